This design comes from an exercise in tuning for small area, a short achievable clock period and few clock cycles on the open sky130 flow, not from production work. At most, simulation tests tie the RTL to the original design; equivalence was not proved. Runs are listed by start time; runs that overlapped did not see each other's results, and the first one shown may already differ from the original design. Not every run is shown, and edits may drop behaviour that the tests do not exercise. For runs 16, 17, 19, 24 and 25, only the layout was checked, not whether the RTL still works. Power is estimated from default activity; no workload was simulated.

==> flow/design.v <==
module mul_unit
    (
        input logic clk,
        input logic rst,
        input logic [1:0] issue_fn3,
        input logic [31:0] rs1,
        input logic [31:0] rs2,
        input logic issue_new_request,
        input logic [3:0] issue_id,
        output logic issue_ready,
        input logic wb_ack,
        output logic wb_done,
        output logic [3:0] wb_id,
        output logic [31:0] wb_rd
    );
    logic signed [63:0] result;
    logic mulh_0;
    logic mulh_1;
    logic valid_0;
    logic valid_1;
    logic [3:0] id_0;
    logic [3:0] id_1;
    logic rs1_is_signed, rs2_is_signed, is_mulhx;
    logic signed [32:0] rs1_ext, rs2_ext;
    logic signed [32:0] rs1_r, rs2_r;
    logic stage1_advance;
    logic stage2_advance;
    assign rs1_is_signed = (issue_fn3 == 2'b01) | (issue_fn3 == 2'b10);
    assign rs2_is_signed = (issue_fn3 == 2'b01);
    assign is_mulhx = (issue_fn3 != 2'b00);
    assign rs1_ext = signed'({rs1_is_signed & rs1[31], rs1});
    assign rs2_ext = signed'({rs2_is_signed & rs2[31], rs2});
    assign issue_ready = stage1_advance;
    assign stage1_advance = ~valid_0 | stage2_advance;
    assign stage2_advance = ~valid_1 | wb_ack;
    always_ff @ (posedge clk) begin
        if (stage1_advance) begin
            rs1_r <= rs1_ext;
            rs2_r <= rs2_ext;
        end
        if (stage2_advance) begin
            result <= 64'(rs1_r * rs2_r);
        end
    end
    always_ff @ (posedge clk) begin
        if (stage1_advance) begin
            mulh_0 <= is_mulhx;
            id_0 <= issue_id;
        end
        if (stage2_advance) begin
            mulh_1 <= mulh_0;
            id_1 <= id_0;
        end
    end
    always_ff @ (posedge clk) begin
        if (rst) begin
            valid_0 <= 0;
            valid_1 <= 0;
        end
        else begin
            valid_0 <= stage1_advance ? issue_new_request : valid_0;
            valid_1 <= stage2_advance ? valid_0 : valid_1;
        end
    end
    assign wb_rd = mulh_1 ? result[63:32] : result[31:0];
    assign wb_done = valid_1;
    assign wb_id = id_1;
endmodule
==> flow/run.sh <==
#!/bin/bash
# synth_recipe.tcl (not shown) runs the flow's synth.tcl, then flattens the netlist and writes it again
# the make line also repeats each setting of config.mk as NAME=value (left out here)
make -C /OpenROAD-flow-scripts/flow DESIGN_CONFIG=/design/flow/config.mk WORK_HOME=/design/flow/orfs CLKGATE_MAP_FILE= SYNTH_SCRIPT=/design/flow/synth_recipe.tcl finish
==> flow/config.mk <==
export PLATFORM = sky130hd
export DESIGN_NAME = mul_unit
export DESIGN_NICKNAME = mul_unit
export VERILOG_FILES = /design/flow/design.v
export SDC_FILE = /design/flow/constraint.sdc
export NUM_CORES = 4
export LEC_CHECK = 0
export CAP_MARGIN = 20
export CORE_MARGIN = 2
export CORE_UTILIZATION = 40
export SLEW_MARGIN = 20
==> flow/constraint.sdc <==
create_clock -name core_clock -period 10.0 [get_ports {clk}]
set_input_delay 2.0000 -clock core_clock [delete_from_list [all_inputs] [get_ports {clk}]]
set_output_delay 2.0000 -clock core_clock [all_outputs]
set_load 0.01 [all_outputs]
==> flow_summary_export.csv, run 1 <==
group,metric,value,unit
outcome,status,"no timing/DRC/antenna violations",
die,core_area,0.107,mm²
min_path,hold_class,"register to register",
critical_path,path_delay_family,"adder cells",
critical_path,critical_path.max_stage_delay,1.00,ns
die,die_h,333,µm
critical_path,r2r_start,"rs2_r[0]",
synth,synth_area_per_cell,9.92,µm²
critical_path,cp-start-kind,"register",
critical_path,crit_path_start,"rs2_r[0]",
timing,rsz0062_at_grt,"false",
cells_and_area,most-common-layout-cells,"1125 x fa_1, 1096 x inv_1, 555 x nand2_1, 549 x and2_1, 214 x ha_1",
clock_network,clkLatencyLatePin,0.52,ns
clock_network,numCtsBuffers,17,
critical_path,cp_max_fo,33,
synth,synth_edf_count,140,
critical_path,crit_type,"register to register",
critical_path,crit_required,10.25,ns
routing,wl_per_cell,19.5,µm
critical_path,cp.depth,21,
timing,worst_clock_skew,0.0299,ns
routing,first_iter_violations,1284,
routing,routed_wl,113000,µm
cells_and_area,finish.net_count,5754,
cells_and_area,layout-drive-gt1-share,3.88,%
run,maxCapViolCount,0,
synth,netlist_instances,4361,
synth,async_reset_ff_share,0,%
critical_path,cp-end-kind,"register",
global_routing,grt_max_degree,66,
clock_network,cts_sinks,142,
timing,final-hold-violation-count,0,
clock_network,cts_tree,"done",
timing,setup_viol,0,
placement,gp_congestion,0.882,
synth,syn-num-nets,5774,
die,io_pins,112,
timing,setup_tns,0,ns
global_routing,grt_overflow,0,
clock_network,cts_hold_buffers,0,
critical_path,r2r-end,"result[61]",
routing,drc_errors,0,
timing,final.min_clock_period,9.21,ns
cells_and_area,layout_commonest_cell,"fa_1",
timing,max_freq,0.109,GHz
clock_network,h-tree-depth,4,
cells_and_area,syn_to_final_growth,7.41,%
synth,yosysUniqueCellTypes,74,
synth,synthesis.area,0.0432,mm²
clock_network,cts-root-buf,"clkbuf_16",
die,die_w,333,µm
critical_path,cp_data_arrival_time,9.45,ns
global_routing,grt_use_total,21.3,%
timing,finalMaxSlewViolations,0,
synth,synth_ff_type,"edfxtp_1",
clock_network,cts_resized,0,
die,dieArea,0.111,mm²
critical_path,crit_chain,"nand2_1 -> inv_1 -> fa_1 -> fa_1 -> fa_1 -> inv_1 -> fa_1 -> inv_1 -> fa_1 -> fa_1 -> fa_1 -> fa_1 -> ha_1 -> and4_1 -> a221oi_2 -> o211ai_1 -> a221oi_2 -> o31ai_2 -> a31oi_4 -> nor4b_2 -> a211o_1",
clock_network,clk_path_buf_depth,2,
die,rows,120,
placement,port_buffers,111,
placement,hpwl,96200,µm
timing,relSlewSlack,21.9,%
synth,synth-seq-cells,142,
timing,min_period_over_period,92.1,%
global_routing,grt_first_pass_wirelength,182000,µm
routing,first_pass_iters,7,
routing,route.vias.total,28409,
critical_path,crit_buf_inv,3,
routing,via_per_inst,4.93,
critical_path,r2r_cells,21,
global_routing,grt_pass1_vias,31638,
clock_network,cts_setup_buffers,0,
critical_path,crit_end,"result[61]",
critical_path,cp_slowest_cell,"edfxtp_1",
synth,yosys_warnings,1,
die,start_util,40.3,%
routing,ant_nets,0,
timing,tightestPinTransition,1.17,ns
clock_network,clk_pin_slew_worst_paths,0.08,ns
critical_path,cp_common_cell,"fa_1",
critical_path,regToRegSetupSlack,0.79,ns
global_routing,antenna_found_initial,1,
synth,yosysSeqAreaShare,9.81,%
## layout make-up
class | instances | area [µm²]
diodes | 2 | 5.00
clock inverters | 15 | 174
inverters | 1097 | 4120
repair buffers | 189 | 1730
well taps | 1403 | 1760
clock buffers | 17 | 425
flip-flops and latches | 142 | 4240
fillers | 10371 | 60800
multi-input cells | 2894 | 34000
## worst reg2reg max path, cell delays in order, from the launching register on
cell      delay [ns]
edfxtp_1        1.00
nand2_1         0.22
inv_1           0.18
fa_1            0.50
fa_1            0.57
fa_1            0.92
inv_1           0.25
fa_1            0.95
inv_1           0.30
fa_1            0.52
fa_1            0.56
fa_1            0.43
fa_1            0.44
ha_1            0.41
and4_1          0.25
a221oi_2        0.23
o211ai_1        0.17
a221oi_2        0.30
o31ai_2         0.16
a31oi_4         0.29
nor4b_2         0.08
a211o_1         0.23
## layer usage
metal,GRT usage (%),up-vias,wire [µm]
li1,-,12512,-
met1,28.4,15214,48100
met2,37.3,599,57700
met3,2.65,84,4840
met4,4.36,0,1940
met5,0,-,0
## how the worst min path moves through the flow
stage / start / to / slack, ns / depth (start not counted)
after global routing: id_0[3] / id_1[3] / 0.43 / 0
after detailed placement: id_0[3] / id_1[3] / 0.41 / 0
after floorplan: id_0[0] / id_1[0] / 0.40 / 0
final: id_0[3] / id_1[3] / 0.42 / 0
after global placement: id_0[3] / id_1[3] / 0.40 / 0
after CTS: id_0[3] / id_1[3] / 0.43 / 0
## logic make-up (layout without fill, tap and decap cells)
| logic type | Yosys count | count (layout) | share of synthesized area (%) |
|---|---|---|---|
| AOI/OAI and AO/OA | 193 | 193 | 3.16 |
| xor gates and xnor gates | 78 | 78 | 1.58 |
| adders and majority gates | 1339 | 1339 | 58.3 |
| buffers and inverters | 1325 | 1318 | 11.6 |
| DFF | 142 | 142 | 9.81 |
| muxes | 33 | 33 | 0.856 |
| other | 0 | 2 | 0 |
| and+or+nand+nor | 1251 | 1251 | 14.7 |
## registers in the layout, summed over array words and instances (netlist names)
register,flops
rs2_r,33
mulh_1,1
valid_0,1
id_1,4
id_0,4
mulh_0,1
valid_1,1
rs1_r,33
result,64
## cell usage after synthesis (all sizes together), types with 32 or more instances
cell    instances  area (µm²)
a21o           37         282
a21oi          53         280
and2          551        3450
clkbuf        208         782
edfxtp        140        4200
fa           1125       22500
ha            214        2680
inv          1097        4120
mux2           32         360
nand2         556        2090
nor2           32         120
nor2b          32         200
o21ai          34         178
xnor2          48         420
## stage by stage
stage | hold slack [ns] | worst slack, ns | cells | util (%) | area, µm²
final | 0.422 | 0.792 | 5759 | 43.3 | 46400
after global routing | 0.428 | 0.255 | 5757 | 43.3 | 46400
after CTS | 0.426 | 0.787 | 5755 | 43.3 | 46400
after detailed placement | 0.408 | 0.860 | 5723 | 42.7 | 45800
after global placement | 0.404 | 0.934 | 5720 | 42.7 | 45800
after floorplan | 0.400 | 2.01 | 4361 | - | 43200
Testbench counts, summed over its fixed seeds: cycles 20,113.
Power of run 1 is left out: the tool's default activity adds up to more than one toggle a clock period on the data nets, which glitch-free logic cannot reach.
## Run 2: large edit since run 1, in outline
flow/design.v: 68 -> 1718 lines; modules unchanged: 0
  mul_unit: edited, 68 -> 1718 lines, shown in part
==> module mul_unit, changes in run 2, first 23 of 1748 lines <==
@@ -15,14 +15,13 @@
     );
-    logic signed [63:0] result;
-    logic mulh_0;
-    logic mulh_1;
-    logic valid_0;
-    logic valid_1;
-    logic [3:0] id_0;
-    logic [3:0] id_1;
     logic rs1_is_signed, rs2_is_signed, is_mulhx;
-    logic signed [32:0] rs1_ext, rs2_ext;
-    logic signed [32:0] rs1_r, rs2_r;
-    logic stage1_advance;
-    logic stage2_advance;
+    logic [32:0] a;
+    logic [33:0] b;
+    logic advance;
+    logic valid_r;
+    logic mulh_r;
+    logic [3:0] id_r;
+    logic [126:0] cut_d;
+    logic [126:0] cut_q;
+    logic [63:0] sum_x, sum_y, product;
==> flow_summary_export.csv, run 2 <==
group,metric,value,unit
outcome,status,"no timing/DRC/antenna violations",
global_routing,grt_use_total,29.4,%
synth,netlist_instances,5480,
routing,ant_nets,0,
critical_path,crit_required,10.18,ns
die,die_h,319,µm
cells_and_area,fillers,10056,
routing,wl_per_cell,24.2,µm
cells_and_area,multi_input_area,0.0310,mm²
min_path,hold_class,"register to register",
clock_network,numCtsBuffers,17,
die,die_w,319,µm
synth,synthesis.area,0.0396,mm²
synth,yosysMostFrequentCell,"nand2_1",
critical_path,crit_type,"input port to register",
synth,netlist.area_leader.share,23.7,%
cells_and_area,most-common-layout-cells,"748 x nand2_1, 579 x a21oi_1, 549 x inv_1, 469 x fa_1, 392 x nor2_1",
clock_network,clk_pin_slew_worst_paths,0.06,ns
routing,first_iter_violations,6466,
cells_and_area,regMostFlops,"cut_q",
synth,yosysSeqAreaShare,10.1,%
power_and_ir_drop,p_per_area,290,mW/mm²
clock_network,clkLatencyLatePin,0.44,ns
timing,finalMaxSlewViolations,0,
routing,via_per_inst,6.29,
timing,rsz0062_at_grt,"false",
clock_network,cts_hold_buffers,0,
cells_and_area,finish.net_count,5699,
global_routing,antenna_found_initial,6,
timing,setup_viol,0,
die,io_pins,112,
synth,async_reset_ff_share,0,%
placement,port_buffers,111,
cells_and_area,final-seq-area,0.00398,mm²
timing,relSlewSlack,25.8,%
clock_network,cts_sinks,133,
global_routing,grt_max_degree,116,
timing,tightestPinTransition,1.11,ns
clock_network,clk_path_buf_depth,2,
die,rows,115,
clock_network,cts_resized,0,
cells_and_area,largest_reg_flops,127,
power_and_ir_drop,ir_worst_vdd,0.222,mV
critical_path,r2r-end,"cut_q[9]",
clock_network,h-tree-depth,4,
synth,post-synth-top-area-cell,"fa_1",
synth,yosysUniqueCellTypes,69,
synth,synth_ff_type,"edfxtp_1",
run,maxCapViolCount,0,
timing,final.min_clock_period,7.27,ns
min_path,min_from,"valid_r",
critical_path,cp-end-kind,"register",
critical_path,r2r_start,"valid_r",
synth,synthTopCellsByArea,"fa_1 24%, edfxtp_1 10%, a21oi_1 7.3%, nand2_1 7.1%, inv_1 5.2%",
die,dieArea,0.102,mm²
placement,hpwl,112000,µm
clock_network,cts-root-buf,"clkbuf_16",
cells_and_area,largestRegisters,"cut_q x127, id_r x4",
clock_network,cts_tree,"done",
critical_path,cp-start-kind,"input port",
timing,worst_clock_skew,0.00983,ns
min_path,hold_depth,2,
critical_path,regToRegSetupSlack,7.70,ns
synth,synth_area_per_cell,7.23,µm²
synth,yosys_warnings,1,
timing,setup_tns,0,ns
die,core_area,0.0983,mm²
cells_and_area,layout_commonest_cell,"nand2_1",
global_routing,grt_pass1_vias,35408,
placement,gp_congestion,0.945,
timing,min_period_over_period,72.7,%
routing,routed_wl,153000,µm
synth,synth-seq-cells,133,
min_path,min_to,"valid_r",
synth,synth_edf_count,132,
critical_path,r2r_cells,2,
power_and_ir_drop,p_leak,16.5,nW
cells_and_area,layout-drive-gt1-share,4.45,%
routing,drc_errors,0,
timing,max_freq,0.138,GHz
global_routing,grt_overflow,0,
clock_network,cts_setup_buffers,0,
critical_path,cp_max_fo,23,
cells_and_area,syn_to_final_growth,3.51,%
synth,synth_commonest_cells,"749 x nand2_1, 579 x a21oi_1, 549 x inv_1",
power_and_ir_drop,fin_total_pwr,11.9,mW
synth,syn-num-nets,6140,
die,start_util,40.3,%
critical_path,cp_data_arrival_time,7.44,ns
global_routing,grt_first_pass_wirelength,232000,µm
routing,route.vias.total,39919,
timing,final-hold-violation-count,0,
routing,first_pass_iters,7,
-- run 2: cell count changes after synthesis, moves of 194 or more --
cell | before | now
fa_1 | 1125 | 469
and2_1 | 549 | 36
inv_1 | 1097 | 549
o22ai_1 | 1 | 247
a21oi_1 | 51 | 579
clkbuf_1 | 207 | 541
o21ai_0 | 24 | 218
nor2_1 | 32 | 403
-- run 2: worst max-delay path by stage --
stage / to / from / slack [ns]
6_report: cut_q[66] / rs2[24] / 2.73
3_5_place_dp: cut_q[66] / rs2[24] / 2.38
2_1_floorplan: issue_ready / wb_ack / 2.73
4_1_cts: wb_rd[29] / cut_q[3] / 2.76
5_1_grt: cut_q[66] / rs2[24] / 2.47
3_3_place_gp: cut_q[66] / rs2[24] / 2.43
-- run 2: layout make-up --
type	count	share of cell area, %
multi-input cells	4109	75.7
diodes	4	0.0244
inverters	556	5.09
repair buffers	222	4.10
clock buffers	19	1.06
flip-flops and latches	133	9.71
well taps	1287	3.93
clock inverters	13	0.418
-- run 2: stage by stage --
step	setup WS, ns	area, µm²	cells	hold slack, ns	utilization [%]
final	2.73	41000	6343	1.14	41.7
after detailed placement	2.38	40400	6306	1.18	41.1
after global placement	2.43	40400	6306	1.19	41.1
after global routing	2.47	41000	6340	1.27	41.7
after floorplan	2.73	39600	5480	2.07	-
after CTS	2.76	41000	6338	1.19	41.7
-- run 2: cell families after synthesis --
group / Yosys count / share of synthesized area, %
xor gates and xnor gates: 91 / 2.01
buffers and inverters: 1238 / 11.8
and+or+nand+nor: 1419 / 15.0
muxes: 10 / 0.259
AOI/OAI and AO/OA: 1844 / 29.5
DFF: 133 / 10.1
adders and majority gates: 745 / 31.4
-- run 2: power by group --
part	total, mW	switching (mW)	internal (mW)	leakage (nW)
clock network	0.651	0.256	0.395	0.289
registers	1.49	0.112	1.38	1.38
logic	9.73	5.96	3.77	14.9
-- run 2: worst max-delay path, cell delays in order --
cell and delay, ns:
clkdlybuf4s50_1 1.01, inv_1 0.43, nor2_1 0.18, buf_4 0.34, nand2_1 0.09, a21oi_1 0.14
nor2_1 0.05, a221oi_1 0.27, ha_1 0.32, fa_1 0.51, fa_1 0.44, fa_1 0.54
inv_1 0.05, fa_1 0.51, inv_1 0.06, fa_1 0.48
-- run 2: layer usage --
metal / routed length, µm / GRT usage (%) / part of all wire (%) / vias up
met1: 66300 / 43.5 / 43 / 19420
met2: 63600 / 42.3 / 41 / 2268
met3: 18500 / 6.83 / 12 / 245
li1: - / - / - / 17982
met5: 21 / 0 / 0.014 / -
met4: 5110 / 8.65 / 3.3 / 4
Testbench counts for the RTL of run 2, summed over its fixed seeds: cycles 16,008.
==> run 3: changes to the inputs <==
--- a/flow/design.v
+++ b/flow/design.v
@@ -22,4 +22,4 @@
     logic [3:0] id_r;
-    logic [126:0] cut_d;
-    logic [126:0] cut_q;
+    logic [187:0] cut_d;
+    logic [187:0] cut_q;
     logic [63:0] sum_x, sum_y, product;
@@ -1571,129 +1571,129 @@
     assign c1540 = 1'b1 & pp575;
-    assign s1541 = b[3] ^ pp5;
-    assign c1542 = b[3] & pp5;
-    assign s1543 = pp6 ^ pp40;
-    assign c1544 = pp6 & pp40;
-    assign s1545 = pp41 ^ pp75 ^ s1423;
-    assign c1546 = (pp41 & pp75) | (pp41 & s1423) | (pp75 & s1423);
-    assign s1547 = pp76 ^ c1424 ^ s1425;
-    assign c1548 = (pp76 & c1424) | (pp76 & s1425) | (c1424 & s1425);
-    assign s1549 = c1426 ^ s1211 ^ s1427;
-    assign c1550 = (c1426 & s1211) | (c1426 & s1427) | (s1211 & s1427);
-    assign s1551 = s1213 ^ c1428 ^ s1429;
-    assign c1552 = (s1213 & c1428) | (s1213 & s1429) | (c1428 & s1429);
-    assign s1553 = s1215 ^ c1430 ^ s1431;
-    assign c1554 = (s1215 & c1430) | (s1215 & s1431) | (c1430 & s1431);
-    assign s1555 = s1219 ^ c1432 ^ s1433;
-    assign c1556 = (s1219 & c1432) | (s1219 & s1433) | (c1432 & s1433);
-    assign s1557 = s1225 ^ c1434 ^ s1435;
-    assign c1558 = (s1225 & c1434) | (s1225 & s1435) | (c1434 & s1435);
-    assign s1559 = s1229 ^ c1436 ^ s1437;
-    assign c1560 = (s1229 & c1436) | (s1229 & s1437) | (c1436 & s1437);
-    assign s1561 = s1233 ^ c1438 ^ s1439;
-    assign c1562 = (s1233 & c1438) | (s1233 & s1439) | (c1438 & s1439);
-    assign s1563 = s1237 ^ c1440 ^ s1441;
-    assign c1564 = (s1237 & c1440) | (s1237 & s1441) | (c1440 & s1441);
-    assign s1565 = s1241 ^ c1442 ^ s1443;
-    assign c1566 = (s1241 & c1442) | (s1241 & s1443) | (c1442 & s1443);
-    assign s1567 = s1245 ^ c1444 ^ s1445;
-    assign c1568 = (s1245 & c1444) | (s1245 & s1445) | (c1444 & s1445);
-    assign s1569 = s1249 ^ c1446 ^ s1447;
-    assign c1570 = (s1249 & c1446) | (s1249 & s1447) | (c1446 & s1447);
-    assign s1571 = s1253 ^ c1448 ^ s1449;
-    assign c1572 = (s1253 & c1448) | (s1253 & s1449) | (c1448 & s1449);
-    assign s1573 = s1257 ^ c1450 ^ s1451;
-    assign c1574 = (s1257 & c1450) | (s1257 & s1451) | (c1450 & s1451);
-    assign s1575 = s1261 ^ c1452 ^ s1453;
-    assign c1576 = (s1261 & c1452) | (s1261 & s1453) | (c1452 & s1453);
-    assign s1577 = s1265 ^ c1454 ^ s1455;
-    assign c1578 = (s1265 & c1454) | (s1265 & s1455) | (c1454 & s1455);
-    assign s1579 = s1269 ^ c1456 ^ s1457;
-    assign c1580 = (s1269 & c1456) | (s1269 & s1457) | (c1456 & s1457);
-    assign s1581 = s1273 ^ c1458 ^ s1459;
-    assign c1582 = (s1273 & c1458) | (s1273 & s1459) | (c1458 & s1459);
-    assign s1583 = s1277 ^ c1460 ^ s1461;
-    assign c1584 = (s1277 & c1460) | (s1277 & s1461) | (c1460 & s1461);
-    assign s1585 = s1281 ^ c1462 ^ s1463;
-    assign c1586 = (s1281 & c1462) | (s1281 & s1463) | (c1462 & s1463);
-    assign s1587 = s1285 ^ c1464 ^ s1465;
-    assign c1588 = (s1285 & c1464) | (s1285 & s1465) | (c1464 & s1465);
-    assign s1589 = s1289 ^ c1466 ^ s1467;
-    assign c1590 = (s1289 & c1466) | (s1289 & s1467) | (c1466 & s1467);
-    assign s1591 = s1293 ^ c1468 ^ s1469;
-    assign c1592 = (s1293 & c1468) | (s1293 & s1469) | (c1468 & s1469);
-    assign s1593 = s1297 ^ c1470 ^ s1471;
-    assign c1594 = (s1297 & c1470) | (s1297 & s1471) | (c1470 & s1471);
-    assign s1595 = s1301 ^ c1472 ^ s1473;
-    assign c1596 = (s1301 & c1472) | (s1301 & s1473) | (c1472 & s1473);
-    assign s1597 = s1305 ^ c1474 ^ s1475;
-    assign c1598 = (s1305 & c1474) | (s1305 & s1475) | (c1474 & s1475);
-    assign s1599 = s1309 ^ c1476 ^ s1477;
-    assign c1600 = (s1309 & c1476) | (s1309 & s1477) | (c1476 & s1477);
-    assign s1601 = s1313 ^ c1478 ^ s1479;
-    assign c1602 = (s1313 & c1478) | (s1313 & s1479) | (c1478 & s1479);
-    assign s1603 = s1317 ^ c1480 ^ s1481;
-    assign c1604 = (s1317 & c1480) | (s1317 & s1481) | (c1480 & s1481);
-    assign s1605 = s1321 ^ c1482 ^ s1483;
-    assign c1606 = (s1321 & c1482) | (s1321 & s1483) | (c1482 & s1483);
-    assign s1607 = s1325 ^ c1484 ^ s1485;
-    assign c1608 = (s1325 & c1484) | (s1325 & s1485) | (c1484 & s1485);
-    assign s1609 = s1329 ^ c1486 ^ s1487;
-    assign c1610 = (s1329 & c1486) | (s1329 & s1487) | (c1486 & s1487);
-    assign s1611 = s1333 ^ c1488 ^ s1489;
-    assign c1612 = (s1333 & c1488) | (s1333 & s1489) | (c1488 & s1489);
-    assign s1613 = s1337 ^ c1490 ^ s1491;
-    assign c1614 = (s1337 & c1490) | (s1337 & s1491) | (c1490 & s1491);
-    assign s1615 = s1341 ^ c1492 ^ s1493;
-    assign c1616 = (s1341 & c1492) | (s1341 & s1493) | (c1492 & s1493);
-    assign s1617 = s1345 ^ c1494 ^ s1495;
-    assign c1618 = (s1345 & c1494) | (s1345 & s1495) | (c1494 & s1495);
-    assign s1619 = s1349 ^ c1496 ^ s1497;
-    assign c1620 = (s1349 & c1496) | (s1349 & s1497) | (c1496 & s1497);
-    assign s1621 = c1350 ^ c1498 ^ s1499;
-    assign c1622 = (c1350 & c1498) | (c1350 & s1499) | (c1498 & s1499);
-    assign s1623 = s1357 ^ c1500 ^ s1501;
-    assign c1624 = (s1357 & c1500) | (s1357 & s1501) | (c1500 & s1501);
-    assign s1625 = c1358 ^ s1503 ^ c1502;
-    assign c1626 = (c1358 & s1503) | (c1358 & c1502) | (s1503 & c1502);
-    assign s1627 = c1362 ^ s1505 ^ c1504;
-    assign c1628 = (c1362 & s1505) | (c1362 & c1504) | (s1505 & c1504);
-    assign s1629 = s1369 ^ c1506 ^ s1507;
-    assign c1630 = (s1369 & c1506) | (s1369 & s1507) | (c1506 & s1507);
-    assign s1631 = s1373 ^ c1508 ^ s1509;
-    assign c1632 = (s1373 & c1508) | (s1373 & s1509) | (c1508 & s1509);
-    assign s1633 = s1377 ^ c1510 ^ s1511;
-    assign c1634 = (s1377 & c1510) | (s1377 & s1511) | (c1510 & s1511);
-    assign s1635 = s1381 ^ c1512 ^ s1513;
-    assign c1636 = (s1381 & c1512) | (s1381 & s1513) | (c1512 & s1513);
-    assign s1637 = s1385 ^ c1514 ^ s1515;
-    assign c1638 = (s1385 & c1514) | (s1385 & s1515) | (c1514 & s1515);
-    assign s1639 = s1389 ^ s1517 ^ c1516;
-    assign c1640 = (s1389 & s1517) | (s1389 & c1516) | (s1517 & c1516);
-    assign s1641 = c1390 ^ s1519 ^ c1518;
-    assign c1642 = (c1390 & s1519) | (c1390 & c1518) | (s1519 & c1518);
-    assign s1643 = c1394 ^ s1521 ^ c1520;
-    assign c1644 = (c1394 & s1521) | (c1394 & c1520) | (s1521 & c1520);
-    assign s1645 = s1401 ^ c1522 ^ s1523;
-    assign c1646 = (s1401 & c1522) | (s1401 & s1523) | (c1522 & s1523);
-    assign s1647 = s1405 ^ c1524 ^ s1525;
-    assign c1648 = (s1405 & c1524) | (s1405 & s1525) | (c1524 & s1525);
-    assign s1649 = s1409 ^ c1526 ^ s1527;
-    assign c1650 = (s1409 & c1526) | (s1409 & s1527) | (c1526 & s1527);
-    assign s1651 = c1410 ^ s1529 ^ c1528;
-    assign c1652 = (c1410 & s1529) | (c1410 & c1528) | (s1529 & c1528);
-    assign s1653 = c1414 ^ s1531 ^ c1530;
-    assign c1654 = (c1414 & s1531) | (c1414 & c1530) | (s1531 & c1530);
-    assign s1655 = s1419 ^ c1532 ^ s1533;
-    assign c1656 = (s1419 & c1532) | (s1419 & s1533) | (c1532 & s1533);
-    assign s1657 = c1420 ^ s1535 ^ c1534;
-    assign c1658 = (c1420 & s1535) | (c1420 & c1534) | (s1535 & c1534);
-    assign s1659 = c1422 ^ s1537 ^ c1536;
-    assign c1660 = (c1422 & s1537) | (c1422 & c1536) | (s1537 & c1536);
-    assign s1661 = pp609 ^ s1539 ^ c1538;
-    assign c1662 = (pp609 & s1539) | (pp609 & c1538) | (s1539 & c1538);
-    assign s1663 = pp576 ^ pp610 ^ c1540;
-    assign c1664 = (pp576 & pp610) | (pp576 & c1540) | (pp610 & c1540);
-    assign cut_d = {c1662, s1663, c1660, s1661, c1658, s1659, s1657, c1656, c1654, s1655, c1652, s1653, c1650, s1651, s1649, c1648, s1647, c1646, c1644, s1645, c1642, s1643, c1640, s1641, s1639, c1638, s1637, c1636, s1635, c1634, s1633, c1632, s1631, c1630, c1628, s1629, c1626, s1627, s1625, c1624, s1623, c1622, s1621, c1620, s1619, c1618, s1617, c1616, s1615, c1614, s1613, c1612, s1611, c1610, s1609, c1608, s1607, c1606, s1605, c1604, s1603, c1602, s1601, c1600, s1599, c1598, s1597, c1596, s1595, c1594, s1593, c1592, s1591, c1590, s1589, c1588, s1587, c1586, s1585, c1584, s1583, c1582, s1581, c1580, s1579, c1578, s1577, c1576, s1575, c1574, s1573, c1572, s1571, c1570, s1569, c1568, s1567, c1566, s1565, c1564, s1563, c1562, s1561, c1560, s1559, c1558, s1557, c1556, s1555, c1554, s1553, c1552, s1551, c1550, s1549, c1548, s1547, c1546, s1545, c1544, s1543, c1542, s1541, pp39, pp4, pp3, b[1]};
-    assign sum_x = {cut_q[125], cut_q[123], cut_q[121], cut_q[119], cut_q[117], cut_q[115], cut_q[113], cut_q[111], cut_q[109], cut_q[107], cut_q[105], cut_q[103], cut_q[101], cut_q[99], cut_q[97], cut_q[95], cut_q[93], cut_q[91], cut_q[89], cut_q[87], cut_q[85], cut_q[83], cut_q[81], cut_q[79], cut_q[77], cut_q[75], cut_q[73], cut_q[71], cut_q[69], cut_q[67], cut_q[65], cut_q[63], cut_q[61], cut_q[59], cut_q[57], cut_q[55], cut_q[53], cut_q[51], cut_q[49], cut_q[47], cut_q[45], cut_q[43], cut_q[41], cut_q[39], cut_q[37], cut_q[35], cut_q[33], cut_q[31], cut_q[29], cut_q[27], cut_q[25], cut_q[23], cut_q[21], cut_q[19], cut_q[17], cut_q[15], cut_q[13], cut_q[11], cut_q[9], cut_q[7], cut_q[5], cut_q[3], cut_q[2], cut_q[0]};
-    assign sum_y = {cut_q[126], cut_q[124], cut_q[122], cut_q[120], cut_q[118], cut_q[116], cut_q[114], cut_q[112], cut_q[110], cut_q[108], cut_q[106], cut_q[104], cut_q[102], cut_q[100], cut_q[98], cut_q[96], cut_q[94], cut_q[92], cut_q[90], cut_q[88], cut_q[86], cut_q[84], cut_q[82], cut_q[80], cut_q[78], cut_q[76], cut_q[74], cut_q[72], cut_q[70], cut_q[68], cut_q[66], cut_q[64], cut_q[62], cut_q[60], cut_q[58], cut_q[56], cut_q[54], cut_q[52], cut_q[50], cut_q[48], cut_q[46], cut_q[44], cut_q[42], cut_q[40], cut_q[38], cut_q[36], cut_q[34], cut_q[32], cut_q[30], cut_q[28], cut_q[26], cut_q[24], cut_q[22], cut_q[20], cut_q[18], cut_q[16], cut_q[14], cut_q[12], cut_q[10], cut_q[8], cut_q[6], cut_q[4], 1'b0, cut_q[1]};
+    assign cut_d = {c1540, pp610, pp576, c1538, s1539, pp609, c1536, s1537, c1422, c1534, s1535, c1420, s1533, c1532, s1419, c1530, s1531, c1414, c1528, s1529, c1410, s1527, c1526, s1409, s1525, c1524, s1405, s1523, c1522, s1401, c1520, s1521, c1394, c1518, s1519, c1390, c1516, s1517, s1389, s1515, c1514, s1385, s1513, c1512, s1381, s1511, c1510, s1377, s1509, c1508, s1373, s1507, c1506, s1369, c1504, s1505, c1362, c1502, s1503, c1358, s1501, c1500, s1357, s1499, c1498, c1350, s1497, c1496, s1349, s1495, c1494, s1345, s1493, c1492, s1341, s1491, c1490, s1337, s1489, c1488, s1333, s1487, c1486, s1329, s1485, c1484, s1325, s1483, c1482, s1321, s1481, c1480, s1317, s1479, c1478, s1313, s1477, c1476, s1309, s1475, c1474, s1305, s1473, c1472, s1301, s1471, c1470, s1297, s1469, c1468, s1293, s1467, c1466, s1289, s1465, c1464, s1285, s1463, c1462, s1281, s1461, c1460, s1277, s1459, c1458, s1273, s1457, c1456, s1269, s1455, c1454, s1265, s1453, c1452, s1261, s1451, c1450, s1257, s1449, c1448, s1253, s1447, c1446, s1249, s1445, c1444, s1245, s1443, c1442, s1241, s1441, c1440, s1237, s1439, c1438, s1233, s1437, c1436, s1229, s1435, c1434, s1225, s1433, c1432, s1219, s1431, c1430, s1215, s1429, c1428, s1213, s1427, s1211, c1426, s1425, c1424, pp76, s1423, pp75, pp41, pp40, pp6, pp39, pp5, b[3], pp4, pp3, b[1]};
+    assign s1541 = cut_q[3] ^ cut_q[4];
+    assign c1542 = cut_q[3] & cut_q[4];
+    assign s1543 = cut_q[6] ^ cut_q[7];
+    assign c1544 = cut_q[6] & cut_q[7];
+    assign s1545 = cut_q[8] ^ cut_q[9] ^ cut_q[10];
+    assign c1546 = (cut_q[8] & cut_q[9]) | (cut_q[8] & cut_q[10]) | (cut_q[9] & cut_q[10]);
+    assign s1547 = cut_q[11] ^ cut_q[12] ^ cut_q[13];
+    assign c1548 = (cut_q[11] & cut_q[12]) | (cut_q[11] & cut_q[13]) | (cut_q[12] & cut_q[13]);
+    assign s1549 = cut_q[14] ^ cut_q[15] ^ cut_q[16];
+    assign c1550 = (cut_q[14] & cut_q[15]) | (cut_q[14] & cut_q[16]) | (cut_q[15] & cut_q[16]);
+    assign s1551 = cut_q[17] ^ cut_q[18] ^ cut_q[19];
+    assign c1552 = (cut_q[17] & cut_q[18]) | (cut_q[17] & cut_q[19]) | (cut_q[18] & cut_q[19]);
+    assign s1553 = cut_q[20] ^ cut_q[21] ^ cut_q[22];
+    assign c1554 = (cut_q[20] & cut_q[21]) | (cut_q[20] & cut_q[22]) | (cut_q[21] & cut_q[22]);
+    assign s1555 = cut_q[23] ^ cut_q[24] ^ cut_q[25];
+    assign c1556 = (cut_q[23] & cut_q[24]) | (cut_q[23] & cut_q[25]) | (cut_q[24] & cut_q[25]);
+    assign s1557 = cut_q[26] ^ cut_q[27] ^ cut_q[28];
+    assign c1558 = (cut_q[26] & cut_q[27]) | (cut_q[26] & cut_q[28]) | (cut_q[27] & cut_q[28]);
+    assign s1559 = cut_q[29] ^ cut_q[30] ^ cut_q[31];
+    assign c1560 = (cut_q[29] & cut_q[30]) | (cut_q[29] & cut_q[31]) | (cut_q[30] & cut_q[31]);
+    assign s1561 = cut_q[32] ^ cut_q[33] ^ cut_q[34];
+    assign c1562 = (cut_q[32] & cut_q[33]) | (cut_q[32] & cut_q[34]) | (cut_q[33] & cut_q[34]);
+    assign s1563 = cut_q[35] ^ cut_q[36] ^ cut_q[37];
+    assign c1564 = (cut_q[35] & cut_q[36]) | (cut_q[35] & cut_q[37]) | (cut_q[36] & cut_q[37]);
+    assign s1565 = cut_q[38] ^ cut_q[39] ^ cut_q[40];
+    assign c1566 = (cut_q[38] & cut_q[39]) | (cut_q[38] & cut_q[40]) | (cut_q[39] & cut_q[40]);
+    assign s1567 = cut_q[41] ^ cut_q[42] ^ cut_q[43];
+    assign c1568 = (cut_q[41] & cut_q[42]) | (cut_q[41] & cut_q[43]) | (cut_q[42] & cut_q[43]);
+    assign s1569 = cut_q[44] ^ cut_q[45] ^ cut_q[46];
+    assign c1570 = (cut_q[44] & cut_q[45]) | (cut_q[44] & cut_q[46]) | (cut_q[45] & cut_q[46]);
+    assign s1571 = cut_q[47] ^ cut_q[48] ^ cut_q[49];
+    assign c1572 = (cut_q[47] & cut_q[48]) | (cut_q[47] & cut_q[49]) | (cut_q[48] & cut_q[49]);
+    assign s1573 = cut_q[50] ^ cut_q[51] ^ cut_q[52];
+    assign c1574 = (cut_q[50] & cut_q[51]) | (cut_q[50] & cut_q[52]) | (cut_q[51] & cut_q[52]);
+    assign s1575 = cut_q[53] ^ cut_q[54] ^ cut_q[55];
+    assign c1576 = (cut_q[53] & cut_q[54]) | (cut_q[53] & cut_q[55]) | (cut_q[54] & cut_q[55]);
+    assign s1577 = cut_q[56] ^ cut_q[57] ^ cut_q[58];
+    assign c1578 = (cut_q[56] & cut_q[57]) | (cut_q[56] & cut_q[58]) | (cut_q[57] & cut_q[58]);
+    assign s1579 = cut_q[59] ^ cut_q[60] ^ cut_q[61];
+    assign c1580 = (cut_q[59] & cut_q[60]) | (cut_q[59] & cut_q[61]) | (cut_q[60] & cut_q[61]);
+    assign s1581 = cut_q[62] ^ cut_q[63] ^ cut_q[64];
+    assign c1582 = (cut_q[62] & cut_q[63]) | (cut_q[62] & cut_q[64]) | (cut_q[63] & cut_q[64]);
+    assign s1583 = cut_q[65] ^ cut_q[66] ^ cut_q[67];
+    assign c1584 = (cut_q[65] & cut_q[66]) | (cut_q[65] & cut_q[67]) | (cut_q[66] & cut_q[67]);
+    assign s1585 = cut_q[68] ^ cut_q[69] ^ cut_q[70];
+    assign c1586 = (cut_q[68] & cut_q[69]) | (cut_q[68] & cut_q[70]) | (cut_q[69] & cut_q[70]);
+    assign s1587 = cut_q[71] ^ cut_q[72] ^ cut_q[73];
+    assign c1588 = (cut_q[71] & cut_q[72]) | (cut_q[71] & cut_q[73]) | (cut_q[72] & cut_q[73]);
+    assign s1589 = cut_q[74] ^ cut_q[75] ^ cut_q[76];
+    assign c1590 = (cut_q[74] & cut_q[75]) | (cut_q[74] & cut_q[76]) | (cut_q[75] & cut_q[76]);
+    assign s1591 = cut_q[77] ^ cut_q[78] ^ cut_q[79];
+    assign c1592 = (cut_q[77] & cut_q[78]) | (cut_q[77] & cut_q[79]) | (cut_q[78] & cut_q[79]);
+    assign s1593 = cut_q[80] ^ cut_q[81] ^ cut_q[82];
+    assign c1594 = (cut_q[80] & cut_q[81]) | (cut_q[80] & cut_q[82]) | (cut_q[81] & cut_q[82]);
+    assign s1595 = cut_q[83] ^ cut_q[84] ^ cut_q[85];
+    assign c1596 = (cut_q[83] & cut_q[84]) | (cut_q[83] & cut_q[85]) | (cut_q[84] & cut_q[85]);
+    assign s1597 = cut_q[86] ^ cut_q[87] ^ cut_q[88];
+    assign c1598 = (cut_q[86] & cut_q[87]) | (cut_q[86] & cut_q[88]) | (cut_q[87] & cut_q[88]);
+    assign s1599 = cut_q[89] ^ cut_q[90] ^ cut_q[91];
+    assign c1600 = (cut_q[89] & cut_q[90]) | (cut_q[89] & cut_q[91]) | (cut_q[90] & cut_q[91]);
+    assign s1601 = cut_q[92] ^ cut_q[93] ^ cut_q[94];
+    assign c1602 = (cut_q[92] & cut_q[93]) | (cut_q[92] & cut_q[94]) | (cut_q[93] & cut_q[94]);
+    assign s1603 = cut_q[95] ^ cut_q[96] ^ cut_q[97];
+    assign c1604 = (cut_q[95] & cut_q[96]) | (cut_q[95] & cut_q[97]) | (cut_q[96] & cut_q[97]);
+    assign s1605 = cut_q[98] ^ cut_q[99] ^ cut_q[100];
+    assign c1606 = (cut_q[98] & cut_q[99]) | (cut_q[98] & cut_q[100]) | (cut_q[99] & cut_q[100]);
+    assign s1607 = cut_q[101] ^ cut_q[102] ^ cut_q[103];
+    assign c1608 = (cut_q[101] & cut_q[102]) | (cut_q[101] & cut_q[103]) | (cut_q[102] & cut_q[103]);
+    assign s1609 = cut_q[104] ^ cut_q[105] ^ cut_q[106];
+    assign c1610 = (cut_q[104] & cut_q[105]) | (cut_q[104] & cut_q[106]) | (cut_q[105] & cut_q[106]);
+    assign s1611 = cut_q[107] ^ cut_q[108] ^ cut_q[109];
+    assign c1612 = (cut_q[107] & cut_q[108]) | (cut_q[107] & cut_q[109]) | (cut_q[108] & cut_q[109]);
+    assign s1613 = cut_q[110] ^ cut_q[111] ^ cut_q[112];
+    assign c1614 = (cut_q[110] & cut_q[111]) | (cut_q[110] & cut_q[112]) | (cut_q[111] & cut_q[112]);
+    assign s1615 = cut_q[113] ^ cut_q[114] ^ cut_q[115];
+    assign c1616 = (cut_q[113] & cut_q[114]) | (cut_q[113] & cut_q[115]) | (cut_q[114] & cut_q[115]);
+    assign s1617 = cut_q[116] ^ cut_q[117] ^ cut_q[118];
+    assign c1618 = (cut_q[116] & cut_q[117]) | (cut_q[116] & cut_q[118]) | (cut_q[117] & cut_q[118]);
+    assign s1619 = cut_q[119] ^ cut_q[120] ^ cut_q[121];
+    assign c1620 = (cut_q[119] & cut_q[120]) | (cut_q[119] & cut_q[121]) | (cut_q[120] & cut_q[121]);
+    assign s1621 = cut_q[122] ^ cut_q[123] ^ cut_q[124];
+    assign c1622 = (cut_q[122] & cut_q[123]) | (cut_q[122] & cut_q[124]) | (cut_q[123] & cut_q[124]);
+    assign s1623 = cut_q[125] ^ cut_q[126] ^ cut_q[127];
+    assign c1624 = (cut_q[125] & cut_q[126]) | (cut_q[125] & cut_q[127]) | (cut_q[126] & cut_q[127]);
+    assign s1625 = cut_q[128] ^ cut_q[129] ^ cut_q[130];
+    assign c1626 = (cut_q[128] & cut_q[129]) | (cut_q[128] & cut_q[130]) | (cut_q[129] & cut_q[130]);
+    assign s1627 = cut_q[131] ^ cut_q[132] ^ cut_q[133];
+    assign c1628 = (cut_q[131] & cut_q[132]) | (cut_q[131] & cut_q[133]) | (cut_q[132] & cut_q[133]);
+    assign s1629 = cut_q[134] ^ cut_q[135] ^ cut_q[136];
+    assign c1630 = (cut_q[134] & cut_q[135]) | (cut_q[134] & cut_q[136]) | (cut_q[135] & cut_q[136]);
+    assign s1631 = cut_q[137] ^ cut_q[138] ^ cut_q[139];
+    assign c1632 = (cut_q[137] & cut_q[138]) | (cut_q[137] & cut_q[139]) | (cut_q[138] & cut_q[139]);
+    assign s1633 = cut_q[140] ^ cut_q[141] ^ cut_q[142];
+    assign c1634 = (cut_q[140] & cut_q[141]) | (cut_q[140] & cut_q[142]) | (cut_q[141] & cut_q[142]);
+    assign s1635 = cut_q[143] ^ cut_q[144] ^ cut_q[145];
+    assign c1636 = (cut_q[143] & cut_q[144]) | (cut_q[143] & cut_q[145]) | (cut_q[144] & cut_q[145]);
+    assign s1637 = cut_q[146] ^ cut_q[147] ^ cut_q[148];
+    assign c1638 = (cut_q[146] & cut_q[147]) | (cut_q[146] & cut_q[148]) | (cut_q[147] & cut_q[148]);
+    assign s1639 = cut_q[149] ^ cut_q[150] ^ cut_q[151];
+    assign c1640 = (cut_q[149] & cut_q[150]) | (cut_q[149] & cut_q[151]) | (cut_q[150] & cut_q[151]);
+    assign s1641 = cut_q[152] ^ cut_q[153] ^ cut_q[154];
+    assign c1642 = (cut_q[152] & cut_q[153]) | (cut_q[152] & cut_q[154]) | (cut_q[153] & cut_q[154]);
+    assign s1643 = cut_q[155] ^ cut_q[156] ^ cut_q[157];
+    assign c1644 = (cut_q[155] & cut_q[156]) | (cut_q[155] & cut_q[157]) | (cut_q[156] & cut_q[157]);
+    assign s1645 = cut_q[158] ^ cut_q[159] ^ cut_q[160];
+    assign c1646 = (cut_q[158] & cut_q[159]) | (cut_q[158] & cut_q[160]) | (cut_q[159] & cut_q[160]);
+    assign s1647 = cut_q[161] ^ cut_q[162] ^ cut_q[163];
+    assign c1648 = (cut_q[161] & cut_q[162]) | (cut_q[161] & cut_q[163]) | (cut_q[162] & cut_q[163]);
+    assign s1649 = cut_q[164] ^ cut_q[165] ^ cut_q[166];
+    assign c1650 = (cut_q[164] & cut_q[165]) | (cut_q[164] & cut_q[166]) | (cut_q[165] & cut_q[166]);
+    assign s1651 = cut_q[167] ^ cut_q[168] ^ cut_q[169];
+    assign c1652 = (cut_q[167] & cut_q[168]) | (cut_q[167] & cut_q[169]) | (cut_q[168] & cut_q[169]);
+    assign s1653 = cut_q[170] ^ cut_q[171] ^ cut_q[172];
+    assign c1654 = (cut_q[170] & cut_q[171]) | (cut_q[170] & cut_q[172]) | (cut_q[171] & cut_q[172]);
+    assign s1655 = cut_q[173] ^ cut_q[174] ^ cut_q[175];
+    assign c1656 = (cut_q[173] & cut_q[174]) | (cut_q[173] & cut_q[175]) | (cut_q[174] & cut_q[175]);
+    assign s1657 = cut_q[176] ^ cut_q[177] ^ cut_q[178];
+    assign c1658 = (cut_q[176] & cut_q[177]) | (cut_q[176] & cut_q[178]) | (cut_q[177] & cut_q[178]);
+    assign s1659 = cut_q[179] ^ cut_q[180] ^ cut_q[181];
+    assign c1660 = (cut_q[179] & cut_q[180]) | (cut_q[179] & cut_q[181]) | (cut_q[180] & cut_q[181]);
+    assign s1661 = cut_q[182] ^ cut_q[183] ^ cut_q[184];
+    assign c1662 = (cut_q[182] & cut_q[183]) | (cut_q[182] & cut_q[184]) | (cut_q[183] & cut_q[184]);
+    assign s1663 = cut_q[185] ^ cut_q[186] ^ cut_q[187];
+    assign c1664 = (cut_q[185] & cut_q[186]) | (cut_q[185] & cut_q[187]) | (cut_q[186] & cut_q[187]);
+    assign sum_x = {c1662, c1660, c1658, c1656, c1654, c1652, c1650, c1648, c1646, c1644, c1642, c1640, c1638, c1636, c1634, c1632, c1630, c1628, c1626, c1624, c1622, c1620, c1618, c1616, c1614, c1612, c1610, c1608, c1606, c1604, c1602, c1600, c1598, c1596, c1594, c1592, c1590, c1588, c1586, c1584, c1582, c1580, c1578, c1576, c1574, c1572, c1570, c1568, c1566, c1564, c1562, c1560, c1558, c1556, c1554, c1552, c1550, c1548, c1546, c1544, c1542, cut_q[5], cut_q[2], cut_q[0]};
+    assign sum_y = {s1663, s1661, s1659, s1657, s1655, s1653, s1651, s1649, s1647, s1645, s1643, s1641, s1639, s1637, s1635, s1633, s1631, s1629, s1627, s1625, s1623, s1621, s1619, s1617, s1615, s1613, s1611, s1609, s1607, s1605, s1603, s1601, s1599, s1597, s1595, s1593, s1591, s1589, s1587, s1585, s1583, s1581, s1579, s1577, s1575, s1573, s1571, s1569, s1567, s1565, s1563, s1561, s1559, s1557, s1555, s1553, s1551, s1549, s1547, s1545, s1543, s1541, 1'b0, cut_q[1]};
     assign advance = ~valid_r | wb_ack;
==> flow_summary_export.csv, run 3 <==
group,metric,value,unit
critical_path,cp_data_arrival_time,5.10,ns
clock_network,numCtsBuffers,17,
timing,tightestPinTransition,1.16,ns
global_routing,grt_overflow,0,
placement,port_buffers,111,
timing,final.min_clock_period,7.10,ns
critical_path,crit_required,8.00,ns
cells_and_area,syn_to_final_growth,3.06,%
synth,synth_commonest_cells,"854 x nand2_1, 559 x clkbuf_1, 534 x a21oi_1",
synth,synth-xor-area-share,1.52,%
routing,via_per_inst,6.34,
routing,routed_wl,167000,µm
timing,setup_tns,0,ns
clock_network,cts_setup_buffers,0,
die,rows,119,
synth,async_reset_ff_share,0,%
routing,ant_nets,0,
placement,hpwl,123000,µm
cells_and_area,multi_input_area,0.0324,mm²
die,die_w,331,µm
routing,wl_per_cell,25.6,µm
synth,yosysSeqAreaShare,13.6,%
timing,relSlewSlack,22.8,%
synth,synthAdderAreaFrac,30.8,%
timing,rsz0062_at_grt,"false",
clock_network,clk_pin_slew_worst_paths,0.07,ns
timing,final-hold-violation-count,0,
synth,synth_edf_count,193,
critical_path,cp-end-kind,"output port",
synth,syn-num-nets,6253,
power_and_ir_drop,ir_worst_vdd,0.230,mV
clock_network,cts_hold_buffers,0,
cells_and_area,layout_commonest_cell,"nand2_1",
critical_path,crit_type,"register to output port",
clock_network,clkLatencyLatePin,0.47,ns
synth,yosys_warnings,1,
synth,synth_top_family_by_area,"adder cells",
cells_and_area,finish.net_count,5791,
clock_network,cts_tree,"done",
synth,synth_area_per_cell,7.64,µm²
routing,route.vias.total,41424,
synth,synth-seq-cells,194,
critical_path,cp_max_fo,7,
outcome,status,"no timing/DRC/antenna violations",
critical_path,cp-start-kind,"register",
timing,holdWs,1.21,ns
cells_and_area,fillers,10683,
synth,synthesis.area,0.0427,mm²
clock_network,cts_sinks,194,
global_routing,grt_pass1_vias,36527,
die,die_h,331,µm
synth,post-synth-top-area-cell,"fa_1",
cells_and_area,largest_reg_flops,188,
cells_and_area,most-common-layout-cells,"854 x nand2_1, 534 x a21oi_1, 471 x inv_1, 469 x fa_1, 255 x nor2_1",
timing,setup_viol,0,
synth,synthMuxAreaShare,0.173,%
clock_network,cts-root-buf,"clkbuf_16",
cells_and_area,stdcell_area,0.0441,mm²
timing,finalMaxSlewViolations,0,
synth,synthSimpleGateAreaFrac,15.4,%
synth,synthTopCellsByArea,"fa_1 22%, edfxtp_1 14%, nand2_1 7.5%, a21oi_1 6.3%, maj3_1 5.4%",
die,dieArea,0.110,mm²
synth,netlist.area_leader.share,22.0,%
clock_network,clk_path_buf_depth,2,
run,maxCapViolCount,0,
synth,synth_ff_type,"edfxtp_1",
clock_network,h-tree-depth,4,
routing,first_pass_iters,7,
cells_and_area,largestRegisters,"cut_q x188, id_r x4",
routing,drc_errors,0,
placement,gp_congestion,0.978,
synth,synth_compound_gate_area_share,27.9,%
synth,yosysMostFrequentCell,"nand2_1",
cells_and_area,final-seq-area,0.00582,mm²
global_routing,antenna_found_initial,3,
cells_and_area,final_core_util,41.7,%
global_routing,grt_first_pass_wirelength,247000,µm
timing,max_freq,0.141,GHz
synth,yosysUniqueCellTypes,79,
min_path,hold_class,"register to register",
cells_and_area,layout-drive-gt1-share,4.39,%
synth,netlist_instances,5593,
die,io_pins,112,
routing,first_iter_violations,6267,
global_routing,grt_use_total,29.9,%
power_and_ir_drop,p_leak,17.0,nW
timing,min_period_over_period,71.0,%
cells_and_area,regMostFlops,"cut_q",
placement,place_area,0.0435,mm²
die,core_area,0.106,mm²
cells_and_area,diodes,0,
clock_network,cts_resized,0,
die,start_util,40.4,%
power_and_ir_drop,p_per_area,350,mW/mm²
global_routing,grt_max_degree,106,
timing,worst_clock_skew,0.0219,ns
## run 3: cell types whose count changed in the layout (fill, tap and decap cells not counted), moves of 45 or more
cell,change
a21oi_1,-45
edfxtp_1,+61
inv_1,-78
maj3_1,+73
nand2_1,+106
nor2_1,-137
nor2b_1,+65
o21ai_1,-109
## run 3: cells by family (layout without fill, tap and decap cells)
family,Yosys count,count (layout)
xor+xnor,74,74
mux,7,7
compound gates,1809,1809
fa+ha+maj,818,818
buf+inv,1180,731
simple gates,1511,1511
flops,194,194
## run 3: cell type report
| cell class | instances | area share, % |
|---|---|---|
| Multi-Input combinational cell | 4219 | 73.6 |
| Sequential cell | 194 | 13.2 |
| Inverter | 478 | 4.07 |
| Tap cell | 1391 | 3.95 |
| Timing Repair Buffer | 221 | 3.87 |
| Clock buffer | 18 | 0.974 |
| Clock inverter | 14 | 0.290 |
## run 3: path summary, 6_finish.rpt
check | start | endpoint | depth (start not counted) | slack, ns
setup / recovery | cut_q[38] | wb_rd[25] | 11 | 2.90
hold / removal | valid_r | valid_r | 2 | 1.21
setup reg to reg | valid_r | cut_q[169] | 3 | 6.97
hold reg to reg | valid_r | valid_r | 2 | 1.21
## run 3: worst max-delay path, stage by stage, from the launching register on
cell and delay, ns:
edfxtp_1 0.41, fa_1 0.56, ha_1 0.48, a21oi_1 0.15, o21ai_0 0.36, a311oi_1 0.09, o21ai_1 0.59, o21ai_1 0.29
o2bb2ai_1 0.55, nor2_1 0.10, o311ai_0 0.43, clkdlybuf4s50_1 0.62
## run 3: power breakdown
part | switching (mW) | internal (mW) | total (mW)
combinational | 8.13 | 4.83 | 13.0
sequential | 0.222 | 1.58 | 1.80
clock | 0.349 | 0.328 | 0.677
## run 3: through the flow
| step | total power, mW | setup WS, ns | instances |
|---|---|---|---|
| 2_1_floorplan | 9.52 | 1.28 | 5593 |
| 3_3_place_gp | 14.4 | 2.63 | 6502 |
| 3_5_place_dp | 14.5 | 2.54 | 6502 |
| 4_1_cts | 15.2 | 2.89 | 6534 |
| 5_1_grt | 16.6 | 2.60 | 6535 |
| 6_report | 15.4 | 2.90 | 6535 |
## run 3: per-layer routing
metal / track usage [%] / up-vias / routed length, µm
met2: 43.8 / 2343 / 71400
met5: 0 / - / 12
li1: - / 18626 / -
met3: 6.86 / 189 / 20100
met4: 8.52 / 2 / 5350
met1: 43.7 / 20264 / 70700
Testbench counts for the RTL of run 3, summed over its fixed seeds: cycles 16,008.
--- run 4: outline of the changes from run 3 ---
flow/design.v: 1718 -> 2844 lines; modules unchanged: 0
  mul_unit: edited, 1718 -> 2844 lines, shown in part
==> module mul_unit as of run 4, first 25 of 2844 lines <==
module mul_unit
    (
        input logic clk,
        input logic rst,
        input logic [1:0] issue_fn3,
        input logic [31:0] rs1,
        input logic [31:0] rs2,
        input logic issue_new_request,
        input logic [3:0] issue_id,
        output logic issue_ready,
        input logic wb_ack,
        output logic wb_done,
        output logic [3:0] wb_id,
        output logic [31:0] wb_rd
    );
    logic rs1_is_signed, rs2_is_signed, is_mulhx;
    logic [32:0] a;
    logic [33:0] b;
    logic advance;
    logic valid_r;
    logic mulh_r;
    logic [3:0] id_r;
    logic [126:0] cut_d;
    logic [126:0] cut_q;
    logic [63:0] sum_x, sum_y, product;
--- a/flow/config.mk
+++ b/flow/config.mk
@@ -10,2 +10,3 @@
 export CORE_UTILIZATION = 40
+export SETUP_SLACK_MARGIN = 4
 export SLEW_MARGIN = 20
==> flow_summary_export.csv, run 4 <==
group,metric,value,unit
outcome,status,"no timing/DRC/antenna violations",
synth,yosysUniqueCellTypes,80,
die,dieArea,0.0776,mm²
synth,synthTopCellsByArea,"fa_1 31%, edfxtp_1 13%, xnor2_1 8.5%, xor2_1 7.2%, a22oi_1 6.7%",
critical_path,r2r_start,"valid_r",
timing,rsz0062_at_grt,"true",
cells_and_area,regMostFlops,"cut_q",
synth,async_reset_ff_share,0,%
routing,wl_per_cell,27.0,µm
critical_path,crit_buf_inv,3,
critical_path,cp_slowest_cell,"fa_2",
cells_and_area,syn_to_final_growth,22.2,%
timing,relSlewSlack,35.9,%
timing,holdWs,1.05,ns
critical_path,r2r-end,"cut_q[48]",
cells_and_area,largestRegisters,"cut_q x127, id_r x4",
placement,hpwl,85300,µm
synth,yosys_warnings,1,
clock_network,cts-root-buf,"clkbuf_16",
die,start_util,40.4,%
global_routing,grt_pass1_vias,26270,
critical_path,crit_type,"input port to register",
critical_path,critical_path.max_stage_delay,0.68,ns
synth,synth_edf_count,132,
global_routing,grt_overflow,0,
clock_network,cts_sinks,133,
run,maxCapViolCount,0,
cells_and_area,most-common-layout-cells,"400 x fa_1, 272 x inv_1, 267 x xnor2_1, 223 x a22oi_1, 200 x a21oi_1",
clock_network,cts_hold_buffers,0,
synth,netlist.area_leader.share,31.2,%
routing,first_pass_iters,8,
die,die_w,278,µm
die,core_area,0.0746,mm²
timing,worst_clock_skew,0.00965,ns
synth,synth_commonest_cells,"469 x fa_1, 294 x inv_1, 293 x xnor2_1",
placement,place_inst,4143,
critical_path,cp-start-kind,"input port",
cells_and_area,layout-drive-gt1-share,19.8,%
min_path,hold_depth,1,
min_path,hold_class,"register to register",
clock_network,clk_path_buf_depth,2,
critical_path,cp_max_fo,18,
min_path,min_from,"valid_r",
routing,ant_nets,0,
timing,finalMaxSlewViolations,0,
timing,tightestPinTransition,0.961,ns
die,rows,100,
clock_network,clkLatencyLatePin,0.43,ns
placement,gp_congestion,0.973,
synth,synthesis.area,0.0301,mm²
routing,first_iter_violations,3139,
cells_and_area,layout_commonest_cell,"fa_1",
timing,max_freq,0.164,GHz
timing,setup_viol,0,
timing,setup_tns,0,ns
synth,netlist_instances,3251,
synth,synth-seq-cells,133,
synth,post-synth-top-area-cell,"fa_1",
die,io_pins,112,
timing,final-hold-violation-count,0,
synth,synth_area_per_cell,9.27,µm²
synth,syn-num-nets,3926,
cells_and_area,finish.net_count,4033,
clock_network,clk_pin_slew_worst_paths,0.06,ns
global_routing,antenna_found_initial,5,
synth,yosysMostFrequentCell,"fa_1",
critical_path,crit_chain,"clkdlybuf4s50_1 -> buf_12 -> xor2_1 -> a22oi_1 -> fa_2 -> fa_2 -> fa_1 -> fa_2 -> fa_1 -> fa_1 -> inv_1",
critical_path,path_delay_family,"adder cells",
critical_path,r2r_cells,2,
global_routing,grt_use_total,29.7,%
clock_network,cts_tree,"done",
routing,routed_wl,117000,µm
cells_and_area,largest_reg_flops,127,
global_routing,grt_first_pass_wirelength,171000,µm
min_path,min_to,"cut_q[56]",
routing,drc_errors,0,
critical_path,cp_data_arrival_time,6.28,ns
synth,yosysSeqAreaShare,13.2,%
global_routing,grt_max_degree,69,
critical_path,regToRegSetupSlack,8.12,ns
die,die_h,278,µm
routing,via_per_inst,6.00,
critical_path,crit_required,10.18,ns
clock_network,h-tree-depth,4,
timing,min_period_over_period,61.0,%
synth,synth_ff_type,"edfxtp_1",
placement,port_buffers,111,
cells_and_area,final_core_util,49.4,%
timing,final.min_clock_period,6.10,ns
routing,route.vias.total,26051,
critical_path,cp-end-kind,"register",
clock_network,numCtsBuffers,17,
cells_and_area,fin_cells,4342,
## run 4: changes by cell type after synthesis, moves of 131 or more
cell,delta
o22ai_1,-167
nand2_1,-653
inv_1,-178
maj3_1,-232
nor2b_1,-176
xor2_1,+215
clkbuf_1,-385
a22oi_1,+131
a221oi_1,-159
a21oi_1,-318
xnor2_1,+252
## run 4: worst max path at each step
stage | startpoint | endpoint | slack, ns | cells after the start
after floorplan | rs2[5] | cut_q[68] | 3.93 | 15
after global placement | rs2[13] | cut_q[66] | 2.57 | 14
after detailed placement | issue_fn3[0] | cut_q[80] | 2.53 | 16
after CTS | rs2[30] | cut_q[78] | 3.96 | 15
after global routing | rs1[16] | cut_q[72] | 3.88 | 11
final | rs1[16] | cut_q[72] | 3.90 | 11
## run 4: through the flow
stage          area [µm²]  setup WS, ns
2_1_floorplan       30700          3.93
3_3_place_gp        32200          2.57
3_5_place_dp        32200          2.53
4_1_cts             35500          3.96
5_1_grt             36800          3.88
6_report            36800          3.90
## run 4: cells by family (layout without fill, tap and decap cells)
group | Yosys count | after routing | share of synthesized area [%]
xor+xnor | 541 | 541 | 15.7
compound gates | 873 | 875 | 18.9
fa+ha+maj | 601 | 601 | 36.6
mux | 13 | 13 | 0.440
simple gates | 522 | 527 | 7.63
buf+inv | 567 | 680 | 7.48
flops | 133 | 133 | 13.2
other cells | 1 | 3 | 0.0124
## run 4: cell type report
class,instances,area [µm²]
clock inverter,14,196
timing repair buffer,348,3840
antenna,2,5.00
clock buffer,18,429
timing repair inverter,1,7.51
multi-input combinational,2558,25900
fill,6794,37700
tap,969,1210
sequential,133,3980
inverter,299,1200
## run 4: metal layers
metal  global-route usage, %  part of all wire, %  up-vias
li1                        -                    -    11195
met1                    39.3                   40    12824
met2                    44.9                   43     1651
met3                    8.36                   12      375
met4                    14.0                  5.9        6
met5                       0                0.039        -
## run 4: repair_timing
item                                    in CTS  in global routing
hold endpoints to repair                     0                  0
buffers inserted                            99                 40
cloned                                      21                  5
endpoints found under the setup margin     103                 66
resized for setup                          365                248
pin swaps                                   80                 84
Testbench counts for the RTL of run 4, summed over its fixed seeds: cycles 16,008.
Power of run 4 is not shown: the default activity estimate is doubtful for this run.
==> run 5: changes to the inputs <==
--- a/flow/config.mk
+++ b/flow/config.mk
@@ -10,3 +10,2 @@
 export CORE_UTILIZATION = 40
-export SETUP_SLACK_MARGIN = 4
 export SLEW_MARGIN = 20
==> flow_summary_export.csv, run 5 <==
group,metric,value,unit
clock_network,clkLatencyLatePin,0.42,ns
global_routing,antenna_found_initial,0,
synth,synthSimpleGateAreaFrac,7.63,%
clock_network,numCtsBuffers,17,
timing,finalMaxSlewViolations,0,
synth,post-synth-top-area-cell,"fa_1",
die,die_w,278,µm
clock_network,cts-root-buf,"clkbuf_16",
critical_path,crit_required,10.15,ns
timing,worst_clock_skew,0.0143,ns
synth,synthAdderAreaFrac,36.6,%
synth,synth-seq-cells,133,
routing,routed_wl,106000,µm
routing,wl_per_cell,25.4,µm
synth,yosys_warnings,1,
timing,holdWs,0.698,ns
global_routing,grt_first_pass_wirelength,160000,µm
critical_path,cp-start-kind,"input port",
cells_and_area,fillers,7252,
synth,synth_top_family_by_area,"adder cells",
global_routing,grt_max_degree,129,
synth,netlist_instances,3251,
clock_network,clk_path_buf_depth,2,
cells_and_area,largest_reg_flops,127,
global_routing,grt_use_total,27.5,%
cells_and_area,multi_input_area,0.0240,mm²
cells_and_area,final-seq-area,0.00398,mm²
synth,synth-xor-area-share,15.7,%
critical_path,cp_data_arrival_time,7.51,ns
placement,port_buffers,111,
cells_and_area,finish.net_count,3870,
cells_and_area,final_core_util,43.8,%
clock_network,cts_setup_buffers,0,
synth,synth_area_per_cell,9.27,µm²
synth,synthTopCellsByArea,"fa_1 31%, edfxtp_1 13%, xnor2_1 8.5%, xor2_1 7.2%, a22oi_1 6.7%",
cells_and_area,diodes,0,
timing,relSlewSlack,22.6,%
synth,yosysSeqAreaShare,13.2,%
routing,route.vias.total,24787,
die,die_h,278,µm
die,core_area,0.0746,mm²
critical_path,cp-end-kind,"register",
clock_network,cts_hold_buffers,0,
clock_network,cts_resized,0,
synth,synthesis.area,0.0301,mm²
routing,ant_nets,0,
routing,first_pass_iters,5,
global_routing,grt_pass1_vias,24802,
synth,synth_compound_gate_area_share,18.9,%
outcome,status,"no timing/DRC/antenna violations",
cells_and_area,most-common-layout-cells,"469 x fa_1, 294 x inv_1, 293 x xnor2_1, 269 x a22oi_1, 248 x xor2_1",
cells_and_area,syn_to_final_growth,8.28,%
die,rows,100,
cells_and_area,regMostFlops,"cut_q",
synth,yosysUniqueCellTypes,80,
synth,synth_ff_type,"edfxtp_1",
routing,via_per_inst,5.93,
timing,setup_viol,0,
cells_and_area,layout-drive-gt1-share,5.14,%
clock_network,cts_sinks,133,
timing,rsz0062_at_grt,"false",
placement,gp_congestion,0.960,
clock_network,h-tree-depth,4,
critical_path,crit_type,"input port to register",
global_routing,grt_overflow,0,
timing,final.min_clock_period,7.37,ns
routing,first_iter_violations,2616,
min_path,hold_class,"register to register",
die,dieArea,0.0776,mm²
cells_and_area,largestRegisters,"cut_q x127, id_r x4",
cells_and_area,layout_commonest_cell,"fa_1",
die,start_util,40.4,%
die,io_pins,112,
routing,drc_errors,0,
timing,min_period_over_period,73.7,%
timing,tightestPinTransition,1.16,ns
synth,synthMuxAreaShare,0.440,%
timing,max_freq,0.136,GHz
run,maxCapViolCount,0,
synth,synth_commonest_cells,"469 x fa_1, 294 x inv_1, 293 x xnor2_1",
synth,yosysMostFrequentCell,"fa_1",
synth,synth_edf_count,132,
timing,final-hold-violation-count,0,
placement,hpwl,83900,µm
critical_path,cp_max_fo,26,
timing,setup_tns,0,ns
synth,syn-num-nets,3926,
clock_network,clk_pin_slew_worst_paths,0.07,ns
synth,async_reset_ff_share,0,%
synth,netlist.area_leader.share,31.2,%
clock_network,cts_tree,"done",
==> run 5: cell counts after synthesis <==
Identical to the previous run, type by type.
==> run 5: worst paths after layout <==
kind,from,end,slack (ns),depth (start not counted)
worst max register to register,valid_r,cut_q[4],8.43,2
worst min-delay path,valid_r,cut_q[18],0.70,1
worst max-delay path,rs2[17],cut_q[66],2.63,12
worst min register to register,valid_r,cut_q[18],0.70,1
==> run 5: cells by family (layout without fill, tap and decap cells) <==
logic type,Yosys count,after routing
AOI/OAI and AO/OA,873,873
DFF,133,133
buffers and inverters,567,524
and+or+nand+nor,522,522
other,1,1
muxes,13,13
xor gates and xnor gates,541,541
adders and majority gates,601,601
==> run 5: worst max-delay path, stage by stage <==
cell             delay [ns]
clkdlybuf4s50_1        0.61
ha_1                   1.00
clkinv_1               0.58
o22ai_1                0.55
ha_1                   0.25
inv_1                  0.06
fa_1                   0.42
fa_1                   0.51
fa_1                   0.50
fa_1                   0.53
inv_1                  0.05
fa_1                   0.45
==> run 5: stage by stage <==
stage | worst slack [ns] | instance area, µm² | instances
2_1_floorplan | 2.73 | 30100 | 3251
3_3_place_gp | 2.38 | 32100 | 4145
3_5_place_dp | 2.35 | 32100 | 4145
4_1_cts | 2.80 | 32600 | 4177
5_1_grt | 2.42 | 32600 | 4177
6_report | 2.63 | 32600 | 4177
==> run 5: final cells by class <==
cell class / count / area share, %
clock buffer: 17 / 1.30
multi-input combinational: 2551 / 73.6
inverter: 299 / 3.44
timing repair buffer: 193 / 5.27
clock inverter: 15 / 0.418
sequential: 133 / 12.2
tap: 969 / 3.72
==> run 5: layer usage <==
metal	vias up	track usage, %	routed length, µm
li1	10891	-	-
met1	12331	38.6	45100
met2	1367	41.8	45600
met3	198	6.41	11900
met4	0	8.86	3580
met5	-	0	0
Power of run 5 is not shown: the default activity estimate is doubtful for this run.
==> run 6: too many edits to list; what changed since run 5 <==
flow/design.v: 2844 -> 2459 lines; modules unchanged: 0
  mul_unit: edited, 2844 -> 2459 lines, shown in part
==> module mul_unit, changes in run 6, first 7 of 1494 lines <==
@@ -22,6 +22,7 @@
     logic [3:0] id_r;
-    logic [126:0] cut_d;
-    logic [126:0] cut_q;
+    logic [112:0] cut_d;
+    logic [112:0] cut_q;
     logic [63:0] sum_x, sum_y, product;
--- a/flow/config.mk
+++ b/flow/config.mk
@@ -10,2 +10,3 @@
 export CORE_UTILIZATION = 40
+export SETUP_SLACK_MARGIN = 4
 export SLEW_MARGIN = 20
==> flow_summary_export.csv, run 6 <==
group,metric,value,unit
outcome,status,"no timing/DRC/antenna violations",
synth,yosys_warnings,1,
global_routing,antenna_found_initial,5,
critical_path,cp_max_fo,11,
timing,relSlewSlack,33.9,%
die,rows,97,
critical_path,crit_chain,"buf_2 -> buf_4 -> xor2_2 -> a21oi_2 -> fa_1 -> fa_1 -> fa_1 -> inv_2 -> ha_4 -> and2_4 -> a31oi_4 -> o31ai_2 -> or3_4 -> a31oi_4 -> xnor2_2",
cells_and_area,finish.net_count,3876,
clock_network,cts_hold_buffers,0,
cells_and_area,largest_reg_flops,113,
timing,rsz0062_at_grt,"true",
critical_path,cp-end-kind,"register",
routing,route.vias.total,25218,
synth,synth_commonest_cells,"471 x fa_1, 326 x xnor2_1, 305 x inv_1",
clock_network,cts_sinks,119,
min_path,hold_class,"register to register",
global_routing,grt_overflow,0,
die,dieArea,0.0734,mm²
routing,wl_per_cell,28.2,µm
timing,final.min_clock_period,6.01,ns
routing,drc_errors,0,
synth,synth_edf_count,118,
synth,yosysMostFrequentCell,"fa_1",
clock_network,clk_pin_slew_worst_paths,0.06,ns
synth,async_reset_ff_share,0,%
routing,routed_wl,117000,µm
synth,netlist_instances,3031,
die,start_util,40.6,%
timing,final-hold-violation-count,0,
cells_and_area,layout-drive-gt1-share,21.5,%
clock_network,cts_tree,"done",
placement,hpwl,81700,µm
die,core_area,0.0703,mm²
synth,synthesis.area,0.0285,mm²
global_routing,grt_max_degree,74,
timing,setup_slack,3.99,ns
cells_and_area,layout_commonest_cell,"fa_1",
cells_and_area,stdcell_area,0.0356,mm²
critical_path,cp_data_arrival_time,6.20,ns
placement,port_buffers,111,
critical_path,crit_type,"input port to register",
die,die_h,271,µm
synth,synth-seq-cells,119,
synth,netlist.area_leader.share,33.1,%
critical_path,crit_buf_inv,3,
die,die_w,271,µm
clock_network,h-tree-depth,4,
clock_network,numCtsBuffers,17,
clock_network,clkLatencyLatePin,0.43,ns
global_routing,grt_first_pass_wirelength,168000,µm
synth,post-synth-top-area-cell,"fa_1",
timing,max_freq,0.166,GHz
timing,setup_viol,0,
global_routing,grt_use_total,31.1,%
global_routing,grt_pass1_vias,25360,
critical_path,cp-start-kind,"input port",
placement,gp_congestion,0.982,
synth,yosysUniqueCellTypes,59,
cells_and_area,regMostFlops,"cut_q",
run,maxCapViolCount,0,
cells_and_area,largestRegisters,"cut_q x113, id_r x4",
critical_path,critical_path.max_stage_delay,0.59,ns
routing,via_per_inst,6.07,
clock_network,cts-root-buf,"clkbuf_16",
critical_path,cp_common_cell,"fa_1",
cells_and_area,most-common-layout-cells,"412 x fa_1, 287 x inv_1, 278 x xnor2_1, 227 x a22oi_1, 180 x xor2_1",
timing,setup_tns,0,ns
synth,synth_area_per_cell,9.41,µm²
synth,synth_ff_type,"edfxtp_1",
critical_path,crit_required,10.19,ns
timing,finalMaxSlewViolations,0,
synth,yosysSeqAreaShare,12.5,%
placement,place_ws,2.03,ns
timing,tightestPinTransition,0.991,ns
critical_path,cp_slowest_cell,"fa_1",
routing,first_iter_violations,3133,
critical_path,path_delay_family,"adder cells",
clock_network,clk_path_buf_depth,2,
timing,holdWs,1.04,ns
routing,ant_nets,0,
synth,syn-num-nets,3708,
timing,worst_clock_skew,0.00744,ns
die,io_pins,112,
timing,min_period_over_period,60.1,%
placement,place_area,0.0309,mm²
cells_and_area,syn_to_final_growth,24.9,%
routing,first_pass_iters,9,
cells_and_area,fillers,6162,
synth,synthTopCellsByArea,"fa_1 33%, edfxtp_1 12%, xnor2_1 10%, xor2_1 6.8%, a22oi_1 6.8%",
==> run 6: cell count changes after synthesis, moves of 11 or more <==
| cell | before | now |
|---|---|---|
| o21ai_0 | 133 | 103 |
| a22oi_1 | 269 | 257 |
| a21o_1 | 29 | 14 |
| nor2_1 | 172 | 160 |
| mux2_2 | 2 | 13 |
| nand4_1 | 23 | 4 |
| nand2_1 | 201 | 146 |
| xnor2_1 | 293 | 326 |
| inv_1 | 294 | 305 |
| edfxtp_1 | 132 | 118 |
| xor2_1 | 248 | 222 |
| clkbuf_1 | 174 | 159 |
| a21oi_1 | 216 | 191 |
==> run 6: worst reg2reg max path: stages, from the launching register on <==
cell and delay [ns]:
dfxtp_1 0.33, nand2b_4 0.52, buf_4 0.91
==> run 6: final timing paths <==
check,from,end,slack (ns),depth (start not counted)
max,rs1[4],cut_q[15],3.99,15
min,valid_r,valid_r,1.04,2
max reg2reg,valid_r,cut_q[21],7.79,2
min reg2reg,valid_r,valid_r,1.04,2
==> run 6: through the flow <==
| stage | util, % | cells |
|---|---|---|
| finish | 50.7 | 4153 |
| global route | 50.7 | 4152 |
| global placement | 44.0 | 3916 |
| floorplan | - | 3031 |
| CTS | 48.3 | 4072 |
| detailed placement | 44.0 | 3916 |
==> run 6: timing repair <==
action,4_1_cts,5_1_grt
setup endpoints to repair,103,64
pin swaps,56,76
gates resized for setup,327,261
setup buffers,101,76
cloned,23,4
==> run 6: final cells by class <==
cell class	instances	area (µm²)	area share [%]
Tap cell	940	1180	3.30
Antenna cell	1	2.50	0.00703
Sequential cell	119	3560	10.0
Timing Repair inverter	4	41.3	0.116
Clock buffer	18	439	1.23
Multi-Input combinational cell	2361	24700	69.5
Clock inverter	14	220	0.619
Timing Repair Buffer	382	4140	11.6
Inverter	314	1290	3.63
==> run 6: cell families (layout without fill, tap and decap cells) <==
kind of cell	count (synthesis)	after routing	synth area share (%)
other cells	1	2	0.0132
buf+inv	558	732	7.39
compound gates	757	757	17.1
simple gates	425	432	6.53
flops	119	119	12.5
fa+ha+maj	603	603	38.9
xor+xnor	548	548	16.8
mux	20	20	0.781
==> run 6: metal layers <==
layer  vias to the layer above  global-route usage, %  wire length [µm]
met3                       420                   9.80             16200
met2                      1920                   46.8             50200
met5                         -                      0                27
li1                      10488                      -                 -
met1                     12386                   40.4             43400
met4                         4                   15.0              7190
Testbench counts for the RTL of run 6, summed over its fixed seeds: cycles 16,008.
Power of run 6 is not shown: the default activity estimate is doubtful for this run.
==> run 7: changes to the inputs <==
--- a/flow/config.mk
+++ b/flow/config.mk
@@ -10,3 +10,3 @@
 export CORE_UTILIZATION = 40
-export SETUP_SLACK_MARGIN = 4
+export SETUP_SLACK_MARGIN = 5
 export SLEW_MARGIN = 20
==> flow_summary_export.csv, run 7 <==
group,metric,value,unit
global_routing,grt_use_total,34.5,%
die,dieArea,0.0734,mm²
die,die_h,271,µm
clock_network,clkLatencyLatePin,0.42,ns
routing,drc_errors,0,
critical_path,cp_max_fo,8,
cells_and_area,fillers,5287,
synth,yosysSeqAreaShare,12.5,%
global_routing,grt_max_degree,78,
critical_path,cp-start-kind,"input port",
routing,wl_per_cell,30.2,µm
outcome,status,"no timing/DRC/antenna violations",
placement,gp_congestion,0.960,
synth,synth_edf_count,118,
cells_and_area,most-common-layout-cells,"288 x buf_4, 240 x fa_1, 231 x fa_2, 227 x inv_1, 187 x xnor2_1",
cells_and_area,syn_to_final_growth,50.8,%
synth,netlist.area_leader.share,33.1,%
critical_path,cp_slowest_cell,"fa_1",
placement,port_buffers,111,
synth,synth_commonest_cells,"471 x fa_1, 326 x xnor2_1, 305 x inv_1",
synth,yosys_warnings,1,
routing,routed_wl,134000,µm
cells_and_area,regMostFlops,"cut_q",
cells_and_area,diodes,0,
clock_network,clk_pin_slew_worst_paths,0.06,ns
clock_network,cts_sinks,119,
timing,setup_tns,0,ns
critical_path,crit_required,10.16,ns
min_path,hold_class,"register to register",
critical_path,crit_type,"input port to register",
clock_network,cts_tree,"done",
timing,worst_clock_skew,0.00914,ns
synth,netlist_instances,3031,
routing,ant_nets,0,
routing,first_iter_violations,3214,
critical_path,critical_path.max_stage_delay,0.52,ns
cells_and_area,largestRegisters,"cut_q x113, id_r x4",
placement,hpwl,83800,µm
timing,max_freq,0.169,GHz
cells_and_area,largest_reg_flops,113,
clock_network,numCtsBuffers,17,
synth,synthesis.area,0.0285,mm²
critical_path,cp_data_arrival_time,6.08,ns
critical_path,crit_buf_inv,5,
clock_network,cts-root-buf,"clkbuf_16",
timing,setup_viol,0,
timing,final.min_clock_period,5.92,ns
run,maxCapViolCount,0,
synth,yosysUniqueCellTypes,59,
synth,async_reset_ff_share,0,%
global_routing,grt_pass1_vias,27703,
global_routing,grt_overflow,0,
timing,relSlewSlack,32.4,%
die,io_pins,112,
critical_path,path_delay_family,"adder cells",
global_routing,grt_first_pass_wirelength,185000,µm
routing,via_per_inst,6.15,
clock_network,h-tree-depth,4,
synth,yosysMostFrequentCell,"fa_1",
timing,finalMaxSlewViolations,0,
die,rows,97,
timing,min_period_over_period,59.2,%
die,core_area,0.0703,mm²
cells_and_area,layout-drive-gt1-share,46.5,%
synth,synth-seq-cells,119,
critical_path,crit_chain,"buf_8 -> ha_4 -> nor2b_4 -> buf_12 -> buf_4 -> buf_12 -> xnor2_1 -> nor2_1 -> a21oi_2 -> fa_2 -> fa_1 -> fa_1 -> inv_2 -> ha_4 -> and2_4 -> a31oi_4 -> o31ai_2 -> or3_1 -> a31oi_1 -> xnor2_1",
synth,synth_ff_type,"edfxtp_1",
global_routing,antenna_found_initial,2,
cells_and_area,finish.net_count,4147,
synth,post-synth-top-area-cell,"fa_1",
timing,rsz0062_at_grt,"true",
critical_path,cp-end-kind,"register",
timing,tightestPinTransition,1.01,ns
synth,synth_area_per_cell,9.41,µm²
cells_and_area,layout_commonest_cell,"buf_4",
routing,first_pass_iters,6,
synth,synthTopCellsByArea,"fa_1 33%, edfxtp_1 12%, xnor2_1 10%, xor2_1 6.8%, a22oi_1 6.8%",
die,die_w,271,µm
timing,final-hold-violation-count,0,
clock_network,clk_path_buf_depth,2,
die,start_util,40.6,%
synth,syn-num-nets,3708,
routing,route.vias.total,27181,
==> run 7: worst paths after layout <==
check | endpoint | cells past startpoint | startpoint | slack [ns]
worst max-delay path | cut_q[15] | 20 | rs2[5] | 4.08
worst min register to register | cut_q[108] | 2 | valid_r | 0.85
worst max register to register | cut_q[26] | 3 | valid_r | 8.05
worst min-delay path | cut_q[108] | 2 | valid_r | 0.85
==> run 7: final cells by class <==
| class | count | area (µm²) | share of cell area (%) |
|---|---|---|---|
| clock buffers | 18 | 429 | 0.998 |
| repair inverters | 8 | 129 | 0.300 |
| well taps | 940 | 1180 | 2.74 |
| clock inverters | 14 | 150 | 0.349 |
| flip-flops and latches | 119 | 3560 | 8.29 |
| multi-input cells | 2366 | 28900 | 67.2 |
| repair buffers | 644 | 7300 | 17.0 |
| inverters | 314 | 1340 | 3.13 |
==> run 7: cells by family after synthesis <==
logic type                 Yosys count  synth area share, %
AOI/OAI and AO/OA                  757                 17.1
adders and majority gates          603                 38.9
buffers and inverters              558                 7.39
xor gates and xnor gates           548                 16.8
and+or+nand+nor                    425                 6.53
DFF                                119                 12.5
muxes                               20                0.781
other                                1               0.0132
==> run 7: worst min-delay path: stages (launching register included) <==
cell and delay (ns):
dfxtp_1 0.40, nand2b_4 0.11, buf_4 0.19
==> run 7: stage by stage <==
step	utilization [%]	hold slack (ns)	instance area (µm²)	std cells	setup WS, ns
after floorplan	-	1.97	30600	3031	3.94
after global placement	45.2	0.919	31800	3905	2.49
after detailed placement	45.2	0.965	31800	3905	2.42
after CTS	57.0	0.867	40100	4325	4.13
after global routing	61.2	0.890	43000	4423	3.99
final	61.2	0.852	43000	4423	4.08
==> run 7: metal layers <==
layer	GRT usage [%]	routed length, µm
met1	43.2	48400
met2	51.3	56600
met3	12.0	17700
met4	21.0	10700
met5	0	103
==> run 7: repair_timing <==
| item | in CTS | in global routing |
|---|---|---|
| hold buffers | 0 | 0 |
| hold endpoints to repair | 0 | 0 |
| endpoints found under the setup margin | 139 | 127 |
| buffers inserted | 352 | 96 |
| pin swaps | 292 | 244 |
| cloned | 36 | 2 |
| gates resized for setup | 1182 | 410 |
Power of run 7 is not shown: the default activity estimate is doubtful for this run.
==> run 8: changes to the inputs <==
==> flow/flow/run.sh (new file) <==
#!/bin/bash
# Standard ORFS layout (standard.sh), with the port buffers that
# buffer_ports inserts made plain buffers instead of the default delay cells.
cp standard.sh standard_sh_copy.log
export BUFFER_PORTS_ARGS="-buffer_cell sky130_fd_sc_hd__buf_4"
bash standard.sh > standard.log 2>&1
status=$?
tail -50 standard.log
exit $status
==> flow/standard.sh (new file) <==
#!/bin/bash
# synth_recipe.tcl (not shown) runs the flow's synth.tcl, then flattens the netlist and writes it again
# the make line also repeats each setting of config.mk as NAME=value (left out here)
make -C /OpenROAD-flow-scripts/flow DESIGN_CONFIG=/design/flow/config.mk WORK_HOME=/design/flow/orfs CLKGATE_MAP_FILE= SYNTH_SCRIPT=/design/flow/synth_recipe.tcl "${@:-finish}"
--- a/flow/config.mk
+++ b/flow/config.mk
@@ -10,3 +10,3 @@
 export CORE_UTILIZATION = 40
-export SETUP_SLACK_MARGIN = 5
+export SETUP_SLACK_MARGIN = 4
 export SLEW_MARGIN = 20
removed: flow/run.sh
==> flow_summary_export.csv, run 8 <==
group,metric,value,unit
outcome,status,"no timing/DRC/antenna violations",
critical_path,cp_data_arrival_time,6.16,ns
timing,setup_tns,0,ns
clock_network,cts_tree,"done",
timing,rsz0062_at_grt,"true",
synth,synth_ff_type,"edfxtp_1",
synth,netlist.area_leader.share,33.1,%
synth,synthAdderAreaFrac,38.9,%
synth,synthMuxAreaShare,0.781,%
critical_path,crit_type,"input port to register",
cells_and_area,regMostFlops,"cut_q",
critical_path,crit_chain,"buf_4 -> ha_2 -> buf_8 -> clkinvlp_4 -> buf_12 -> a21oi_4 -> fa_1 -> fa_2 -> fa_1 -> fa_1 -> fa_1 -> fa_1 -> inv_1",
die,die_h,271,µm
synth,synthesis.area,0.0285,mm²
critical_path,cp-end-kind,"register",
synth,synth_area_per_cell,9.41,µm²
critical_path,cp_max_fo,24,
die,die_w,271,µm
synth,yosysUniqueCellTypes,59,
synth,synth_top_family_by_area,"adder cells",
critical_path,regToRegSetupSlack,7.85,ns
global_routing,grt_max_degree,75,
clock_network,h-tree-depth,4,
cells_and_area,multi_input_area,0.0239,mm²
die,dieArea,0.0734,mm²
routing,via_per_inst,5.98,
clock_network,clkLatencyLatePin,0.43,ns
synth,synth-xor-area-share,16.8,%
critical_path,r2r_cells,2,
clock_network,clk_path_buf_depth,2,
timing,setup_viol,0,
routing,route.vias.total,23902,
global_routing,grt_pass1_vias,23909,
cells_and_area,layout_commonest_cell,"fa_1",
cells_and_area,diodes,0,
global_routing,grt_first_pass_wirelength,159000,µm
critical_path,critical_path.max_stage_delay,0.56,ns
routing,routed_wl,110000,µm
global_routing,antenna_found_initial,3,
cells_and_area,syn_to_final_growth,14.3,%
clock_network,cts_sinks,119,
global_routing,grt_use_total,29.3,%
critical_path,cp_common_cell,"fa_1",
synth,synth_commonest_cells,"471 x fa_1, 326 x xnor2_1, 305 x inv_1",
timing,min_period_over_period,59.7,%
timing,worst_clock_skew,0.0108,ns
min_path,hold_class,"register to register",
clock_network,numCtsBuffers,17,
clock_network,cts-root-buf,"clkbuf_16",
die,start_util,40.6,%
placement,hpwl,79300,µm
critical_path,cp_slowest_cell,"fa_2",
critical_path,crit_required,10.19,ns
synth,yosys_warnings,1,
synth,async_reset_ff_share,0,%
timing,tightestPinTransition,1.01,ns
synth,synthSimpleGateAreaFrac,6.53,%
cells_and_area,largestRegisters,"cut_q x113, id_r x4",
synth,post-synth-top-area-cell,"fa_1",
cells_and_area,final-seq-area,0.00356,mm²
placement,port_buffers,111,
routing,first_iter_violations,2726,
min_path,hold_depth,2,
timing,finalMaxSlewViolations,0,
synth,synth_edf_count,118,
cells_and_area,fillers,6565,
cells_and_area,layout-drive-gt1-share,15.7,%
synth,yosysSeqAreaShare,12.5,%
synth,syn-num-nets,3708,
synth,synthTopCellsByArea,"fa_1 33%, edfxtp_1 12%, xnor2_1 10%, xor2_1 6.8%, a22oi_1 6.8%",
timing,relSlewSlack,33.0,%
critical_path,r2r_start,"valid_r",
min_path,min_to,"valid_r",
die,core_area,0.0703,mm²
clock_network,clk_pin_slew_worst_paths,0.06,ns
cells_and_area,largest_reg_flops,113,
timing,max_freq,0.167,GHz
routing,drc_errors,0,
critical_path,r2r-end,"cut_q[6]",
synth,synth_compound_gate_area_share,17.1,%
placement,gp_congestion,0.931,
synth,netlist_instances,3031,
critical_path,crit_path_start,"rs2[3]",
die,io_pins,112,
cells_and_area,most-common-layout-cells,"428 x fa_1, 305 x xnor2_1, 292 x inv_1, 243 x a22oi_1, 202 x xor2_1",
routing,first_pass_iters,6,
routing,ant_nets,0,
die,rows,97,
timing,final-hold-violation-count,0,
timing,final.min_clock_period,5.97,ns
global_routing,grt_overflow,0,
synth,synth-seq-cells,119,
cells_and_area,finish.net_count,3722,
run,maxCapViolCount,0,
critical_path,cp-start-kind,"input port",
routing,wl_per_cell,27.5,µm
synth,yosysMostFrequentCell,"fa_1",
min_path,min_from,"valid_r",
==> run 8: cell counts after synthesis <==
No cell type changed its count.
==> run 8: cell families after synthesis <==
| group | after synthesis |
|---|---|
| buffers and inverters | 558 |
| XOR/XNOR | 548 |
| multiplexers | 20 |
| other | 1 |
| flip-flops | 119 |
| adder cells (fa/ha/maj) | 603 |
| AO/OA/AOI/OAI | 757 |
| AND/OR/NAND/NOR | 425 |
==> run 8: worst max-delay path by stage <==
stage	end	slack, ns	cells after the start
4_1_cts	cut_q[62]	3.98	12
6_report	cut_q[62]	4.03	13
5_1_grt	cut_q[62]	3.94	13
3_3_place_gp	cut_q[62]	2.64	13
3_5_place_dp	cut_q[62]	2.51	13
2_1_floorplan	cut_q[62]	3.88	14
==> run 8: final cells by class <==
| class | count | share of cell area, % |
|---|---|---|
| tap | 940 | 3.61 |
| multi-input combinational | 2362 | 73.2 |
| timing repair inverter | 4 | 0.0844 |
| clock buffer | 17 | 1.30 |
| timing repair buffer | 227 | 6.50 |
| inverter | 314 | 3.88 |
| sequential | 119 | 10.9 |
| clock inverter | 14 | 0.464 |
==> run 8: stage by stage <==
step                util [%]  hold slack, ns  cells  area [µm²]  setup WS, ns
global placement        43.2            1.00   3876       30300          2.64
global route            46.4            1.10   3997       32600          3.94
detailed placement      43.2           0.995   3877       30300          2.51
floorplan                  -            1.97   3031       29300          3.88
finish                  46.4           0.983   3997       32600          4.03
CTS                     45.0            1.01   3951       31600          3.98
==> run 8: worst max-delay path, delay by kind of cell <==
family | cells | cell delay (ns)
AO/OA/AOI/OAI | 1 | 0.19
buffers and inverters | 5 | 0.73
adder cells (fa/ha/maj) | 7 | 3.23
==> run 8: timing repair <==
action / CTS / global route
resized for setup: 65 / 96
setup endpoints to repair: 82 / 46
endpoints found under the hold margin: 0 / 0
pin swaps: 0 / 14
hold buffers: 0 / 0
setup buffers: 31 / 39
cloned: 12 / 7
==> run 8: per-layer routing <==
layer	track usage (%)	vias up	part of all wire [%]
li1	-	10210	-
met1	39.3	11735	40
met2	43.3	1638	42
met3	9.72	317	13
met4	12.2	2	5.0
met5	0	-	0.010
Power of run 8 is not shown: the default activity estimate is doubtful for this run.
==> run 9: changes to the inputs <==
--- a/flow/config.mk
+++ b/flow/config.mk
@@ -10,3 +10,3 @@
 export CORE_UTILIZATION = 40
-export SETUP_SLACK_MARGIN = 4
+export SETUP_SLACK_MARGIN = 4.5
 export SLEW_MARGIN = 20
==> flow_summary_export.csv, run 9 <==
group,metric,value,unit
synth,yosysSeqAreaShare,12.5,%
routing,routed_wl,122000,µm
cells_and_area,syn_to_final_growth,32.1,%
cells_and_area,regMostFlops,"cut_q",
timing,setup_viol,0,
routing,route.vias.total,25186,
run,maxCapViolCount,0,
synth,yosys_warnings,1,
global_routing,grt_overflow,0,
timing,rsz0062_at_grt,"true",
cells_and_area,final-seq-area,0.00356,mm²
synth,post-synth-top-area-cell,"fa_1",
cells_and_area,layout_commonest_cell,"fa_1",
clock_network,clk_path_buf_depth,2,
cells_and_area,largest_reg_flops,113,
timing,min_period_over_period,58.9,%
critical_path,cp-start-kind,"input port",
synth,synthesis.area,0.0285,mm²
critical_path,crit_path_start,"rs2[6]",
cells_and_area,largestRegisters,"cut_q x113, id_r x4",
timing,max_freq,0.170,GHz
die,dieArea,0.0734,mm²
routing,first_iter_violations,2828,
critical_path,cp_max_fo,6,
clock_network,cts_hold_buffers,0,
critical_path,cp_slowest_cell,"fa_2",
global_routing,grt_pass1_vias,26091,
cells_and_area,fillers,5964,
critical_path,regToRegSetupSlack,7.88,ns
timing,finalMaxSlewViolations,0,
clock_network,clkLatencyLatePin,0.44,ns
cells_and_area,layout-drive-gt1-share,34.4,%
critical_path,r2r_cells,2,
synth,syn-num-nets,3708,
die,die_w,271,µm
placement,gp_congestion,0.932,
routing,via_per_inst,6.04,
clock_network,cts_tree,"done",
synth,netlist_instances,3031,
global_routing,grt_use_total,32.7,%
timing,setup_tns,0,ns
synth,async_reset_ff_share,0,%
die,rows,97,
synth,yosysUniqueCellTypes,59,
critical_path,r2r-end,"cut_q[2]",
min_path,min_from,"valid_r",
routing,ant_nets,0,
synth,synth-seq-cells,119,
routing,first_pass_iters,6,
clock_network,cts_sinks,119,
die,start_util,40.6,%
timing,relSlewSlack,33.6,%
timing,tightestPinTransition,0.996,ns
critical_path,critical_path.max_stage_delay,0.60,ns
critical_path,cp_data_arrival_time,6.09,ns
timing,setup_slack,4.11,ns
cells_and_area,most-common-layout-cells,"286 x fa_1, 265 x buf_4, 260 x inv_1, 247 x xnor2_1, 189 x a22oi_1",
die,die_h,271,µm
critical_path,crit_required,10.20,ns
min_path,hold_class,"register to register",
placement,hpwl,83800,µm
cells_and_area,multi_input_area,0.0267,mm²
timing,final.min_clock_period,5.89,ns
cells_and_area,finish.net_count,3895,
synth,synthTopCellsByArea,"fa_1 33%, edfxtp_1 12%, xnor2_1 10%, xor2_1 6.8%, a22oi_1 6.8%",
clock_network,clk_pin_slew_worst_paths,0.07,ns
routing,drc_errors,0,
synth,yosysMostFrequentCell,"fa_1",
synth,synth_edf_count,118,
critical_path,crit_type,"input port to register",
die,io_pins,112,
placement,place_ws,2.49,ns
timing,worst_clock_skew,0.0140,ns
synth,synth_ff_type,"edfxtp_1",
routing,wl_per_cell,29.2,µm
critical_path,r2r_start,"valid_r",
global_routing,grt_max_degree,78,
synth,synth_area_per_cell,9.41,µm²
critical_path,cp-end-kind,"register",
synth,netlist.area_leader.share,33.1,%
die,core_area,0.0703,mm²
critical_path,crit_chain,"buf_8 -> ha_4 -> nor2b_4 -> buf_4 -> buf_12 -> xor2_4 -> a22oi_2 -> fa_2 -> fa_2 -> fa_2 -> fa_2 -> fa_2 -> fa_1 -> inv_1",
placement,port_buffers,111,
critical_path,cp_common_cell,"fa_2",
global_routing,antenna_found_initial,4,
outcome,status,"no timing/DRC/antenna violations",
clock_network,numCtsBuffers,17,
clock_network,cts-root-buf,"clkbuf_16",
critical_path,crit_end,"cut_q[62]",
timing,final-hold-violation-count,0,
timing,holdWs,0.972,ns
synth,synth_commonest_cells,"471 x fa_1, 326 x xnor2_1, 305 x inv_1",
global_routing,grt_first_pass_wirelength,175000,µm
clock_network,h-tree-depth,4,
==> run 9: cells by family (layout without fill, tap and decap cells) <==
| kind of cell | after synthesis | count (layout) | synth area share, % |
|---|---|---|---|
| DFF | 119 | 119 | 12.5 |
| xor gates and xnor gates | 548 | 548 | 16.8 |
| buffers and inverters | 558 | 750 | 7.39 |
| AOI/OAI and AO/OA | 757 | 757 | 17.1 |
| other | 1 | 2 | 0.0132 |
| and+or+nand+nor | 425 | 433 | 6.53 |
| muxes | 20 | 20 | 0.781 |
| adders and majority gates | 603 | 603 | 38.9 |
==> run 9: worst min-delay path by stage <==
stage | end | depth (start not counted) | slack, ns
2_1_floorplan | valid_r | 2 | 1.97
3_3_place_gp | valid_r | 2 | 0.96
3_5_place_dp | valid_r | 2 | 0.97
4_1_cts | valid_r | 2 | 0.98
5_1_grt | valid_r | 2 | 1.05
6_report | valid_r | 2 | 0.97
==> run 9: timing repair <==
action | CTS | global route
cloned | 24 | 3
pin swaps | 119 | 127
setup endpoints to repair | 108 | 83
hold endpoints to repair | 0 | 0
buffers inserted | 194 | 45
resized for setup | 478 | 246
==> run 9: stage by stage <==
step           utilization (%)  instances  area (µm²)
2_1_floorplan                -       3031       30300
3_3_place_gp              44.1       3873       31000
3_5_place_dp              44.1       3873       31000
4_1_cts                   51.3       4123       36000
5_1_grt                   53.6       4171       37700
6_report                  53.6       4172       37700
==> run 9: final cells by class <==
cell class              instances  share of cell area [%]
flip-flops and latches        119                    9.46
repair inverters                7                   0.223
well taps                     940                    3.12
clock buffers                  18                    1.14
repair buffers                397                    11.3
clock inverters                14                   0.432
diodes                          1                 0.00664
inverters                     314                    3.53
multi-input cells            2362                    70.8
==> run 9: routing by layer <==
layer	vias up	part of all wire [%]	GRT usage, %
met3	417	13	9.85
met4	4	6.1	15.8
met5	-	0.024	0
li1	10517	-	-
met1	12542	38	42.8
met2	1706	43	49.2
==> run 9: critical path, delay by kind of cell <==
| kind | cells | cell delay (ns) |
|---|---|---|
| xor+xnor | 1 | 0.09 |
| compound gates | 1 | 0.30 |
| simple gates | 1 | 0.16 |
| buf+inv | 4 | 0.44 |
| fa+ha+maj | 7 | 3.11 |
Power of run 9 is not shown: the default activity estimate is doubtful for this run.
==> run 10: changes to the inputs <==
==> flow/flow/run.sh (replaced) <==
#!/bin/bash
# The standard ORFS layout (standard.sh) with two changes:
#  - SYNTH_ARGS=-noabc: Yosys's synth skips its quick "abc -fast" pass, so
#    the full adders written in the RTL reach extract_fa as written; the
#    registers are the same as the standard synthesis's;
#  - the port buffers that buffer_ports inserts are plain buffers
#    (buf_4) instead of the default delay cells.
cp standard.sh standard_sh_copy.log
export BUFFER_PORTS_ARGS="-buffer_cell sky130_fd_sc_hd__buf_4"
bash standard.sh SYNTH_ARGS=-noabc finish > standard.log 2>&1
status=$?
tail -50 standard.log
exit $status
--- a/flow/config.mk
+++ b/flow/config.mk
@@ -10,3 +10,3 @@
 export CORE_UTILIZATION = 40
-export SETUP_SLACK_MARGIN = 4.5
+export SETUP_SLACK_MARGIN = 4
 export SLEW_MARGIN = 20
==> flow_summary_export.csv, run 10 <==
group,metric,value,unit
outcome,status,"no timing/DRC/antenna violations",
routing,route.vias.total,22903,
die,die_h,265,µm
critical_path,cp-end-kind,"register",
clock_network,clkLatencyLatePin,0.45,ns
cells_and_area,stdcell_area,0.0305,mm²
die,io_pins,112,
cells_and_area,largest_reg_flops,113,
critical_path,crit_buf_inv,3,
routing,drc_errors,0,
routing,via_per_inst,6.37,
power_and_ir_drop,ir_worst_vdd,0.320,mV
timing,max_freq,0.167,GHz
critical_path,cp-start-kind,"input port",
critical_path,cp.depth,10,
timing,final-hold-violation-count,0,
routing,first_pass_iters,8,
global_routing,grt_max_degree,70,
synth,yosysUniqueCellTypes,61,
min_path,min_from,"valid_r",
routing,wl_per_cell,29.1,µm
critical_path,r2r_cells,3,
clock_network,cts-root-buf,"clkbuf_16",
critical_path,path_delay_family,"adder cells",
placement,port_buffers,111,
power_and_ir_drop,fin_total_pwr,11.6,mW
power_and_ir_drop,p_int,5.83,mW
die,rows,95,
cells_and_area,fin_cells,3594,
global_routing,grt_use_total,29.2,%
die,dieArea,0.0702,mm²
clock_network,cts_sinks,119,
clock_network,h-tree-depth,4,
clock_network,cts_tree,"done",
min_path,hold_depth,2,
clock_network,numCtsBuffers,17,
synth,synth_ff_type,"edfxtp_1",
routing,routed_wl,104000,µm
synth,netlist.area_leader.share,34.6,%
cells_and_area,finish.net_count,3386,
synth,yosys_warnings,1,
die,die_w,265,µm
power_and_ir_drop,p_per_area,381,mW/mm²
cells_and_area,fillers,6264,
clock_network,clk_path_buf_depth,2,
timing,final.min_clock_period,5.98,ns
routing,ant_nets,0,
synth,post-synth-top-area-cell,"fa_1",
cells_and_area,regMostFlops,"cut_q",
critical_path,cp_common_cell,"fa_1",
critical_path,critical_path.max_stage_delay,0.57,ns
critical_path,r2r_start,"valid_r",
power_and_ir_drop,pwr-share-clk,5.2,%
critical_path,cp_slowest_cell,"fa_1",
critical_path,crit_required,10.17,ns
placement,hpwl,75900,µm
timing,holdWs,0.682,ns
power_and_ir_drop,pwr-share-comb,81.4,%
synth,yosysSeqAreaShare,13.1,%
timing,worst_clock_skew,0.00780,ns
global_routing,grt_overflow,0,
critical_path,crit_path_start,"rs2[25]",
timing,rsz0062_at_grt,"true",
cells_and_area,syn_to_final_growth,12.0,%
timing,setup_tns,0,ns
synth,synth-seq-cells,119,
placement,gp_congestion,0.986,
timing,relSlewSlack,12.0,%
synth,synthTopCellsByArea,"fa_1 35%, xnor2_1 17%, edfxtp_1 13%, o22ai_1 10%, ha_1 6.1%",
min_path,hold_class,"register to register",
synth,synth_commonest_cells,"521 x xnor2_1, 471 x fa_1, 438 x o22ai_1",
run,maxCapViolCount,0,
synth,syn-num-nets,3395,
synth,synth_edf_count,118,
clock_network,cts_hold_buffers,0,
routing,first_iter_violations,2943,
global_routing,grt_first_pass_wirelength,152000,µm
synth,netlist_instances,2717,
power_and_ir_drop,p_switching,5.79,mW
critical_path,crit_type,"input port to register",
cells_and_area,largestRegisters,"cut_q x113, id_r x4",
placement,place_area,0.0287,mm²
global_routing,grt_pass1_vias,23315,
global_routing,antenna_found_initial,3,
critical_path,cp_max_fo,22,
power_and_ir_drop,p_leak,11.5,nW
synth,yosysMostFrequentCell,"xnor2_1",
die,start_util,40.5,%
cells_and_area,layout_commonest_cell,"xnor2_1",
synth,synth_area_per_cell,10.0,µm²
cells_and_area,diodes,0,
synth,synthesis.area,0.0272,mm²
synth,async_reset_ff_share,0,%
power_and_ir_drop,p_seq_share,13.4,%
timing,tightestPinTransition,1.31,ns
timing,setup_viol,0,
critical_path,crit_chain,"buf_4 -> ha_1 -> clkinvlp_4 -> buf_4 -> o22ai_1 -> fa_1 -> fa_1 -> fa_1 -> fa_2 -> fa_2",
cells_and_area,layout-drive-gt1-share,13.3,%
clock_network,clk_pin_slew_worst_paths,0.07,ns
cells_and_area,most-common-layout-cells,"510 x xnor2_1, 465 x fa_1, 432 x o22ai_1, 177 x buf_4, 128 x ha_1",
timing,finalMaxSlewViolations,0,
timing,min_period_over_period,59.8,%
power_and_ir_drop,p_sw_share,49.8,%
critical_path,cp_data_arrival_time,6.15,ns
die,core_area,0.0673,mm²
placement,place_inst,3502,
[run 10: cells by family (layout without fill, tap and decap cells)]
| family | after synthesis | count (layout) | synth area share (%) |
|---|---|---|---|
| buffers and inverters | 356 | 359 | 4.92 |
| DFF | 119 | 119 | 13.1 |
| muxes | 18 | 18 | 0.735 |
| adders and majority gates | 604 | 604 | 40.7 |
| xor gates and xnor gates | 573 | 573 | 18.4 |
| and+or+nand+nor | 318 | 319 | 5.52 |
| AOI/OAI and AO/OA | 729 | 729 | 16.6 |
[run 10: per-stage QoR]
stage / util, % / setup slack [ns]
2_1_floorplan: - / 4.00
3_3_place_gp: 42.7 / 2.80
3_5_place_dp: 42.7 / 2.88
4_1_cts: 44.4 / 4.01
5_1_grt: 45.3 / 3.99
6_report: 45.3 / 4.02
[run 10: what timing repair did]
action	in CTS	in global routing
endpoints found under the setup margin	95	51
gates resized for setup	66	70
cloned	6	8
hold endpoints to repair	0	0
pin swaps	0	2
buffers inserted	17	29
[run 10: layer usage]
layer	share of wire [%]	track usage, %	vias up	wire, µm
li1	-	-	9513	-
met1	39	39.0	11451	40900
met2	43	44.0	1607	44800
met3	12	8.16	328	12600
met4	5.9	13.4	4	6120
met5	0.088	0	-	92
[run 10: power by group through the flow]
stage               Combinational [mW]  Sequential, mW  Clock (mW)
floorplan                         5.57            1.47           0
detailed placement                9.01            1.57           0
finish                            9.46            1.56       0.608
global route                      10.3            1.58       0.627
CTS                               9.12            1.56       0.611
global placement                  8.70            1.57           0
[run 10: layout make-up]
cell class                 instances  area (µm²)  share of cell area (%)
multi-input combinational       2243       22800                    74.7
sequential                       119        3560                    11.7
timing repair buffer             212        1960                    6.43
tap                              873        1090                    3.58
inverter                         109         500                    1.64
clock buffer                      17         425                    1.39
clock inverter                    15         125                   0.410
timing repair inverter             6        40.0                   0.131
[run 10: worst min-delay path, stage by stage, from the launching register on]
cell and delay [ns]:
dfxtp_1 0.33, nand2b_4 0.21, a21oi_1 0.10
[run 10: worst paths after layout]
| path | to | slack [ns] |
|---|---|---|
| worst max-delay path | cut_q[70] | 4.02 |
| worst min-delay path | valid_r | 0.68 |
| worst max register to register | cut_q[24] | 7.52 |
| worst min register to register | valid_r | 0.68 |
==> run 11: changes to the inputs <==
--- a/flow/config.mk
+++ b/flow/config.mk
@@ -10,3 +10,3 @@
 export CORE_UTILIZATION = 40
-export SETUP_SLACK_MARGIN = 4
+export SETUP_SLACK_MARGIN = 3.5
 export SLEW_MARGIN = 20
==> flow_summary_export.csv, run 11 <==
group,metric,value,unit
placement,hpwl,76400,µm
routing,via_per_inst,6.32,
die,io_pins,112,
timing,rsz0062_at_grt,"true",
timing,worst_clock_skew,0.0145,ns
power_and_ir_drop,p_per_area,371,mW/mm²
routing,first_pass_iters,8,
critical_path,cp-end-kind,"register",
critical_path,cp_max_fo,27,
clock_network,cts_tree,"done",
min_path,hold_class,"register to register",
power_and_ir_drop,ir_worst_vdd,0.190,mV
global_routing,grt_first_pass_wirelength,149000,µm
synth,synth_commonest_cells,"521 x xnor2_1, 471 x fa_1, 438 x o22ai_1",
clock_network,clkLatencyLatePin,0.47,ns
routing,ant_nets,0,
synth,yosysSeqAreaShare,13.1,%
min_path,hold_depth,2,
synth,synth_edf_count,118,
clock_network,cts-root-buf,"clkbuf_16",
synth,netlist_instances,2717,
synth,post-synth-top-area-cell,"fa_1",
timing,tightestPinTransition,1.10,ns
power_and_ir_drop,p_leak,11.1,nW
critical_path,cp-start-kind,"input port",
synth,syn-num-nets,3395,
timing,relSlewSlack,26.5,%
timing,max_freq,0.155,GHz
clock_network,clk_pin_slew_worst_paths,0.06,ns
min_path,min_from,"valid_r",
timing,final.min_clock_period,6.45,ns
routing,first_iter_violations,3113,
cells_and_area,regMostFlops,"cut_q",
global_routing,grt_max_degree,70,
run,maxCapViolCount,0,
timing,setup_viol,0,
timing,min_period_over_period,64.5,%
cells_and_area,largestRegisters,"cut_q x113, id_r x4",
timing,finalMaxSlewViolations,0,
synth,yosys_warnings,1,
die,start_util,40.5,%
routing,wl_per_cell,28.1,µm
cells_and_area,layout_commonest_cell,"xnor2_1",
die,core_area,0.0673,mm²
cells_and_area,largest_reg_flops,113,
clock_network,cts_sinks,119,
die,die_h,265,µm
outcome,status,"no timing/DRC/antenna violations",
cells_and_area,most-common-layout-cells,"519 x xnor2_1, 471 x fa_1, 438 x o22ai_1, 163 x buf_4, 132 x ha_1",
global_routing,grt_use_total,28.5,%
critical_path,r2r_start,"valid_r",
cells_and_area,finish.net_count,3339,
synth,yosysMostFrequentCell,"xnor2_1",
die,dieArea,0.0702,mm²
cells_and_area,diodes,0,
critical_path,crit_required,10.20,ns
synth,synthesis.area,0.0272,mm²
critical_path,cp_data_arrival_time,6.65,ns
synth,synth-seq-cells,119,
timing,setup_tns,0,ns
cells_and_area,fin_cells,3547,
routing,routed_wl,99500,µm
timing,final-hold-violation-count,0,
clock_network,clk_path_buf_depth,2,
critical_path,regToRegSetupSlack,7.53,ns
synth,async_reset_ff_share,0,%
synth,netlist.area_leader.share,34.6,%
cells_and_area,syn_to_final_growth,8.60,%
synth,yosysUniqueCellTypes,61,
critical_path,crit_type,"input port to register",
min_path,min_to,"valid_r",
global_routing,antenna_found_initial,0,
placement,place_inst,3503,
routing,route.vias.total,22402,
clock_network,numCtsBuffers,17,
synth,synth_ff_type,"edfxtp_1",
routing,drc_errors,0,
placement,port_buffers,111,
synth,synth_area_per_cell,10.0,µm²
critical_path,r2r_cells,3,
global_routing,grt_overflow,0,
clock_network,h-tree-depth,4,
critical_path,r2r-end,"cut_q[33]",
cells_and_area,layout-drive-gt1-share,10.2,%
die,die_w,265,µm
die,rows,95,
placement,gp_congestion,0.992,
global_routing,grt_pass1_vias,22892,
timing,holdWs,0.933,ns
synth,synthTopCellsByArea,"fa_1 35%, xnor2_1 17%, edfxtp_1 13%, o22ai_1 10%, ha_1 6.1%",
run 11: cell counts after synthesis:
Identical to the previous run, type by type.
run 11: logic make-up (layout without fill, tap and decap cells):
| family | after synthesis | after routing | synth area share [%] |
|---|---|---|---|
| muxes | 18 | 18 | 0.735 |
| AOI/OAI and AO/OA | 729 | 729 | 16.6 |
| buffers and inverters | 356 | 311 | 4.92 |
| and+or+nand+nor | 318 | 320 | 5.52 |
| DFF | 119 | 119 | 13.1 |
| adders and majority gates | 604 | 604 | 40.7 |
| xor gates and xnor gates | 573 | 573 | 18.4 |
run 11: layout make-up:
cell class | count | area, µm²
sequential | 119 | 3560
tap | 873 | 1090
fill | 6326 | 37700
timing repair inverter | 1 | 5.00
inverter | 109 | 440
clock buffer | 17 | 425
multi-input combinational | 2244 | 22500
clock inverter | 15 | 216
timing repair buffer | 169 | 1300
run 11: power breakdown:
part / leakage [nW] / internal [mW] / switching, mW / total [mW]
logic: 9.54 / 3.82 / 4.89 / 8.71
registers: 1.24 / 1.42 / 0.154 / 1.57
clock network: 0.312 / 0.423 / 0.273 / 0.696
total: 11.1 / 5.66 / 5.32 / 11.0
run 11: through the flow:
step                      power (mW)  setup slack [ns]  utilization [%]  area (µm²)
after CTS                       10.9              3.49             43.7       29400
after detailed placement        10.2              2.65             42.7       28700
after global routing            12.0              3.47             44.0       29600
after global placement          9.89              2.64             42.7       28700
final                           11.0              3.55             44.0       29600
after floorplan                 7.03              3.53                -       27200
run 11: worst max path at each step:
stage                            start        end  depth (start not counted)
after floorplan                rs2[21]  cut_q[58]                         12
after global placement    issue_fn3[1]  cut_q[64]                         15
after detailed placement  issue_fn3[1]  cut_q[62]                         15
after CTS                 issue_fn3[1]  cut_q[62]                         15
after global routing           rs2[19]  cut_q[62]                         11
final                     issue_fn3[1]  cut_q[62]                         15
run 11: repair_timing:
item,CTS,global route
hold buffers,0,0
endpoints found under the setup margin,35,37
resized for setup,11,21
setup buffers,0,9
cloned,1,2
run 11: critical path, cell delays in order:
cell and delay, ns:
buf_4 0.08, inv_1 0.05, ha_1 0.32, buf_12 0.21, nand2_2 0.19, buf_6 0.28
xnor2_4 0.30, a21oi_1 0.13, fa_1 0.51, inv_1 0.05, fa_1 0.58, fa_1 0.50
fa_1 0.43, fa_1 0.55, fa_1 0.44
run 11: metal layers:
layer	global-route usage [%]	vias up	part of all wire, %
met5	0	-	0
met2	42.1	1527	42
met4	11.6	0	4.6
li1	-	9417	-
met1	39.1	11216	41
met3	8.31	242	12
==> run 12: changes to the inputs <==
--- a/flow/design.v
+++ b/flow/design.v
@@ -25,2 +25,4 @@
     logic [63:0] sum_x, sum_y, product;
+    logic held_r;
+    logic [31:0] held_rd;
     logic one1, two2, neg3, x4, x5, x6, x7, x8, x9, x10, x11, x12, x13, x14, x15, x16, x17, x18, x19, x20, x21, x22, x23, x24, x25, x26, x27, x28, x29, x30, x31, x32, x33, x34, x35, x36, pp37, pp38, pp39, pp40, pp41, pp42, pp43, pp44, pp45, pp46, pp47, pp48, pp49, pp50, pp51, pp52, pp53, pp54, pp55, pp56, pp57, pp58, pp59, pp60, pp61, pp62, pp63, pp64, pp65, pp66, pp67, pp68, pp69, pp70, one71, two72, neg73, x74, x75, x76, x77, x78, x79, x80, x81, x82, x83, x84, x85, x86, x87, x88, x89, x90, x91, x92, x93, x94, x95, x96, x97, x98, x99, x100, x101, x102, x103, x104, x105, x106, pp107, pp108, pp109, pp110, pp111, pp112, pp113, pp114, pp115, pp116, pp117, pp118, pp119, pp120, pp121, pp122, pp123, pp124, pp125, pp126, pp127, pp128, pp129, pp130, pp131, pp132, pp133, pp134, pp135, pp136, pp137, pp138, pp139, pp140, one141, two142, neg143, x144, x145, x146, x147, x148, x149, x150, x151, x152, x153, x154, x155, x156, x157, x158, x159, x160, x161, x162, x163, x164, x165, x166, x167, x168, x169, x170, x171, x172, x173, x174, x175, x176, pp177, pp178, pp179, pp180, pp181, pp182, pp183, pp184, pp185, pp186, pp187, pp188, pp189, pp190, pp191, pp192, pp193, pp194, pp195, pp196, pp197, pp198, pp199, pp200, pp201, pp202, pp203, pp204, pp205, pp206, pp207, pp208, pp209, pp210, one211, two212, neg213, x214, x215, x216, x217, x218, x219, x220, x221, x222, x223, x224, x225, x226, x227, x228, x229, x230, x231, x232, x233, x234, x235, x236, x237, x238, x239, x240, x241, x242, x243, x244, x245, x246, pp247, pp248, pp249, pp250, pp251, pp252, pp253, pp254, pp255, pp256, pp257, pp258, pp259, pp260, pp261, pp262, pp263, pp264, pp265, pp266, pp267, pp268, pp269, pp270, pp271, pp272, pp273, pp274, pp275, pp276, pp277, pp278, pp279, pp280, one281, two282, neg283, x284, x285, x286, x287, x288, x289, x290, x291, x292, x293, x294, x295, x296, x297, x298, x299, x300, x301, x302, x303, x304, x305, x306, x307, x308, x309, x310, x311, x312, x313, x314, x315, x316, pp317, pp318, pp319, pp320, pp321, pp322, pp323, pp324, pp325, pp326, pp327, pp328, pp329, pp330, pp331, pp332, pp333, pp334, pp335, pp336, pp337, pp338, pp339, pp340, pp341, pp342, pp343, pp344, pp345, pp346, pp347, pp348, pp349, pp350, one351, two352, neg353, x354, x355, x356, x357, x358, x359, x360, x361, x362, x363, x364, x365, x366, x367, x368, x369, x370, x371, x372, x373, x374, x375, x376, x377, x378, x379, x380, x381, x382, x383, x384, x385, x386, pp387, pp388, pp389, pp390, pp391, pp392, pp393, pp394, pp395, pp396, pp397, pp398, pp399, pp400, pp401, pp402, pp403, pp404, pp405, pp406, pp407, pp408, pp409, pp410, pp411, pp412, pp413, pp414, pp415, pp416, pp417, pp418, pp419, pp420, one421, two422, neg423, x424, x425, x426, x427, x428, x429, x430, x431, x432, x433, x434, x435, x436, x437, x438, x439, x440, x441, x442, x443, x444, x445, x446, x447, x448, x449, x450, x451, x452, x453, x454, x455, x456, pp457, pp458, pp459, pp460, pp461, pp462, pp463, pp464, pp465, pp466, pp467, pp468, pp469, pp470, pp471, pp472, pp473, pp474, pp475, pp476, pp477, pp478, pp479, pp480, pp481, pp482, pp483, pp484, pp485, pp486, pp487, pp488, pp489, pp490, one491, two492, neg493, x494, x495, x496, x497, x498, x499, x500, x501, x502, x503, x504, x505, x506, x507, x508, x509, x510, x511, x512, x513, x514, x515, x516, x517, x518, x519, x520, x521, x522, x523, x524, x525, x526, pp527, pp528, pp529, pp530, pp531, pp532, pp533, pp534, pp535, pp536, pp537, pp538, pp539, pp540, pp541, pp542, pp543, pp544, pp545, pp546, pp547, pp548, pp549, pp550, pp551, pp552, pp553, pp554, pp555, pp556, pp557, pp558, pp559, pp560, one561, two562, neg563, x564, x565, x566, x567, x568, x569, x570, x571, x572, x573, x574, x575, x576, x577, x578, x579, x580, x581, x582, x583, x584, x585, x586, x587, x588, x589, x590, x591, x592, x593, x594, x595, x596, pp597, pp598, pp599, pp600, pp601, pp602, pp603, pp604, pp605, pp606, pp607, pp608, pp609, pp610, pp611, pp612, pp613, pp614, pp615, pp616, pp617, pp618, pp619, pp620, pp621, pp622, pp623, pp624, pp625, pp626, pp627, pp628, pp629, pp630, one631, two632, neg633, x634, x635, x636, x637, x638, x639, x640, x641, x642, x643, x644, x645, x646, x647, x648, x649, x650, x651, x652, x653, x654, x655, x656, x657, x658, x659, x660, x661, x662, x663, x664, x665, x666, pp667, pp668, pp669, pp670, pp671, pp672, pp673, pp674, pp675, pp676, pp677, pp678, pp679, pp680, pp681, pp682, pp683, pp684, pp685, pp686, pp687, pp688, pp689, pp690, pp691, pp692, pp693, pp694, pp695, pp696, pp697, pp698, pp699, pp700, one701, two702, neg703, x704, x705, x706, x707, x708, x709, x710, x711, x712, x713, x714, x715, x716, x717, x718, x719, x720, x721, x722, x723, x724, x725, x726, x727, x728, x729, x730, x731, x732, x733, x734, x735, x736, pp737, pp738, pp739, pp740, pp741, pp742, pp743, pp744, pp745, pp746, pp747, pp748, pp749, pp750, pp751, pp752, pp753, pp754, pp755, pp756, pp757, pp758, pp759, pp760, pp761, pp762, pp763, pp764, pp765, pp766, pp767, pp768, pp769, pp770, one771, two772, neg773, x774, x775, x776, x777, x778, x779, x780, x781, x782, x783, x784, x785, x786, x787, x788, x789, x790, x791, x792, x793, x794, x795, x796, x797, x798, x799, x800, x801, x802, x803, x804, x805, x806, pp807, pp808, pp809, pp810, pp811, pp812, pp813, pp814, pp815, pp816, pp817, pp818, pp819, pp820, pp821, pp822, pp823, pp824, pp825, pp826, pp827, pp828, pp829, pp830, pp831, pp832, pp833, pp834, pp835, pp836, pp837, pp838, pp839, pp840, one841, two842, neg843, x844, x845, x846, x847, x848, x849, x850, x851, x852, x853, x854, x855, x856, x857, x858, x859, x860, x861, x862, x863, x864, x865, x866, x867, x868, x869, x870, x871, x872, x873, x874, x875, x876, pp877, pp878, pp879, pp880, pp881, pp882, pp883, pp884, pp885, pp886, pp887, pp888, pp889, pp890, pp891, pp892, pp893, pp894, pp895, pp896, pp897, pp898, pp899, pp900, pp901, pp902, pp903, pp904, pp905, pp906, pp907, pp908, pp909, pp910, one911, two912, neg913, x914, x915, x916, x917, x918, x919, x920, x921, x922, x923, x924, x925, x926, x927, x928, x929, x930, x931, x932, x933, x934, x935, x936, x937, x938, x939, x940, x941, x942, x943, x944, x945, x946, pp947, pp948, pp949, pp950, pp951, pp952, pp953, pp954, pp955, pp956, pp957, pp958, pp959, pp960, pp961, pp962, pp963, pp964, pp965, pp966, pp967, pp968, pp969, pp970, pp971, pp972, pp973, pp974, pp975, pp976, pp977, pp978, pp979, pp980, one981, two982, neg983, x984, x985, x986, x987, x988, x989, x990, x991, x992, x993, x994, x995, x996, x997, x998, x999, x1000, x1001, x1002, x1003, x1004, x1005, x1006, x1007, x1008, x1009, x1010, x1011, x1012, x1013, x1014, x1015, x1016, pp1017, pp1018, pp1019, pp1020, pp1021, pp1022, pp1023, pp1024, pp1025, pp1026, pp1027, pp1028, pp1029, pp1030, pp1031, pp1032, pp1033, pp1034, pp1035, pp1036, pp1037, pp1038, pp1039, pp1040, pp1041, pp1042, pp1043, pp1044, pp1045, pp1046, pp1047, pp1048, pp1049, pp1050, one1051, two1052, neg1053, x1054, x1055, x1056, x1057, x1058, x1059, x1060, x1061, x1062, x1063, x1064, x1065, x1066, x1067, x1068, x1069, x1070, x1071, x1072, x1073, x1074, x1075, x1076, x1077, x1078, x1079, x1080, x1081, x1082, x1083, x1084, x1085, x1086, pp1087, pp1088, pp1089, pp1090, pp1091, pp1092, pp1093, pp1094, pp1095, pp1096, pp1097, pp1098, pp1099, pp1100, pp1101, pp1102, pp1103, pp1104, pp1105, pp1106, pp1107, pp1108, pp1109, pp1110, pp1111, pp1112, pp1113, pp1114, pp1115, pp1116, pp1117, pp1118, pp1119, pp1120, one1121, two1122, neg1123, x1124, x1125, x1126, x1127, x1128, x1129, x1130, x1131, x1132, x1133, x1134, x1135, x1136, x1137, x1138, x1139, x1140, x1141, x1142, x1143, x1144, x1145, x1146, x1147, x1148, x1149, x1150, x1151, x1152, x1153, x1154, x1155, x1156, pp1157, pp1158, pp1159, pp1160, pp1161, pp1162, pp1163, pp1164, pp1165, pp1166, pp1167, pp1168, pp1169, pp1170, pp1171, pp1172, pp1173, pp1174, pp1175, pp1176, pp1177, pp1178, pp1179, pp1180, pp1181, pp1182, pp1183, pp1184, pp1185, pp1186, pp1187, pp1188, s1189, c1190, s1191, c1192, s1193, c1194, s1195, c1196, s1197, c1198, s1199, c1200, s1201, c1202, s1203, c1204, s1205, c1206, s1207, c1208, s1209, c1210, s1211, c1212, s1213, c1214, s1215, c1216, s1217, c1218, s1219, c1220, s1221, c1222, s1223, c1224, s1225, c1226, s1227, c1228, s1229, c1230, s1231, c1232, s1233, c1234, s1235, c1236, s1237, c1238, s1239, c1240, s1241, c1242, s1243, c1244, s1245, c1246, s1247, c1248, s1249, c1250, s1251, c1252, s1253, c1254, s1255, c1256, s1257, c1258, s1259, c1260, s1261, c1262, s1263, c1264, s1265, c1266, s1267, c1268, s1269, c1270, s1271, c1272, s1273, c1274, s1275, c1276, s1277, c1278, s1279, c1280, s1281, c1282, s1283, c1284, s1285, c1286, s1287, c1288, s1289, c1290, s1291, c1292, s1293, c1294, s1295, c1296, s1297, c1298, s1299, c1300, s1301, c1302, s1303, c1304, s1305, c1306, s1307, c1308, s1309, c1310, s1311, c1312, s1313, c1314, s1315, c1316, s1317, c1318, s1319, c1320, s1321, c1322, s1323, c1324, s1325, c1326, s1327, c1328, s1329, c1330, s1331, c1332, s1333, c1334, s1335, c1336, s1337, c1338, s1339, c1340, s1341, c1342, s1343, c1344, s1345, c1346, s1347, c1348, s1349, c1350, s1351, c1352, s1353, c1354, s1355, c1356, s1357, c1358, s1359, c1360, s1361, c1362, s1363, c1364, s1365, c1366, s1367, c1368, s1369, c1370, s1371, c1372, s1373, c1374, s1375, c1376, s1377, c1378, s1379, c1380, s1381, c1382, s1383, c1384, s1385, c1386, s1387, c1388, s1389, c1390, s1391, c1392, s1393, c1394, s1395, c1396, s1397, c1398, s1399, c1400, s1401, c1402, s1403, c1404, s1405, c1406, s1407, c1408, s1409, c1410, s1411, c1412, s1413, c1414, s1415, c1416, s1417, c1418, s1419, c1420, s1421, c1422, s1423, c1424, s1425, c1426, s1427, c1428, s1429, c1430, s1431, c1432, s1433, c1434, s1435, c1436, s1437, c1438, s1439, c1440, s1441, c1442, s1443, c1444, s1445, c1446, s1447, c1448, s1449, c1450, s1451, c1452, s1453, c1454, s1455, c1456, s1457, c1458, s1459, c1460, s1461, c1462, s1463, c1464, s1465, c1466, s1467, c1468, s1469, c1470, s1471, c1472, s1473, c1474, s1475, c1476, s1477, c1478, s1479, c1480, s1481, c1482, s1483, c1484, s1485, c1486, s1487, c1488, s1489, c1490, s1491, c1492, s1493, c1494, s1495, c1496, s1497, c1498, s1499, c1500, s1501, c1502, s1503, c1504, s1505, c1506, s1507, c1508, s1509, c1510, s1511, c1512, s1513, c1514, s1515, c1516, s1517, c1518, s1519, c1520, s1521, c1522, s1523, c1524, s1525, c1526, s1527, c1528, s1529, c1530, s1531, c1532, s1533, c1534, s1535, c1536, s1537, c1538, s1539, c1540, s1541, c1542, s1543, c1544, s1545, c1546, s1547, c1548, s1549, c1550, s1551, c1552, s1553, c1554, s1555, c1556, s1557, c1558, s1559, c1560, s1561, c1562, s1563, c1564, s1565, c1566, s1567, c1568, s1569, c1570, s1571, c1572, s1573, c1574, s1575, c1576, s1577, c1578, s1579, c1580, s1581, c1582, s1583, c1584, s1585, c1586, s1587, c1588, s1589, c1590, s1591, c1592, s1593, c1594, s1595, c1596, s1597, c1598, s1599, c1600, s1601, c1602, s1603, c1604, s1605, c1606, s1607, c1608, s1609, c1610, s1611, c1612, s1613, c1614, s1615, c1616, s1617, c1618, s1619, c1620, s1621, c1622, s1623, c1624, s1625, c1626, s1627, c1628, s1629, c1630, s1631, c1632, s1633, c1634, s1635, c1636, s1637, c1638, s1639, c1640, s1641, c1642, s1643, c1644, s1645, c1646, s1647, c1648, s1649, c1650, s1651, c1652, s1653, c1654, s1655, c1656, s1657, c1658, s1659, c1660, s1661, c1662, s1663, c1664, s1665, c1666, s1667, c1668, s1669, c1670, s1671, c1672, s1673, c1674, s1675, c1676, s1677, c1678, s1679, c1680, s1681, c1682, s1683, c1684, s1685, c1686, s1687, c1688, s1689, c1690, s1691, c1692, s1693, c1694, s1695, c1696, s1697, c1698, s1699, c1700, s1701, c1702, s1703, c1704, s1705, c1706, s1707, c1708, s1709, c1710, s1711, c1712, s1713, c1714, s1715, c1716, s1717, c1718, s1719, c1720, s1721, c1722, s1723, c1724, s1725, c1726, s1727, c1728, s1729, c1730, s1731, c1732, s1733, c1734, s1735, c1736, s1737, c1738, s1739, c1740, s1741, c1742, s1743, c1744, s1745, c1746, s1747, c1748, s1749, c1750, s1751, c1752, s1753, c1754, s1755, c1756, s1757, c1758, s1759, c1760, s1761, c1762, s1763, c1764, s1765, c1766, s1767, c1768, s1769, c1770, s1771, c1772, s1773, c1774, s1775, c1776, s1777, c1778, s1779, c1780, s1781, c1782, s1783, c1784, s1785, c1786, s1787, c1788, s1789, c1790, s1791, c1792, s1793, c1794, s1795, c1796, s1797, c1798, s1799, c1800, s1801, c1802, s1803, c1804, s1805, c1806, s1807, c1808, s1809, c1810, s1811, c1812, s1813, c1814, s1815, c1816, s1817, c1818, s1819, c1820, s1821, c1822, s1823, c1824, s1825, c1826, s1827, c1828, s1829, c1830, s1831, c1832, s1833, c1834, s1835, c1836, s1837, c1838, s1839, c1840, s1841, c1842, s1843, c1844, s1845, c1846, s1847, c1848, s1849, c1850, s1851, c1852, s1853, c1854, s1855, c1856, s1857, c1858, s1859, c1860, s1861, c1862, s1863, c1864, s1865, c1866, s1867, c1868, s1869, c1870, s1871, c1872, s1873, c1874, s1875, c1876, s1877, c1878, s1879, c1880, s1881, c1882, s1883, c1884, s1885, c1886, s1887, c1888, s1889, c1890, s1891, c1892, s1893, c1894, s1895, c1896, s1897, c1898, s1899, c1900, s1901, c1902, s1903, c1904, s1905, c1906, s1907, c1908, s1909, c1910, s1911, c1912, s1913, c1914, s1915, c1916, s1917, c1918, s1919, c1920, s1921, c1922, s1923, c1924, s1925, c1926, s1927, c1928, s1929, c1930, s1931, c1932, s1933, c1934, s1935, c1936, s1937, c1938, s1939, c1940, s1941, c1942, s1943, c1944, s1945, c1946, s1947, c1948, s1949, c1950, s1951, c1952, s1953, c1954, s1955, c1956, s1957, c1958, s1959, c1960, s1961, c1962, s1963, c1964, s1965, c1966, s1967, c1968, s1969, c1970, s1971, c1972, s1973, c1974, s1975, c1976, s1977, c1978, s1979, c1980, s1981, c1982, s1983, c1984, s1985, c1986, s1987, c1988, s1989, c1990, s1991, c1992, s1993, c1994, s1995, c1996, s1997, c1998, s1999, c2000, s2001, c2002, s2003, c2004, s2005, c2006, s2007, c2008, s2009, c2010, s2011, c2012, s2013, c2014, s2015, c2016, s2017, c2018, s2019, c2020, s2021, c2022, s2023, c2024, s2025, c2026, s2027, c2028, s2029, c2030, s2031, c2032, s2033, c2034, s2035, c2036, s2037, c2038, s2039, c2040, s2041, c2042, s2043, c2044, s2045, c2046, s2047, c2048, s2049, c2050, s2051, c2052, s2053, c2054, s2055, c2056, s2057, c2058, s2059, c2060, s2061, c2062, s2063, c2064, s2065, c2066, s2067, c2068, s2069, c2070, s2071, c2072, s2073, c2074, s2075, c2076, s2077, c2078, s2079, c2080, s2081, c2082, s2083, c2084, s2085, c2086, s2087, c2088, s2089, c2090, s2091, c2092, s2093, c2094, s2095, c2096, s2097, c2098, s2099, c2100, s2101, c2102, s2103, c2104, s2105, c2106, s2107, c2108, s2109, c2110, s2111, c2112, s2113, c2114, s2115, c2116, s2117, c2118, s2119, c2120, s2121, c2122, s2123, c2124, s2125, c2126, s2127, c2128, s2129, c2130, s2131, c2132, s2133, c2134, s2135, c2136, s2137, c2138, s2139, c2140, s2141, c2142, s2143, c2144, s2145, c2146, s2147, c2148, s2149, c2150, s2151, c2152, s2153, c2154, s2155, c2156, s2157, c2158, s2159, c2160, s2161, c2162, s2163, c2164, s2165, c2166, s2167, c2168, s2169, c2170, s2171, c2172, s2173, c2174, s2175, c2176, s2177, c2178, s2179, c2180, s2181, c2182, s2183, c2184, s2185, c2186, s2187, c2188, s2189, c2190, s2191, c2192, s2193, c2194, s2195, c2196, s2197, c2198, s2199, c2200, s2201, c2202, s2203, c2204, s2205, c2206, s2207, c2208, s2209, c2210, s2211, c2212, s2213, c2214, s2215, c2216, s2217, c2218, s2219, c2220, s2221, c2222, s2223, c2224, s2225, c2226, s2227, c2228, s2229, c2230, s2231, c2232, s2233, c2234, s2235, c2236, s2237, c2238, s2239, c2240, s2241, c2242;
@@ -1800,4 +1802,4 @@
     always_ff @ (posedge clk) begin
+        cut_q <= cut_d;
         if (advance) begin
-            cut_q <= cut_d;
             mulh_r <= is_mulhx;
@@ -1807,7 +1809,14 @@
     always_ff @ (posedge clk) begin
-        if (rst)
+        if (rst) begin
             valid_r <= 0;
-        else if (advance)
-            valid_r <= issue_new_request;
+            held_r <= 0;
+        end
+        else begin
+            if (advance)
+                valid_r <= issue_new_request;
+            held_r <= valid_r & ~wb_ack;
+        end
     end
+    always_ff @ (posedge clk)
+        held_rd <= wb_rd;
     logic [63:0] ag, ap;
@@ -2455,3 +2464,3 @@
     assign product[63] = ap[63] ^ kg191;
-    assign wb_rd = mulh_r ? product[63:32] : product[31:0];
+    assign wb_rd = held_r ? held_rd : mulh_r ? product[63:32] : product[31:0];
     assign wb_done = valid_r;
--- a/flow/config.mk
+++ b/flow/config.mk
@@ -10,3 +10,3 @@
 export CORE_UTILIZATION = 40
-export SETUP_SLACK_MARGIN = 3.5
+export SETUP_SLACK_MARGIN = 4
 export SLEW_MARGIN = 20
==> flow_summary_export.csv, run 12 <==
group,metric,value,unit
outcome,status,"no timing/DRC/antenna violations",
critical_path,critical_path.max_stage_delay,0.38,ns
critical_path,r2r_cells,12,
placement,place_ws,2.82,ns
synth,async_reset_ff_share,0,%
timing,max_freq,0.168,GHz
clock_network,cts_tree,"done",
synth,yosysSeqAreaShare,11.4,%
die,die_w,264,µm
placement,place_area,0.0286,mm²
global_routing,grt_max_degree,66,
critical_path,r2r-end,"held_rd[22]",
synth,netlist_instances,2788,
timing,holdWs,0.458,ns
clock_network,clk_path_buf_depth,2,
critical_path,crit_path_start,"cut_q[49]",
global_routing,antenna_found_initial,0,
routing,wl_per_cell,25.0,µm
die,start_util,40.4,%
synth,synth_area_per_cell,9.73,µm²
cells_and_area,syn_to_final_growth,10.7,%
cells_and_area,finish.net_count,3443,
cells_and_area,final_core_util,44.7,%
cells_and_area,stdcell_area,0.0300,mm²
power_and_ir_drop,p_leak,11.5,nW
critical_path,crit_required,8.00,ns
synth,synth_edf_count,5,
critical_path,crit_type,"register to output port",
die,io_pins,112,
critical_path,crit_end,"wb_rd[22]",
clock_network,cts_sinks,152,
clock_network,clk_pin_slew_worst_paths,0.08,ns
critical_path,cp-end-kind,"output port",
global_routing,grt_pass1_vias,23596,
timing,setup_tns,0,ns
run,maxCapViolCount,0,
synth,yosys_warnings,1,
cells_and_area,regMostFlops,"cut_q",
die,rows,95,
timing,tightestPinTransition,0.995,ns
critical_path,cp_data_arrival_time,3.96,ns
synth,post-synth-top-area-cell,"fa_1",
routing,routed_wl,91200,µm
cells_and_area,diodes,0,
placement,place_inst,3569,
critical_path,cp_common_cell,"a21o_1",
critical_path,cp_max_fo,3,
synth,yosysMostFrequentCell,"xnor2_1",
cells_and_area,most-common-layout-cells,"508 x xnor2_1, 471 x fa_1, 435 x o22ai_1, 190 x buf_4, 142 x dfxtp_1",
critical_path,crit_chain,"ha_1 -> a21o_1 -> a21o_1 -> a221o_1 -> a221oi_2 -> o211a_4 -> a21oi_2 -> a211o_1 -> o21a_1 -> or3_1 -> and3_1 -> o31a_1 -> buf_4",
timing,final-hold-violation-count,0,
placement,port_buffers,111,
routing,via_per_inst,6.06,
timing,setup_slack,4.04,ns
min_path,hold_class,"register to register",
clock_network,cts-root-buf,"clkbuf_16",
power_and_ir_drop,p_per_area,340,mW/mm²
routing,first_iter_violations,2118,
synth,syn-num-nets,3466,
die,core_area,0.0672,mm²
clock_network,numCtsBuffers,17,
power_and_ir_drop,ir_worst_vdd,0.180,mV
critical_path,cp_slowest_cell,"a221o_1",
routing,ant_nets,0,
placement,gp_congestion,0.928,
synth,synthTopCellsByArea,"fa_1 35%, xnor2_1 16%, dfxtp_1 11%, o22ai_1 10%, ha_1 6.1%",
timing,setup_viol,0,
routing,first_pass_iters,7,
critical_path,regToRegSetupSlack,6.55,ns
timing,worst_clock_skew,0.00913,ns
timing,finalMaxSlewViolations,0,
global_routing,grt_use_total,26.0,%
clock_network,cts_hold_buffers,0,
timing,rsz0062_at_grt,"true",
routing,route.vias.total,22127,
clock_network,clkLatencyLatePin,0.49,ns
power_and_ir_drop,fin_total_pwr,10.2,mW
critical_path,r2r_start,"cut_q[49]",
global_routing,grt_first_pass_wirelength,139000,µm
synth,synthesis.area,0.0271,mm²
routing,drc_errors,0,
synth,yosysUniqueCellTypes,58,
cells_and_area,largest_reg_flops,113,
synth,synth_ff_type,"dfxtp_1",
timing,relSlewSlack,33.4,%
cells_and_area,largestRegisters,"cut_q x113, held_rd x32, id_r x4",
cells_and_area,layout-drive-gt1-share,11.8,%
timing,min_period_over_period,59.6,%
critical_path,cp-start-kind,"register",
cells_and_area,fin_cells,3651,
timing,final.min_clock_period,5.96,ns
die,dieArea,0.0699,mm²
clock_network,h-tree-depth,4,
synth,synth-seq-cells,152,
synth,netlist.area_leader.share,34.8,%
global_routing,grt_overflow,0,
placement,hpwl,68500,µm
synth,synth_commonest_cells,"508 x xnor2_1, 471 x fa_1, 436 x o22ai_1",
cells_and_area,layout_commonest_cell,"xnor2_1",
die,die_h,264,µm
## run 12: what timing repair did
| item | CTS | global route |
|---|---|---|
| pin swaps | 11 | 10 |
| gates cloned | 4 | 6 |
| setup buffers | 11 | 29 |
| setup endpoints to repair | 71 | 48 |
| resized for setup | 48 | 44 |
## run 12: where the power goes
| group | internal (mW) | switching, mW | leakage (nW) |
|---|---|---|---|
| sequential | 1.12 | 0.122 | 1.29 |
| clock | 0.398 | 0.310 | 0.299 |
| combinational | 3.69 | 4.57 | 9.95 |
| total | 5.20 | 5.00 | 11.5 |
## run 12: worst min path at each step
stage,startpoint,end,cells after the start
floorplan,held_rd[24],held_rd[24],2
finish,held_rd[19],held_rd[19],2
detailed placement,held_rd[19],held_rd[19],2
global route,held_rd[24],held_rd[24],2
global placement,held_rd[7],held_rd[7],2
CTS,held_rd[19],held_rd[19],2
## run 12: cells by family (layout without fill, tap and decap cells)
kind of cell / Yosys count / count (layout) / synth area share (%)
AND/OR/NAND/NOR: 293 / 295 / 5.08
multiplexers: 17 / 17 / 0.651
flip-flops: 152 / 152 / 11.4
XOR/XNOR: 603 / 603 / 19.5
AO/OA/AOI/OAI: 759 / 759 / 17.5
adder cells (fa/ha/maj): 604 / 604 / 40.9
buffers and inverters: 360 / 348 / 5.00
## run 12: routing by layer
| metal | part of all wire [%] | up-vias | global-route usage (%) |
|---|---|---|---|
| met5 | 0 | - | 0 |
| met4 | 4.9 | 0 | 12.6 |
| met3 | 8.2 | 266 | 5.54 |
| met2 | 47 | 1148 | 42.1 |
| met1 | 40 | 11080 | 33.1 |
| li1 | - | 9633 | - |
## run 12: critical path: cells and delay by family (launching register included)
kind                       cells  cell delay [ns]
and+or+nand+nor                2             0.51
buffers and inverters          1             0.16
adders and majority gates      1             0.23
DFF                            1             0.35
AOI/OAI and AO/OA              9             2.23
## run 12: area by class of cell
class / instances / area (µm²)
Clock buffer: 17 / 425
Clock inverter: 15 / 190
Fill cell: 6349 / 37100
Inverter: 107 / 489
Multi-Input combinational cell: 2278 / 23100
Sequential cell: 152 / 3100
Tap cell: 873 / 1090
Timing Repair Buffer: 202 / 1610
Timing Repair inverter: 7 / 53.8
Testbench counts for the RTL of run 12, summed over its fixed seeds: cycles 16,008.
==> run 13: changes to the inputs <==
--- a/flow/config.mk
+++ b/flow/config.mk
@@ -10,3 +10,3 @@
 export CORE_UTILIZATION = 40
-export SETUP_SLACK_MARGIN = 4
+export SETUP_SLACK_MARGIN = 4.25
 export SLEW_MARGIN = 20
==> flow_summary_export.csv, run 13 <==
group,metric,value,unit
synth,synthesis.area,0.0271,mm²
critical_path,cp_max_fo,4,
timing,tightestPinTransition,0.950,ns
clock_network,cts_tree,"done",
global_routing,grt_first_pass_wirelength,143000,µm
critical_path,crit_type,"register to output port",
die,io_pins,112,
placement,place_area,0.0287,mm²
timing,final-hold-violation-count,0,
synth,yosysSeqAreaShare,11.4,%
synth,yosys_warnings,1,
routing,ant_nets,0,
timing,finalMaxSlewViolations,0,
cells_and_area,largestRegisters,"cut_q x113, held_rd x32, id_r x4",
timing,min_period_over_period,59.3,%
timing,rsz0062_at_grt,"true",
critical_path,cp_slowest_cell,"a221o_2",
placement,gp_congestion,0.910,
critical_path,cp-start-kind,"register",
die,start_util,40.4,%
synth,synth-seq-cells,152,
placement,hpwl,68700,µm
routing,via_per_inst,6.09,
synth,synth_area_per_cell,9.73,µm²
cells_and_area,largest_reg_flops,113,
synth,synthTopCellsByArea,"fa_1 35%, xnor2_1 16%, dfxtp_1 11%, o22ai_1 10%, ha_1 6.1%",
cells_and_area,layout_commonest_cell,"xnor2_1",
clock_network,h-tree-depth,4,
routing,first_pass_iters,6,
cells_and_area,stdcell_area,0.0309,mm²
routing,drc_errors,0,
global_routing,grt_max_degree,66,
critical_path,critical_path.max_stage_delay,0.41,ns
timing,setup_tns,0,ns
power_and_ir_drop,p_per_area,346,mW/mm²
synth,syn-num-nets,3466,
clock_network,cts_sinks,152,
synth,netlist_instances,2788,
cells_and_area,syn_to_final_growth,14.0,%
synth,synth_ff_type,"dfxtp_1",
placement,place_ws,3.04,ns
timing,setup_viol,0,
global_routing,grt_pass1_vias,23919,
global_routing,grt_overflow,0,
die,die_h,264,µm
die,rows,95,
critical_path,crit_chain,"ha_4 -> a21o_1 -> a21o_1 -> a221o_2 -> a221oi_4 -> o211a_4 -> a21oi_4 -> a211o_1 -> o21a_1 -> or3_1 -> and3_4 -> o31a_1 -> buf_6",
clock_network,clk_path_buf_depth,2,
cells_and_area,finish.net_count,3459,
power_and_ir_drop,ir_worst_vdd,0.161,mV
routing,route.vias.total,22323,
timing,setup_slack,4.07,ns
die,die_w,264,µm
synth,post-synth-top-area-cell,"fa_1",
global_routing,grt_use_total,27.0,%
timing,worst_clock_skew,0.0202,ns
placement,port_buffers,111,
global_routing,antenna_found_initial,0,
clock_network,cts-root-buf,"clkbuf_16",
critical_path,cp_common_cell,"a21o_1",
synth,synth_commonest_cells,"508 x xnor2_1, 471 x fa_1, 436 x o22ai_1",
die,dieArea,0.0699,mm²
cells_and_area,fin_cells,3666,
synth,netlist.area_leader.share,34.8,%
timing,holdWs,0.456,ns
cells_and_area,layout-drive-gt1-share,15.2,%
synth,synth_edf_count,5,
die,core_area,0.0672,mm²
clock_network,clkLatencyLatePin,0.50,ns
power_and_ir_drop,p_leak,11.8,nW
critical_path,cp-end-kind,"output port",
clock_network,numCtsBuffers,17,
min_path,hold_class,"register to register",
run,maxCapViolCount,0,
outcome,status,"no timing/DRC/antenna violations",
timing,max_freq,0.169,GHz
routing,first_iter_violations,2185,
synth,async_reset_ff_share,0,%
cells_and_area,most-common-layout-cells,"494 x xnor2_1, 443 x fa_1, 433 x o22ai_1, 189 x buf_4, 140 x dfxtp_1",
timing,relSlewSlack,36.4,%
clock_network,clk_pin_slew_worst_paths,0.07,ns
routing,wl_per_cell,25.7,µm
cells_and_area,diodes,0,
placement,place_inst,3568,
timing,final.min_clock_period,5.93,ns
synth,yosysMostFrequentCell,"xnor2_1",
cells_and_area,regMostFlops,"cut_q",
critical_path,cp_data_arrival_time,3.93,ns
routing,routed_wl,94100,µm
synth,yosysUniqueCellTypes,58,
critical_path,crit_required,8.00,ns
[run 13: cell types whose count changed in the layout (fill, tap and decap cells not counted), sizes merged]
cell and change:
inv -1, bufinv -1, buf +14, clkinvlp -3
nor2b +1, clkbuf +4, bufbuf +1
[run 13: final cells by class]
type                       count  area (µm²)
multi-input combinational   2279       23600
timing repair buffer         220        1950
clock buffer                  18         429
tap                          873        1090
inverter                     107         488
clock inverter                13         194
sequential                   152        3100
fill                        6256       36300
timing repair inverter         4        31.3
[run 13: what timing repair did]
action                                  CTS  global route
pin swaps                                32            28
cloned                                    8             3
setup buffers                            23            33
endpoints found under the setup margin  100            56
hold buffers                              0             0
gates resized for setup                 101            88
[run 13: worst max-delay path, delay by kind of cell, from the launching register on]
family | cells | cell delay [ns]
buffers and inverters | 1 | 0.15
flip-flops | 1 | 0.33
AO/OA/AOI/OAI | 9 | 2.20
AND/OR/NAND/NOR | 2 | 0.50
adder cells (fa/ha/maj) | 1 | 0.25
[run 13: stage by stage]
| step | utilization, % | power [mW] |
|---|---|---|
| 3_3_place_gp | 42.8 | 9.16 |
| 2_1_floorplan | - | 6.79 |
| 6_report | 46.0 | 10.7 |
| 5_1_grt | 46.0 | 11.7 |
| 3_5_place_dp | 42.8 | 9.38 |
| 4_1_cts | 44.9 | 10.5 |
[run 13: kinds of logic after synthesis]
| group | synth area share (%) |
|---|---|
| DFF | 11.4 |
| xor gates and xnor gates | 19.5 |
| AOI/OAI and AO/OA | 17.5 |
| adders and majority gates | 40.9 |
| muxes | 0.651 |
| and+or+nand+nor | 5.08 |
| buffers and inverters | 5.00 |
[run 13: final timing paths]
| kind | slack, ns | endpoint | depth (start not counted) | start |
|---|---|---|---|---|
| worst min-delay path | 0.46 | held_rd[24] | 2 | held_rd[24] |
| worst max register to register | 6.55 | held_rd[26] | 16 | cut_q[51] |
| worst min register to register | 0.46 | held_rd[24] | 2 | held_rd[24] |
| worst max-delay path | 4.07 | wb_rd[22] | 13 | cut_q[51] |
[run 13: layer usage]
metal,global-route usage [%],up-vias,routed length (µm)
met5,0,-,0
met3,6.30,259,8280
met4,13.2,0,4570
met2,43.9,1158,44300
met1,33.8,11214,37000
li1,-,9692,-
[run 13: report_power, final]
group | total (mW) | switching, mW | internal [mW] | leakage (nW)
registers | 1.27 | 0.145 | 1.12 | 1.29
logic | 8.68 | 4.72 | 3.96 | 10.2
clock network | 0.729 | 0.310 | 0.419 | 0.307
==> run 14: changes to the inputs <==
--- a/flow/config.mk
+++ b/flow/config.mk
@@ -9,4 +9,4 @@
 export CORE_MARGIN = 2
-export CORE_UTILIZATION = 40
-export SETUP_SLACK_MARGIN = 4.25
+export CORE_UTILIZATION = 65
+export SETUP_SLACK_MARGIN = 4
 export SLEW_MARGIN = 20
==> flow_summary_export.csv, run 14 <==
group,metric,value,unit
synth,synth_ff_type,"dfxtp_1",
routing,drc_errors,0,
critical_path,cp-end-kind,"output port",
power_and_ir_drop,ir_worst_vdd,0.359,mV
synth,synth_area_per_cell,9.73,µm²
global_routing,grt_overflow,0,
cells_and_area,regMostFlops,"cut_q",
cells_and_area,syn_to_final_growth,8.14,%
synth,synth-seq-cells,152,
die,core_area,0.0410,mm²
critical_path,cp_max_fo,3,
critical_path,path_delay_family,"compound AO/OA/AOI/OAI gates",
placement,place_area,0.0281,mm²
synth,yosys_warnings,1,
synth,synth-xor-area-share,19.5,%
global_routing,grt_first_pass_wirelength,137000,µm
synth,yosysSeqAreaShare,11.4,%
global_routing,grt_use_total,42.1,%
cells_and_area,layout-drive-gt1-share,11.2,%
synth,synthTopCellsByArea,"fa_1 35%, xnor2_1 16%, dfxtp_1 11%, o22ai_1 10%, ha_1 6.1%",
synth,synthesis.area,0.0271,mm²
cells_and_area,finish.net_count,3417,
timing,tightestPinTransition,0.900,ns
synth,yosysMostFrequentCell,"xnor2_1",
global_routing,antenna_found_initial,2,
die,dieArea,0.0434,mm²
die,die_h,208,µm
cells_and_area,largestRegisters,"cut_q x113, held_rd x32, id_r x4",
routing,via_per_inst,6.87,
die,start_util,66.1,%
timing,max_freq,0.166,GHz
cells_and_area,diodes,0,
run,maxCapViolCount,0,
cells_and_area,largest_reg_flops,113,
critical_path,crit_chain,"ha_4 -> a21o_1 -> a21o_1 -> a221o_1 -> a221oi_4 -> o211a_4 -> a21oi_4 -> a211o_1 -> o21a_1 -> or3_4 -> and3_4 -> o31a_1 -> buf_6",
synth,netlist_instances,2788,
synth,synth_top_family_by_area,"adder cells",
global_routing,grt_busiest_layer,"met2",
critical_path,critical_path.max_stage_delay,0.42,ns
global_routing,grt_pass1_vias,23567,
die,rows,74,
clock_network,cts_sinks,152,
timing,min_period_over_period,60.3,%
clock_network,numCtsBuffers,17,
cells_and_area,layout_commonest_cell,"xnor2_1",
cells_and_area,stdcell_area,0.0293,mm²
timing,holdWs,0.459,ns
synth,synthMuxAreaShare,0.651,%
timing,final-hold-violation-count,0,
die,die_w,208,µm
clock_network,cts_hold_buffers,0,
synth,synth_commonest_cells,"508 x xnor2_1, 471 x fa_1, 436 x o22ai_1",
critical_path,cp_slowest_cell,"a221o_1",
critical_path,crit_buf_inv,1,
clock_network,clk_path_buf_depth,2,
critical_path,crit_type,"register to output port",
critical_path,cp_common_cell,"a21o_1",
clock_network,h-tree-depth,4,
min_path,hold_class,"register to register",
synth,yosysUniqueCellTypes,58,
synth,synth_compound_gate_area_share,17.5,%
critical_path,cp-start-kind,"register",
clock_network,clkLatencyLatePin,0.49,ns
power_and_ir_drop,p_leak,11.4,nW
critical_path,crit_required,8.00,ns
synth,synthSimpleGateAreaFrac,5.08,%
routing,wl_per_cell,27.4,µm
placement,gp_congestion,0.953,
timing,setup_viol,0,
global_routing,grt_max_degree,66,
synth,post-synth-top-area-cell,"fa_1",
timing,finalMaxSlewViolations,0,
timing,worst_clock_skew,0.00907,ns
synth,synth_edf_count,5,
synth,async_reset_ff_share,0,%
routing,ant_nets,0,
routing,routed_wl,90000,µm
timing,rsz0062_at_grt,"true",
cells_and_area,most-common-layout-cells,"508 x xnor2_1, 471 x fa_1, 435 x o22ai_1, 167 x buf_4, 143 x dfxtp_1",
timing,relSlewSlack,39.7,%
routing,route.vias.total,22574,
global_routing,grt_use_met2,65.4,%
synth,netlist.area_leader.share,34.8,%
global_routing,gr-usage-met3,10.7,%
critical_path,cp_data_arrival_time,4.03,ns
placement,port_buffers,111,
timing,final.min_clock_period,6.03,ns
synth,syn-num-nets,3466,
die,io_pins,112,
clock_network,clk_pin_slew_worst_paths,0.08,ns
global_routing,grt_util_met1,53.9,%
timing,setup_tns,0,ns
power_and_ir_drop,p_per_area,348,mW/mm²
clock_network,cts_tree,"done",
clock_network,cts-root-buf,"clkbuf_16",
placement,hpwl,65600,µm
routing,first_iter_violations,2454,
outcome,status,"no timing/DRC/antenna violations",
synth,synthAdderAreaFrac,40.9,%
routing,first_pass_iters,6,
## run 14: cell counts after synthesis
Identical to the previous run, type by type.
## run 14: cell type report
cell class,count,area [µm²]
inverter,107,473
tap,532,666
timing repair inverter,5,31.3
fill,3201,11700
clock buffer,18,429
multi-input combinational,2278,23100
timing repair buffer,178,1410
sequential,152,3100
clock inverter,14,154
## run 14: final timing paths
kind              start           to  slack, ns  cells past startpoint
min          held_rd[7]   held_rd[7]       0.46                      2
min reg2reg  held_rd[7]   held_rd[7]       0.46                      2
max           cut_q[51]    wb_rd[22]       3.97                     13
max reg2reg   cut_q[51]  held_rd[22]       6.46                     12
## run 14: cell families (layout without fill, tap and decap cells)
group | count (synthesis) | after routing
AND/OR/NAND/NOR | 293 | 295
buffers and inverters | 360 | 322
AO/OA/AOI/OAI | 759 | 759
multiplexers | 17 | 17
XOR/XNOR | 603 | 603
flip-flops | 152 | 152
adder cells (fa/ha/maj) | 604 | 604
## run 14: worst register-to-register path, cell delays in order (launching register included)
cell      delay, ns
dfxtp_2        0.34
ha_4           0.25
a21o_1         0.16
a21o_1         0.18
a221o_1        0.42
a221oi_4       0.39
o211a_4        0.26
a21oi_4        0.08
a211o_1        0.28
o21a_1         0.20
or3_4          0.35
and3_4         0.20
o31a_1         0.30
## run 14: layer usage
| metal | share of wire, % | vias to the layer above | wire length [µm] |
|---|---|---|---|
| met5 | 0 | - | 0 |
| met4 | 6.4 | 0 | 5800 |
| met3 | 11 | 384 | 10100 |
| met2 | 45 | 1557 | 40400 |
| met1 | 37 | 11063 | 33700 |
| li1 | - | 9570 | - |
## run 14: what timing repair did
| action | CTS | global route |
|---|---|---|
| gates cloned | 1 | 6 |
| gates resized for setup | 35 | 57 |
| setup buffers | 9 | 12 |
| pin swaps | 5 | 11 |
| endpoints found under the setup margin | 68 | 61 |
## run 14: per-stage QoR
step / utilization, % / setup slack [ns] / cells / power (mW)
after detailed placement: 68.6 / 3.05 / 3223 / 9.24
after global routing: 71.5 / 3.89 / 3284 / 11.2
final: 71.5 / 3.97 / 3284 / 10.2
after global placement: 68.6 / 3.18 / 3223 / 8.91
after floorplan: - / 4.00 / 2788 / 6.69
after CTS: 70.5 / 3.89 / 3265 / 10.0
## run 14: report_power, final
part	total, mW	switching, mW	internal [mW]
Sequential	1.25	0.134	1.12
Combinational	8.27	4.58	3.69
Clock	0.679	0.325	0.354
==> run 15: changes to the inputs <==
--- a/flow/config.mk
+++ b/flow/config.mk
@@ -7,5 +7,6 @@
 export LEC_CHECK = 0
+export ABC_AREA = 1
 export CAP_MARGIN = 20
 export CORE_MARGIN = 2
-export CORE_UTILIZATION = 65
+export CORE_UTILIZATION = 40
 export SETUP_SLACK_MARGIN = 4
==> flow_summary_export.csv, run 15 <==
group,metric,value,unit
outcome,status,"no timing/DRC/antenna violations",
critical_path,cp_data_arrival_time,6.35,ns
critical_path,crit_type,"input port to register",
global_routing,antenna_found_initial,3,
die,io_pins,112,
cells_and_area,layout_commonest_cell,"o22ai_1",
timing,worst_clock_skew,0.0160,ns
synth,synth_area_per_cell,8.85,µm²
cells_and_area,largestRegisters,"cut_q x113, held_rd x32, id_r x4",
synth,syn-num-nets,3874,
critical_path,cp-end-kind,"register",
critical_path,regToRegSetupSlack,7.11,ns
die,die_w,270,µm
timing,setup_tns,0,ns
synth,synth_ff_type,"dfxtp_1",
cells_and_area,diodes,0,
critical_path,crit_end,"cut_q[26]",
timing,relSlewSlack,31.3,%
critical_path,r2r_start,"cut_q[36]",
clock_network,numCtsBuffers,17,
cells_and_area,largest_reg_flops,113,
synth,yosysSeqAreaShare,10.9,%
cells_and_area,finish.net_count,3881,
routing,wl_per_cell,24.2,µm
routing,via_per_inst,5.76,
critical_path,crit_required,10.32,ns
timing,min_period_over_period,60.3,%
synth,netlist.area_leader.share,33.3,%
routing,ant_nets,0,
power_and_ir_drop,ir_worst_vdd,0.231,mV
synth,async_reset_ff_share,0,%
clock_network,h-tree-depth,4,
power_and_ir_drop,p_leak,13.6,nW
routing,route.vias.total,23940,
global_routing,grt_overflow,0,
synth,synthesis.area,0.0283,mm²
critical_path,r2r_cells,12,
power_and_ir_drop,p_per_area,354,mW/mm²
clock_network,cts_tree,"done",
cells_and_area,most-common-layout-cells,"494 x o22ai_1, 471 x fa_1, 431 x xor2_1, 293 x nand2_1, 292 x inv_1",
global_routing,grt_pass1_vias,23356,
synth,synthTopCellsByArea,"fa_1 33%, xor2_1 13%, o22ai_1 11%, dfxtp_1 10%, ha_1 5.9%",
critical_path,crit_path_start,"rs2[1]",
synth,yosys_warnings,1,
placement,gp_congestion,0.940,
synth,post-synth-top-area-cell,"fa_1",
synth,synth_commonest_cells,"494 x o22ai_1, 471 x fa_1, 431 x xor2_1",
global_routing,grt_max_degree,42,
die,rows,97,
routing,first_iter_violations,2543,
placement,hpwl,77800,µm
global_routing,grt_use_total,27.1,%
run,maxCapViolCount,0,
timing,finalMaxSlewViolations,0,
critical_path,cp-start-kind,"input port",
synth,synth-seq-cells,152,
critical_path,cp_max_fo,39,
synth,netlist_instances,3196,
clock_network,clk_pin_slew_worst_paths,0.07,ns
routing,drc_errors,0,
cells_and_area,layout-drive-gt1-share,10.9,%
die,dieArea,0.0729,mm²
cells_and_area,syn_to_final_growth,9.01,%
timing,holdWs,0.462,ns
routing,routed_wl,100000,µm
clock_network,clk_path_buf_depth,2,
synth,yosysMostFrequentCell,"o22ai_1",
routing,first_pass_iters,5,
critical_path,r2r-end,"held_rd[1]",
timing,tightestPinTransition,1.03,ns
die,core_area,0.0700,mm²
clock_network,clkLatencyLatePin,0.46,ns
placement,port_buffers,111,
min_path,hold_class,"register to register",
timing,final.min_clock_period,6.03,ns
clock_network,cts-root-buf,"clkbuf_16",
synth,synth_edf_count,5,
timing,max_freq,0.166,GHz
timing,final-hold-violation-count,0,
timing,rsz0062_at_grt,"true",
die,start_util,40.4,%
cells_and_area,regMostFlops,"cut_q",
global_routing,grt_first_pass_wirelength,150000,µm
synth,yosysUniqueCellTypes,45,
clock_network,cts_sinks,152,
die,die_h,270,µm
timing,setup_viol,0,
-- run 15: cell count changes in the layout (fill, tap and decap cells not counted), moves of 59 or more --
cell,change
inv_1,+199
nand2_1,+200
nand3_1,+101
o22ai_1,+59
xnor2_1,-391
xor2_1,+342
-- run 15: critical path, cell delays in order --
cell and delay, ns:
clkbuf_8 0.27, ha_2 0.32, nor2_4 0.49, xor2_1 0.20
o22ai_1 0.38, fa_1 0.53, fa_1 0.46, fa_1 0.46
fa_1 0.48, fa_1 0.73
-- run 15: what timing repair did --
| action | in CTS | in global routing |
|---|---|---|
| buffers inserted | 16 | 16 |
| setup endpoints to repair | 58 | 66 |
| hold buffers | 0 | 0 |
| gates cloned | 5 | 4 |
| pin swaps | 3 | 3 |
| resized for setup | 24 | 39 |
-- run 15: worst min-delay path by stage --
stage | cells past startpoint | slack, ns | startpoint | end
3_3_place_gp | 2 | 0.44 | held_rd[14] | held_rd[14]
6_report | 2 | 0.46 | held_rd[5] | held_rd[5]
5_1_grt | 2 | 0.48 | held_rd[11] | held_rd[11]
3_5_place_dp | 2 | 0.45 | held_rd[5] | held_rd[5]
2_1_floorplan | 2 | 0.48 | held_rd[11] | held_rd[11]
4_1_cts | 2 | 0.46 | held_rd[5] | held_rd[5]
-- run 15: cell families (layout without fill, tap and decap cells) --
group	after synthesis	count (layout)	share of synthesized area [%]
fa+ha+maj	604	604	39.2
xor+xnor	548	548	17.0
buf+inv	543	559	7.86
compound gates	747	747	15.6
simple gates	602	605	9.40
flops	152	152	10.9
-- run 15: layout make-up --
cell class	count	area, µm²
fillers	6920	39200
multi-input cells	2504	23100
flip-flops and latches	152	3090
repair buffers	191	1540
inverters	331	1270
well taps	940	1180
clock buffers	19	453
clock inverters	12	118
repair inverters	6	42.5
-- run 15: where the power goes --
group	total [mW]	leakage, nW	internal, mW	switching [mW]
Clock	0.638	0.277	0.357	0.281
Combinational	9.01	12.1	3.66	5.34
Sequential	1.28	1.29	1.12	0.160
Total	10.9	13.6	5.14	5.78
-- run 15: stage by stage --
step / setup slack (ns) / power [mW] / util, % / instances / area (µm²)
floorplan: 4.00 / 7.12 / - / 3196 / 28300
global placement: 2.94 / 9.90 / 42.5 / 4083 / 29700
detailed placement: 2.91 / 10.1 / 42.5 / 4083 / 29700
CTS: 4.01 / 10.8 / 43.6 / 4135 / 30500
global route: 3.88 / 12.1 / 44.0 / 4155 / 30800
finish: 3.97 / 10.9 / 44.0 / 4155 / 30800
-- run 15: per-layer routing --
metal / vias to the layer above / GRT usage [%] / wire length [µm]
met1: 11603 / 37.6 / 42200
met2: 1397 / 39.8 / 42200
met3: 214 / 7.37 / 11600
li1: 10724 / - / -
met5: - / 0 / 12
met4: 2 / 10.8 / 4470
==> run 16: changes to the inputs <==
--- a/flow/design.v
+++ b/flow/design.v
@@ -1828,574 +1828,961 @@
     logic kg2, kp2;
-    assign kg2 = ag[3] | (ap[3] & ag[2]);
-    assign kp2 = ap[3] & ap[2];
+    assign kg2 = ag[2] | (ap[2] & ag[1]);
+    assign kp2 = ap[2] & ap[1];
     logic kg3, kp3;
-    assign kg3 = ag[5] | (ap[5] & ag[4]);
-    assign kp3 = ap[5] & ap[4];
+    assign kg3 = ag[3] | (ap[3] & ag[2]);
+    assign kp3 = ap[3] & ap[2];
     logic kg4, kp4;
-    assign kg4 = ag[7] | (ap[7] & ag[6]);
-    assign kp4 = ap[7] & ap[6];
+    assign kg4 = ag[4] | (ap[4] & ag[3]);
+    assign kp4 = ap[4] & ap[3];
     logic kg5, kp5;
-    assign kg5 = ag[9] | (ap[9] & ag[8]);
-    assign kp5 = ap[9] & ap[8];
+    assign kg5 = ag[5] | (ap[5] & ag[4]);
+    assign kp5 = ap[5] & ap[4];
     logic kg6, kp6;
-    assign kg6 = ag[11] | (ap[11] & ag[10]);
-    assign kp6 = ap[11] & ap[10];
+    assign kg6 = ag[6] | (ap[6] & ag[5]);
+    assign kp6 = ap[6] & ap[5];
     logic kg7, kp7;
-    assign kg7 = ag[13] | (ap[13] & ag[12]);
-    assign kp7 = ap[13] & ap[12];
+    assign kg7 = ag[7] | (ap[7] & ag[6]);
+    assign kp7 = ap[7] & ap[6];
     logic kg8, kp8;
-    assign kg8 = ag[15] | (ap[15] & ag[14]);
-    assign kp8 = ap[15] & ap[14];
+    assign kg8 = ag[8] | (ap[8] & ag[7]);
+    assign kp8 = ap[8] & ap[7];
     logic kg9, kp9;
-    assign kg9 = ag[17] | (ap[17] & ag[16]);
-    assign kp9 = ap[17] & ap[16];
+    assign kg9 = ag[9] | (ap[9] & ag[8]);
+    assign kp9 = ap[9] & ap[8];
     logic kg10, kp10;
-    assign kg10 = ag[19] | (ap[19] & ag[18]);
-    assign kp10 = ap[19] & ap[18];
+    assign kg10 = ag[10] | (ap[10] & ag[9]);
+    assign kp10 = ap[10] & ap[9];
     logic kg11, kp11;
-    assign kg11 = ag[21] | (ap[21] & ag[20]);
-    assign kp11 = ap[21] & ap[20];
+    assign kg11 = ag[11] | (ap[11] & ag[10]);
+    assign kp11 = ap[11] & ap[10];
     logic kg12, kp12;
-    assign kg12 = ag[23] | (ap[23] & ag[22]);
-    assign kp12 = ap[23] & ap[22];
+    assign kg12 = ag[12] | (ap[12] & ag[11]);
+    assign kp12 = ap[12] & ap[11];
     logic kg13, kp13;
-    assign kg13 = ag[25] | (ap[25] & ag[24]);
-    assign kp13 = ap[25] & ap[24];
+    assign kg13 = ag[13] | (ap[13] & ag[12]);
+    assign kp13 = ap[13] & ap[12];
     logic kg14, kp14;
-    assign kg14 = ag[27] | (ap[27] & ag[26]);
-    assign kp14 = ap[27] & ap[26];
+    assign kg14 = ag[14] | (ap[14] & ag[13]);
+    assign kp14 = ap[14] & ap[13];
     logic kg15, kp15;
-    assign kg15 = ag[29] | (ap[29] & ag[28]);
-    assign kp15 = ap[29] & ap[28];
+    assign kg15 = ag[15] | (ap[15] & ag[14]);
+    assign kp15 = ap[15] & ap[14];
     logic kg16, kp16;
-    assign kg16 = ag[31] | (ap[31] & ag[30]);
-    assign kp16 = ap[31] & ap[30];
+    assign kg16 = ag[16] | (ap[16] & ag[15]);
+    assign kp16 = ap[16] & ap[15];
     logic kg17, kp17;
-    assign kg17 = ag[33] | (ap[33] & ag[32]);
-    assign kp17 = ap[33] & ap[32];
+    assign kg17 = ag[17] | (ap[17] & ag[16]);
+    assign kp17 = ap[17] & ap[16];
     logic kg18, kp18;
-    assign kg18 = ag[35] | (ap[35] & ag[34]);
-    assign kp18 = ap[35] & ap[34];
+    assign kg18 = ag[18] | (ap[18] & ag[17]);
+    assign kp18 = ap[18] & ap[17];
     logic kg19, kp19;
-    assign kg19 = ag[37] | (ap[37] & ag[36]);
-    assign kp19 = ap[37] & ap[36];
+    assign kg19 = ag[19] | (ap[19] & ag[18]);
+    assign kp19 = ap[19] & ap[18];
     logic kg20, kp20;
-    assign kg20 = ag[39] | (ap[39] & ag[38]);
-    assign kp20 = ap[39] & ap[38];
+    assign kg20 = ag[20] | (ap[20] & ag[19]);
+    assign kp20 = ap[20] & ap[19];
     logic kg21, kp21;
-    assign kg21 = ag[41] | (ap[41] & ag[40]);
-    assign kp21 = ap[41] & ap[40];
+    assign kg21 = ag[21] | (ap[21] & ag[20]);
+    assign kp21 = ap[21] & ap[20];
     logic kg22, kp22;
-    assign kg22 = ag[43] | (ap[43] & ag[42]);
-    assign kp22 = ap[43] & ap[42];
+    assign kg22 = ag[22] | (ap[22] & ag[21]);
+    assign kp22 = ap[22] & ap[21];
     logic kg23, kp23;
-    assign kg23 = ag[45] | (ap[45] & ag[44]);
-    assign kp23 = ap[45] & ap[44];
+    assign kg23 = ag[23] | (ap[23] & ag[22]);
+    assign kp23 = ap[23] & ap[22];
     logic kg24, kp24;
-    assign kg24 = ag[47] | (ap[47] & ag[46]);
-    assign kp24 = ap[47] & ap[46];
+    assign kg24 = ag[24] | (ap[24] & ag[23]);
+    assign kp24 = ap[24] & ap[23];
     logic kg25, kp25;
-    assign kg25 = ag[49] | (ap[49] & ag[48]);
-    assign kp25 = ap[49] & ap[48];
+    assign kg25 = ag[25] | (ap[25] & ag[24]);
+    assign kp25 = ap[25] & ap[24];
     logic kg26, kp26;
-    assign kg26 = ag[51] | (ap[51] & ag[50]);
-    assign kp26 = ap[51] & ap[50];
+    assign kg26 = ag[26] | (ap[26] & ag[25]);
+    assign kp26 = ap[26] & ap[25];
     logic kg27, kp27;
-    assign kg27 = ag[53] | (ap[53] & ag[52]);
-    assign kp27 = ap[53] & ap[52];
+    assign kg27 = ag[27] | (ap[27] & ag[26]);
+    assign kp27 = ap[27] & ap[26];
     logic kg28, kp28;
-    assign kg28 = ag[55] | (ap[55] & ag[54]);
-    assign kp28 = ap[55] & ap[54];
+    assign kg28 = ag[28] | (ap[28] & ag[27]);
+    assign kp28 = ap[28] & ap[27];
     logic kg29, kp29;
-    assign kg29 = ag[57] | (ap[57] & ag[56]);
-    assign kp29 = ap[57] & ap[56];
+    assign kg29 = ag[29] | (ap[29] & ag[28]);
+    assign kp29 = ap[29] & ap[28];
     logic kg30, kp30;
-    assign kg30 = ag[59] | (ap[59] & ag[58]);
-    assign kp30 = ap[59] & ap[58];
+    assign kg30 = ag[30] | (ap[30] & ag[29]);
+    assign kp30 = ap[30] & ap[29];
     logic kg31, kp31;
-    assign kg31 = ag[61] | (ap[61] & ag[60]);
-    assign kp31 = ap[61] & ap[60];
+    assign kg31 = ag[31] | (ap[31] & ag[30]);
+    assign kp31 = ap[31] & ap[30];
     logic kg32, kp32;
-    assign kg32 = ag[63] | (ap[63] & ag[62]);
-    assign kp32 = ap[63] & ap[62];
+    assign kg32 = ag[32] | (ap[32] & ag[31]);
+    assign kp32 = ap[32] & ap[31];
     logic kg33, kp33;
-    assign kg33 = ag[2] | (ap[2] & kg1);
-    assign kp33 = ap[2] & kp1;
+    assign kg33 = ag[33] | (ap[33] & ag[32]);
+    assign kp33 = ap[33] & ap[32];
     logic kg34, kp34;
-    assign kg34 = kg2 | (kp2 & kg1);
-    assign kp34 = kp2 & kp1;
+    assign kg34 = ag[34] | (ap[34] & ag[33]);
+    assign kp34 = ap[34] & ap[33];
     logic kg35, kp35;
-    assign kg35 = ag[6] | (ap[6] & kg3);
-    assign kp35 = ap[6] & kp3;
+    assign kg35 = ag[35] | (ap[35] & ag[34]);
+    assign kp35 = ap[35] & ap[34];
     logic kg36, kp36;
-    assign kg36 = kg4 | (kp4 & kg3);
-    assign kp36 = kp4 & kp3;
+    assign kg36 = ag[36] | (ap[36] & ag[35]);
+    assign kp36 = ap[36] & ap[35];
     logic kg37, kp37;
-    assign kg37 = ag[10] | (ap[10] & kg5);
-    assign kp37 = ap[10] & kp5;
+    assign kg37 = ag[37] | (ap[37] & ag[36]);
+    assign kp37 = ap[37] & ap[36];
     logic kg38, kp38;
-    assign kg38 = kg6 | (kp6 & kg5);
-    assign kp38 = kp6 & kp5;
+    assign kg38 = ag[38] | (ap[38] & ag[37]);
+    assign kp38 = ap[38] & ap[37];
     logic kg39, kp39;
-    assign kg39 = ag[14] | (ap[14] & kg7);
-    assign kp39 = ap[14] & kp7;
+    assign kg39 = ag[39] | (ap[39] & ag[38]);
+    assign kp39 = ap[39] & ap[38];
     logic kg40, kp40;
-    assign kg40 = kg8 | (kp8 & kg7);
-    assign kp40 = kp8 & kp7;
+    assign kg40 = ag[40] | (ap[40] & ag[39]);
+    assign kp40 = ap[40] & ap[39];
     logic kg41, kp41;
-    assign kg41 = ag[18] | (ap[18] & kg9);
-    assign kp41 = ap[18] & kp9;
+    assign kg41 = ag[41] | (ap[41] & ag[40]);
+    assign kp41 = ap[41] & ap[40];
     logic kg42, kp42;
-    assign kg42 = kg10 | (kp10 & kg9);
-    assign kp42 = kp10 & kp9;
+    assign kg42 = ag[42] | (ap[42] & ag[41]);
+    assign kp42 = ap[42] & ap[41];
     logic kg43, kp43;
-    assign kg43 = ag[22] | (ap[22] & kg11);
-    assign kp43 = ap[22] & kp11;
+    assign kg43 = ag[43] | (ap[43] & ag[42]);
+    assign kp43 = ap[43] & ap[42];
     logic kg44, kp44;
-    assign kg44 = kg12 | (kp12 & kg11);
-    assign kp44 = kp12 & kp11;
+    assign kg44 = ag[44] | (ap[44] & ag[43]);
+    assign kp44 = ap[44] & ap[43];
     logic kg45, kp45;
-    assign kg45 = ag[26] | (ap[26] & kg13);
-    assign kp45 = ap[26] & kp13;
+    assign kg45 = ag[45] | (ap[45] & ag[44]);
+    assign kp45 = ap[45] & ap[44];
     logic kg46, kp46;
-    assign kg46 = kg14 | (kp14 & kg13);
-    assign kp46 = kp14 & kp13;
+    assign kg46 = ag[46] | (ap[46] & ag[45]);
+    assign kp46 = ap[46] & ap[45];
     logic kg47, kp47;
-    assign kg47 = ag[30] | (ap[30] & kg15);
-    assign kp47 = ap[30] & kp15;
+    assign kg47 = ag[47] | (ap[47] & ag[46]);
+    assign kp47 = ap[47] & ap[46];
     logic kg48, kp48;
-    assign kg48 = kg16 | (kp16 & kg15);
-    assign kp48 = kp16 & kp15;
+    assign kg48 = ag[48] | (ap[48] & ag[47]);
+    assign kp48 = ap[48] & ap[47];
     logic kg49, kp49;
-    assign kg49 = ag[34] | (ap[34] & kg17);
-    assign kp49 = ap[34] & kp17;
+    assign kg49 = ag[49] | (ap[49] & ag[48]);
+    assign kp49 = ap[49] & ap[48];
     logic kg50, kp50;
-    assign kg50 = kg18 | (kp18 & kg17);
-    assign kp50 = kp18 & kp17;
+    assign kg50 = ag[50] | (ap[50] & ag[49]);
+    assign kp50 = ap[50] & ap[49];
     logic kg51, kp51;
-    assign kg51 = ag[38] | (ap[38] & kg19);
-    assign kp51 = ap[38] & kp19;
+    assign kg51 = ag[51] | (ap[51] & ag[50]);
+    assign kp51 = ap[51] & ap[50];
     logic kg52, kp52;
-    assign kg52 = kg20 | (kp20 & kg19);
-    assign kp52 = kp20 & kp19;
+    assign kg52 = ag[52] | (ap[52] & ag[51]);
+    assign kp52 = ap[52] & ap[51];
     logic kg53, kp53;
-    assign kg53 = ag[42] | (ap[42] & kg21);
-    assign kp53 = ap[42] & kp21;
+    assign kg53 = ag[53] | (ap[53] & ag[52]);
+    assign kp53 = ap[53] & ap[52];
     logic kg54, kp54;
-    assign kg54 = kg22 | (kp22 & kg21);
-    assign kp54 = kp22 & kp21;
+    assign kg54 = ag[54] | (ap[54] & ag[53]);
+    assign kp54 = ap[54] & ap[53];
     logic kg55, kp55;
-    assign kg55 = ag[46] | (ap[46] & kg23);
-    assign kp55 = ap[46] & kp23;
+    assign kg55 = ag[55] | (ap[55] & ag[54]);
+    assign kp55 = ap[55] & ap[54];
     logic kg56, kp56;
-    assign kg56 = kg24 | (kp24 & kg23);
-    assign kp56 = kp24 & kp23;
+    assign kg56 = ag[56] | (ap[56] & ag[55]);
+    assign kp56 = ap[56] & ap[55];
     logic kg57, kp57;
-    assign kg57 = ag[50] | (ap[50] & kg25);
-    assign kp57 = ap[50] & kp25;
+    assign kg57 = ag[57] | (ap[57] & ag[56]);
+    assign kp57 = ap[57] & ap[56];
     logic kg58, kp58;
-    assign kg58 = kg26 | (kp26 & kg25);
-    assign kp58 = kp26 & kp25;
+    assign kg58 = ag[58] | (ap[58] & ag[57]);
+    assign kp58 = ap[58] & ap[57];
     logic kg59, kp59;
-    assign kg59 = ag[54] | (ap[54] & kg27);
-    assign kp59 = ap[54] & kp27;
+    assign kg59 = ag[59] | (ap[59] & ag[58]);
+    assign kp59 = ap[59] & ap[58];
     logic kg60, kp60;
-    assign kg60 = kg28 | (kp28 & kg27);
-    assign kp60 = kp28 & kp27;
+    assign kg60 = ag[60] | (ap[60] & ag[59]);
+    assign kp60 = ap[60] & ap[59];
     logic kg61, kp61;
-    assign kg61 = ag[58] | (ap[58] & kg29);
-    assign kp61 = ap[58] & kp29;
+    assign kg61 = ag[61] | (ap[61] & ag[60]);
+    assign kp61 = ap[61] & ap[60];
     logic kg62, kp62;
-    assign kg62 = kg30 | (kp30 & kg29);
-    assign kp62 = kp30 & kp29;
+    assign kg62 = ag[62] | (ap[62] & ag[61]);
+    assign kp62 = ap[62] & ap[61];
     logic kg63, kp63;
-    assign kg63 = ag[62] | (ap[62] & kg31);
-    assign kp63 = ap[62] & kp31;
+    assign kg63 = ag[63] | (ap[63] & ag[62]);
+    assign kp63 = ap[63] & ap[62];
     logic kg64, kp64;
-    assign kg64 = kg32 | (kp32 & kg31);
-    assign kp64 = kp32 & kp31;
+    assign kg64 = kg2 | (kp2 & ag[0]);
+    assign kp64 = kp2 & ap[0];
     logic kg65, kp65;
-    assign kg65 = ag[4] | (ap[4] & kg34);
-    assign kp65 = ap[4] & kp34;
+    assign kg65 = kg3 | (kp3 & kg1);
+    assign kp65 = kp3 & kp1;
     logic kg66, kp66;
-    assign kg66 = kg3 | (kp3 & kg34);
-    assign kp66 = kp3 & kp34;
+    assign kg66 = kg4 | (kp4 & kg2);
+    assign kp66 = kp4 & kp2;
     logic kg67, kp67;
-    assign kg67 = kg35 | (kp35 & kg34);
-    assign kp67 = kp35 & kp34;
+    assign kg67 = kg5 | (kp5 & kg3);
+    assign kp67 = kp5 & kp3;
     logic kg68, kp68;
-    assign kg68 = kg36 | (kp36 & kg34);
-    assign kp68 = kp36 & kp34;
+    assign kg68 = kg6 | (kp6 & kg4);
+    assign kp68 = kp6 & kp4;
     logic kg69, kp69;
-    assign kg69 = ag[12] | (ap[12] & kg38);
-    assign kp69 = ap[12] & kp38;
+    assign kg69 = kg7 | (kp7 & kg5);
+    assign kp69 = kp7 & kp5;
     logic kg70, kp70;
-    assign kg70 = kg7 | (kp7 & kg38);
-    assign kp70 = kp7 & kp38;
+    assign kg70 = kg8 | (kp8 & kg6);
+    assign kp70 = kp8 & kp6;
     logic kg71, kp71;
-    assign kg71 = kg39 | (kp39 & kg38);
-    assign kp71 = kp39 & kp38;
+    assign kg71 = kg9 | (kp9 & kg7);
+    assign kp71 = kp9 & kp7;
     logic kg72, kp72;
-    assign kg72 = kg40 | (kp40 & kg38);
-    assign kp72 = kp40 & kp38;
+    assign kg72 = kg10 | (kp10 & kg8);
+    assign kp72 = kp10 & kp8;
     logic kg73, kp73;
-    assign kg73 = ag[20] | (ap[20] & kg42);
-    assign kp73 = ap[20] & kp42;
+    assign kg73 = kg11 | (kp11 & kg9);
+    assign kp73 = kp11 & kp9;
     logic kg74, kp74;
-    assign kg74 = kg11 | (kp11 & kg42);
-    assign kp74 = kp11 & kp42;
+    assign kg74 = kg12 | (kp12 & kg10);
+    assign kp74 = kp12 & kp10;
     logic kg75, kp75;
-    assign kg75 = kg43 | (kp43 & kg42);
-    assign kp75 = kp43 & kp42;
+    assign kg75 = kg13 | (kp13 & kg11);
+    assign kp75 = kp13 & kp11;
     logic kg76, kp76;
-    assign kg76 = kg44 | (kp44 & kg42);
-    assign kp76 = kp44 & kp42;
+    assign kg76 = kg14 | (kp14 & kg12);
+    assign kp76 = kp14 & kp12;
     logic kg77, kp77;
-    assign kg77 = ag[28] | (ap[28] & kg46);
-    assign kp77 = ap[28] & kp46;
+    assign kg77 = kg15 | (kp15 & kg13);
+    assign kp77 = kp15 & kp13;
     logic kg78, kp78;
-    assign kg78 = kg15 | (kp15 & kg46);
-    assign kp78 = kp15 & kp46;
+    assign kg78 = kg16 | (kp16 & kg14);
+    assign kp78 = kp16 & kp14;
     logic kg79, kp79;
-    assign kg79 = kg47 | (kp47 & kg46);
-    assign kp79 = kp47 & kp46;
+    assign kg79 = kg17 | (kp17 & kg15);
+    assign kp79 = kp17 & kp15;
     logic kg80, kp80;
-    assign kg80 = kg48 | (kp48 & kg46);
-    assign kp80 = kp48 & kp46;
+    assign kg80 = kg18 | (kp18 & kg16);
+    assign kp80 = kp18 & kp16;
     logic kg81, kp81;
-    assign kg81 = ag[36] | (ap[36] & kg50);
-    assign kp81 = ap[36] & kp50;
+    assign kg81 = kg19 | (kp19 & kg17);
+    assign kp81 = kp19 & kp17;
     logic kg82, kp82;
-    assign kg82 = kg19 | (kp19 & kg50);
-    assign kp82 = kp19 & kp50;
+    assign kg82 = kg20 | (kp20 & kg18);
+    assign kp82 = kp20 & kp18;
     logic kg83, kp83;
-    assign kg83 = kg51 | (kp51 & kg50);
-    assign kp83 = kp51 & kp50;
+    assign kg83 = kg21 | (kp21 & kg19);
+    assign kp83 = kp21 & kp19;
     logic kg84, kp84;
-    assign kg84 = kg52 | (kp52 & kg50);
-    assign kp84 = kp52 & kp50;
+    assign kg84 = kg22 | (kp22 & kg20);
+    assign kp84 = kp22 & kp20;
     logic kg85, kp85;
-    assign kg85 = ag[44] | (ap[44] & kg54);
-    assign kp85 = ap[44] & kp54;
+    assign kg85 = kg23 | (kp23 & kg21);
+    assign kp85 = kp23 & kp21;
     logic kg86, kp86;
-    assign kg86 = kg23 | (kp23 & kg54);
-    assign kp86 = kp23 & kp54;
+    assign kg86 = kg24 | (kp24 & kg22);
+    assign kp86 = kp24 & kp22;
     logic kg87, kp87;
-    assign kg87 = kg55 | (kp55 & kg54);
-    assign kp87 = kp55 & kp54;
+    assign kg87 = kg25 | (kp25 & kg23);
+    assign kp87 = kp25 & kp23;
     logic kg88, kp88;
-    assign kg88 = kg56 | (kp56 & kg54);
-    assign kp88 = kp56 & kp54;
+    assign kg88 = kg26 | (kp26 & kg24);
+    assign kp88 = kp26 & kp24;
     logic kg89, kp89;
-    assign kg89 = ag[52] | (ap[52] & kg58);
-    assign kp89 = ap[52] & kp58;
+    assign kg89 = kg27 | (kp27 & kg25);
+    assign kp89 = kp27 & kp25;
     logic kg90, kp90;
-    assign kg90 = kg27 | (kp27 & kg58);
-    assign kp90 = kp27 & kp58;
+    assign kg90 = kg28 | (kp28 & kg26);
+    assign kp90 = kp28 & kp26;
     logic kg91, kp91;
-    assign kg91 = kg59 | (kp59 & kg58);
-    assign kp91 = kp59 & kp58;
+    assign kg91 = kg29 | (kp29 & kg27);
+    assign kp91 = kp29 & kp27;
     logic kg92, kp92;
-    assign kg92 = kg60 | (kp60 & kg58);
-    assign kp92 = kp60 & kp58;
+    assign kg92 = kg30 | (kp30 & kg28);
+    assign kp92 = kp30 & kp28;
     logic kg93, kp93;
-    assign kg93 = ag[60] | (ap[60] & kg62);
-    assign kp93 = ap[60] & kp62;
+    assign kg93 = kg31 | (kp31 & kg29);
+    assign kp93 = kp31 & kp29;
     logic kg94, kp94;
-    assign kg94 = kg31 | (kp31 & kg62);
-    assign kp94 = kp31 & kp62;
+    assign kg94 = kg32 | (kp32 & kg30);
+    assign kp94 = kp32 & kp30;
     logic kg95, kp95;
-    assign kg95 = kg63 | (kp63 & kg62);
-    assign kp95 = kp63 & kp62;
+    assign kg95 = kg33 | (kp33 & kg31);
+    assign kp95 = kp33 & kp31;
     logic kg96, kp96;
-    assign kg96 = kg64 | (kp64 & kg62);
-    assign kp96 = kp64 & kp62;
+    assign kg96 = kg34 | (kp34 & kg32);
+    assign kp96 = kp34 & kp32;
     logic kg97, kp97;
-    assign kg97 = ag[8] | (ap[8] & kg68);
-    assign kp97 = ap[8] & kp68;
+    assign kg97 = kg35 | (kp35 & kg33);
+    assign kp97 = kp35 & kp33;
     logic kg98, kp98;
-    assign kg98 = kg5 | (kp5 & kg68);
-    assign kp98 = kp5 & kp68;
+    assign kg98 = kg36 | (kp36 & kg34);
+    assign kp98 = kp36 & kp34;
     logic kg99, kp99;
-    assign kg99 = kg37 | (kp37 & kg68);
-    assign kp99 = kp37 & kp68;
+    assign kg99 = kg37 | (kp37 & kg35);
+    assign kp99 = kp37 & kp35;
     logic kg100, kp100;
-    assign kg100 = kg38 | (kp38 & kg68);
-    assign kp100 = kp38 & kp68;
+    assign kg100 = kg38 | (kp38 & kg36);
+    assign kp100 = kp38 & kp36;
     logic kg101, kp101;
-    assign kg101 = kg69 | (kp69 & kg68);
-    assign kp101 = kp69 & kp68;
+    assign kg101 = kg39 | (kp39 & kg37);
+    assign kp101 = kp39 & kp37;
     logic kg102, kp102;
-    assign kg102 = kg70 | (kp70 & kg68);
-    assign kp102 = kp70 & kp68;
+    assign kg102 = kg40 | (kp40 & kg38);
+    assign kp102 = kp40 & kp38;
     logic kg103, kp103;
-    assign kg103 = kg71 | (kp71 & kg68);
-    assign kp103 = kp71 & kp68;
+    assign kg103 = kg41 | (kp41 & kg39);
+    assign kp103 = kp41 & kp39;
     logic kg104, kp104;
-    assign kg104 = kg72 | (kp72 & kg68);
-    assign kp104 = kp72 & kp68;
+    assign kg104 = kg42 | (kp42 & kg40);
+    assign kp104 = kp42 & kp40;
     logic kg105, kp105;
-    assign kg105 = ag[24] | (ap[24] & kg76);
-    assign kp105 = ap[24] & kp76;
+    assign kg105 = kg43 | (kp43 & kg41);
+    assign kp105 = kp43 & kp41;
     logic kg106, kp106;
-    assign kg106 = kg13 | (kp13 & kg76);
-    assign kp106 = kp13 & kp76;
+    assign kg106 = kg44 | (kp44 & kg42);
+    assign kp106 = kp44 & kp42;
     logic kg107, kp107;
-    assign kg107 = kg45 | (kp45 & kg76);
-    assign kp107 = kp45 & kp76;
+    assign kg107 = kg45 | (kp45 & kg43);
+    assign kp107 = kp45 & kp43;
     logic kg108, kp108;
-    assign kg108 = kg46 | (kp46 & kg76);
-    assign kp108 = kp46 & kp76;
+    assign kg108 = kg46 | (kp46 & kg44);
+    assign kp108 = kp46 & kp44;
     logic kg109, kp109;
-    assign kg109 = kg77 | (kp77 & kg76);
-    assign kp109 = kp77 & kp76;
+    assign kg109 = kg47 | (kp47 & kg45);
+    assign kp109 = kp47 & kp45;
     logic kg110, kp110;
-    assign kg110 = kg78 | (kp78 & kg76);
-    assign kp110 = kp78 & kp76;
+    assign kg110 = kg48 | (kp48 & kg46);
+    assign kp110 = kp48 & kp46;
     logic kg111, kp111;
-    assign kg111 = kg79 | (kp79 & kg76);
-    assign kp111 = kp79 & kp76;
+    assign kg111 = kg49 | (kp49 & kg47);
+    assign kp111 = kp49 & kp47;
     logic kg112, kp112;
-    assign kg112 = kg80 | (kp80 & kg76);
-    assign kp112 = kp80 & kp76;
+    assign kg112 = kg50 | (kp50 & kg48);
+    assign kp112 = kp50 & kp48;
     logic kg113, kp113;
-    assign kg113 = ag[40] | (ap[40] & kg84);
-    assign kp113 = ap[40] & kp84;
+    assign kg113 = kg51 | (kp51 & kg49);
+    assign kp113 = kp51 & kp49;
     logic kg114, kp114;
-    assign kg114 = kg21 | (kp21 & kg84);
-    assign kp114 = kp21 & kp84;
+    assign kg114 = kg52 | (kp52 & kg50);
+    assign kp114 = kp52 & kp50;
     logic kg115, kp115;
-    assign kg115 = kg53 | (kp53 & kg84);
-    assign kp115 = kp53 & kp84;
+    assign kg115 = kg53 | (kp53 & kg51);
+    assign kp115 = kp53 & kp51;
     logic kg116, kp116;
-    assign kg116 = kg54 | (kp54 & kg84);
-    assign kp116 = kp54 & kp84;
+    assign kg116 = kg54 | (kp54 & kg52);
+    assign kp116 = kp54 & kp52;
     logic kg117, kp117;
-    assign kg117 = kg85 | (kp85 & kg84);
-    assign kp117 = kp85 & kp84;
+    assign kg117 = kg55 | (kp55 & kg53);
+    assign kp117 = kp55 & kp53;
     logic kg118, kp118;
-    assign kg118 = kg86 | (kp86 & kg84);
-    assign kp118 = kp86 & kp84;
+    assign kg118 = kg56 | (kp56 & kg54);
+    assign kp118 = kp56 & kp54;
     logic kg119, kp119;
-    assign kg119 = kg87 | (kp87 & kg84);
-    assign kp119 = kp87 & kp84;
+    assign kg119 = kg57 | (kp57 & kg55);
+    assign kp119 = kp57 & kp55;
     logic kg120, kp120;
-    assign kg120 = kg88 | (kp88 & kg84);
-    assign kp120 = kp88 & kp84;
+    assign kg120 = kg58 | (kp58 & kg56);
+    assign kp120 = kp58 & kp56;
     logic kg121, kp121;
-    assign kg121 = ag[56] | (ap[56] & kg92);
-    assign kp121 = ap[56] & kp92;
+    assign kg121 = kg59 | (kp59 & kg57);
+    assign kp121 = kp59 & kp57;
     logic kg122, kp122;
-    assign kg122 = kg29 | (kp29 & kg92);
-    assign kp122 = kp29 & kp92;
+    assign kg122 = kg60 | (kp60 & kg58);
+    assign kp122 = kp60 & kp58;
     logic kg123, kp123;
-    assign kg123 = kg61 | (kp61 & kg92);
-    assign kp123 = kp61 & kp92;
+    assign kg123 = kg61 | (kp61 & kg59);
+    assign kp123 = kp61 & kp59;
     logic kg124, kp124;
-    assign kg124 = kg62 | (kp62 & kg92);
-    assign kp124 = kp62 & kp92;
+    assign kg124 = kg62 | (kp62 & kg60);
+    assign kp124 = kp62 & kp60;
     logic kg125, kp125;
-    assign kg125 = kg93 | (kp93 & kg92);
-    assign kp125 = kp93 & kp92;
+    assign kg125 = kg63 | (kp63 & kg61);
+    assign kp125 = kp63 & kp61;
     logic kg126, kp126;
-    assign kg126 = kg94 | (kp94 & kg92);
-    assign kp126 = kp94 & kp92;
+    assign kg126 = kg66 | (kp66 & ag[0]);
+    assign kp126 = kp66 & ap[0];
     logic kg127, kp127;
-    assign kg127 = kg95 | (kp95 & kg92);
-    assign kp127 = kp95 & kp92;
+    assign kg127 = kg67 | (kp67 & kg1);
+    assign kp127 = kp67 & kp1;
     logic kg128, kp128;
-    assign kg128 = kg96 | (kp96 & kg92);
-    assign kp128 = kp96 & kp92;
+    assign kg128 = kg68 | (kp68 & kg64);
+    assign kp128 = kp68 & kp64;
     logic kg129, kp129;
-    assign kg129 = ag[16] | (ap[16] & kg104);
-    assign kp129 = ap[16] & kp104;
+    assign kg129 = kg69 | (kp69 & kg65);
+    assign kp129 = kp69 & kp65;
     logic kg130, kp130;
-    assign kg130 = kg9 | (kp9 & kg104);
-    assign kp130 = kp9 & kp104;
+    assign kg130 = kg70 | (kp70 & kg66);
+    assign kp130 = kp70 & kp66;
     logic kg131, kp131;
-    assign kg131 = kg41 | (kp41 & kg104);
-    assign kp131 = kp41 & kp104;
+    assign kg131 = kg71 | (kp71 & kg67);
+    assign kp131 = kp71 & kp67;
     logic kg132, kp132;
-    assign kg132 = kg42 | (kp42 & kg104);
-    assign kp132 = kp42 & kp104;
+    assign kg132 = kg72 | (kp72 & kg68);
+    assign kp132 = kp72 & kp68;
     logic kg133, kp133;
-    assign kg133 = kg73 | (kp73 & kg104);
-    assign kp133 = kp73 & kp104;
+    assign kg133 = kg73 | (kp73 & kg69);
+    assign kp133 = kp73 & kp69;
     logic kg134, kp134;
-    assign kg134 = kg74 | (kp74 & kg104);
-    assign kp134 = kp74 & kp104;
+    assign kg134 = kg74 | (kp74 & kg70);
+    assign kp134 = kp74 & kp70;
     logic kg135, kp135;
-    assign kg135 = kg75 | (kp75 & kg104);
-    assign kp135 = kp75 & kp104;
+    assign kg135 = kg75 | (kp75 & kg71);
+    assign kp135 = kp75 & kp71;
     logic kg136, kp136;
-    assign kg136 = kg76 | (kp76 & kg104);
-    assign kp136 = kp76 & kp104;
+    assign kg136 = kg76 | (kp76 & kg72);
+    assign kp136 = kp76 & kp72;
     logic kg137, kp137;
-    assign kg137 = kg105 | (kp105 & kg104);
-    assign kp137 = kp105 & kp104;
+    assign kg137 = kg77 | (kp77 & kg73);
+    assign kp137 = kp77 & kp73;
     logic kg138, kp138;
-    assign kg138 = kg106 | (kp106 & kg104);
-    assign kp138 = kp106 & kp104;
+    assign kg138 = kg78 | (kp78 & kg74);
+    assign kp138 = kp78 & kp74;
     logic kg139, kp139;
-    assign kg139 = kg107 | (kp107 & kg104);
-    assign kp139 = kp107 & kp104;
+    assign kg139 = kg79 | (kp79 & kg75);
+    assign kp139 = kp79 & kp75;
     logic kg140, kp140;
-    assign kg140 = kg108 | (kp108 & kg104);
-    assign kp140 = kp108 & kp104;
+    assign kg140 = kg80 | (kp80 & kg76);
+    assign kp140 = kp80 & kp76;
     logic kg141, kp141;
-    assign kg141 = kg109 | (kp109 & kg104);
-    assign kp141 = kp109 & kp104;
+    assign kg141 = kg81 | (kp81 & kg77);
+    assign kp141 = kp81 & kp77;
     logic kg142, kp142;
-    assign kg142 = kg110 | (kp110 & kg104);
-    assign kp142 = kp110 & kp104;
+    assign kg142 = kg82 | (kp82 & kg78);
+    assign kp142 = kp82 & kp78;
     logic kg143, kp143;
-    assign kg143 = kg111 | (kp111 & kg104);
-    assign kp143 = kp111 & kp104;
+    assign kg143 = kg83 | (kp83 & kg79);
+    assign kp143 = kp83 & kp79;
     logic kg144, kp144;
-    assign kg144 = kg112 | (kp112 & kg104);
-    assign kp144 = kp112 & kp104;
+    assign kg144 = kg84 | (kp84 & kg80);
+    assign kp144 = kp84 & kp80;
     logic kg145, kp145;
-    assign kg145 = ag[48] | (ap[48] & kg120);
-    assign kp145 = ap[48] & kp120;
+    assign kg145 = kg85 | (kp85 & kg81);
+    assign kp145 = kp85 & kp81;
     logic kg146, kp146;
-    assign kg146 = kg25 | (kp25 & kg120);
-    assign kp146 = kp25 & kp120;
+    assign kg146 = kg86 | (kp86 & kg82);
+    assign kp146 = kp86 & kp82;
     logic kg147, kp147;
-    assign kg147 = kg57 | (kp57 & kg120);
-    assign kp147 = kp57 & kp120;
+    assign kg147 = kg87 | (kp87 & kg83);
+    assign kp147 = kp87 & kp83;
     logic kg148, kp148;
-    assign kg148 = kg58 | (kp58 & kg120);
-    assign kp148 = kp58 & kp120;
+    assign kg148 = kg88 | (kp88 & kg84);
+    assign kp148 = kp88 & kp84;
     logic kg149, kp149;
-    assign kg149 = kg89 | (kp89 & kg120);
-    assign kp149 = kp89 & kp120;
+    assign kg149 = kg89 | (kp89 & kg85);
+    assign kp149 = kp89 & kp85;
     logic kg150, kp150;
-    assign kg150 = kg90 | (kp90 & kg120);
-    assign kp150 = kp90 & kp120;
+    assign kg150 = kg90 | (kp90 & kg86);
+    assign kp150 = kp90 & kp86;
     logic kg151, kp151;
-    assign kg151 = kg91 | (kp91 & kg120);
-    assign kp151 = kp91 & kp120;
+    assign kg151 = kg91 | (kp91 & kg87);
+    assign kp151 = kp91 & kp87;
     logic kg152, kp152;
-    assign kg152 = kg92 | (kp92 & kg120);
-    assign kp152 = kp92 & kp120;
+    assign kg152 = kg92 | (kp92 & kg88);
+    assign kp152 = kp92 & kp88;
     logic kg153, kp153;
-    assign kg153 = kg121 | (kp121 & kg120);
-    assign kp153 = kp121 & kp120;
+    assign kg153 = kg93 | (kp93 & kg89);
+    assign kp153 = kp93 & kp89;
     logic kg154, kp154;
-    assign kg154 = kg122 | (kp122 & kg120);
-    assign kp154 = kp122 & kp120;
+    assign kg154 = kg94 | (kp94 & kg90);
+    assign kp154 = kp94 & kp90;
     logic kg155, kp155;
-    assign kg155 = kg123 | (kp123 & kg120);
-    assign kp155 = kp123 & kp120;
+    assign kg155 = kg95 | (kp95 & kg91);
+    assign kp155 = kp95 & kp91;
     logic kg156, kp156;
-    assign kg156 = kg124 | (kp124 & kg120);
-    assign kp156 = kp124 & kp120;
+    assign kg156 = kg96 | (kp96 & kg92);
+    assign kp156 = kp96 & kp92;
     logic kg157, kp157;
-    assign kg157 = kg125 | (kp125 & kg120);
-    assign kp157 = kp125 & kp120;
+    assign kg157 = kg97 | (kp97 & kg93);
+    assign kp157 = kp97 & kp93;
     logic kg158, kp158;
-    assign kg158 = kg126 | (kp126 & kg120);
-    assign kp158 = kp126 & kp120;
+    assign kg158 = kg98 | (kp98 & kg94);
+    assign kp158 = kp98 & kp94;
     logic kg159, kp159;
-    assign kg159 = kg127 | (kp127 & kg120);
-    assign kp159 = kp127 & kp120;
+    assign kg159 = kg99 | (kp99 & kg95);
+    assign kp159 = kp99 & kp95;
     logic kg160, kp160;
-    assign kg160 = kg128 | (kp128 & kg120);
-    assign kp160 = kp128 & kp120;
+    assign kg160 = kg100 | (kp100 & kg96);
+    assign kp160 = kp100 & kp96;
     logic kg161, kp161;
-    assign kg161 = ag[32] | (ap[32] & kg144);
-    assign kp161 = ap[32] & kp144;
+    assign kg161 = kg101 | (kp101 & kg97);
+    assign kp161 = kp101 & kp97;
     logic kg162, kp162;
-    assign kg162 = kg17 | (kp17 & kg144);
-    assign kp162 = kp17 & kp144;
+    assign kg162 = kg102 | (kp102 & kg98);
+    assign kp162 = kp102 & kp98;
     logic kg163, kp163;
-    assign kg163 = kg49 | (kp49 & kg144);
-    assign kp163 = kp49 & kp144;
+    assign kg163 = kg103 | (kp103 & kg99);
+    assign kp163 = kp103 & kp99;
     logic kg164, kp164;
-    assign kg164 = kg50 | (kp50 & kg144);
-    assign kp164 = kp50 & kp144;
+    assign kg164 = kg104 | (kp104 & kg100);
+    assign kp164 = kp104 & kp100;
     logic kg165, kp165;
-    assign kg165 = kg81 | (kp81 & kg144);
-    assign kp165 = kp81 & kp144;
+    assign kg165 = kg105 | (kp105 & kg101);
+    assign kp165 = kp105 & kp101;
     logic kg166, kp166;
-    assign kg166 = kg82 | (kp82 & kg144);
-    assign kp166 = kp82 & kp144;
+    assign kg166 = kg106 | (kp106 & kg102);
+    assign kp166 = kp106 & kp102;
     logic kg167, kp167;
-    assign kg167 = kg83 | (kp83 & kg144);
-    assign kp167 = kp83 & kp144;
+    assign kg167 = kg107 | (kp107 & kg103);
+    assign kp167 = kp107 & kp103;
     logic kg168, kp168;
-    assign kg168 = kg84 | (kp84 & kg144);
-    assign kp168 = kp84 & kp144;
+    assign kg168 = kg108 | (kp108 & kg104);
+    assign kp168 = kp108 & kp104;
     logic kg169, kp169;
-    assign kg169 = kg113 | (kp113 & kg144);
-    assign kp169 = kp113 & kp144;
+    assign kg169 = kg109 | (kp109 & kg105);
+    assign kp169 = kp109 & kp105;
     logic kg170, kp170;
-    assign kg170 = kg114 | (kp114 & kg144);
-    assign kp170 = kp114 & kp144;
+    assign kg170 = kg110 | (kp110 & kg106);
+    assign kp170 = kp110 & kp106;
     logic kg171, kp171;
-    assign kg171 = kg115 | (kp115 & kg144);
-    assign kp171 = kp115 & kp144;
+    assign kg171 = kg111 | (kp111 & kg107);
+    assign kp171 = kp111 & kp107;
     logic kg172, kp172;
-    assign kg172 = kg116 | (kp116 & kg144);
-    assign kp172 = kp116 & kp144;
+    assign kg172 = kg112 | (kp112 & kg108);
+    assign kp172 = kp112 & kp108;
     logic kg173, kp173;
-    assign kg173 = kg117 | (kp117 & kg144);
-    assign kp173 = kp117 & kp144;
+    assign kg173 = kg113 | (kp113 & kg109);
+    assign kp173 = kp113 & kp109;
     logic kg174, kp174;
-    assign kg174 = kg118 | (kp118 & kg144);
-    assign kp174 = kp118 & kp144;
+    assign kg174 = kg114 | (kp114 & kg110);
+    assign kp174 = kp114 & kp110;
     logic kg175, kp175;
-    assign kg175 = kg119 | (kp119 & kg144);
-    assign kp175 = kp119 & kp144;
+    assign kg175 = kg115 | (kp115 & kg111);
+    assign kp175 = kp115 & kp111;
     logic kg176, kp176;
-    assign kg176 = kg120 | (kp120 & kg144);
-    assign kp176 = kp120 & kp144;
+    assign kg176 = kg116 | (kp116 & kg112);
+    assign kp176 = kp116 & kp112;
     logic kg177, kp177;
-    assign kg177 = kg145 | (kp145 & kg144);
-    assign kp177 = kp145 & kp144;
+    assign kg177 = kg117 | (kp117 & kg113);
+    assign kp177 = kp117 & kp113;
     logic kg178, kp178;
-    assign kg178 = kg146 | (kp146 & kg144);
-    assign kp178 = kp146 & kp144;
+    assign kg178 = kg118 | (kp118 & kg114);
+    assign kp178 = kp118 & kp114;
     logic kg179, kp179;
-    assign kg179 = kg147 | (kp147 & kg144);
-    assign kp179 = kp147 & kp144;
+    assign kg179 = kg119 | (kp119 & kg115);
+    assign kp179 = kp119 & kp115;
     logic kg180, kp180;
-    assign kg180 = kg148 | (kp148 & kg144);
-    assign kp180 = kp148 & kp144;
+    assign kg180 = kg120 | (kp120 & kg116);
+    assign kp180 = kp120 & kp116;
     logic kg181, kp181;
-    assign kg181 = kg149 | (kp149 & kg144);
-    assign kp181 = kp149 & kp144;
+    assign kg181 = kg121 | (kp121 & kg117);
+    assign kp181 = kp121 & kp117;
     logic kg182, kp182;
-    assign kg182 = kg150 | (kp150 & kg144);
-    assign kp182 = kp150 & kp144;
+    assign kg182 = kg122 | (kp122 & kg118);
+    assign kp182 = kp122 & kp118;
     logic kg183, kp183;
-    assign kg183 = kg151 | (kp151 & kg144);
-    assign kp183 = kp151 & kp144;
+    assign kg183 = kg123 | (kp123 & kg119);
+    assign kp183 = kp123 & kp119;
     logic kg184, kp184;
-    assign kg184 = kg152 | (kp152 & kg144);
-    assign kp184 = kp152 & kp144;
+    assign kg184 = kg124 | (kp124 & kg120);
+    assign kp184 = kp124 & kp120;
     logic kg185, kp185;
-    assign kg185 = kg153 | (kp153 & kg144);
-    assign kp185 = kp153 & kp144;
+    assign kg185 = kg125 | (kp125 & kg121);
+    assign kp185 = kp125 & kp121;
     logic kg186, kp186;
-    assign kg186 = kg154 | (kp154 & kg144);
-    assign kp186 = kp154 & kp144;
+    assign kg186 = kg130 | (kp130 & ag[0]);
+    assign kp186 = kp130 & ap[0];
     logic kg187, kp187;
-    assign kg187 = kg155 | (kp155 & kg144);
-    assign kp187 = kp155 & kp144;
+    assign kg187 = kg131 | (kp131 & kg1);
+    assign kp187 = kp131 & kp1;
     logic kg188, kp188;
-    assign kg188 = kg156 | (kp156 & kg144);
-    assign kp188 = kp156 & kp144;
+    assign kg188 = kg132 | (kp132 & kg64);
+    assign kp188 = kp132 & kp64;
     logic kg189, kp189;
-    assign kg189 = kg157 | (kp157 & kg144);
-    assign kp189 = kp157 & kp144;
+    assign kg189 = kg133 | (kp133 & kg65);
+    assign kp189 = kp133 & kp65;
     logic kg190, kp190;
-    assign kg190 = kg158 | (kp158 & kg144);
-    assign kp190 = kp158 & kp144;
+    assign kg190 = kg134 | (kp134 & kg126);
+    assign kp190 = kp134 & kp126;
     logic kg191, kp191;
-    assign kg191 = kg159 | (kp159 & kg144);
-    assign kp191 = kp159 & kp144;
+    assign kg191 = kg135 | (kp135 & kg127);
+    assign kp191 = kp135 & kp127;
     logic kg192, kp192;
-    assign kg192 = kg160 | (kp160 & kg144);
-    assign kp192 = kp160 & kp144;
+    assign kg192 = kg136 | (kp136 & kg128);
+    assign kp192 = kp136 & kp128;
+    logic kg193, kp193;
+    assign kg193 = kg137 | (kp137 & kg129);
+    assign kp193 = kp137 & kp129;
+    logic kg194, kp194;
+    assign kg194 = kg138 | (kp138 & kg130);
+    assign kp194 = kp138 & kp130;
+    logic kg195, kp195;
+    assign kg195 = kg139 | (kp139 & kg131);
+    assign kp195 = kp139 & kp131;
+    logic kg196, kp196;
+    assign kg196 = kg140 | (kp140 & kg132);
+    assign kp196 = kp140 & kp132;
+    logic kg197, kp197;
+    assign kg197 = kg141 | (kp141 & kg133);
+    assign kp197 = kp141 & kp133;
+    logic kg198, kp198;
+    assign kg198 = kg142 | (kp142 & kg134);
+    assign kp198 = kp142 & kp134;
+    logic kg199, kp199;
+    assign kg199 = kg143 | (kp143 & kg135);
+    assign kp199 = kp143 & kp135;
+    logic kg200, kp200;
+    assign kg200 = kg144 | (kp144 & kg136);
+    assign kp200 = kp144 & kp136;
+    logic kg201, kp201;
+    assign kg201 = kg145 | (kp145 & kg137);
+    assign kp201 = kp145 & kp137;
+    logic kg202, kp202;
+    assign kg202 = kg146 | (kp146 & kg138);
+    assign kp202 = kp146 & kp138;
+    logic kg203, kp203;
+    assign kg203 = kg147 | (kp147 & kg139);
+    assign kp203 = kp147 & kp139;
+    logic kg204, kp204;
+    assign kg204 = kg148 | (kp148 & kg140);
+    assign kp204 = kp148 & kp140;
+    logic kg205, kp205;
+    assign kg205 = kg149 | (kp149 & kg141);
+    assign kp205 = kp149 & kp141;
+    logic kg206, kp206;
+    assign kg206 = kg150 | (kp150 & kg142);
+    assign kp206 = kp150 & kp142;
+    logic kg207, kp207;
+    assign kg207 = kg151 | (kp151 & kg143);
+    assign kp207 = kp151 & kp143;
+    logic kg208, kp208;
+    assign kg208 = kg152 | (kp152 & kg144);
+    assign kp208 = kp152 & kp144;
+    logic kg209, kp209;
+    assign kg209 = kg153 | (kp153 & kg145);
+    assign kp209 = kp153 & kp145;
+    logic kg210, kp210;
+    assign kg210 = kg154 | (kp154 & kg146);
+    assign kp210 = kp154 & kp146;
+    logic kg211, kp211;
+    assign kg211 = kg155 | (kp155 & kg147);
+    assign kp211 = kp155 & kp147;
+    logic kg212, kp212;
+    assign kg212 = kg156 | (kp156 & kg148);
+    assign kp212 = kp156 & kp148;
+    logic kg213, kp213;
+    assign kg213 = kg157 | (kp157 & kg149);
+    assign kp213 = kp157 & kp149;
+    logic kg214, kp214;
+    assign kg214 = kg158 | (kp158 & kg150);
+    assign kp214 = kp158 & kp150;
+    logic kg215, kp215;
+    assign kg215 = kg159 | (kp159 & kg151);
+    assign kp215 = kp159 & kp151;
+    logic kg216, kp216;
+    assign kg216 = kg160 | (kp160 & kg152);
+    assign kp216 = kp160 & kp152;
+    logic kg217, kp217;
+    assign kg217 = kg161 | (kp161 & kg153);
+    assign kp217 = kp161 & kp153;
+    logic kg218, kp218;
+    assign kg218 = kg162 | (kp162 & kg154);
+    assign kp218 = kp162 & kp154;
+    logic kg219, kp219;
+    assign kg219 = kg163 | (kp163 & kg155);
+    assign kp219 = kp163 & kp155;
+    logic kg220, kp220;
+    assign kg220 = kg164 | (kp164 & kg156);
+    assign kp220 = kp164 & kp156;
+    logic kg221, kp221;
+    assign kg221 = kg165 | (kp165 & kg157);
+    assign kp221 = kp165 & kp157;
+    logic kg222, kp222;
+    assign kg222 = kg166 | (kp166 & kg158);
+    assign kp222 = kp166 & kp158;
+    logic kg223, kp223;
+    assign kg223 = kg167 | (kp167 & kg159);
+    assign kp223 = kp167 & kp159;
+    logic kg224, kp224;
+    assign kg224 = kg168 | (kp168 & kg160);
+    assign kp224 = kp168 & kp160;
+    logic kg225, kp225;
+    assign kg225 = kg169 | (kp169 & kg161);
+    assign kp225 = kp169 & kp161;
+    logic kg226, kp226;
+    assign kg226 = kg170 | (kp170 & kg162);
+    assign kp226 = kp170 & kp162;
+    logic kg227, kp227;
+    assign kg227 = kg171 | (kp171 & kg163);
+    assign kp227 = kp171 & kp163;
+    logic kg228, kp228;
+    assign kg228 = kg172 | (kp172 & kg164);
+    assign kp228 = kp172 & kp164;
+    logic kg229, kp229;
+    assign kg229 = kg173 | (kp173 & kg165);
+    assign kp229 = kp173 & kp165;
+    logic kg230, kp230;
+    assign kg230 = kg174 | (kp174 & kg166);
+    assign kp230 = kp174 & kp166;
+    logic kg231, kp231;
+    assign kg231 = kg175 | (kp175 & kg167);
+    assign kp231 = kp175 & kp167;
+    logic kg232, kp232;
+    assign kg232 = kg176 | (kp176 & kg168);
+    assign kp232 = kp176 & kp168;
+    logic kg233, kp233;
+    assign kg233 = kg177 | (kp177 & kg169);
+    assign kp233 = kp177 & kp169;
+    logic kg234, kp234;
+    assign kg234 = kg178 | (kp178 & kg170);
+    assign kp234 = kp178 & kp170;
+    logic kg235, kp235;
+    assign kg235 = kg179 | (kp179 & kg171);
+    assign kp235 = kp179 & kp171;
+    logic kg236, kp236;
+    assign kg236 = kg180 | (kp180 & kg172);
+    assign kp236 = kp180 & kp172;
+    logic kg237, kp237;
+    assign kg237 = kg181 | (kp181 & kg173);
+    assign kp237 = kp181 & kp173;
+    logic kg238, kp238;
+    assign kg238 = kg182 | (kp182 & kg174);
+    assign kp238 = kp182 & kp174;
+    logic kg239, kp239;
+    assign kg239 = kg183 | (kp183 & kg175);
+    assign kp239 = kp183 & kp175;
+    logic kg240, kp240;
+    assign kg240 = kg184 | (kp184 & kg176);
+    assign kp240 = kp184 & kp176;
+    logic kg241, kp241;
+    assign kg241 = kg185 | (kp185 & kg177);
+    assign kp241 = kp185 & kp177;
+    logic kg242, kp242;
+    assign kg242 = kg194 | (kp194 & ag[0]);
+    assign kp242 = kp194 & ap[0];
+    logic kg243, kp243;
+    assign kg243 = kg195 | (kp195 & kg1);
+    assign kp243 = kp195 & kp1;
+    logic kg244, kp244;
+    assign kg244 = kg196 | (kp196 & kg64);
+    assign kp244 = kp196 & kp64;
+    logic kg245, kp245;
+    assign kg245 = kg197 | (kp197 & kg65);
+    assign kp245 = kp197 & kp65;
+    logic kg246, kp246;
+    assign kg246 = kg198 | (kp198 & kg126);
+    assign kp246 = kp198 & kp126;
+    logic kg247, kp247;
+    assign kg247 = kg199 | (kp199 & kg127);
+    assign kp247 = kp199 & kp127;
+    logic kg248, kp248;
+    assign kg248 = kg200 | (kp200 & kg128);
+    assign kp248 = kp200 & kp128;
+    logic kg249, kp249;
+    assign kg249 = kg201 | (kp201 & kg129);
+    assign kp249 = kp201 & kp129;
+    logic kg250, kp250;
+    assign kg250 = kg202 | (kp202 & kg186);
+    assign kp250 = kp202 & kp186;
+    logic kg251, kp251;
+    assign kg251 = kg203 | (kp203 & kg187);
+    assign kp251 = kp203 & kp187;
+    logic kg252, kp252;
+    assign kg252 = kg204 | (kp204 & kg188);
+    assign kp252 = kp204 & kp188;
+    logic kg253, kp253;
+    assign kg253 = kg205 | (kp205 & kg189);
+    assign kp253 = kp205 & kp189;
+    logic kg254, kp254;
+    assign kg254 = kg206 | (kp206 & kg190);
+    assign kp254 = kp206 & kp190;
+    logic kg255, kp255;
+    assign kg255 = kg207 | (kp207 & kg191);
+    assign kp255 = kp207 & kp191;
+    logic kg256, kp256;
+    assign kg256 = kg208 | (kp208 & kg192);
+    assign kp256 = kp208 & kp192;
+    logic kg257, kp257;
+    assign kg257 = kg209 | (kp209 & kg193);
+    assign kp257 = kp209 & kp193;
+    logic kg258, kp258;
+    assign kg258 = kg210 | (kp210 & kg194);
+    assign kp258 = kp210 & kp194;
+    logic kg259, kp259;
+    assign kg259 = kg211 | (kp211 & kg195);
+    assign kp259 = kp211 & kp195;
+    logic kg260, kp260;
+    assign kg260 = kg212 | (kp212 & kg196);
+    assign kp260 = kp212 & kp196;
+    logic kg261, kp261;
+    assign kg261 = kg213 | (kp213 & kg197);
+    assign kp261 = kp213 & kp197;
+    logic kg262, kp262;
+    assign kg262 = kg214 | (kp214 & kg198);
+    assign kp262 = kp214 & kp198;
+    logic kg263, kp263;
+    assign kg263 = kg215 | (kp215 & kg199);
+    assign kp263 = kp215 & kp199;
+    logic kg264, kp264;
+    assign kg264 = kg216 | (kp216 & kg200);
+    assign kp264 = kp216 & kp200;
+    logic kg265, kp265;
+    assign kg265 = kg217 | (kp217 & kg201);
+    assign kp265 = kp217 & kp201;
+    logic kg266, kp266;
+    assign kg266 = kg218 | (kp218 & kg202);
+    assign kp266 = kp218 & kp202;
+    logic kg267, kp267;
+    assign kg267 = kg219 | (kp219 & kg203);
+    assign kp267 = kp219 & kp203;
+    logic kg268, kp268;
+    assign kg268 = kg220 | (kp220 & kg204);
+    assign kp268 = kp220 & kp204;
+    logic kg269, kp269;
+    assign kg269 = kg221 | (kp221 & kg205);
+    assign kp269 = kp221 & kp205;
+    logic kg270, kp270;
+    assign kg270 = kg222 | (kp222 & kg206);
+    assign kp270 = kp222 & kp206;
+    logic kg271, kp271;
+    assign kg271 = kg223 | (kp223 & kg207);
+    assign kp271 = kp223 & kp207;
+    logic kg272, kp272;
+    assign kg272 = kg224 | (kp224 & kg208);
+    assign kp272 = kp224 & kp208;
+    logic kg273, kp273;
+    assign kg273 = kg225 | (kp225 & kg209);
+    assign kp273 = kp225 & kp209;
+    logic kg274, kp274;
+    assign kg274 = kg226 | (kp226 & kg210);
+    assign kp274 = kp226 & kp210;
+    logic kg275, kp275;
+    assign kg275 = kg227 | (kp227 & kg211);
+    assign kp275 = kp227 & kp211;
+    logic kg276, kp276;
+    assign kg276 = kg228 | (kp228 & kg212);
+    assign kp276 = kp228 & kp212;
+    logic kg277, kp277;
+    assign kg277 = kg229 | (kp229 & kg213);
+    assign kp277 = kp229 & kp213;
+    logic kg278, kp278;
+    assign kg278 = kg230 | (kp230 & kg214);
+    assign kp278 = kp230 & kp214;
+    logic kg279, kp279;
+    assign kg279 = kg231 | (kp231 & kg215);
+    assign kp279 = kp231 & kp215;
+    logic kg280, kp280;
+    assign kg280 = kg232 | (kp232 & kg216);
+    assign kp280 = kp232 & kp216;
+    logic kg281, kp281;
+    assign kg281 = kg233 | (kp233 & kg217);
+    assign kp281 = kp233 & kp217;
+    logic kg282, kp282;
+    assign kg282 = kg234 | (kp234 & kg218);
+    assign kp282 = kp234 & kp218;
+    logic kg283, kp283;
+    assign kg283 = kg235 | (kp235 & kg219);
+    assign kp283 = kp235 & kp219;
+    logic kg284, kp284;
+    assign kg284 = kg236 | (kp236 & kg220);
+    assign kp284 = kp236 & kp220;
+    logic kg285, kp285;
+    assign kg285 = kg237 | (kp237 & kg221);
+    assign kp285 = kp237 & kp221;
+    logic kg286, kp286;
+    assign kg286 = kg238 | (kp238 & kg222);
+    assign kp286 = kp238 & kp222;
+    logic kg287, kp287;
+    assign kg287 = kg239 | (kp239 & kg223);
+    assign kp287 = kp239 & kp223;
+    logic kg288, kp288;
+    assign kg288 = kg240 | (kp240 & kg224);
+    assign kp288 = kp240 & kp224;
+    logic kg289, kp289;
+    assign kg289 = kg241 | (kp241 & kg225);
+    assign kp289 = kp241 & kp225;
+    logic kg290, kp290;
+    assign kg290 = kg258 | (kp258 & ag[0]);
+    assign kp290 = kp258 & ap[0];
+    logic kg291, kp291;
+    assign kg291 = kg259 | (kp259 & kg1);
+    assign kp291 = kp259 & kp1;
+    logic kg292, kp292;
+    assign kg292 = kg260 | (kp260 & kg64);
+    assign kp292 = kp260 & kp64;
+    logic kg293, kp293;
+    assign kg293 = kg261 | (kp261 & kg65);
+    assign kp293 = kp261 & kp65;
+    logic kg294, kp294;
+    assign kg294 = kg262 | (kp262 & kg126);
+    assign kp294 = kp262 & kp126;
+    logic kg295, kp295;
+    assign kg295 = kg263 | (kp263 & kg127);
+    assign kp295 = kp263 & kp127;
+    logic kg296, kp296;
+    assign kg296 = kg264 | (kp264 & kg128);
+    assign kp296 = kp264 & kp128;
+    logic kg297, kp297;
+    assign kg297 = kg265 | (kp265 & kg129);
+    assign kp297 = kp265 & kp129;
+    logic kg298, kp298;
+    assign kg298 = kg266 | (kp266 & kg186);
+    assign kp298 = kp266 & kp186;
+    logic kg299, kp299;
+    assign kg299 = kg267 | (kp267 & kg187);
+    assign kp299 = kp267 & kp187;
+    logic kg300, kp300;
+    assign kg300 = kg268 | (kp268 & kg188);
+    assign kp300 = kp268 & kp188;
+    logic kg301, kp301;
+    assign kg301 = kg269 | (kp269 & kg189);
+    assign kp301 = kp269 & kp189;
+    logic kg302, kp302;
+    assign kg302 = kg270 | (kp270 & kg190);
+    assign kp302 = kp270 & kp190;
+    logic kg303, kp303;
+    assign kg303 = kg271 | (kp271 & kg191);
+    assign kp303 = kp271 & kp191;
+    logic kg304, kp304;
+    assign kg304 = kg272 | (kp272 & kg192);
+    assign kp304 = kp272 & kp192;
+    logic kg305, kp305;
+    assign kg305 = kg273 | (kp273 & kg193);
+    assign kp305 = kp273 & kp193;
+    logic kg306, kp306;
+    assign kg306 = kg274 | (kp274 & kg242);
+    assign kp306 = kp274 & kp242;
+    logic kg307, kp307;
+    assign kg307 = kg275 | (kp275 & kg243);
+    assign kp307 = kp275 & kp243;
+    logic kg308, kp308;
+    assign kg308 = kg276 | (kp276 & kg244);
+    assign kp308 = kp276 & kp244;
+    logic kg309, kp309;
+    assign kg309 = kg277 | (kp277 & kg245);
+    assign kp309 = kp277 & kp245;
+    logic kg310, kp310;
+    assign kg310 = kg278 | (kp278 & kg246);
+    assign kp310 = kp278 & kp246;
+    logic kg311, kp311;
+    assign kg311 = kg279 | (kp279 & kg247);
+    assign kp311 = kp279 & kp247;
+    logic kg312, kp312;
+    assign kg312 = kg280 | (kp280 & kg248);
+    assign kp312 = kp280 & kp248;
+    logic kg313, kp313;
+    assign kg313 = kg281 | (kp281 & kg249);
+    assign kp313 = kp281 & kp249;
+    logic kg314, kp314;
+    assign kg314 = kg282 | (kp282 & kg250);
+    assign kp314 = kp282 & kp250;
+    logic kg315, kp315;
+    assign kg315 = kg283 | (kp283 & kg251);
+    assign kp315 = kp283 & kp251;
+    logic kg316, kp316;
+    assign kg316 = kg284 | (kp284 & kg252);
+    assign kp316 = kp284 & kp252;
+    logic kg317, kp317;
+    assign kg317 = kg285 | (kp285 & kg253);
+    assign kp317 = kp285 & kp253;
+    logic kg318, kp318;
+    assign kg318 = kg286 | (kp286 & kg254);
+    assign kp318 = kp286 & kp254;
+    logic kg319, kp319;
+    assign kg319 = kg287 | (kp287 & kg255);
+    assign kp319 = kp287 & kp255;
+    logic kg320, kp320;
+    assign kg320 = kg288 | (kp288 & kg256);
+    assign kp320 = kp288 & kp256;
+    logic kg321, kp321;
+    assign kg321 = kg289 | (kp289 & kg257);
+    assign kp321 = kp289 & kp257;
     assign product[0] = ap[0];
@@ -2403,63 +2790,63 @@
     assign product[2] = ap[2] ^ kg1;
-    assign product[3] = ap[3] ^ kg33;
-    assign product[4] = ap[4] ^ kg34;
-    assign product[5] = ap[5] ^ kg65;
-    assign product[6] = ap[6] ^ kg66;
-    assign product[7] = ap[7] ^ kg67;
-    assign product[8] = ap[8] ^ kg68;
-    assign product[9] = ap[9] ^ kg97;
-    assign product[10] = ap[10] ^ kg98;
-    assign product[11] = ap[11] ^ kg99;
-    assign product[12] = ap[12] ^ kg100;
-    assign product[13] = ap[13] ^ kg101;
-    assign product[14] = ap[14] ^ kg102;
-    assign product[15] = ap[15] ^ kg103;
-    assign product[16] = ap[16] ^ kg104;
-    assign product[17] = ap[17] ^ kg129;
-    assign product[18] = ap[18] ^ kg130;
-    assign product[19] = ap[19] ^ kg131;
-    assign product[20] = ap[20] ^ kg132;
-    assign product[21] = ap[21] ^ kg133;
-    assign product[22] = ap[22] ^ kg134;
-    assign product[23] = ap[23] ^ kg135;
-    assign product[24] = ap[24] ^ kg136;
-    assign product[25] = ap[25] ^ kg137;
-    assign product[26] = ap[26] ^ kg138;
-    assign product[27] = ap[27] ^ kg139;
-    assign product[28] = ap[28] ^ kg140;
-    assign product[29] = ap[29] ^ kg141;
-    assign product[30] = ap[30] ^ kg142;
-    assign product[31] = ap[31] ^ kg143;
-    assign product[32] = ap[32] ^ kg144;
-    assign product[33] = ap[33] ^ kg161;
-    assign product[34] = ap[34] ^ kg162;
-    assign product[35] = ap[35] ^ kg163;
-    assign product[36] = ap[36] ^ kg164;
-    assign product[37] = ap[37] ^ kg165;
-    assign product[38] = ap[38] ^ kg166;
-    assign product[39] = ap[39] ^ kg167;
-    assign product[40] = ap[40] ^ kg168;
-    assign product[41] = ap[41] ^ kg169;
-    assign product[42] = ap[42] ^ kg170;
-    assign product[43] = ap[43] ^ kg171;
-    assign product[44] = ap[44] ^ kg172;
-    assign product[45] = ap[45] ^ kg173;
-    assign product[46] = ap[46] ^ kg174;
-    assign product[47] = ap[47] ^ kg175;
-    assign product[48] = ap[48] ^ kg176;
-    assign product[49] = ap[49] ^ kg177;
-    assign product[50] = ap[50] ^ kg178;
-    assign product[51] = ap[51] ^ kg179;
-    assign product[52] = ap[52] ^ kg180;
-    assign product[53] = ap[53] ^ kg181;
-    assign product[54] = ap[54] ^ kg182;
-    assign product[55] = ap[55] ^ kg183;
-    assign product[56] = ap[56] ^ kg184;
-    assign product[57] = ap[57] ^ kg185;
-    assign product[58] = ap[58] ^ kg186;
-    assign product[59] = ap[59] ^ kg187;
-    assign product[60] = ap[60] ^ kg188;
-    assign product[61] = ap[61] ^ kg189;
-    assign product[62] = ap[62] ^ kg190;
-    assign product[63] = ap[63] ^ kg191;
+    assign product[3] = ap[3] ^ kg64;
+    assign product[4] = ap[4] ^ kg65;
+    assign product[5] = ap[5] ^ kg126;
+    assign product[6] = ap[6] ^ kg127;
+    assign product[7] = ap[7] ^ kg128;
+    assign product[8] = ap[8] ^ kg129;
+    assign product[9] = ap[9] ^ kg186;
+    assign product[10] = ap[10] ^ kg187;
+    assign product[11] = ap[11] ^ kg188;
+    assign product[12] = ap[12] ^ kg189;
+    assign product[13] = ap[13] ^ kg190;
+    assign product[14] = ap[14] ^ kg191;
+    assign product[15] = ap[15] ^ kg192;
+    assign product[16] = ap[16] ^ kg193;
+    assign product[17] = ap[17] ^ kg242;
+    assign product[18] = ap[18] ^ kg243;
+    assign product[19] = ap[19] ^ kg244;
+    assign product[20] = ap[20] ^ kg245;
+    assign product[21] = ap[21] ^ kg246;
+    assign product[22] = ap[22] ^ kg247;
+    assign product[23] = ap[23] ^ kg248;
+    assign product[24] = ap[24] ^ kg249;
+    assign product[25] = ap[25] ^ kg250;
+    assign product[26] = ap[26] ^ kg251;
+    assign product[27] = ap[27] ^ kg252;
+    assign product[28] = ap[28] ^ kg253;
+    assign product[29] = ap[29] ^ kg254;
+    assign product[30] = ap[30] ^ kg255;
+    assign product[31] = ap[31] ^ kg256;
+    assign product[32] = ap[32] ^ kg257;
+    assign product[33] = ap[33] ^ kg290;
+    assign product[34] = ap[34] ^ kg291;
+    assign product[35] = ap[35] ^ kg292;
+    assign product[36] = ap[36] ^ kg293;
+    assign product[37] = ap[37] ^ kg294;
+    assign product[38] = ap[38] ^ kg295;
+    assign product[39] = ap[39] ^ kg296;
+    assign product[40] = ap[40] ^ kg297;
+    assign product[41] = ap[41] ^ kg298;
+    assign product[42] = ap[42] ^ kg299;
+    assign product[43] = ap[43] ^ kg300;
+    assign product[44] = ap[44] ^ kg301;
+    assign product[45] = ap[45] ^ kg302;
+    assign product[46] = ap[46] ^ kg303;
+    assign product[47] = ap[47] ^ kg304;
+    assign product[48] = ap[48] ^ kg305;
+    assign product[49] = ap[49] ^ kg306;
+    assign product[50] = ap[50] ^ kg307;
+    assign product[51] = ap[51] ^ kg308;
+    assign product[52] = ap[52] ^ kg309;
+    assign product[53] = ap[53] ^ kg310;
+    assign product[54] = ap[54] ^ kg311;
+    assign product[55] = ap[55] ^ kg312;
+    assign product[56] = ap[56] ^ kg313;
+    assign product[57] = ap[57] ^ kg314;
+    assign product[58] = ap[58] ^ kg315;
+    assign product[59] = ap[59] ^ kg316;
+    assign product[60] = ap[60] ^ kg317;
+    assign product[61] = ap[61] ^ kg318;
+    assign product[62] = ap[62] ^ kg319;
+    assign product[63] = ap[63] ^ kg320;
     assign wb_rd = held_r ? held_rd : mulh_r ? product[63:32] : product[31:0];
==> flow_summary_export.csv, run 16 <==
group,metric,value,unit
synth,async_reset_ff_share,0,%
critical_path,regToRegSetupSlack,7.45,ns
global_routing,grt_max_degree,52,
run,maxCapViolCount,0,
clock_network,h-tree-depth,4,
cells_and_area,regMostFlops,"cut_q",
synth,netlist.area_leader.share,31.8,%
synth,synth_ff_type,"dfxtp_1",
critical_path,r2r_start,"cut_q[73]",
routing,ant_nets,0,
synth,synthTopCellsByArea,"fa_1 32%, xor2_1 13%, o22ai_1 10%, dfxtp_1 9.9%, nand2_1 6.6%",
clock_network,clk_path_buf_depth,2,
timing,finalMaxSlewViolations,0,
placement,gp_congestion,0.975,
clock_network,cts_hold_buffers,0,
routing,via_per_inst,5.65,
die,rows,99,
synth,syn-num-nets,4221,
global_routing,grt_overflow,0,
clock_network,clk_pin_slew_worst_paths,0.08,ns
cells_and_area,layout_commonest_cell,"nand2_1",
synth,synthesis.area,0.0296,mm²
timing,rsz0062_at_grt,"true",
synth,synth_edf_count,5,
global_routing,grt_use_total,28.3,%
timing,setup_viol,0,
die,die_h,276,µm
die,start_util,40.5,%
routing,first_iter_violations,2608,
critical_path,crit_path_start,"rs2[5]",
synth,yosys_warnings,1,
cells_and_area,stdcell_area,0.0321,mm²
synth,netlist_instances,3544,
synth,yosysSeqAreaShare,10.5,%
critical_path,cp-end-kind,"register",
die,io_pins,112,
timing,final.min_clock_period,5.96,ns
cells_and_area,fillers,7447,
synth,post-synth-top-area-cell,"fa_1",
cells_and_area,layout-drive-gt1-share,10.4,%
critical_path,cp_max_fo,35,
global_routing,antenna_found_initial,4,
clock_network,cts-root-buf,"clkbuf_16",
cells_and_area,finish.net_count,4233,
placement,place_ws,3.00,ns
clock_network,cts_tree,"done",
die,core_area,0.0731,mm²
timing,setup_tns,0,ns
synth,yosysMostFrequentCell,"nand2_1",
timing,min_period_over_period,59.6,%
global_routing,grt_first_pass_wirelength,159000,µm
timing,setup_slack,4.04,ns
synth,yosysUniqueCellTypes,43,
routing,route.vias.total,25570,
critical_path,r2r_cells,12,
die,dieArea,0.0762,mm²
routing,routed_wl,106000,µm
placement,port_buffers,111,
timing,max_freq,0.168,GHz
synth,synth_commonest_cells,"520 x nand2_1, 494 x o22ai_1, 470 x fa_1",
critical_path,crit_end,"cut_q[60]",
critical_path,r2r-end,"held_rd[13]",
cells_and_area,syn_to_final_growth,8.62,%
cells_and_area,largestRegisters,"cut_q x113, held_rd x32, id_r x4",
global_routing,grt_pass1_vias,25086,
critical_path,cp_data_arrival_time,6.32,ns
critical_path,crit_required,10.36,ns
clock_network,numCtsBuffers,17,
routing,wl_per_cell,23.5,µm
min_path,hold_class,"register to register",
placement,hpwl,85000,µm
timing,holdWs,0.465,ns
cells_and_area,most-common-layout-cells,"520 x nand2_1, 494 x o22ai_1, 470 x fa_1, 440 x xor2_1, 405 x inv_1",
routing,first_pass_iters,17,
cells_and_area,largest_reg_flops,113,
placement,place_area,0.0311,mm²
timing,tightestPinTransition,0.866,ns
synth,synth_area_per_cell,8.35,µm²
outcome,status,"no timing/DRC/antenna violations",
die,die_w,276,µm
critical_path,crit_type,"input port to register",
timing,worst_clock_skew,0.0132,ns
synth,synth-seq-cells,152,
routing,drc_errors,0,
critical_path,cp-start-kind,"input port",
timing,relSlewSlack,41.6,%
timing,final-hold-violation-count,0,
clock_network,cts_sinks,152,
clock_network,clkLatencyLatePin,0.49,ns
[run 16: cell count changes in the layout (fill, tap and decap cells not counted), sizes merged, moves of 18 or more]
cell	delta
nand3	-22
nand2	+214
nor2	+18
o21ai	+18
a21oi	-20
inv	+139
[run 16: routing by layer]
| layer | wire (µm) | vias to the layer above | share of wire, % | GRT usage, % |
|---|---|---|---|---|
| met3 | 12300 | 217 | 12 | 8.58 |
| met4 | 4370 | 0 | 4.1 | 11.1 |
| met2 | 45400 | 1332 | 43 | 42.0 |
| met1 | 44300 | 12384 | 42 | 38.5 |
| li1 | - | 11637 | - | - |
| met5 | 0 | - | 0 | 0 |
[run 16: timing repair]
action / in CTS / in global routing
endpoints found under the hold margin: 0 / 0
gates cloned: 3 / 0
setup endpoints to repair: 58 / 42
setup buffers: 8 / 26
resized for setup: 15 / 32
pin swaps: 2 / 5
[run 16: worst max-delay path, cell delays in order]
cell	delay [ns]
buf_4	0.14
ha_1	0.22
nor2_4	0.11
buf_6	0.40
xor2_1	0.33
o22ai_1	0.18
fa_1	0.49
fa_1	0.54
fa_1	0.45
fa_1	0.48
fa_1	0.54
fa_1	0.41
[run 16: logic make-up (layout without fill, tap and decap cells)]
logic type	Yosys count	in the layout	synth area share (%)
xor+xnor	553	553	16.4
compound gates	742	742	14.8
simple gates	827	827	12.0
other cells	0	1	0
buf+inv	667	692	8.96
fa+ha+maj	603	603	37.4
flops	152	152	10.5
[run 16: how the worst min path moves through the flow]
stage,from,to,cells after the start
floorplan,held_rd[14],held_rd[14],2
global placement,held_rd[15],held_rd[15],2
detailed placement,held_rd[16],held_rd[16],2
CTS,held_rd[16],held_rd[16],2
global route,held_rd[16],held_rd[16],2
finish,held_rd[16],held_rd[16],2
[run 16: final cells by class]
type / instances / area, µm² / share of cell area, %
multi-input cells: 2725 / 23900 / 74.4
inverters: 461 / 1750 / 5.45
flip-flops and latches: 152 / 3090 / 9.62
well taps: 959 / 1200 / 3.73
clock buffers: 17 / 425 / 1.32
repair inverters: 3 / 22.5 / 0.0701
clock inverters: 15 / 173 / 0.537
repair buffers: 196 / 1550 / 4.82
diodes: 1 / 2.50 / 0.00779
[run 16: per-stage QoR]
step / util, % / cells
global placement: 42.5 / 4459
floorplan: - / 3544
detailed placement: 42.5 / 4459
global route: 44.0 / 4528
CTS: 43.5 / 4502
finish: 44.0 / 4529
Power of run 16 is not shown: the default activity estimate is doubtful for this run.
==> run 17: changes to the inputs <==
--- a/flow/design.v
+++ b/flow/design.v
@@ -22,4 +22,4 @@
     logic [3:0] id_r;
-    logic [112:0] cut_d;
-    logic [112:0] cut_q;
+    logic [141:0] cut_d;
+    logic [141:0] cut_q;
     logic [63:0] sum_x, sum_y, product;
@@ -27,4 +27,4 @@
     logic [31:0] held_rd;
-    logic one1, two2, neg3, x4, x5, x6, x7, x8, x9, x10, x11, x12, x13, x14, x15, x16, x17, x18, x19, x20, x21, x22, x23, x24, x25, x26, x27, x28, x29, x30, x31, x32, x33, x34, x35, x36, pp37, pp38, pp39, pp40, pp41, pp42, pp43, pp44, pp45, pp46, pp47, pp48, pp49, pp50, pp51, pp52, pp53, pp54, pp55, pp56, pp57, pp58, pp59, pp60, pp61, pp62, pp63, pp64, pp65, pp66, pp67, pp68, pp69, pp70, one71, two72, neg73, x74, x75, x76, x77, x78, x79, x80, x81, x82, x83, x84, x85, x86, x87, x88, x89, x90, x91, x92, x93, x94, x95, x96, x97, x98, x99, x100, x101, x102, x103, x104, x105, x106, pp107, pp108, pp109, pp110, pp111, pp112, pp113, pp114, pp115, pp116, pp117, pp118, pp119, pp120, pp121, pp122, pp123, pp124, pp125, pp126, pp127, pp128, pp129, pp130, pp131, pp132, pp133, pp134, pp135, pp136, pp137, pp138, pp139, pp140, one141, two142, neg143, x144, x145, x146, x147, x148, x149, x150, x151, x152, x153, x154, x155, x156, x157, x158, x159, x160, x161, x162, x163, x164, x165, x166, x167, x168, x169, x170, x171, x172, x173, x174, x175, x176, pp177, pp178, pp179, pp180, pp181, pp182, pp183, pp184, pp185, pp186, pp187, pp188, pp189, pp190, pp191, pp192, pp193, pp194, pp195, pp196, pp197, pp198, pp199, pp200, pp201, pp202, pp203, pp204, pp205, pp206, pp207, pp208, pp209, pp210, one211, two212, neg213, x214, x215, x216, x217, x218, x219, x220, x221, x222, x223, x224, x225, x226, x227, x228, x229, x230, x231, x232, x233, x234, x235, x236, x237, x238, x239, x240, x241, x242, x243, x244, x245, x246, pp247, pp248, pp249, pp250, pp251, pp252, pp253, pp254, pp255, pp256, pp257, pp258, pp259, pp260, pp261, pp262, pp263, pp264, pp265, pp266, pp267, pp268, pp269, pp270, pp271, pp272, pp273, pp274, pp275, pp276, pp277, pp278, pp279, pp280, one281, two282, neg283, x284, x285, x286, x287, x288, x289, x290, x291, x292, x293, x294, x295, x296, x297, x298, x299, x300, x301, x302, x303, x304, x305, x306, x307, x308, x309, x310, x311, x312, x313, x314, x315, x316, pp317, pp318, pp319, pp320, pp321, pp322, pp323, pp324, pp325, pp326, pp327, pp328, pp329, pp330, pp331, pp332, pp333, pp334, pp335, pp336, pp337, pp338, pp339, pp340, pp341, pp342, pp343, pp344, pp345, pp346, pp347, pp348, pp349, pp350, one351, two352, neg353, x354, x355, x356, x357, x358, x359, x360, x361, x362, x363, x364, x365, x366, x367, x368, x369, x370, x371, x372, x373, x374, x375, x376, x377, x378, x379, x380, x381, x382, x383, x384, x385, x386, pp387, pp388, pp389, pp390, pp391, pp392, pp393, pp394, pp395, pp396, pp397, pp398, pp399, pp400, pp401, pp402, pp403, pp404, pp405, pp406, pp407, pp408, pp409, pp410, pp411, pp412, pp413, pp414, pp415, pp416, pp417, pp418, pp419, pp420, one421, two422, neg423, x424, x425, x426, x427, x428, x429, x430, x431, x432, x433, x434, x435, x436, x437, x438, x439, x440, x441, x442, x443, x444, x445, x446, x447, x448, x449, x450, x451, x452, x453, x454, x455, x456, pp457, pp458, pp459, pp460, pp461, pp462, pp463, pp464, pp465, pp466, pp467, pp468, pp469, pp470, pp471, pp472, pp473, pp474, pp475, pp476, pp477, pp478, pp479, pp480, pp481, pp482, pp483, pp484, pp485, pp486, pp487, pp488, pp489, pp490, one491, two492, neg493, x494, x495, x496, x497, x498, x499, x500, x501, x502, x503, x504, x505, x506, x507, x508, x509, x510, x511, x512, x513, x514, x515, x516, x517, x518, x519, x520, x521, x522, x523, x524, x525, x526, pp527, pp528, pp529, pp530, pp531, pp532, pp533, pp534, pp535, pp536, pp537, pp538, pp539, pp540, pp541, pp542, pp543, pp544, pp545, pp546, pp547, pp548, pp549, pp550, pp551, pp552, pp553, pp554, pp555, pp556, pp557, pp558, pp559, pp560, one561, two562, neg563, x564, x565, x566, x567, x568, x569, x570, x571, x572, x573, x574, x575, x576, x577, x578, x579, x580, x581, x582, x583, x584, x585, x586, x587, x588, x589, x590, x591, x592, x593, x594, x595, x596, pp597, pp598, pp599, pp600, pp601, pp602, pp603, pp604, pp605, pp606, pp607, pp608, pp609, pp610, pp611, pp612, pp613, pp614, pp615, pp616, pp617, pp618, pp619, pp620, pp621, pp622, pp623, pp624, pp625, pp626, pp627, pp628, pp629, pp630, one631, two632, neg633, x634, x635, x636, x637, x638, x639, x640, x641, x642, x643, x644, x645, x646, x647, x648, x649, x650, x651, x652, x653, x654, x655, x656, x657, x658, x659, x660, x661, x662, x663, x664, x665, x666, pp667, pp668, pp669, pp670, pp671, pp672, pp673, pp674, pp675, pp676, pp677, pp678, pp679, pp680, pp681, pp682, pp683, pp684, pp685, pp686, pp687, pp688, pp689, pp690, pp691, pp692, pp693, pp694, pp695, pp696, pp697, pp698, pp699, pp700, one701, two702, neg703, x704, x705, x706, x707, x708, x709, x710, x711, x712, x713, x714, x715, x716, x717, x718, x719, x720, x721, x722, x723, x724, x725, x726, x727, x728, x729, x730, x731, x732, x733, x734, x735, x736, pp737, pp738, pp739, pp740, pp741, pp742, pp743, pp744, pp745, pp746, pp747, pp748, pp749, pp750, pp751, pp752, pp753, pp754, pp755, pp756, pp757, pp758, pp759, pp760, pp761, pp762, pp763, pp764, pp765, pp766, pp767, pp768, pp769, pp770, one771, two772, neg773, x774, x775, x776, x777, x778, x779, x780, x781, x782, x783, x784, x785, x786, x787, x788, x789, x790, x791, x792, x793, x794, x795, x796, x797, x798, x799, x800, x801, x802, x803, x804, x805, x806, pp807, pp808, pp809, pp810, pp811, pp812, pp813, pp814, pp815, pp816, pp817, pp818, pp819, pp820, pp821, pp822, pp823, pp824, pp825, pp826, pp827, pp828, pp829, pp830, pp831, pp832, pp833, pp834, pp835, pp836, pp837, pp838, pp839, pp840, one841, two842, neg843, x844, x845, x846, x847, x848, x849, x850, x851, x852, x853, x854, x855, x856, x857, x858, x859, x860, x861, x862, x863, x864, x865, x866, x867, x868, x869, x870, x871, x872, x873, x874, x875, x876, pp877, pp878, pp879, pp880, pp881, pp882, pp883, pp884, pp885, pp886, pp887, pp888, pp889, pp890, pp891, pp892, pp893, pp894, pp895, pp896, pp897, pp898, pp899, pp900, pp901, pp902, pp903, pp904, pp905, pp906, pp907, pp908, pp909, pp910, one911, two912, neg913, x914, x915, x916, x917, x918, x919, x920, x921, x922, x923, x924, x925, x926, x927, x928, x929, x930, x931, x932, x933, x934, x935, x936, x937, x938, x939, x940, x941, x942, x943, x944, x945, x946, pp947, pp948, pp949, pp950, pp951, pp952, pp953, pp954, pp955, pp956, pp957, pp958, pp959, pp960, pp961, pp962, pp963, pp964, pp965, pp966, pp967, pp968, pp969, pp970, pp971, pp972, pp973, pp974, pp975, pp976, pp977, pp978, pp979, pp980, one981, two982, neg983, x984, x985, x986, x987, x988, x989, x990, x991, x992, x993, x994, x995, x996, x997, x998, x999, x1000, x1001, x1002, x1003, x1004, x1005, x1006, x1007, x1008, x1009, x1010, x1011, x1012, x1013, x1014, x1015, x1016, pp1017, pp1018, pp1019, pp1020, pp1021, pp1022, pp1023, pp1024, pp1025, pp1026, pp1027, pp1028, pp1029, pp1030, pp1031, pp1032, pp1033, pp1034, pp1035, pp1036, pp1037, pp1038, pp1039, pp1040, pp1041, pp1042, pp1043, pp1044, pp1045, pp1046, pp1047, pp1048, pp1049, pp1050, one1051, two1052, neg1053, x1054, x1055, x1056, x1057, x1058, x1059, x1060, x1061, x1062, x1063, x1064, x1065, x1066, x1067, x1068, x1069, x1070, x1071, x1072, x1073, x1074, x1075, x1076, x1077, x1078, x1079, x1080, x1081, x1082, x1083, x1084, x1085, x1086, pp1087, pp1088, pp1089, pp1090, pp1091, pp1092, pp1093, pp1094, pp1095, pp1096, pp1097, pp1098, pp1099, pp1100, pp1101, pp1102, pp1103, pp1104, pp1105, pp1106, pp1107, pp1108, pp1109, pp1110, pp1111, pp1112, pp1113, pp1114, pp1115, pp1116, pp1117, pp1118, pp1119, pp1120, one1121, two1122, neg1123, x1124, x1125, x1126, x1127, x1128, x1129, x1130, x1131, x1132, x1133, x1134, x1135, x1136, x1137, x1138, x1139, x1140, x1141, x1142, x1143, x1144, x1145, x1146, x1147, x1148, x1149, x1150, x1151, x1152, x1153, x1154, x1155, x1156, pp1157, pp1158, pp1159, pp1160, pp1161, pp1162, pp1163, pp1164, pp1165, pp1166, pp1167, pp1168, pp1169, pp1170, pp1171, pp1172, pp1173, pp1174, pp1175, pp1176, pp1177, pp1178, pp1179, pp1180, pp1181, pp1182, pp1183, pp1184, pp1185, pp1186, pp1187, pp1188, s1189, c1190, s1191, c1192, s1193, c1194, s1195, c1196, s1197, c1198, s1199, c1200, s1201, c1202, s1203, c1204, s1205, c1206, s1207, c1208, s1209, c1210, s1211, c1212, s1213, c1214, s1215, c1216, s1217, c1218, s1219, c1220, s1221, c1222, s1223, c1224, s1225, c1226, s1227, c1228, s1229, c1230, s1231, c1232, s1233, c1234, s1235, c1236, s1237, c1238, s1239, c1240, s1241, c1242, s1243, c1244, s1245, c1246, s1247, c1248, s1249, c1250, s1251, c1252, s1253, c1254, s1255, c1256, s1257, c1258, s1259, c1260, s1261, c1262, s1263, c1264, s1265, c1266, s1267, c1268, s1269, c1270, s1271, c1272, s1273, c1274, s1275, c1276, s1277, c1278, s1279, c1280, s1281, c1282, s1283, c1284, s1285, c1286, s1287, c1288, s1289, c1290, s1291, c1292, s1293, c1294, s1295, c1296, s1297, c1298, s1299, c1300, s1301, c1302, s1303, c1304, s1305, c1306, s1307, c1308, s1309, c1310, s1311, c1312, s1313, c1314, s1315, c1316, s1317, c1318, s1319, c1320, s1321, c1322, s1323, c1324, s1325, c1326, s1327, c1328, s1329, c1330, s1331, c1332, s1333, c1334, s1335, c1336, s1337, c1338, s1339, c1340, s1341, c1342, s1343, c1344, s1345, c1346, s1347, c1348, s1349, c1350, s1351, c1352, s1353, c1354, s1355, c1356, s1357, c1358, s1359, c1360, s1361, c1362, s1363, c1364, s1365, c1366, s1367, c1368, s1369, c1370, s1371, c1372, s1373, c1374, s1375, c1376, s1377, c1378, s1379, c1380, s1381, c1382, s1383, c1384, s1385, c1386, s1387, c1388, s1389, c1390, s1391, c1392, s1393, c1394, s1395, c1396, s1397, c1398, s1399, c1400, s1401, c1402, s1403, c1404, s1405, c1406, s1407, c1408, s1409, c1410, s1411, c1412, s1413, c1414, s1415, c1416, s1417, c1418, s1419, c1420, s1421, c1422, s1423, c1424, s1425, c1426, s1427, c1428, s1429, c1430, s1431, c1432, s1433, c1434, s1435, c1436, s1437, c1438, s1439, c1440, s1441, c1442, s1443, c1444, s1445, c1446, s1447, c1448, s1449, c1450, s1451, c1452, s1453, c1454, s1455, c1456, s1457, c1458, s1459, c1460, s1461, c1462, s1463, c1464, s1465, c1466, s1467, c1468, s1469, c1470, s1471, c1472, s1473, c1474, s1475, c1476, s1477, c1478, s1479, c1480, s1481, c1482, s1483, c1484, s1485, c1486, s1487, c1488, s1489, c1490, s1491, c1492, s1493, c1494, s1495, c1496, s1497, c1498, s1499, c1500, s1501, c1502, s1503, c1504, s1505, c1506, s1507, c1508, s1509, c1510, s1511, c1512, s1513, c1514, s1515, c1516, s1517, c1518, s1519, c1520, s1521, c1522, s1523, c1524, s1525, c1526, s1527, c1528, s1529, c1530, s1531, c1532, s1533, c1534, s1535, c1536, s1537, c1538, s1539, c1540, s1541, c1542, s1543, c1544, s1545, c1546, s1547, c1548, s1549, c1550, s1551, c1552, s1553, c1554, s1555, c1556, s1557, c1558, s1559, c1560, s1561, c1562, s1563, c1564, s1565, c1566, s1567, c1568, s1569, c1570, s1571, c1572, s1573, c1574, s1575, c1576, s1577, c1578, s1579, c1580, s1581, c1582, s1583, c1584, s1585, c1586, s1587, c1588, s1589, c1590, s1591, c1592, s1593, c1594, s1595, c1596, s1597, c1598, s1599, c1600, s1601, c1602, s1603, c1604, s1605, c1606, s1607, c1608, s1609, c1610, s1611, c1612, s1613, c1614, s1615, c1616, s1617, c1618, s1619, c1620, s1621, c1622, s1623, c1624, s1625, c1626, s1627, c1628, s1629, c1630, s1631, c1632, s1633, c1634, s1635, c1636, s1637, c1638, s1639, c1640, s1641, c1642, s1643, c1644, s1645, c1646, s1647, c1648, s1649, c1650, s1651, c1652, s1653, c1654, s1655, c1656, s1657, c1658, s1659, c1660, s1661, c1662, s1663, c1664, s1665, c1666, s1667, c1668, s1669, c1670, s1671, c1672, s1673, c1674, s1675, c1676, s1677, c1678, s1679, c1680, s1681, c1682, s1683, c1684, s1685, c1686, s1687, c1688, s1689, c1690, s1691, c1692, s1693, c1694, s1695, c1696, s1697, c1698, s1699, c1700, s1701, c1702, s1703, c1704, s1705, c1706, s1707, c1708, s1709, c1710, s1711, c1712, s1713, c1714, s1715, c1716, s1717, c1718, s1719, c1720, s1721, c1722, s1723, c1724, s1725, c1726, s1727, c1728, s1729, c1730, s1731, c1732, s1733, c1734, s1735, c1736, s1737, c1738, s1739, c1740, s1741, c1742, s1743, c1744, s1745, c1746, s1747, c1748, s1749, c1750, s1751, c1752, s1753, c1754, s1755, c1756, s1757, c1758, s1759, c1760, s1761, c1762, s1763, c1764, s1765, c1766, s1767, c1768, s1769, c1770, s1771, c1772, s1773, c1774, s1775, c1776, s1777, c1778, s1779, c1780, s1781, c1782, s1783, c1784, s1785, c1786, s1787, c1788, s1789, c1790, s1791, c1792, s1793, c1794, s1795, c1796, s1797, c1798, s1799, c1800, s1801, c1802, s1803, c1804, s1805, c1806, s1807, c1808, s1809, c1810, s1811, c1812, s1813, c1814, s1815, c1816, s1817, c1818, s1819, c1820, s1821, c1822, s1823, c1824, s1825, c1826, s1827, c1828, s1829, c1830, s1831, c1832, s1833, c1834, s1835, c1836, s1837, c1838, s1839, c1840, s1841, c1842, s1843, c1844, s1845, c1846, s1847, c1848, s1849, c1850, s1851, c1852, s1853, c1854, s1855, c1856, s1857, c1858, s1859, c1860, s1861, c1862, s1863, c1864, s1865, c1866, s1867, c1868, s1869, c1870, s1871, c1872, s1873, c1874, s1875, c1876, s1877, c1878, s1879, c1880, s1881, c1882, s1883, c1884, s1885, c1886, s1887, c1888, s1889, c1890, s1891, c1892, s1893, c1894, s1895, c1896, s1897, c1898, s1899, c1900, s1901, c1902, s1903, c1904, s1905, c1906, s1907, c1908, s1909, c1910, s1911, c1912, s1913, c1914, s1915, c1916, s1917, c1918, s1919, c1920, s1921, c1922, s1923, c1924, s1925, c1926, s1927, c1928, s1929, c1930, s1931, c1932, s1933, c1934, s1935, c1936, s1937, c1938, s1939, c1940, s1941, c1942, s1943, c1944, s1945, c1946, s1947, c1948, s1949, c1950, s1951, c1952, s1953, c1954, s1955, c1956, s1957, c1958, s1959, c1960, s1961, c1962, s1963, c1964, s1965, c1966, s1967, c1968, s1969, c1970, s1971, c1972, s1973, c1974, s1975, c1976, s1977, c1978, s1979, c1980, s1981, c1982, s1983, c1984, s1985, c1986, s1987, c1988, s1989, c1990, s1991, c1992, s1993, c1994, s1995, c1996, s1997, c1998, s1999, c2000, s2001, c2002, s2003, c2004, s2005, c2006, s2007, c2008, s2009, c2010, s2011, c2012, s2013, c2014, s2015, c2016, s2017, c2018, s2019, c2020, s2021, c2022, s2023, c2024, s2025, c2026, s2027, c2028, s2029, c2030, s2031, c2032, s2033, c2034, s2035, c2036, s2037, c2038, s2039, c2040, s2041, c2042, s2043, c2044, s2045, c2046, s2047, c2048, s2049, c2050, s2051, c2052, s2053, c2054, s2055, c2056, s2057, c2058, s2059, c2060, s2061, c2062, s2063, c2064, s2065, c2066, s2067, c2068, s2069, c2070, s2071, c2072, s2073, c2074, s2075, c2076, s2077, c2078, s2079, c2080, s2081, c2082, s2083, c2084, s2085, c2086, s2087, c2088, s2089, c2090, s2091, c2092, s2093, c2094, s2095, c2096, s2097, c2098, s2099, c2100, s2101, c2102, s2103, c2104, s2105, c2106, s2107, c2108, s2109, c2110, s2111, c2112, s2113, c2114, s2115, c2116, s2117, c2118, s2119, c2120, s2121, c2122, s2123, c2124, s2125, c2126, s2127, c2128, s2129, c2130, s2131, c2132, s2133, c2134, s2135, c2136, s2137, c2138, s2139, c2140, s2141, c2142, s2143, c2144, s2145, c2146, s2147, c2148, s2149, c2150, s2151, c2152, s2153, c2154, s2155, c2156, s2157, c2158, s2159, c2160, s2161, c2162, s2163, c2164, s2165, c2166, s2167, c2168, s2169, c2170, s2171, c2172, s2173, c2174, s2175, c2176, s2177, c2178, s2179, c2180, s2181, c2182, s2183, c2184, s2185, c2186, s2187, c2188, s2189, c2190, s2191, c2192, s2193, c2194, s2195, c2196, s2197, c2198, s2199, c2200, s2201, c2202, s2203, c2204, s2205, c2206, s2207, c2208, s2209, c2210, s2211, c2212, s2213, c2214, s2215, c2216, s2217, c2218, s2219, c2220, s2221, c2222, s2223, c2224, s2225, c2226, s2227, c2228, s2229, c2230, s2231, c2232, s2233, c2234, s2235, c2236, s2237, c2238, s2239, c2240, s2241, c2242;
-    logic [16:0] low_sum;
+    logic one1, two2, neg3, x4, x5, x6, x7, x8, x9, x10, x11, x12, x13, x14, x15, x16, x17, x18, x19, x20, x21, x22, x23, x24, x25, x26, x27, x28, x29, x30, x31, x32, x33, x34, x35, x36, pp37, pp38, pp39, pp40, pp41, pp42, pp43, pp44, pp45, pp46, pp47, pp48, pp49, pp50, pp51, pp52, pp53, pp54, pp55, pp56, pp57, pp58, pp59, pp60, pp61, pp62, pp63, pp64, pp65, pp66, pp67, pp68, pp69, pp70, one71, two72, neg73, x74, x75, x76, x77, x78, x79, x80, x81, x82, x83, x84, x85, x86, x87, x88, x89, x90, x91, x92, x93, x94, x95, x96, x97, x98, x99, x100, x101, x102, x103, x104, x105, x106, pp107, pp108, pp109, pp110, pp111, pp112, pp113, pp114, pp115, pp116, pp117, pp118, pp119, pp120, pp121, pp122, pp123, pp124, pp125, pp126, pp127, pp128, pp129, pp130, pp131, pp132, pp133, pp134, pp135, pp136, pp137, pp138, pp139, pp140, one141, two142, neg143, x144, x145, x146, x147, x148, x149, x150, x151, x152, x153, x154, x155, x156, x157, x158, x159, x160, x161, x162, x163, x164, x165, x166, x167, x168, x169, x170, x171, x172, x173, x174, x175, x176, pp177, pp178, pp179, pp180, pp181, pp182, pp183, pp184, pp185, pp186, pp187, pp188, pp189, pp190, pp191, pp192, pp193, pp194, pp195, pp196, pp197, pp198, pp199, pp200, pp201, pp202, pp203, pp204, pp205, pp206, pp207, pp208, pp209, pp210, one211, two212, neg213, x214, x215, x216, x217, x218, x219, x220, x221, x222, x223, x224, x225, x226, x227, x228, x229, x230, x231, x232, x233, x234, x235, x236, x237, x238, x239, x240, x241, x242, x243, x244, x245, x246, pp247, pp248, pp249, pp250, pp251, pp252, pp253, pp254, pp255, pp256, pp257, pp258, pp259, pp260, pp261, pp262, pp263, pp264, pp265, pp266, pp267, pp268, pp269, pp270, pp271, pp272, pp273, pp274, pp275, pp276, pp277, pp278, pp279, pp280, one281, two282, neg283, x284, x285, x286, x287, x288, x289, x290, x291, x292, x293, x294, x295, x296, x297, x298, x299, x300, x301, x302, x303, x304, x305, x306, x307, x308, x309, x310, x311, x312, x313, x314, x315, x316, pp317, pp318, pp319, pp320, pp321, pp322, pp323, pp324, pp325, pp326, pp327, pp328, pp329, pp330, pp331, pp332, pp333, pp334, pp335, pp336, pp337, pp338, pp339, pp340, pp341, pp342, pp343, pp344, pp345, pp346, pp347, pp348, pp349, pp350, one351, two352, neg353, x354, x355, x356, x357, x358, x359, x360, x361, x362, x363, x364, x365, x366, x367, x368, x369, x370, x371, x372, x373, x374, x375, x376, x377, x378, x379, x380, x381, x382, x383, x384, x385, x386, pp387, pp388, pp389, pp390, pp391, pp392, pp393, pp394, pp395, pp396, pp397, pp398, pp399, pp400, pp401, pp402, pp403, pp404, pp405, pp406, pp407, pp408, pp409, pp410, pp411, pp412, pp413, pp414, pp415, pp416, pp417, pp418, pp419, pp420, one421, two422, neg423, x424, x425, x426, x427, x428, x429, x430, x431, x432, x433, x434, x435, x436, x437, x438, x439, x440, x441, x442, x443, x444, x445, x446, x447, x448, x449, x450, x451, x452, x453, x454, x455, x456, pp457, pp458, pp459, pp460, pp461, pp462, pp463, pp464, pp465, pp466, pp467, pp468, pp469, pp470, pp471, pp472, pp473, pp474, pp475, pp476, pp477, pp478, pp479, pp480, pp481, pp482, pp483, pp484, pp485, pp486, pp487, pp488, pp489, pp490, one491, two492, neg493, x494, x495, x496, x497, x498, x499, x500, x501, x502, x503, x504, x505, x506, x507, x508, x509, x510, x511, x512, x513, x514, x515, x516, x517, x518, x519, x520, x521, x522, x523, x524, x525, x526, pp527, pp528, pp529, pp530, pp531, pp532, pp533, pp534, pp535, pp536, pp537, pp538, pp539, pp540, pp541, pp542, pp543, pp544, pp545, pp546, pp547, pp548, pp549, pp550, pp551, pp552, pp553, pp554, pp555, pp556, pp557, pp558, pp559, pp560, one561, two562, neg563, x564, x565, x566, x567, x568, x569, x570, x571, x572, x573, x574, x575, x576, x577, x578, x579, x580, x581, x582, x583, x584, x585, x586, x587, x588, x589, x590, x591, x592, x593, x594, x595, x596, pp597, pp598, pp599, pp600, pp601, pp602, pp603, pp604, pp605, pp606, pp607, pp608, pp609, pp610, pp611, pp612, pp613, pp614, pp615, pp616, pp617, pp618, pp619, pp620, pp621, pp622, pp623, pp624, pp625, pp626, pp627, pp628, pp629, pp630, one631, two632, neg633, x634, x635, x636, x637, x638, x639, x640, x641, x642, x643, x644, x645, x646, x647, x648, x649, x650, x651, x652, x653, x654, x655, x656, x657, x658, x659, x660, x661, x662, x663, x664, x665, x666, pp667, pp668, pp669, pp670, pp671, pp672, pp673, pp674, pp675, pp676, pp677, pp678, pp679, pp680, pp681, pp682, pp683, pp684, pp685, pp686, pp687, pp688, pp689, pp690, pp691, pp692, pp693, pp694, pp695, pp696, pp697, pp698, pp699, pp700, one701, two702, neg703, x704, x705, x706, x707, x708, x709, x710, x711, x712, x713, x714, x715, x716, x717, x718, x719, x720, x721, x722, x723, x724, x725, x726, x727, x728, x729, x730, x731, x732, x733, x734, x735, x736, pp737, pp738, pp739, pp740, pp741, pp742, pp743, pp744, pp745, pp746, pp747, pp748, pp749, pp750, pp751, pp752, pp753, pp754, pp755, pp756, pp757, pp758, pp759, pp760, pp761, pp762, pp763, pp764, pp765, pp766, pp767, pp768, pp769, pp770, one771, two772, neg773, x774, x775, x776, x777, x778, x779, x780, x781, x782, x783, x784, x785, x786, x787, x788, x789, x790, x791, x792, x793, x794, x795, x796, x797, x798, x799, x800, x801, x802, x803, x804, x805, x806, pp807, pp808, pp809, pp810, pp811, pp812, pp813, pp814, pp815, pp816, pp817, pp818, pp819, pp820, pp821, pp822, pp823, pp824, pp825, pp826, pp827, pp828, pp829, pp830, pp831, pp832, pp833, pp834, pp835, pp836, pp837, pp838, pp839, pp840, one841, two842, neg843, x844, x845, x846, x847, x848, x849, x850, x851, x852, x853, x854, x855, x856, x857, x858, x859, x860, x861, x862, x863, x864, x865, x866, x867, x868, x869, x870, x871, x872, x873, x874, x875, x876, pp877, pp878, pp879, pp880, pp881, pp882, pp883, pp884, pp885, pp886, pp887, pp888, pp889, pp890, pp891, pp892, pp893, pp894, pp895, pp896, pp897, pp898, pp899, pp900, pp901, pp902, pp903, pp904, pp905, pp906, pp907, pp908, pp909, pp910, one911, two912, neg913, x914, x915, x916, x917, x918, x919, x920, x921, x922, x923, x924, x925, x926, x927, x928, x929, x930, x931, x932, x933, x934, x935, x936, x937, x938, x939, x940, x941, x942, x943, x944, x945, x946, pp947, pp948, pp949, pp950, pp951, pp952, pp953, pp954, pp955, pp956, pp957, pp958, pp959, pp960, pp961, pp962, pp963, pp964, pp965, pp966, pp967, pp968, pp969, pp970, pp971, pp972, pp973, pp974, pp975, pp976, pp977, pp978, pp979, pp980, one981, two982, neg983, x984, x985, x986, x987, x988, x989, x990, x991, x992, x993, x994, x995, x996, x997, x998, x999, x1000, x1001, x1002, x1003, x1004, x1005, x1006, x1007, x1008, x1009, x1010, x1011, x1012, x1013, x1014, x1015, x1016, pp1017, pp1018, pp1019, pp1020, pp1021, pp1022, pp1023, pp1024, pp1025, pp1026, pp1027, pp1028, pp1029, pp1030, pp1031, pp1032, pp1033, pp1034, pp1035, pp1036, pp1037, pp1038, pp1039, pp1040, pp1041, pp1042, pp1043, pp1044, pp1045, pp1046, pp1047, pp1048, pp1049, pp1050, one1051, two1052, neg1053, x1054, x1055, x1056, x1057, x1058, x1059, x1060, x1061, x1062, x1063, x1064, x1065, x1066, x1067, x1068, x1069, x1070, x1071, x1072, x1073, x1074, x1075, x1076, x1077, x1078, x1079, x1080, x1081, x1082, x1083, x1084, x1085, x1086, pp1087, pp1088, pp1089, pp1090, pp1091, pp1092, pp1093, pp1094, pp1095, pp1096, pp1097, pp1098, pp1099, pp1100, pp1101, pp1102, pp1103, pp1104, pp1105, pp1106, pp1107, pp1108, pp1109, pp1110, pp1111, pp1112, pp1113, pp1114, pp1115, pp1116, pp1117, pp1118, pp1119, pp1120, one1121, two1122, neg1123, x1124, x1125, x1126, x1127, x1128, x1129, x1130, x1131, x1132, x1133, x1134, x1135, x1136, x1137, x1138, x1139, x1140, x1141, x1142, x1143, x1144, x1145, x1146, x1147, x1148, x1149, x1150, x1151, x1152, x1153, x1154, x1155, x1156, pp1157, pp1158, pp1159, pp1160, pp1161, pp1162, pp1163, pp1164, pp1165, pp1166, pp1167, pp1168, pp1169, pp1170, pp1171, pp1172, pp1173, pp1174, pp1175, pp1176, pp1177, pp1178, pp1179, pp1180, pp1181, pp1182, pp1183, pp1184, pp1185, pp1186, pp1187, pp1188, s1189, c1190, s1191, c1192, s1193, c1194, s1195, c1196, s1197, c1198, s1199, c1200, s1201, c1202, s1203, c1204, s1205, c1206, s1207, c1208, s1209, c1210, s1211, c1212, s1213, c1214, s1215, c1216, s1217, c1218, s1219, c1220, s1221, c1222, s1223, c1224, s1225, c1226, s1227, c1228, s1229, c1230, s1231, c1232, s1233, c1234, s1235, c1236, s1237, c1238, s1239, c1240, s1241, c1242, s1243, c1244, s1245, c1246, s1247, c1248, s1249, c1250, s1251, c1252, s1253, c1254, s1255, c1256, s1257, c1258, s1259, c1260, s1261, c1262, s1263, c1264, s1265, c1266, s1267, c1268, s1269, c1270, s1271, c1272, s1273, c1274, s1275, c1276, s1277, c1278, s1279, c1280, s1281, c1282, s1283, c1284, s1285, c1286, s1287, c1288, s1289, c1290, s1291, c1292, s1293, c1294, s1295, c1296, s1297, c1298, s1299, c1300, s1301, c1302, s1303, c1304, s1305, c1306, s1307, c1308, s1309, c1310, s1311, c1312, s1313, c1314, s1315, c1316, s1317, c1318, s1319, c1320, s1321, c1322, s1323, c1324, s1325, c1326, s1327, c1328, s1329, c1330, s1331, c1332, s1333, c1334, s1335, c1336, s1337, c1338, s1339, c1340, s1341, c1342, s1343, c1344, s1345, c1346, s1347, c1348, s1349, c1350, s1351, c1352, s1353, c1354, s1355, c1356, s1357, c1358, s1359, c1360, s1361, c1362, s1363, c1364, s1365, c1366, s1367, c1368, s1369, c1370, s1371, c1372, s1373, c1374, s1375, c1376, s1377, c1378, s1379, c1380, s1381, c1382, s1383, c1384, s1385, c1386, s1387, c1388, s1389, c1390, s1391, c1392, s1393, c1394, s1395, c1396, s1397, c1398, s1399, c1400, s1401, c1402, s1403, c1404, s1405, c1406, s1407, c1408, s1409, c1410, s1411, c1412, s1413, c1414, s1415, c1416, s1417, c1418, s1419, c1420, s1421, c1422, s1423, c1424, s1425, c1426, s1427, c1428, s1429, c1430, s1431, c1432, s1433, c1434, s1435, c1436, s1437, c1438, s1439, c1440, s1441, c1442, s1443, c1444, s1445, c1446, s1447, c1448, s1449, c1450, s1451, c1452, s1453, c1454, s1455, c1456, s1457, c1458, s1459, c1460, s1461, c1462, s1463, c1464, s1465, c1466, s1467, c1468, s1469, c1470, s1471, c1472, s1473, c1474, s1475, c1476, s1477, c1478, s1479, c1480, s1481, c1482, s1483, c1484, s1485, c1486, s1487, c1488, s1489, c1490, s1491, c1492, s1493, c1494, s1495, c1496, s1497, c1498, s1499, c1500, s1501, c1502, s1503, c1504, s1505, c1506, s1507, c1508, s1509, c1510, s1511, c1512, s1513, c1514, s1515, c1516, s1517, c1518, s1519, c1520, s1521, c1522, s1523, c1524, s1525, c1526, s1527, c1528, s1529, c1530, s1531, c1532, s1533, c1534, s1535, c1536, s1537, c1538, s1539, c1540, s1541, c1542, s1543, c1544, s1545, c1546, s1547, c1548, s1549, c1550, s1551, c1552, s1553, c1554, s1555, c1556, s1557, c1558, s1559, c1560, s1561, c1562, s1563, c1564, s1565, c1566, s1567, c1568, s1569, c1570, s1571, c1572, s1573, c1574, s1575, c1576, s1577, c1578, s1579, c1580, s1581, c1582, s1583, c1584, s1585, c1586, s1587, c1588, s1589, c1590, s1591, c1592, s1593, c1594, s1595, c1596, s1597, c1598, s1599, c1600, s1601, c1602, s1603, c1604, s1605, c1606, s1607, c1608, s1609, c1610, s1611, c1612, s1613, c1614, s1615, c1616, s1617, c1618, s1619, c1620, s1621, c1622, s1623, c1624, s1625, c1626, s1627, c1628, s1629, c1630, s1631, c1632, s1633, c1634, s1635, c1636, s1637, c1638, s1639, c1640, s1641, c1642, s1643, c1644, s1645, c1646, s1647, c1648, s1649, c1650, s1651, c1652, s1653, c1654, s1655, c1656, s1657, c1658, s1659, c1660, s1661, c1662, s1663, c1664, s1665, c1666, s1667, c1668, s1669, c1670, s1671, c1672, s1673, c1674, s1675, c1676, s1677, c1678, s1679, c1680, s1681, c1682, s1683, c1684, s1685, c1686, s1687, c1688, s1689, c1690, s1691, c1692, s1693, c1694, s1695, c1696, s1697, c1698, s1699, c1700, s1701, c1702, s1703, c1704, s1705, c1706, s1707, c1708, s1709, c1710, s1711, c1712, s1713, c1714, s1715, c1716, s1717, c1718, s1719, c1720, s1721, c1722, s1723, c1724, s1725, c1726, s1727, c1728, s1729, c1730, s1731, c1732, s1733, c1734, s1735, c1736, s1737, c1738, s1739, c1740, s1741, c1742, s1743, c1744, s1745, c1746, s1747, c1748, s1749, c1750, s1751, c1752, s1753, c1754, s1755, c1756, s1757, c1758, s1759, c1760, s1761, c1762, s1763, c1764, s1765, c1766, s1767, c1768, s1769, c1770, s1771, c1772, s1773, c1774, s1775, c1776, s1777, c1778, s1779, c1780, s1781, c1782, s1783, c1784, s1785, c1786, s1787, c1788, s1789, c1790, s1791, c1792, s1793, c1794, s1795, c1796, s1797, c1798, s1799, c1800, s1801, c1802, s1803, c1804, s1805, c1806, s1807, c1808, s1809, c1810, s1811, c1812, s1813, c1814, s1815, c1816, s1817, c1818, s1819, c1820, s1821, c1822, s1823, c1824, s1825, c1826, s1827, c1828, s1829, c1830, s1831, c1832, s1833, c1834, s1835, c1836, s1837, c1838, s1839, c1840, s1841, c1842, s1843, c1844, s1845, c1846, s1847, c1848, s1849, c1850, s1851, c1852, s1853, c1854, s1855, c1856, s1857, c1858, s1859, c1860, s1861, c1862, s1863, c1864, s1865, c1866, s1867, c1868, s1869, c1870, s1871, c1872, s1873, c1874, s1875, c1876, s1877, c1878, s1879, c1880, s1881, c1882, s1883, c1884, s1885, c1886, s1887, c1888, s1889, c1890, s1891, c1892, s1893, c1894, s1895, c1896, s1897, c1898, s1899, c1900, s1901, c1902, s1903, c1904, s1905, c1906, s1907, c1908, s1909, c1910, s1911, c1912, s1913, c1914, s1915, c1916, s1917, c1918, s1919, c1920, s1921, c1922, s1923, c1924, s1925, c1926, s1927, c1928, s1929, c1930, s1931, c1932, s1933, c1934, s1935, c1936, s1937, c1938, s1939, c1940, s1941, c1942, s1943, c1944, s1945, c1946, s1947, c1948, s1949, c1950, s1951, c1952, s1953, c1954, s1955, c1956, s1957, c1958, s1959, c1960, s1961, c1962, s1963, c1964, s1965, c1966, s1967, c1968, s1969, c1970, s1971, c1972, s1973, c1974, s1975, c1976, s1977, c1978, s1979, c1980, s1981, c1982, s1983, c1984, s1985, c1986, s1987, c1988, s1989, c1990, s1991, c1992, s1993, c1994, s1995, c1996, s1997, c1998, s1999, c2000, s2001, c2002, s2003, c2004, s2005, c2006, s2007, c2008, s2009, c2010, s2011, c2012, s2013, c2014, s2015, c2016, s2017, c2018, s2019, c2020, s2021, c2022, s2023, c2024, s2025, c2026, s2027, c2028, s2029, c2030, s2031, c2032, s2033, c2034, s2035, c2036, s2037, c2038, s2039, c2040, s2041, c2042, s2043, c2044, s2045, c2046, s2047, c2048, s2049, c2050, s2051, c2052, s2053, c2054, s2055, c2056, s2057, c2058, s2059, c2060, s2061, c2062, s2063, c2064, s2065, c2066, s2067, c2068, s2069, c2070, s2071, c2072, s2073, c2074, s2075, c2076, s2077, c2078, s2079, c2080, s2081, c2082, s2083, c2084, s2085, c2086, s2087, c2088, s2089, c2090, s2091, c2092, s2093, c2094, s2095, c2096, s2097, c2098, s2099, c2100, s2101, c2102, s2103, c2104, s2105, c2106, s2107, c2108, s2109, c2110, s2111, c2112, s2113, c2114, s2115, c2116, s2117, c2118, s2119, c2120, s2121, c2122, s2123, c2124, s2125, c2126, s2127, c2128, s2129, c2130, s2131, c2132, s2133, c2134, s2135, c2136, s2137, c2138, s2139, c2140, s2141, c2142, s2143, c2144, s2145, c2146, s2147, c2148, s2149, c2150, s2151, c2152, s2153, c2154, s2155, c2156, s2157, c2158, s2159, c2160, s2161, c2162, s2163, c2164, s2165, c2166, s2167, c2168, s2169, c2170, s2171, c2172, s2173, c2174, s2175, c2176, s2177, c2178, s2179, c2180, s2181, c2182, s2183, c2184, s2185, c2186, s2187, c2188, s2189, c2190, s2191, c2192, s2193, c2194, s2195, c2196, s2197, c2198, s2199, c2200, s2201, c2202, s2203, c2204, s2205, c2206, s2207, c2208, s2209, c2210, s2211, c2212, s2213, c2214, s2215, c2216, s2217, c2218, s2219, c2220, s2221, c2222, s2223, c2224, s2225, c2226, s2227, c2228, s2229, c2230, s2231, c2232, s2233, c2234, s2235, c2236, s2237, c2238, s2239, c2240, s2241, c2242, s2243, c2244, s2245, c2246, s2247, c2248, s2249, c2250, s2251, c2252, s2253, c2254, s2255, c2256, s2257, c2258, s2259, c2260, s2261, c2262, s2263, c2264, s2265, c2266, s2267, c2268, s2269, c2270, s2271, c2272, s2273, c2274, s2275, c2276, s2277, c2278;
+    logic [8:0] low_sum;
     assign rs1_is_signed = (issue_fn3 == 2'b01) | (issue_fn3 == 2'b10);
@@ -1757,44 +1757,81 @@
     assign {c2166, s2165} = {1'b0, s1863} + {1'b0, c2042} + {1'b0, s2043};
-    assign {c2168, s2167} = {1'b0, s1867} + {1'b0, c2044} + {1'b0, s2045};
-    assign {c2170, s2169} = {1'b0, s1871} + {1'b0, c2046} + {1'b0, s2047};
-    assign {c2172, s2171} = {1'b0, s1875} + {1'b0, c2048} + {1'b0, s2049};
-    assign {c2174, s2173} = {1'b0, s1879} + {1'b0, c2050} + {1'b0, s2051};
-    assign {c2176, s2175} = {1'b0, s1883} + {1'b0, c2052} + {1'b0, s2053};
-    assign {c2178, s2177} = {1'b0, s1887} + {1'b0, c2054} + {1'b0, s2055};
-    assign {c2180, s2179} = {1'b0, s1891} + {1'b0, c2056} + {1'b0, s2057};
-    assign {c2182, s2181} = {1'b0, s1895} + {1'b0, c2058} + {1'b0, s2059};
-    assign {c2184, s2183} = {1'b0, s1899} + {1'b0, c2060} + {1'b0, s2061};
-    assign {c2186, s2185} = {1'b0, s1903} + {1'b0, c2062} + {1'b0, s2063};
-    assign {c2188, s2187} = {1'b0, s1907} + {1'b0, c2064} + {1'b0, s2065};
-    assign {c2190, s2189} = {1'b0, s1911} + {1'b0, c2066} + {1'b0, s2067};
-    assign {c2192, s2191} = {1'b0, s1915} + {1'b0, c2068} + {1'b0, s2069};
-    assign {c2194, s2193} = {1'b0, s1919} + {1'b0, c2070} + {1'b0, s2071};
-    assign {c2196, s2195} = {1'b0, s1923} + {1'b0, c2072} + {1'b0, s2073};
-    assign {c2198, s2197} = {1'b0, s1927} + {1'b0, c2074} + {1'b0, s2075};
-    assign {c2200, s2199} = {1'b0, c1928} + {1'b0, c2076} + {1'b0, s2077};
-    assign {c2202, s2201} = {1'b0, s1935} + {1'b0, c2078} + {1'b0, s2079};
-    assign {c2204, s2203} = {1'b0, c1936} + {1'b0, s2081} + {1'b0, c2080};
-    assign {c2206, s2205} = {1'b0, c1940} + {1'b0, s2083} + {1'b0, c2082};
-    assign {c2208, s2207} = {1'b0, s1947} + {1'b0, c2084} + {1'b0, s2085};
-    assign {c2210, s2209} = {1'b0, s1951} + {1'b0, c2086} + {1'b0, s2087};
-    assign {c2212, s2211} = {1'b0, s1955} + {1'b0, c2088} + {1'b0, s2089};
-    assign {c2214, s2213} = {1'b0, s1959} + {1'b0, c2090} + {1'b0, s2091};
-    assign {c2216, s2215} = {1'b0, s1963} + {1'b0, c2092} + {1'b0, s2093};
-    assign {c2218, s2217} = {1'b0, s1967} + {1'b0, s2095} + {1'b0, c2094};
-    assign {c2220, s2219} = {1'b0, c1968} + {1'b0, s2097} + {1'b0, c2096};
-    assign {c2222, s2221} = {1'b0, c1972} + {1'b0, s2099} + {1'b0, c2098};
-    assign {c2224, s2223} = {1'b0, s1979} + {1'b0, c2100} + {1'b0, s2101};
-    assign {c2226, s2225} = {1'b0, s1983} + {1'b0, c2102} + {1'b0, s2103};
-    assign {c2228, s2227} = {1'b0, s1987} + {1'b0, c2104} + {1'b0, s2105};
-    assign {c2230, s2229} = {1'b0, c1988} + {1'b0, s2107} + {1'b0, c2106};
-    assign {c2232, s2231} = {1'b0, c1992} + {1'b0, s2109} + {1'b0, c2108};
-    assign {c2234, s2233} = {1'b0, s1997} + {1'b0, c2110} + {1'b0, s2111};
-    assign {c2236, s2235} = {1'b0, c1998} + {1'b0, s2113} + {1'b0, c2112};
-    assign {c2238, s2237} = {1'b0, c2000} + {1'b0, s2115} + {1'b0, c2114};
-    assign {c2240, s2239} = {1'b0, pp1187} + {1'b0, s2117} + {1'b0, c2116};
-    assign {c2242, s2241} = {1'b0, pp1120} + {1'b0, pp1188} + {1'b0, c2118};
-    assign low_sum = {1'b0, c2144, c2142, c2140, c2138, c2136, c2134, c2132, c2130, c2128, c2126, c2124, c2122, c2120, pp107, pp38, neg3} + {1'b0, s2145, s2143, s2141, s2139, s2137, s2135, s2133, s2131, s2129, s2127, s2125, s2123, s2121, s2119, 1'b0, pp37};
-    assign cut_d = {c2240, s2241, c2238, s2239, c2236, s2237, s2235, c2234, c2232, s2233, c2230, s2231, c2228, s2229, s2227, c2226, s2225, c2224, c2222, s2223, c2220, s2221, c2218, s2219, s2217, c2216, s2215, c2214, s2213, c2212, s2211, c2210, s2209, c2208, c2206, s2207, c2204, s2205, s2203, c2202, s2201, c2200, s2199, c2198, s2197, c2196, s2195, c2194, s2193, c2192, s2191, c2190, s2189, c2188, s2187, c2186, s2185, c2184, s2183, c2182, s2181, c2180, s2179, c2178, s2177, c2176, s2175, c2174, s2173, c2172, s2171, c2170, s2169, c2168, s2167, c2166, s2165, c2164, s2163, c2162, s2161, c2160, s2159, c2158, s2157, c2156, s2155, c2154, s2153, c2152, s2151, c2150, s2149, c2148, s2147, c2146, low_sum[16], low_sum[15], low_sum[14], low_sum[13], low_sum[12], low_sum[11], low_sum[10], low_sum[9], low_sum[8], low_sum[7], low_sum[6], low_sum[5], low_sum[4], low_sum[3], low_sum[2], low_sum[1], low_sum[0]};
-    assign sum_x = {cut_q[111], cut_q[109], cut_q[107], cut_q[105], cut_q[103], cut_q[101], cut_q[99], cut_q[97], cut_q[95], cut_q[93], cut_q[91], cut_q[89], cut_q[87], cut_q[85], cut_q[83], cut_q[81], cut_q[79], cut_q[77], cut_q[75], cut_q[73], cut_q[71], cut_q[69], cut_q[67], cut_q[65], cut_q[63], cut_q[61], cut_q[59], cut_q[57], cut_q[55], cut_q[53], cut_q[51], cut_q[49], cut_q[47], cut_q[45], cut_q[43], cut_q[41], cut_q[39], cut_q[37], cut_q[35], cut_q[33], cut_q[31], cut_q[29], cut_q[27], cut_q[25], cut_q[23], cut_q[21], cut_q[19], cut_q[17], cut_q[15], cut_q[14], cut_q[13], cut_q[12], cut_q[11], cut_q[10], cut_q[9], cut_q[8], cut_q[7], cut_q[6], cut_q[5], cut_q[4], cut_q[3], cut_q[2], cut_q[1], cut_q[0]};
-    assign sum_y = {cut_q[112], cut_q[110], cut_q[108], cut_q[106], cut_q[104], cut_q[102], cut_q[100], cut_q[98], cut_q[96], cut_q[94], cut_q[92], cut_q[90], cut_q[88], cut_q[86], cut_q[84], cut_q[82], cut_q[80], cut_q[78], cut_q[76], cut_q[74], cut_q[72], cut_q[70], cut_q[68], cut_q[66], cut_q[64], cut_q[62], cut_q[60], cut_q[58], cut_q[56], cut_q[54], cut_q[52], cut_q[50], cut_q[48], cut_q[46], cut_q[44], cut_q[42], cut_q[40], cut_q[38], cut_q[36], cut_q[34], cut_q[32], cut_q[30], cut_q[28], cut_q[26], cut_q[24], cut_q[22], cut_q[20], cut_q[18], 1'b0, 1'b0, 1'b0, 1'b0, 1'b0, 1'b0, 1'b0, 1'b0, 1'b0, 1'b0, 1'b0, 1'b0, 1'b0, 1'b0, 1'b0, 1'b0};
+    assign s2167 = s1947 ^ c2084;
+    assign c2168 = s1947 & c2084;
+    assign {c2170, s2169} = {1'b0, s1951} + {1'b0, c2086} + {1'b0, s2087};
+    assign {c2172, s2171} = {1'b0, s1955} + {1'b0, c2088} + {1'b0, s2089};
+    assign {c2174, s2173} = {1'b0, s1959} + {1'b0, c2090} + {1'b0, s2091};
+    assign {c2176, s2175} = {1'b0, s1963} + {1'b0, c2092} + {1'b0, s2093};
+    assign {c2178, s2177} = {1'b0, s1967} + {1'b0, s2095} + {1'b0, c2094};
+    assign {c2180, s2179} = {1'b0, c1968} + {1'b0, s2097} + {1'b0, c2096};
+    assign {c2182, s2181} = {1'b0, c1972} + {1'b0, s2099} + {1'b0, c2098};
+    assign {c2184, s2183} = {1'b0, s1979} + {1'b0, c2100} + {1'b0, s2101};
+    assign {c2186, s2185} = {1'b0, s1983} + {1'b0, c2102} + {1'b0, s2103};
+    assign {c2188, s2187} = {1'b0, s1987} + {1'b0, c2104} + {1'b0, s2105};
+    assign {c2190, s2189} = {1'b0, c1988} + {1'b0, s2107} + {1'b0, c2106};
+    assign {c2192, s2191} = {1'b0, c1992} + {1'b0, s2109} + {1'b0, c2108};
+    assign {c2194, s2193} = {1'b0, s1997} + {1'b0, c2110} + {1'b0, s2111};
+    assign {c2196, s2195} = {1'b0, c1998} + {1'b0, s2113} + {1'b0, c2112};
+    assign {c2198, s2197} = {1'b0, c2000} + {1'b0, s2115} + {1'b0, c2114};
+    assign {c2200, s2199} = {1'b0, pp1187} + {1'b0, s2117} + {1'b0, c2116};
+    assign {c2202, s2201} = {1'b0, pp1120} + {1'b0, pp1188} + {1'b0, c2118};
+    assign low_sum = {1'b0, c2128, c2126, c2124, c2122, c2120, pp107, pp38, neg3} + {1'b0, s2129, s2127, s2125, s2123, s2121, s2119, 1'b0, pp37};
+    assign cut_d = {c2200, s2201, c2198, s2199, c2196, s2197, s2195, c2194, c2192, s2193, c2190, s2191, c2188, s2189, s2187, c2186, s2185, c2184, c2182, s2183, c2180, s2181, c2178, s2179, s2177, c2176, s2175, c2174, s2173, c2172, s2171, c2170, s2169, c2168, s2167, s2085, c2082, s2083, c1940, c2080, s2081, c1936, s2079, c2078, s1935, s2077, c2076, c1928, s2075, c2074, s1927, s2073, c2072, s1923, s2071, c2070, s1919, s2069, c2068, s1915, s2067, c2066, s1911, s2065, c2064, s1907, s2063, c2062, s1903, s2061, c2060, s1899, s2059, c2058, s1895, s2057, c2056, s1891, s2055, c2054, s1887, s2053, c2052, s1883, s2051, c2050, s1879, s2049, c2048, s1875, s2047, c2046, s1871, c2166, s2045, c2044, s1867, s2165, c2164, s2163, c2162, s2161, c2160, s2159, c2158, s2157, c2156, s2155, c2154, s2153, c2152, s2151, c2150, s2149, c2148, s2147, c2146, s2145, c2144, s2143, c2142, s2141, c2140, s2139, c2138, s2137, c2136, s2135, c2134, s2133, c2132, s2131, c2130, low_sum[8], low_sum[7], low_sum[6], low_sum[5], low_sum[4], low_sum[3], low_sum[2], low_sum[1], low_sum[0]};
+    assign {c2204, s2203} = {1'b0, cut_q[45]} + {1'b0, cut_q[46]} + {1'b0, cut_q[47]};
+    assign {c2206, s2205} = {1'b0, cut_q[49]} + {1'b0, cut_q[50]} + {1'b0, cut_q[51]};
+    assign {c2208, s2207} = {1'b0, cut_q[52]} + {1'b0, cut_q[53]} + {1'b0, cut_q[54]};
+    assign {c2210, s2209} = {1'b0, cut_q[55]} + {1'b0, cut_q[56]} + {1'b0, cut_q[57]};
+    assign {c2212, s2211} = {1'b0, cut_q[58]} + {1'b0, cut_q[59]} + {1'b0, cut_q[60]};
+    assign {c2214, s2213} = {1'b0, cut_q[61]} + {1'b0, cut_q[62]} + {1'b0, cut_q[63]};
+    assign {c2216, s2215} = {1'b0, cut_q[64]} + {1'b0, cut_q[65]} + {1'b0, cut_q[66]};
+    assign {c2218, s2217} = {1'b0, cut_q[67]} + {1'b0, cut_q[68]} + {1'b0, cut_q[69]};
+    assign {c2220, s2219} = {1'b0, cut_q[70]} + {1'b0, cut_q[71]} + {1'b0, cut_q[72]};
+    assign {c2222, s2221} = {1'b0, cut_q[73]} + {1'b0, cut_q[74]} + {1'b0, cut_q[75]};
+    assign {c2224, s2223} = {1'b0, cut_q[76]} + {1'b0, cut_q[77]} + {1'b0, cut_q[78]};
+    assign {c2226, s2225} = {1'b0, cut_q[79]} + {1'b0, cut_q[80]} + {1'b0, cut_q[81]};
+    assign {c2228, s2227} = {1'b0, cut_q[82]} + {1'b0, cut_q[83]} + {1'b0, cut_q[84]};
+    assign {c2230, s2229} = {1'b0, cut_q[85]} + {1'b0, cut_q[86]} + {1'b0, cut_q[87]};
+    assign {c2232, s2231} = {1'b0, cut_q[88]} + {1'b0, cut_q[89]} + {1'b0, cut_q[90]};
+    assign {c2234, s2233} = {1'b0, cut_q[91]} + {1'b0, cut_q[92]} + {1'b0, cut_q[93]};
+    assign {c2236, s2235} = {1'b0, cut_q[94]} + {1'b0, cut_q[95]} + {1'b0, cut_q[96]};
+    assign {c2238, s2237} = {1'b0, cut_q[97]} + {1'b0, cut_q[98]} + {1'b0, cut_q[99]};
+    assign {c2240, s2239} = {1'b0, cut_q[100]} + {1'b0, cut_q[101]} + {1'b0, cut_q[102]};
+    assign {c2242, s2241} = {1'b0, cut_q[103]} + {1'b0, cut_q[104]} + {1'b0, cut_q[105]};
+    assign s2243 = cut_q[106] ^ cut_q[107];
+    assign c2244 = cut_q[106] & cut_q[107];
+    assign s2245 = cut_q[108] ^ cut_q[109];
+    assign c2246 = cut_q[108] & cut_q[109];
+    assign s2247 = cut_q[110] ^ cut_q[111];
+    assign c2248 = cut_q[110] & cut_q[111];
+    assign s2249 = cut_q[112] ^ cut_q[113];
+    assign c2250 = cut_q[112] & cut_q[113];
+    assign s2251 = cut_q[114] ^ cut_q[115];
+    assign c2252 = cut_q[114] & cut_q[115];
+    assign s2253 = cut_q[116] ^ cut_q[117];
+    assign c2254 = cut_q[116] & cut_q[117];
+    assign s2255 = cut_q[118] ^ cut_q[119];
+    assign c2256 = cut_q[118] & cut_q[119];
+    assign s2257 = cut_q[120] ^ cut_q[121];
+    assign c2258 = cut_q[120] & cut_q[121];
+    assign s2259 = cut_q[122] ^ cut_q[123];
+    assign c2260 = cut_q[122] & cut_q[123];
+    assign s2261 = cut_q[124] ^ cut_q[125];
+    assign c2262 = cut_q[124] & cut_q[125];
+    assign s2263 = cut_q[126] ^ cut_q[127];
+    assign c2264 = cut_q[126] & cut_q[127];
+    assign s2265 = cut_q[128] ^ cut_q[129];
+    assign c2266 = cut_q[128] & cut_q[129];
+    assign s2267 = cut_q[130] ^ cut_q[131];
+    assign c2268 = cut_q[130] & cut_q[131];
+    assign s2269 = cut_q[132] ^ cut_q[133];
+    assign c2270 = cut_q[132] & cut_q[133];
+    assign s2271 = cut_q[134] ^ cut_q[135];
+    assign c2272 = cut_q[134] & cut_q[135];
+    assign s2273 = cut_q[136] ^ cut_q[137];
+    assign c2274 = cut_q[136] & cut_q[137];
+    assign s2275 = cut_q[138] ^ cut_q[139];
+    assign c2276 = cut_q[138] & cut_q[139];
+    assign s2277 = cut_q[140] ^ cut_q[141];
+    assign c2278 = cut_q[140] & cut_q[141];
+    assign sum_x = {c2276, c2274, c2272, c2270, c2268, c2266, c2264, c2262, c2260, c2258, c2256, c2254, c2252, c2250, c2248, c2246, c2244, c2242, c2240, c2238, c2236, c2234, c2232, c2230, c2228, c2226, c2224, c2222, c2220, c2218, c2216, c2214, c2212, c2210, c2208, c2206, c2204, s2203, cut_q[43], cut_q[41], cut_q[39], cut_q[37], cut_q[35], cut_q[33], cut_q[31], cut_q[29], cut_q[27], cut_q[25], cut_q[23], cut_q[21], cut_q[19], cut_q[17], cut_q[15], cut_q[13], cut_q[11], cut_q[9], cut_q[7], cut_q[6], cut_q[5], cut_q[4], cut_q[3], cut_q[2], cut_q[1], cut_q[0]};
+    assign sum_y = {s2277, s2275, s2273, s2271, s2269, s2267, s2265, s2263, s2261, s2259, s2257, s2255, s2253, s2251, s2249, s2247, s2245, s2243, s2241, s2239, s2237, s2235, s2233, s2231, s2229, s2227, s2225, s2223, s2221, s2219, s2217, s2215, s2213, s2211, s2209, s2207, s2205, cut_q[48], cut_q[44], cut_q[42], cut_q[40], cut_q[38], cut_q[36], cut_q[34], cut_q[32], cut_q[30], cut_q[28], cut_q[26], cut_q[24], cut_q[22], cut_q[20], cut_q[18], cut_q[16], cut_q[14], cut_q[12], cut_q[10], 1'b0, 1'b0, 1'b0, 1'b0, 1'b0, 1'b0, 1'b0, 1'b0};
     assign advance = ~valid_r | wb_ack;
@@ -1822,3 +1859,3 @@
     logic [63:0] ag, ap;
-    assign ag = (sum_x & sum_y) | {48'b0, cut_q[16], 15'b0};
+    assign ag = (sum_x & sum_y) | {56'b0, cut_q[8], 7'b0};
     assign ap = sum_x ^ sum_y;
==> flow_summary_export.csv, run 17 <==
group,metric,value,unit
outcome,status,"no timing/DRC/antenna violations",
die,die_w,283,µm
critical_path,crit_buf_inv,5,
synth,yosysUniqueCellTypes,39,
placement,hpwl,87500,µm
synth,yosysMostFrequentCell,"nand2_1",
critical_path,crit_type,"input port to register",
critical_path,cp_data_arrival_time,6.25,ns
timing,setup_tns,0,ns
synth,syn-num-nets,4458,
timing,rsz0062_at_grt,"false",
critical_path,critical_path.max_stage_delay,0.53,ns
global_routing,grt_max_degree,52,
critical_path,cp-end-kind,"register",
synth,post-synth-top-area-cell,"fa_1",
critical_path,r2r_cells,13,
routing,route.vias.total,26519,
cells_and_area,layout_commonest_cell,"nand2_1",
die,rows,102,
synth,synth_ff_type,"dfxtp_1",
clock_network,clkLatencyLatePin,0.49,ns
min_path,hold_class,"register to register",
cells_and_area,syn_to_final_growth,7.09,%
cells_and_area,fillers,7863,
synth,synthesis.area,0.0310,mm²
critical_path,cp_common_cell,"fa_1",
critical_path,r2r-end,"held_rd[7]",
cells_and_area,multi_input_area,0.0244,mm²
timing,min_period_over_period,58.7,%
routing,wl_per_cell,22.9,µm
clock_network,numCtsBuffers,17,
global_routing,grt_first_pass_wirelength,165000,µm
critical_path,regToRegSetupSlack,6.97,ns
cells_and_area,finish.net_count,4435,
clock_network,clk_path_buf_depth,2,
synth,netlist_instances,3764,
placement,port_buffers,111,
critical_path,cp_slowest_cell,"fa_1",
min_path,min_to,"held_rd[17]",
cells_and_area,largestRegisters,"cut_q x142, held_rd x32, id_r x4",
cells_and_area,most-common-layout-cells,"629 x nand2_1, 495 x o22ai_1, 480 x inv_1, 469 x fa_1, 429 x xor2_1",
synth,synth_area_per_cell,8.24,µm²
clock_network,h-tree-depth,4,
placement,gp_congestion,0.962,
clock_network,cts_tree,"done",
cells_and_area,regMostFlops,"cut_q",
cells_and_area,final-seq-area,0.00367,mm²
timing,worst_clock_skew,0.0102,ns
critical_path,path_delay_family,"adder cells",
synth,synthTopCellsByArea,"fa_1 30%, xor2_1 12%, dfxtp_1 11%, o22ai_1 10%, nand2_1 7.6%",
routing,via_per_inst,5.53,
global_routing,grt_use_total,27.9,%
synth,synth_edf_count,5,
routing,routed_wl,110000,µm
clock_network,cts-root-buf,"clkbuf_16",
die,dieArea,0.0798,mm²
clock_network,cts_sinks,181,
synth,synth_commonest_cells,"629 x nand2_1, 495 x o22ai_1, 481 x inv_1",
clock_network,cts_hold_buffers,0,
critical_path,crit_chain,"buf_4 -> inv_1 -> ha_1 -> nand2_1 -> buf_4 -> xnor2_1 -> o21ai_1 -> inv_1 -> fa_1 -> inv_1 -> fa_1 -> fa_1 -> fa_1 -> fa_1",
timing,final-hold-violation-count,0,
synth,netlist.area_leader.share,30.3,%
timing,setup_viol,0,
timing,finalMaxSlewViolations,0,
routing,ant_nets,0,
synth,yosysSeqAreaShare,11.8,%
min_path,hold_depth,2,
die,die_h,283,µm
run,maxCapViolCount,0,
synth,synth-seq-cells,181,
critical_path,crit_required,10.38,ns
timing,max_freq,0.170,GHz
die,io_pins,112,
timing,tightestPinTransition,1.05,ns
routing,drc_errors,0,
cells_and_area,largest_reg_flops,142,
min_path,min_from,"held_rd[17]",
critical_path,r2r_start,"cut_q[45]",
timing,final.min_clock_period,5.87,ns
global_routing,grt_overflow,0,
synth,yosys_warnings,1,
die,start_util,40.3,%
critical_path,cp_max_fo,17,
routing,first_iter_violations,2824,
global_routing,antenna_found_initial,2,
clock_network,clk_pin_slew_worst_paths,0.07,ns
routing,first_pass_iters,6,
global_routing,grt_pass1_vias,26251,
cells_and_area,layout-drive-gt1-share,9.11,%
timing,relSlewSlack,29.6,%
die,core_area,0.0771,mm²
synth,async_reset_ff_share,0,%
critical_path,cp-start-kind,"input port",
run 17: timing repair:
item                       in CTS  in global routing
buffers inserted                0                  0
gates resized for setup         0                  2
setup endpoints to repair       0                  7
run 17: logic make-up (layout without fill, tap and decap cells):
| kind of cell | after synthesis | after routing | synth area share, % |
|---|---|---|---|
| and+or+nand+nor | 958 | 958 | 13.2 |
| buffers and inverters | 742 | 731 | 9.65 |
| AOI/OAI and AO/OA | 722 | 722 | 13.7 |
| adders and majority gates | 620 | 620 | 36.3 |
| xor gates and xnor gates | 541 | 541 | 15.3 |
| DFF | 181 | 181 | 11.8 |
| other | 0 | 1 | 0 |
run 17: worst max path at each step:
| stage | start | endpoint | cells after the start |
|---|---|---|---|
| floorplan | rs2[1] | cut_q[44] | 10 |
| global placement | issue_fn3[0] | cut_q[90] | 14 |
| detailed placement | issue_fn3[0] | cut_q[90] | 14 |
| CTS | issue_fn3[0] | cut_q[90] | 14 |
| global route | rs2[19] | cut_q[118] | 13 |
| finish | issue_fn3[0] | cut_q[90] | 14 |
run 17: metrics by stage:
step	worst slack (ns)	utilization, %	cells	hold WS (ns)	instance area, µm²
2_1_floorplan	4.44	-	3764	0.479	31000
3_3_place_gp	3.63	42.4	4762	0.439	32600
3_5_place_dp	3.64	42.4	4762	0.442	32600
4_1_cts	4.17	43.1	4793	0.460	33200
5_1_grt	4.03	43.1	4793	0.492	33200
6_report	4.13	43.1	4794	0.457	33200
run 17: tightest hold or removal path: cells and delay by family (launching register included):
kind	cells	cell delay, ns
flip-flops	1	0.31
AND/OR/NAND/NOR	2	0.11
run 17: layer usage:
layer	wire, µm	global-route usage [%]	part of all wire [%]	vias to the layer above
met3	10800	6.86	9.9	228
met4	5070	12.1	4.6	0
met2	46600	42.0	42	1394
met1	47200	38.0	43	12762
met5	0	0	0	-
li1	-	-	-	12135
run 17: final cells by class:
class | count | area share (%)
diodes | 1 | 0.00753
clock inverters | 11 | 0.346
inverters | 537 | 6.08
flip-flops and latches | 181 | 11.1
well taps | 1040 | 3.92
repair buffers | 163 | 3.68
clock buffers | 20 | 1.37
multi-input cells | 2841 | 73.5
Power of run 17 is not shown: the default activity estimate is doubtful for this run.
==> run 18: changes to the inputs <==
==> flow/design.v: back to that of run 12 <==
--- a/flow/config.mk
+++ b/flow/config.mk
@@ -7,3 +7,2 @@
 export LEC_CHECK = 0
-export ABC_AREA = 1
 export CAP_MARGIN = 20
@@ -11,2 +10,3 @@
 export CORE_UTILIZATION = 40
+export CTS_BUF_LIST = sky130_fd_sc_hd__clkbuf_4 sky130_fd_sc_hd__clkbuf_8
 export SETUP_SLACK_MARGIN = 4
==> flow_summary_export.csv, run 18 <==
group,metric,value,unit
die,core_area,0.0672,mm²
timing,setup_viol,0,
critical_path,cp-end-kind,"output port",
critical_path,cp-start-kind,"register",
power_and_ir_drop,p_per_area,341,mW/mm²
critical_path,cp_slowest_cell,"a221o_1",
power_and_ir_drop,ir_worst_vdd,0.180,mV
critical_path,crit_buf_inv,1,
synth,synthesis.area,0.0271,mm²
timing,finalMaxSlewViolations,0,
routing,ant_nets,0,
clock_network,cts-root-buf,"clkbuf_8",
synth,synth_top_family_by_area,"adder cells",
critical_path,critical_path.max_stage_delay,0.38,ns
critical_path,cp_common_cell,"a21o_1",
power_and_ir_drop,pwr-share-clk,5.4,%
power_and_ir_drop,p_seq_share,12.3,%
synth,yosysSeqAreaShare,11.4,%
synth,netlist.area_leader.share,34.8,%
global_routing,grt_max_degree,66,
synth,yosysUniqueCellTypes,58,
routing,first_iter_violations,2058,
placement,gp_congestion,0.928,
synth,synth_area_per_cell,9.73,µm²
timing,tightestPinTransition,0.998,ns
synth,synth_edf_count,5,
global_routing,grt_overflow,0,
critical_path,path_delay_family,"compound AO/OA/AOI/OAI gates",
critical_path,crit_chain,"ha_4 -> a21o_1 -> a21o_1 -> a221o_1 -> a221oi_2 -> o211a_4 -> a21oi_4 -> a211o_1 -> o21a_1 -> or3_1 -> and3_4 -> o31a_1 -> buf_6",
clock_network,cts_hold_buffers,0,
synth,synthMuxAreaShare,0.651,%
timing,rsz0062_at_grt,"true",
routing,route.vias.total,21981,
cells_and_area,finish.net_count,3424,
synth,synth_ff_type,"dfxtp_1",
die,rows,95,
synth,yosysMostFrequentCell,"xnor2_1",
global_routing,grt_pass1_vias,23573,
clock_network,cts_sinks,152,
die,start_util,40.4,%
placement,hpwl,68500,µm
cells_and_area,layout_commonest_cell,"xnor2_1",
synth,synth-seq-cells,152,
placement,place_ws,2.82,ns
routing,first_pass_iters,5,
cells_and_area,regMostFlops,"cut_q",
synth,synth_commonest_cells,"508 x xnor2_1, 471 x fa_1, 436 x o22ai_1",
clock_network,clkLatencyLatePin,0.56,ns
cells_and_area,largest_reg_flops,113,
timing,setup_tns,0,ns
run,maxCapViolCount,0,
power_and_ir_drop,p_switching,5.02,mW
synth,synthSimpleGateAreaFrac,5.08,%
timing,worst_clock_skew,0.0192,ns
cells_and_area,most-common-layout-cells,"507 x xnor2_1, 471 x fa_1, 435 x o22ai_1, 179 x buf_4, 140 x dfxtp_1",
cells_and_area,largestRegisters,"cut_q x113, held_rd x32, id_r x4",
synth,synth-xor-area-share,19.5,%
outcome,status,"no timing/DRC/antenna violations",
routing,routed_wl,89900,µm
clock_network,clk_path_buf_depth,2,
timing,final-hold-violation-count,0,
placement,port_buffers,111,
power_and_ir_drop,p_leak,11.4,nW
synth,syn-num-nets,3466,
timing,min_period_over_period,60.2,%
critical_path,crit_required,8.00,ns
synth,synth_compound_gate_area_share,17.5,%
power_and_ir_drop,p_int,5.10,mW
clock_network,h-tree-depth,4,
die,io_pins,112,
critical_path,cp_data_arrival_time,4.02,ns
routing,drc_errors,0,
die,die_h,264,µm
synth,async_reset_ff_share,0,%
global_routing,grt_first_pass_wirelength,139000,µm
cells_and_area,syn_to_final_growth,9.55,%
timing,max_freq,0.166,GHz
timing,final.min_clock_period,6.02,ns
synth,post-synth-top-area-cell,"fa_1",
critical_path,cp_max_fo,4,
power_and_ir_drop,p_sw_share,49.6,%
die,dieArea,0.0699,mm²
synth,yosys_warnings,1,
synth,netlist_instances,2788,
global_routing,antenna_found_initial,2,
timing,relSlewSlack,33.1,%
clock_network,clk_pin_slew_worst_paths,0.11,ns
synth,synthTopCellsByArea,"fa_1 35%, xnor2_1 16%, dfxtp_1 11%, o22ai_1 10%, ha_1 6.1%",
cells_and_area,layout-drive-gt1-share,11.7,%
die,die_w,264,µm
global_routing,grt_use_total,25.9,%
critical_path,crit_type,"register to output port",
timing,setup_slack,3.98,ns
clock_network,numCtsBuffers,17,
power_and_ir_drop,pwr-share-comb,82.4,%
clock_network,cts_tree,"done",
synth,synthAdderAreaFrac,40.9,%
routing,via_per_inst,6.05,
routing,wl_per_cell,24.8,µm
min_path,hold_class,"register to register",
[run 18: cells by family after synthesis]
| family | count (synthesis) |
|---|---|
| buffers and inverters | 360 |
| XOR/XNOR | 603 |
| flip-flops | 152 |
| multiplexers | 17 |
| adder cells (fa/ha/maj) | 604 |
| AND/OR/NAND/NOR | 293 |
| AO/OA/AOI/OAI | 759 |
[run 18: power by group through the flow]
stage	Combinational, mW	Sequential (mW)	Clock [mW]
2_1_floorplan	5.49	1.20	0
3_3_place_gp	7.88	1.24	0
3_5_place_dp	8.11	1.25	0
4_1_cts	8.26	1.24	0.561
5_1_grt	9.32	1.27	0.585
6_report	8.33	1.24	0.544
[run 18: area by class of cell]
| cell class | instances | area, µm² |
|---|---|---|
| fillers | 6383 | 37500 |
| clock inverters | 15 | 190 |
| diodes | 1 | 2.50 |
| clock buffers | 17 | 234 |
| flip-flops and latches | 152 | 3100 |
| multi-input cells | 2278 | 23100 |
| well taps | 873 | 1090 |
| repair inverters | 3 | 21.3 |
| repair buffers | 187 | 1450 |
| inverters | 107 | 475 |
[run 18: what timing repair did]
item,CTS,global route
gates cloned,2,3
gates resized for setup,54,50
endpoints found under the setup margin,70,41
pin swaps,19,9
buffers inserted,11,15
[run 18: worst reg2reg max path: cells and delay by family, from the launching register on]
kind	cells	cell delay [ns]
compound gates	9	2.22
simple gates	2	0.51
flops	1	0.35
fa+ha+maj	1	0.25
[run 18: path summary, 6_finish.rpt]
path | from | to | slack, ns | cells past startpoint
worst max-delay path | cut_q[52] | wb_rd[22] | 3.98 | 13
worst min-delay path | held_rd[24] | held_rd[24] | 0.46 | 2
worst min register to register | held_rd[24] | held_rd[24] | 0.46 | 2
worst max register to register | cut_q[52] | held_rd[22] | 6.55 | 12
[run 18: layer usage]
layer / share of wire (%) / vias up / GRT usage, %
li1: - / 9598 / -
met1: 40 / 10940 / 33.1
met2: 46 / 1182 / 42.0
met3: 8.3 / 261 / 5.30
met4: 5.2 / 0 / 12.9
met5: 0 / - / 0
[run 18: stage by stage]
step	instance area, µm²	util (%)	power (mW)	hold slack, ns	std cells
floorplan	27200	-	6.69	0.484	2788
global placement	28600	42.6	9.12	0.451	3569
detailed placement	28600	42.6	9.35	0.451	3569
CTS	29400	43.7	10.1	0.466	3614
global route	29700	44.2	11.2	0.471	3633
finish	29700	44.2	10.1	0.458	3633
Testbench counts for the RTL of run 18, summed over its fixed seeds: cycles 16,008.
==> run 19: changes to the inputs <==
--- a/flow/design.v
+++ b/flow/design.v
@@ -22,4 +22,4 @@
     logic [3:0] id_r;
-    logic [112:0] cut_d;
-    logic [112:0] cut_q;
+    logic [141:0] cut_d;
+    logic [141:0] cut_q;
     logic [63:0] sum_x, sum_y, product;
@@ -27,4 +27,4 @@
     logic [31:0] held_rd;
-    logic one1, two2, neg3, x4, x5, x6, x7, x8, x9, x10, x11, x12, x13, x14, x15, x16, x17, x18, x19, x20, x21, x22, x23, x24, x25, x26, x27, x28, x29, x30, x31, x32, x33, x34, x35, x36, pp37, pp38, pp39, pp40, pp41, pp42, pp43, pp44, pp45, pp46, pp47, pp48, pp49, pp50, pp51, pp52, pp53, pp54, pp55, pp56, pp57, pp58, pp59, pp60, pp61, pp62, pp63, pp64, pp65, pp66, pp67, pp68, pp69, pp70, one71, two72, neg73, x74, x75, x76, x77, x78, x79, x80, x81, x82, x83, x84, x85, x86, x87, x88, x89, x90, x91, x92, x93, x94, x95, x96, x97, x98, x99, x100, x101, x102, x103, x104, x105, x106, pp107, pp108, pp109, pp110, pp111, pp112, pp113, pp114, pp115, pp116, pp117, pp118, pp119, pp120, pp121, pp122, pp123, pp124, pp125, pp126, pp127, pp128, pp129, pp130, pp131, pp132, pp133, pp134, pp135, pp136, pp137, pp138, pp139, pp140, one141, two142, neg143, x144, x145, x146, x147, x148, x149, x150, x151, x152, x153, x154, x155, x156, x157, x158, x159, x160, x161, x162, x163, x164, x165, x166, x167, x168, x169, x170, x171, x172, x173, x174, x175, x176, pp177, pp178, pp179, pp180, pp181, pp182, pp183, pp184, pp185, pp186, pp187, pp188, pp189, pp190, pp191, pp192, pp193, pp194, pp195, pp196, pp197, pp198, pp199, pp200, pp201, pp202, pp203, pp204, pp205, pp206, pp207, pp208, pp209, pp210, one211, two212, neg213, x214, x215, x216, x217, x218, x219, x220, x221, x222, x223, x224, x225, x226, x227, x228, x229, x230, x231, x232, x233, x234, x235, x236, x237, x238, x239, x240, x241, x242, x243, x244, x245, x246, pp247, pp248, pp249, pp250, pp251, pp252, pp253, pp254, pp255, pp256, pp257, pp258, pp259, pp260, pp261, pp262, pp263, pp264, pp265, pp266, pp267, pp268, pp269, pp270, pp271, pp272, pp273, pp274, pp275, pp276, pp277, pp278, pp279, pp280, one281, two282, neg283, x284, x285, x286, x287, x288, x289, x290, x291, x292, x293, x294, x295, x296, x297, x298, x299, x300, x301, x302, x303, x304, x305, x306, x307, x308, x309, x310, x311, x312, x313, x314, x315, x316, pp317, pp318, pp319, pp320, pp321, pp322, pp323, pp324, pp325, pp326, pp327, pp328, pp329, pp330, pp331, pp332, pp333, pp334, pp335, pp336, pp337, pp338, pp339, pp340, pp341, pp342, pp343, pp344, pp345, pp346, pp347, pp348, pp349, pp350, one351, two352, neg353, x354, x355, x356, x357, x358, x359, x360, x361, x362, x363, x364, x365, x366, x367, x368, x369, x370, x371, x372, x373, x374, x375, x376, x377, x378, x379, x380, x381, x382, x383, x384, x385, x386, pp387, pp388, pp389, pp390, pp391, pp392, pp393, pp394, pp395, pp396, pp397, pp398, pp399, pp400, pp401, pp402, pp403, pp404, pp405, pp406, pp407, pp408, pp409, pp410, pp411, pp412, pp413, pp414, pp415, pp416, pp417, pp418, pp419, pp420, one421, two422, neg423, x424, x425, x426, x427, x428, x429, x430, x431, x432, x433, x434, x435, x436, x437, x438, x439, x440, x441, x442, x443, x444, x445, x446, x447, x448, x449, x450, x451, x452, x453, x454, x455, x456, pp457, pp458, pp459, pp460, pp461, pp462, pp463, pp464, pp465, pp466, pp467, pp468, pp469, pp470, pp471, pp472, pp473, pp474, pp475, pp476, pp477, pp478, pp479, pp480, pp481, pp482, pp483, pp484, pp485, pp486, pp487, pp488, pp489, pp490, one491, two492, neg493, x494, x495, x496, x497, x498, x499, x500, x501, x502, x503, x504, x505, x506, x507, x508, x509, x510, x511, x512, x513, x514, x515, x516, x517, x518, x519, x520, x521, x522, x523, x524, x525, x526, pp527, pp528, pp529, pp530, pp531, pp532, pp533, pp534, pp535, pp536, pp537, pp538, pp539, pp540, pp541, pp542, pp543, pp544, pp545, pp546, pp547, pp548, pp549, pp550, pp551, pp552, pp553, pp554, pp555, pp556, pp557, pp558, pp559, pp560, one561, two562, neg563, x564, x565, x566, x567, x568, x569, x570, x571, x572, x573, x574, x575, x576, x577, x578, x579, x580, x581, x582, x583, x584, x585, x586, x587, x588, x589, x590, x591, x592, x593, x594, x595, x596, pp597, pp598, pp599, pp600, pp601, pp602, pp603, pp604, pp605, pp606, pp607, pp608, pp609, pp610, pp611, pp612, pp613, pp614, pp615, pp616, pp617, pp618, pp619, pp620, pp621, pp622, pp623, pp624, pp625, pp626, pp627, pp628, pp629, pp630, one631, two632, neg633, x634, x635, x636, x637, x638, x639, x640, x641, x642, x643, x644, x645, x646, x647, x648, x649, x650, x651, x652, x653, x654, x655, x656, x657, x658, x659, x660, x661, x662, x663, x664, x665, x666, pp667, pp668, pp669, pp670, pp671, pp672, pp673, pp674, pp675, pp676, pp677, pp678, pp679, pp680, pp681, pp682, pp683, pp684, pp685, pp686, pp687, pp688, pp689, pp690, pp691, pp692, pp693, pp694, pp695, pp696, pp697, pp698, pp699, pp700, one701, two702, neg703, x704, x705, x706, x707, x708, x709, x710, x711, x712, x713, x714, x715, x716, x717, x718, x719, x720, x721, x722, x723, x724, x725, x726, x727, x728, x729, x730, x731, x732, x733, x734, x735, x736, pp737, pp738, pp739, pp740, pp741, pp742, pp743, pp744, pp745, pp746, pp747, pp748, pp749, pp750, pp751, pp752, pp753, pp754, pp755, pp756, pp757, pp758, pp759, pp760, pp761, pp762, pp763, pp764, pp765, pp766, pp767, pp768, pp769, pp770, one771, two772, neg773, x774, x775, x776, x777, x778, x779, x780, x781, x782, x783, x784, x785, x786, x787, x788, x789, x790, x791, x792, x793, x794, x795, x796, x797, x798, x799, x800, x801, x802, x803, x804, x805, x806, pp807, pp808, pp809, pp810, pp811, pp812, pp813, pp814, pp815, pp816, pp817, pp818, pp819, pp820, pp821, pp822, pp823, pp824, pp825, pp826, pp827, pp828, pp829, pp830, pp831, pp832, pp833, pp834, pp835, pp836, pp837, pp838, pp839, pp840, one841, two842, neg843, x844, x845, x846, x847, x848, x849, x850, x851, x852, x853, x854, x855, x856, x857, x858, x859, x860, x861, x862, x863, x864, x865, x866, x867, x868, x869, x870, x871, x872, x873, x874, x875, x876, pp877, pp878, pp879, pp880, pp881, pp882, pp883, pp884, pp885, pp886, pp887, pp888, pp889, pp890, pp891, pp892, pp893, pp894, pp895, pp896, pp897, pp898, pp899, pp900, pp901, pp902, pp903, pp904, pp905, pp906, pp907, pp908, pp909, pp910, one911, two912, neg913, x914, x915, x916, x917, x918, x919, x920, x921, x922, x923, x924, x925, x926, x927, x928, x929, x930, x931, x932, x933, x934, x935, x936, x937, x938, x939, x940, x941, x942, x943, x944, x945, x946, pp947, pp948, pp949, pp950, pp951, pp952, pp953, pp954, pp955, pp956, pp957, pp958, pp959, pp960, pp961, pp962, pp963, pp964, pp965, pp966, pp967, pp968, pp969, pp970, pp971, pp972, pp973, pp974, pp975, pp976, pp977, pp978, pp979, pp980, one981, two982, neg983, x984, x985, x986, x987, x988, x989, x990, x991, x992, x993, x994, x995, x996, x997, x998, x999, x1000, x1001, x1002, x1003, x1004, x1005, x1006, x1007, x1008, x1009, x1010, x1011, x1012, x1013, x1014, x1015, x1016, pp1017, pp1018, pp1019, pp1020, pp1021, pp1022, pp1023, pp1024, pp1025, pp1026, pp1027, pp1028, pp1029, pp1030, pp1031, pp1032, pp1033, pp1034, pp1035, pp1036, pp1037, pp1038, pp1039, pp1040, pp1041, pp1042, pp1043, pp1044, pp1045, pp1046, pp1047, pp1048, pp1049, pp1050, one1051, two1052, neg1053, x1054, x1055, x1056, x1057, x1058, x1059, x1060, x1061, x1062, x1063, x1064, x1065, x1066, x1067, x1068, x1069, x1070, x1071, x1072, x1073, x1074, x1075, x1076, x1077, x1078, x1079, x1080, x1081, x1082, x1083, x1084, x1085, x1086, pp1087, pp1088, pp1089, pp1090, pp1091, pp1092, pp1093, pp1094, pp1095, pp1096, pp1097, pp1098, pp1099, pp1100, pp1101, pp1102, pp1103, pp1104, pp1105, pp1106, pp1107, pp1108, pp1109, pp1110, pp1111, pp1112, pp1113, pp1114, pp1115, pp1116, pp1117, pp1118, pp1119, pp1120, one1121, two1122, neg1123, x1124, x1125, x1126, x1127, x1128, x1129, x1130, x1131, x1132, x1133, x1134, x1135, x1136, x1137, x1138, x1139, x1140, x1141, x1142, x1143, x1144, x1145, x1146, x1147, x1148, x1149, x1150, x1151, x1152, x1153, x1154, x1155, x1156, pp1157, pp1158, pp1159, pp1160, pp1161, pp1162, pp1163, pp1164, pp1165, pp1166, pp1167, pp1168, pp1169, pp1170, pp1171, pp1172, pp1173, pp1174, pp1175, pp1176, pp1177, pp1178, pp1179, pp1180, pp1181, pp1182, pp1183, pp1184, pp1185, pp1186, pp1187, pp1188, s1189, c1190, s1191, c1192, s1193, c1194, s1195, c1196, s1197, c1198, s1199, c1200, s1201, c1202, s1203, c1204, s1205, c1206, s1207, c1208, s1209, c1210, s1211, c1212, s1213, c1214, s1215, c1216, s1217, c1218, s1219, c1220, s1221, c1222, s1223, c1224, s1225, c1226, s1227, c1228, s1229, c1230, s1231, c1232, s1233, c1234, s1235, c1236, s1237, c1238, s1239, c1240, s1241, c1242, s1243, c1244, s1245, c1246, s1247, c1248, s1249, c1250, s1251, c1252, s1253, c1254, s1255, c1256, s1257, c1258, s1259, c1260, s1261, c1262, s1263, c1264, s1265, c1266, s1267, c1268, s1269, c1270, s1271, c1272, s1273, c1274, s1275, c1276, s1277, c1278, s1279, c1280, s1281, c1282, s1283, c1284, s1285, c1286, s1287, c1288, s1289, c1290, s1291, c1292, s1293, c1294, s1295, c1296, s1297, c1298, s1299, c1300, s1301, c1302, s1303, c1304, s1305, c1306, s1307, c1308, s1309, c1310, s1311, c1312, s1313, c1314, s1315, c1316, s1317, c1318, s1319, c1320, s1321, c1322, s1323, c1324, s1325, c1326, s1327, c1328, s1329, c1330, s1331, c1332, s1333, c1334, s1335, c1336, s1337, c1338, s1339, c1340, s1341, c1342, s1343, c1344, s1345, c1346, s1347, c1348, s1349, c1350, s1351, c1352, s1353, c1354, s1355, c1356, s1357, c1358, s1359, c1360, s1361, c1362, s1363, c1364, s1365, c1366, s1367, c1368, s1369, c1370, s1371, c1372, s1373, c1374, s1375, c1376, s1377, c1378, s1379, c1380, s1381, c1382, s1383, c1384, s1385, c1386, s1387, c1388, s1389, c1390, s1391, c1392, s1393, c1394, s1395, c1396, s1397, c1398, s1399, c1400, s1401, c1402, s1403, c1404, s1405, c1406, s1407, c1408, s1409, c1410, s1411, c1412, s1413, c1414, s1415, c1416, s1417, c1418, s1419, c1420, s1421, c1422, s1423, c1424, s1425, c1426, s1427, c1428, s1429, c1430, s1431, c1432, s1433, c1434, s1435, c1436, s1437, c1438, s1439, c1440, s1441, c1442, s1443, c1444, s1445, c1446, s1447, c1448, s1449, c1450, s1451, c1452, s1453, c1454, s1455, c1456, s1457, c1458, s1459, c1460, s1461, c1462, s1463, c1464, s1465, c1466, s1467, c1468, s1469, c1470, s1471, c1472, s1473, c1474, s1475, c1476, s1477, c1478, s1479, c1480, s1481, c1482, s1483, c1484, s1485, c1486, s1487, c1488, s1489, c1490, s1491, c1492, s1493, c1494, s1495, c1496, s1497, c1498, s1499, c1500, s1501, c1502, s1503, c1504, s1505, c1506, s1507, c1508, s1509, c1510, s1511, c1512, s1513, c1514, s1515, c1516, s1517, c1518, s1519, c1520, s1521, c1522, s1523, c1524, s1525, c1526, s1527, c1528, s1529, c1530, s1531, c1532, s1533, c1534, s1535, c1536, s1537, c1538, s1539, c1540, s1541, c1542, s1543, c1544, s1545, c1546, s1547, c1548, s1549, c1550, s1551, c1552, s1553, c1554, s1555, c1556, s1557, c1558, s1559, c1560, s1561, c1562, s1563, c1564, s1565, c1566, s1567, c1568, s1569, c1570, s1571, c1572, s1573, c1574, s1575, c1576, s1577, c1578, s1579, c1580, s1581, c1582, s1583, c1584, s1585, c1586, s1587, c1588, s1589, c1590, s1591, c1592, s1593, c1594, s1595, c1596, s1597, c1598, s1599, c1600, s1601, c1602, s1603, c1604, s1605, c1606, s1607, c1608, s1609, c1610, s1611, c1612, s1613, c1614, s1615, c1616, s1617, c1618, s1619, c1620, s1621, c1622, s1623, c1624, s1625, c1626, s1627, c1628, s1629, c1630, s1631, c1632, s1633, c1634, s1635, c1636, s1637, c1638, s1639, c1640, s1641, c1642, s1643, c1644, s1645, c1646, s1647, c1648, s1649, c1650, s1651, c1652, s1653, c1654, s1655, c1656, s1657, c1658, s1659, c1660, s1661, c1662, s1663, c1664, s1665, c1666, s1667, c1668, s1669, c1670, s1671, c1672, s1673, c1674, s1675, c1676, s1677, c1678, s1679, c1680, s1681, c1682, s1683, c1684, s1685, c1686, s1687, c1688, s1689, c1690, s1691, c1692, s1693, c1694, s1695, c1696, s1697, c1698, s1699, c1700, s1701, c1702, s1703, c1704, s1705, c1706, s1707, c1708, s1709, c1710, s1711, c1712, s1713, c1714, s1715, c1716, s1717, c1718, s1719, c1720, s1721, c1722, s1723, c1724, s1725, c1726, s1727, c1728, s1729, c1730, s1731, c1732, s1733, c1734, s1735, c1736, s1737, c1738, s1739, c1740, s1741, c1742, s1743, c1744, s1745, c1746, s1747, c1748, s1749, c1750, s1751, c1752, s1753, c1754, s1755, c1756, s1757, c1758, s1759, c1760, s1761, c1762, s1763, c1764, s1765, c1766, s1767, c1768, s1769, c1770, s1771, c1772, s1773, c1774, s1775, c1776, s1777, c1778, s1779, c1780, s1781, c1782, s1783, c1784, s1785, c1786, s1787, c1788, s1789, c1790, s1791, c1792, s1793, c1794, s1795, c1796, s1797, c1798, s1799, c1800, s1801, c1802, s1803, c1804, s1805, c1806, s1807, c1808, s1809, c1810, s1811, c1812, s1813, c1814, s1815, c1816, s1817, c1818, s1819, c1820, s1821, c1822, s1823, c1824, s1825, c1826, s1827, c1828, s1829, c1830, s1831, c1832, s1833, c1834, s1835, c1836, s1837, c1838, s1839, c1840, s1841, c1842, s1843, c1844, s1845, c1846, s1847, c1848, s1849, c1850, s1851, c1852, s1853, c1854, s1855, c1856, s1857, c1858, s1859, c1860, s1861, c1862, s1863, c1864, s1865, c1866, s1867, c1868, s1869, c1870, s1871, c1872, s1873, c1874, s1875, c1876, s1877, c1878, s1879, c1880, s1881, c1882, s1883, c1884, s1885, c1886, s1887, c1888, s1889, c1890, s1891, c1892, s1893, c1894, s1895, c1896, s1897, c1898, s1899, c1900, s1901, c1902, s1903, c1904, s1905, c1906, s1907, c1908, s1909, c1910, s1911, c1912, s1913, c1914, s1915, c1916, s1917, c1918, s1919, c1920, s1921, c1922, s1923, c1924, s1925, c1926, s1927, c1928, s1929, c1930, s1931, c1932, s1933, c1934, s1935, c1936, s1937, c1938, s1939, c1940, s1941, c1942, s1943, c1944, s1945, c1946, s1947, c1948, s1949, c1950, s1951, c1952, s1953, c1954, s1955, c1956, s1957, c1958, s1959, c1960, s1961, c1962, s1963, c1964, s1965, c1966, s1967, c1968, s1969, c1970, s1971, c1972, s1973, c1974, s1975, c1976, s1977, c1978, s1979, c1980, s1981, c1982, s1983, c1984, s1985, c1986, s1987, c1988, s1989, c1990, s1991, c1992, s1993, c1994, s1995, c1996, s1997, c1998, s1999, c2000, s2001, c2002, s2003, c2004, s2005, c2006, s2007, c2008, s2009, c2010, s2011, c2012, s2013, c2014, s2015, c2016, s2017, c2018, s2019, c2020, s2021, c2022, s2023, c2024, s2025, c2026, s2027, c2028, s2029, c2030, s2031, c2032, s2033, c2034, s2035, c2036, s2037, c2038, s2039, c2040, s2041, c2042, s2043, c2044, s2045, c2046, s2047, c2048, s2049, c2050, s2051, c2052, s2053, c2054, s2055, c2056, s2057, c2058, s2059, c2060, s2061, c2062, s2063, c2064, s2065, c2066, s2067, c2068, s2069, c2070, s2071, c2072, s2073, c2074, s2075, c2076, s2077, c2078, s2079, c2080, s2081, c2082, s2083, c2084, s2085, c2086, s2087, c2088, s2089, c2090, s2091, c2092, s2093, c2094, s2095, c2096, s2097, c2098, s2099, c2100, s2101, c2102, s2103, c2104, s2105, c2106, s2107, c2108, s2109, c2110, s2111, c2112, s2113, c2114, s2115, c2116, s2117, c2118, s2119, c2120, s2121, c2122, s2123, c2124, s2125, c2126, s2127, c2128, s2129, c2130, s2131, c2132, s2133, c2134, s2135, c2136, s2137, c2138, s2139, c2140, s2141, c2142, s2143, c2144, s2145, c2146, s2147, c2148, s2149, c2150, s2151, c2152, s2153, c2154, s2155, c2156, s2157, c2158, s2159, c2160, s2161, c2162, s2163, c2164, s2165, c2166, s2167, c2168, s2169, c2170, s2171, c2172, s2173, c2174, s2175, c2176, s2177, c2178, s2179, c2180, s2181, c2182, s2183, c2184, s2185, c2186, s2187, c2188, s2189, c2190, s2191, c2192, s2193, c2194, s2195, c2196, s2197, c2198, s2199, c2200, s2201, c2202, s2203, c2204, s2205, c2206, s2207, c2208, s2209, c2210, s2211, c2212, s2213, c2214, s2215, c2216, s2217, c2218, s2219, c2220, s2221, c2222, s2223, c2224, s2225, c2226, s2227, c2228, s2229, c2230, s2231, c2232, s2233, c2234, s2235, c2236, s2237, c2238, s2239, c2240, s2241, c2242;
-    logic [16:0] low_sum;
+    logic one1, two2, neg3, x4, x5, x6, x7, x8, x9, x10, x11, x12, x13, x14, x15, x16, x17, x18, x19, x20, x21, x22, x23, x24, x25, x26, x27, x28, x29, x30, x31, x32, x33, x34, x35, x36, pp37, pp38, pp39, pp40, pp41, pp42, pp43, pp44, pp45, pp46, pp47, pp48, pp49, pp50, pp51, pp52, pp53, pp54, pp55, pp56, pp57, pp58, pp59, pp60, pp61, pp62, pp63, pp64, pp65, pp66, pp67, pp68, pp69, pp70, one71, two72, neg73, x74, x75, x76, x77, x78, x79, x80, x81, x82, x83, x84, x85, x86, x87, x88, x89, x90, x91, x92, x93, x94, x95, x96, x97, x98, x99, x100, x101, x102, x103, x104, x105, x106, pp107, pp108, pp109, pp110, pp111, pp112, pp113, pp114, pp115, pp116, pp117, pp118, pp119, pp120, pp121, pp122, pp123, pp124, pp125, pp126, pp127, pp128, pp129, pp130, pp131, pp132, pp133, pp134, pp135, pp136, pp137, pp138, pp139, pp140, one141, two142, neg143, x144, x145, x146, x147, x148, x149, x150, x151, x152, x153, x154, x155, x156, x157, x158, x159, x160, x161, x162, x163, x164, x165, x166, x167, x168, x169, x170, x171, x172, x173, x174, x175, x176, pp177, pp178, pp179, pp180, pp181, pp182, pp183, pp184, pp185, pp186, pp187, pp188, pp189, pp190, pp191, pp192, pp193, pp194, pp195, pp196, pp197, pp198, pp199, pp200, pp201, pp202, pp203, pp204, pp205, pp206, pp207, pp208, pp209, pp210, one211, two212, neg213, x214, x215, x216, x217, x218, x219, x220, x221, x222, x223, x224, x225, x226, x227, x228, x229, x230, x231, x232, x233, x234, x235, x236, x237, x238, x239, x240, x241, x242, x243, x244, x245, x246, pp247, pp248, pp249, pp250, pp251, pp252, pp253, pp254, pp255, pp256, pp257, pp258, pp259, pp260, pp261, pp262, pp263, pp264, pp265, pp266, pp267, pp268, pp269, pp270, pp271, pp272, pp273, pp274, pp275, pp276, pp277, pp278, pp279, pp280, one281, two282, neg283, x284, x285, x286, x287, x288, x289, x290, x291, x292, x293, x294, x295, x296, x297, x298, x299, x300, x301, x302, x303, x304, x305, x306, x307, x308, x309, x310, x311, x312, x313, x314, x315, x316, pp317, pp318, pp319, pp320, pp321, pp322, pp323, pp324, pp325, pp326, pp327, pp328, pp329, pp330, pp331, pp332, pp333, pp334, pp335, pp336, pp337, pp338, pp339, pp340, pp341, pp342, pp343, pp344, pp345, pp346, pp347, pp348, pp349, pp350, one351, two352, neg353, x354, x355, x356, x357, x358, x359, x360, x361, x362, x363, x364, x365, x366, x367, x368, x369, x370, x371, x372, x373, x374, x375, x376, x377, x378, x379, x380, x381, x382, x383, x384, x385, x386, pp387, pp388, pp389, pp390, pp391, pp392, pp393, pp394, pp395, pp396, pp397, pp398, pp399, pp400, pp401, pp402, pp403, pp404, pp405, pp406, pp407, pp408, pp409, pp410, pp411, pp412, pp413, pp414, pp415, pp416, pp417, pp418, pp419, pp420, one421, two422, neg423, x424, x425, x426, x427, x428, x429, x430, x431, x432, x433, x434, x435, x436, x437, x438, x439, x440, x441, x442, x443, x444, x445, x446, x447, x448, x449, x450, x451, x452, x453, x454, x455, x456, pp457, pp458, pp459, pp460, pp461, pp462, pp463, pp464, pp465, pp466, pp467, pp468, pp469, pp470, pp471, pp472, pp473, pp474, pp475, pp476, pp477, pp478, pp479, pp480, pp481, pp482, pp483, pp484, pp485, pp486, pp487, pp488, pp489, pp490, one491, two492, neg493, x494, x495, x496, x497, x498, x499, x500, x501, x502, x503, x504, x505, x506, x507, x508, x509, x510, x511, x512, x513, x514, x515, x516, x517, x518, x519, x520, x521, x522, x523, x524, x525, x526, pp527, pp528, pp529, pp530, pp531, pp532, pp533, pp534, pp535, pp536, pp537, pp538, pp539, pp540, pp541, pp542, pp543, pp544, pp545, pp546, pp547, pp548, pp549, pp550, pp551, pp552, pp553, pp554, pp555, pp556, pp557, pp558, pp559, pp560, one561, two562, neg563, x564, x565, x566, x567, x568, x569, x570, x571, x572, x573, x574, x575, x576, x577, x578, x579, x580, x581, x582, x583, x584, x585, x586, x587, x588, x589, x590, x591, x592, x593, x594, x595, x596, pp597, pp598, pp599, pp600, pp601, pp602, pp603, pp604, pp605, pp606, pp607, pp608, pp609, pp610, pp611, pp612, pp613, pp614, pp615, pp616, pp617, pp618, pp619, pp620, pp621, pp622, pp623, pp624, pp625, pp626, pp627, pp628, pp629, pp630, one631, two632, neg633, x634, x635, x636, x637, x638, x639, x640, x641, x642, x643, x644, x645, x646, x647, x648, x649, x650, x651, x652, x653, x654, x655, x656, x657, x658, x659, x660, x661, x662, x663, x664, x665, x666, pp667, pp668, pp669, pp670, pp671, pp672, pp673, pp674, pp675, pp676, pp677, pp678, pp679, pp680, pp681, pp682, pp683, pp684, pp685, pp686, pp687, pp688, pp689, pp690, pp691, pp692, pp693, pp694, pp695, pp696, pp697, pp698, pp699, pp700, one701, two702, neg703, x704, x705, x706, x707, x708, x709, x710, x711, x712, x713, x714, x715, x716, x717, x718, x719, x720, x721, x722, x723, x724, x725, x726, x727, x728, x729, x730, x731, x732, x733, x734, x735, x736, pp737, pp738, pp739, pp740, pp741, pp742, pp743, pp744, pp745, pp746, pp747, pp748, pp749, pp750, pp751, pp752, pp753, pp754, pp755, pp756, pp757, pp758, pp759, pp760, pp761, pp762, pp763, pp764, pp765, pp766, pp767, pp768, pp769, pp770, one771, two772, neg773, x774, x775, x776, x777, x778, x779, x780, x781, x782, x783, x784, x785, x786, x787, x788, x789, x790, x791, x792, x793, x794, x795, x796, x797, x798, x799, x800, x801, x802, x803, x804, x805, x806, pp807, pp808, pp809, pp810, pp811, pp812, pp813, pp814, pp815, pp816, pp817, pp818, pp819, pp820, pp821, pp822, pp823, pp824, pp825, pp826, pp827, pp828, pp829, pp830, pp831, pp832, pp833, pp834, pp835, pp836, pp837, pp838, pp839, pp840, one841, two842, neg843, x844, x845, x846, x847, x848, x849, x850, x851, x852, x853, x854, x855, x856, x857, x858, x859, x860, x861, x862, x863, x864, x865, x866, x867, x868, x869, x870, x871, x872, x873, x874, x875, x876, pp877, pp878, pp879, pp880, pp881, pp882, pp883, pp884, pp885, pp886, pp887, pp888, pp889, pp890, pp891, pp892, pp893, pp894, pp895, pp896, pp897, pp898, pp899, pp900, pp901, pp902, pp903, pp904, pp905, pp906, pp907, pp908, pp909, pp910, one911, two912, neg913, x914, x915, x916, x917, x918, x919, x920, x921, x922, x923, x924, x925, x926, x927, x928, x929, x930, x931, x932, x933, x934, x935, x936, x937, x938, x939, x940, x941, x942, x943, x944, x945, x946, pp947, pp948, pp949, pp950, pp951, pp952, pp953, pp954, pp955, pp956, pp957, pp958, pp959, pp960, pp961, pp962, pp963, pp964, pp965, pp966, pp967, pp968, pp969, pp970, pp971, pp972, pp973, pp974, pp975, pp976, pp977, pp978, pp979, pp980, one981, two982, neg983, x984, x985, x986, x987, x988, x989, x990, x991, x992, x993, x994, x995, x996, x997, x998, x999, x1000, x1001, x1002, x1003, x1004, x1005, x1006, x1007, x1008, x1009, x1010, x1011, x1012, x1013, x1014, x1015, x1016, pp1017, pp1018, pp1019, pp1020, pp1021, pp1022, pp1023, pp1024, pp1025, pp1026, pp1027, pp1028, pp1029, pp1030, pp1031, pp1032, pp1033, pp1034, pp1035, pp1036, pp1037, pp1038, pp1039, pp1040, pp1041, pp1042, pp1043, pp1044, pp1045, pp1046, pp1047, pp1048, pp1049, pp1050, one1051, two1052, neg1053, x1054, x1055, x1056, x1057, x1058, x1059, x1060, x1061, x1062, x1063, x1064, x1065, x1066, x1067, x1068, x1069, x1070, x1071, x1072, x1073, x1074, x1075, x1076, x1077, x1078, x1079, x1080, x1081, x1082, x1083, x1084, x1085, x1086, pp1087, pp1088, pp1089, pp1090, pp1091, pp1092, pp1093, pp1094, pp1095, pp1096, pp1097, pp1098, pp1099, pp1100, pp1101, pp1102, pp1103, pp1104, pp1105, pp1106, pp1107, pp1108, pp1109, pp1110, pp1111, pp1112, pp1113, pp1114, pp1115, pp1116, pp1117, pp1118, pp1119, pp1120, one1121, two1122, neg1123, x1124, x1125, x1126, x1127, x1128, x1129, x1130, x1131, x1132, x1133, x1134, x1135, x1136, x1137, x1138, x1139, x1140, x1141, x1142, x1143, x1144, x1145, x1146, x1147, x1148, x1149, x1150, x1151, x1152, x1153, x1154, x1155, x1156, pp1157, pp1158, pp1159, pp1160, pp1161, pp1162, pp1163, pp1164, pp1165, pp1166, pp1167, pp1168, pp1169, pp1170, pp1171, pp1172, pp1173, pp1174, pp1175, pp1176, pp1177, pp1178, pp1179, pp1180, pp1181, pp1182, pp1183, pp1184, pp1185, pp1186, pp1187, pp1188, s1189, c1190, s1191, c1192, s1193, c1194, s1195, c1196, s1197, c1198, s1199, c1200, s1201, c1202, s1203, c1204, s1205, c1206, s1207, c1208, s1209, c1210, s1211, c1212, s1213, c1214, s1215, c1216, s1217, c1218, s1219, c1220, s1221, c1222, s1223, c1224, s1225, c1226, s1227, c1228, s1229, c1230, s1231, c1232, s1233, c1234, s1235, c1236, s1237, c1238, s1239, c1240, s1241, c1242, s1243, c1244, s1245, c1246, s1247, c1248, s1249, c1250, s1251, c1252, s1253, c1254, s1255, c1256, s1257, c1258, s1259, c1260, s1261, c1262, s1263, c1264, s1265, c1266, s1267, c1268, s1269, c1270, s1271, c1272, s1273, c1274, s1275, c1276, s1277, c1278, s1279, c1280, s1281, c1282, s1283, c1284, s1285, c1286, s1287, c1288, s1289, c1290, s1291, c1292, s1293, c1294, s1295, c1296, s1297, c1298, s1299, c1300, s1301, c1302, s1303, c1304, s1305, c1306, s1307, c1308, s1309, c1310, s1311, c1312, s1313, c1314, s1315, c1316, s1317, c1318, s1319, c1320, s1321, c1322, s1323, c1324, s1325, c1326, s1327, c1328, s1329, c1330, s1331, c1332, s1333, c1334, s1335, c1336, s1337, c1338, s1339, c1340, s1341, c1342, s1343, c1344, s1345, c1346, s1347, c1348, s1349, c1350, s1351, c1352, s1353, c1354, s1355, c1356, s1357, c1358, s1359, c1360, s1361, c1362, s1363, c1364, s1365, c1366, s1367, c1368, s1369, c1370, s1371, c1372, s1373, c1374, s1375, c1376, s1377, c1378, s1379, c1380, s1381, c1382, s1383, c1384, s1385, c1386, s1387, c1388, s1389, c1390, s1391, c1392, s1393, c1394, s1395, c1396, s1397, c1398, s1399, c1400, s1401, c1402, s1403, c1404, s1405, c1406, s1407, c1408, s1409, c1410, s1411, c1412, s1413, c1414, s1415, c1416, s1417, c1418, s1419, c1420, s1421, c1422, s1423, c1424, s1425, c1426, s1427, c1428, s1429, c1430, s1431, c1432, s1433, c1434, s1435, c1436, s1437, c1438, s1439, c1440, s1441, c1442, s1443, c1444, s1445, c1446, s1447, c1448, s1449, c1450, s1451, c1452, s1453, c1454, s1455, c1456, s1457, c1458, s1459, c1460, s1461, c1462, s1463, c1464, s1465, c1466, s1467, c1468, s1469, c1470, s1471, c1472, s1473, c1474, s1475, c1476, s1477, c1478, s1479, c1480, s1481, c1482, s1483, c1484, s1485, c1486, s1487, c1488, s1489, c1490, s1491, c1492, s1493, c1494, s1495, c1496, s1497, c1498, s1499, c1500, s1501, c1502, s1503, c1504, s1505, c1506, s1507, c1508, s1509, c1510, s1511, c1512, s1513, c1514, s1515, c1516, s1517, c1518, s1519, c1520, s1521, c1522, s1523, c1524, s1525, c1526, s1527, c1528, s1529, c1530, s1531, c1532, s1533, c1534, s1535, c1536, s1537, c1538, s1539, c1540, s1541, c1542, s1543, c1544, s1545, c1546, s1547, c1548, s1549, c1550, s1551, c1552, s1553, c1554, s1555, c1556, s1557, c1558, s1559, c1560, s1561, c1562, s1563, c1564, s1565, c1566, s1567, c1568, s1569, c1570, s1571, c1572, s1573, c1574, s1575, c1576, s1577, c1578, s1579, c1580, s1581, c1582, s1583, c1584, s1585, c1586, s1587, c1588, s1589, c1590, s1591, c1592, s1593, c1594, s1595, c1596, s1597, c1598, s1599, c1600, s1601, c1602, s1603, c1604, s1605, c1606, s1607, c1608, s1609, c1610, s1611, c1612, s1613, c1614, s1615, c1616, s1617, c1618, s1619, c1620, s1621, c1622, s1623, c1624, s1625, c1626, s1627, c1628, s1629, c1630, s1631, c1632, s1633, c1634, s1635, c1636, s1637, c1638, s1639, c1640, s1641, c1642, s1643, c1644, s1645, c1646, s1647, c1648, s1649, c1650, s1651, c1652, s1653, c1654, s1655, c1656, s1657, c1658, s1659, c1660, s1661, c1662, s1663, c1664, s1665, c1666, s1667, c1668, s1669, c1670, s1671, c1672, s1673, c1674, s1675, c1676, s1677, c1678, s1679, c1680, s1681, c1682, s1683, c1684, s1685, c1686, s1687, c1688, s1689, c1690, s1691, c1692, s1693, c1694, s1695, c1696, s1697, c1698, s1699, c1700, s1701, c1702, s1703, c1704, s1705, c1706, s1707, c1708, s1709, c1710, s1711, c1712, s1713, c1714, s1715, c1716, s1717, c1718, s1719, c1720, s1721, c1722, s1723, c1724, s1725, c1726, s1727, c1728, s1729, c1730, s1731, c1732, s1733, c1734, s1735, c1736, s1737, c1738, s1739, c1740, s1741, c1742, s1743, c1744, s1745, c1746, s1747, c1748, s1749, c1750, s1751, c1752, s1753, c1754, s1755, c1756, s1757, c1758, s1759, c1760, s1761, c1762, s1763, c1764, s1765, c1766, s1767, c1768, s1769, c1770, s1771, c1772, s1773, c1774, s1775, c1776, s1777, c1778, s1779, c1780, s1781, c1782, s1783, c1784, s1785, c1786, s1787, c1788, s1789, c1790, s1791, c1792, s1793, c1794, s1795, c1796, s1797, c1798, s1799, c1800, s1801, c1802, s1803, c1804, s1805, c1806, s1807, c1808, s1809, c1810, s1811, c1812, s1813, c1814, s1815, c1816, s1817, c1818, s1819, c1820, s1821, c1822, s1823, c1824, s1825, c1826, s1827, c1828, s1829, c1830, s1831, c1832, s1833, c1834, s1835, c1836, s1837, c1838, s1839, c1840, s1841, c1842, s1843, c1844, s1845, c1846, s1847, c1848, s1849, c1850, s1851, c1852, s1853, c1854, s1855, c1856, s1857, c1858, s1859, c1860, s1861, c1862, s1863, c1864, s1865, c1866, s1867, c1868, s1869, c1870, s1871, c1872, s1873, c1874, s1875, c1876, s1877, c1878, s1879, c1880, s1881, c1882, s1883, c1884, s1885, c1886, s1887, c1888, s1889, c1890, s1891, c1892, s1893, c1894, s1895, c1896, s1897, c1898, s1899, c1900, s1901, c1902, s1903, c1904, s1905, c1906, s1907, c1908, s1909, c1910, s1911, c1912, s1913, c1914, s1915, c1916, s1917, c1918, s1919, c1920, s1921, c1922, s1923, c1924, s1925, c1926, s1927, c1928, s1929, c1930, s1931, c1932, s1933, c1934, s1935, c1936, s1937, c1938, s1939, c1940, s1941, c1942, s1943, c1944, s1945, c1946, s1947, c1948, s1949, c1950, s1951, c1952, s1953, c1954, s1955, c1956, s1957, c1958, s1959, c1960, s1961, c1962, s1963, c1964, s1965, c1966, s1967, c1968, s1969, c1970, s1971, c1972, s1973, c1974, s1975, c1976, s1977, c1978, s1979, c1980, s1981, c1982, s1983, c1984, s1985, c1986, s1987, c1988, s1989, c1990, s1991, c1992, s1993, c1994, s1995, c1996, s1997, c1998, s1999, c2000, s2001, c2002, s2003, c2004, s2005, c2006, s2007, c2008, s2009, c2010, s2011, c2012, s2013, c2014, s2015, c2016, s2017, c2018, s2019, c2020, s2021, c2022, s2023, c2024, s2025, c2026, s2027, c2028, s2029, c2030, s2031, c2032, s2033, c2034, s2035, c2036, s2037, c2038, s2039, c2040, s2041, c2042, s2043, c2044, s2045, c2046, s2047, c2048, s2049, c2050, s2051, c2052, s2053, c2054, s2055, c2056, s2057, c2058, s2059, c2060, s2061, c2062, s2063, c2064, s2065, c2066, s2067, c2068, s2069, c2070, s2071, c2072, s2073, c2074, s2075, c2076, s2077, c2078, s2079, c2080, s2081, c2082, s2083, c2084, s2085, c2086, s2087, c2088, s2089, c2090, s2091, c2092, s2093, c2094, s2095, c2096, s2097, c2098, s2099, c2100, s2101, c2102, s2103, c2104, s2105, c2106, s2107, c2108, s2109, c2110, s2111, c2112, s2113, c2114, s2115, c2116, s2117, c2118, s2119, c2120, s2121, c2122, s2123, c2124, s2125, c2126, s2127, c2128, s2129, c2130, s2131, c2132, s2133, c2134, s2135, c2136, s2137, c2138, s2139, c2140, s2141, c2142, s2143, c2144, s2145, c2146, s2147, c2148, s2149, c2150, s2151, c2152, s2153, c2154, s2155, c2156, s2157, c2158, s2159, c2160, s2161, c2162, s2163, c2164, s2165, c2166, s2167, c2168, s2169, c2170, s2171, c2172, s2173, c2174, s2175, c2176, s2177, c2178, s2179, c2180, s2181, c2182, s2183, c2184, s2185, c2186, s2187, c2188, s2189, c2190, s2191, c2192, s2193, c2194, s2195, c2196, s2197, c2198, s2199, c2200, s2201, c2202, s2203, c2204, s2205, c2206, s2207, c2208, s2209, c2210, s2211, c2212, s2213, c2214, s2215, c2216, s2217, c2218, s2219, c2220, s2221, c2222, s2223, c2224, s2225, c2226, s2227, c2228, s2229, c2230, s2231, c2232, s2233, c2234, s2235, c2236, s2237, c2238, s2239, c2240, s2241, c2242, s2243, c2244, s2245, c2246, s2247, c2248, s2249, c2250, s2251, c2252, s2253, c2254, s2255, c2256, s2257, c2258, s2259, c2260, s2261, c2262, s2263, c2264, s2265, c2266, s2267, c2268, s2269, c2270, s2271, c2272, s2273, c2274, s2275, c2276, s2277, c2278;
+    logic [8:0] low_sum;
     assign rs1_is_signed = (issue_fn3 == 2'b01) | (issue_fn3 == 2'b10);
@@ -1757,44 +1757,81 @@
     assign {c2166, s2165} = {1'b0, s1863} + {1'b0, c2042} + {1'b0, s2043};
-    assign {c2168, s2167} = {1'b0, s1867} + {1'b0, c2044} + {1'b0, s2045};
-    assign {c2170, s2169} = {1'b0, s1871} + {1'b0, c2046} + {1'b0, s2047};
-    assign {c2172, s2171} = {1'b0, s1875} + {1'b0, c2048} + {1'b0, s2049};
-    assign {c2174, s2173} = {1'b0, s1879} + {1'b0, c2050} + {1'b0, s2051};
-    assign {c2176, s2175} = {1'b0, s1883} + {1'b0, c2052} + {1'b0, s2053};
-    assign {c2178, s2177} = {1'b0, s1887} + {1'b0, c2054} + {1'b0, s2055};
-    assign {c2180, s2179} = {1'b0, s1891} + {1'b0, c2056} + {1'b0, s2057};
-    assign {c2182, s2181} = {1'b0, s1895} + {1'b0, c2058} + {1'b0, s2059};
-    assign {c2184, s2183} = {1'b0, s1899} + {1'b0, c2060} + {1'b0, s2061};
-    assign {c2186, s2185} = {1'b0, s1903} + {1'b0, c2062} + {1'b0, s2063};
-    assign {c2188, s2187} = {1'b0, s1907} + {1'b0, c2064} + {1'b0, s2065};
-    assign {c2190, s2189} = {1'b0, s1911} + {1'b0, c2066} + {1'b0, s2067};
-    assign {c2192, s2191} = {1'b0, s1915} + {1'b0, c2068} + {1'b0, s2069};
-    assign {c2194, s2193} = {1'b0, s1919} + {1'b0, c2070} + {1'b0, s2071};
-    assign {c2196, s2195} = {1'b0, s1923} + {1'b0, c2072} + {1'b0, s2073};
-    assign {c2198, s2197} = {1'b0, s1927} + {1'b0, c2074} + {1'b0, s2075};
-    assign {c2200, s2199} = {1'b0, c1928} + {1'b0, c2076} + {1'b0, s2077};
-    assign {c2202, s2201} = {1'b0, s1935} + {1'b0, c2078} + {1'b0, s2079};
-    assign {c2204, s2203} = {1'b0, c1936} + {1'b0, s2081} + {1'b0, c2080};
-    assign {c2206, s2205} = {1'b0, c1940} + {1'b0, s2083} + {1'b0, c2082};
-    assign {c2208, s2207} = {1'b0, s1947} + {1'b0, c2084} + {1'b0, s2085};
-    assign {c2210, s2209} = {1'b0, s1951} + {1'b0, c2086} + {1'b0, s2087};
-    assign {c2212, s2211} = {1'b0, s1955} + {1'b0, c2088} + {1'b0, s2089};
-    assign {c2214, s2213} = {1'b0, s1959} + {1'b0, c2090} + {1'b0, s2091};
-    assign {c2216, s2215} = {1'b0, s1963} + {1'b0, c2092} + {1'b0, s2093};
-    assign {c2218, s2217} = {1'b0, s1967} + {1'b0, s2095} + {1'b0, c2094};
-    assign {c2220, s2219} = {1'b0, c1968} + {1'b0, s2097} + {1'b0, c2096};
-    assign {c2222, s2221} = {1'b0, c1972} + {1'b0, s2099} + {1'b0, c2098};
-    assign {c2224, s2223} = {1'b0, s1979} + {1'b0, c2100} + {1'b0, s2101};
-    assign {c2226, s2225} = {1'b0, s1983} + {1'b0, c2102} + {1'b0, s2103};
-    assign {c2228, s2227} = {1'b0, s1987} + {1'b0, c2104} + {1'b0, s2105};
-    assign {c2230, s2229} = {1'b0, c1988} + {1'b0, s2107} + {1'b0, c2106};
-    assign {c2232, s2231} = {1'b0, c1992} + {1'b0, s2109} + {1'b0, c2108};
-    assign {c2234, s2233} = {1'b0, s1997} + {1'b0, c2110} + {1'b0, s2111};
-    assign {c2236, s2235} = {1'b0, c1998} + {1'b0, s2113} + {1'b0, c2112};
-    assign {c2238, s2237} = {1'b0, c2000} + {1'b0, s2115} + {1'b0, c2114};
-    assign {c2240, s2239} = {1'b0, pp1187} + {1'b0, s2117} + {1'b0, c2116};
-    assign {c2242, s2241} = {1'b0, pp1120} + {1'b0, pp1188} + {1'b0, c2118};
-    assign low_sum = {1'b0, c2144, c2142, c2140, c2138, c2136, c2134, c2132, c2130, c2128, c2126, c2124, c2122, c2120, pp107, pp38, neg3} + {1'b0, s2145, s2143, s2141, s2139, s2137, s2135, s2133, s2131, s2129, s2127, s2125, s2123, s2121, s2119, 1'b0, pp37};
-    assign cut_d = {c2240, s2241, c2238, s2239, c2236, s2237, s2235, c2234, c2232, s2233, c2230, s2231, c2228, s2229, s2227, c2226, s2225, c2224, c2222, s2223, c2220, s2221, c2218, s2219, s2217, c2216, s2215, c2214, s2213, c2212, s2211, c2210, s2209, c2208, c2206, s2207, c2204, s2205, s2203, c2202, s2201, c2200, s2199, c2198, s2197, c2196, s2195, c2194, s2193, c2192, s2191, c2190, s2189, c2188, s2187, c2186, s2185, c2184, s2183, c2182, s2181, c2180, s2179, c2178, s2177, c2176, s2175, c2174, s2173, c2172, s2171, c2170, s2169, c2168, s2167, c2166, s2165, c2164, s2163, c2162, s2161, c2160, s2159, c2158, s2157, c2156, s2155, c2154, s2153, c2152, s2151, c2150, s2149, c2148, s2147, c2146, low_sum[16], low_sum[15], low_sum[14], low_sum[13], low_sum[12], low_sum[11], low_sum[10], low_sum[9], low_sum[8], low_sum[7], low_sum[6], low_sum[5], low_sum[4], low_sum[3], low_sum[2], low_sum[1], low_sum[0]};
-    assign sum_x = {cut_q[111], cut_q[109], cut_q[107], cut_q[105], cut_q[103], cut_q[101], cut_q[99], cut_q[97], cut_q[95], cut_q[93], cut_q[91], cut_q[89], cut_q[87], cut_q[85], cut_q[83], cut_q[81], cut_q[79], cut_q[77], cut_q[75], cut_q[73], cut_q[71], cut_q[69], cut_q[67], cut_q[65], cut_q[63], cut_q[61], cut_q[59], cut_q[57], cut_q[55], cut_q[53], cut_q[51], cut_q[49], cut_q[47], cut_q[45], cut_q[43], cut_q[41], cut_q[39], cut_q[37], cut_q[35], cut_q[33], cut_q[31], cut_q[29], cut_q[27], cut_q[25], cut_q[23], cut_q[21], cut_q[19], cut_q[17], cut_q[15], cut_q[14], cut_q[13], cut_q[12], cut_q[11], cut_q[10], cut_q[9], cut_q[8], cut_q[7], cut_q[6], cut_q[5], cut_q[4], cut_q[3], cut_q[2], cut_q[1], cut_q[0]};
-    assign sum_y = {cut_q[112], cut_q[110], cut_q[108], cut_q[106], cut_q[104], cut_q[102], cut_q[100], cut_q[98], cut_q[96], cut_q[94], cut_q[92], cut_q[90], cut_q[88], cut_q[86], cut_q[84], cut_q[82], cut_q[80], cut_q[78], cut_q[76], cut_q[74], cut_q[72], cut_q[70], cut_q[68], cut_q[66], cut_q[64], cut_q[62], cut_q[60], cut_q[58], cut_q[56], cut_q[54], cut_q[52], cut_q[50], cut_q[48], cut_q[46], cut_q[44], cut_q[42], cut_q[40], cut_q[38], cut_q[36], cut_q[34], cut_q[32], cut_q[30], cut_q[28], cut_q[26], cut_q[24], cut_q[22], cut_q[20], cut_q[18], 1'b0, 1'b0, 1'b0, 1'b0, 1'b0, 1'b0, 1'b0, 1'b0, 1'b0, 1'b0, 1'b0, 1'b0, 1'b0, 1'b0, 1'b0, 1'b0};
+    assign s2167 = s1947 ^ c2084;
+    assign c2168 = s1947 & c2084;
+    assign {c2170, s2169} = {1'b0, s1951} + {1'b0, c2086} + {1'b0, s2087};
+    assign {c2172, s2171} = {1'b0, s1955} + {1'b0, c2088} + {1'b0, s2089};
+    assign {c2174, s2173} = {1'b0, s1959} + {1'b0, c2090} + {1'b0, s2091};
+    assign {c2176, s2175} = {1'b0, s1963} + {1'b0, c2092} + {1'b0, s2093};
+    assign {c2178, s2177} = {1'b0, s1967} + {1'b0, s2095} + {1'b0, c2094};
+    assign {c2180, s2179} = {1'b0, c1968} + {1'b0, s2097} + {1'b0, c2096};
+    assign {c2182, s2181} = {1'b0, c1972} + {1'b0, s2099} + {1'b0, c2098};
+    assign {c2184, s2183} = {1'b0, s1979} + {1'b0, c2100} + {1'b0, s2101};
+    assign {c2186, s2185} = {1'b0, s1983} + {1'b0, c2102} + {1'b0, s2103};
+    assign {c2188, s2187} = {1'b0, s1987} + {1'b0, c2104} + {1'b0, s2105};
+    assign {c2190, s2189} = {1'b0, c1988} + {1'b0, s2107} + {1'b0, c2106};
+    assign {c2192, s2191} = {1'b0, c1992} + {1'b0, s2109} + {1'b0, c2108};
+    assign {c2194, s2193} = {1'b0, s1997} + {1'b0, c2110} + {1'b0, s2111};
+    assign {c2196, s2195} = {1'b0, c1998} + {1'b0, s2113} + {1'b0, c2112};
+    assign {c2198, s2197} = {1'b0, c2000} + {1'b0, s2115} + {1'b0, c2114};
+    assign {c2200, s2199} = {1'b0, pp1187} + {1'b0, s2117} + {1'b0, c2116};
+    assign {c2202, s2201} = {1'b0, pp1120} + {1'b0, pp1188} + {1'b0, c2118};
+    assign low_sum = {1'b0, c2128, c2126, c2124, c2122, c2120, pp107, pp38, neg3} + {1'b0, s2129, s2127, s2125, s2123, s2121, s2119, 1'b0, pp37};
+    assign cut_d = {c2200, s2201, c2198, s2199, c2196, s2197, s2195, c2194, c2192, s2193, c2190, s2191, c2188, s2189, s2187, c2186, s2185, c2184, c2182, s2183, c2180, s2181, c2178, s2179, s2177, c2176, s2175, c2174, s2173, c2172, s2171, c2170, s2169, c2168, s2167, s2085, c2082, s2083, c1940, c2080, s2081, c1936, s2079, c2078, s1935, s2077, c2076, c1928, s2075, c2074, s1927, s2073, c2072, s1923, s2071, c2070, s1919, s2069, c2068, s1915, s2067, c2066, s1911, s2065, c2064, s1907, s2063, c2062, s1903, s2061, c2060, s1899, s2059, c2058, s1895, s2057, c2056, s1891, s2055, c2054, s1887, s2053, c2052, s1883, s2051, c2050, s1879, s2049, c2048, s1875, s2047, c2046, s1871, c2166, s2045, c2044, s1867, s2165, c2164, s2163, c2162, s2161, c2160, s2159, c2158, s2157, c2156, s2155, c2154, s2153, c2152, s2151, c2150, s2149, c2148, s2147, c2146, s2145, c2144, s2143, c2142, s2141, c2140, s2139, c2138, s2137, c2136, s2135, c2134, s2133, c2132, s2131, c2130, low_sum[8], low_sum[7], low_sum[6], low_sum[5], low_sum[4], low_sum[3], low_sum[2], low_sum[1], low_sum[0]};
+    assign {c2204, s2203} = {1'b0, cut_q[45]} + {1'b0, cut_q[46]} + {1'b0, cut_q[47]};
+    assign {c2206, s2205} = {1'b0, cut_q[49]} + {1'b0, cut_q[50]} + {1'b0, cut_q[51]};
+    assign {c2208, s2207} = {1'b0, cut_q[52]} + {1'b0, cut_q[53]} + {1'b0, cut_q[54]};
+    assign {c2210, s2209} = {1'b0, cut_q[55]} + {1'b0, cut_q[56]} + {1'b0, cut_q[57]};
+    assign {c2212, s2211} = {1'b0, cut_q[58]} + {1'b0, cut_q[59]} + {1'b0, cut_q[60]};
+    assign {c2214, s2213} = {1'b0, cut_q[61]} + {1'b0, cut_q[62]} + {1'b0, cut_q[63]};
+    assign {c2216, s2215} = {1'b0, cut_q[64]} + {1'b0, cut_q[65]} + {1'b0, cut_q[66]};
+    assign {c2218, s2217} = {1'b0, cut_q[67]} + {1'b0, cut_q[68]} + {1'b0, cut_q[69]};
+    assign {c2220, s2219} = {1'b0, cut_q[70]} + {1'b0, cut_q[71]} + {1'b0, cut_q[72]};
+    assign {c2222, s2221} = {1'b0, cut_q[73]} + {1'b0, cut_q[74]} + {1'b0, cut_q[75]};
+    assign {c2224, s2223} = {1'b0, cut_q[76]} + {1'b0, cut_q[77]} + {1'b0, cut_q[78]};
+    assign {c2226, s2225} = {1'b0, cut_q[79]} + {1'b0, cut_q[80]} + {1'b0, cut_q[81]};
+    assign {c2228, s2227} = {1'b0, cut_q[82]} + {1'b0, cut_q[83]} + {1'b0, cut_q[84]};
+    assign {c2230, s2229} = {1'b0, cut_q[85]} + {1'b0, cut_q[86]} + {1'b0, cut_q[87]};
+    assign {c2232, s2231} = {1'b0, cut_q[88]} + {1'b0, cut_q[89]} + {1'b0, cut_q[90]};
+    assign {c2234, s2233} = {1'b0, cut_q[91]} + {1'b0, cut_q[92]} + {1'b0, cut_q[93]};
+    assign {c2236, s2235} = {1'b0, cut_q[94]} + {1'b0, cut_q[95]} + {1'b0, cut_q[96]};
+    assign {c2238, s2237} = {1'b0, cut_q[97]} + {1'b0, cut_q[98]} + {1'b0, cut_q[99]};
+    assign {c2240, s2239} = {1'b0, cut_q[100]} + {1'b0, cut_q[101]} + {1'b0, cut_q[102]};
+    assign {c2242, s2241} = {1'b0, cut_q[103]} + {1'b0, cut_q[104]} + {1'b0, cut_q[105]};
+    assign s2243 = cut_q[106] ^ cut_q[107];
+    assign c2244 = cut_q[106] & cut_q[107];
+    assign s2245 = cut_q[108] ^ cut_q[109];
+    assign c2246 = cut_q[108] & cut_q[109];
+    assign s2247 = cut_q[110] ^ cut_q[111];
+    assign c2248 = cut_q[110] & cut_q[111];
+    assign s2249 = cut_q[112] ^ cut_q[113];
+    assign c2250 = cut_q[112] & cut_q[113];
+    assign s2251 = cut_q[114] ^ cut_q[115];
+    assign c2252 = cut_q[114] & cut_q[115];
+    assign s2253 = cut_q[116] ^ cut_q[117];
+    assign c2254 = cut_q[116] & cut_q[117];
+    assign s2255 = cut_q[118] ^ cut_q[119];
+    assign c2256 = cut_q[118] & cut_q[119];
+    assign s2257 = cut_q[120] ^ cut_q[121];
+    assign c2258 = cut_q[120] & cut_q[121];
+    assign s2259 = cut_q[122] ^ cut_q[123];
+    assign c2260 = cut_q[122] & cut_q[123];
+    assign s2261 = cut_q[124] ^ cut_q[125];
+    assign c2262 = cut_q[124] & cut_q[125];
+    assign s2263 = cut_q[126] ^ cut_q[127];
+    assign c2264 = cut_q[126] & cut_q[127];
+    assign s2265 = cut_q[128] ^ cut_q[129];
+    assign c2266 = cut_q[128] & cut_q[129];
+    assign s2267 = cut_q[130] ^ cut_q[131];
+    assign c2268 = cut_q[130] & cut_q[131];
+    assign s2269 = cut_q[132] ^ cut_q[133];
+    assign c2270 = cut_q[132] & cut_q[133];
+    assign s2271 = cut_q[134] ^ cut_q[135];
+    assign c2272 = cut_q[134] & cut_q[135];
+    assign s2273 = cut_q[136] ^ cut_q[137];
+    assign c2274 = cut_q[136] & cut_q[137];
+    assign s2275 = cut_q[138] ^ cut_q[139];
+    assign c2276 = cut_q[138] & cut_q[139];
+    assign s2277 = cut_q[140] ^ cut_q[141];
+    assign c2278 = cut_q[140] & cut_q[141];
+    assign sum_x = {c2276, c2274, c2272, c2270, c2268, c2266, c2264, c2262, c2260, c2258, c2256, c2254, c2252, c2250, c2248, c2246, c2244, c2242, c2240, c2238, c2236, c2234, c2232, c2230, c2228, c2226, c2224, c2222, c2220, c2218, c2216, c2214, c2212, c2210, c2208, c2206, c2204, s2203, cut_q[43], cut_q[41], cut_q[39], cut_q[37], cut_q[35], cut_q[33], cut_q[31], cut_q[29], cut_q[27], cut_q[25], cut_q[23], cut_q[21], cut_q[19], cut_q[17], cut_q[15], cut_q[13], cut_q[11], cut_q[9], cut_q[7], cut_q[6], cut_q[5], cut_q[4], cut_q[3], cut_q[2], cut_q[1], cut_q[0]};
+    assign sum_y = {s2277, s2275, s2273, s2271, s2269, s2267, s2265, s2263, s2261, s2259, s2257, s2255, s2253, s2251, s2249, s2247, s2245, s2243, s2241, s2239, s2237, s2235, s2233, s2231, s2229, s2227, s2225, s2223, s2221, s2219, s2217, s2215, s2213, s2211, s2209, s2207, s2205, cut_q[48], cut_q[44], cut_q[42], cut_q[40], cut_q[38], cut_q[36], cut_q[34], cut_q[32], cut_q[30], cut_q[28], cut_q[26], cut_q[24], cut_q[22], cut_q[20], cut_q[18], cut_q[16], cut_q[14], cut_q[12], cut_q[10], 1'b0, 1'b0, 1'b0, 1'b0, 1'b0, 1'b0, 1'b0, 1'b0};
     assign advance = ~valid_r | wb_ack;
@@ -1822,3 +1859,3 @@
     logic [63:0] ag, ap;
-    assign ag = (sum_x & sum_y) | {48'b0, cut_q[16], 15'b0};
+    assign ag = (sum_x & sum_y) | {56'b0, cut_q[8], 7'b0};
     assign ap = sum_x ^ sum_y;
--- a/flow/config.mk
+++ b/flow/config.mk
@@ -7,2 +7,3 @@
 export LEC_CHECK = 0
+export ABC_AREA = 1
 export CAP_MARGIN = 20
@@ -10,3 +11,2 @@
 export CORE_UTILIZATION = 40
-export CTS_BUF_LIST = sky130_fd_sc_hd__clkbuf_4 sky130_fd_sc_hd__clkbuf_8
 export SETUP_SLACK_MARGIN = 4
==> flow_summary_export.csv, run 19 <==
group,metric,value,unit
outcome,status,"no timing/DRC/antenna violations",
die,rows,98,
cells_and_area,syn_to_final_growth,7.69,%
cells_and_area,fin_cells,4174,
critical_path,cp_common_cell,"fa_1",
synth,synthAdderAreaFrac,38.9,%
cells_and_area,fillers,7011,
timing,setup_viol,0,
timing,final-hold-violation-count,0,
synth,synth_commonest_cells,"495 x o22ai_1, 471 x fa_1, 426 x xor2_1",
synth,yosysUniqueCellTypes,43,
synth,synthTopCellsByArea,"fa_1 32%, xor2_1 13%, dfxtp_1 12%, o22ai_1 11%, ha_1 6.5%",
cells_and_area,finish.net_count,3906,
critical_path,cp_slowest_cell,"clkinvlp_4",
synth,netlist_instances,3235,
synth,synth_edf_count,5,
synth,post-synth-top-area-cell,"fa_1",
critical_path,crit_required,10.37,ns
die,die_w,274,µm
clock_network,clk_path_buf_depth,2,
clock_network,numCtsBuffers,17,
critical_path,crit_type,"input port to register",
global_routing,antenna_found_initial,2,
timing,relSlewSlack,30.7,%
die,io_pins,112,
die,die_h,274,µm
global_routing,grt_first_pass_wirelength,152000,µm
timing,worst_clock_skew,0.0105,ns
routing,routed_wl,101000,µm
synth,yosysSeqAreaShare,12.6,%
min_path,hold_class,"register to register",
placement,place_inst,4129,
critical_path,cp_max_fo,16,
clock_network,clkLatencyLatePin,0.50,ns
critical_path,regToRegSetupSlack,6.87,ns
cells_and_area,final_core_util,43.7,%
clock_network,cts_tree,"done",
synth,synthMuxAreaShare,0,%
critical_path,cp-start-kind,"input port",
synth,async_reset_ff_share,0,%
cells_and_area,regMostFlops,"cut_q",
global_routing,grt_max_degree,45,
clock_network,clk_pin_slew_worst_paths,0.07,ns
routing,first_pass_iters,5,
synth,synthSimpleGateAreaFrac,9.46,%
routing,route.vias.total,24065,
global_routing,grt_pass1_vias,24067,
timing,rsz0062_at_grt,"false",
synth,yosys_warnings,1,
clock_network,cts_sinks,181,
cells_and_area,largestRegisters,"cut_q x142, held_rd x32, id_r x4",
placement,gp_congestion,0.950,
routing,first_iter_violations,2617,
timing,finalMaxSlewViolations,0,
cells_and_area,largest_reg_flops,142,
die,core_area,0.0717,mm²
synth,synthesis.area,0.0291,mm²
critical_path,critical_path.max_stage_delay,0.67,ns
routing,drc_errors,0,
clock_network,h-tree-depth,4,
synth,synth-xor-area-share,16.3,%
routing,via_per_inst,5.77,
cells_and_area,most-common-layout-cells,"495 x o22ai_1, 471 x fa_1, 426 x xor2_1, 301 x nand2_1, 287 x inv_1",
timing,setup_tns,0,ns
cells_and_area,layout_commonest_cell,"o22ai_1",
synth,synth_top_family_by_area,"adder cells",
synth,syn-num-nets,3931,
routing,wl_per_cell,24.3,µm
timing,max_freq,0.170,GHz
synth,netlist.area_leader.share,32.4,%
timing,min_period_over_period,58.9,%
clock_network,cts-root-buf,"clkbuf_16",
placement,port_buffers,111,
synth,synth_ff_type,"dfxtp_1",
timing,tightestPinTransition,1.04,ns
placement,hpwl,78600,µm
timing,final.min_clock_period,5.89,ns
die,dieArea,0.0749,mm²
synth,synth_compound_gate_area_share,15.3,%
critical_path,cp_data_arrival_time,6.27,ns
synth,synth_area_per_cell,9.00,µm²
cells_and_area,layout-drive-gt1-share,10.4,%
critical_path,crit_chain,"buf_4 -> inv_1 -> or2_2 -> o21ai_1 -> clkinvlp_4 -> o22ai_1 -> fa_1 -> fa_1 -> fa_1 -> fa_1 -> fa_1",
global_routing,grt_use_total,27.2,%
critical_path,crit_buf_inv,3,
synth,yosysMostFrequentCell,"o22ai_1",
critical_path,path_delay_family,"adder cells",
synth,synth-seq-cells,181,
critical_path,cp-end-kind,"register",
die,start_util,40.6,%
run,maxCapViolCount,0,
routing,ant_nets,0,
global_routing,grt_overflow,0,
-- run 19: cell count changes in the layout (fill, tap and decap cells not counted), sizes merged, moves of 30 or more --
cell | previous run | this run
o22ai | 436 | 495
nor2 | 87 | 136
nand2 | 94 | 323
nand3 | 12 | 114
o21ai | 71 | 104
inv | 102 | 332
o31ai | 30 | 0
xnor2 | 508 | 116
nor2b | 49 | 0
xor2 | 95 | 426
-- run 19: metrics by stage --
stage	cell area (µm²)	setup WS, ns	hold WS (ns)
2_1_floorplan	29100	4.42	0.484
6_report	31300	4.11	0.457
5_1_grt	31300	4.01	0.485
3_5_place_dp	30600	3.51	0.443
3_3_place_gp	30600	3.57	0.438
4_1_cts	31200	4.03	0.461
-- run 19: worst reg2reg max path: cells and delay by family (launching register included) --
family | cells | cell delay (ns)
XOR/XNOR | 1 | 0.13
flip-flops | 1 | 0.33
AO/OA/AOI/OAI | 3 | 0.60
AND/OR/NAND/NOR | 5 | 0.55
adder cells (fa/ha/maj) | 3 | 1.37
buffers and inverters | 1 | 0.05
-- run 19: final timing paths --
path	start	end	cells after the start
worst min-delay path	held_rd[16]	held_rd[16]	2
worst max-delay path	rs2[15]	cut_q[66]	11
worst min register to register	held_rd[16]	held_rd[16]	2
worst max register to register	cut_q[45]	held_rd[1]	13
-- run 19: metal layers --
metal,vias up,GRT usage [%],routed length [µm]
li1,10751,-,-
met1,11793,37.3,43000
met2,1320,39.5,42500
met3,199,7.59,11000
met4,2,12.7,4830
met5,-,0,13
-- run 19: area by class of cell --
| class | instances | area, µm² | area share [%] |
|---|---|---|---|
| multi-input combinational | 2512 | 23400 | 74.5 |
| sequential | 181 | 3670 | 11.7 |
| inverter | 332 | 1260 | 4.01 |
| timing repair buffer | 164 | 1230 | 3.94 |
| tap | 950 | 1190 | 3.79 |
| clock buffer | 19 | 443 | 1.41 |
| clock inverter | 13 | 166 | 0.531 |
| timing repair inverter | 2 | 15.0 | 0.0479 |
| antenna | 1 | 2.50 | 0.00798 |
-- run 19: kinds of logic after synthesis --
logic type	count (synthesis)
adder cells (fa/ha/maj)	622
AND/OR/NAND/NOR	608
buffers and inverters	543
XOR/XNOR	542
AO/OA/AOI/OAI	739
flip-flops	181
-- run 19: repair_timing --
item,in CTS,in global routing
setup buffers,0,9
resized for setup,0,10
hold buffers,0,0
endpoints found under the setup margin,0,64
Power of run 19 is not shown: the default activity estimate is doubtful for this run.
==> run 20: changes to the inputs <==
==> flow/design.v: back to that of run 12 <==
--- a/flow/flow/run.sh
+++ b/flow/flow/run.sh
@@ -6,5 +6,5 @@
 #  - the port buffers that buffer_ports inserts are plain buffers
-#    (buf_4) instead of the default delay cells.
+#    (buf_2) instead of the default delay cells.
 cp standard.sh standard_sh_copy.log
-export BUFFER_PORTS_ARGS="-buffer_cell sky130_fd_sc_hd__buf_4"
+export BUFFER_PORTS_ARGS="-buffer_cell sky130_fd_sc_hd__buf_2"
 bash standard.sh SYNTH_ARGS=-noabc finish > standard.log 2>&1
--- a/flow/config.mk
+++ b/flow/config.mk
@@ -7,3 +7,2 @@
 export LEC_CHECK = 0
-export ABC_AREA = 1
 export CAP_MARGIN = 20
==> flow_summary_export.csv, run 20 <==
group,metric,value,unit
outcome,status,"no timing/DRC/antenna violations",
power_and_ir_drop,p_per_area,342,mW/mm²
placement,gp_congestion,0.911,
global_routing,grt_max_degree,66,
critical_path,cp_max_fo,4,
global_routing,grt_pass1_vias,23722,
clock_network,cts-root-buf,"clkbuf_16",
routing,via_per_inst,6.08,
die,die_h,264,µm
power_and_ir_drop,p_leak,11.5,nW
cells_and_area,diodes,0,
placement,place_inst,3574,
routing,route.vias.total,22203,
min_path,hold_class,"register to register",
routing,routed_wl,90100,µm
die,io_pins,112,
die,core_area,0.0672,mm²
clock_network,numCtsBuffers,17,
synth,syn-num-nets,3466,
critical_path,crit_required,8.00,ns
timing,relSlewSlack,34.8,%
synth,post-synth-top-area-cell,"fa_1",
clock_network,cts_tree,"done",
timing,final-hold-violation-count,0,
global_routing,grt_use_total,26.0,%
timing,min_period_over_period,59.6,%
synth,yosysUniqueCellTypes,58,
power_and_ir_drop,p_int,5.12,mW
timing,tightestPinTransition,0.974,ns
run,maxCapViolCount,0,
die,dieArea,0.0699,mm²
cells_and_area,finish.net_count,3443,
synth,netlist.area_leader.share,34.8,%
routing,wl_per_cell,24.7,µm
synth,async_reset_ff_share,0,%
timing,worst_clock_skew,0.0183,ns
critical_path,cp_data_arrival_time,3.96,ns
placement,port_buffers,111,
synth,yosys_warnings,1,
clock_network,clk_path_buf_depth,2,
global_routing,grt_busiest_layer,"met2",
global_routing,grt_overflow,0,
synth,synth-seq-cells,152,
die,rows,95,
global_routing,grt_first_pass_wirelength,139000,µm
cells_and_area,largest_reg_flops,113,
cells_and_area,syn_to_final_growth,9.73,%
placement,hpwl,68000,µm
global_routing,grt_use_met2,43.0,%
cells_and_area,layout-drive-gt1-share,12.1,%
clock_network,clkLatencyLatePin,0.50,ns
clock_network,cts_sinks,152,
cells_and_area,largestRegisters,"cut_q x113, held_rd x32, id_r x4",
clock_network,h-tree-depth,4,
routing,first_iter_violations,2009,
timing,rsz0062_at_grt,"true",
synth,netlist_instances,2788,
synth,synthesis.area,0.0271,mm²
synth,synthTopCellsByArea,"fa_1 35%, xnor2_1 16%, dfxtp_1 11%, o22ai_1 10%, ha_1 6.1%",
synth,yosysSeqAreaShare,11.4,%
timing,final.min_clock_period,5.96,ns
timing,max_freq,0.168,GHz
cells_and_area,most-common-layout-cells,"508 x xnor2_1, 471 x fa_1, 435 x o22ai_1, 140 x dfxtp_1, 125 x ha_1",
critical_path,cp-end-kind,"output port",
cells_and_area,layout_commonest_cell,"xnor2_1",
synth,synth_ff_type,"dfxtp_1",
timing,setup_slack,4.04,ns
power_and_ir_drop,ir_worst_vdd,0.172,mV
power_and_ir_drop,pwr-share-comb,80.9,%
critical_path,cp-start-kind,"register",
timing,setup_tns,0,ns
clock_network,clk_pin_slew_worst_paths,0.08,ns
power_and_ir_drop,p_switching,5.06,mW
routing,drc_errors,0,
die,start_util,40.4,%
routing,first_pass_iters,8,
global_routing,gr-usage-met3,5.32,%
routing,ant_nets,0,
power_and_ir_drop,p_seq_share,12.3,%
synth,synth_commonest_cells,"508 x xnor2_1, 471 x fa_1, 436 x o22ai_1",
critical_path,crit_type,"register to output port",
timing,finalMaxSlewViolations,0,
global_routing,grt_util_met1,32.2,%
cells_and_area,regMostFlops,"cut_q",
die,die_w,264,µm
timing,setup_viol,0,
power_and_ir_drop,pwr-share-clk,6.8,%
cells_and_area,fin_cells,3651,
power_and_ir_drop,p_sw_share,49.7,%
synth,yosysMostFrequentCell,"xnor2_1",
synth,synth_area_per_cell,9.73,µm²
synth,synth_edf_count,5,
placement,place_ws,2.91,ns
global_routing,antenna_found_initial,0,
[run 20: cell count changes in the layout (fill, tap and decap cells not counted), moves of 37 or more]
cell | before | now
nand2_1 | 301 | 93
xor2_1 | 426 | 94
nor2b_1 | 0 | 37
nand3_1 | 109 | 10
inv_2 | 39 | 1
o22ai_1 | 495 | 435
buf_4 | 163 | 80
xnor2_1 | 116 | 508
inv_1 | 287 | 99
buf_2 | 0 | 111
[run 20: critical path: stages (launching register included)]
cell	delay, ns
dfxtp_2	0.35
ha_4	0.25
a21o_1	0.15
a21o_1	0.18
a221o_1	0.40
a221oi_2	0.34
o211a_4	0.28
a21oi_4	0.09
a211o_1	0.28
o21a_1	0.20
or3_1	0.32
and3_4	0.20
o31a_1	0.27
buf_2	0.15
[run 20: layout make-up]
class | instances | area, µm²
Inverter | 107 | 465
Sequential cell | 152 | 3110
Multi-Input combinational cell | 2279 | 23100
Clock inverter | 13 | 136
Tap cell | 873 | 1090
Timing Repair inverter | 6 | 46.3
Clock buffer | 19 | 464
Fill cell | 6262 | 37400
Timing Repair Buffer | 202 | 1330
[run 20: routing by layer]
metal  vias to the layer above  routed length (µm)
li1                       9627                   -
met1                     11190               35800
met2                      1098               42600
met3                       288                6930
met4                         0                4770
met5                         -                   0
[run 20: worst paths after layout]
path / from / to / slack, ns / cells after the start
worst min register to register: held_rd[24] / held_rd[24] / 0.45 / 2
worst min-delay path: held_rd[24] / held_rd[24] / 0.45 / 2
worst max-delay path: cut_q[51] / wb_rd[22] / 4.04 / 13
worst max register to register: cut_q[51] / held_rd[22] / 6.57 / 12
[run 20: power groups by stage]
stage,logic [mW],clock network [mW],registers (mW)
after floorplan,5.49,0,1.20
after global placement,7.84,0,1.25
after detailed placement,8.06,0,1.25
after CTS,8.19,0.706,1.25
after global routing,9.22,0.728,1.28
final,8.24,0.688,1.25
[run 20: what timing repair did]
item / 4_1_cts / 5_1_grt
endpoints found under the hold margin: 0 / 0
endpoints found under the setup margin: 80 / 54
gates cloned: 6 / 4
hold buffers: 0 / 0
setup buffers: 8 / 27
gates resized for setup: 52 / 52
pin swaps: 16 / 16
[run 20: per-stage QoR]
step,util (%),hold slack [ns],cell area (µm²),power [mW]
floorplan,-,0.484,27200,6.69
global placement,42.2,0.445,28400,9.09
detailed placement,42.2,0.446,28400,9.31
CTS,43.6,0.457,29300,10.1
global route,44.3,0.484,29800,11.2
finish,44.3,0.454,29800,10.2
[run 20: cell families after synthesis]
group / after synthesis / share of synthesized area (%)
compound gates: 759 / 17.5
simple gates: 293 / 5.08
flops: 152 / 11.4
xor+xnor: 603 / 19.5
fa+ha+maj: 604 / 40.9
buf+inv: 360 / 5.00
mux: 17 / 0.651
Testbench counts for the RTL of run 20, summed over its fixed seeds: cycles 16,008.
==> run 21: changes to the inputs <==
--- a/flow/config.mk
+++ b/flow/config.mk
@@ -10,2 +10,4 @@
 export CORE_UTILIZATION = 40
+export GPL_ROUTABILITY_DRIVEN = 0
+export GPL_TIMING_DRIVEN = 0
 export SETUP_SLACK_MARGIN = 4
==> flow_summary_export.csv, run 21 <==
group,metric,value,unit
global_routing,grt_first_pass_wirelength,150000,µm
die,die_w,264,µm
die,dieArea,0.0699,mm²
cells_and_area,layout-drive-gt1-share,12.9,%
clock_network,cts-root-buf,"clkbuf_16",
synth,yosysSeqAreaShare,11.4,%
power_and_ir_drop,ir_worst_vdd,0.211,mV
critical_path,cp-end-kind,"register",
routing,routed_wl,102000,µm
power_and_ir_drop,p_per_area,349,mW/mm²
synth,netlist.area_leader.share,34.8,%
critical_path,crit_required,10.36,ns
timing,final.min_clock_period,6.00,ns
min_path,hold_class,"register to register",
global_routing,antenna_found_initial,4,
timing,relSlewSlack,25.2,%
routing,first_iter_violations,2897,
run,maxCapViolCount,0,
synth,synth_area_per_cell,9.73,µm²
routing,drc_errors,0,
clock_network,clkLatencyLatePin,0.49,ns
synth,synthesis.area,0.0271,mm²
timing,setup_tns,0,ns
timing,max_freq,0.167,GHz
clock_network,numCtsBuffers,17,
critical_path,crit_type,"input port to register",
routing,first_pass_iters,6,
cells_and_area,layout_commonest_cell,"xnor2_1",
clock_network,cts_hold_buffers,0,
cells_and_area,regMostFlops,"cut_q",
placement,place_ws,2.66,ns
outcome,status,"no timing/DRC/antenna violations",
synth,async_reset_ff_share,0,%
clock_network,clk_path_buf_depth,2,
timing,worst_clock_skew,0.0113,ns
cells_and_area,largestRegisters,"cut_q x113, held_rd x32, id_r x4",
timing,final-hold-violation-count,0,
synth,yosys_warnings,1,
global_routing,grt_overflow,0,
die,core_area,0.0672,mm²
timing,rsz0062_at_grt,"true",
die,io_pins,112,
cells_and_area,most-common-layout-cells,"505 x xnor2_1, 471 x fa_1, 430 x o22ai_1, 141 x dfxtp_1, 127 x ha_1",
power_and_ir_drop,p_leak,11.7,nW
critical_path,cp-start-kind,"input port",
synth,synth_edf_count,5,
clock_network,cts_tree,"done",
timing,finalMaxSlewViolations,0,
cells_and_area,fin_cells,3789,
synth,synth-seq-cells,152,
synth,yosysMostFrequentCell,"xnor2_1",
synth,synthTopCellsByArea,"fa_1 35%, xnor2_1 16%, dfxtp_1 11%, o22ai_1 10%, ha_1 6.1%",
global_routing,grt_use_total,29.0,%
cells_and_area,finish.net_count,3582,
synth,syn-num-nets,3466,
timing,setup_slack,4.00,ns
cells_and_area,diodes,0,
cells_and_area,largest_reg_flops,113,
critical_path,regToRegSetupSlack,6.58,ns
timing,tightestPinTransition,1.11,ns
clock_network,h-tree-depth,4,
placement,place_area,0.0287,mm²
routing,route.vias.total,23432,
clock_network,clk_pin_slew_worst_paths,0.07,ns
routing,via_per_inst,6.18,
die,rows,95,
synth,netlist_instances,2788,
placement,port_buffers,79,
placement,place_inst,3742,
clock_network,cts_sinks,152,
synth,synth_ff_type,"dfxtp_1",
synth,synth_commonest_cells,"508 x xnor2_1, 471 x fa_1, 436 x o22ai_1",
synth,yosysUniqueCellTypes,58,
cells_and_area,syn_to_final_growth,11.4,%
cells_and_area,stdcell_area,0.0302,mm²
critical_path,cp_data_arrival_time,6.36,ns
timing,min_period_over_period,60.0,%
timing,setup_viol,0,
die,start_util,40.4,%
synth,post-synth-top-area-cell,"fa_1",
die,die_h,264,µm
placement,hpwl,84200,µm
routing,ant_nets,0,
critical_path,cp_max_fo,10,
global_routing,grt_pass1_vias,24212,
routing,wl_per_cell,26.8,µm
global_routing,grt_max_degree,17,
==> run 21: critical path, stage by stage <==
cell and delay [ns]:
buf_2 0.13, ha_1 0.19, nor2b_1 0.28, buf_2 0.37
buf_2 0.37, xnor2_1 0.19, o22ai_1 0.33, fa_1 0.50
fa_1 0.42, fa_1 0.50, fa_1 0.61, fa_1 0.46
==> run 21: worst paths after layout <==
kind	startpoint	endpoint	cells past startpoint
max	rs2[25]	cut_q[75]	12
min	held_rd[7]	held_rd[7]	2
max reg2reg	cut_q[51]	held_rd[22]	12
min reg2reg	held_rd[7]	held_rd[7]	2
==> run 21: what timing repair did <==
item	CTS	global route
setup buffers	7	9
resized for setup	163	174
pin swaps	10	16
setup endpoints to repair	93	63
==> run 21: logic make-up after synthesis <==
kind of cell | Yosys count | share of synthesized area (%)
adder cells (fa/ha/maj) | 604 | 40.9
buffers and inverters | 360 | 5.00
AND/OR/NAND/NOR | 293 | 5.08
multiplexers | 17 | 0.651
flip-flops | 152 | 11.4
XOR/XNOR | 603 | 19.5
AO/OA/AOI/OAI | 759 | 17.5
==> run 21: per-stage QoR <==
stage               power [mW]  util [%]  hold slack, ns
global placement          9.53      42.7           0.441
CTS                       10.5      44.3           0.455
detailed placement        9.65      42.7           0.444
floorplan                 6.69         -           0.484
finish                    10.5      45.0           0.452
global route              11.6      45.0           0.487
==> run 21: layer usage <==
metal  part of all wire, %  vias up  track usage (%)
li1                      -     9874                -
met1                    37    11583             36.7
met2                    43     1615             44.3
met3                    11      354             7.06
met4                   8.0        6             19.4
met5                 0.037        -                0
==> run 21: cell type report <==
cell class	instances	area (µm²)
Inverter	107	410
Clock buffer	20	468
Buffer	253	1410
Multi-Input combinational cell	2276	23000
Fill cell	6387	37000
Timing Repair Buffer	97	542
Clock inverter	11	160
Sequential cell	152	3100
Tap cell	873	1090
==> run 21: power by group <==
part           switching, mW  leakage, nW  internal, mW  total (mW)
Combinational           4.88         10.2          3.72        8.59
Sequential             0.118         1.29          1.12        1.24
Clock                  0.287        0.301         0.416       0.702
==> run 22: changes to the inputs <==
--- a/flow/config.mk
+++ b/flow/config.mk
@@ -10,4 +10,3 @@
 export CORE_UTILIZATION = 40
-export GPL_ROUTABILITY_DRIVEN = 0
-export GPL_TIMING_DRIVEN = 0
+export PLACE_DENSITY = 0.8
 export SETUP_SLACK_MARGIN = 4
==> flow_summary_export.csv, run 22 <==
group,metric,value,unit
synth,synth_commonest_cells,"508 x xnor2_1, 471 x fa_1, 436 x o22ai_1",
global_routing,grt_overflow,0,
synth,yosysMostFrequentCell,"xnor2_1",
clock_network,clk_pin_slew_worst_paths,0.07,ns
critical_path,crit_buf_inv,1,
synth,syn-num-nets,3466,
timing,relSlewSlack,42.3,%
critical_path,crit_path_start,"cut_q[55]",
clock_network,numCtsBuffers,17,
critical_path,r2r_start,"cut_q[55]",
timing,finalMaxSlewViolations,0,
routing,wl_per_cell,23.9,µm
outcome,status,"no timing/DRC/antenna violations",
global_routing,grt_max_degree,66,
timing,final-hold-violation-count,0,
die,core_area,0.0672,mm²
synth,yosysSeqAreaShare,11.4,%
clock_network,cts_hold_buffers,0,
placement,hpwl,64400,µm
critical_path,cp-end-kind,"output port",
die,io_pins,112,
cells_and_area,finish.net_count,3442,
timing,setup_tns,0,ns
routing,first_iter_violations,2921,
synth,netlist_instances,2788,
clock_network,cts-root-buf,"clkbuf_16",
clock_network,h-tree-depth,4,
power_and_ir_drop,p_leak,11.4,nW
synth,netlist.area_leader.share,34.8,%
synth,synth_area_per_cell,9.73,µm²
die,die_h,264,µm
placement,port_buffers,111,
timing,setup_slack,4.04,ns
critical_path,crit_required,8.00,ns
run,maxCapViolCount,0,
cells_and_area,largestRegisters,"cut_q x113, held_rd x32, id_r x4",
timing,setup_viol,0,
cells_and_area,syn_to_final_growth,9.79,%
synth,yosys_warnings,1,
clock_network,cts_tree,"done",
timing,final.min_clock_period,5.96,ns
critical_path,cp.depth,12,
synth,async_reset_ff_share,0,%
critical_path,cp-start-kind,"register",
synth,synth_edf_count,5,
clock_network,clkLatencyLatePin,0.47,ns
synth,yosysUniqueCellTypes,58,
clock_network,cts_sinks,152,
timing,min_period_over_period,59.6,%
cells_and_area,largest_reg_flops,113,
placement,place_ws,2.97,ns
cells_and_area,layout_commonest_cell,"xnor2_1",
placement,gp_congestion,0.950,
timing,rsz0062_at_grt,"true",
global_routing,grt_first_pass_wirelength,134000,µm
synth,synthesis.area,0.0271,mm²
routing,drc_errors,0,
global_routing,grt_use_total,24.7,%
critical_path,cp_data_arrival_time,3.96,ns
die,rows,95,
routing,route.vias.total,22761,
critical_path,cp_max_fo,3,
global_routing,antenna_found_initial,1,
critical_path,crit_chain,"ha_1 -> and4_4 -> a221o_1 -> a221oi_2 -> o211a_4 -> a21oi_2 -> a211o_1 -> o21a_1 -> or3_1 -> and3_4 -> o31a_1 -> buf_2",
cells_and_area,regMostFlops,"cut_q",
min_path,hold_class,"register to register",
power_and_ir_drop,ir_worst_vdd,0.233,mV
critical_path,crit_type,"register to output port",
critical_path,cp_slowest_cell,"a221o_1",
power_and_ir_drop,fin_total_pwr,10.1,mW
routing,via_per_inst,6.23,
synth,post-synth-top-area-cell,"fa_1",
routing,first_pass_iters,6,
clock_network,clk_path_buf_depth,2,
die,start_util,40.4,%
routing,ant_nets,0,
die,dieArea,0.0699,mm²
global_routing,grt_pass1_vias,23389,
critical_path,path_delay_family,"compound AO/OA/AOI/OAI gates",
timing,max_freq,0.168,GHz
critical_path,regToRegSetupSlack,6.55,ns
synth,synth_ff_type,"dfxtp_1",
cells_and_area,most-common-layout-cells,"502 x xnor2_1, 471 x fa_1, 434 x o22ai_1, 142 x dfxtp_1, 122 x ha_1",
critical_path,critical_path.max_stage_delay,0.39,ns
synth,synthTopCellsByArea,"fa_1 35%, xnor2_1 16%, dfxtp_1 11%, o22ai_1 10%, ha_1 6.1%",
routing,routed_wl,87200,µm
timing,worst_clock_skew,0.0157,ns
critical_path,r2r_cells,11,
critical_path,crit_end,"wb_rd[22]",
die,die_w,264,µm
critical_path,r2r-end,"held_rd[22]",
cells_and_area,layout-drive-gt1-share,12.3,%
synth,synth-seq-cells,152,
timing,tightestPinTransition,0.866,ns
power_and_ir_drop,p_per_area,340,mW/mm²
run 22: power breakdown:
part | total (mW) | switching (mW) | internal [mW] | leakage [nW]
clock | 0.665 | 0.309 | 0.356 | 0.276
combinational | 8.22 | 4.60 | 3.62 | 9.87
sequential | 1.25 | 0.132 | 1.12 | 1.29
total | 10.1 | 5.04 | 5.10 | 11.4
run 22: through the flow:
step                      hold WS (ns)  utilization, %  area (µm²)  instances
after floorplan                  0.484               -       27200       2788
after global placement           0.440            42.1       28300       3567
after CTS                        0.457            43.5       29200       3619
after detailed placement         0.447            42.1       28300       3567
final                            0.454            44.3       29800       3651
after global routing             0.485            44.3       29800       3650
run 22: final cells by class:
| cell class | count | area (µm²) |
|---|---|---|
| Clock inverter | 13 | 135 |
| Clock buffer | 19 | 443 |
| Timing Repair Buffer | 200 | 1310 |
| Timing Repair inverter | 9 | 68.8 |
| Sequential cell | 152 | 3100 |
| Fill cell | 6088 | 37400 |
| Antenna cell | 1 | 2.50 |
| Tap cell | 873 | 1090 |
| Multi-Input combinational cell | 2277 | 23100 |
| Inverter | 107 | 493 |
run 22: what timing repair did:
action / in CTS / in global routing
setup endpoints to repair: 66 / 65
resized for setup: 45 / 58
cloned: 7 / 4
pin swaps: 5 / 19
buffers inserted: 13 / 27
run 22: worst min-delay path, stage by stage (launching register included):
cell	delay (ns)
dfxtp_1	0.30
inv_1	0.04
a21oi_1	0.06
run 22: per-layer routing:
metal,routed length [µm],global-route usage [%]
met1,32300,31.0
met5,0,0
met4,5170,13.9
met2,39600,38.9
met3,10100,6.34
run 22: logic make-up (layout without fill, tap and decap cells):
logic type	count (synthesis)	in the layout	synth area share (%)
other	0	1	0
AO/OA/AOI/OAI	759	759	17.5
AND/OR/NAND/NOR	293	294	5.08
adder cells (fa/ha/maj)	604	604	40.9
flip-flops	152	152	11.4
multiplexers	17	17	0.651
XOR/XNOR	603	603	19.5
buffers and inverters	360	348	5.00
run 22: how the worst min path moves through the flow:
stage | slack [ns] | startpoint | to | depth (start not counted)
2_1_floorplan | 0.48 | held_rd[24] | held_rd[24] | 2
3_3_place_gp | 0.44 | held_rd[24] | held_rd[24] | 2
3_5_place_dp | 0.45 | held_rd[19] | held_rd[19] | 2
4_1_cts | 0.46 | held_rd[19] | held_rd[19] | 2
5_1_grt | 0.48 | held_rd[25] | held_rd[25] | 2
6_report | 0.45 | held_rd[19] | held_rd[19] | 2
==> run 23: changes to the inputs <==
--- a/flow/config.mk
+++ b/flow/config.mk
@@ -9,5 +9,5 @@
 export CORE_MARGIN = 2
-export CORE_UTILIZATION = 40
-export PLACE_DENSITY = 0.8
-export SETUP_SLACK_MARGIN = 4
+export CORE_UTILIZATION = 55
+export PLACE_DENSITY = 0.9
+export SETUP_SLACK_MARGIN = 4.1
 export SLEW_MARGIN = 20
==> flow_summary_export.csv, run 23 <==
group,metric,value,unit
outcome,status,"no timing/DRC/antenna violations",
routing,first_pass_iters,8,
cells_and_area,syn_to_final_growth,10.1,%
timing,tightestPinTransition,0.874,ns
global_routing,grt_use_total,34.3,%
placement,hpwl,62400,µm
clock_network,cts_tree,"done",
critical_path,cp_data_arrival_time,3.89,ns
timing,rsz0062_at_grt,"true",
power_and_ir_drop,p_leak,11.6,nW
die,start_util,55.5,%
critical_path,cp_common_cell,"and3_4",
synth,syn-num-nets,3466,
synth,synth-seq-cells,152,
timing,worst_clock_skew,0.0156,ns
cells_and_area,layout-drive-gt1-share,13.2,%
synth,yosysUniqueCellTypes,58,
cells_and_area,most-common-layout-cells,"504 x xnor2_1, 471 x fa_1, 432 x o22ai_1, 135 x dfxtp_1, 116 x ha_1",
timing,finalMaxSlewViolations,0,
synth,yosysSeqAreaShare,11.4,%
global_routing,grt_pass1_vias,24253,
cells_and_area,largest_reg_flops,113,
synth,synth_ff_type,"dfxtp_1",
placement,place_area,0.0280,mm²
run,maxCapViolCount,0,
synth,synthAdderAreaFrac,40.9,%
critical_path,crit_type,"register to output port",
critical_path,crit_chain,"ha_4 -> a21o_1 -> a221oi_2 -> o21ai_1 -> and3_4 -> o211ai_1 -> buf_4 -> a21oi_4 -> a211o_1 -> o21a_1 -> or3_1 -> and3_4 -> o31a_1 -> buf_2",
critical_path,cp_max_fo,4,
die,core_area,0.0488,mm²
synth,synth_area_per_cell,9.73,µm²
synth,synthesis.area,0.0271,mm²
critical_path,cp_slowest_cell,"dfxtp_1",
routing,first_iter_violations,3158,
die,die_w,226,µm
synth,synth_top_family_by_area,"adder cells",
clock_network,cts-root-buf,"clkbuf_16",
routing,ant_nets,0,
clock_network,clkLatencyLatePin,0.48,ns
global_routing,grt_overflow,0,
synth,netlist_instances,2788,
cells_and_area,final-seq-area,0.00311,mm²
global_routing,grt_max_degree,66,
cells_and_area,diodes,0,
clock_network,cts_sinks,152,
cells_and_area,finish.net_count,3450,
synth,post-synth-top-area-cell,"fa_1",
timing,min_period_over_period,58.9,%
routing,drc_errors,0,
die,dieArea,0.0511,mm²
min_path,hold_class,"register to register",
power_and_ir_drop,ir_worst_vdd,0.236,mV
cells_and_area,regMostFlops,"cut_q",
global_routing,grt_first_pass_wirelength,133000,µm
critical_path,cp-start-kind,"register",
cells_and_area,largestRegisters,"cut_q x113, held_rd x32, id_r x4",
routing,wl_per_cell,25.7,µm
synth,async_reset_ff_share,0,%
routing,routed_wl,88500,µm
routing,route.vias.total,23622,
die,rows,81,
cells_and_area,fin_cells,3449,
placement,place_inst,3354,
timing,setup_viol,0,
synth,synth_compound_gate_area_share,17.5,%
clock_network,h-tree-depth,4,
synth,yosysMostFrequentCell,"xnor2_1",
synth,yosys_warnings,1,
die,io_pins,112,
clock_network,clk_pin_slew_worst_paths,0.08,ns
synth,synthTopCellsByArea,"fa_1 35%, xnor2_1 16%, dfxtp_1 11%, o22ai_1 10%, ha_1 6.1%",
cells_and_area,stdcell_area,0.0299,mm²
synth,synthSimpleGateAreaFrac,5.08,%
routing,via_per_inst,6.85,
synth,synth_commonest_cells,"508 x xnor2_1, 471 x fa_1, 436 x o22ai_1",
clock_network,clk_path_buf_depth,2,
global_routing,antenna_found_initial,1,
critical_path,crit_required,8.00,ns
critical_path,cp-end-kind,"output port",
cells_and_area,layout_commonest_cell,"xnor2_1",
synth,synth-xor-area-share,19.5,%
cells_and_area,fillers,3718,
timing,setup_tns,0,ns
placement,port_buffers,111,
timing,relSlewSlack,41.5,%
timing,max_freq,0.170,GHz
cells_and_area,multi_input_area,0.0233,mm²
synth,synth_edf_count,5,
placement,gp_congestion,0.983,
timing,final.min_clock_period,5.89,ns
timing,final-hold-violation-count,0,
power_and_ir_drop,p_per_area,350,mW/mm²
critical_path,critical_path.max_stage_delay,0.39,ns
die,die_h,226,µm
synth,netlist.area_leader.share,34.8,%
clock_network,numCtsBuffers,17,
synth,synthMuxAreaShare,0.651,%
==> run 23: cell count changes in the layout (fill, tap and decap cells not counted), moves of 5 or more <==
cell and delta:
clkinvlp_4 -7, dfxtp_2 +6, ha_1 -6, ha_4 +7, dfxtp_1 -7, clkinv_8 +5
==> run 23: critical path, delay by kind of cell, from the launching register on <==
family	cells	cell delay [ns]
AND/OR/NAND/NOR	3	0.76
flip-flops	1	0.39
AO/OA/AOI/OAI	8	1.68
buffers and inverters	2	0.36
adder cells (fa/ha/maj)	1	0.23
==> run 23: area by class of cell <==
class / instances / area share, %
Multi-Input combinational cell: 2279 / 78.0
Sequential cell: 152 / 10.4
Timing Repair Buffer: 208 / 4.86
Tap cell: 664 / 2.78
Inverter: 107 / 1.64
Clock buffer: 17 / 1.43
Clock inverter: 15 / 0.666
Timing Repair inverter: 7 / 0.172
==> run 23: where the power goes <==
part	leakage [nW]	internal (mW)	switching, mW	total, mW
Clock	0.302	0.362	0.330	0.691
Combinational	9.96	3.77	4.72	8.48
Sequential	1.29	1.12	0.158	1.28
Total	11.6	5.25	5.20	10.5
==> run 23: kinds of logic (layout without fill, tap and decap cells) <==
| group | after synthesis | in the layout |
|---|---|---|
| and+or+nand+nor | 293 | 296 |
| muxes | 17 | 17 |
| DFF | 152 | 152 |
| AOI/OAI and AO/OA | 759 | 759 |
| adders and majority gates | 604 | 604 |
| xor gates and xnor gates | 603 | 603 |
| buffers and inverters | 360 | 354 |
==> run 23: worst paths after layout <==
check         startpoint     endpoint  slack, ns  depth (start not counted)
min          held_rd[21]  held_rd[21]       0.45                          2
min reg2reg  held_rd[21]  held_rd[21]       0.45                          2
max            cut_q[44]    wb_rd[22]       4.11                         14
max reg2reg    cut_q[51]  held_rd[30]       6.60                         14
==> run 23: metal layers <==
layer	part of all wire, %	up-vias	track usage, %
met3	14	601	11.4
met5	0	-	0
met4	8.7	0	24.9
met1	34	11290	41.2
li1	-	9630	-
met2	44	2101	51.7
==> run 23: timing repair <==
item	4_1_cts	5_1_grt
hold buffers	0	0
gates cloned	8	4
setup buffers	22	29
pin swaps	8	24
resized for setup	60	88
setup endpoints to repair	100	62
==> run 23: through the flow <==
| step | total power [mW] | hold slack (ns) | setup WS [ns] | util [%] |
|---|---|---|---|---|
| CTS | 9.99 | 0.454 | 4.03 | 59.7 |
| floorplan | 6.70 | 0.484 | 4.06 | - |
| detailed placement | 9.17 | 0.442 | 2.35 | 57.4 |
| global placement | 8.60 | 0.439 | 2.43 | 57.3 |
| finish | 10.5 | 0.452 | 4.11 | 61.1 |
| global route | 11.3 | 0.478 | 3.99 | 61.1 |
--- run 24: outline of the changes from run 23 ---
flow/design.v: 2468 -> 2949 lines; modules unchanged: 0
  mul_unit: edited, 2468 -> 2949 lines, shown in part
==> module mul_unit, changes in run 24, first 32 of 1519 lines <==
@@ -1226,65 +1226,106 @@
     assign c1192 = pp62 & pp130;
-    assign {c1194, s1193} = {1'b0, neg913} + {1'b0, pp63} + {1'b0, pp131};
+    assign s1193 = neg913 ^ pp63 ^ pp131;
+    assign c1194 = (neg913 & pp63) | (neg913 & pp131) | (pp63 & pp131);
     assign s1195 = pp199 ^ pp267;
     assign c1196 = pp199 & pp267;
-    assign {c1198, s1197} = {1'b0, pp64} + {1'b0, pp132} + {1'b0, pp200};
+    assign s1197 = pp64 ^ pp132 ^ pp200;
+    assign c1198 = (pp64 & pp132) | (pp64 & pp200) | (pp132 & pp200);
     assign s1199 = pp268 ^ pp336;
     assign c1200 = pp268 & pp336;
-    assign {c1202, s1201} = {1'b0, neg983} + {1'b0, pp65} + {1'b0, pp133};
-    assign {c1204, s1203} = {1'b0, pp201} + {1'b0, pp269} + {1'b0, pp337};
+    assign s1201 = neg983 ^ pp65 ^ pp133;
+    assign c1202 = (neg983 & pp65) | (neg983 & pp133) | (pp65 & pp133);
+    assign s1203 = pp201 ^ pp269 ^ pp337;
+    assign c1204 = (pp201 & pp269) | (pp201 & pp337) | (pp269 & pp337);
     assign s1205 = pp405 ^ pp473;
     assign c1206 = pp405 & pp473;
-    assign {c1208, s1207} = {1'b0, pp66} + {1'b0, pp134} + {1'b0, pp202};
-    assign {c1210, s1209} = {1'b0, pp270} + {1'b0, pp338} + {1'b0, pp406};
+    assign s1207 = pp66 ^ pp134 ^ pp202;
+    assign c1208 = (pp66 & pp134) | (pp66 & pp202) | (pp134 & pp202);
+    assign s1209 = pp270 ^ pp338 ^ pp406;
+    assign c1210 = (pp270 & pp338) | (pp270 & pp406) | (pp338 & pp406);
     assign s1211 = pp474 ^ pp542;
     assign c1212 = pp474 & pp542;
-    assign {c1214, s1213} = {1'b0, neg1053} + {1'b0, pp67} + {1'b0, pp135};
-    assign {c1216, s1215} = {1'b0, pp203} + {1'b0, pp271} + {1'b0, pp339};
-    assign {c1218, s1217} = {1'b0, pp407} + {1'b0, pp475} + {1'b0, pp543};
+    assign s1213 = neg1053 ^ pp67 ^ pp135;
--- a/flow/config.mk
+++ b/flow/config.mk
@@ -9,5 +9,5 @@
 export CORE_MARGIN = 2
-export CORE_UTILIZATION = 55
-export PLACE_DENSITY = 0.9
-export SETUP_SLACK_MARGIN = 4.1
+export CORE_UTILIZATION = 40
+export PLACE_DENSITY = 0.8
+export SETUP_SLACK_MARGIN = 4
 export SLEW_MARGIN = 20
==> flow_summary_export.csv, run 24 <==
group,metric,value,unit
die,die_w,265,µm
critical_path,crit_type,"input port to register",
die,core_area,0.0673,mm²
synth,netlist_instances,2808,
critical_path,r2r-end,"held_rd[14]",
timing,min_period_over_period,59.3,%
cells_and_area,finish.net_count,3450,
critical_path,r2r_start,"cut_q[59]",
power_and_ir_drop,p_per_area,352,mW/mm²
cells_and_area,final_core_util,44.4,%
placement,gp_congestion,1.00,
global_routing,antenna_found_initial,3,
clock_network,clk_path_buf_depth,2,
power_and_ir_drop,p_seq_share,12.4,%
routing,route.vias.total,23502,
timing,max_freq,0.169,GHz
power_and_ir_drop,p_leak,11.4,nW
clock_network,h-tree-depth,4,
power_and_ir_drop,p_switching,5.38,mW
timing,tightestPinTransition,1.03,ns
placement,place_ws,2.86,ns
power_and_ir_drop,p_int,5.13,mW
cells_and_area,most-common-layout-cells,"517 x xnor2_1, 471 x fa_1, 443 x o22ai_1, 147 x dfxtp_1, 131 x ha_1",
placement,port_buffers,111,
cells_and_area,largestRegisters,"cut_q x113, held_rd x32, id_r x4",
timing,finalMaxSlewViolations,0,
cells_and_area,largest_reg_flops,113,
routing,drc_errors,0,
synth,synth_edf_count,5,
clock_network,numCtsBuffers,17,
synth,synthesis.area,0.0272,mm²
clock_network,clkLatencyLatePin,0.47,ns
routing,via_per_inst,6.43,
placement,hpwl,71400,µm
synth,post-synth-top-area-cell,"fa_1",
synth,yosysSeqAreaShare,11.4,%
run,maxCapViolCount,0,
timing,setup_tns,0,ns
synth,synth_commonest_cells,"529 x xnor2_1, 471 x fa_1, 446 x o22ai_1",
global_routing,grt_pass1_vias,23810,
clock_network,cts_tree,"done",
global_routing,grt_use_total,27.2,%
synth,synth-seq-cells,152,
clock_network,cts_sinks,152,
synth,synthTopCellsByArea,"fa_1 35%, xnor2_1 17%, dfxtp_1 11%, o22ai_1 10%, ha_1 6.2%",
critical_path,r2r_cells,10,
synth,yosysMostFrequentCell,"xnor2_1",
routing,wl_per_cell,26.8,µm
power_and_ir_drop,p_sw_share,51.2,%
outcome,status,"no timing/DRC/antenna violations",
die,start_util,40.5,%
routing,first_iter_violations,3391,
power_and_ir_drop,pwr-share-comb,81.2,%
synth,netlist.area_leader.share,34.6,%
timing,setup_slack,4.07,ns
min_path,min_to,"held_rd[16]",
critical_path,cp-start-kind,"input port",
timing,rsz0062_at_grt,"false",
synth,yosysUniqueCellTypes,69,
routing,first_pass_iters,8,
critical_path,regToRegSetupSlack,6.68,ns
min_path,hold_class,"register to register",
cells_and_area,syn_to_final_growth,9.51,%
global_routing,grt_max_degree,68,
clock_network,cts-root-buf,"clkbuf_16",
routing,routed_wl,98100,µm
min_path,min_from,"held_rd[16]",
cells_and_area,layout_commonest_cell,"xnor2_1",
min_path,hold_depth,2,
die,rows,95,
timing,final-hold-violation-count,0,
clock_network,clk_pin_slew_worst_paths,0.07,ns
synth,async_reset_ff_share,0,%
critical_path,cp-end-kind,"register",
global_routing,grt_first_pass_wirelength,145000,µm
cells_and_area,layout-drive-gt1-share,10.9,%
critical_path,cp_data_arrival_time,6.27,ns
synth,syn-num-nets,3487,
power_and_ir_drop,ir_worst_vdd,0.219,mV
synth,yosys_warnings,1,
clock_network,cts_hold_buffers,0,
power_and_ir_drop,pwr-share-clk,6.4,%
die,die_h,265,µm
global_routing,grt_overflow,0,
timing,worst_clock_skew,0.0169,ns
synth,synth_area_per_cell,9.70,µm²
cells_and_area,diodes,0,
cells_and_area,regMostFlops,"cut_q",
synth,synth_ff_type,"dfxtp_1",
timing,relSlewSlack,31.6,%
timing,final.min_clock_period,5.93,ns
die,dieArea,0.0702,mm²
die,io_pins,112,
critical_path,crit_required,10.35,ns
critical_path,cp_max_fo,22,
timing,setup_viol,0,
routing,ant_nets,0,
-- run 24: changes by cell type after synthesis, moves of 12 or more --
cell	change
nor2b_1	-34
xor2_1	-22
xnor2_1	+21
nand2b_1	+16
a22oi_1	+13
a21o_1	-12
-- run 24: worst max path at each step --
stage | start | endpoint | slack (ns) | cells past startpoint
5_1_grt | rs2[21] | cut_q[60] | 3.98 | 13
6_report | issue_fn3[0] | cut_q[62] | 4.07 | 15
3_3_place_gp | rs2[1] | cut_q[58] | 2.93 | 12
3_5_place_dp | rs2[1] | cut_q[52] | 2.86 | 13
2_1_floorplan | rs1[14] | cut_q[15] | 4.00 | 13
4_1_cts | rs2[15] | cut_q[56] | 3.98 | 12
-- run 24: per-stage QoR --
stage          std cells  area [µm²]  hold WS, ns  power [mW]
2_1_floorplan       2808       27300        0.482        6.83
3_3_place_gp        3595       28400        0.440        9.16
3_5_place_dp        3595       28400        0.454        9.51
4_1_cts             3640       29400        0.470        10.2
5_1_grt             3657       29800        0.492        11.4
6_report            3657       29800        0.464        10.5
-- run 24: what timing repair did --
item / 4_1_cts / 5_1_grt
endpoints found under the setup margin: 69 / 79
resized for setup: 60 / 73
gates cloned: 6 / 7
pin swaps: 0 / 1
buffers inserted: 7 / 10
-- run 24: power groups by stage --
stage                     Sequential (mW)  Clock [mW]  Combinational [mW]
after floorplan                      1.20           0                5.64
after global placement               1.30           0                7.86
after detailed placement             1.30           0                8.21
after CTS                            1.29       0.677                8.27
after global routing                 1.32       0.699                9.38
final                                1.30       0.674                8.54
-- run 24: worst max-delay path: stages --
cell,delay (ns)
buf_2,0.09
inv_1,0.04
ha_1,0.31
buf_12,0.19
nand2_4,0.14
buf_12,0.21
xnor2_1,0.24
a21oi_2,0.09
fa_1,0.52
inv_1,0.07
fa_1,0.52
fa_1,0.43
fa_1,0.43
fa_1,0.55
fa_1,0.41
-- run 24: cell families after synthesis --
kind of cell	Yosys count	share of synthesized area (%)
DFF	152	11.4
xor gates and xnor gates	602	19.3
muxes	7	0.262
and+or+nand+nor	293	4.94
adders and majority gates	605	40.8
AOI/OAI and AO/OA	785	18.3
buffers and inverters	364	5.02
-- run 24: area by class of cell --
cell class | count | area [µm²]
clock buffers | 18 | 450
clock inverters | 14 | 156
fillers | 6211 | 37400
inverters | 117 | 642
multi-input cells | 2292 | 23100
flip-flops and latches | 152 | 3090
well taps | 873 | 1090
repair buffers | 181 | 1240
repair inverters | 10 | 85.1
-- run 24: layer usage --
metal	up-vias	global-route usage, %	share of wire (%)
met5	-	0	0.046
met4	6	12.2	5.4
met3	421	10.5	16
met2	2014	41.3	43
met1	11323	34.3	36
li1	9738	-	-
--- run 25: outline of the changes from run 24 ---
flow/design.v: 2949 -> 2468 lines; modules unchanged: 0
  mul_unit: edited, 2949 -> 2468 lines, shown in part
==> module mul_unit as of run 25, first 27 of 2468 lines <==
module mul_unit
    (
        input logic clk,
        input logic rst,
        input logic [1:0] issue_fn3,
        input logic [31:0] rs1,
        input logic [31:0] rs2,
        input logic issue_new_request,
        input logic [3:0] issue_id,
        output logic issue_ready,
        input logic wb_ack,
        output logic wb_done,
        output logic [3:0] wb_id,
        output logic [31:0] wb_rd
    );
    logic rs1_is_signed, rs2_is_signed, is_mulhx;
    logic [32:0] a;
    logic [33:0] b;
    logic advance;
    logic valid_r;
    logic mulh_r;
    logic [3:0] id_r;
    logic [116:0] cut_d;
    logic [116:0] cut_q;
    logic [63:0] sum_x, sum_y, product;
    logic held_r;
    logic [31:0] held_rd;
==> flow_summary_export.csv, run 25 <==
group,metric,value,unit
clock_network,h-tree-depth,4,
critical_path,cp-end-kind,"register",
global_routing,grt_first_pass_wirelength,129000,µm
synth,netlist_instances,2820,
routing,first_pass_iters,6,
critical_path,cp-start-kind,"input port",
timing,worst_clock_skew,0.00929,ns
clock_network,numCtsBuffers,17,
synth,synth_edf_count,5,
cells_and_area,largestRegisters,"cut_q x117, held_rd x32, id_r x4",
die,io_pins,112,
timing,max_freq,0.164,GHz
die,die_h,265,µm
synth,netlist.area_leader.share,34.8,%
synth,yosysUniqueCellTypes,59,
timing,tightestPinTransition,0.849,ns
cells_and_area,regMostFlops,"cut_q",
clock_network,clkLatencyLatePin,0.50,ns
synth,yosysSeqAreaShare,11.7,%
power_and_ir_drop,p_per_area,339,mW/mm²
global_routing,grt_max_degree,70,
routing,via_per_inst,6.16,
cells_and_area,syn_to_final_growth,8.64,%
timing,finalMaxSlewViolations,0,
placement,hpwl,64500,µm
timing,final-hold-violation-count,0,
global_routing,grt_overflow,0,
cells_and_area,layout-drive-gt1-share,10.8,%
clock_network,clk_pin_slew_worst_paths,0.07,ns
synth,yosys_warnings,1,
global_routing,grt_use_total,24.1,%
critical_path,crit_type,"input port to register",
clock_network,cts_tree,"done",
synth,synth-seq-cells,156,
synth,synth_ff_type,"dfxtp_1",
synth,synthTopCellsByArea,"fa_1 35%, xnor2_1 17%, dfxtp_1 11%, o22ai_1 10%, ha_1 6.1%",
global_routing,antenna_found_initial,5,
die,rows,95,
placement,place_area,0.0283,mm²
global_routing,grt_pass1_vias,22584,
synth,synthesis.area,0.0272,mm²
cells_and_area,largest_reg_flops,117,
clock_network,cts_sinks,156,
cells_and_area,stdcell_area,0.0295,mm²
clock_network,cts-root-buf,"clkbuf_16",
die,die_w,265,µm
critical_path,cp_max_fo,30,
die,core_area,0.0672,mm²
min_path,hold_class,"register to register",
timing,setup_tns,0,ns
cells_and_area,finish.net_count,3462,
routing,drc_errors,0,
power_and_ir_drop,p_leak,11.4,nW
critical_path,cp_data_arrival_time,6.46,ns
routing,routed_wl,85000,µm
cells_and_area,most-common-layout-cells,"524 x xnor2_1, 472 x fa_1, 435 x o22ai_1, 150 x dfxtp_1, 132 x ha_1",
synth,yosysMostFrequentCell,"xnor2_1",
die,dieArea,0.0700,mm²
timing,final.min_clock_period,6.10,ns
run,maxCapViolCount,0,
synth,syn-num-nets,3499,
synth,synth_area_per_cell,9.63,µm²
synth,synth_commonest_cells,"525 x xnor2_1, 472 x fa_1, 435 x o22ai_1",
critical_path,crit_required,10.36,ns
placement,port_buffers,111,
routing,first_iter_violations,2812,
routing,wl_per_cell,23.1,µm
routing,ant_nets,0,
timing,relSlewSlack,43.4,%
die,start_util,40.4,%
power_and_ir_drop,ir_worst_vdd,0.206,mV
cells_and_area,layout_commonest_cell,"xnor2_1",
timing,setup_viol,0,
clock_network,cts_hold_buffers,0,
synth,async_reset_ff_share,0,%
clock_network,clk_path_buf_depth,2,
placement,gp_congestion,0.960,
timing,rsz0062_at_grt,"true",
outcome,status,"no timing/DRC/antenna violations",
timing,min_period_over_period,61.0,%
synth,post-synth-top-area-cell,"fa_1",
routing,route.vias.total,22637,
-- run 25: path summary, 6_finish.rpt --
path | startpoint | endpoint | slack, ns | cells after the start
worst max-delay path | rs2[9] | cut_q[60] | 3.90 | 10
worst min-delay path | held_rd[26] | held_rd[26] | 0.45 | 2
worst max register to register | cut_q[13] | held_rd[13] | 6.58 | 13
worst min register to register | held_rd[26] | held_rd[26] | 0.45 | 2
-- run 25: worst max-delay path, stage by stage --
cell and delay [ns]:
buf_2 0.17, ha_1 0.47, clkinvlp_4 0.57, o22ai_1 0.41, fa_1 0.50, fa_1 0.54
fa_1 0.44, fa_1 0.41, fa_1 0.54, fa_1 0.42
-- run 25: through the flow --
step	setup slack, ns	cells	hold WS (ns)	util [%]	power, mW
2_1_floorplan	4.00	2820	0.488	-	6.65
3_3_place_gp	3.02	3597	0.440	42.2	8.80
3_5_place_dp	2.91	3597	0.444	42.2	9.17
4_1_cts	3.96	3637	0.455	43.4	9.96
5_1_grt	3.83	3671	0.481	43.9	11.0
6_report	3.90	3672	0.453	43.9	10.0
-- run 25: repair_timing --
item / CTS / global route
endpoints found under the hold margin: 0 / 0
gates resized for setup: 29 / 29
setup buffers: 5 / 29
gates cloned: 3 / 3
pin swaps: 3 / 2
setup endpoints to repair: 63 / 53
-- run 25: kinds of logic (layout without fill, tap and decap cells) --
family	Yosys count	in the layout	share of synthesized area, %
muxes	16	16	0.604
adders and majority gates	605	605	40.9
DFF	156	156	11.7
and+or+nand+nor	343	343	5.88
AOI/OAI and AO/OA	749	749	17.0
xor gates and xnor gates	581	581	18.7
other	0	3	0
buffers and inverters	370	346	5.12
-- run 25: where the power goes --
group / total [mW] / internal [mW] / switching (mW)
Combinational: 8.05 / 3.48 / 4.57
Clock: 0.690 / 0.375 / 0.314
Sequential: 1.26 / 1.14 / 0.124
-- run 25: layout make-up --
| class | count | area [µm²] |
|---|---|---|
| repair inverters | 5 | 33.8 |
| diodes | 3 | 7.51 |
| inverters | 116 | 489 |
| clock buffers | 17 | 425 |
| clock inverters | 15 | 179 |
| repair buffers | 193 | 1260 |
| well taps | 873 | 1090 |
| fillers | 6149 | 37700 |
| multi-input cells | 2294 | 22800 |
| flip-flops and latches | 156 | 3170 |
-- run 25: per-layer routing --
metal	GRT usage, %	share of wire [%]
met1	30.1	37
met2	36.8	44
met3	6.81	12
met4	15.2	6.9
met5	0	0.028
==> run 26: changes to the inputs <==
==> flow/design.v: back to that of run 12 <==
--- a/flow/config.mk
+++ b/flow/config.mk
@@ -11,3 +11,3 @@
 export PLACE_DENSITY = 0.8
-export SETUP_SLACK_MARGIN = 4
+export SETUP_SLACK_MARGIN = 4.15
 export SLEW_MARGIN = 20
==> flow_summary_export.csv, run 26 <==
group,metric,value,unit
power_and_ir_drop,fin_total_pwr,10.1,mW
cells_and_area,most-common-layout-cells,"500 x xnor2_1, 471 x fa_1, 434 x o22ai_1, 139 x dfxtp_1, 122 x ha_1",
clock_network,cts_sinks,152,
synth,syn-num-nets,3466,
timing,setup_tns,0,ns
clock_network,numCtsBuffers,17,
placement,port_buffers,111,
run,maxCapViolCount,0,
power_and_ir_drop,p_leak,11.5,nW
routing,drc_errors,0,
timing,rsz0062_at_grt,"true",
synth,synthesis.area,0.0271,mm²
cells_and_area,final-seq-area,0.00311,mm²
timing,tightestPinTransition,0.887,ns
clock_network,cts_tree,"done",
critical_path,cp_max_fo,3,
global_routing,grt_pass1_vias,23547,
timing,finalMaxSlewViolations,0,
die,rows,95,
timing,final.min_clock_period,5.94,ns
timing,final-hold-violation-count,0,
die,die_w,264,µm
outcome,status,"no timing/DRC/antenna violations",
cells_and_area,layout_commonest_cell,"xnor2_1",
synth,post-synth-top-area-cell,"fa_1",
clock_network,clkLatencyLatePin,0.48,ns
routing,routed_wl,88300,µm
cells_and_area,largestRegisters,"cut_q x113, held_rd x32, id_r x4",
die,io_pins,112,
cells_and_area,largest_reg_flops,113,
timing,min_period_over_period,59.4,%
synth,yosys_warnings,1,
placement,gp_congestion,0.957,
routing,wl_per_cell,24.1,µm
routing,route.vias.total,23136,
clock_network,clk_pin_slew_worst_paths,0.08,ns
global_routing,grt_overflow,0,
global_routing,grt_max_degree,66,
clock_network,cts-root-buf,"clkbuf_16",
routing,ant_nets,0,
placement,hpwl,64400,µm
clock_network,clk_path_buf_depth,2,
min_path,hold_class,"register to register",
routing,first_pass_iters,6,
timing,max_freq,0.168,GHz
die,die_h,264,µm
synth,async_reset_ff_share,0,%
cells_and_area,layout-drive-gt1-share,12.9,%
synth,synth_commonest_cells,"508 x xnor2_1, 471 x fa_1, 436 x o22ai_1",
synth,synth_ff_type,"dfxtp_1",
routing,first_iter_violations,2977,
critical_path,cp_data_arrival_time,3.94,ns
cells_and_area,syn_to_final_growth,10.6,%
synth,synth_edf_count,5,
cells_and_area,regMostFlops,"cut_q",
synth,yosysUniqueCellTypes,58,
die,dieArea,0.0699,mm²
cells_and_area,fillers,6111,
timing,setup_viol,0,
synth,yosysMostFrequentCell,"xnor2_1",
synth,netlist_instances,2788,
synth,synth-seq-cells,152,
routing,via_per_inst,6.33,
clock_network,h-tree-depth,4,
cells_and_area,finish.net_count,3446,
global_routing,grt_use_total,24.9,%
global_routing,grt_first_pass_wirelength,134000,µm
critical_path,cp-end-kind,"output port",
synth,synthTopCellsByArea,"fa_1 35%, xnor2_1 16%, dfxtp_1 11%, o22ai_1 10%, ha_1 6.1%",
timing,relSlewSlack,40.8,%
synth,yosysSeqAreaShare,11.4,%
critical_path,crit_type,"register to output port",
critical_path,crit_required,8.00,ns
die,start_util,40.4,%
global_routing,antenna_found_initial,2,
power_and_ir_drop,ir_worst_vdd,0.209,mV
power_and_ir_drop,p_per_area,336,mW/mm²
die,core_area,0.0672,mm²
timing,worst_clock_skew,0.0193,ns
synth,synth_area_per_cell,9.73,µm²
critical_path,cp-start-kind,"register",
synth,netlist.area_leader.share,34.8,%
cells_and_area,multi_input_area,0.0233,mm²
run 26: changes by cell type in the layout (fill, tap and decap cells not counted), moves of 10 or more:
cell     previous run  this run
o31ai_1             1        28
dfxtp_1           150       139
xnor2_1           524       500
o21ai_0            89        65
xor2_1             54        91
nand2_1           127        93
nand3_1            40        11
ha_1              132       122
run 26: critical path, stage by stage, from the launching register on:
cell and delay, ns:
dfxtp_2 0.36, ha_1 0.32, and4_4 0.22, a221o_1 0.38, a221oi_2 0.33, o211a_4 0.27
a21oi_2 0.08, a211o_1 0.31, o21a_1 0.21, or3_1 0.30, and3_1 0.22, o31a_1 0.29
buf_2 0.15
run 26: report_power, final:
part	internal, mW	switching [mW]	total (mW)
Clock	0.331	0.312	0.643
Sequential	1.12	0.133	1.25
Combinational	3.60	4.58	8.18
run 26: cells by family (layout without fill, tap and decap cells):
| group | after synthesis | in the layout | share of synthesized area, % |
|---|---|---|---|
| AOI/OAI and AO/OA | 759 | 759 | 17.5 |
| buffers and inverters | 360 | 349 | 5.00 |
| xor gates and xnor gates | 603 | 603 | 19.5 |
| muxes | 17 | 17 | 0.651 |
| DFF | 152 | 152 | 11.4 |
| and+or+nand+nor | 293 | 297 | 5.08 |
| adders and majority gates | 604 | 604 | 40.9 |
| other | 0 | 2 | 0 |
run 26: layout make-up:
class,instances,share of cell area [%]
clock inverter,13,0.388
antenna,2,0.0167
multi-input combinational,2280,77.5
tap,873,3.64
timing repair buffer,203,4.75
clock buffer,19,1.48
sequential,152,10.4
timing repair inverter,7,0.184
inverter,107,1.66
run 26: through the flow:
step | setup WS [ns] | cells | hold WS [ns] | cell area, µm² | util, %
final | 4.06 | 3656 | 0.455 | 30000 | 44.7
after global routing | 3.93 | 3655 | 0.478 | 30000 | 44.7
after CTS | 4.05 | 3637 | 0.458 | 29400 | 43.8
after detailed placement | 3.13 | 3567 | 0.447 | 28300 | 42.2
after global placement | 3.18 | 3567 | 0.439 | 28300 | 42.2
after floorplan | 4.14 | 2788 | 0.484 | 27400 | -
run 26: path summary, 6_finish.rpt:
path,from,slack (ns),endpoint,cells after the start
max,cut_q[49],4.06,wb_rd[22],12
min,held_rd[16],0.45,held_rd[16],2
max reg2reg,cut_q[49],6.57,held_rd[22],11
min reg2reg,held_rd[16],0.45,held_rd[16],2
run 26: routing by layer:
layer / vias to the layer above / global-route usage [%] / wire length [µm]
met5: - / 0 / 0
met4: 0 / 15.0 / 6140
met3: 441 / 7.18 / 11200
met2: 1789 / 38.7 / 39400
met1: 11279 / 30.6 / 31500
li1: 9627 / - / -
run 26: repair_timing:
item	4_1_cts	5_1_grt
setup buffers	28	14
gates resized for setup	63	80
gates cloned	10	3
hold buffers	0	0
pin swaps	11	14
endpoints found under the setup margin	89	70
Testbench counts for the RTL of run 26, summed over its fixed seeds: cycles 16,008.
==> run 27: changes to the inputs <==
--- a/flow/config.mk
+++ b/flow/config.mk
@@ -10,4 +10,5 @@
 export CORE_UTILIZATION = 40
+export CTS_BUF_LIST = sky130_fd_sc_hd__clkbuf_8
 export PLACE_DENSITY = 0.8
-export SETUP_SLACK_MARGIN = 4.15
+export SETUP_SLACK_MARGIN = 4
 export SLEW_MARGIN = 20
==> flow_summary_export.csv, run 27 <==
group,metric,value,unit
global_routing,grt_pass1_vias,23237,
critical_path,crit_chain,"ha_2 -> and4_4 -> a221o_1 -> a221oi_2 -> o211a_4 -> a21oi_2 -> a211o_1 -> o21a_1 -> or3_4 -> and3_4 -> o31a_1 -> buf_2",
synth,synthesis.area,0.0271,mm²
synth,synth_compound_gate_area_share,17.5,%
synth,synth_area_per_cell,9.73,µm²
synth,synth-xor-area-share,19.5,%
timing,final-hold-violation-count,0,
timing,final.min_clock_period,5.98,ns
global_routing,grt_overflow,0,
routing,routed_wl,85800,µm
clock_network,clk_pin_slew_worst_paths,0.11,ns
critical_path,cp_max_fo,3,
synth,yosysSeqAreaShare,11.4,%
clock_network,numCtsBuffers,17,
synth,yosys_warnings,1,
min_path,hold_class,"register to register",
synth,synthMuxAreaShare,0.651,%
placement,gp_congestion,0.950,
synth,synth_edf_count,5,
placement,hpwl,64400,µm
synth,async_reset_ff_share,0,%
routing,drc_errors,0,
critical_path,cp-start-kind,"register",
synth,netlist_instances,2788,
global_routing,grt_first_pass_wirelength,132000,µm
synth,syn-num-nets,3466,
global_routing,grt_busiest_layer,"met2",
die,io_pins,112,
synth,synth_ff_type,"dfxtp_1",
power_and_ir_drop,fin_total_pwr,9.91,mW
power_and_ir_drop,p_leak,11.2,nW
die,start_util,40.4,%
routing,via_per_inst,6.23,
cells_and_area,final_core_util,43.7,%
synth,post-synth-top-area-cell,"fa_1",
timing,max_freq,0.167,GHz
timing,setup_viol,0,
die,rows,95,
global_routing,grt_util_met1,30.7,%
clock_network,clk_path_buf_depth,2,
timing,min_period_over_period,59.8,%
synth,synthAdderAreaFrac,40.9,%
clock_network,clkLatencyLatePin,0.54,ns
cells_and_area,syn_to_final_growth,8.18,%
timing,worst_clock_skew,0.0233,ns
die,dieArea,0.0699,mm²
timing,holdWs,0.459,ns
synth,synth_commonest_cells,"508 x xnor2_1, 471 x fa_1, 436 x o22ai_1",
synth,synthTopCellsByArea,"fa_1 35%, xnor2_1 16%, dfxtp_1 11%, o22ai_1 10%, ha_1 6.1%",
routing,first_pass_iters,6,
cells_and_area,layout_commonest_cell,"xnor2_1",
power_and_ir_drop,p_per_area,338,mW/mm²
critical_path,cp-end-kind,"output port",
critical_path,crit_type,"register to output port",
clock_network,cts_tree,"done",
die,die_h,264,µm
cells_and_area,finish.net_count,3425,
placement,port_buffers,111,
cells_and_area,largest_reg_flops,113,
cells_and_area,largestRegisters,"cut_q x113, held_rd x32, id_r x4",
die,core_area,0.0672,mm²
cells_and_area,most-common-layout-cells,"507 x xnor2_1, 471 x fa_1, 434 x o22ai_1, 141 x dfxtp_1, 124 x ha_1",
timing,finalMaxSlewViolations,0,
clock_network,h-tree-depth,4,
critical_path,cp_slowest_cell,"a221o_1",
die,die_w,264,µm
routing,wl_per_cell,23.6,µm
global_routing,gr-usage-met3,6.01,%
timing,tightestPinTransition,0.837,ns
global_routing,grt_max_degree,66,
timing,relSlewSlack,44.2,%
global_routing,antenna_found_initial,2,
synth,netlist.area_leader.share,34.8,%
timing,rsz0062_at_grt,"true",
synth,yosysUniqueCellTypes,58,
clock_network,cts-root-buf,"clkbuf_8",
routing,first_iter_violations,2596,
synth,yosysMostFrequentCell,"xnor2_1",
global_routing,grt_use_total,24.4,%
outcome,status,"no timing/DRC/antenna violations",
run,maxCapViolCount,0,
critical_path,crit_required,8.00,ns
routing,route.vias.total,22631,
cells_and_area,regMostFlops,"cut_q",
synth,synthSimpleGateAreaFrac,5.08,%
synth,synth-seq-cells,152,
global_routing,grt_use_met2,38.6,%
power_and_ir_drop,ir_worst_vdd,0.230,mV
timing,setup_tns,0,ns
routing,ant_nets,0,
critical_path,cp_data_arrival_time,3.98,ns
critical_path,critical_path.max_stage_delay,0.39,ns
cells_and_area,layout-drive-gt1-share,11.5,%
clock_network,cts_sinks,152,
synth,synth_top_family_by_area,"adder cells",
run 27: cell counts after synthesis:
No cell type changed its count.
run 27: area by class of cell:
class | instances | area, µm²
well taps | 873 | 1090
multi-input cells | 2277 | 23100
clock inverters | 14 | 139
flip-flops and latches | 152 | 3100
diodes | 2 | 5.00
clock buffers | 18 | 248
repair inverters | 7 | 52.6
inverters | 107 | 465
fillers | 6159 | 37800
repair buffers | 185 | 1150
run 27: report_power, final:
part           switching (mW)  internal, mW
clock                   0.287         0.209
sequential              0.134          1.12
combinational            4.56          3.61
total                    4.98          4.93
run 27: path summary, 6_finish.rpt:
check                                 start           to  slack (ns)  cells past startpoint
worst min-delay path            held_rd[19]  held_rd[19]        0.46                      2
worst min register to register  held_rd[19]  held_rd[19]        0.46                      2
worst max-delay path              cut_q[50]    wb_rd[22]        4.02                     12
worst max register to register    cut_q[50]  held_rd[22]        6.61                     11
run 27: timing repair:
action | 4_1_cts | 5_1_grt
gates cloned | 4 | 4
pin swaps | 8 | 12
setup buffers | 9 | 17
resized for setup | 40 | 51
setup endpoints to repair | 57 | 53
hold buffers | 0 | 0
run 27: kinds of logic after synthesis:
family | Yosys count
AOI/OAI and AO/OA | 759
adders and majority gates | 604
xor gates and xnor gates | 603
buffers and inverters | 360
and+or+nand+nor | 293
DFF | 152
muxes | 17
run 27: metrics by stage:
stage                     setup slack, ns  area [µm²]  instances
final                                4.02       29300       3635
after CTS                            3.96       29000       3612
after floorplan                      4.00       27200       2788
after detailed placement             2.97       28300       3567
after global placement               3.08       28300       3567
after global routing                 3.90       29300       3634
run 27: worst max-delay path, delay by kind of cell (launching register included):
family	cells	cell delay (ns)
AO/OA/AOI/OAI	7	1.87
adder cells (fa/ha/maj)	1	0.28
buffers and inverters	1	0.15
flip-flops	1	0.38
AND/OR/NAND/NOR	3	0.74
run 27: metal layers:
metal / vias up / share of wire, %
met5: - / 0
met4: 0 / 5.7
met3: 340 / 11
met2: 1614 / 46
met1: 11089 / 37
li1: 9588 / -
==> run 28: changes to the inputs <==
--- a/flow/config.mk
+++ b/flow/config.mk
@@ -7,3 +7,3 @@
 export LEC_CHECK = 0
-export CAP_MARGIN = 20
+export CAP_MARGIN = 5
 export CORE_MARGIN = 2
@@ -13,2 +13,2 @@
 export SETUP_SLACK_MARGIN = 4
-export SLEW_MARGIN = 20
+export SLEW_MARGIN = 5
==> flow_summary_export.csv, run 28 <==
group,metric,value,unit
timing,final-hold-violation-count,0,
global_routing,antenna_found_initial,1,
clock_network,h-tree-depth,4,
synth,post-synth-top-area-cell,"fa_1",
routing,route.vias.total,22674,
synth,yosysMostFrequentCell,"xnor2_1",
power_and_ir_drop,p_sw_share,50.1,%
critical_path,cp-start-kind,"register",
outcome,status,"no timing/DRC/antenna violations",
clock_network,cts-root-buf,"clkbuf_8",
clock_network,clk_path_buf_depth,2,
die,core_area,0.0672,mm²
routing,drc_errors,0,
cells_and_area,multi_input_area,0.0231,mm²
routing,ant_nets,0,
cells_and_area,diodes,0,
timing,worst_clock_skew,0.0243,ns
clock_network,clkLatencyLatePin,0.55,ns
clock_network,cts_hold_buffers,0,
critical_path,cp_common_cell,"and3_4",
timing,min_period_over_period,60.2,%
synth,netlist_instances,2788,
synth,synth_ff_type,"dfxtp_1",
routing,first_iter_violations,2523,
critical_path,critical_path.max_stage_delay,0.33,ns
synth,synthTopCellsByArea,"fa_1 35%, xnor2_1 16%, dfxtp_1 11%, o22ai_1 10%, ha_1 6.1%",
die,io_pins,112,
run,maxCapViolCount,0,
global_routing,grt_max_degree,66,
cells_and_area,largest_reg_flops,113,
critical_path,cp_data_arrival_time,4.02,ns
cells_and_area,regMostFlops,"cut_q",
timing,max_freq,0.166,GHz
timing,relSlewSlack,19.7,%
die,die_w,264,µm
routing,first_pass_iters,6,
cells_and_area,final_core_util,43.7,%
power_and_ir_drop,pwr-share-clk,5.3,%
synth,synth-seq-cells,152,
timing,setup_tns,0,ns
timing,tightestPinTransition,1.20,ns
cells_and_area,most-common-layout-cells,"508 x xnor2_1, 471 x fa_1, 435 x o22ai_1, 141 x dfxtp_1, 125 x ha_1",
routing,wl_per_cell,23.6,µm
synth,synth_area_per_cell,9.73,µm²
routing,via_per_inst,6.24,
synth,netlist.area_leader.share,34.8,%
cells_and_area,syn_to_final_growth,8.26,%
synth,syn-num-nets,3466,
placement,gp_congestion,0.950,
cells_and_area,layout_commonest_cell,"xnor2_1",
synth,yosysUniqueCellTypes,58,
synth,synthesis.area,0.0271,mm²
cells_and_area,final-seq-area,0.00310,mm²
die,die_h,264,µm
min_path,hold_class,"register to register",
clock_network,cts_sinks,152,
cells_and_area,finish.net_count,3428,
placement,hpwl,64400,µm
power_and_ir_drop,p_per_area,338,mW/mm²
cells_and_area,largestRegisters,"cut_q x113, held_rd x32, id_r x4",
die,dieArea,0.0699,mm²
timing,final.min_clock_period,6.02,ns
critical_path,path_delay_family,"compound AO/OA/AOI/OAI gates",
power_and_ir_drop,p_switching,4.97,mW
critical_path,cp_max_fo,4,
placement,port_buffers,111,
critical_path,crit_chain,"ha_1 -> and3_4 -> a221oi_2 -> o21ai_1 -> and3_4 -> o211ai_1 -> buf_4 -> a21oi_2 -> a211o_1 -> o21a_1 -> or3_1 -> and3_4 -> o31a_1 -> buf_2",
die,rows,95,
synth,synth_commonest_cells,"508 x xnor2_1, 471 x fa_1, 436 x o22ai_1",
synth,async_reset_ff_share,0,%
routing,routed_wl,85900,µm
timing,rsz0062_at_grt,"true",
timing,finalMaxSlewViolations,0,
clock_network,numCtsBuffers,17,
timing,setup_viol,0,
cells_and_area,layout-drive-gt1-share,11.4,%
critical_path,crit_buf_inv,2,
global_routing,grt_use_total,24.3,%
die,start_util,40.4,%
cells_and_area,fillers,6147,
timing,holdWs,0.457,ns
critical_path,cp_slowest_cell,"dfxtp_1",
clock_network,cts_tree,"done",
synth,yosys_warnings,1,
synth,yosysSeqAreaShare,11.4,%
critical_path,cp-end-kind,"output port",
power_and_ir_drop,p_int,4.95,mW
synth,synth_edf_count,5,
power_and_ir_drop,ir_worst_vdd,0.248,mV
power_and_ir_drop,p_leak,11.2,nW
critical_path,crit_type,"register to output port",
critical_path,crit_required,8.00,ns
power_and_ir_drop,pwr-share-comb,82.1,%
global_routing,grt_first_pass_wirelength,132000,µm
global_routing,grt_pass1_vias,23156,
global_routing,grt_overflow,0,
power_and_ir_drop,p_seq_share,12.6,%
clock_network,clk_pin_slew_worst_paths,0.10,ns
[run 28: final cells by class]
class	count	share of cell area, %
flip-flops and latches	152	10.6
inverters	107	1.59
clock buffers	18	0.844
repair buffers	187	3.99
well taps	873	3.72
clock inverters	14	0.550
multi-input cells	2277	78.5
repair inverters	8	0.209
[run 28: logic make-up after synthesis]
group	synth area share [%]
fa+ha+maj	40.9
mux	0.651
simple gates	5.08
buf+inv	5.00
xor+xnor	19.5
flops	11.4
compound gates	17.5
[run 28: worst reg2reg max path: stages, from the launching register on]
cell and delay [ns]:
dfxtp_1 0.33, ha_1 0.32, and3_4 0.21, a221oi_2 0.24, o21ai_1 0.14, and3_4 0.25
o211ai_1 0.20, buf_4 0.21, a21oi_2 0.09, a211o_1 0.29, o21a_1 0.20, or3_1 0.32
and3_4 0.20, o31a_1 0.32
[run 28: timing repair]
item	in CTS	in global routing
endpoints found under the setup margin	57	54
setup buffers	9	19
gates cloned	4	5
resized for setup	39	48
pin swaps	4	11
[run 28: power groups by stage]
stage | registers [mW] | clock network [mW] | logic [mW]
6_report | 1.25 | 0.523 | 8.15
5_1_grt | 1.28 | 0.554 | 9.09
4_1_cts | 1.24 | 0.533 | 8.02
3_5_place_dp | 1.25 | 0 | 7.92
3_3_place_gp | 1.24 | 0 | 7.57
2_1_floorplan | 1.20 | 0 | 5.49
[run 28: path summary, 6_finish.rpt]
path	start	endpoint	slack [ns]	cells after the start
worst max-delay path	cut_q[42]	wb_rd[22]	3.98	14
worst min-delay path	held_rd[25]	held_rd[25]	0.46	2
worst max register to register	cut_q[42]	held_rd[22]	6.57	13
worst min register to register	held_rd[25]	held_rd[25]	0.46	2
[run 28: layer usage]
metal | global-route usage (%) | share of wire (%) | vias to the layer above
met1 | 30.3 | 37 | 11094
met2 | 38.4 | 45 | 1618
met3 | 6.78 | 12 | 369
met5 | 0 | 0.016 | -
met4 | 13.1 | 6.4 | 2
li1 | - | - | 9591
[run 28: metrics by stage]
| step | worst slack (ns) | power, mW | instance area (µm²) | cells |
|---|---|---|---|---|
| 2_1_floorplan | 4.00 | 6.69 | 27200 | 2788 |
| 3_3_place_gp | 3.08 | 8.81 | 28300 | 3567 |
| 3_5_place_dp | 2.98 | 9.16 | 28300 | 3567 |
| 4_1_cts | 3.91 | 9.80 | 29000 | 3612 |
| 5_1_grt | 3.86 | 10.9 | 29400 | 3636 |
| 6_report | 3.98 | 9.93 | 29400 | 3636 |
==> run 29: changes to the inputs <==
--- a/flow/config.mk
+++ b/flow/config.mk
@@ -7,3 +7,3 @@
 export LEC_CHECK = 0
-export CAP_MARGIN = 5
+export CAP_MARGIN = 20
 export CORE_MARGIN = 2
@@ -12,3 +12,3 @@
 export PLACE_DENSITY = 0.8
-export SETUP_SLACK_MARGIN = 4
-export SLEW_MARGIN = 5
+export SETUP_SLACK_MARGIN = 3.85
+export SLEW_MARGIN = 20
==> flow_summary_export.csv, run 29 <==
group,metric,value,unit
outcome,status,"no timing/DRC/antenna violations",
routing,ant_nets,0,
synth,synthTopCellsByArea,"fa_1 35%, xnor2_1 16%, dfxtp_1 11%, o22ai_1 10%, ha_1 6.1%",
synth,yosysMostFrequentCell,"xnor2_1",
placement,place_ws,3.04,ns
critical_path,cp-start-kind,"register",
synth,synth_ff_type,"dfxtp_1",
min_path,hold_class,"register to register",
die,start_util,40.4,%
timing,tightestPinTransition,0.920,ns
routing,first_iter_violations,2570,
timing,relSlewSlack,38.4,%
synth,yosysUniqueCellTypes,58,
synth,netlist.area_leader.share,34.8,%
clock_network,clkLatencyLatePin,0.55,ns
power_and_ir_drop,p_leak,11.1,nW
routing,first_pass_iters,8,
min_path,min_from,"held_rd[25]",
timing,max_freq,0.162,GHz
die,io_pins,112,
synth,post-synth-top-area-cell,"fa_1",
cells_and_area,fillers,6214,
synth,synth_commonest_cells,"508 x xnor2_1, 471 x fa_1, 436 x o22ai_1",
timing,min_period_over_period,61.6,%
critical_path,crit_type,"register to output port",
cells_and_area,most-common-layout-cells,"507 x xnor2_1, 471 x fa_1, 435 x o22ai_1, 146 x dfxtp_1, 132 x ha_1",
global_routing,grt_overflow,0,
clock_network,cts_tree,"done",
cells_and_area,layout_commonest_cell,"xnor2_1",
clock_network,h-tree-depth,4,
critical_path,cp-end-kind,"output port",
clock_network,cts_hold_buffers,0,
cells_and_area,regMostFlops,"cut_q",
min_path,min_to,"held_rd[25]",
synth,synth-seq-cells,152,
synth,yosys_warnings,1,
die,die_h,264,µm
die,rows,95,
global_routing,grt_use_total,23.9,%
global_routing,grt_first_pass_wirelength,129000,µm
power_and_ir_drop,ir_worst_vdd,0.198,mV
timing,setup_slack,3.84,ns
synth,async_reset_ff_share,0,%
placement,port_buffers,111,
cells_and_area,syn_to_final_growth,6.86,%
critical_path,crit_required,8.00,ns
power_and_ir_drop,fin_total_pwr,9.74,mW
global_routing,grt_max_degree,66,
cells_and_area,stdcell_area,0.0290,mm²
global_routing,antenna_found_initial,2,
placement,place_area,0.0283,mm²
cells_and_area,largestRegisters,"cut_q x113, held_rd x32, id_r x4",
critical_path,crit_chain,"ha_1 -> a21o_1 -> a21o_1 -> a221o_1 -> a221oi_2 -> o211a_4 -> a21oi_2 -> a211o_1 -> o21a_1 -> or3_1 -> and3_1 -> o31a_1 -> buf_2",
critical_path,cp_data_arrival_time,4.16,ns
clock_network,numCtsBuffers,17,
critical_path,cp_max_fo,4,
critical_path,r2r_start,"cut_q[51]",
critical_path,critical_path.max_stage_delay,0.39,ns
placement,place_inst,3571,
timing,finalMaxSlewViolations,0,
routing,routed_wl,84400,µm
cells_and_area,final-seq-area,0.00309,mm²
die,die_w,264,µm
timing,setup_tns,0,ns
timing,rsz0062_at_grt,"true",
critical_path,regToRegSetupSlack,6.43,ns
global_routing,grt_pass1_vias,23201,
die,core_area,0.0672,mm²
critical_path,r2r-end,"held_rd[22]",
routing,wl_per_cell,23.3,µm
timing,setup_viol,0,
timing,final.min_clock_period,6.16,ns
cells_and_area,layout-drive-gt1-share,9.99,%
synth,syn-num-nets,3466,
cells_and_area,fin_cells,3616,
cells_and_area,finish.net_count,3408,
routing,route.vias.total,22510,
min_path,hold_depth,2,
critical_path,cp_slowest_cell,"a221o_1",
clock_network,cts-root-buf,"clkbuf_8",
cells_and_area,largest_reg_flops,113,
synth,synthesis.area,0.0271,mm²
synth,synth_edf_count,5,
routing,drc_errors,0,
clock_network,clk_pin_slew_worst_paths,0.10,ns
clock_network,clk_path_buf_depth,2,
die,dieArea,0.0699,mm²
placement,hpwl,64000,µm
timing,worst_clock_skew,0.0221,ns
timing,holdWs,0.455,ns
cells_and_area,multi_input_area,0.0230,mm²
synth,netlist_instances,2788,
clock_network,cts_sinks,152,
timing,final-hold-violation-count,0,
run,maxCapViolCount,0,
synth,synth_area_per_cell,9.73,µm²
critical_path,r2r_cells,12,
routing,via_per_inst,6.23,
placement,gp_congestion,0.933,
power_and_ir_drop,p_per_area,336,mW/mm²
cells_and_area,final_core_util,43.1,%
synth,yosysSeqAreaShare,11.4,%
critical_path,cp_common_cell,"a21o_1",
==> run 29: per-layer routing <==
metal	GRT usage, %	routed length, µm	up-vias
li1	-	-	9540
met1	29.0	31200	10978
met2	37.5	37700	1589
met3	7.30	10100	403
met4	14.5	5410	0
met5	0	0	-
==> run 29: worst max-delay path by stage <==
stage | from | cells after the start | to
CTS | cut_q[17] | 15 | wb_rd[22]
detailed placement | rs2[27] | 12 | cut_q[75]
floorplan | rs2[1] | 12 | cut_q[42]
global placement | rs2[27] | 12 | cut_q[75]
finish | cut_q[51] | 13 | wb_rd[22]
global route | cut_q[51] | 13 | wb_rd[22]
==> run 29: cell type report <==
cell class                      instances  share of cell area [%]
Multi-Input combinational cell       2279                    79.2
Sequential cell                       152                    10.7
Tap cell                              873                    3.77
Timing Repair Buffer                  171                    3.50
Inverter                              107                    1.52
Clock buffer                           17                   0.808
Clock inverter                         14                   0.440
Timing Repair inverter                  2                  0.0345
Antenna cell                            1                 0.00864
==> run 29: what timing repair did <==
action / CTS / global route
pin swaps: 3 / 9
resized for setup: 13 / 34
setup endpoints to repair: 55 / 46
buffers inserted: 1 / 7
gates cloned: 2 / 3
==> run 29: kinds of logic (layout without fill, tap and decap cells) <==
group | after synthesis | after routing | share of synthesized area [%]
AOI/OAI and AO/OA | 759 | 759 | 17.5
adders and majority gates | 604 | 604 | 40.9
xor gates and xnor gates | 603 | 603 | 19.5
buffers and inverters | 360 | 311 | 5.00
and+or+nand+nor | 293 | 296 | 5.08
DFF | 152 | 152 | 11.4
muxes | 17 | 17 | 0.651
other | 0 | 1 | 0
==> run 29: worst max-delay path, delay by kind of cell (launching register included) <==
kind	cells	cell delay (ns)
fa+ha+maj	1	0.34
simple gates	2	0.52
buf+inv	1	0.15
compound gates	9	2.29
flops	1	0.32
==> run 29: power by group <==
group / total (mW) / internal [mW] / switching, mW
clock network: 0.486 / 0.198 / 0.289
logic: 8.02 / 3.53 / 4.49
registers: 1.24 / 1.12 / 0.120
total: 9.74 / 4.84 / 4.90

==> port drivers added, routing unchanged <==
No port has a modelled driver above. Below, the same layouts with a new extraction and two added sets of constraints. Step 1 (the two cells are an assumption about what drives the block):
set clk [get_ports {clk}]
set_driving_cell -lib_cell sky130_fd_sc_hd__clkbuf_16 $clk
set_driving_cell -lib_cell sky130_fd_sc_hd__buf_2 [delete_from_list [all_inputs] $clk]
Step 2 times the ports against the registers' clock, not the clock port: input delays grow and output delays shrink by t, the midpoint of the rising clock arrivals with the driver on. a / b / c = ideal ports / drivers / drivers and shift; a / b = the first two.
run	t (ns)	setup slack, ns	worst setup path after step 2	worst data-port slew with drivers (ns)	pins driven straight from the clock port
run 1	0.575	0.792 / 0.792 / 0.792	register to register	0.06	1
run 2	0.493	2.733 / 2.766 / 2.273	input to register	0.10	1
run 3	0.513	2.899 / 2.844 / 2.421	input to register	0.08	1
run 4	0.478	3.902 / 3.930 / 3.452	input to register	0.12	1
run 5	0.471	2.632 / 2.661 / 2.190	input to register	0.05	1
run 6	0.489	3.990 / 4.019 / 3.529	input to register	0.05	1
run 7	0.465	4.085 / 4.082 / 3.617	input to register	0.08	1
run 8	0.485	4.026 / 3.930 / 3.445	input to register	0.21	1
run 9	0.488	4.108 / 4.118 / 3.630	input to register	0.18	1
run 10	0.506	4.023 / 3.962 / 3.456	input to register	0.24	1
run 11	0.513	3.550 / 3.578 / 3.065	input to register	0.09	1
run 12	0.538	4.038 / 3.979 / 3.586	input to register	0.08	1
run 13	0.561	4.068 / 4.002 / 3.617	input to register	0.19	1
run 14	0.548	3.966 / 3.905 / 3.499	input to register	0.09	1
run 15	0.506	3.970 / 3.971 / 3.465	input to register	0.06	1
run 16	0.541	4.044 / 4.080 / 3.539	input to register	0.05	1
run 17	0.546	4.127 / 4.162 / 3.616	input to register	0.04	1
run 18	0.617	3.979 / 3.918 / 3.443	input to register	0.08	1
run 19	0.566	4.108 / 4.142 / 3.577	input to register	0.07	1
run 20	0.556	4.039 / 3.977 / 3.555	input to register	0.07	1
run 21	0.550	4.004 / 3.998 / 3.499	input to register	0.09	1
run 22	0.528	4.044 / 3.984 / 3.553	input to register	0.10	1
run 23	0.523	4.110 / 4.055 / 3.589	input to register	0.07	1
run 24	0.518	4.072 / 4.097 / 3.592	input to register	0.07	1
run 25	0.554	3.902 / 3.939 / 3.385	input to register	0.12	1
run 26	0.534	4.062 / 3.999 / 3.715	input to register	0.10	1
run 27	0.588	4.025 / 3.966 / 3.542	input to register	0.09	1
run 28	0.601	3.980 / 3.920 / 3.465	input to register	0.08	1
run 29	0.595	3.842 / 3.784 / 3.417	input to register	0.13	1
After both steps every run listed still meets setup and hold. For run 8, which loses most, drivers alone change the setup slack by -0.096 ns; drivers and shift together by -0.581 ns.
